This design comes from an exercise in tuning for small area, a short achievable clock period and few clock cycles per item on the open sky130 flow, not from production work.
RTL that was checked went through simulation tests only; none was proved equivalent to the original.
Order is by start time. A run may have started before the one above it ended, and the first run may already hold edits.
Not every run is shown, and edits may drop behaviour that the tests do not exercise.
The RTL of runs 1 to 5, 11 to 16, 19 to 29, 44 to 50, 53 and 60 was laid out without a check of its function.
Power figures rest on the tool's default switching activity, not on a simulated workload.

==> flow/design.v <==
module multiplier_1(
    input clk,
    input res_n,
    input start,
    output reg done,
    input [15:0] arg1,
    input [15:0] arg2,
    output reg [31:0] product
    );
    localparam R = 8;
    localparam K = 16 / R;
    localparam CW = (K > 2) ? $clog2(K) : 1;
    reg [CW-1:0] cnt;            
    wire busy = (cnt != 0);
    wire [R-1:0] x = arg2[cnt*R +: R];
    wire [15:0] acc = busy ? product[31:16] : 16'd0;
    wire [15+R:0] t = acc + arg1 * x;
    always @(posedge clk) begin
        if (!res_n) begin
            done <= 1'b0;
            cnt <= 0;
        end else if (!done && (busy || start)) begin
            cnt <= (cnt == K-1) ? 0 : cnt + 1'b1;
            if (cnt == K-1) done <= 1'b1;
        end
        if (!done)
            product <= {t, product[15:R]};
    end
endmodule
==> flow/run.sh <==
#!/bin/bash
# synth_recipe.tcl (not shown) runs the flow's synth.tcl, then flattens the netlist and writes it again
# the make line also repeats each setting of config.mk as NAME=value (left out here)
make -C /OpenROAD-flow-scripts/flow DESIGN_CONFIG=/design/flow/config.mk WORK_HOME=/design/flow/orfs CLKGATE_MAP_FILE= SYNTH_SCRIPT=/design/flow/synth_recipe.tcl finish
==> flow/config.mk <==
export PLATFORM = sky130hd
export DESIGN_NAME = multiplier_1
export DESIGN_NICKNAME = multiplier_1
export VERILOG_FILES = /design/flow/design.v
export SDC_FILE = /design/flow/constraint.sdc
export NUM_CORES = 4
export LEC_CHECK = 0
export CAP_MARGIN = 20
export CORE_MARGIN = 2
export CORE_UTILIZATION = 40
export PLACE_DENSITY = 0.6
export SLEW_MARGIN = 20
==> flow/constraint.sdc <==
create_clock -name core_clock -period 5.0 [get_ports {clk}]
set_input_delay 1.0000 -clock core_clock [delete_from_list [all_inputs] [get_ports {clk}]]
set_output_delay 1.0000 -clock core_clock [all_outputs]
set_load 0.01 [all_outputs]
==> out/qor.yml, run 1 <==
status: "failed layout checks"
check.faults: "negative setup slack"
cts_made_buffers: 5
clk_latency_ns: 0.28
first_iter_violations: 229
io_buffers: 67
grt_max_degree: 33
num-nets-final: 944
slew_violations: 0
fin_crit_ns: 5.204
path_delay_family: "adder cells"
fin_ws_ns: -0.2037
wl_met3_um: 733
worstSetupStartpointType: "input port"
critPathKind: "input port to flip-flop"
cts_max_level: 2
synth_edf_count: 32
post-synth-top-count-cell: "inv_1"
place_inst: 902
ys_ff_latch: 34
fmax_ghz: 0.1922
cts_tree: "yes"
crit_path_max_fanout: 5
n_antenna_cell: 0
dp_slack_ns: -0.8540
crit_required_ns: 5.03
top_layer_used: "met4"
routabilityCongestion: 0.9171
ys_seq_area_frac: 0.1740
vias: 4602
end_kind: "flip-flop"
netlist_instances: 610
grt_use_total: 0.2211
min_path_type: "flip-flop to flip-flop"
synth.distinct_cells: 51
grt_setup_unrepaired: "true"
grt_pass1_wl_um: 25850
m1WireLength_um: 7328
clock-sinks: 34
period_share: 1.041
die_w_um: 123.9
root_buffer: "clkbuf_16"
rows: 43
final_cell_count_no_fill: 946
ys.flop_type: "edfxtp_1"
syn_area_per_cell_sq_um: 9.433
die-height_um: 123.9
core_area_sq_um: 13990
wl_met2_um: 7425
yosys_warnings: 1
drc: 0
worstPathCellList: "buf_6 -> mux2_4 -> and2_4 -> fa_1 -> inv_2 -> fa_1 -> inv_2 -> fa_1 -> inv_2 -> fa_1 -> inv_2 -> ha_4 -> and3_4 -> nand4_1 -> a2111o_1 -> o21ai_4 -> and4_1 -> nor4_2"
setup_violations: 10
async_reset_ff_frac: 0
grt_pass1_vias: 5011
netlist_top_cells_count: "inv_1 (144), fa_1 (100), nand2_1 (91), and2_1 (69), ha_1 (44)"
io_pins: 68
relSlewSlack: 0.7046
synth_area_sq_um: 5754
worstMarginPinSlew_ns: 0.4431
holdBufCountCts: 0
slowest_delay_ns: 0.56
cp.buffers_inverters: 5
antenna_found_initial: 0
hpwl_um: 12030
initial_utilization: 0.4114
cts_buffer_depth: 2
area_growth_pct: 40.03
drive_gt1_frac: 0.2872
totalWireLength_um: 15750
finalHoldViolCount: 0
yosysTopAreaCell: "fa_1"
critPathSlowestCell: "fa_1"
netlist.area_leader.share: 0.3479
final.setup_skew_ns: 0.004792
yosys-top-cells-area: "fa_1 (35%), edfxtp_1 (17%), ha_1 (9.6%)"
drt-pass1-iter-count: 4
viasPerCell: 4.865
postRouteAntennaNets: 0
gr-total-overflow: 0
max_cap_violations: 0
post_drt_wl_per_cell_um: 16.65
whs_ns: 0.4471
dieArea_sq_um: 15360
cp.arrival_ns: 5.23
clk_pin_slew_ns: 0.06
[path summary, 6_finish.rpt]
| kind | start | end | slack, ns | depth (start not counted) |
|---|---|---|---|---|
| max | arg2[6] | product[28] | -0.20 | 18 |
| min | product[11] | product[3] | 0.45 | 0 |
| max reg2reg | cnt | product[28] | -0.04 | 18 |
| min reg2reg | product[11] | product[3] | 0.45 | 0 |
[metrics by stage]
stage / utilization / instance area, sq um / setup TNS [ns]
after detailed placement: 0.5137 / 7186 / -10.77
final: 0.5760 / 8058 / -0.9688
after global placement: 0.5137 / 7186 / -10.15
after CTS: 0.5572 / 7795 / -0.9425
after global routing: 0.5760 / 8058 / -2.579
after floorplan: - / 5963 / -0.4690
[registers in the layout, indices dropped and copies added (netlist names)]
register  flops
done          1
product      32
cnt           1
[logic make-up (layout without fill, tap and decap cells)]
logic type                 count (synthesis)  in the layout  share of synthesized area
AOI/OAI and AO/OA                         54             54                    0.06914
xor gates and xnor gates                  14             14                    0.02131
adders and majority gates                144            144                     0.4436
buffers and inverters                    159            311                     0.1042
DFF                                       34             34                     0.1740
muxes                                     10             14                    0.01914
and+or+nand+nor                          195            195                     0.1687
[placed cells by master, fill, tap and decap left out, types with 9 or more instances in the layout]
cell type,netlist,layout
dlygate4sd2_1,0,14
a21oi_1,17,12
nor2_1,11,10
nand2_2,1,10
edfxtp_1,32,32
inv_1,144,130
buf_4,0,69
clkdlybuf4s50_1,0,36
inv_2,0,14
ha_1,44,31
mux2_4,0,9
and2_4,0,16
fa_1,100,94
ha_4,0,12
and2_1,69,53
nand2_1,91,79
buf_6,0,25
[cell type report]
| type | instances | area, sq um |
|---|---|---|
| repair buffers | 159 | 1450 |
| clock inverters | 3 | 68.82 |
| clock buffers | 5 | 125.1 |
| fillers | 1226 | 5931 |
| flip-flops and latches | 34 | 1001 |
| well taps | 180 | 225.2 |
| multi-input cells | 421 | 4647 |
| inverters | 144 | 540.5 |
[timing repair]
action,in CTS,in global routing
setup buffers,21,11
gates cloned,5,0
endpoints found under the setup margin,16,14
pin swaps,53,52
resized for setup,130,50
[routing by layer]
layer  vias up  global-route usage
li1       2182                   -
met1      2280              0.3181
met3        22             0.02793
met4         0             0.04705
met2       118              0.3602
met5         -                   0
Power of run 1 is not shown: the default activity estimate is doubtful for this run.
==> run 2, diff against run 1 <==
--- a/flow/design.v
+++ b/flow/design.v
@@ -7,7 +7,7 @@
     input [15:0] arg2,
     output reg [31:0] product
     );
-    localparam R = 8;
+    localparam R = 4;
     localparam K = 16 / R;
     localparam CW = (K > 2) ? $clog2(K) : 1;
     reg [CW-1:0] cnt;            
==> run 2 against run 1 <==
Now clean on timing, DRC and antenna. Maximum frequency is 6.4% higher. Sequential share of layout area increased by 6.8 points. Hold slack better by 0.0055 ns. Critical path depth down 2. Non-clock buffer count decreased by 28. Utilization increased by 0.48 points. Register-to-register slack better by 0.40 ns. Cell area decreased by 34%.
==> out/qor.yml, run 2 <==
clk_pin_slew_ns: 0.09
grt_setup_unrepaired: "true"
grt_pass1_wl_um: 15300
ys_ff_latch: 35
setup_violations: 0
holdBufCountCts: 0
crit_required_ns: 5.06
worstSetupEndpoint: "product[30]"
cp-startpoint: "arg2[13]"
fin_ws_ns: 0.1106
path_delay_family: "adder cells"
slew_violations: 0
synth.distinct_cells: 36
grt_max_degree: 34
drc: 0
hpwl_um: 7127
layout_common_cells: "buf_4 (64), inv_1 (60), clkdlybuf4s50_1 (55)"
critPathSlowestCell: "mux4_2"
gr-total-overflow: 0
dieArea_sq_um: 10140
final_common_cell: "buf_4"
core_area_sq_um: 9153
n_antenna_cell: 0
root_buffer: "clkbuf_8"
setup_tns_ns: 0
clk_latency_ns: 0.30
yosys_warnings: 1
cp_common_cell: "fa_1"
io_buffers: 67
grt_use_total: 0.1919
whs_ns: 0.4526
vias: 3038
postRouteAntennaNets: 0
regMostFlops: "product"
place_inst: 589
cp.arrival_ns: 4.95
area_growth_pct: 42.15
drive_gt1_frac: 0.2831
rrSetupSlack_ns: 0.36
slowest_delay_ns: 0.59
rows: 35
num-nets-final: 605
syn_area_per_cell_sq_um: 10.30
cts_max_level: 2
ys_seq_area_frac: 0.2730
clock-sinks: 35
fin_crit_ns: 4.889
worstSetupStartpointType: "input port"
period_share: 0.9779
final.setup_skew_ns: 0.01936
reg2regPathDepth: 15
reg2reg_from: "cnt[0]"
fin_area_sq_um: 5316
drt-pass1-iter-count: 4
fmax_ghz: 0.2045
cp.buffers_inverters: 4
crit_cells: 16
io_pins: 68
yosys-top-cells-area: "edfxtp_1 (26%), fa_1 (23%), ha_1 (10%)"
netlist_top_cells_count: "inv_1 (63), and2_1 (56), fa_1 (43), edfxtp_1 (32), ha_1 (30)"
worstPathCellList: "buf_6 -> mux4_2 -> and2_4 -> fa_1 -> fa_1 -> inv_1 -> fa_1 -> inv_2 -> ha_4 -> a21o_1 -> a221o_1 -> and3_4 -> buf_4 -> nor3_4 -> o21ai_2 -> xor2_1"
post-synth-top-count-cell: "inv_1"
first_iter_violations: 112
end_kind: "flip-flop"
cts_buffer_depth: 2
ys.flop_type: "edfxtp_1"
status: "no timing/DRC/antenna violations"
die-height_um: 100.7
async_reset_ff_frac: 0
dp_slack_ns: -0.7265
initial_utilization: 0.4086
synth_edf_count: 32
reg_top3: "product (32), cnt (2), done (1)"
viasPerCell: 4.989
final_cell_count_no_fill: 609
max_cap_violations: 0
dpl_cell_area_sq_um: 4987
crit_path_max_fanout: 7
routabilityCongestion: 0.8533
grt_pass1_vias: 3172
fillers: 839
cts_made_buffers: 5
antenna_found_initial: 0
finalHoldViolCount: 0
worstMarginPinSlew_ns: 0.6171
post_drt_wl_per_cell_um: 15.14
worstReg2RegEnd: "product[30]"
postLayoutCoreUtil: 0.5809
relSlewSlack: 0.5886
netlist.area_leader.share: 0.2569
die_w_um: 100.7
totalWireLength_um: 9221
synth_area_sq_um: 3740
cts_tree: "yes"
critPathKind: "input port to flip-flop"
netlist_instances: 363
largest_register_ff_count: 32
yosysTopAreaCell: "edfxtp_1"
min_path_type: "flip-flop to flip-flop"
==> run 2: cell types whose count changed after synthesis, moves of 4 or more <==
cell / previous run / this run
a21o_1: 6 / 11
and2_1: 69 / 56
mux4_2: 0 / 4
mux2_2: 8 / 0
nand2_1: 91 / 19
fa_1: 100 / 43
clkbuf_1: 12 / 6
inv_1: 144 / 63
ha_1: 44 / 30
nand2b_1: 3 / 15
==> run 2: layer usage <==
metal,global-route usage,routed length (um),part of all wire
met1,0.2661,4263,0.46
met2,0.3256,4564,0.49
met3,0.03121,304,0.033
met4,0.02634,90,0.0098
met5,0,0,0
==> run 2: cell type report <==
type                    instances  area [sq um]  share of cell area
clock buffers                   5         68.82             0.01294
flip-flops and latches         35          1022              0.1923
multi-input cells             261          2720              0.5116
well taps                     111         138.9             0.02612
clock inverters                 3         20.02            0.003766
repair buffers                131          1110              0.2088
inverters                      63         236.5             0.04448
==> run 2: logic make-up (layout without fill, tap and decap cells) <==
group,Yosys count,after routing,synth area share
AND/OR/NAND/NOR,120,120,0.1810
adder cells (fa/ha/maj),73,73,0.3305
buffers and inverters,70,202,0.07227
AO/OA/AOI/OAI,45,45,0.08164
flip-flops,35,35,0.2730
XOR/XNOR,16,16,0.03747
multiplexers,4,7,0.02409
==> run 2: what timing repair did <==
item	CTS	global route
cloned	3	0
pin swaps	36	10
resized for setup	84	12
buffers inserted	7	2
setup endpoints to repair	14	11
==> run 2: worst min path at each step <==
| stage | start | endpoint | slack (ns) | cells past startpoint |
|---|---|---|---|---|
| floorplan | product[4] | product[0] | 0.50 | 0 |
| global placement | product[13] | product[9] | 0.44 | 0 |
| detailed placement | product[9] | product[5] | 0.44 | 0 |
| CTS | product[13] | product[9] | 0.46 | 0 |
| global route | product[5] | product[1] | 0.48 | 0 |
| finish | product[13] | product[9] | 0.45 | 0 |
Power of run 2 is not shown: the default activity estimate is doubtful for this run.
==> run 3: too many edits to list; what changed since run 2 <==
flow/design.v: 29 -> 351 lines; modules unchanged: 0
  multiplier_1: edited, 29 -> 351 lines, shown in part
==> module multiplier_1, changes in run 3, first 40 of 355 lines <==
@@ -7,23 +7,345 @@
     input [15:0] arg2,
     output reg [31:0] product
     );
-    localparam R = 4;
-    localparam K = 16 / R;
-    localparam CW = (K > 2) ? $clog2(K) : 1;
-    reg [CW-1:0] cnt;            
+    reg [0:0] cnt;             
     wire busy = (cnt != 0);
-    wire [R-1:0] x = arg2[cnt*R +: R];
+    wire [7:0] x = busy ? arg2[15:8] : arg2[7:0];
     wire [15:0] acc = busy ? product[31:16] : 16'd0;
-    wire [15+R:0] t = acc + arg1 * x;
+    wire [15:0] pp0 = x[0] ? arg1 : 16'd0;
+    wire [15:0] pp1 = x[1] ? arg1 : 16'd0;
+    wire [15:0] pp2 = x[2] ? arg1 : 16'd0;
+    wire [15:0] pp3 = x[3] ? arg1 : 16'd0;
+    wire [15:0] pp4 = x[4] ? arg1 : 16'd0;
+    wire [15:0] pp5 = x[5] ? arg1 : 16'd0;
+    wire [15:0] pp6 = x[6] ? arg1 : 16'd0;
+    wire [15:0] pp7 = x[7] ? arg1 : 16'd0;
+    wire s1;
+    wire c2;
+    wire s3;
+    wire c4;
+    wire s5;
+    wire c6;
+    wire s7;
+    wire c8;
+    wire s9;
+    wire c10;
+    wire s11;
+    wire c12;
+    wire s13;
+    wire c14;
+    wire s15;
+    wire c16;
+    wire s17;
+    wire c18;
==> run 3 against run 2 <==
The layout now fails its checks (negative setup slack). Utilization is 5.4 points higher. Cell area is 51% higher. Maximum frequency is 5.1% lower. Register-to-register slack worse by 0.38 ns. First-iteration DRC count grew to 2.9 times the previous value. Die area is 38% higher. Sequential cell count is 1 lower. Non-clock buffer count is 77 higher. Global-route usage is 3.8 points higher. Area after synthesis is 40% higher. Count of clock-buffer cells in the layout stayed put. Via count is 54% higher. Critical endpoint is now product[20]. Largest cell class unchanged.
==> out/qor.yml, run 3 <==
setup_violations: 9
rrSetupSlack_ns: -0.02
synth.distinct_cells: 38
cts_max_level: 2
netlist_top_cells_count: "nand2_1 (124), fa_1 (99), inv_1 (67), and2_1 (39), edfxtp_1 (32)"
top_layer_used: "met4"
regMostFlops: "product"
clk_latency_ns: 0.29
viasPerCell: 5.140
fmax_ghz: 0.1940
crit_path_max_fanout: 5
yosys-top-cells-area: "fa_1 (38%), edfxtp_1 (18%), nand2_1 (8.9%)"
yosysTopAreaCell: "fa_1"
first_iter_violations: 327
path_delay_family: "adder cells"
fin_crit_ns: 5.154
worstReg2RegEnd: "product[20]"
post_drt_wl_per_cell_um: 17.72
worstMarginPinSlew_ns: 0.4651
min_path_type: "flip-flop to flip-flop"
wl_met2_um: 7862
critPathKind: "input port to flip-flop"
postRouteAntennaNets: 0
status: "failed layout checks"
synth_edf_count: 32
ys_ff_latch: 34
clk_pin_slew_ns: 0.06
cp.buffers_inverters: 4
cts_tree: "yes"
reg_top3: "product (32), cnt (1), done (1)"
rows: 41
async_reset_ff_frac: 0
whs_path_depth: 0
reg2reg_from: "cnt"
fin_ws_ns: -0.1544
m1WireLength_um: 6962
layout_common_cells: "buf_4 (117), nand2_1 (94), fa_1 (87)"
clock-sinks: 34
cp_common_cell: "fa_1"
core_area_sq_um: 12670
gr-usage-met3: 0.03764
yosys_warnings: 1
io_pins: 68
drt-pass1-iter-count: 5
totalWireLength_um: 16090
grt_max_degree: 33
synth_area_sq_um: 5223
largest_register_ff_count: 32
period_share: 1.031
die-height_um: 118.3
num-nets-final: 899
wl_met3_um: 976
slowest_delay_ns: 0.59
hpwl_um: 11640
min_from: "product[10]"
antenna_found_initial: 0
busiest_layer: "met2"
grt_use_met2: 0.3616
reg2regPathDepth: 17
vias: 4667
end_kind: "flip-flop"
grt_setup_unrepaired: "true"
root_buffer: "clkbuf_16"
hold_end: "product[2]"
post-synth-top-count-cell: "nand2_1"
setup_tns_ns: -0.6112
netlist_instances: 536
syn_area_per_cell_sq_um: 9.743
ys_seq_area_frac: 0.1917
die_w_um: 118.3
finalHoldViolCount: 0
netlist.area_leader.share: 0.3795
cp.arrival_ns: 5.20
holdBufCountCts: 0
crit_required_ns: 5.05
final.setup_skew_ns: 0.007265
check.faults: "negative setup slack"
routabilityCongestion: 0.9235
n_antenna_cell: 0
slew_violations: 0
worstSetupStartpointType: "input port"
area_growth_pct: 53.95
dieArea_sq_um: 13990
initial_utilization: 0.4122
cts_buffer_depth: 2
worstPathCellList: "clkdlybuf4s15_1 -> mux2_4 -> nand2_2 -> fa_1 -> fa_2 -> fa_1 -> fa_1 -> inv_2 -> ha_4 -> and3_4 -> and2_4 -> buf_4 -> a211oi_2 -> buf_4 -> nand3b_1 -> nand2_1 -> xor2_1"
ys.flop_type: "edfxtp_1"
grt_use_total: 0.2303
final_common_cell: "buf_4"
grtUsageMet1: 0.3306
drive_gt1_frac: 0.3886
critPathSlowestCell: "fa_2"
cts_made_buffers: 5
io_buffers: 67
relSlewSlack: 0.6899
grt_pass1_vias: 4864
max_cap_violations: 0
grt_pass1_wl_um: 25430
drc: 0
gr-total-overflow: 0
run 3: changes by cell type after synthesis, moves of 6 or more:
cell / before / now
nand2b_1: 15 / 1
o21ai_0: 4 / 10
fa_1: 43 / 99
buf_1: 0 / 7
mux2_2: 0 / 8
a21oi_1: 14 / 21
clkbuf_1: 6 / 13
nand2_1: 19 / 124
and2_1: 56 / 39
run 3: cell type report:
class,count,area (sq um)
Fill cell,1020,4631
Multi-Input combinational cell,419,4622
Timing Repair Buffer,208,1808
Sequential cell,34,1002
Inverter,67,251.5
Tap cell,172,215.2
Clock buffer,5,125.1
Clock inverter,3,16.27
run 3: through the flow:
stage	area (sq um)	std cells	setup slack (ns)	hold WS [ns]	utilization
after floorplan	5368	536	-0.03810	0.4990	-
after global placement	6879	851	-0.7169	0.4326	0.5429
after detailed placement	6879	851	-0.7267	0.4426	0.5429
after CTS	7651	886	-0.02222	0.4561	0.6038
after global routing	8040	908	-0.2418	0.4607	0.6345
final	8040	908	-0.1544	0.4525	0.6345
run 3: worst max-delay path by stage:
| stage | depth (start not counted) | endpoint | startpoint | slack (ns) |
|---|---|---|---|---|
| after global placement | 16 | product[30] | arg2[8] | -0.72 |
| final | 17 | product[20] | arg2[12] | -0.15 |
| after floorplan | 15 | product[30] | arg2[8] | -0.04 |
| after detailed placement | 16 | product[30] | arg2[0] | -0.73 |
| after global routing | 17 | product[20] | arg2[12] | -0.24 |
| after CTS | 15 | product[30] | arg2[12] | -0.02 |
run 3: cell families after synthesis:
| family | count (synthesis) | share of synthesized area |
|---|---|---|
| XOR/XNOR | 21 | 0.03522 |
| AND/OR/NAND/NOR | 197 | 0.1687 |
| AO/OA/AOI/OAI | 60 | 0.07331 |
| buffers and inverters | 87 | 0.06253 |
| adder cells (fa/ha/maj) | 129 | 0.4514 |
| multiplexers | 8 | 0.01725 |
| flip-flops | 34 | 0.1917 |
run 3: timing repair:
action	4_1_cts	5_1_grt
setup endpoints to repair	17	16
gates cloned	5	0
resized for setup	135	95
setup buffers	22	24
pin swaps	82	73
Power of run 3 is not shown: the default activity estimate is doubtful for this run.
==> run 4, diff against run 3 <==
==> flow/design.v (replaced) <==
module multiplier_1(
    input clk,
    input res_n,
    input start,
    output reg done,
    input [15:0] arg1,
    input [15:0] arg2,
    output reg [31:0] product
    );
    reg [1:0] cnt;             
    wire busy = (cnt != 0);
    wire [3:0] x = arg2[cnt*4 +: 4];
    wire [15:0] acc = busy ? product[31:16] : 16'd0;
    wire [15:0] pp0 = x[0] ? arg1 : 16'd0;
    wire [15:0] pp1 = x[1] ? arg1 : 16'd0;
    wire [15:0] pp2 = x[2] ? arg1 : 16'd0;
    wire [15:0] pp3 = x[3] ? arg1 : 16'd0;
    wire s1;
    wire c2;
    wire s3;
    wire c4;
    wire s5;
    wire c6;
    wire s7;
    wire c8;
    wire s9;
    wire c10;
    wire s11;
    wire c12;
    wire s13;
    wire c14;
    wire s15;
    wire c16;
    wire s17;
    wire c18;
    wire s19;
    wire c20;
    wire s21;
    wire c22;
    wire s23;
    wire c24;
    wire s25;
    wire c26;
    wire s27;
    wire c28;
    wire s29;
    wire c30;
    wire s31;
    wire c32;
    wire s33;
    wire c34;
    wire s35;
    wire c36;
    wire s37;
    wire c38;
    wire s39;
    wire c40;
    wire s41;
    wire c42;
    wire s43;
    wire c44;
    wire s45;
    wire c46;
    wire s47;
    wire c48;
    wire s49;
    wire c50;
    wire s51;
    wire c52;
    wire s53;
    wire c54;
    wire s55;
    wire c56;
    wire s57;
    wire c58;
    wire s59;
    wire c60;
    wire s61;
    wire c62;
    wire s63;
    wire c64;
    wire s65;
    wire c66;
    wire s67;
    wire c68;
    wire s69;
    wire c70;
    wire s71;
    wire c72;
    wire s73;
    wire c74;
    wire s75;
    wire c76;
    wire s77;
    wire c78;
    wire s79;
    wire c80;
    wire s81;
    wire c82;
    wire s83;
    wire c84;
    wire s85;
    wire c86;
    wire s87;
    wire c88;
    wire s89;
    wire c90;
    assign {c2, s1} = acc[3] + pp0[3];
    assign {c4, s3} = acc[4] + pp0[4] + pp1[3];
    assign {c6, s5} = acc[5] + pp0[5] + pp1[4];
    assign {c8, s7} = acc[6] + pp0[6] + pp1[5];
    assign {c10, s9} = acc[7] + pp0[7] + pp1[6];
    assign {c12, s11} = acc[8] + pp0[8] + pp1[7];
    assign {c14, s13} = acc[9] + pp0[9] + pp1[8];
    assign {c16, s15} = acc[10] + pp0[10] + pp1[9];
    assign {c18, s17} = acc[11] + pp0[11] + pp1[10];
    assign {c20, s19} = acc[12] + pp0[12] + pp1[11];
    assign {c22, s21} = acc[13] + pp0[13] + pp1[12];
    assign {c24, s23} = acc[14] + pp0[14] + pp1[13];
    assign {c26, s25} = acc[15] + pp0[15] + pp1[14];
    assign {c28, s27} = acc[2] + pp0[2];
    assign {c30, s29} = s1 + pp1[2] + pp2[1];
    assign {c32, s31} = s3 + pp2[2] + pp3[1];
    assign {c34, s33} = s5 + pp2[3] + pp3[2];
    assign {c36, s35} = s7 + pp2[4] + pp3[3];
    assign {c38, s37} = s9 + pp2[5] + pp3[4];
    assign {c40, s39} = s11 + pp2[6] + pp3[5];
    assign {c42, s41} = s13 + pp2[7] + pp3[6];
    assign {c44, s43} = s15 + pp2[8] + pp3[7];
    assign {c46, s45} = s17 + pp2[9] + pp3[8];
    assign {c48, s47} = s19 + pp2[10] + pp3[9];
    assign {c50, s49} = s21 + pp2[11] + pp3[10];
    assign {c52, s51} = s23 + pp2[12] + pp3[11];
    assign {c54, s53} = s25 + pp2[13] + pp3[12];
    assign {c56, s55} = pp1[15] + pp2[14] + pp3[13];
    assign {c58, s57} = acc[1] + pp0[1];
    assign {c60, s59} = s27 + pp1[1] + pp2[0];
    assign {c62, s61} = s29 + pp3[0] + c28;
    assign {c64, s63} = s31 + c2 + c30;
    assign {c66, s65} = s33 + c4 + c32;
    assign {c68, s67} = s35 + c6 + c34;
    assign {c70, s69} = s37 + c8 + c36;
    assign {c72, s71} = s39 + c10 + c38;
    assign {c74, s73} = s41 + c12 + c40;
    assign {c76, s75} = s43 + c14 + c42;
    assign {c78, s77} = s45 + c16 + c44;
    assign {c80, s79} = s47 + c18 + c46;
    assign {c82, s81} = s49 + c20 + c48;
    assign {c84, s83} = s51 + c22 + c50;
    assign {c86, s85} = s53 + c24 + c52;
    assign {c88, s87} = s55 + c26 + c54;
    assign {c90, s89} = pp2[15] + pp3[14] + c56;
    wire [19:0] ra = {1'b0, pp3[15], s89, s87, s85, s83, s81, s79, s77, s75, s73, s71, s69, s67, s65, s63, s61, s59, s57, acc[0]};
    wire [19:0] rb = {1'b0, c90, c88, c86, c84, c82, c80, c78, c76, c74, c72, c70, c68, c66, c64, c62, c60, c58, pp1[0], pp0[0]};
    wire [19:0] t = ra + rb;
    always @(posedge clk) begin
        if (!res_n) begin
            done <= 1'b0;
            cnt <= 0;
        end else if (!done && (busy || start)) begin
            cnt <= (cnt == 3) ? 0 : cnt + 1'b1;
            if (cnt == 3) done <= 1'b1;
        end
        if (!done)
            product <= {t, product[15:4]};
    end
endmodule
==> run 4 against run 3 <==
The run now finishes clean. Utilization is 5.2 points lower. Register-to-register slack better by 0.41 ns. Sequential cell count is 1 higher. Non-clock buffer count is 85 lower. Area after synthesis is 31% lower. First-iteration DRC count is 67% lower. Synthesized cell count is 34% lower.
==> out/qor.yml, run 4 <==
fillers: 749
final.setup_skew_ns: 0.01447
clk_latency_ns: 0.29
crit_required_ns: 5.03
whs_path_depth: 0
whs_ns: 0.4565
setup_violations: 0
root_buffer: "clkbuf_8"
initial_utilization: 0.4116
reg2reg_from: "cnt[0]"
reg2regPathDepth: 17
netlist_instances: 353
end_kind: "flip-flop"
io_buffers: 67
syn_area_per_cell_sq_um: 10.17
final_common_cell: "clkdlybuf4s50_1"
cts_made_buffers: 5
antenna_found_initial: 0
grt_setup_unrepaired: "false"
grt_max_degree: 34
hold_end: "product[2]"
yosys.area_share.simple: 0.1631
largest_register_ff_count: 32
gr-total-overflow: 0
cts_tree: "yes"
fin_ws_ns: 0.1340
crit_path_max_fanout: 6
muxShareOfSynthArea: 0.02510
ys_ff_latch: 35
viasPerCell: 5.039
die_w_um: 98.73
slowest_delay_ns: 0.58
place_inst: 570
critPathKind: "input port to flip-flop"
area_growth_pct: 41.44
num-nets-final: 576
synth_top_family_by_area: "adder cells"
worstSetupStartpointType: "input port"
grt_pass1_wl_um: 15190
worstMarginPinSlew_ns: 0.6036
postRouteAntennaNets: 0
synth_xor_xnor_area_share: 0.03904
yosys-top-cells-area: "edfxtp_1 (27%), fa_1 (24%), ha_1 (8.4%)"
fin_crit_ns: 4.866
hpwl_um: 7076
synth_fa_ha_area_frac: 0.3235
io_pins: 68
cts_buffer_depth: 2
critPathSlowestCell: "mux4_2"
drc: 0
max_cap_violations: 0
synth_area_sq_um: 3590
yosys_warnings: 1
core_area_sq_um: 8721
min_from: "product[6]"
final_cell_count_no_fill: 583
worstReg2RegEnd: "product[27]"
grt_pass1_vias: 3109
vias: 2938
netlist.area_leader.share: 0.2677
synth.distinct_cells: 36
rows: 34
finalHoldViolCount: 0
min_path_type: "flip-flop to flip-flop"
ff_latch_area_sq_um: 1021
n_antenna_cell: 0
synth_compound_area_frac: 0.09655
totalWireLength_um: 9067
setup_tns_ns: 0
multi_input_area_sq_um: 2491
drt-pass1-iter-count: 4
regMostFlops: "product"
synth_edf_count: 32
fmax_ghz: 0.2055
cp.arrival_ns: 4.90
clk_pin_slew_ns: 0.08
relSlewSlack: 0.5976
worstPathCellList: "dlygate4sd2_1 -> mux4_2 -> and2_4 -> ha_1 -> fa_1 -> fa_1 -> ha_1 -> buf_4 -> nand2_2 -> a21oi_2 -> o41a_1 -> a31oi_4 -> o31a_1 -> a31oi_1"
status: "no timing/DRC/antenna violations"
grt_use_total: 0.1963
period_share: 0.9732
drive_gt1_frac: 0.2042
layout_common_cells: "clkdlybuf4s50_1 (59), inv_1 (54), buf_4 (49)"
post_drt_wl_per_cell_um: 15.55
yosysTopAreaCell: "edfxtp_1"
reg_top3: "product (32), cnt (2), done (1)"
holdBufCountCts: 0
post-synth-top-count-cell: "inv_1"
slew_violations: 0
netlist_top_cells_count: "inv_1 (56), nand2_1 (47), fa_1 (43), edfxtp_1 (32), and2_1 (27)"
dp_slack_ns: -0.5937
first_iter_violations: 107
clock-sinks: 35
async_reset_ff_frac: 0
ys_seq_area_frac: 0.2844
cts_max_level: 2
routabilityCongestion: 0.7772
ys.flop_type: "edfxtp_1"
rrSetupSlack_ns: 0.39
dieArea_sq_um: 9748
die-height_um: 98.73
[run 4: metrics by stage]
step / util / area (sq um)
floorplan: - / 3591
global placement: 0.5468 / 4768
detailed placement: 0.5468 / 4768
CTS: 0.5818 / 5074
global route: 0.5822 / 5077
finish: 0.5822 / 5077
[run 4: cells by family (layout without fill, tap and decap cells)]
| kind of cell | Yosys count | count (layout) |
|---|---|---|
| DFF | 35 | 35 |
| adders and majority gates | 67 | 67 |
| buffers and inverters | 65 | 187 |
| and+or+nand+nor | 115 | 115 |
| AOI/OAI and AO/OA | 51 | 51 |
| muxes | 4 | 4 |
| xor gates and xnor gates | 16 | 16 |
[run 4: worst max-delay path, delay by kind of cell]
kind	cells	cell delay (ns)
fa+ha+maj	4	1.63
mux	1	0.58
simple gates	2	0.26
buf+inv	2	0.39
compound gates	5	1.03
[run 4: final cells by class]
type / instances / share of cell area
well taps: 108 / 0.02661
clock inverters: 2 / 0.002711
multi-input cells: 253 / 0.4906
clock buffers: 6 / 0.01429
inverters: 56 / 0.04140
repair buffers: 123 / 0.2233
flip-flops and latches: 35 / 0.2011
[run 4: what timing repair did]
item	CTS	global route
pin swaps	28	2
setup endpoints to repair	11	3
buffers inserted	5	0
gates resized for setup	40	1
[run 4: how the worst max path moves through the flow]
stage                        start     endpoint
after floorplan            arg2[4]  product[30]
after global placement    arg2[13]  product[31]
after detailed placement  arg2[12]  product[31]
after CTS                 arg2[12]  product[28]
after global routing      arg2[12]  product[30]
final                     arg2[12]  product[31]
[run 4: routing by layer]
metal	routed length [um]	track usage
met1	3906	0.2622
met2	4727	0.3448
met3	337	0.02270
met4	95	0.04426
met5	0	0
Power of run 4 is not shown: the default activity estimate is doubtful for this run.
--- run 5: outline of the changes from run 4 ---
flow/design.v: 167 -> 433 lines; modules unchanged: 0
  multiplier_1: edited, 167 -> 433 lines, shown in part
==> module multiplier_1, changes in run 5, first 32 of 400 lines <==
@@ -7,14 +7,23 @@
     input [15:0] arg2,
     output reg [31:0] product
     );
-    reg [1:0] cnt;             
+    reg [0:0] cnt;             
+    reg [15:0] S, C;               
+    reg ci;                        
+    reg [15:0] L;                  
     wire busy = (cnt != 0);
-    wire [3:0] x = arg2[cnt*4 +: 4];
-    wire [15:0] acc = busy ? product[31:16] : 16'd0;
+    wire [7:0] x = busy ? arg2[15:8] : arg2[7:0];
+    wire [15:0] as = busy ? S : 16'd0;
+    wire [15:0] ac = busy ? C : 16'd0;
+    wire aci = busy & ci;
     wire [15:0] pp0 = x[0] ? arg1 : 16'd0;
     wire [15:0] pp1 = x[1] ? arg1 : 16'd0;
     wire [15:0] pp2 = x[2] ? arg1 : 16'd0;
     wire [15:0] pp3 = x[3] ? arg1 : 16'd0;
+    wire [15:0] pp4 = x[4] ? arg1 : 16'd0;
+    wire [15:0] pp5 = x[5] ? arg1 : 16'd0;
+    wire [15:0] pp6 = x[6] ? arg1 : 16'd0;
+    wire [15:0] pp7 = x[7] ? arg1 : 16'd0;
     wire s1;
     wire c2;
     wire s3;
@@ -105,63 +114,320 @@
     wire c88;
     wire s89;
     wire c90;
-    assign {c2, s1} = acc[3] + pp0[3];
==> run 5 against run 4 <==
Clock skew is 0.0027 ns lower. Via count is 55% higher. First-iteration DRC count grew to 2.6 times the previous value. Wire length is 74% higher. Global-route usage is 0.12 points lower.
==> out/qor.yml, run 5 <==
worstSetupStartpointType: "input port"
cp_common_cell: "fa_1"
routabilityCongestion: 0.8648
holdBufCountCts: 0
busiest_layer: "met2"
slowest_delay_ns: 0.57
ys_ff_latch: 50
critPathSlowestCell: "fa_1"
crit_path_max_fanout: 8
worstReg2RegEnd: "L[15]"
vias: 4566
dieArea_sq_um: 17500
critPathKind: "input port to flip-flop"
drc: 0
status: "no timing/DRC/antenna violations"
gr-usage-met3: 0.04344
drt-pass1-iter-count: 4
n_antenna_cell: 0
cts_tree: "yes"
grt_max_degree: 49
grt_pass1_vias: 4911
yosysTopAreaCell: "fa_1"
end_kind: "flip-flop"
area_growth_pct: 19.17
p_leak_uw: 0.003694
totalWireLength_um: 15810
worstPathCellList: "clkdlybuf4s50_1 -> mux2_2 -> and2_1 -> fa_1 -> inv_1 -> fa_1 -> fa_1 -> fa_1 -> inv_1 -> ha_1 -> or3_1 -> o22ai_1 -> xnor2_1"
postCtsSetupRepairBufs: 0
whs_path_depth: 0
drive_gt1_frac: 0.06640
cts_max_level: 2
reg2regPathDepth: 14
netlist_top_cells_count: "inv_1 (154), fa_1 (116), and2_1 (97), nand2_1 (57), edfxtp_1 (48)"
power_density_nw_per_um2: 507.1
power.total_uw: 3979
period_share: 0.9653
io_pins: 68
cp.arrival_ns: 4.90
hold_end: "L[3]"
min_path_type: "flip-flop to flip-flop"
relSlewSlack: 0.6950
async_reset_ff_frac: 0
layout_common_cells: "inv_1 (153), fa_1 (116), and2_1 (97)"
clk_pin_slew_ns: 0.08
max_cap_violations: 0
num-nets-final: 926
netlist_instances: 648
postLayoutCoreUtil: 0.4905
initial_utilization: 0.4116
die_w_um: 132.3
setup_violations: 0
antenna_found_initial: 0
reg_top3: "L (16), S (16), C (15)"
grtUsageMet1: 0.2778
synth_edf_count: 48
yosys_warnings: 1
clk_latency_ns: 0.31
fmax_ghz: 0.2072
min_from: "L[11]"
fin_crit_ns: 4.827
grt_setup_unrepaired: "false"
grt_pass1_wl_um: 26520
cts_made_buffers: 5
first_iter_violations: 279
slew_violations: 0
grt_use_total: 0.1951
gr-total-overflow: 0
reg2reg_from: "cnt"
crit_required_ns: 5.07
grt_use_met2: 0.3044
core_area_sq_um: 16000
path_delay_family: "adder cells"
vdd_drop_max_uv: 315.5
final_common_cell: "inv_1"
post-synth-top-count-cell: "inv_1"
rrSetupSlack_ns: 0.61
io_buffers: 67
synth.distinct_cells: 46
viasPerCell: 4.786
die-height_um: 132.3
cp.buffers_inverters: 3
postRouteAntennaNets: 0
ys.flop_type: "edfxtp_1"
hpwl_um: 12980
rows: 46
ys_seq_area_frac: 0.2250
post_drt_wl_per_cell_um: 16.58
clock-sinks: 50
syn_area_per_cell_sq_um: 10.16
root_buffer: "clkbuf_16"
synth_area_sq_um: 6585
netlist.area_leader.share: 0.3527
finalHoldViolCount: 0
cts.repair.resized: 0
final.setup_skew_ns: 0.01176
worstMarginPinSlew_ns: 0.4556
yosys-top-cells-area: "fa_1 (35%), edfxtp_1 (22%), and2_1 (9.2%)"
cts_buffer_depth: 2
## run 5: area by class of cell
type	count	area, sq um
inverter	154	578.1
multi-input combinational	431	4471
clock inverter	3	28.78
tap	216	270.3
timing repair buffer	95	893.4
clock buffer	5	125.1
sequential	50	1481
fill	1519	8153
## run 5: cell families (layout without fill, tap and decap cells)
logic type               after synthesis  after routing  share of synthesized area
AND/OR/NAND/NOR                      195            195                     0.1615
buffers and inverters                167            257                    0.09614
adder cells (fa/ha/maj)              154            154                     0.4249
AO/OA/AOI/OAI                         55             55                    0.05339
flip-flops                            50             50                     0.2250
XOR/XNOR                              17             17                    0.02261
multiplexers                          10             10                    0.01653
## run 5: metrics by stage
stage,TNS (ns),setup slack (ns),area (sq um),hold slack (ns),std cells
after global placement,-0.07052,-0.07052,7674,0.4270,945
after floorplan,0,0.4137,6585,0.4990,648
after global routing,0,0.01427,7848,0.4570,954
after detailed placement,-0.2373,-0.1702,7674,0.4320,945
final,0,0.1733,7848,0.4485,954
after CTS,0,0.1734,7828,0.4509,953
## run 5: layer usage
metal	up-vias	wire length, um
met4	0	299
met2	151	7154
met3	16	1063
met5	-	0
met1	2250	7297
li1	2149	-
## run 5: worst max path at each step
stage          startpoint    end  cells past startpoint
2_1_floorplan     arg2[8]  L[15]                     14
3_3_place_gp      arg2[8]  L[15]                     13
3_5_place_dp      arg2[0]  L[15]                     13
4_1_cts           arg2[0]  L[15]                     13
5_1_grt           arg2[0]  L[15]                     13
6_report          arg2[0]  L[15]                     13
## run 5: power breakdown
part | total [uW] | switching (uW) | leakage [uW] | internal, uW
Combinational | 2740 | 1400 | 0.00309 | 1330
Clock | 365 | 174 | 0.0000759 | 191
Sequential | 874 | 109 | 0.000532 | 765
Total | 3980 | 1690 | 0.00369 | 2290
==> run 6, diff against run 5 <==
==> flow/design.v (replaced) <==
module multiplier_1(
    input clk,
    input res_n,
    input start,
    output reg done,
    input [15:0] arg1,
    input [15:0] arg2,
    output reg [31:0] product
    );
    reg [1:0] cnt;             
    reg [15:0] S, C;               
    reg ci;                        
    reg [15:0] L;                  
    wire busy = (cnt != 0);
    wire [3:0] x = arg2[cnt*4 +: 4];
    wire [15:0] as = busy ? S : 16'd0;
    wire [15:0] ac = busy ? C : 16'd0;
    wire aci = busy & ci;
    wire [15:0] pp0 = x[0] ? arg1 : 16'd0;
    wire [15:0] pp1 = x[1] ? arg1 : 16'd0;
    wire [15:0] pp2 = x[2] ? arg1 : 16'd0;
    wire [15:0] pp3 = x[3] ? arg1 : 16'd0;
    wire s1;
    wire c2;
    wire s3;
    wire c4;
    wire s5;
    wire c6;
    wire s7;
    wire c8;
    wire s9;
    wire c10;
    wire s11;
    wire c12;
    wire s13;
    wire c14;
    wire s15;
    wire c16;
    wire s17;
    wire c18;
    wire s19;
    wire c20;
    wire s21;
    wire c22;
    wire s23;
    wire c24;
    wire s25;
    wire c26;
    wire s27;
    wire c28;
    wire s29;
    wire c30;
    wire s31;
    wire c32;
    wire s33;
    wire c34;
    wire s35;
    wire c36;
    wire s37;
    wire c38;
    wire s39;
    wire c40;
    wire s41;
    wire c42;
    wire s43;
    wire c44;
    wire s45;
    wire c46;
    wire s47;
    wire c48;
    wire s49;
    wire c50;
    wire s51;
    wire c52;
    wire s53;
    wire c54;
    wire s55;
    wire c56;
    wire s57;
    wire c58;
    wire s59;
    wire c60;
    wire s61;
    wire c62;
    wire s63;
    wire c64;
    wire s65;
    wire c66;
    wire s67;
    wire c68;
    wire s69;
    wire c70;
    wire s71;
    wire c72;
    wire s73;
    wire c74;
    wire s75;
    wire c76;
    wire s77;
    wire c78;
    wire s79;
    wire c80;
    wire s81;
    wire c82;
    wire s83;
    wire c84;
    wire s85;
    wire c86;
    wire s87;
    wire c88;
    wire s89;
    wire c90;
    wire s91;
    wire c92;
    wire s93;
    wire c94;
    wire s95;
    wire c96;
    wire s97;
    wire c98;
    wire s99;
    wire c100;
    wire s101;
    wire c102;
    wire s103;
    wire c104;
    wire s105;
    wire c106;
    wire s107;
    wire c108;
    wire s109;
    wire c110;
    wire s111;
    wire c112;
    wire s113;
    wire c114;
    wire s115;
    wire c116;
    wire s117;
    wire c118;
    wire s119;
    wire c120;
    wire s121;
    wire c122;
    wire s123;
    wire c124;
    wire s125;
    wire c126;
    wire s127;
    wire c128;
    wire s129;
    wire c130;
    assign {c2, s1} = as[2] + ac[2];
    assign {c4, s3} = as[3] + ac[3] + pp0[3];
    assign {c6, s5} = pp1[2] + pp2[1];
    assign {c8, s7} = as[4] + ac[4] + pp0[4];
    assign {c10, s9} = pp1[3] + pp2[2] + pp3[1];
    assign {c12, s11} = as[5] + ac[5] + pp0[5];
    assign {c14, s13} = pp1[4] + pp2[3] + pp3[2];
    assign {c16, s15} = as[6] + ac[6] + pp0[6];
    assign {c18, s17} = pp1[5] + pp2[4] + pp3[3];
    assign {c20, s19} = as[7] + ac[7] + pp0[7];
    assign {c22, s21} = pp1[6] + pp2[5] + pp3[4];
    assign {c24, s23} = as[8] + ac[8] + pp0[8];
    assign {c26, s25} = pp1[7] + pp2[6] + pp3[5];
    assign {c28, s27} = as[9] + ac[9] + pp0[9];
    assign {c30, s29} = pp1[8] + pp2[7] + pp3[6];
    assign {c32, s31} = as[10] + ac[10] + pp0[10];
    assign {c34, s33} = pp1[9] + pp2[8] + pp3[7];
    assign {c36, s35} = as[11] + ac[11] + pp0[11];
    assign {c38, s37} = pp1[10] + pp2[9] + pp3[8];
    assign {c40, s39} = as[12] + ac[12] + pp0[12];
    assign {c42, s41} = pp1[11] + pp2[10] + pp3[9];
    assign {c44, s43} = as[13] + ac[13] + pp0[13];
    assign {c46, s45} = pp1[12] + pp2[11] + pp3[10];
    assign {c48, s47} = as[14] + ac[14] + pp0[14];
    assign {c50, s49} = pp1[13] + pp2[12] + pp3[11];
    assign {c52, s51} = as[15] + ac[15] + pp0[15];
    assign {c54, s53} = pp1[14] + pp2[13] + pp3[12];
    assign {c56, s55} = pp1[15] + pp2[14];
    assign {c58, s57} = as[0] + ac[0];
    assign {c60, s59} = as[1] + ac[1] + pp0[1];
    assign {c62, s61} = s1 + pp0[2] + pp1[1];
    assign {c64, s63} = s3 + s5 + pp3[0];
    assign {c66, s65} = s7 + s9 + c4;
    assign {c68, s67} = s11 + s13 + c8;
    assign {c70, s69} = s15 + s17 + c12;
    assign {c72, s71} = s19 + s21 + c16;
    assign {c74, s73} = s23 + s25 + c20;
    assign {c76, s75} = s27 + s29 + c24;
    assign {c78, s77} = s31 + s33 + c28;
    assign {c80, s79} = s35 + s37 + c32;
    assign {c82, s81} = s39 + s41 + c36;
    assign {c84, s83} = s43 + s45 + c40;
    assign {c86, s85} = s47 + s49 + c44;
    assign {c88, s87} = s51 + s53 + c48;
    assign {c90, s89} = s55 + pp3[13] + c52;
    assign {c92, s91} = pp2[15] + pp3[14];
    assign {c94, s93} = s57 + aci;
    assign {c96, s95} = s59 + pp1[0] + c58;
    assign {c98, s97} = s61 + pp2[0] + c60;
    assign {c100, s99} = s63 + c2 + c62;
    assign {c102, s101} = s65 + c6 + c64;
    assign {c104, s103} = s67 + c10 + c66;
    assign {c106, s105} = s69 + c14 + c68;
    assign {c108, s107} = s71 + c18 + c70;
    assign {c110, s109} = s73 + c22 + c72;
    assign {c112, s111} = s75 + c26 + c74;
    assign {c114, s113} = s77 + c30 + c76;
    assign {c116, s115} = s79 + c34 + c78;
    assign {c118, s117} = s81 + c38 + c80;
    assign {c120, s119} = s83 + c42 + c82;
    assign {c122, s121} = s85 + c46 + c84;
    assign {c124, s123} = s87 + c50 + c86;
    assign {c126, s125} = s89 + c54 + c88;
    assign {c128, s127} = s91 + c56 + c90;
    assign {c130, s129} = pp3[15] + c92;
    wire [19:0] ra = {c130, s129, s127, s125, s123, s121, s119, s117, s115, s113, s111, s109, s107, s105, s103, s101, s99, s97, s95, s93};
    wire [19:0] rb = {1'b0, c128, c126, c124, c122, c120, c118, c116, c114, c112, c110, c108, c106, c104, c102, c100, c98, c96, c94, pp0[0]};
    wire [4:0] lo = ra[3:0] + rb[3:0];
    always @(*) product = {S + C + {15'd0, ci}, L};
    always @(posedge clk) begin
        if (!res_n) begin
            done <= 1'b0;
            cnt <= 0;
        end else if (!done && (busy || start)) begin
            cnt <= (cnt == 3) ? 0 : cnt + 1'b1;
            if (cnt == 3) done <= 1'b1;
        end
        if (!done) begin
            S <= ra[19:4];
            C <= rb[19:4];
            ci <= lo[4];
            L <= {lo[3:0], L[15:4]};
        end
    end
endmodule
==> run 6 against run 5 <==
Clock power decreased by 29%. Via count decreased by 35%. Cell count decreased by 37%. Highest routed layer unchanged.
==> out/qor.yml, run 6 <==
first_iter_violations: 134
clk_pin_slew_ns: 0.11
holdBufCountCts: 0
layout_common_cells: "clkdlybuf4s50_1 (67), fa_1 (60), inv_1 (54)"
initial_utilization: 0.4100
netlist_instances: 397
fin_area_sq_um: 5376
worstSetupStartpointType: "flip-flop"
syn_area_per_cell_sq_um: 11.25
worstSetupEndpoint: "product[28]"
synth_xor_xnor_area_share: 0.02747
setup_tns_ns: 0
synth.distinct_cells: 39
cts_buffer_depth: 2
pg_seq_uw: 893
core_area_sq_um: 10890
clk_latency_ns: 0.32
yosysTopAreaCell: "edfxtp_1"
post-synth-top-count-cell: "fa_1"
min_from: "L[7]"
cts.repair.resized: 0
grt_pass1_wl_um: 15500
worstReg2RegEnd: "ci"
period_share: 0.8408
finalHoldViolCount: 0
clock-sinks: 51
reg2reg_from: "cnt[0]"
synth_area_sq_um: 4464
clockPowerShare: 0.073
reg_top3: "L (16), S (16), C (15)"
yosys-top-cells-area: "edfxtp_1 (32%), fa_1 (27%), ha_1 (7.8%)"
ys_ff_latch: 51
fin_crit_ns: 4.204
relSlewSlack: 0.4241
fillers: 998
status: "no timing/DRC/antenna violations"
netlist.area_leader.share: 0.3229
cp-startpoint: "C[0]"
slew_violations: 0
dpl_cell_area_sq_um: 5283
hpwl_um: 7460
p_leak_uw: 0.002366
yosys_warnings: 1
cts_tree: "yes"
routabilityCongestion: 0.8274
crit_required_ns: 4.00
p_int_uw: 2068
num-nets-final: 586
synth_fa_ha_area_frac: 0.3475
rrSetupSlack_ns: 1.33
ys_seq_area_frac: 0.3363
crit_path_max_fanout: 3
cp.arrival_ns: 3.20
worstMarginPinSlew_ns: 0.8629
final_common_cell: "clkdlybuf4s50_1"
viasPerCell: 4.950
cts_made_buffers: 5
vdd_drop_max_uv: 255.0
p_comb_frac: 0.676
root_buffer: "clkbuf_8"
drc: 0
yosys.area_share.simple: 0.1483
die_w_um: 109.6
power-top-group: "combinational cells"
post_drt_wl_per_cell_um: 15.07
rows: 38
cts_max_level: 2
async_reset_ff_frac: 0
synth_top_family_by_area: "adder cells"
synth_edf_count: 48
fmax_ghz: 0.2379
grt_use_total: 0.1691
pwr-share-seq: 0.251
grt_setup_unrepaired: "false"
gr-total-overflow: 0
switchingPower_uw: 1495
end_kind: "output port"
setup_violations: 0
reg2regPathDepth: 10
min_path_type: "flip-flop to flip-flop"
totalWireLength_um: 9103
io_pins: 68
muxShareOfSynthArea: 0.02018
ys.flop_type: "edfxtp_1"
pg_comb_uw: 2410
grt_max_degree: 50
max_cap_violations: 0
grt_pass1_vias: 3210
final.setup_skew_ns: 0.01427
drive_gt1_frac: 0.03879
io_buffers: 67
power_density_nw_per_um2: 662.8
swShare: 0.4196
netlist_top_cells_count: "fa_1 (60), inv_1 (55), nand2_1 (50), edfxtp_1 (48), ha_1 (28)"
dieArea_sq_um: 12020
die-height_um: 109.6
power_clock_uw: 260
drt-pass1-iter-count: 4
area_growth_pct: 20.43
synth_compound_area_frac: 0.06614
vias: 2990
critPathKind: "flip-flop to output port"
postCtsSetupRepairBufs: 0
antenna_found_initial: 0
n_antenna_cell: 0
postRouteAntennaNets: 0
## run 6: cell count changes after synthesis, moves of 5 or more
| cell | change |
|---|---|
| nand2b_1 | +5 |
| inv_1 | -99 |
| nor2_1 | +6 |
| and2_1 | -76 |
| mux2_2 | -7 |
| ha_1 | -10 |
| fa_1 | -56 |
| nor2b_1 | +14 |
| nand2_1 | -7 |
| o21ai_0 | -7 |
## run 6: worst min path at each step
stage | end | depth (start not counted)
after floorplan | L[0] | 0
after global placement | L[7] | 0
after detailed placement | L[11] | 0
after CTS | L[3] | 0
after global routing | L[11] | 0
final | L[3] | 0
## run 6: cell type report
cell class              count  area (sq um)  area share
flip-flops and latches     51          1501      0.2793
multi-input cells         282          2721      0.5062
well taps                 140         175.2     0.03258
clock buffers               5         68.82     0.01280
repair buffers             68         678.2      0.1261
inverters                  55         207.7     0.03863
clock inverters             3         23.77    0.004422
## run 6: metrics by stage
step,util,hold slack (ns),power [uW],instances,worst slack [ns]
final,0.4938,0.4549,3563,604,0.7961
after detailed placement,0.4852,0.4382,3368,596,0.5764
after floorplan,-,0.4990,2429,397,1.100
after global placement,0.4852,0.4286,3301,596,0.6633
after global routing,0.4938,0.4755,3961,604,0.6138
after CTS,0.4937,0.4572,3635,604,0.7809
## run 6: cell families after synthesis
group           Yosys count
simple gates            132
flops                    51
mux                       4
compound gates           44
xor+xnor                 14
buf+inv                  64
fa+ha+maj                88
## run 6: metal layers
metal / part of all wire / up-vias / wire length, um / track usage
met2: 0.48 / 83 / 4411 / 0.2813
met4: 0.0063 / 0 / 57 / 0.02712
met1: 0.44 / 1482 / 3969 / 0.2349
met3: 0.073 / 5 / 665 / 0.03260
met5: 0 / - / 0 / 0
li1: - / 1420 / - / -
## run 6: worst max-delay path, stage by stage (launching register included)
cell and delay (ns):
edfxtp_1 0.39, inv_1 0.11, fa_1 0.20, inv_1 0.05, fa_1 0.41, a21o_1 0.27
a221oi_2 0.36, o221ai_1 0.19, a21oi_1 0.20, xnor2_1 0.15, clkdlybuf4s50_1 0.56
Testbench counts for the RTL of run 6, summed over its fixed seeds: cycles 952, items 192.
==> run 7, diff against run 6 <==
==> flow/flow/run.sh (new file) <==
#!/bin/bash
# The standard layout, with every port buffered by a small buffer
# (sky130_fd_sc_hd__buf_2) instead of the default choice.
set -euo pipefail
bash standard.sh BUFFER_PORTS_ARGS="-buffer_cell sky130_fd_sc_hd__buf_2" > standard.log 2>&1
==> flow/standard.sh (new file) <==
#!/bin/bash
# synth_recipe.tcl (not shown) runs the flow's synth.tcl, then flattens the netlist and writes it again
# the make line also repeats each setting of config.mk as NAME=value (left out here)
make -C /OpenROAD-flow-scripts/flow DESIGN_CONFIG=/design/flow/config.mk WORK_HOME=/design/flow/orfs CLKGATE_MAP_FILE= SYNTH_SCRIPT=/design/flow/synth_recipe.tcl "${@:-finish}"
removed: flow/run.sh
==> run 7 against run 6 <==
Sequential cell count unchanged. Register-to-register slack better by 0.04 ns. Cell area down 6.3%. Power down 7.5%. First-iteration DRC count down 1.5%. Combinational power down 11%. Worst setup slack better by 0.44 ns. Clock power down 3%. Hold slack worse by 0.0074 ns. Clock skew down 0.0024 ns. Cell count down 0.17%. Die area unchanged. Critical endpoint unchanged. Largest power group unchanged.
==> out/qor.yml, run 7 <==
relSlewSlack: 0.4259
critPathKind: "flip-flop to output port"
io_pins: 68
end_kind: "output port"
grt_pass1_vias: 3123
synth_compound_area_frac: 0.06614
synth.distinct_cells: 39
synth_top_family_by_area: "adder cells"
min_from: "L[6]"
final.setup_skew_ns: 0.01189
post-synth-top-count-cell: "fa_1"
max_cap_violations: 0
rows: 38
ys_seq_area_frac: 0.3363
async_reset_ff_frac: 0
setup_violations: 0
ff_latch_area_sq_um: 1501
reg_top3: "L (16), S (16), C (15)"
initial_utilization: 0.4100
power_density_nw_per_um2: 654.0
synth_area_sq_um: 4464
cts_buffer_depth: 2
netlist.area_leader.share: 0.3229
drc: 0
hold_end: "L[2]"
period_share: 0.7525
fmax_ghz: 0.2658
viasPerCell: 4.957
yosysTopAreaCell: "edfxtp_1"
io_buffers: 67
clock-sinks: 51
worstSetupStartpointType: "flip-flop"
routabilityCongestion: 0.8182
netlist_instances: 397
clk_pin_slew_ns: 0.11
crit_required_ns: 4.00
wl_met3_um: 423
cts_max_level: 2
ys.flop_type: "edfxtp_1"
n_antenna_cell: 0
muxShareOfSynthArea: 0.02018
totalWireLength_um: 8877
area_growth_pct: 12.84
cts_made_buffers: 5
finalHoldViolCount: 0
synth_edf_count: 48
p_leak_uw: 0.002374
post_drt_wl_per_cell_um: 14.72
gr-usage-met3: 0.02490
setup_tns_ns: 0
clk_latency_ns: 0.31
final_common_cell: "buf_2"
gr-total-overflow: 0
hpwl_um: 7259
reg2regPathDepth: 12
core_area_sq_um: 10890
crit_path_max_fanout: 3
status: "no timing/DRC/antenna violations"
rrSetupSlack_ns: 1.37
fin_crit_ns: 3.762
multi_input_area_sq_um: 2724
fin_area_sq_um: 5037
yosys.area_share.simple: 0.1483
whs_path_depth: 0
grt_setup_unrepaired: "false"
holdBufCountCts: 0
grt_use_met2: 0.2743
die_w_um: 109.6
worstMarginPinSlew_ns: 0.8611
first_iter_violations: 132
antenna_found_initial: 0
vias: 2989
top_layer_used: "met4"
root_buffer: "clkbuf_8"
postCtsSetupRepairBufs: 0
drive_gt1_frac: 0.1836
yosys_warnings: 1
grtUsageMet1: 0.2195
synth_xor_xnor_area_share: 0.02747
synth_fa_ha_area_frac: 0.3475
grt_pass1_wl_um: 14810
reg2reg_from: "cnt[0]"
num-nets-final: 585
yosys-top-cells-area: "edfxtp_1 (32%), fa_1 (27%), ha_1 (7.8%)"
min_path_type: "flip-flop to flip-flop"
m1WireLength_um: 3928
die-height_um: 109.6
fillers: 1055
cp.arrival_ns: 2.76
layout_common_cells: "buf_2 (67), fa_1 (60), inv_1 (54)"
wl_met2_um: 4385
busiest_layer: "met2"
slew_violations: 0
netlist_top_cells_count: "fa_1 (60), inv_1 (55), nand2_1 (50), edfxtp_1 (48), ha_1 (28)"
worstReg2RegEnd: "ci"
drt-pass1-iter-count: 4
syn_area_per_cell_sq_um: 11.25
grt_use_total: 0.1616
ys_ff_latch: 51
cts.repair.resized: 0
postRouteAntennaNets: 0
cts_tree: "yes"
grt_max_degree: 50
dieArea_sq_um: 12020
dpl_cell_area_sq_um: 4942
vdd_drop_max_uv: 211.7
[run 7: cell counts after synthesis]
Identical to the previous run, type by type.
[run 7: cell type report]
class	instances	share of cell area
Clock inverter	3	0.004968
Timing Repair Buffer	67	0.06657
Sequential cell	51	0.2981
Clock buffer	5	0.01366
Tap cell	140	0.03477
Inverter	55	0.04123
Multi-Input combinational cell	282	0.5407
[run 7: cells by family (layout without fill, tap and decap cells)]
group	Yosys count	count (layout)
AND/OR/NAND/NOR	132	132
buffers and inverters	64	130
flip-flops	51	51
multiplexers	4	4
XOR/XNOR	14	14
AO/OA/AOI/OAI	44	44
adder cells (fa/ha/maj)	88	88
[run 7: where the power goes]
part / total (uW) / internal, uW / switching (uW)
Clock: 252 / 101 / 151
Combinational: 2150 / 936 / 1220
Sequential: 891 / 790 / 101
Total: 3290 / 1830 / 1470
[run 7: per-stage QoR]
step / setup WS, ns / hold slack, ns / total power [uW] / utilization / instances
after floorplan: 1.100 / 0.4990 / 2429 / - / 397
after global placement: 0.9728 / 0.4232 / 3040 / 0.4537 / 595
after detailed placement: 0.8867 / 0.4285 / 3104 / 0.4539 / 595
after CTS: 1.230 / 0.4532 / 3364 / 0.4625 / 603
after global routing: 1.045 / 0.4630 / 3674 / 0.4627 / 603
final: 1.238 / 0.4476 / 3295 / 0.4627 / 603
[run 7: critical path, cell delays in order, from the launching register on]
cell and delay, ns:
edfxtp_1 0.39, inv_1 0.11, fa_1 0.20, inv_1 0.05, fa_1 0.41, a21o_1 0.26
a221oi_2 0.34, o221ai_1 0.19, a21oi_1 0.20, xnor2_1 0.14, buf_2 0.15
[run 7: how the worst max path moves through the flow]
| stage | startpoint | endpoint | slack [ns] | cells past startpoint |
|---|---|---|---|---|
| after floorplan | arg2[12] | ci | 1.10 | 10 |
| after global placement | arg2[12] | L[15] | 0.97 | 11 |
| after detailed placement | arg2[12] | ci | 0.89 | 10 |
| after CTS | S[0] | product[28] | 1.23 | 10 |
| after global routing | S[0] | product[28] | 1.05 | 10 |
| final | S[0] | product[28] | 1.24 | 10 |
==> run 8, diff against run 7 <==
==> flow/flow/run.sh (replaced) <==
#!/bin/bash
# The standard layout, with every port buffered by a small buffer
# (sky130_fd_sc_hd__buf_1) instead of the default choice.
set -euo pipefail
bash standard.sh BUFFER_PORTS_ARGS="-buffer_cell sky130_fd_sc_hd__buf_1" > standard.log 2>&1
==> run 8 against run 7 <==
Cell area shrank 1.1%. Critical path type unchanged. Still clean on timing, DRC and antenna. Critical endpoint is now product[30]. Highest routed layer unchanged. Non-clock buffer count grew 1. Wire length grew 0.95%.
==> out/qor.yml, run 8 <==
critPathKind: "flip-flop to output port"
max_cap_violations: 0
routabilityCongestion: 0.8356
core_area_sq_um: 10890
finalHoldViolCount: 0
synth_edf_count: 48
first_iter_violations: 126
ys.flop_type: "edfxtp_1"
fmax_ghz: 0.2626
min_path_type: "flip-flop to flip-flop"
cts.repair.resized: 0
cts_made_buffers: 5
clk_latency_ns: 0.32
netlist_instances: 397
slew_violations: 0
fin_crit_ns: 3.809
ys_ff_latch: 51
grt_pass1_wl_um: 14980
initial_utilization: 0.4100
gr-total-overflow: 0
rows: 38
setup_violations: 0
hpwl_um: 7281
crit_required_ns: 4.00
postCtsSetupRepairBufs: 0
dieArea_sq_um: 12020
cts_buffer_depth: 2
grt_max_degree: 50
synth.distinct_cells: 39
viasPerCell: 4.987
yosysTopAreaCell: "edfxtp_1"
ys_seq_area_frac: 0.3363
clock-sinks: 51
area_growth_pct: 11.60
vias: 3012
die_w_um: 109.6
critPathSlowestCell: "a221oi_1"
yosys_warnings: 1
cp.arrival_ns: 2.81
async_reset_ff_frac: 0
drt-pass1-iter-count: 4
layout_common_cells: "buf_1 (67), fa_1 (60), inv_1 (54)"
worstSetupStartpointType: "flip-flop"
post_drt_wl_per_cell_um: 14.84
grt_use_total: 0.1637
fillers: 1026
slowest_delay_ns: 0.41
grt_pass1_vias: 3171
end_kind: "output port"
clk_pin_slew_ns: 0.11
n_antenna_cell: 0
cts_tree: "yes"
netlist.area_leader.share: 0.3229
grt_setup_unrepaired: "false"
io_pins: 68
worstMarginPinSlew_ns: 0.6244
syn_area_per_cell_sq_um: 11.25
synth_area_sq_um: 4464
setup_tns_ns: 0
postRouteAntennaNets: 0
die-height_um: 109.6
relSlewSlack: 0.5837
reg_top3: "L (16), S (16), C (15)"
crit_path_max_fanout: 3
antenna_found_initial: 0
final_common_cell: "buf_1"
totalWireLength_um: 8961
period_share: 0.7617
status: "no timing/DRC/antenna violations"
cts_max_level: 2
io_buffers: 67
drive_gt1_frac: 0.04095
holdBufCountCts: 0
netlist_top_cells_count: "fa_1 (60), inv_1 (55), nand2_1 (50), edfxtp_1 (48), ha_1 (28)"
worstPathCellList: "inv_1 -> fa_1 -> inv_1 -> fa_1 -> a21o_1 -> a221oi_1 -> o31a_1 -> o21ai_2 -> xor2_1 -> buf_1"
yosys-top-cells-area: "edfxtp_1 (32%), fa_1 (27%), ha_1 (7.8%)"
num-nets-final: 586
drc: 0
final.setup_skew_ns: 0.005750
root_buffer: "clkbuf_8"
post-synth-top-count-cell: "fa_1"
[run 8: cell counts after synthesis]
No cell type changed its count.
[run 8: routing by layer]
metal,share of wire,global-route usage
met1,0.45,0.2234
met2,0.48,0.2738
met3,0.062,0.02667
met4,0.015,0.04069
met5,0,0
[run 8: layout make-up]
type / count / area [sq um] / area share
Inverter: 55 / 206.4 / 0.04144
Timing Repair Buffer: 68 / 279.0 / 0.05600
Multi-Input combinational cell: 282 / 2724 / 0.5467
Clock inverter: 3 / 27.53 / 0.005525
Clock buffer: 5 / 68.82 / 0.01381
Tap cell: 140 / 175.2 / 0.03516
Sequential cell: 51 / 1501 / 0.3014
[run 8: worst max-delay path: cells and delay by family (launching register included)]
kind                       cells  cell delay (ns)
AOI/OAI and AO/OA              4             1.05
xor gates and xnor gates       1             0.14
buffers and inverters          3             0.33
DFF                            1             0.39
adders and majority gates      2             0.59
[run 8: path summary, 6_finish.rpt]
path	from	end	slack [ns]	cells past startpoint
max	C[0]	product[30]	1.19	10
min	L[5]	L[1]	0.46	0
min reg2reg	L[5]	L[1]	0.46	0
max reg2reg	cnt[0]	ci	1.37	9
[run 8: logic make-up after synthesis]
family	count (synthesis)	share of synthesized area
AND/OR/NAND/NOR	132	0.1483
adder cells (fa/ha/maj)	88	0.3475
buffers and inverters	64	0.05409
flip-flops	51	0.3363
AO/OA/AOI/OAI	44	0.06615
XOR/XNOR	14	0.02747
multiplexers	4	0.02018
[run 8: through the flow]
stage | hold WS [ns] | cell area [sq um] | instances | utilization | setup slack, ns
after global placement | 0.4262 | 4856 | 595 | 0.4460 | 0.9981
after floorplan | 0.4990 | 4464 | 397 | - | 1.100
final | 0.4573 | 4982 | 604 | 0.4576 | 1.191
after detailed placement | 0.4332 | 4858 | 595 | 0.4462 | 0.9115
after global routing | 0.4691 | 4982 | 604 | 0.4576 | 1.020
after CTS | 0.4596 | 4955 | 603 | 0.4551 | 1.183
Power of run 8 is not shown: the default activity estimate is doubtful for this run.
==> run 9, diff against run 8 <==
--- a/flow/config.mk
+++ b/flow/config.mk
@@ -9,4 +9,5 @@
 export CORE_MARGIN = 2
 export CORE_UTILIZATION = 40
 export PLACE_DENSITY = 0.6
+export SETUP_SLACK_MARGIN = 1.6
 export SLEW_MARGIN = 20
==> run 9 against run 8 <==
Critical path depth is the same. Synthesized cell count did not move. Wire length up 4.9%. Count of clock-buffer cells in the layout unchanged. Still clean on timing, DRC and antenna. Via count rose by 1.9%. First-iteration DRC count grew 3.2%. Cell count grew 1.3%.
==> out/qor.yml, run 9 <==
cts_made_buffers: 5
clk_latency_ns: 0.32
grt_max_degree: 50
crit_required_ns: 4.00
grt_use_total: 0.1697
cp.buffers_inverters: 3
synth_edf_count: 48
dieArea_sq_um: 12020
nonClkBufAreaFrac: 0.06513
finalHoldViolCount: 0
cts_max_level: 2
relSlewSlack: 0.4243
fin_crit_ns: 3.555
root_buffer: "clkbuf_8"
multi_input_area_sq_um: 2849
post-synth-top-count-cell: "fa_1"
seq-cell-share: 0.2908
worstPathCellList: "inv_2 -> fa_2 -> inv_2 -> fa_2 -> a21o_4 -> a221oi_4 -> o31a_1 -> o21ai_2 -> xor2_1 -> buf_2"
grt_pass1_wl_um: 15460
yosys-top-cells-area: "edfxtp_1 (32%), fa_1 (27%), ha_1 (7.8%)"
netlist_instances: 397
slew_violations: 0
ff_latch_area_sq_um: 1503
grt_setup_unrepaired: "true"
synth.distinct_cells: 39
slowest_delay_ns: 0.42
final_common_cell: "buf_1"
clock_area_frac: 0.01864
path_delay_family: "compound AO/OA/AOI/OAI gates"
antenna_found_initial: 0
clock-sinks: 51
clkbuf_count: 5
final.setup_skew_ns: 0.01240
multi_input_area_share: 0.5513
yosysTopAreaCell: "edfxtp_1"
layout_common_cells: "buf_1 (62), inv_1 (52), fa_1 (51)"
period_share: 0.7110
reg_top3: "L (16), S (16), C (15)"
max_cap_violations: 0
totalWireLength_um: 9404
cp.arrival_ns: 2.56
grt_pass1_vias: 3198
dp_slack_ns: 0.9563
status: "no timing/DRC/antenna violations"
fmax_ghz: 0.2813
n_antenna_cell: 0
die_w_um: 109.6
routabilityCongestion: 0.8481
buffers: 76
io_buffers: 67
num-nets-final: 594
worstSetupStartpointType: "flip-flop"
fin_ws_ns: 1.445
initial_utilization: 0.4100
drt-pass1-iter-count: 4
yosys_warnings: 1
ys.flop_type: "edfxtp_1"
setup_violations: 0
setup_tns_ns: 0
ys_ff_latch: 51
vias: 3068
synth_area_sq_um: 4464
io_pins: 68
holdBufCountCts: 0
min_path_type: "flip-flop to flip-flop"
drc: 0
critPathKind: "flip-flop to output port"
hpwl_um: 7319
netlist.area_leader.share: 0.3229
die-height_um: 109.6
crit_path_max_fanout: 3
rows: 38
cts_buffer_depth: 2
critPathSlowestCell: "edfxtp_1"
ys_seq_area_frac: 0.3363
core_area_sq_um: 10890
worstMarginPinSlew_ns: 0.8635
post_drt_wl_per_cell_um: 15.37
gr-total-overflow: 0
netlist_top_cells_count: "fa_1 (60), inv_1 (55), nand2_1 (50), edfxtp_1 (48), ha_1 (28)"
postRouteAntennaNets: 0
num-nonclk-inverters: 55
async_reset_ff_frac: 0
nFlopsAndLatches: 51
cts_tree: "yes"
clk_pin_slew_ns: 0.11
largestClassByArea: "multi-input combinational cells"
viasPerCell: 5.013
syn_area_per_cell_sq_um: 11.25
first_iter_violations: 130
drive_gt1_frac: 0.1271
end_kind: "output port"
multi_input_gates: 282
fillers: 1004
tapCellCount: 140
area_growth_pct: 15.75
-- run 9: cell counts after synthesis --
Identical to the previous run, type by type.
-- run 9: worst paths after layout --
kind,start,endpoint,slack [ns],cells past startpoint
setup / recovery,C[0],product[30],1.44,10
hold / removal,L[11],L[7],0.45,0
setup reg to reg,cnt[1],ci,1.74,10
hold reg to reg,L[11],L[7],0.45,0
-- run 9: through the flow --
step	util	instance area [sq um]	hold WS (ns)	instances
6_report	0.4746	5167	0.4515	612
5_1_grt	0.4746	5167	0.4687	612
4_1_cts	0.4664	5079	0.4557	608
3_5_place_dp	0.4482	4880	0.4342	596
3_3_place_gp	0.4482	4880	0.4247	596
2_1_floorplan	-	4497	0.4990	397
-- run 9: what timing repair did --
item                                    CTS  global route
gates cloned                              0             0
pin swaps                                10            14
endpoints found under the setup margin   14            19
resized for setup                        18            17
buffers inserted                          4             4
hold endpoints to repair                  0             0
-- run 9: layer usage --
metal  vias to the layer above  part of all wire  wire, um  GRT usage
li1                       1442                 -         -          -
met1                      1536              0.43      4067     0.2268
met2                        79              0.49      4589     0.2791
met3                        11             0.060       566    0.03794
met4                         0             0.019       181    0.04702
met5                         -                 0         0          0
-- run 9: logic make-up (layout without fill, tap and decap cells) --
family,after synthesis,count (layout),share of synthesized area
AO/OA/AOI/OAI,44,44,0.06615
XOR/XNOR,14,14,0.02747
adder cells (fa/ha/maj),88,88,0.3475
buffers and inverters,64,139,0.05409
flip-flops,51,51,0.3363
multiplexers,4,4,0.02018
AND/OR/NAND/NOR,132,132,0.1483
-- run 9: worst register-to-register path, cell delays in order (launching register included) --
cell,delay [ns]
dfxtp_1,0.47
inv_1,0.10
ha_2,0.27
nand2b_1,0.25
fa_1,0.51
fa_1,0.49
inv_1,0.05
fa_1,0.53
ha_4,0.21
o21ai_1,0.08
nand2b_1,0.07
Power of run 9 is not shown: the default activity estimate is doubtful for this run.
==> run 10, diff against run 9 <==
--- a/flow/config.mk
+++ b/flow/config.mk
@@ -9,5 +9,5 @@
 export CORE_MARGIN = 2
 export CORE_UTILIZATION = 40
 export PLACE_DENSITY = 0.6
-export SETUP_SLACK_MARGIN = 1.6
+export SETUP_SLACK_MARGIN = 2.2
 export SLEW_MARGIN = 20
==> run 10 against run 9 <==
Still clean on timing, DRC and antenna. Die area is the same. Sequential cell count unchanged. Register-to-register slack lost 0.16 ns. Worst setup slack worse by 0.031 ns. Cell area increased by 6.4%. Area after synthesis stayed put. Hold slack gained 0.0069 ns. Non-clock buffer count grew 8. Critical endpoint is now product[28]. Highest routed layer unchanged.
==> out/qor.yml, run 10 <==
clock-sinks: 51
synth_compound_area_frac: 0.06614
synth_top_family_by_area: "adder cells"
synth_edf_count: 48
ys_ff_latch: 51
worstMarginPinSlew_ns: 0.8717
netlist.area_leader.share: 0.3229
die-height_um: 109.6
setup_violations: 0
postRouteAntennaNets: 0
drive_gt1_frac: 0.2729
yosys-top-cells-area: "edfxtp_1 (32%), fa_1 (27%), ha_1 (7.8%)"
holdBufCountCts: 0
synth_xor_xnor_area_share: 0.02747
finalHoldViolCount: 0
n_antenna_cell: 0
gr-total-overflow: 0
setup_tns_ns: 0
area_growth_pct: 23.12
worstSetupStartpointType: "flip-flop"
reg2regPathDepth: 10
synth_area_sq_um: 4464
fin_crit_ns: 3.586
root_buffer: "clkbuf_8"
crit_required_ns: 4.00
layout_common_cells: "buf_1 (52), inv_1 (49), edfxtp_1 (48)"
drt-pass1-iter-count: 4
end_kind: "output port"
cp.buffers_inverters: 3
status: "no timing/DRC/antenna violations"
yosysTopAreaCell: "edfxtp_1"
yosys.area_share.simple: 0.1483
post_drt_wl_per_cell_um: 15.50
path_delay_family: "compound AO/OA/AOI/OAI gates"
grt_pass1_vias: 3285
die_w_um: 109.6
fin_area_sq_um: 5497
clk_latency_ns: 0.31
antenna_found_initial: 0
io_pins: 68
dieArea_sq_um: 12020
cts_made_buffers: 5
grt_max_degree: 50
reg2reg_from: "cnt[1]"
min_from: "L[4]"
hold_end: "L[0]"
netlist_instances: 397
whs_ns: 0.4584
yosys_warnings: 1
whs_path_depth: 0
crit_cells: 10
final.setup_skew_ns: 0.009778
max_cap_violations: 0
hpwl_um: 7379
netlist_top_cells_count: "fa_1 (60), inv_1 (55), nand2_1 (50), edfxtp_1 (48), ha_1 (28)"
grt_setup_unrepaired: "true"
dpl_cell_area_sq_um: 4956
synth.distinct_cells: 39
routabilityCongestion: 0.8300
post-synth-top-count-cell: "fa_1"
crit_path_max_fanout: 3
cp.arrival_ns: 2.59
rrSetupSlack_ns: 1.58
slowest_delay_ns: 0.40
place_inst: 596
grt_use_total: 0.1771
vias: 3080
cts_tree: "yes"
cts_max_level: 2
period_share: 0.7172
viasPerCell: 4.968
reg_top3: "L (16), S (16), C (15)"
final_common_cell: "buf_1"
first_iter_violations: 139
initial_utilization: 0.4100
totalWireLength_um: 9607
min_path_type: "flip-flop to flip-flop"
relSlewSlack: 0.4189
cts_buffer_depth: 2
core_area_sq_um: 10890
muxShareOfSynthArea: 0.02018
syn_area_per_cell_sq_um: 11.25
slew_violations: 0
num-nets-final: 602
critPathKind: "flip-flop to output port"
drc: 0
synth_fa_ha_area_frac: 0.3475
fmax_ghz: 0.2789
ys_seq_area_frac: 0.3363
ys.flop_type: "edfxtp_1"
rows: 38
clk_pin_slew_ns: 0.11
io_buffers: 67
critPathSlowestCell: "edfxtp_1"
worstPathCellList: "inv_2 -> fa_2 -> inv_2 -> fa_2 -> a21o_4 -> a221oi_4 -> o221ai_2 -> a21oi_2 -> xnor2_1 -> buf_2"
async_reset_ff_frac: 0
grt_pass1_wl_um: 16230
worstReg2RegEnd: "ci"
final_cell_count_no_fill: 620
[run 10: how the worst max path moves through the flow]
stage          slack (ns)      from          end
3_5_place_dp         0.92  arg2[13]           ci
2_1_floorplan        1.20  arg2[12]           ci
3_3_place_gp         1.01  arg2[13]           ci
6_report             1.41      C[0]  product[28]
4_1_cts              1.40      C[0]  product[30]
5_1_grt              1.30      C[0]  product[28]
[run 10: timing repair]
| item | CTS | global route |
|---|---|---|
| setup buffers | 13 | 2 |
| resized for setup | 71 | 12 |
| pin swaps | 43 | 20 |
| hold endpoints to repair | 0 | 0 |
| setup endpoints to repair | 48 | 48 |
| gates cloned | 1 | 0 |
[run 10: per-layer routing]
layer / share of wire / wire length, um / global-route usage / up-vias
met3: 0.044 / 421 / 0.02549 / 9
met1: 0.45 / 4327 / 0.2441 / 1552
li1: - / - / - / 1453
met2: 0.49 / 4691 / 0.2963 / 66
met5: 0 / 0 / 0 / -
met4: 0.017 / 167 / 0.04340 / 0
[run 10: area by class of cell]
class / instances / area, sq um
multi-input cells: 282 / 3060
clock buffers: 5 / 68.82
flip-flops and latches: 51 / 1503
well taps: 140 / 175.2
repair buffers: 84 / 435.4
fillers: 984 / 5391
inverters: 55 / 207.7
clock inverters: 3 / 46.29
[run 10: cell families after synthesis]
family                     Yosys count
and+or+nand+nor                    132
DFF                                 51
AOI/OAI and AO/OA                   44
muxes                                4
xor gates and xnor gates            14
buffers and inverters               64
adders and majority gates           88
[run 10: through the flow]
stage               setup slack (ns)  utilization
global placement               1.010       0.4552
detailed placement            0.9243       0.4552
finish                         1.414       0.5048
global route                   1.301       0.5048
CTS                            1.403       0.4999
floorplan                      1.201            -
[run 10: worst reg2reg max path: stages, from the launching register on]
cell and delay, ns:
dfxtp_1 0.47, inv_1 0.09, ha_1 0.36, nand2b_1 0.30, fa_1 0.51, fa_1 0.50, inv_1 0.05, fa_2 0.54
ha_4 0.20, o21ai_1 0.07, nand2b_1 0.08
Power of run 10 is not shown: the default activity estimate is doubtful for this run.
==> run 11, diff against run 10 <==
--- a/flow/design.v
+++ b/flow/design.v
@@ -8,14 +8,16 @@
     output reg [31:0] product
     );
     reg [1:0] cnt;             
+    reg busy;                      
     reg [15:0] S, C;               
-    reg ci;                        
-    reg [15:0] L;                  
-    wire busy = (cnt != 0);
-    wire [3:0] x = arg2[cnt*4 +: 4];
+    reg [3:0] LS, LC;              
+    reg [11:0] L;                  
+    reg [3:0] xr;                 
+    wire [3:0] x = busy ? xr : arg2[3:0];
+    wire [4:0] lo = LS + LC;         
     wire [15:0] as = busy ? S : 16'd0;
     wire [15:0] ac = busy ? C : 16'd0;
-    wire aci = busy & ci;
+    wire aci = busy & lo[4];
     wire [15:0] pp0 = x[0] ? arg1 : 16'd0;
     wire [15:0] pp1 = x[1] ? arg1 : 16'd0;
     wire [15:0] pp2 = x[2] ? arg1 : 16'd0;
@@ -217,21 +219,28 @@
     assign {c130, s129} = pp3[15] + c92;
     wire [19:0] ra = {c130, s129, s127, s125, s123, s121, s119, s117, s115, s113, s111, s109, s107, s105, s103, s101, s99, s97, s95, s93};
     wire [19:0] rb = {1'b0, c128, c126, c124, c122, c120, c118, c116, c114, c112, c110, c108, c106, c104, c102, c100, c98, c96, c94, pp0[0]};
-    wire [4:0] lo = ra[3:0] + rb[3:0];
-    always @(*) product = {S + C + {15'd0, ci}, L};
+    always @(*) product = {{S, LS} + {C, LC}, L};
     always @(posedge clk) begin
         if (!res_n) begin
             done <= 1'b0;
+            busy <= 1'b0;
             cnt <= 0;
         end else if (!done && (busy || start)) begin
             cnt <= (cnt == 3) ? 0 : cnt + 1'b1;
+            busy <= (cnt != 3);
             if (cnt == 3) done <= 1'b1;
         end
         if (!done) begin
             S <= ra[19:4];
             C <= rb[19:4];
-            ci <= lo[4];
-            L <= {lo[3:0], L[15:4]};
+            LS <= ra[3:0];
+            LC <= rb[3:0];
+            L <= {lo[3:0], L[11:4]};
         end
+        case (cnt)
+            0: xr <= arg2[7:4];
+            1: xr <= arg2[11:8];
+            default: xr <= arg2[15:12];
+        endcase
     end
 endmodule
--- a/flow/config.mk
+++ b/flow/config.mk
@@ -9,5 +9,5 @@
 export CORE_MARGIN = 2
 export CORE_UTILIZATION = 40
 export PLACE_DENSITY = 0.6
-export SETUP_SLACK_MARGIN = 2.2
+export SETUP_SLACK_MARGIN = 1.6
 export SLEW_MARGIN = 20
==> run 11 against run 10 <==
Critical path type unchanged. Area after synthesis rose by 5.9%. Highest routed layer unchanged. Largest cell class unchanged. Sequential share of layout area rose by 2.5 points. Critical endpoint unchanged. Still clean. Die area rose by 5.7%. Non-clock buffer count fell by 6.
==> out/qor.yml, run 11 <==
status: "no timing/DRC/antenna violations"
largest_register_ff_count: 16
syn_area_per_cell_sq_um: 11.18
cp-startpoint: "LC[0]"
yosys-top-cells-area: "edfxtp_1 (32%), fa_1 (25%), ha_1 (7.9%)"
clk_pin_slew_ns: 0.06
cts_made_buffers: 9
netlist.area_leader.share: 0.3239
grt_setup_unrepaired: "true"
totalWireLength_um: 10040
hpwl_um: 7499
core_area_sq_um: 11470
worstSetupStartpointType: "flip-flop"
critPathKind: "flip-flop to output port"
layout_common_cells: "nand2_1 (70), buf_1 (59), fa_1 (57)"
final_cell_count_no_fill: 651
slew_violations: 0
drt-pass1-iter-count: 5
multi_input_area_sq_um: 2992
reg_top3: "S (16), C (15), L (12)"
yosys_warnings: 1
finalHoldViolCount: 0
fmax_ghz: 0.2798
synth_edf_count: 51
power_density_nw_per_um2: 629.7
netlist_top_cells_count: "nand2_1 (71), fa_1 (58), edfxtp_1 (51), inv_1 (49), and2_1 (45)"
p_leak_uw: 0.002572
rows: 39
clock-sinks: 59
crit_path_max_fanout: 4
async_reset_ff_frac: 0
die_w_um: 112.7
root_buffer: "clkbuf_16"
gr-total-overflow: 0
grt_pass1_wl_um: 17150
ys.flop_type: "edfxtp_1"
drive_gt1_frac: 0.1398
die-height_um: 112.7
cp.arrival_ns: 2.57
n_antenna_cell: 0
first_iter_violations: 144
cts_buffer_depth: 2
io_pins: 68
power.total_uw: 3576
grt_pass1_vias: 3551
reg2reg_from: "busy"
synth_area_sq_um: 4728
antenna_found_initial: 0
setup_violations: 0
post_drt_wl_per_cell_um: 15.43
end_kind: "output port"
drc: 0
clk_latency_ns: 0.33
routabilityCongestion: 0.7678
place_inst: 626
cts_tree: "yes"
num-nets-final: 626
crit_required_ns: 4.00
viasPerCell: 5.028
post-synth-top-count-cell: "nand2_1"
fin_crit_ns: 3.574
area_growth_pct: 20.11
synth.distinct_cells: 40
whs_ns: 0.4449
fin_area_sq_um: 5679
rrSetupSlack_ns: 1.95
min_from: "L[8]"
initial_utilization: 0.4123
ff_latch_area_sq_um: 1693
worstMarginPinSlew_ns: 0.7297
postRouteAntennaNets: 0
netlist_instances: 423
yosysTopAreaCell: "edfxtp_1"
io_buffers: 67
vdd_drop_max_uv: 391.4
regMostFlops: "S"
fin_ws_ns: 1.426
postLayoutCoreUtil: 0.4953
final_common_cell: "nand2_1"
dpl_cell_area_sq_um: 5132
vias: 3273
holdBufCountCts: 0
dieArea_sq_um: 12710
min_path_type: "flip-flop to flip-flop"
fillers: 1018
setup_tns_ns: 0
cts_max_level: 3
final.setup_skew_ns: 0.009330
grt_use_total: 0.1704
relSlewSlack: 0.5135
period_share: 0.7148
max_cap_violations: 0
grt_max_degree: 56
dp_slack_ns: 1.325
ys_seq_area_frac: 0.3578
ys_ff_latch: 59
-- run 11: cell types whose count changed after synthesis, moves of 5 or more --
cell / delta
inv_1: -6
nand2_1: +21
dfxtp_1: +5
nand2b_1: -10
o21ai_0: +8
nor2b_1: -25
and2_1: +24
-- run 11: worst paths after layout --
kind	endpoint	cells after the start
max	product[28]	9
min	L[4]	0
max reg2reg	S[0]	7
min reg2reg	L[4]	0
-- run 11: area by class of cell --
cell class / instances / area share
timing repair buffer: 78 / 0.06125
sequential: 59 / 0.2981
inverter: 49 / 0.03239
tap: 143 / 0.03150
multi-input combinational: 306 / 0.5268
clock buffer: 9 / 0.03966
clock inverter: 7 / 0.01035
-- run 11: report_power, final --
part           internal, uW  leakage [uW]  switching (uW)
clock network           342      0.000133             244
registers               824      0.000638             132
logic                   893       0.00180            1140
total                  2060       0.00257            1520
-- run 11: cell families after synthesis --
| group | count (synthesis) | synth area share |
|---|---|---|
| DFF | 59 | 0.3578 |
| AOI/OAI and AO/OA | 57 | 0.08733 |
| and+or+nand+nor | 138 | 0.1373 |
| adders and majority gates | 88 | 0.3250 |
| muxes | 5 | 0.01164 |
| buffers and inverters | 58 | 0.04763 |
| xor gates and xnor gates | 18 | 0.03334 |
-- run 11: metal layers --
layer,share of wire,up-vias,global-route usage
met5,0,-,0
met4,0.0088,0,0.04959
met3,0.047,7,0.04285
met2,0.49,77,0.2858
met1,0.46,1628,0.2201
li1,-,1561,-
-- run 11: repair_timing --
item                                    in CTS  in global routing
gates resized for setup                     29                 11
setup buffers                                7                  2
pin swaps                                   13                  3
cloned                                       0                  0
endpoints found under the setup margin      11                 15
-- run 11: worst max-delay path, cell delays in order, from the launching register on --
cell and delay, ns:
edfxtp_1 0.42, ha_4 0.20, fa_2 0.37, a211oi_2 0.23, o21ai_2 0.12, o21ai_1 0.25
nor3_1 0.10, nor3_2 0.22, xnor2_1 0.17, buf_1 0.17
--- run 12: outline of the changes from run 11 ---
flow/design.v: 246 -> 436 lines; modules unchanged: 0
  multiplier_1: edited, 246 -> 436 lines, shown in part
==> module multiplier_1, changes in run 12, first 24 of 395 lines <==
@@ -7,21 +7,24 @@
     input [15:0] arg2,
     output reg [31:0] product
     );
-    reg [1:0] cnt;             
+    reg [0:0] cnt;             
     reg busy;                      
     reg [15:0] S, C;               
-    reg [3:0] LS, LC;              
-    reg [11:0] L;                  
-    reg [3:0] xr;                 
-    wire [3:0] x = busy ? xr : arg2[3:0];
-    wire [4:0] lo = LS + LC;         
+    reg [7:0] LS, LC;              
+    reg [7:0] L;                  
+    wire [7:0] x = busy ? arg2[15:8] : arg2[7:0];
+    wire [8:0] lo = LS + LC;         
     wire [15:0] as = busy ? S : 16'd0;
     wire [15:0] ac = busy ? C : 16'd0;
-    wire aci = busy & lo[4];
+    wire aci = busy & lo[8];
     wire [15:0] pp0 = x[0] ? arg1 : 16'd0;
     wire [15:0] pp1 = x[1] ? arg1 : 16'd0;
     wire [15:0] pp2 = x[2] ? arg1 : 16'd0;
--- a/flow/config.mk
+++ b/flow/config.mk
@@ -9,5 +9,5 @@
 export CORE_MARGIN = 2
 export CORE_UTILIZATION = 40
 export PLACE_DENSITY = 0.6
-export SETUP_SLACK_MARGIN = 1.6
+export SETUP_SLACK_MARGIN = 0.8
 export SLEW_MARGIN = 20
==> run 12 against run 11 <==
Still clean on timing, DRC and antenna. Count of clock-buffer cells in the layout is the same. Sequential power hardly changed. Hold slack better by 0.11 ns. Clock skew is 0.0020 ns lower. Wire length rose by 61%. Worst setup slack got worse by 0.50 ns. Critical path depth unchanged. Cell count grew 46%. Die area up 42%. Non-clock buffer count decreased by 5. Area after synthesis increased by 44%. Largest power group unchanged. Highest routed layer unchanged.
==> out/qor.yml, run 12 <==
synth_area_sq_um: 6813
num-nets-final: 915
grt_max_degree: 56
clock-sinks: 57
fin_ws_ns: 0.9273
power_density_nw_per_um2: 535.1
post_drt_wl_per_cell_um: 16.97
yosys_warnings: 1
worstReg2RegEnd: "LS[7]"
fin_area_sq_um: 7630
worstPathCellList: "buf_1 -> nor2b_1 -> fa_1 -> fa_1 -> inv_1 -> fa_1 -> inv_1 -> fa_1 -> fa_1"
clockPowerShare: 0.150
drive_gt1_frac: 0.04925
min_path_type: "flip-flop to flip-flop"
netlist_top_cells_count: "inv_1 (130), fa_1 (114), and2_1 (89), nand2_1 (75), edfxtp_1 (55)"
layout_common_cells: "inv_1 (129), fa_1 (114), and2_1 (89)"
cts_buffer_depth: 2
fmax_ghz: 0.2455
viasPerCell: 4.924
pg_comb_uw: 2520
power_clock_uw: 614
crit_required_ns: 5.08
worstMarginPinSlew_ns: 0.7398
slowest_delay_ns: 0.53
yosys-top-cells-area: "fa_1 (33%), edfxtp_1 (24%), and2_1 (8.2%)"
p_leak_uw: 0.003511
clk_pin_slew_ns: 0.06
whs_path_depth: 2
ys_seq_area_frac: 0.2483
cts_max_level: 3
final_cell_count_no_fill: 951
die_w_um: 134.5
slew_violations: 0
postRouteAntennaNets: 0
finalHoldViolCount: 0
core_area_sq_um: 16640
root_buffer: "clkbuf_16"
cp_common_cell: "fa_1"
crit_path_max_fanout: 8
cts_tree: "yes"
dp_slack_ns: 0.4921
rows: 47
area_growth_pct: 11.99
reg2regPathDepth: 9
async_reset_ff_frac: 0
grt_pass1_wl_um: 26550
pg_seq_uw: 954
final_common_cell: "inv_1"
whs_ns: 0.5590
p_int_uw: 2234
drc: 0
ys_ff_latch: 57
gr-total-overflow: 0
first_iter_violations: 206
vdd_drop_max_uv: 283.9
regMostFlops: "S"
cts.repair.resized: 0
postLayoutCoreUtil: 0.4585
relSlewSlack: 0.5068
synth_edf_count: 55
status: "no timing/DRC/antenna violations"
setup_violations: 0
netlist.area_leader.share: 0.3350
min_from: "done"
yosysTopAreaCell: "fa_1"
worstSetupStartpointType: "input port"
die-height_um: 134.5
setup_tns_ns: 0
grt_pass1_vias: 5223
critPathSlowestCell: "fa_1"
vias: 4683
dieArea_sq_um: 18090
clk_latency_ns: 0.34
end_kind: "flip-flop"
switchingPower_uw: 1848
netlist_instances: 660
power.total_uw: 4083
largest_register_ff_count: 16
dpl_cell_area_sq_um: 7325
totalWireLength_um: 16140
ys.flop_type: "edfxtp_1"
post-synth-top-count-cell: "inv_1"
hpwl_um: 12770
reg2reg_from: "busy"
initial_utilization: 0.4094
syn_area_per_cell_sq_um: 10.32
io_buffers: 67
grt_setup_unrepaired: "false"
drt-pass1-iter-count: 4
critPathKind: "input port to flip-flop"
synth.distinct_cells: 43
period_share: 0.8145
rrSetupSlack_ns: 0.99
path_delay_family: "adder cells"
max_cap_violations: 0
pwr-share-seq: 0.234
final.setup_skew_ns: 0.007326
reg_top3: "S (16), C (15)"
io_pins: 68
hold_end: "busy"
routabilityCongestion: 0.8582
swShare: 0.4528
p_comb_frac: 0.616
power-top-group: "combinational cells"
place_inst: 935
cp.arrival_ns: 4.15
cts_made_buffers: 9
cp.buffers_inverters: 3
antenna_found_initial: 0
n_antenna_cell: 0
fin_crit_ns: 4.073
grt_use_total: 0.1928
-- run 12: changes by cell type after synthesis, sizes merged, moves of 6 or more --
cell / previous run / this run
nand2b: 0 / 7
ha: 30 / 39
and2: 45 / 89
nor2b: 2 / 16
a21oi: 14 / 22
dfxtp: 8 / 2
inv: 49 / 130
clkbuf: 8 / 16
fa: 58 / 114
-- run 12: worst max-delay path by stage --
stage / start / end / slack, ns / depth (start not counted)
3_3_place_gp: arg2[0] / S[0] / 0.55 / 11
2_1_floorplan: arg2[0] / S[0] / 0.82 / 10
5_1_grt: busy / LS[7] / 0.84 / 9
6_report: arg1[10] / S[2] / 0.93 / 9
3_5_place_dp: arg2[0] / S[0] / 0.49 / 11
4_1_cts: arg2[0] / S[0] / 0.85 / 11
-- run 12: repair_timing --
item	CTS	global route
hold buffers	0	0
endpoints found under the setup margin	0	1
setup buffers	0	1
-- run 12: logic make-up (layout without fill, tap and decap cells) --
kind of cell,after synthesis,in the layout,synth area share
multiplexers,8,8,0.01304
buffers and inverters,147,218,0.08117
AO/OA/AOI/OAI,63,63,0.06079
XOR/XNOR,20,20,0.02571
AND/OR/NAND/NOR,212,212,0.1644
adder cells (fa/ha/maj),153,153,0.4066
flip-flops,57,57,0.2483
-- run 12: worst reg2reg max path: stages (launching register included) --
cell	delay [ns]
dfxtp_1	0.39
buf_4	0.36
mux2_2	0.55
and2_1	0.25
fa_1	0.54
inv_1	0.06
fa_1	0.52
inv_1	0.06
fa_1	0.55
fa_1	0.45
-- run 12: layer usage --
metal / global-route usage / vias to the layer above / part of all wire
met5: 0 / - / 0
met4: 0.05614 / 0 / 0.021
met3: 0.03566 / 26 / 0.032
met2: 0.3707 / 84 / 0.55
met1: 0.2160 / 2383 / 0.39
li1: - / 2190 / -
-- run 12: cell type report --
type,count,area [sq um]
Clock buffer,9,225.2
Clock inverter,6,60.06
Fill cell,1604,9012
Inverter,130,488.0
Multi-Input combinational cell,456,4581
Sequential cell,57,1692
Tap cell,220,275.3
Timing Repair Buffer,73,309.0
==> run 13: too many edits to list; what changed since run 12 <==
flow/design.v: 436 -> 261 lines; modules unchanged: 0
  multiplier_1: edited, 436 -> 261 lines, shown in part
==> module multiplier_1, changes in run 13, first 24 of 411 lines <==
@@ -7,24 +7,22 @@
     input [15:0] arg2,
     output reg [31:0] product
     );
-    reg [0:0] cnt;             
+    reg [1:0] cnt;             
     reg busy;                      
     reg [15:0] S, C;               
-    reg [7:0] LS, LC;              
-    reg [7:0] L;                  
-    wire [7:0] x = busy ? arg2[15:8] : arg2[7:0];
-    wire [8:0] lo = LS + LC;         
+    reg [3:0] LS, LC;              
+    reg [11:0] L;                  
+    wire [15:0] b = arg2;          
+    reg [3:0] xr;                 
+    wire [3:0] x = busy ? xr : b[3:0];
+    wire [4:0] lo = LS + LC;         
     wire [15:0] as = busy ? S : 16'd0;
     wire [15:0] ac = busy ? C : 16'd0;
-    wire aci = busy & lo[8];
+    wire aci = busy & lo[4];
     wire [15:0] pp0 = x[0] ? arg1 : 16'd0;
     wire [15:0] pp1 = x[1] ? arg1 : 16'd0;
--- a/flow/config.mk
+++ b/flow/config.mk
@@ -9,5 +9,5 @@
 export CORE_MARGIN = 2
 export CORE_UTILIZATION = 40
 export PLACE_DENSITY = 0.6
-export SETUP_SLACK_MARGIN = 0.8
+export SETUP_SLACK_MARGIN = 1.6
 export SLEW_MARGIN = 20
==> run 13 against run 12 <==
Synthesized cell count shrank 33%. Global-route usage shrank 1.3 points. Cell count shrank 29%. Register-to-register slack gained 0.82 ns. Utilization grew 2.5 points. Cell area shrank 24%. Maximum frequency grew 11%. Sequential cell count grew 2. Critical endpoint is now product[30]. Largest cell class unchanged.
==> out/qor.yml, run 13 <==
fillers: 1108
critPathKind: "flip-flop to output port"
grt_pass1_vias: 3633
cts_max_level: 3
power.total_uw: 3677
reg2regPathDepth: 7
worstPathCellList: "ha_2 -> fa_2 -> a21o_1 -> a31oi_4 -> nor2_1 -> o221a_2 -> or4_1 -> and3_1 -> buf_2"
grt_use_total: 0.1800
min_path_type: "flip-flop to flip-flop"
die-height_um: 113.8
area_growth_pct: 19.54
die_w_um: 113.8
layout_common_cells: "nand2_1 (73), buf_1 (58), fa_1 (57)"
drive_gt1_frac: 0.1317
setup_tns_ns: 0
n_antenna_cell: 0
clk_latency_ns: 0.34
netlist_top_cells_count: "nand2_1 (73), fa_1 (58), edfxtp_1 (51), inv_1 (49), and2_1 (42)"
m1WireLength_um: 4617
post_drt_wl_per_cell_um: 15.73
syn_area_per_cell_sq_um: 10.86
clk_pin_slew_ns: 0.06
fmax_ghz: 0.2720
fin_ws_ns: 1.324
period_share: 0.7352
top_layer_used: "met4"
viasPerCell: 5.058
relSlewSlack: 0.5268
cts_buffer_depth: 2
drc: 0
setup_violations: 0
hpwl_um: 8043
reg_top3: "S (16), C (15), L (12)"
ys_seq_area_frac: 0.3508
dp_slack_ns: 1.375
ff_latch_area_sq_um: 1692
whs_ns: 0.4494
wl_met2_um: 5106
fin_crit_ns: 3.676
drt-pass1-iter-count: 4
dieArea_sq_um: 12950
yosys_warnings: 1
power_density_nw_per_um2: 637.9
root_buffer: "clkbuf_16"
post-synth-top-count-cell: "nand2_1"
ys.flop_type: "edfxtp_1"
grt_max_degree: 56
gr-total-overflow: 0
postRouteAntennaNets: 0
vdd_drop_max_uv: 165.7
worstMarginPinSlew_ns: 0.7098
largest_register_ff_count: 16
grt_setup_unrepaired: "true"
cts_tree: "yes"
multi_input_area_sq_um: 3060
regMostFlops: "S"
io_pins: 68
critPathSlowestCell: "or4_1"
crit_path_max_fanout: 3
slowest_delay_ns: 0.38
cp.arrival_ns: 2.68
routabilityCongestion: 0.7816
totalWireLength_um: 10560
antenna_found_initial: 0
status: "no timing/DRC/antenna violations"
p_leak_uw: 0.002623
grt_pass1_wl_um: 17880
netlist_instances: 444
crit_required_ns: 4.00
first_iter_violations: 172
initial_utilization: 0.4048
async_reset_ff_frac: 0
worstSetupStartpointType: "flip-flop"
vias: 3394
io_buffers: 67
finalHoldViolCount: 0
max_cap_violations: 0
synth_edf_count: 51
final_common_cell: "nand2_1"
core_area_sq_um: 11910
netlist.area_leader.share: 0.3176
end_kind: "output port"
final.setup_skew_ns: 0.009238
cts_made_buffers: 9
wl_met3_um: 706
rows: 40
ys_ff_latch: 59
clock-sinks: 59
num-nets-final: 642
synth_area_sq_um: 4822
synth.distinct_cells: 45
fin_area_sq_um: 5764
slew_violations: 0
yosys-top-cells-area: "edfxtp_1 (32%), fa_1 (24%), ha_1 (7.8%)"
dpl_cell_area_sq_um: 5209
yosysTopAreaCell: "edfxtp_1"
whs_path_depth: 0
run 13: cell types whose count changed after synthesis, moves of 6 or more:
cell,before,now
inv_1,130,49
fa_1,114,58
and2_1,89,42
nor2b_1,16,1
ha_1,39,30
o21ai_0,14,7
dfxtp_1,2,8
run 13: final cells by class:
| cell class | instances | area share |
|---|---|---|
| Clock inverter | 7 | 0.01411 |
| Multi-Input combinational cell | 323 | 0.5309 |
| Clock buffer | 9 | 0.03907 |
| Timing Repair Buffer | 77 | 0.05861 |
| Inverter | 49 | 0.03191 |
| Sequential cell | 59 | 0.2935 |
| Tap cell | 147 | 0.03191 |
run 13: worst paths after layout:
kind	startpoint	end	slack (ns)
max reg2reg	busy	LS[3]	1.81
min reg2reg	L[4]	L[0]	0.45
max	LS[0]	product[30]	1.32
min	L[4]	L[0]	0.45
run 13: routing by layer:
metal,track usage,vias up
met2,0.2930,99
met5,0,-
met1,0.2331,1650
li1,-,1633
met4,0.04797,0
met3,0.05898,12
run 13: metrics by stage:
| step | cells | util |
|---|---|---|
| after floorplan | 444 | - |
| after global placement | 647 | 0.4373 |
| after detailed placement | 647 | 0.4373 |
| after CTS | 669 | 0.4748 |
| after global routing | 671 | 0.4839 |
| final | 671 | 0.4839 |
run 13: critical path, delay by kind of cell (launching register included):
kind            cells  cell delay (ns)
flops               1             0.37
compound gates      3             0.69
fa+ha+maj           2             0.54
simple gates        3             0.60
buf+inv             1             0.13
run 13: timing repair:
item                       CTS  global route
setup endpoints to repair   10            12
resized for setup           22            17
hold buffers                 0             0
pin swaps                   16            14
setup buffers                6             2
gates cloned                 0             0
run 13: cell families after synthesis:
| logic type | share of synthesized area |
|---|---|
| buf+inv | 0.05138 |
| simple gates | 0.1531 |
| flops | 0.3508 |
| fa+ha+maj | 0.3186 |
| mux | 0.01142 |
| compound gates | 0.08381 |
| xor+xnor | 0.03088 |
run 13: where the power goes:
part           switching (uW)  leakage [uW]  internal [uW]
clock network             247      0.000148            394
registers                 136      0.000638            823
logic                    1180       0.00184            894
==> run 14, diff against run 13 <==
--- a/flow/design.v
+++ b/flow/design.v
@@ -220,20 +220,7 @@
     assign {c130, s129} = pp3[15] + c92;
     wire [19:0] ra = {c130, s129, s127, s125, s123, s121, s119, s117, s115, s113, s111, s109, s107, s105, s103, s101, s99, s97, s95, s93};
     wire [19:0] rb = {1'b0, c128, c126, c124, c122, c120, c118, c116, c114, c112, c110, c108, c106, c104, c102, c100, c98, c96, c94, pp0[0]};
-    wire [19:0] ha = {S, LS}, hb = {C, LC};
-    wire [19:0] hp = ha ^ hb, hg0 = ha & hb;
-    wire [19:0] kg0 = hg0, kp0 = hp;
-    wire [19:0] kg1 = {kg0[19] | (kp0[19] & kg0[18]), kg0[18] | (kp0[18] & kg0[17]), kg0[17] | (kp0[17] & kg0[16]), kg0[16] | (kp0[16] & kg0[15]), kg0[15] | (kp0[15] & kg0[14]), kg0[14] | (kp0[14] & kg0[13]), kg0[13] | (kp0[13] & kg0[12]), kg0[12] | (kp0[12] & kg0[11]), kg0[11] | (kp0[11] & kg0[10]), kg0[10] | (kp0[10] & kg0[9]), kg0[9] | (kp0[9] & kg0[8]), kg0[8] | (kp0[8] & kg0[7]), kg0[7] | (kp0[7] & kg0[6]), kg0[6] | (kp0[6] & kg0[5]), kg0[5] | (kp0[5] & kg0[4]), kg0[4] | (kp0[4] & kg0[3]), kg0[3] | (kp0[3] & kg0[2]), kg0[2] | (kp0[2] & kg0[1]), kg0[1] | (kp0[1] & kg0[0]), kg0[0]};
-    wire [19:0] kp1 = {kp0[19] & kp0[18], kp0[18] & kp0[17], kp0[17] & kp0[16], kp0[16] & kp0[15], kp0[15] & kp0[14], kp0[14] & kp0[13], kp0[13] & kp0[12], kp0[12] & kp0[11], kp0[11] & kp0[10], kp0[10] & kp0[9], kp0[9] & kp0[8], kp0[8] & kp0[7], kp0[7] & kp0[6], kp0[6] & kp0[5], kp0[5] & kp0[4], kp0[4] & kp0[3], kp0[3] & kp0[2], kp0[2] & kp0[1], kp0[1] & kp0[0], kp0[0]};
-    wire [19:0] kg2 = {kg1[19] | (kp1[19] & kg1[17]), kg1[18] | (kp1[18] & kg1[16]), kg1[17] | (kp1[17] & kg1[15]), kg1[16] | (kp1[16] & kg1[14]), kg1[15] | (kp1[15] & kg1[13]), kg1[14] | (kp1[14] & kg1[12]), kg1[13] | (kp1[13] & kg1[11]), kg1[12] | (kp1[12] & kg1[10]), kg1[11] | (kp1[11] & kg1[9]), kg1[10] | (kp1[10] & kg1[8]), kg1[9] | (kp1[9] & kg1[7]), kg1[8] | (kp1[8] & kg1[6]), kg1[7] | (kp1[7] & kg1[5]), kg1[6] | (kp1[6] & kg1[4]), kg1[5] | (kp1[5] & kg1[3]), kg1[4] | (kp1[4] & kg1[2]), kg1[3] | (kp1[3] & kg1[1]), kg1[2] | (kp1[2] & kg1[0]), kg1[1], kg1[0]};
-    wire [19:0] kp2 = {kp1[19] & kp1[17], kp1[18] & kp1[16], kp1[17] & kp1[15], kp1[16] & kp1[14], kp1[15] & kp1[13], kp1[14] & kp1[12], kp1[13] & kp1[11], kp1[12] & kp1[10], kp1[11] & kp1[9], kp1[10] & kp1[8], kp1[9] & kp1[7], kp1[8] & kp1[6], kp1[7] & kp1[5], kp1[6] & kp1[4], kp1[5] & kp1[3], kp1[4] & kp1[2], kp1[3] & kp1[1], kp1[2] & kp1[0], kp1[1], kp1[0]};
-    wire [19:0] kg3 = {kg2[19] | (kp2[19] & kg2[15]), kg2[18] | (kp2[18] & kg2[14]), kg2[17] | (kp2[17] & kg2[13]), kg2[16] | (kp2[16] & kg2[12]), kg2[15] | (kp2[15] & kg2[11]), kg2[14] | (kp2[14] & kg2[10]), kg2[13] | (kp2[13] & kg2[9]), kg2[12] | (kp2[12] & kg2[8]), kg2[11] | (kp2[11] & kg2[7]), kg2[10] | (kp2[10] & kg2[6]), kg2[9] | (kp2[9] & kg2[5]), kg2[8] | (kp2[8] & kg2[4]), kg2[7] | (kp2[7] & kg2[3]), kg2[6] | (kp2[6] & kg2[2]), kg2[5] | (kp2[5] & kg2[1]), kg2[4] | (kp2[4] & kg2[0]), kg2[3], kg2[2], kg2[1], kg2[0]};
-    wire [19:0] kp3 = {kp2[19] & kp2[15], kp2[18] & kp2[14], kp2[17] & kp2[13], kp2[16] & kp2[12], kp2[15] & kp2[11], kp2[14] & kp2[10], kp2[13] & kp2[9], kp2[12] & kp2[8], kp2[11] & kp2[7], kp2[10] & kp2[6], kp2[9] & kp2[5], kp2[8] & kp2[4], kp2[7] & kp2[3], kp2[6] & kp2[2], kp2[5] & kp2[1], kp2[4] & kp2[0], kp2[3], kp2[2], kp2[1], kp2[0]};
-    wire [19:0] kg4 = {kg3[19] | (kp3[19] & kg3[11]), kg3[18] | (kp3[18] & kg3[10]), kg3[17] | (kp3[17] & kg3[9]), kg3[16] | (kp3[16] & kg3[8]), kg3[15] | (kp3[15] & kg3[7]), kg3[14] | (kp3[14] & kg3[6]), kg3[13] | (kp3[13] & kg3[5]), kg3[12] | (kp3[12] & kg3[4]), kg3[11] | (kp3[11] & kg3[3]), kg3[10] | (kp3[10] & kg3[2]), kg3[9] | (kp3[9] & kg3[1]), kg3[8] | (kp3[8] & kg3[0]), kg3[7], kg3[6], kg3[5], kg3[4], kg3[3], kg3[2], kg3[1], kg3[0]};
-    wire [19:0] kp4 = {kp3[19] & kp3[11], kp3[18] & kp3[10], kp3[17] & kp3[9], kp3[16] & kp3[8], kp3[15] & kp3[7], kp3[14] & kp3[6], kp3[13] & kp3[5], kp3[12] & kp3[4], kp3[11] & kp3[3], kp3[10] & kp3[2], kp3[9] & kp3[1], kp3[8] & kp3[0], kp3[7], kp3[6], kp3[5], kp3[4], kp3[3], kp3[2], kp3[1], kp3[0]};
-    wire [19:0] kg5 = {kg4[19] | (kp4[19] & kg4[3]), kg4[18] | (kp4[18] & kg4[2]), kg4[17] | (kp4[17] & kg4[1]), kg4[16] | (kp4[16] & kg4[0]), kg4[15], kg4[14], kg4[13], kg4[12], kg4[11], kg4[10], kg4[9], kg4[8], kg4[7], kg4[6], kg4[5], kg4[4], kg4[3], kg4[2], kg4[1], kg4[0]};
-    wire [19:0] kp5 = {kp4[19] & kp4[3], kp4[18] & kp4[2], kp4[17] & kp4[1], kp4[16] & kp4[0], kp4[15], kp4[14], kp4[13], kp4[12], kp4[11], kp4[10], kp4[9], kp4[8], kp4[7], kp4[6], kp4[5], kp4[4], kp4[3], kp4[2], kp4[1], kp4[0]};
-    wire [19:0] hi = hp ^ {kg5[18:0], 1'b0};
+    wire [19:0] hi = {S, LS} + {C, LC};
     always @(*) product = {hi[19:0], L};
     always @(posedge clk) begin
         if (!res_n) begin
--- a/flow/config.mk
+++ b/flow/config.mk
@@ -9,5 +9,5 @@
 export CORE_MARGIN = 2
 export CORE_UTILIZATION = 40
 export PLACE_DENSITY = 0.6
-export SETUP_SLACK_MARGIN = 1.6
+export SETUP_SLACK_MARGIN = 0
 export SLEW_MARGIN = 20
==> run 14 against run 13 <==
Non-clock buffer count down 8. Critical path depth unchanged. Area after synthesis down 1.9%. Hold slack got worse by 0.0038 ns. Cell area shrank 6.1%. Sequential share of layout area grew 1.9 points. Wire length fell by 6.3%. Utilization down 1.2 points. Register-to-register slack got worse by 0.08 ns. Sequential power fell by 2.9%. Count of clock-buffer cells in the layout is the same. Largest cell class unchanged.
==> out/qor.yml, run 14 <==
rows: 39
synth_edf_count: 51
relSlewSlack: 0.5082
first_iter_violations: 135
num-nets-final: 617
worstSetupStartpointType: "flip-flop"
grt_setup_unrepaired: "false"
cp.arrival_ns: 3.03
power-top-group: "combinational cells"
post_drt_wl_per_cell_um: 15.41
routabilityCongestion: 0.8068
min_path_type: "flip-flop to flip-flop"
final_cell_count_no_fill: 642
async_reset_ff_frac: 0
postRouteAntennaNets: 0
place_inst: 626
die-height_um: 112.7
reg2regPathDepth: 7
p_comb_frac: 0.541
status: "no timing/DRC/antenna violations"
swShare: 0.4293
fin_area_sq_um: 5414
grt_pass1_vias: 3444
n_antenna_cell: 0
power_clock_uw: 587
finalHoldViolCount: 0
dp_slack_ns: 1.373
clk_latency_ns: 0.34
totalWireLength_um: 9892
drc: 0
pg_comb_uw: 1790
fin_ws_ns: 0.9652
largest_register_ff_count: 16
grt_max_degree: 56
grt_pass1_wl_um: 17020
pg_seq_uw: 931
period_share: 0.8070
clockPowerShare: 0.177
layout_common_cells: "nand2_1 (71), buf_1 (67), fa_1 (58)"
regMostFlops: "S"
power.total_uw: 3306
holdBufCountCts: 0
fin_crit_ns: 4.035
die_w_um: 112.7
dpl_cell_area_sq_um: 5132
ys_ff_latch: 59
antenna_found_initial: 0
p_leak_uw: 0.002490
cts_max_level: 3
dieArea_sq_um: 12710
slew_violations: 0
critPathKind: "flip-flop to output port"
netlist.area_leader.share: 0.3239
gr-total-overflow: 0
yosysTopAreaCell: "edfxtp_1"
setup_violations: 0
reg2reg_from: "busy"
initial_utilization: 0.4123
end_kind: "output port"
cts_made_buffers: 9
grt_use_total: 0.1707
viasPerCell: 4.972
cts_tree: "yes"
postLayoutCoreUtil: 0.4721
netlist_instances: 423
io_pins: 68
ys.flop_type: "edfxtp_1"
syn_area_per_cell_sq_um: 11.18
worstMarginPinSlew_ns: 0.7377
cts.repair.resized: 0
root_buffer: "clkbuf_16"
postCtsSetupRepairBufs: 0
whs_ns: 0.4456
drive_gt1_frac: 0.06413
drt-pass1-iter-count: 4
p_int_uw: 1887
rrSetupSlack_ns: 1.73
netlist_top_cells_count: "nand2_1 (71), fa_1 (58), edfxtp_1 (51), inv_1 (49), and2_1 (45)"
clk_pin_slew_ns: 0.06
synth_area_sq_um: 4728
crit_required_ns: 4.00
crit_path_max_fanout: 4
cts_buffer_depth: 2
pwr-share-seq: 0.282
post-synth-top-count-cell: "nand2_1"
final.setup_skew_ns: 0.008041
yosys_warnings: 1
core_area_sq_um: 11470
fmax_ghz: 0.2478
yosys-top-cells-area: "edfxtp_1 (32%), fa_1 (25%), ha_1 (7.9%)"
worstSetupEndpoint: "product[28]"
cp-startpoint: "LS[0]"
area_growth_pct: 14.50
vdd_drop_max_uv: 272.5
reg_top3: "S (16), C (15), L (12)"
power_density_nw_per_um2: 610.7
vias: 3192
switchingPower_uw: 1420
synth.distinct_cells: 40
ys_seq_area_frac: 0.3578
io_buffers: 67
hpwl_um: 7660
max_cap_violations: 0
clock-sinks: 59
final_common_cell: "nand2_1"
worstReg2RegEnd: "S[0]"
setup_tns_ns: 0
run 14: cell types whose count changed in the layout (fill, tap and decap cells not counted), sizes merged, moves of 3 or more:
cell and delta:
buf -6, nand2b -3, nand3 -7, a31oi -3, and2 +3, o211ai -3
a21oi -7, o21ai +5, and3 -3
run 14: per-layer routing:
metal | global-route usage | part of all wire | up-vias
met5 | 0 | 0 | -
met4 | 0.04959 | 0.013 | 0
met3 | 0.04446 | 0.045 | 11
met2 | 0.2754 | 0.48 | 75
met1 | 0.2294 | 0.47 | 1565
li1 | - | - | 1541
run 14: cell families (layout without fill, tap and decap cells):
family,Yosys count,in the layout,synth area share
muxes,5,5,0.01164
xor gates and xnor gates,18,18,0.03334
and+or+nand+nor,138,138,0.1373
DFF,59,59,0.3578
buffers and inverters,58,134,0.04763
adders and majority gates,88,88,0.3250
AOI/OAI and AO/OA,57,57,0.08733
run 14: critical path: stages (launching register included):
cell and delay, ns:
edfxtp_1 0.37, ha_1 0.25, fa_1 0.44, a211oi_1 0.23
o21ai_0 0.24, o21ai_0 0.37, nor3_1 0.10, nor3_1 0.33
xnor2_1 0.19, buf_1 0.17
run 14: layout make-up:
cell class / instances / area, sq um
multi-input cells: 306 / 2811
flip-flops and latches: 59 / 1692
clock inverters: 7 / 56.30
well taps: 143 / 178.9
clock buffers: 9 / 225.2
fillers: 1065 / 6053
inverters: 49 / 183.9
repair buffers: 69 / 266.5
run 14: how the worst min path moves through the flow:
stage	start	endpoint	slack [ns]	cells past startpoint
final	L[4]	L[0]	0.45	0
after global routing	L[4]	L[0]	0.46	0
after CTS	L[4]	L[0]	0.45	0
after detailed placement	L[4]	L[0]	0.43	0
after global placement	L[4]	L[0]	0.43	0
after floorplan	cnt[1]	cnt[1]	0.49	2
==> run 15, diff against run 14 <==
--- a/flow/design.v
+++ b/flow/design.v
@@ -15,7 +15,8 @@
     wire [15:0] b = arg2;          
     reg [3:0] xr;                 
     wire [3:0] x = busy ? xr : b[3:0];
-    wire [4:0] lo = LS + LC;         
+    wire [19:0] hi = {S, LS} + {C, LC};
+    wire [4:0] lo = {hi[4] ^ S[0] ^ C[0], hi[3:0]};   
     wire [15:0] as = busy ? S : 16'd0;
     wire [15:0] ac = busy ? C : 16'd0;
     wire aci = busy & lo[4];
@@ -220,7 +221,6 @@
     assign {c130, s129} = pp3[15] + c92;
     wire [19:0] ra = {c130, s129, s127, s125, s123, s121, s119, s117, s115, s113, s111, s109, s107, s105, s103, s101, s99, s97, s95, s93};
     wire [19:0] rb = {1'b0, c128, c126, c124, c122, c120, c118, c116, c114, c112, c110, c108, c106, c104, c102, c100, c98, c96, c94, pp0[0]};
-    wire [19:0] hi = {S, LS} + {C, LC};
     always @(*) product = {hi[19:0], L};
     always @(posedge clk) begin
         if (!res_n) begin
--- a/flow/config.mk
+++ b/flow/config.mk
@@ -9,5 +9,5 @@
 export CORE_MARGIN = 2
 export CORE_UTILIZATION = 40
 export PLACE_DENSITY = 0.6
-export SETUP_SLACK_MARGIN = 0
+export SETUP_SLACK_MARGIN = 1.6
 export SLEW_MARGIN = 20
==> run 15 against run 14 <==
Worst setup slack gained 0.63 ns. Global-route usage is essentially flat. Maximum frequency grew 18%. Sequential power grew 2%. Register-to-register slack gained 0.16 ns. Clock skew shrank 0.0014 ns. Hold slack is essentially flat. Sequential share of layout area shrank 1.3 points. Via count grew 1.8%. First-iteration DRC count grew 64%.
==> out/qor.yml, run 15 <==
routabilityCongestion: 0.8359
drive_gt1_frac: 0.1094
setup_violations: 0
p_int_uw: 2117
p_leak_uw: 0.002548
grt_use_total: 0.1710
viasPerCell: 4.960
grt_pass1_wl_um: 16930
dp_slack_ns: 1.552
reg_top3: "S (16), C (15), L (12)"
final.setup_skew_ns: 0.006662
crit_required_ns: 4.00
postRouteAntennaNets: 0
num-nets-final: 630
pg_seq_uw: 947
netlist_top_cells_count: "nand2_1 (74), fa_1 (58), edfxtp_1 (51), inv_1 (51), and2_1 (46)"
grt_max_degree: 34
rrSetupSlack_ns: 1.89
reg2regPathDepth: 5
ys_seq_area_frac: 0.3534
whs_ns: 0.4460
clk_latency_ns: 0.33
worstSetupStartpointType: "flip-flop"
power_clock_uw: 705
synth_area_sq_um: 4787
crit_path_max_fanout: 3
power_density_nw_per_um2: 641.0
die-height_um: 113.4
netlist_instances: 433
slew_violations: 0
dpl_cell_area_sq_um: 5197
swShare: 0.4149
fin_ws_ns: 1.592
postLayoutCoreUtil: 0.4879
syn_area_per_cell_sq_um: 11.06
whs_path_depth: 0
netlist.area_leader.share: 0.3199
worstMarginPinSlew_ns: 0.5086
finalHoldViolCount: 0
relSlewSlack: 0.6604
synth_edf_count: 51
ys.flop_type: "edfxtp_1"
clockPowerShare: 0.195
io_buffers: 67
power.total_uw: 3617
yosys-top-cells-area: "edfxtp_1 (32%), fa_1 (24%), ha_1 (7.8%)"
regMostFlops: "S"
power-top-group: "combinational cells"
first_iter_violations: 221
n_antenna_cell: 0
cts_tree: "yes"
root_buffer: "clkbuf_16"
initial_utilization: 0.4139
area_growth_pct: 17.88
critPathKind: "flip-flop to output port"
rows: 39
cts_buffer_depth: 2
largest_register_ff_count: 16
pwr-share-seq: 0.262
clock-sinks: 59
fin_area_sq_um: 5643
core_area_sq_um: 11560
cts_made_buffers: 9
end_kind: "output port"
switchingPower_uw: 1501
max_cap_violations: 0
cp.arrival_ns: 2.41
io_pins: 68
die_w_um: 113.4
grt_pass1_vias: 3377
fin_crit_ns: 3.408
async_reset_ff_frac: 0
grt_setup_unrepaired: "true"
period_share: 0.6817
p_comb_frac: 0.543
dieArea_sq_um: 12860
min_path_type: "flip-flop to flip-flop"
hpwl_um: 7798
drc: 0
fmax_ghz: 0.2934
cts_max_level: 3
yosysTopAreaCell: "edfxtp_1"
layout_common_cells: "nand2_1 (74), buf_1 (61), fa_1 (57)"
vias: 3249
post_drt_wl_per_cell_um: 15.12
place_inst: 635
vdd_drop_max_uv: 231.9
post-synth-top-count-cell: "nand2_1"
antenna_found_initial: 0
pg_comb_uw: 1970
drt-pass1-iter-count: 4
yosys_warnings: 1
final_cell_count_no_fill: 655
final_common_cell: "nand2_1"
clk_pin_slew_ns: 0.05
setup_tns_ns: 0
gr-total-overflow: 0
status: "no timing/DRC/antenna violations"
totalWireLength_um: 9904
ys_ff_latch: 59
synth.distinct_cells: 43
[run 15: cell count changes after synthesis, sizes merged, moves of 2 or more]
cell    change
xor2        -2
a21oi       +7
a21o        -3
a41oi       +3
nor3        -2
xnor2       +4
nand2       +3
o21ai       -4
inv         +2
buf         +2
nand2b      +3
[run 15: logic make-up (layout without fill, tap and decap cells)]
group,after synthesis,count (layout),synth area share
AOI/OAI and AO/OA,55,55,0.08338
adders and majority gates,88,88,0.3210
buffers and inverters,61,140,0.04992
and+or+nand+nor,145,145,0.1443
muxes,5,5,0.01150
DFF,59,59,0.3534
xor gates and xnor gates,20,20,0.03659
[run 15: area by class of cell]
| class | count | area [sq um] |
|---|---|---|
| Inverter | 51 | 191.4 |
| Timing Repair Buffer | 73 | 316.6 |
| Fill cell | 1046 | 5922 |
| Clock buffer | 10 | 229.0 |
| Tap cell | 143 | 178.9 |
| Clock inverter | 6 | 103.9 |
| Multi-Input combinational cell | 313 | 2932 |
| Sequential cell | 59 | 1692 |
[run 15: path summary, 6_finish.rpt]
path                             from     endpoint
worst max-delay path            LC[0]  product[26]
worst min-delay path             L[4]         L[0]
worst max register to register   busy         S[5]
worst min register to register   L[4]         L[0]
[run 15: routing by layer]
layer  up-vias  track usage  wire (um)
li1       1570            -          -
met1      1577       0.2431       4737
met2        87       0.2567       4449
met3        15      0.03932        552
met4         0      0.06585        165
met5         -            0          0
[run 15: what timing repair did]
| action | in CTS | in global routing |
|---|---|---|
| gates resized for setup | 11 | 14 |
| hold buffers | 0 | 0 |
| endpoints found under the setup margin | 6 | 9 |
| cloned | 0 | 0 |
| setup buffers | 0 | 4 |
| pin swaps | 4 | 11 |
[run 15: worst max-delay path, stage by stage (launching register included)]
cell      delay (ns)
edfxtp_1        0.35
ha_2            0.19
inv_2           0.04
fa_2            0.35
nand2b_4        0.16
a21oi_4         0.19
o21ai_4         0.09
o31ai_4         0.32
a21boi_2        0.10
xnor2_1         0.14
buf_2           0.14
==> run 16, diff against run 15 <==
--- a/flow/design.v
+++ b/flow/design.v
@@ -15,7 +15,20 @@
     wire [15:0] b = arg2;          
     reg [3:0] xr;                 
     wire [3:0] x = busy ? xr : b[3:0];
-    wire [19:0] hi = {S, LS} + {C, LC};
+    wire [19:0] ha = {S, LS}, hb = {C, LC};
+    wire [19:0] hp = ha ^ hb, hg0 = ha & hb;
+    wire [19:0] kg0 = hg0, kp0 = hp;
+    wire [19:0] kg1 = {kg0[19] | (kp0[19] & kg0[18]), kg0[18] | (kp0[18] & kg0[17]), kg0[17] | (kp0[17] & kg0[16]), kg0[16] | (kp0[16] & kg0[15]), kg0[15] | (kp0[15] & kg0[14]), kg0[14] | (kp0[14] & kg0[13]), kg0[13] | (kp0[13] & kg0[12]), kg0[12] | (kp0[12] & kg0[11]), kg0[11] | (kp0[11] & kg0[10]), kg0[10] | (kp0[10] & kg0[9]), kg0[9] | (kp0[9] & kg0[8]), kg0[8] | (kp0[8] & kg0[7]), kg0[7] | (kp0[7] & kg0[6]), kg0[6] | (kp0[6] & kg0[5]), kg0[5] | (kp0[5] & kg0[4]), kg0[4] | (kp0[4] & kg0[3]), kg0[3] | (kp0[3] & kg0[2]), kg0[2] | (kp0[2] & kg0[1]), kg0[1] | (kp0[1] & kg0[0]), kg0[0]};
+    wire [19:0] kp1 = {kp0[19] & kp0[18], kp0[18] & kp0[17], kp0[17] & kp0[16], kp0[16] & kp0[15], kp0[15] & kp0[14], kp0[14] & kp0[13], kp0[13] & kp0[12], kp0[12] & kp0[11], kp0[11] & kp0[10], kp0[10] & kp0[9], kp0[9] & kp0[8], kp0[8] & kp0[7], kp0[7] & kp0[6], kp0[6] & kp0[5], kp0[5] & kp0[4], kp0[4] & kp0[3], kp0[3] & kp0[2], kp0[2] & kp0[1], kp0[1] & kp0[0], kp0[0]};
+    wire [19:0] kg2 = {kg1[19] | (kp1[19] & kg1[17]), kg1[18] | (kp1[18] & kg1[16]), kg1[17] | (kp1[17] & kg1[15]), kg1[16] | (kp1[16] & kg1[14]), kg1[15] | (kp1[15] & kg1[13]), kg1[14] | (kp1[14] & kg1[12]), kg1[13] | (kp1[13] & kg1[11]), kg1[12] | (kp1[12] & kg1[10]), kg1[11] | (kp1[11] & kg1[9]), kg1[10] | (kp1[10] & kg1[8]), kg1[9] | (kp1[9] & kg1[7]), kg1[8] | (kp1[8] & kg1[6]), kg1[7] | (kp1[7] & kg1[5]), kg1[6] | (kp1[6] & kg1[4]), kg1[5] | (kp1[5] & kg1[3]), kg1[4] | (kp1[4] & kg1[2]), kg1[3] | (kp1[3] & kg1[1]), kg1[2] | (kp1[2] & kg1[0]), kg1[1], kg1[0]};
+    wire [19:0] kp2 = {kp1[19] & kp1[17], kp1[18] & kp1[16], kp1[17] & kp1[15], kp1[16] & kp1[14], kp1[15] & kp1[13], kp1[14] & kp1[12], kp1[13] & kp1[11], kp1[12] & kp1[10], kp1[11] & kp1[9], kp1[10] & kp1[8], kp1[9] & kp1[7], kp1[8] & kp1[6], kp1[7] & kp1[5], kp1[6] & kp1[4], kp1[5] & kp1[3], kp1[4] & kp1[2], kp1[3] & kp1[1], kp1[2] & kp1[0], kp1[1], kp1[0]};
+    wire [19:0] kg3 = {kg2[19] | (kp2[19] & kg2[15]), kg2[18] | (kp2[18] & kg2[14]), kg2[17] | (kp2[17] & kg2[13]), kg2[16] | (kp2[16] & kg2[12]), kg2[15] | (kp2[15] & kg2[11]), kg2[14] | (kp2[14] & kg2[10]), kg2[13] | (kp2[13] & kg2[9]), kg2[12] | (kp2[12] & kg2[8]), kg2[11] | (kp2[11] & kg2[7]), kg2[10] | (kp2[10] & kg2[6]), kg2[9] | (kp2[9] & kg2[5]), kg2[8] | (kp2[8] & kg2[4]), kg2[7] | (kp2[7] & kg2[3]), kg2[6] | (kp2[6] & kg2[2]), kg2[5] | (kp2[5] & kg2[1]), kg2[4] | (kp2[4] & kg2[0]), kg2[3], kg2[2], kg2[1], kg2[0]};
+    wire [19:0] kp3 = {kp2[19] & kp2[15], kp2[18] & kp2[14], kp2[17] & kp2[13], kp2[16] & kp2[12], kp2[15] & kp2[11], kp2[14] & kp2[10], kp2[13] & kp2[9], kp2[12] & kp2[8], kp2[11] & kp2[7], kp2[10] & kp2[6], kp2[9] & kp2[5], kp2[8] & kp2[4], kp2[7] & kp2[3], kp2[6] & kp2[2], kp2[5] & kp2[1], kp2[4] & kp2[0], kp2[3], kp2[2], kp2[1], kp2[0]};
+    wire [19:0] kg4 = {kg3[19] | (kp3[19] & kg3[11]), kg3[18] | (kp3[18] & kg3[10]), kg3[17] | (kp3[17] & kg3[9]), kg3[16] | (kp3[16] & kg3[8]), kg3[15] | (kp3[15] & kg3[7]), kg3[14] | (kp3[14] & kg3[6]), kg3[13] | (kp3[13] & kg3[5]), kg3[12] | (kp3[12] & kg3[4]), kg3[11] | (kp3[11] & kg3[3]), kg3[10] | (kp3[10] & kg3[2]), kg3[9] | (kp3[9] & kg3[1]), kg3[8] | (kp3[8] & kg3[0]), kg3[7], kg3[6], kg3[5], kg3[4], kg3[3], kg3[2], kg3[1], kg3[0]};
+    wire [19:0] kp4 = {kp3[19] & kp3[11], kp3[18] & kp3[10], kp3[17] & kp3[9], kp3[16] & kp3[8], kp3[15] & kp3[7], kp3[14] & kp3[6], kp3[13] & kp3[5], kp3[12] & kp3[4], kp3[11] & kp3[3], kp3[10] & kp3[2], kp3[9] & kp3[1], kp3[8] & kp3[0], kp3[7], kp3[6], kp3[5], kp3[4], kp3[3], kp3[2], kp3[1], kp3[0]};
+    wire [19:0] kg5 = {kg4[19] | (kp4[19] & kg4[3]), kg4[18] | (kp4[18] & kg4[2]), kg4[17] | (kp4[17] & kg4[1]), kg4[16] | (kp4[16] & kg4[0]), kg4[15], kg4[14], kg4[13], kg4[12], kg4[11], kg4[10], kg4[9], kg4[8], kg4[7], kg4[6], kg4[5], kg4[4], kg4[3], kg4[2], kg4[1], kg4[0]};
+    wire [19:0] kp5 = {kp4[19] & kp4[3], kp4[18] & kp4[2], kp4[17] & kp4[1], kp4[16] & kp4[0], kp4[15], kp4[14], kp4[13], kp4[12], kp4[11], kp4[10], kp4[9], kp4[8], kp4[7], kp4[6], kp4[5], kp4[4], kp4[3], kp4[2], kp4[1], kp4[0]};
+    wire [19:0] hi = hp ^ {kg5[18:0], 1'b0};
     wire [4:0] lo = {hi[4] ^ S[0] ^ C[0], hi[3:0]};   
     wire [15:0] as = busy ? S : 16'd0;
     wire [15:0] ac = busy ? C : 16'd0;
==> run 16 against run 15 <==
Still clean on timing, DRC and antenna. Die area grew 0.66%. Sequential share of layout area shrank 1.4 points. Clock skew shrank 0.00088 ns. Cell area grew 5.0%. First-iteration DRC count shrank 13%. Cell count grew 2.7%. Area after synthesis grew 0.68%. Sequential cell count is the same. Hold slack gained 0.0035 ns. Synthesized cell count grew 0.46%. Power grew 8.8%. Non-clock buffer count grew 13. Critical endpoint is now product[30]. Largest cell class unchanged. Highest routed layer unchanged.
==> out/qor.yml, run 16 <==
status: "no timing/DRC/antenna violations"
hold_end: "L[4]"
root_buffer: "clkbuf_16"
slew_violations: 0
dieArea_sq_um: 12940
postLayoutCoreUtil: 0.4994
crit_path_max_fanout: 3
worstReg2RegEnd: "LS[3]"
min_path_type: "flip-flop to flip-flop"
io_pins: 68
fmax_ghz: 0.2813
hpwl_um: 7875
first_iter_violations: 193
min_from: "L[8]"
critPathSlowestCell: "edfxtp_1"
fin_crit_ns: 3.555
ys_ff_latch: 59
pg_seq_uw: 962
final_common_cell: "nand2_1"
cts_max_level: 3
drt-pass1-iter-count: 4
grt_use_total: 0.1742
largest_register_ff_count: 16
core_area_sq_um: 11860
final.setup_skew_ns: 0.005785
netlist.area_leader.share: 0.3178
synth.distinct_cells: 46
setup_violations: 0
netlist_instances: 435
ys_seq_area_frac: 0.3510
postCtsSetupRepairBufs: 11
die_w_um: 113.8
cts_tree: "yes"
viasPerCell: 5.055
layout_common_cells: "nand2_1 (69), fa_1 (57), buf_1 (56)"
post_drt_wl_per_cell_um: 15.62
final_cell_count_no_fill: 673
pwr-share-seq: 0.244
clk_pin_slew_ns: 0.05
post-synth-top-count-cell: "nand2_1"
vdd_drop_max_uv: 217.6
worstMarginPinSlew_ns: 0.7257
critPathKind: "flip-flop to output port"
p_comb_frac: 0.562
reg_top3: "S (16), C (15), L (12)"
reg2reg_from: "busy"
worstPathCellList: "ha_4 -> fa_2 -> a21o_1 -> a221oi_4 -> nor4_4 -> o2111a_1 -> a311oi_2 -> buf_2"
io_buffers: 67
clk_latency_ns: 0.34
num-nets-final: 644
clockPowerShare: 0.193
vias: 3402
power-top-group: "combinational cells"
crit_required_ns: 4.00
netlist_top_cells_count: "nand2_1 (69), fa_1 (58), inv_1 (56), edfxtp_1 (51), and2_1 (40)"
power_clock_uw: 760
drive_gt1_frac: 0.1464
whs_path_depth: 0
syn_area_per_cell_sq_um: 11.08
antenna_found_initial: 0
slowest_delay_ns: 0.42
yosys_warnings: 1
grt_pass1_vias: 3529
rrSetupSlack_ns: 2.05
cts.repair.resized: 29
grt_pass1_wl_um: 17420
max_cap_violations: 0
power_density_nw_per_um2: 664.6
finalHoldViolCount: 0
gr-total-overflow: 0
reg2regPathDepth: 7
switchingPower_uw: 1581
setup_tns_ns: 0
period_share: 0.7111
p_leak_uw: 0.002757
cp.arrival_ns: 2.56
holdBufCountCts: 0
ys.flop_type: "edfxtp_1"
routabilityCongestion: 0.8138
totalWireLength_um: 10510
yosys-top-cells-area: "edfxtp_1 (32%), fa_1 (24%), ha_1 (7.8%)"
clock-sinks: 59
n_antenna_cell: 0
async_reset_ff_frac: 0
synth_edf_count: 51
drc: 0
initial_utilization: 0.4063
grt_setup_unrepaired: "true"
relSlewSlack: 0.5162
rows: 40
cts_made_buffers: 9
swShare: 0.4017
postRouteAntennaNets: 0
p_int_uw: 2355
regMostFlops: "S"
end_kind: "output port"
cp-startpoint: "LC[0]"
worstSetupStartpointType: "flip-flop"
die-height_um: 113.8
synth_area_sq_um: 4820
area_growth_pct: 22.90
place_inst: 640
cts_buffer_depth: 2
yosysTopAreaCell: "edfxtp_1"
pg_comb_uw: 2210
grt_max_degree: 56
## run 16: cell count changes in the layout (fill, tap and decap cells not counted), moves of 5 or more
cell     before  now
nand2_1      74   69
a21o_1        4   13
a21oi_1      16   11
and2_1       46   40
buf_1        61   56
ha_1         25   20
ha_4          0    5
inv_1        49   55
buf_4         5   17
## run 16: logic make-up after synthesis
| family | share of synthesized area |
|---|---|
| compound gates | 0.09813 |
| simple gates | 0.1327 |
| flops | 0.3510 |
| mux | 0.01584 |
| fa+ha+maj | 0.3188 |
| xor+xnor | 0.02908 |
| buf+inv | 0.05452 |
## run 16: metrics by stage
stage / total power (uW) / hold WS (ns) / setup slack, ns / cell area (sq um)
4_1_cts: 3847 / 0.4560 / 1.457 / 5809
3_5_place_dp: 2818 / 0.4425 / 1.479 / 5218
2_1_floorplan: 2282 / 0.4905 / 1.610 / 4821
3_3_place_gp: 2768 / 0.4360 / 1.530 / 5218
6_report: 3937 / 0.4495 / 1.445 / 5923
5_1_grt: 4249 / 0.4652 / 1.306 / 5923
## run 16: how the worst max path moves through the flow
| stage | endpoint | slack (ns) |
|---|---|---|
| finish | product[30] | 1.44 |
| global route | product[30] | 1.31 |
| CTS | product[30] | 1.46 |
| detailed placement | LS[3] | 1.48 |
| global placement | LS[3] | 1.53 |
| floorplan | LS[3] | 1.61 |
## run 16: critical path, delay by kind of cell (launching register included)
kind / cells / cell delay [ns]
compound gates: 4 / 1.01
fa+ha+maj: 2 / 0.53
buf+inv: 1 / 0.17
flops: 1 / 0.42
simple gates: 1 / 0.09
## run 16: routing by layer
layer / GRT usage / vias up / wire length, um
met2: 0.2739 / 82 / 4895
met3: 0.04145 / 12 / 547
met5: 0 / - / 0
met1: 0.2386 / 1680 / 4915
met4: 0.05935 / 0 / 155
li1: - / 1628 / -
## run 16: layout make-up
type	count	area (sq um)
clock buffers	9	225.2
clock inverters	7	140.1
fillers	1095	5938
inverters	56	210.2
multi-input cells	309	3057
flip-flops and latches	59	1692
well taps	147	183.9
repair buffers	86	415.4
==> run 17, diff against run 16 <==
==> flow/design.v (replaced) <==
module multiplier_1(
    input clk,
    input res_n,
    input start,
    output reg done,
    input [15:0] arg1,
    input [15:0] arg2,
    output reg [31:0] product
    );
    reg [1:0] cnt;             
    reg [15:0] S, C;               
    reg ci;                        
    reg [15:0] L;                  
    wire busy = (cnt != 0);
    reg [3:0] xr;                 
    wire [3:0] x = busy ? xr : arg2[3:0];
    wire [15:0] as = busy ? S : 16'd0;
    wire [15:0] ac = busy ? C : 16'd0;
    wire aci = busy & ci;
    wire [15:0] pp0 = x[0] ? arg1 : 16'd0;
    wire [15:0] pp1 = x[1] ? arg1 : 16'd0;
    wire [15:0] pp2 = x[2] ? arg1 : 16'd0;
    wire [15:0] pp3 = x[3] ? arg1 : 16'd0;
    wire s1;
    wire c2;
    wire s3;
    wire c4;
    wire s5;
    wire c6;
    wire s7;
    wire c8;
    wire s9;
    wire c10;
    wire s11;
    wire c12;
    wire s13;
    wire c14;
    wire s15;
    wire c16;
    wire s17;
    wire c18;
    wire s19;
    wire c20;
    wire s21;
    wire c22;
    wire s23;
    wire c24;
    wire s25;
    wire c26;
    wire s27;
    wire c28;
    wire s29;
    wire c30;
    wire s31;
    wire c32;
    wire s33;
    wire c34;
    wire s35;
    wire c36;
    wire s37;
    wire c38;
    wire s39;
    wire c40;
    wire s41;
    wire c42;
    wire s43;
    wire c44;
    wire s45;
    wire c46;
    wire s47;
    wire c48;
    wire s49;
    wire c50;
    wire s51;
    wire c52;
    wire s53;
    wire c54;
    wire s55;
    wire c56;
    wire s57;
    wire c58;
    wire s59;
    wire c60;
    wire s61;
    wire c62;
    wire s63;
    wire c64;
    wire s65;
    wire c66;
    wire s67;
    wire c68;
    wire s69;
    wire c70;
    wire s71;
    wire c72;
    wire s73;
    wire c74;
    wire s75;
    wire c76;
    wire s77;
    wire c78;
    wire s79;
    wire c80;
    wire s81;
    wire c82;
    wire s83;
    wire c84;
    wire s85;
    wire c86;
    wire s87;
    wire c88;
    wire s89;
    wire c90;
    wire s91;
    wire c92;
    wire s93;
    wire c94;
    wire s95;
    wire c96;
    wire s97;
    wire c98;
    wire s99;
    wire c100;
    wire s101;
    wire c102;
    wire s103;
    wire c104;
    wire s105;
    wire c106;
    wire s107;
    wire c108;
    wire s109;
    wire c110;
    wire s111;
    wire c112;
    wire s113;
    wire c114;
    wire s115;
    wire c116;
    wire s117;
    wire c118;
    wire s119;
    wire c120;
    wire s121;
    wire c122;
    wire s123;
    wire c124;
    wire s125;
    wire c126;
    wire s127;
    wire c128;
    wire s129;
    wire c130;
    assign {c2, s1} = as[2] + ac[2];
    assign {c4, s3} = as[3] + ac[3] + pp0[3];
    assign {c6, s5} = pp1[2] + pp2[1];
    assign {c8, s7} = as[4] + ac[4] + pp0[4];
    assign {c10, s9} = pp1[3] + pp2[2] + pp3[1];
    assign {c12, s11} = as[5] + ac[5] + pp0[5];
    assign {c14, s13} = pp1[4] + pp2[3] + pp3[2];
    assign {c16, s15} = as[6] + ac[6] + pp0[6];
    assign {c18, s17} = pp1[5] + pp2[4] + pp3[3];
    assign {c20, s19} = as[7] + ac[7] + pp0[7];
    assign {c22, s21} = pp1[6] + pp2[5] + pp3[4];
    assign {c24, s23} = as[8] + ac[8] + pp0[8];
    assign {c26, s25} = pp1[7] + pp2[6] + pp3[5];
    assign {c28, s27} = as[9] + ac[9] + pp0[9];
    assign {c30, s29} = pp1[8] + pp2[7] + pp3[6];
    assign {c32, s31} = as[10] + ac[10] + pp0[10];
    assign {c34, s33} = pp1[9] + pp2[8] + pp3[7];
    assign {c36, s35} = as[11] + ac[11] + pp0[11];
    assign {c38, s37} = pp1[10] + pp2[9] + pp3[8];
    assign {c40, s39} = as[12] + ac[12] + pp0[12];
    assign {c42, s41} = pp1[11] + pp2[10] + pp3[9];
    assign {c44, s43} = as[13] + ac[13] + pp0[13];
    assign {c46, s45} = pp1[12] + pp2[11] + pp3[10];
    assign {c48, s47} = as[14] + ac[14] + pp0[14];
    assign {c50, s49} = pp1[13] + pp2[12] + pp3[11];
    assign {c52, s51} = as[15] + ac[15] + pp0[15];
    assign {c54, s53} = pp1[14] + pp2[13] + pp3[12];
    assign {c56, s55} = pp1[15] + pp2[14];
    assign {c58, s57} = as[0] + ac[0];
    assign {c60, s59} = as[1] + ac[1] + pp0[1];
    assign {c62, s61} = s1 + pp0[2] + pp1[1];
    assign {c64, s63} = s3 + s5 + pp3[0];
    assign {c66, s65} = s7 + s9 + c4;
    assign {c68, s67} = s11 + s13 + c8;
    assign {c70, s69} = s15 + s17 + c12;
    assign {c72, s71} = s19 + s21 + c16;
    assign {c74, s73} = s23 + s25 + c20;
    assign {c76, s75} = s27 + s29 + c24;
    assign {c78, s77} = s31 + s33 + c28;
    assign {c80, s79} = s35 + s37 + c32;
    assign {c82, s81} = s39 + s41 + c36;
    assign {c84, s83} = s43 + s45 + c40;
    assign {c86, s85} = s47 + s49 + c44;
    assign {c88, s87} = s51 + s53 + c48;
    assign {c90, s89} = s55 + pp3[13] + c52;
    assign {c92, s91} = pp2[15] + pp3[14];
    assign {c94, s93} = s57 + aci;
    assign {c96, s95} = s59 + pp1[0] + c58;
    assign {c98, s97} = s61 + pp2[0] + c60;
    assign {c100, s99} = s63 + c2 + c62;
    assign {c102, s101} = s65 + c6 + c64;
    assign {c104, s103} = s67 + c10 + c66;
    assign {c106, s105} = s69 + c14 + c68;
    assign {c108, s107} = s71 + c18 + c70;
    assign {c110, s109} = s73 + c22 + c72;
    assign {c112, s111} = s75 + c26 + c74;
    assign {c114, s113} = s77 + c30 + c76;
    assign {c116, s115} = s79 + c34 + c78;
    assign {c118, s117} = s81 + c38 + c80;
    assign {c120, s119} = s83 + c42 + c82;
    assign {c122, s121} = s85 + c46 + c84;
    assign {c124, s123} = s87 + c50 + c86;
    assign {c126, s125} = s89 + c54 + c88;
    assign {c128, s127} = s91 + c56 + c90;
    assign {c130, s129} = pp3[15] + c92;
    wire [19:0] ra = {c130, s129, s127, s125, s123, s121, s119, s117, s115, s113, s111, s109, s107, s105, s103, s101, s99, s97, s95, s93};
    wire [19:0] rb = {1'b0, c128, c126, c124, c122, c120, c118, c116, c114, c112, c110, c108, c106, c104, c102, c100, c98, c96, c94, pp0[0]};
    wire [4:0] lo = ra[3:0] + rb[3:0];
    always @(*) product = {S + C + {15'd0, ci}, L};
    always @(posedge clk) begin
        if (!res_n) begin
            done <= 1'b0;
            cnt <= 0;
        end else if (!done && (busy || start)) begin
            cnt <= (cnt == 3) ? 0 : cnt + 1'b1;
            if (cnt == 3) done <= 1'b1;
        end
        if (!done) begin
            S <= ra[19:4];
            C <= rb[19:4];
            ci <= lo[4];
            L <= {lo[3:0], L[15:4]};
            xr <= arg2[(cnt+1'b1)*4 +: 4];
        end
    end
endmodule
==> flow/flow/run.sh (replaced) <==
#!/bin/bash
# The standard layout, with every port buffered by the smallest buffer
# (sky130_fd_sc_hd__buf_1) and a leaner clock tree.
set -euo pipefail
bash standard.sh BUFFER_PORTS_ARGS="-buffer_cell sky130_fd_sc_hd__buf_1" CTS_ARGS="-sink_clustering_enable -repair_clock_nets -dont_use_dummy_load -buf_list sky130_fd_sc_hd__clkbuf_8" > standard.log 2>&1
==> run 17 against run 16 <==
Still clean on timing, DRC and antenna. Area after synthesis shrank 3.3%. Sequential share of layout area up 2.1 points. Wire length fell by 6.2%. Hold slack better by 0.015 ns. Critical path type unchanged. Critical endpoint is now product[26].
==> out/qor.yml, run 17 <==
fin_area_sq_um: 5316
n_antenna_cell: 0
netlist_top_cells_count: "nand2_1 (61), fa_1 (60), inv_1 (53), edfxtp_1 (52), ha_1 (28)"
netlist.area_leader.share: 0.3352
slowest_delay_ns: 0.43
layout_common_cells: "buf_1 (64), nand2_1 (60), fa_1 (58)"
cts_tree: "yes"
crit_path_max_fanout: 3
relSlewSlack: 0.3964
gr-usage-met3: 0.03375
io_pins: 68
finalHoldViolCount: 0
period_share: 0.6912
rows: 39
io_buffers: 67
post-synth-top-count-cell: "nand2_1"
status: "no timing/DRC/antenna violations"
critPathSlowestCell: "edfxtp_1"
ys.flop_type: "edfxtp_1"
dieArea_sq_um: 12530
setup_tns_ns: 0
final.setup_skew_ns: 0.02943
final_common_cell: "buf_1"
netlist_instances: 423
cp.buffers_inverters: 3
fin_crit_ns: 3.456
yosysTopAreaCell: "edfxtp_1"
gr-total-overflow: 0
path_delay_family: "adder cells"
crit_required_ns: 4.00
ys_ff_latch: 55
drc: 0
synth.distinct_cells: 39
whs_path_depth: 0
first_iter_violations: 171
area_growth_pct: 14.13
hpwl_um: 7680
reg2regPathDepth: 12
clock-sinks: 55
holdBufCountCts: 0
yosys-top-cells-area: "edfxtp_1 (34%), fa_1 (26%), ha_1 (7.5%)"
root_buffer: "clkbuf_8"
grt_pass1_vias: 3266
ys_seq_area_frac: 0.3481
slew_violations: 0
drt-pass1-iter-count: 4
critPathKind: "flip-flop to output port"
grtUsageMet1: 0.2354
syn_area_per_cell_sq_um: 11.01
cts_made_buffers: 5
cts_max_level: 2
postRouteAntennaNets: 0
grt_use_met2: 0.2586
synth_edf_count: 52
busiest_layer: "met2"
totalWireLength_um: 9865
worstSetupStartpointType: "flip-flop"
die_w_um: 111.9
clk_pin_slew_ns: 0.11
grt_max_degree: 54
grt_use_total: 0.1654
initial_utilization: 0.4097
grt_pass1_wl_um: 16340
worstPathCellList: "inv_2 -> fa_2 -> inv_2 -> fa_2 -> a21oi_4 -> or2_1 -> a41oi_2 -> a31oi_1 -> xnor2_1 -> buf_2"
num-nets-final: 620
crit_cells: 10
post_drt_wl_per_cell_um: 15.46
async_reset_ff_frac: 0
reg_top3: "L (16), S (16), C (15)"
cp.arrival_ns: 2.46
die-height_um: 111.9
synth_area_sq_um: 4658
dpl_cell_area_sq_um: 5055
cts_buffer_depth: 2
whs_ns: 0.4640
max_cap_violations: 0
yosys_warnings: 1
grt_setup_unrepaired: "true"
clk_latency_ns: 0.33
drive_gt1_frac: 0.09091
viasPerCell: 4.900
worstMarginPinSlew_ns: 0.9044
fmax_ghz: 0.2894
routabilityCongestion: 0.8478
core_area_sq_um: 11370
antenna_found_initial: 0
end_kind: "output port"
setup_violations: 0
postLayoutCoreUtil: 0.4676
min_path_type: "flip-flop to flip-flop"
vias: 3126
run 17: cell count changes after synthesis, sizes merged, moves of 6 or more:
cell and delta:
nand2b +11, a21o -11, nor2 +6, nor2b +26, nand2 -8, a21oi +7
and2 -19
run 17: per-layer routing:
metal  share of wire  vias to the layer above
met5               0                        -
met4           0.018                        0
met3           0.052                       12
met2            0.46                       75
met1            0.47                     1526
li1                -                     1513
run 17: what timing repair did:
| item | in CTS | in global routing |
|---|---|---|
| setup endpoints to repair | 26 | 17 |
| gates resized for setup | 20 | 10 |
| endpoints found under the hold margin | 0 | 0 |
| pin swaps | 5 | 2 |
| setup buffers | 5 | 3 |
| cloned | 1 | 0 |
run 17: area by class of cell:
cell class | instances | area [sq um]
clock buffers | 5 | 68.82
well taps | 143 | 178.9
fillers | 1082 | 6053
inverters | 53 | 200.2
flip-flops and latches | 55 | 1629
multi-input cells | 305 | 2872
repair buffers | 77 | 367.9
run 17: worst paths after layout:
| check | start | to | slack (ns) |
|---|---|---|---|
| worst min register to register | L[14] | L[10] | 0.46 |
| worst max register to register | cnt[0] | ci | 1.75 |
| worst max-delay path | C[0] | product[26] | 1.54 |
| worst min-delay path | L[14] | L[10] | 0.46 |
run 17: cells by family after synthesis:
family	after synthesis	share of synthesized area
AOI/OAI and AO/OA	42	0.05748
xor gates and xnor gates	15	0.02820
adders and majority gates	88	0.3331
buffers and inverters	63	0.05291
DFF	55	0.3481
muxes	8	0.01826
and+or+nand+nor	152	0.1620
run 17: per-stage QoR:
| step | cells | setup WS, ns |
|---|---|---|
| 2_1_floorplan | 423 | 1.479 |
| 3_3_place_gp | 624 | 1.301 |
| 3_5_place_dp | 624 | 1.252 |
| 4_1_cts | 635 | 1.563 |
| 5_1_grt | 638 | 1.453 |
| 6_report | 638 | 1.544 |
Testbench counts for the RTL of run 17, summed over its fixed seeds: cycles 952, items 192.
Power of run 17 is not shown: the default activity estimate is doubtful for this run.
==> run 18, diff against run 17 <==
==> flow/flow/run.sh (replaced) <==
#!/bin/bash
# The standard layout, with every port buffered by a small buffer
# (sky130_fd_sc_hd__buf_1) instead of the default choice.
set -euo pipefail
bash standard.sh BUFFER_PORTS_ARGS="-buffer_cell sky130_fd_sc_hd__buf_1" > standard.log 2>&1
==> run 18 against run 17 <==
Still clean on timing, DRC and antenna. Clock skew down 0.023 ns. Cell area up 0.56%. Sequential share of layout area down 0.17 points. Critical path depth stayed put. Wire length down 0.95%. Count of clock-buffer cells in the layout unchanged. Die area unchanged. Non-clock buffer count decreased by 1. First-iteration DRC count decreased by 6.4%. Via count about the same. Hold slack got worse by 0.0076 ns. Area after synthesis unchanged.
==> out/qor.yml, run 18 <==
gr-total-overflow: 0
ys.flop_type: "edfxtp_1"
die_w_um: 111.9
io_buffers: 67
ys_ff_latch: 55
postRouteAntennaNets: 0
area_growth_pct: 14.77
rrSetupSlack_ns: 1.67
cts_tree: "yes"
n_antenna_cell: 0
final_common_cell: "buf_1"
grt_pass1_wl_um: 16030
syn_area_per_cell_sq_um: 11.01
cts_buffer_depth: 2
yosys_warnings: 1
grt_setup_unrepaired: "true"
antenna_found_initial: 0
dp_slack_ns: 1.252
async_reset_ff_frac: 0
final.setup_skew_ns: 0.006243
crit_path_max_fanout: 3
whs_ns: 0.4564
num-nets-final: 619
relSlewSlack: 0.4016
totalWireLength_um: 9771
status: "no timing/DRC/antenna violations"
finalHoldViolCount: 0
clk_pin_slew_ns: 0.08
post_drt_wl_per_cell_um: 15.27
critPathKind: "flip-flop to output port"
drive_gt1_frac: 0.08652
post-synth-top-count-cell: "nand2_1"
layout_common_cells: "buf_1 (64), nand2_1 (60), fa_1 (58)"
yosys-top-cells-area: "edfxtp_1 (34%), fa_1 (26%), ha_1 (7.5%)"
holdBufCountCts: 0
slew_violations: 0
core_area_sq_um: 11370
hpwl_um: 7680
max_cap_violations: 0
fmax_ghz: 0.2922
yosysTopAreaCell: "edfxtp_1"
crit_required_ns: 4.00
fillers: 1077
grt_max_degree: 54
clk_latency_ns: 0.30
synth_edf_count: 52
worstSetupStartpointType: "flip-flop"
netlist_top_cells_count: "nand2_1 (61), fa_1 (60), inv_1 (53), edfxtp_1 (52), ha_1 (28)"
first_iter_violations: 160
cp.arrival_ns: 2.42
end_kind: "output port"
cts_max_level: 2
viasPerCell: 4.888
ff_latch_area_sq_um: 1629
routabilityCongestion: 0.8478
die-height_um: 111.9
synth_area_sq_um: 4658
dieArea_sq_um: 12530
vias: 3128
setup_tns_ns: 0
fin_ws_ns: 1.578
fin_crit_ns: 3.422
drc: 0
clock-sinks: 55
grt_use_total: 0.1621
io_pins: 68
root_buffer: "clkbuf_16"
min_path_type: "flip-flop to flip-flop"
initial_utilization: 0.4097
multi_input_area_sq_um: 2836
drt-pass1-iter-count: 4
cts_made_buffers: 5
period_share: 0.6844
ys_seq_area_frac: 0.3481
netlist.area_leader.share: 0.3352
synth.distinct_cells: 39
reg_top3: "L (16), S (16), C (15)"
grt_pass1_vias: 3226
setup_violations: 0
netlist_instances: 423
worstMarginPinSlew_ns: 0.8976
rows: 39
-- run 18: cell type report --
type	instances	area share
multi-input combinational	305	0.5305
tap	143	0.03347
sequential	55	0.3047
clock buffer	5	0.02340
timing repair buffer	76	0.06600
inverter	53	0.03744
clock inverter	3	0.004447
-- run 18: what timing repair did --
action                     CTS  global route
setup endpoints to repair   22            15
resized for setup           16            11
gates cloned                 0             1
setup buffers                5             2
pin swaps                    5             3
-- run 18: logic make-up (layout without fill, tap and decap cells) --
family | count (synthesis) | count (layout) | share of synthesized area
flops | 55 | 55 | 0.3481
xor+xnor | 15 | 15 | 0.02820
buf+inv | 63 | 137 | 0.05291
mux | 8 | 8 | 0.01826
compound gates | 42 | 42 | 0.05748
fa+ha+maj | 88 | 88 | 0.3331
simple gates | 152 | 152 | 0.1620
-- run 18: stage by stage --
stage          instances  utilization  cell area [sq um]
6_report             640       0.4702               5346
3_3_place_gp         624       0.4446               5055
5_1_grt              640       0.4702               5346
2_1_floorplan        423            -               4672
4_1_cts              637       0.4644               5280
3_5_place_dp         624       0.4446               5055
-- run 18: worst paths after layout --
| check | from | to | cells after the start |
|---|---|---|---|
| worst max-delay path | C[0] | product[26] | 10 |
| worst min-delay path | L[14] | L[10] | 0 |
| worst max register to register | cnt[1] | ci | 12 |
| worst min register to register | L[14] | L[10] | 0 |
-- run 18: worst max-delay path, stage by stage (launching register included) --
cell      delay [ns]
edfxtp_1        0.42
inv_2           0.09
fa_2            0.22
inv_2           0.04
fa_2            0.36
a21oi_4         0.15
or2_1           0.16
a41oi_2         0.16
a31oi_1         0.23
xnor2_1         0.13
buf_2           0.14
-- run 18: per-layer routing --
| metal | global-route usage | part of all wire | wire length (um) | vias up |
|---|---|---|---|---|
| met3 | 0.03647 | 0.056 | 546 | 10 |
| met5 | 0 | 0 | 0 | - |
| met1 | 0.2259 | 0.46 | 4524 | 1519 |
| met2 | 0.2570 | 0.47 | 4564 | 83 |
| li1 | - | - | - | 1516 |
| met4 | 0.04609 | 0.014 | 136 | 0 |
Power of run 18 is not shown: the default activity estimate is doubtful for this run.
==> run 19, diff against run 18 <==
--- a/flow/design.v
+++ b/flow/design.v
@@ -233,7 +233,11 @@
             C <= rb[19:4];
             ci <= lo[4];
             L <= {lo[3:0], L[15:4]};
-            xr <= arg2[(cnt+1'b1)*4 +: 4];
+            case (cnt)
+                0: xr <= arg2[7:4];
+                1: xr <= arg2[11:8];
+                default: xr <= arg2[15:12];
+            endcase
         end
     end
 endmodule
==> flow/flow/run.sh (replaced) <==
#!/bin/bash
# The standard layout, with every port buffered by the smallest buffer
# (sky130_fd_sc_hd__buf_1) and a leaner clock tree.
set -euo pipefail
bash standard.sh BUFFER_PORTS_ARGS="-buffer_cell sky130_fd_sc_hd__buf_1" CTS_ARGS="-sink_clustering_enable -repair_clock_nets -dont_use_dummy_load -buf_list sky130_fd_sc_hd__clkbuf_8" > standard.log 2>&1
==> run 19 against run 18 <==
Critical path depth unchanged. Via count fell by 3.2%. Non-clock buffer count grew 6.
==> out/qor.yml, run 19 <==
status: "no timing/DRC/antenna violations"
fillers: 1084
top_layer_used: "met4"
syn_area_per_cell_sq_um: 11.46
die-height_um: 111.2
rrSetupSlack_ns: 1.70
yosysTopAreaCell: "edfxtp_1"
clock-sinks: 55
grt_pass1_wl_um: 15790
post-synth-top-count-cell: "fa_1"
drt-pass1-iter-count: 4
async_reset_ff_frac: 0
dieArea_sq_um: 12360
synth.distinct_cells: 39
finalHoldViolCount: 0
viasPerCell: 4.859
antenna_found_initial: 0
critPathKind: "flip-flop to output port"
drc: 0
critPathSlowestCell: "edfxtp_1"
yosys_warnings: 1
min_path_type: "flip-flop to flip-flop"
initial_utilization: 0.4058
yosys.area_share.simple: 0.1457
slew_violations: 0
hpwl_um: 7524
cts_made_buffers: 5
cts_max_level: 2
worstPathCellList: "fa_2 -> inv_1 -> fa_2 -> nor2b_4 -> o21bai_4 -> a21boi_4 -> a41oi_2 -> o31ai_2 -> xor2_1 -> buf_2"
cp.buffers_inverters: 2
grt_setup_unrepaired: "true"
fmax_ghz: 0.2810
layout_common_cells: "buf_1 (59), fa_1 (58), nand2_1 (53)"
die_w_um: 111.2
netlist_instances: 401
routabilityCongestion: 0.7851
wl_met3_um: 263
netlist_top_cells_count: "fa_1 (60), inv_1 (53), nand2_1 (53), edfxtp_1 (52), ha_1 (29)"
yosys-top-cells-area: "edfxtp_1 (34%), fa_1 (26%), ha_1 (7.9%)"
ys_seq_area_frac: 0.3529
multi_input_area_sq_um: 2870
relSlewSlack: 0.3931
vias: 3027
area_growth_pct: 15.77
cp.arrival_ns: 2.56
worstMarginPinSlew_ns: 0.9103
whs_path_depth: 0
end_kind: "output port"
cp_common_cell: "fa_2"
min_from: "L[4]"
synth_area_sq_um: 4594
totalWireLength_um: 9376
reg2reg_from: "cnt[0]"
clk_latency_ns: 0.32
first_iter_violations: 118
reg_top3: "L (16), S (16), C (15)"
crit_required_ns: 4.00
rows: 39
n_antenna_cell: 0
cts_tree: "yes"
ff_latch_area_sq_um: 1623
root_buffer: "clkbuf_8"
grt_max_degree: 54
synth_top_family_by_area: "adder cells"
m1WireLength_um: 4159
io_buffers: 67
ys.flop_type: "edfxtp_1"
reg2regPathDepth: 11
max_cap_violations: 0
final.setup_skew_ns: 0.02662
clk_pin_slew_ns: 0.11
ys_ff_latch: 55
netlist.area_leader.share: 0.3399
cts_buffer_depth: 2
setup_tns_ns: 0
setup_violations: 0
worstSetupStartpointType: "flip-flop"
crit_path_max_fanout: 3
postRouteAntennaNets: 0
core_area_sq_um: 11320
synth_compound_area_frac: 0.07435
postLayoutCoreUtil: 0.4698
num-nets-final: 606
muxShareOfSynthArea: 0.01198
gr-total-overflow: 0
holdBufCountCts: 0
period_share: 0.7117
post_drt_wl_per_cell_um: 15.05
drive_gt1_frac: 0.1104
grt_pass1_vias: 3201
path_delay_family: "compound AO/OA/AOI/OAI gates"
hold_end: "L[0]"
grt_use_total: 0.1600
wl_met2_um: 4876
synth_edf_count: 52
worstReg2RegEnd: "L[15]"
final_common_cell: "buf_1"
synth_fa_ha_area_frac: 0.3404
io_pins: 68
slowest_delay_ns: 0.40
fin_crit_ns: 3.558
synth_xor_xnor_area_share: 0.02478
run 19: changes by cell type in the layout (fill, tap and decap cells not counted), moves of 6 or more:
cell	change
nand2_1	-7
o21ai_0	-8
inv_1	+6
buf_4	+7
a21oi_1	-7
nor2_1	-8
inv_2	-6
clkbuf_16	-6
a21o_1	+8
run 19: metrics by stage:
step / hold WS, ns / setup slack [ns] / std cells / instance area (sq um)
3_3_place_gp: 0.4281 / 1.215 / 604 / 5009
6_report: 0.4598 / 1.442 / 623 / 5319
3_5_place_dp: 0.4318 / 1.148 / 604 / 5009
5_1_grt: 0.4749 / 1.310 / 623 / 5319
4_1_cts: 0.4586 / 1.403 / 621 / 5258
2_1_floorplan: 0.4990 / 1.447 / 401 / 4601
run 19: per-layer routing:
metal	track usage	vias up
met1	0.2102	1513
met3	0.02078	5
li1	-	1457
met4	0.02963	0
met2	0.2866	52
met5	0	-
run 19: cells by family after synthesis:
group / count (synthesis)
AO/OA/AOI/OAI: 47
XOR/XNOR: 13
adder cells (fa/ha/maj): 89
buffers and inverters: 61
flip-flops: 55
multiplexers: 5
AND/OR/NAND/NOR: 131
run 19: cell type report:
cell class	count	area share
multi-input cells	285	0.5396
flip-flops and latches	55	0.3051
repair buffers	82	0.07104
clock buffers	5	0.01294
well taps	143	0.03364
inverters	53	0.03764
run 19: worst max path at each step:
| stage | cells past startpoint | endpoint | slack, ns | startpoint |
|---|---|---|---|---|
| 2_1_floorplan | 10 | ci | 1.45 | arg2[0] |
| 3_3_place_gp | 11 | ci | 1.21 | arg2[0] |
| 3_5_place_dp | 12 | ci | 1.15 | cnt[1] |
| 4_1_cts | 8 | product[31] | 1.40 | C[0] |
| 5_1_grt | 8 | product[31] | 1.31 | C[0] |
| 6_report | 10 | product[30] | 1.44 | ci |
run 19: repair_timing:
action	in CTS	in global routing
resized for setup	22	9
buffers inserted	12	2
endpoints found under the setup margin	39	23
pin swaps	11	6
Power of run 19 is not shown: the default activity estimate is doubtful for this run.
==> run 20, diff against run 19 <==
--- a/flow/design.v
+++ b/flow/design.v
@@ -11,7 +11,7 @@
     reg [15:0] S, C;               
     reg ci;                        
     reg [15:0] L;                  
-    wire busy = (cnt != 0);
+    reg busy;                      
     reg [3:0] xr;                 
     wire [3:0] x = busy ? xr : arg2[3:0];
     wire [15:0] as = busy ? S : 16'd0;
@@ -224,8 +224,10 @@
         if (!res_n) begin
             done <= 1'b0;
             cnt <= 0;
+            busy <= 1'b0;
         end else if (!done && (busy || start)) begin
             cnt <= (cnt == 3) ? 0 : cnt + 1'b1;
+            busy <= (cnt != 3);
             if (cnt == 3) done <= 1'b1;
         end
         if (!done) begin
==> run 20 against run 19 <==
Count of clock-buffer cells in the layout did not move. Worst setup slack lost 0.039 ns. Clock skew is 0.0078 ns lower. Critical path type unchanged.
==> out/qor.yml, run 20 <==
worstReg2RegEnd: "ci"
ys_seq_area_frac: 0.3469
finalHoldViolCount: 0
cts_max_level: 2
num-nets-final: 618
synth_area_sq_um: 4732
ff_latch_area_sq_um: 1643
max_cap_violations: 0
totalWireLength_um: 9522
ys_ff_latch: 56
min_from: "L[15]"
post_drt_wl_per_cell_um: 15.00
reg_top3: "L (16), S (16), C (15)"
p_leak_uw: 0.002404
fillers: 1074
cp.arrival_ns: 2.60
grt_use_total: 0.1535
fmax_ghz: 0.2780
netlist_top_cells_count: "fa_1 (60), nand2_1 (57), edfxtp_1 (52), inv_1 (46), and2_1 (40)"
switchingPower_uw: 1344
multi_input_area_sq_um: 2968
hold_end: "L[11]"
critPathKind: "flip-flop to output port"
drt-pass1-iter-count: 4
power.total_uw: 3036
syn_area_per_cell_sq_um: 11.24
vdd_drop_max_uv: 287.1
rows: 39
swShare: 0.4428
whs_ns: 0.4555
initial_utilization: 0.4127
dieArea_sq_um: 12720
min_path_type: "flip-flop to flip-flop"
grt_max_degree: 33
fin_crit_ns: 3.598
grt_setup_unrepaired: "true"
setup_tns_ns: 0
io_pins: 68
p_int_uw: 1692
async_reset_ff_frac: 0
crit_required_ns: 4.00
cts_made_buffers: 5
worstMarginPinSlew_ns: 0.7429
end_kind: "output port"
crit_path_max_fanout: 3
drive_gt1_frac: 0.09146
dp_slack_ns: 1.048
yosys-top-cells-area: "edfxtp_1 (33%), fa_1 (25%), ha_1 (7.7%)"
holdBufCountCts: 0
fin_area_sq_um: 5396
synth.distinct_cells: 45
power_density_nw_per_um2: 562.6
drc: 0
hpwl_um: 7666
cts_buffer_depth: 2
final.setup_skew_ns: 0.01879
die-height_um: 112.8
gr-total-overflow: 0
netlist_instances: 421
relSlewSlack: 0.5040
clock-sinks: 56
core_area_sq_um: 11470
setup_violations: 0
reg2regPathDepth: 10
ys.flop_type: "edfxtp_1"
dpl_cell_area_sq_um: 5157
worstSetupStartpointType: "flip-flop"
fin_ws_ns: 1.402
clk_pin_slew_ns: 0.11
reg2reg_from: "busy"
layout_common_cells: "buf_1 (64), fa_1 (58), nand2_1 (57)"
vias: 3189
whs_path_depth: 0
grt_pass1_wl_um: 15440
clockPowerShare: 0.076
viasPerCell: 5.022
post-synth-top-count-cell: "fa_1"
slew_violations: 0
yosys_warnings: 1
die_w_um: 112.8
p_comb_frac: 0.625
yosysTopAreaCell: "edfxtp_1"
period_share: 0.7195
root_buffer: "clkbuf_8"
postRouteAntennaNets: 0
synth_edf_count: 52
n_antenna_cell: 0
rrSetupSlack_ns: 1.81
io_buffers: 67
grt_pass1_vias: 3271
routabilityCongestion: 0.8338
antenna_found_initial: 0
first_iter_violations: 180
clk_latency_ns: 0.31
cts_tree: "yes"
status: "no timing/DRC/antenna violations"
pwr-share-seq: 0.299
final_common_cell: "buf_1"
area_growth_pct: 14.04
netlist.area_leader.share: 0.3300
## run 20: critical path, stage by stage (launching register included)
cell and delay (ns):
edfxtp_1 0.44, fa_2 0.44, inv_2 0.07, fa_2 0.21, nor2b_2 0.06, o2111ai_4 0.28, a21boi_2 0.11, or4b_1 0.47
nand3_1 0.09, buf_2 0.13
## run 20: worst max-delay path by stage
stage	from	endpoint
finish	C[0]	product[24]
global route	C[0]	product[28]
CTS	ci	product[24]
detailed placement	arg2[0]	ci
global placement	arg2[0]	ci
floorplan	arg2[0]	ci
## run 20: cell families (layout without fill, tap and decap cells)
kind of cell | after synthesis | after routing | synth area share
and+or+nand+nor | 146 | 146 | 0.1539
muxes | 7 | 7 | 0.01586
DFF | 56 | 56 | 0.3469
AOI/OAI and AO/OA | 53 | 53 | 0.08488
xor gates and xnor gates | 11 | 11 | 0.02036
buffers and inverters | 59 | 130 | 0.04759
adders and majority gates | 89 | 89 | 0.3305
## run 20: metal layers
metal  global-route usage  share of wire  wire length [um]  up-vias
met2               0.2595           0.50              4795       72
met3              0.02303          0.040               384        6
li1                     -              -                 -     1537
met4              0.04715          0.012               116        0
met1               0.2057           0.44              4225     1574
met5                    0              0                 0        -
## run 20: what timing repair did
action	in CTS	in global routing
resized for setup	10	11
buffers inserted	4	6
endpoints found under the setup margin	9	10
pin swaps	7	7
gates cloned	0	0
## run 20: power by group through the flow
stage                     Sequential (uW)  Combinational, uW  Clock [uW]
final                                 908               1900         231
after global routing                  932               2130         258
after CTS                             909               1860         239
after detailed placement              919               1790           0
after global placement                911               1750           0
after floorplan                       913               1290           0
## run 20: stage by stage
stage	utilization	std cells
after detailed placement	0.4498	620
after global routing	0.4706	635
after global placement	0.4474	619
after CTS	0.4620	629
after floorplan	-	421
final	0.4706	635
## run 20: final cells by class
cell class,count,share of cell area
Clock buffer,5,0.01275
Inverter,46,0.03200
Multi-Input combinational cell,306,0.5500
Sequential cell,56,0.3044
Tap cell,143,0.03316
Timing Repair Buffer,79,0.06770
==> run 21, diff against run 20 <==
--- a/flow/design.v
+++ b/flow/design.v
@@ -11,7 +11,7 @@
     reg [15:0] S, C;               
     reg ci;                        
     reg [15:0] L;                  
-    reg busy;                      
+    wire busy = (cnt != 0);
     reg [3:0] xr;                 
     wire [3:0] x = busy ? xr : arg2[3:0];
     wire [15:0] as = busy ? S : 16'd0;
@@ -224,10 +224,8 @@
         if (!res_n) begin
             done <= 1'b0;
             cnt <= 0;
-            busy <= 1'b0;
         end else if (!done && (busy || start)) begin
             cnt <= (cnt == 3) ? 0 : cnt + 1'b1;
-            busy <= (cnt != 3);
             if (cnt == 3) done <= 1'b1;
         end
         if (!done) begin
--- a/flow/config.mk
+++ b/flow/config.mk
@@ -9,5 +9,5 @@
 export CORE_MARGIN = 2
 export CORE_UTILIZATION = 40
 export PLACE_DENSITY = 0.6
-export SETUP_SLACK_MARGIN = 1.6
+export SETUP_SLACK_MARGIN = 2.0
 export SLEW_MARGIN = 20
==> run 21 against run 20 <==
Still clean. Sequential share of layout area fell by 2.7 points. Worst setup slack got worse by 0.055 ns. Global-route usage rose by 2.1 points. Cell area rose by 8.6%. Maximum frequency fell by 1.5%. Count of clock-buffer cells in the layout did not move. Via count rose by 0.41%. Register-to-register slack got worse by 0.11 ns. Area after synthesis fell by 2.9%. Non-clock buffer count rose by 23. Wire length rose by 8.9%. Critical path type unchanged. Largest cell class unchanged.
==> out/qor.yml, run 21 <==
grt_max_degree: 54
grt_setup_unrepaired: "true"
clk_pin_slew_ns: 0.11
cts_tree: "yes"
vias: 3202
layout_common_cells: "buf_1 (54), edfxtp_1 (52), inv_1 (42)"
worstSetupStartpointType: "flip-flop"
clk_latency_ns: 0.31
min_path_type: "flip-flop to flip-flop"
io_buffers: 67
yosys_warnings: 1
post_drt_wl_per_cell_um: 16.09
reg2regPathDepth: 13
n_antenna_cell: 0
viasPerCell: 4.972
worstPathCellList: "fa_2 -> inv_2 -> fa_2 -> nor2b_2 -> o21bai_2 -> a21boi_2 -> a221o_1 -> a21oi_2 -> xnor2_2 -> buf_2"
synth_edf_count: 52
slew_violations: 0
area_growth_pct: 27.53
end_kind: "output port"
yosys.area_share.simple: 0.1457
rrSetupSlack_ns: 1.70
num-nets-final: 627
grt_use_met2: 0.3033
yosys-top-cells-area: "edfxtp_1 (34%), fa_1 (26%), ha_1 (7.9%)"
netlist_top_cells_count: "fa_1 (60), inv_1 (53), nand2_1 (53), edfxtp_1 (52), ha_1 (29)"
status: "no timing/DRC/antenna violations"
busiest_layer: "met2"
worstReg2RegEnd: "ci"
drc: 0
reg2reg_from: "cnt[1]"
first_iter_violations: 134
crit_required_ns: 4.00
relSlewSlack: 0.3944
finalHoldViolCount: 0
final_cell_count_no_fill: 644
cp.buffers_inverters: 2
netlist_instances: 401
reg_top3: "L (16), S (16), C (15)"
cts_made_buffers: 5
worstMarginPinSlew_ns: 0.9083
ys_ff_latch: 55
cts_max_level: 2
gr-total-overflow: 0
critPathKind: "flip-flop to output port"
final.setup_skew_ns: 0.02719
synth_fa_ha_area_frac: 0.3404
fmax_ghz: 0.2738
hold_end: "L[10]"
antenna_found_initial: 0
ys_seq_area_frac: 0.3529
drt-pass1-iter-count: 4
cp.arrival_ns: 2.65
whs_path_depth: 0
core_area_sq_um: 11320
min_from: "L[14]"
fin_crit_ns: 3.653
hpwl_um: 7633
cp_common_cell: "fa_2"
holdBufCountCts: 0
clock-sinks: 55
synth_compound_area_frac: 0.07435
dieArea_sq_um: 12360
postRouteAntennaNets: 0
synth_top_family_by_area: "adder cells"
dp_slack_ns: 1.161
routabilityCongestion: 0.7832
async_reset_ff_frac: 0
die_w_um: 111.2
post-synth-top-count-cell: "fa_1"
setup_violations: 0
root_buffer: "clkbuf_8"
final_common_cell: "buf_1"
cts_buffer_depth: 2
critPathSlowestCell: "edfxtp_1"
crit_path_max_fanout: 3
fin_ws_ns: 1.347
place_inst: 604
grt_pass1_wl_um: 17060
rows: 39
grt_use_total: 0.1742
period_share: 0.7305
yosysTopAreaCell: "edfxtp_1"
die-height_um: 111.2
drive_gt1_frac: 0.3014
setup_tns_ns: 0
io_pins: 68
initial_utilization: 0.4058
synth_area_sq_um: 4594
crit_cells: 10
gr-usage-met3: 0.02078
path_delay_family: "compound AO/OA/AOI/OAI gates"
ys.flop_type: "edfxtp_1"
max_cap_violations: 0
syn_area_per_cell_sq_um: 11.46
synth_xor_xnor_area_share: 0.02478
muxShareOfSynthArea: 0.01198
slowest_delay_ns: 0.44
grtUsageMet1: 0.2297
synth.distinct_cells: 39
totalWireLength_um: 10370
netlist.area_leader.share: 0.3399
grt_pass1_vias: 3446
==> run 21: changes by cell type after synthesis, moves of 4 or more <==
cell	before	now
a21o_1	6	10
a21oi_1	14	9
and2_1	40	22
inv_1	46	53
nand2_1	57	53
nand2b_1	2	14
nor2_1	14	9
nor2b_1	19	28
nor3_1	4	0
==> run 21: per-stage QoR <==
step | hold slack [ns] | cell area (sq um) | utilization
CTS | 0.4551 | 5662 | 0.5001
finish | 0.4439 | 5859 | 0.5176
global placement | 0.4269 | 5102 | 0.4507
detailed placement | 0.4332 | 5102 | 0.4507
global route | 0.4521 | 5859 | 0.5176
floorplan | 0.4990 | 4747 | -
==> run 21: how the worst max path moves through the flow <==
stage,from,end,slack (ns)
2_1_floorplan,arg2[0],ci,1.45
3_5_place_dp,cnt[0],ci,1.16
6_report,ci,product[28],1.35
3_3_place_gp,arg2[0],ci,1.21
5_1_grt,ci,product[31],1.25
4_1_cts,C[0],product[28],1.33
==> run 21: final cells by class <==
type / instances / area, sq um
Timing Repair Buffer: 102 / 691.9
Tap cell: 143 / 178.9
Clock buffer: 5 / 68.82
Fill cell: 1035 / 5461
Sequential cell: 55 / 1624
Multi-Input combinational cell: 286 / 3093
Inverter: 53 / 202.7
==> run 21: worst register-to-register path, delay by kind of cell (launching register included) <==
| kind | cells | cell delay, ns |
|---|---|---|
| adder cells (fa/ha/maj) | 5 | 1.75 |
| multiplexers | 1 | 0.39 |
| flip-flops | 1 | 0.36 |
| buffers and inverters | 4 | 0.26 |
| AND/OR/NAND/NOR | 2 | 0.26 |
| AO/OA/AOI/OAI | 1 | 0.06 |
==> run 21: per-layer routing <==
| layer | vias to the layer above | part of all wire |
|---|---|---|
| met2 | 73 | 0.51 |
| li1 | 1508 | - |
| met4 | 0 | 0.023 |
| met3 | 18 | 0.030 |
| met5 | - | 0 |
| met1 | 1603 | 0.44 |
==> run 21: timing repair <==
action                     in CTS  in global routing
pin swaps                      49                 28
setup endpoints to repair      45                 43
cloned                          4                  0
resized for setup              73                 42
buffers inserted               24                  7
Power of run 21 is not shown: the default activity estimate is doubtful for this run.
==> run 22, diff against run 21 <==
--- a/flow/design.v
+++ b/flow/design.v
@@ -8,15 +8,18 @@
     output reg [31:0] product
     );
     reg [1:0] cnt;             
+    reg busy;                      
     reg [15:0] S, C;               
-    reg ci;                        
-    reg [15:0] L;                  
-    wire busy = (cnt != 0);
+    reg [3:0] LS, LC;              
+    reg [11:0] L;                  
+    wire [15:0] b = arg2;          
     reg [3:0] xr;                 
-    wire [3:0] x = busy ? xr : arg2[3:0];
+    wire [3:0] x = busy ? xr : b[3:0];
+    wire [19:0] hi = {S, LS} + {C, LC};
+    wire [4:0] lo = {hi[4] ^ S[0] ^ C[0], hi[3:0]};   
     wire [15:0] as = busy ? S : 16'd0;
     wire [15:0] ac = busy ? C : 16'd0;
-    wire aci = busy & ci;
+    wire aci = busy & lo[4];
     wire [15:0] pp0 = x[0] ? arg1 : 16'd0;
     wire [15:0] pp1 = x[1] ? arg1 : 16'd0;
     wire [15:0] pp2 = x[2] ? arg1 : 16'd0;
@@ -218,26 +221,28 @@
     assign {c130, s129} = pp3[15] + c92;
     wire [19:0] ra = {c130, s129, s127, s125, s123, s121, s119, s117, s115, s113, s111, s109, s107, s105, s103, s101, s99, s97, s95, s93};
     wire [19:0] rb = {1'b0, c128, c126, c124, c122, c120, c118, c116, c114, c112, c110, c108, c106, c104, c102, c100, c98, c96, c94, pp0[0]};
-    wire [4:0] lo = ra[3:0] + rb[3:0];
-    always @(*) product = {S + C + {15'd0, ci}, L};
+    always @(*) product = {hi[19:0], L};
     always @(posedge clk) begin
         if (!res_n) begin
             done <= 1'b0;
+            busy <= 1'b0;
             cnt <= 0;
         end else if (!done && (busy || start)) begin
             cnt <= (cnt == 3) ? 0 : cnt + 1'b1;
+            busy <= (cnt != 3);
             if (cnt == 3) done <= 1'b1;
         end
         if (!done) begin
             S <= ra[19:4];
             C <= rb[19:4];
-            ci <= lo[4];
-            L <= {lo[3:0], L[15:4]};
-            case (cnt)
-                0: xr <= arg2[7:4];
-                1: xr <= arg2[11:8];
-                default: xr <= arg2[15:12];
-            endcase
+            LS <= ra[3:0];
+            LC <= rb[3:0];
+            L <= {lo[3:0], L[11:4]};
         end
+        case (cnt)
+            0: xr <= b[7:4];
+            1: xr <= b[11:8];
+            default: xr <= b[15:12];
+        endcase
     end
 endmodule
==> run 22 against run 21 <==
Still clean on timing, DRC and antenna. Cell area is 0.90% lower. Hold slack worse by 0.0051 ns. Utilization shrank 1.5 points. Non-clock buffer count fell by 13. Sequential share of layout area increased by 1.4 points. Synthesized cell count grew 8.0%. Critical path type unchanged. Largest cell class unchanged.
==> out/qor.yml, run 22 <==
status: "no timing/DRC/antenna violations"
clk_pin_slew_ns: 0.08
io_buffers: 67
worstMarginPinSlew_ns: 0.7220
fillers: 1065
pwr-share-seq: 0.272
p_int_uw: 1997
crit_path_max_fanout: 2
min_path_type: "flip-flop to flip-flop"
crit_required_ns: 4.00
io_pins: 68
slowest_delay_ns: 0.34
initial_utilization: 0.4139
whs_path_depth: 0
path_delay_family: "compound AO/OA/AOI/OAI gates"
clock-sinks: 59
netlist.area_leader.share: 0.3199
drc: 0
vias: 3373
gr-total-overflow: 0
ys_ff_latch: 59
ys.flop_type: "edfxtp_1"
reg2regPathDepth: 6
vdd_drop_max_uv: 199.6
critPathSlowestCell: "edfxtp_1"
slew_violations: 0
pg_comb_uw: 2240
cts_max_level: 3
die-height_um: 113.4
period_share: 0.6788
rows: 39
grt_pass1_wl_um: 17000
post_drt_wl_per_cell_um: 15.97
cts_buffer_depth: 2
max_cap_violations: 0
postRouteAntennaNets: 0
yosys_warnings: 1
end_kind: "output port"
synth_area_sq_um: 4787
ys_seq_area_frac: 0.3534
muxShareOfSynthArea: 0.01150
cp.arrival_ns: 2.39
crit_cells: 10
swShare: 0.4348
post-synth-top-count-cell: "nand2_1"
holdBufCountCts: 0
synth_xor_xnor_area_share: 0.03659
routabilityCongestion: 0.8292
setup_tns_ns: 0
dieArea_sq_um: 12860
async_reset_ff_frac: 0
hpwl_um: 7545
final_common_cell: "nand2_1"
grt_setup_unrepaired: "true"
num-nets-final: 650
grt_use_met2: 0.2683
cts_made_buffers: 9
viasPerCell: 5.049
core_area_sq_um: 11560
netlist_instances: 433
antenna_found_initial: 0
final.setup_skew_ns: 0.02247
netlist_top_cells_count: "nand2_1 (74), fa_1 (58), edfxtp_1 (51), inv_1 (51), and2_1 (46)"
power_clock_uw: 336
pg_seq_uw: 961
reg_top3: "S (16), C (15), L (12)"
cts_tree: "yes"
postLayoutCoreUtil: 0.5021
relSlewSlack: 0.5187
die_w_um: 113.4
first_iter_violations: 239
syn_area_per_cell_sq_um: 11.06
synth_compound_area_frac: 0.08338
yosys.area_share.simple: 0.1443
drt-pass1-iter-count: 4
yosys-top-cells-area: "edfxtp_1 (32%), fa_1 (24%), ha_1 (7.8%)"
regMostFlops: "S"
area_growth_pct: 21.30
grt_pass1_vias: 3469
fin_crit_ns: 3.394
synth.distinct_cells: 43
cp.buffers_inverters: 2
n_antenna_cell: 0
clockPowerShare: 0.095
busiest_layer: "met2"
critPathKind: "flip-flop to output port"
finalHoldViolCount: 0
layout_common_cells: "nand2_1 (62), edfxtp_1 (51), inv_1 (49)"
switchingPower_uw: 1537
synth_top_family_by_area: "adder cells"
power_density_nw_per_um2: 608.5
grtUsageMet1: 0.2354
grt_use_total: 0.1701
root_buffer: "clkbuf_8"
clk_latency_ns: 0.36
synth_fa_ha_area_frac: 0.3210
power-top-group: "combinational cells"
gr-usage-met3: 0.04198
p_leak_uw: 0.002629
worstSetupStartpointType: "flip-flop"
synth_edf_count: 51
drive_gt1_frac: 0.2305
largest_register_ff_count: 16
grt_max_degree: 56
yosysTopAreaCell: "edfxtp_1"
setup_violations: 0
fmax_ghz: 0.2946
totalWireLength_um: 10670
worstPathCellList: "ha_2 -> inv_2 -> fa_2 -> nand2b_4 -> a21oi_4 -> nor2b_2 -> o31ai_4 -> a2111oi_2 -> xnor2_1 -> buf_2"
p_comb_frac: 0.633
-- run 22: cell count changes in the layout (fill, tap and decap cells not counted), moves of 7 or more --
cell | before | now
and2_1 | 14 | 41
nor2b_1 | 27 | 1
nand2_1 | 37 | 62
fa_2 | 30 | 11
fa_1 | 30 | 47
nand2b_1 | 14 | 2
buf_6 | 13 | 4
a21oi_2 | 1 | 8
buf_1 | 54 | 47
dfxtp_1 | 1 | 8
inv_1 | 42 | 49
inv_2 | 9 | 2
nand2_4 | 10 | 3
-- run 22: layout make-up --
class | instances | area (sq um) | share of cell area
Timing Repair Buffer | 89 | 456.7 | 0.07865
Inverter | 51 | 191.4 | 0.03297
Multi-Input combinational cell | 317 | 3164 | 0.5449
Tap cell | 143 | 178.9 | 0.03081
Sequential cell | 59 | 1692 | 0.2913
Clock buffer | 9 | 123.9 | 0.02133
-- run 22: repair_timing --
item                       in CTS  in global routing
pin swaps                      14                 10
resized for setup              36                 24
buffers inserted               14                  6
gates cloned                    1                  3
setup endpoints to repair      21                 29
-- run 22: final timing paths --
kind                  to  startpoint  slack [ns]
max reg2reg         S[9]        busy        2.08
max          product[30]       LS[0]        1.61
min reg2reg         L[6]       L[10]        0.44
min                 L[6]       L[10]        0.44
-- run 22: metal layers --
metal / wire length, um / up-vias
met5: 0 / -
met4: 144 / 0
met3: 580 / 13
met2: 4938 / 91
met1: 5003 / 1655
li1: - / 1614
-- run 22: per-stage QoR --
stage                     worst slack, ns  area [sq um]  total power, uW  std cells  hold WS [ns]
final                               1.606          5807             3534        668        0.4388
after global routing                1.463          5807             3833        668        0.4541
after CTS                           1.587          5652             3414        659        0.4383
after detailed placement            1.619          5281             2839        635        0.4310
after global placement              1.667          5281             2789        635        0.4248
after floorplan                     1.813          4935             2322        433        0.4905
-- run 22: kinds of logic after synthesis --
group	after synthesis
xor+xnor	20
buf+inv	61
simple gates	145
compound gates	55
mux	5
flops	59
fa+ha+maj	88
==> run 23: too many edits to list; what changed since run 22 <==
flow/design.v: 248 -> 249 lines; modules unchanged: 0
  multiplier_1: edited, 248 -> 243 lines, shown in part
  mul_fa: new, 3 lines
  mul_ha: new, 3 lines
==> module multiplier_1, changes in run 23, first 16 of 203 lines <==
@@ -8,22 +8,19 @@
     output reg [31:0] product
     );
     reg [1:0] cnt;             
-    reg busy;                      
     reg [15:0] S, C;               
-    reg [3:0] LS, LC;              
-    reg [11:0] L;                  
-    wire [15:0] b = arg2;          
+    reg ci;                        
+    reg [15:0] L;                  
+    wire busy = (cnt != 0);
     reg [3:0] xr;                 
-    wire [3:0] x = busy ? xr : b[3:0];
-    wire [19:0] hi = {S, LS} + {C, LC};
-    wire [4:0] lo = {hi[4] ^ S[0] ^ C[0], hi[3:0]};   
==> module mul_fa as of run 23 <==
module mul_fa(input a, input b, input c, output s, output co);
    assign {co, s} = a + b + c;
endmodule
==> module mul_ha as of run 23 <==
module mul_ha(input a, input b, output s, output co);
    assign {co, s} = a + b;
endmodule
--- a/flow/config.mk
+++ b/flow/config.mk
@@ -9,5 +9,6 @@
 export CORE_MARGIN = 2
 export CORE_UTILIZATION = 40
 export PLACE_DENSITY = 0.6
-export SETUP_SLACK_MARGIN = 2.0
+export SETUP_SLACK_MARGIN = 1.6
 export SLEW_MARGIN = 20
+export SYNTH_HIERARCHICAL = 1
==> run 23 against run 22 <==
Cell count is 13% lower. Count of clock-buffer cells in the layout down 4. Cell area down 13%. First-iteration DRC count fell by 54%. Sequential cell count down 4. Global-route usage down 0.53 points. Hold slack improved by 0.020 ns. Area after synthesis is 8.0% lower. Register-to-register slack got worse by 0.39 ns. Clock skew grew 0.0024 ns. Critical endpoint is now product[24]. Highest routed layer unchanged.
==> out/qor.yml, run 23 <==
status: "no timing/DRC/antenna violations"
cts_made_buffers: 5
drive_gt1_frac: 0.1810
clock-sinks: 55
layout_common_cells: "nand2_1 (80), fa_1 (66), buf_1 (61)"
root_buffer: "clkbuf_8"
io_pins: 68
rows: 38
area_growth_pct: 15.23
postCtsSetupRepairBufs: 5
drt-pass1-iter-count: 4
ys_ff_latch: 55
cts_tree: "yes"
cts_max_level: 2
cp.arrival_ns: 2.60
viasPerCell: 4.909
end_kind: "output port"
grt_pass1_vias: 3020
postRouteAntennaNets: 0
relSlewSlack: 0.4178
yosys-top-cells-area: "edfxtp_1 (33%), fa_1 (31%), nand2_1 (6.9%)"
netlist_instances: 362
clk_pin_slew_ns: 0.11
multi_input_area_sq_um: 2874
worstPathCellList: "inv_2 -> fa_2 -> inv_2 -> fa_2 -> nor2b_4 -> o2111ai_2 -> nand3_2 -> buf_4 -> a21o_2 -> a21oi_2 -> xor2_1 -> buf_2"
num-nets-final: 568
synth_edf_count: 48
fmax_ghz: 0.2776
setup_violations: 0
slew_violations: 0
synth_area_sq_um: 4404
synth.distinct_cells: 37
die-height_um: 108.9
final_common_cell: "nand2_1"
reg_top3: "L (16), S (16), C (15)"
netlist.area_leader.share: 0.3273
setup_tns_ns: 0
post-synth-top-count-cell: "nand2_1"
grt_pass1_wl_um: 14790
totalWireLength_um: 9234
die_w_um: 108.9
grt_setup_unrepaired: "true"
syn_area_per_cell_sq_um: 12.17
cts_buffer_depth: 2
finalHoldViolCount: 0
dieArea_sq_um: 11870
n_antenna_cell: 0
ys_seq_area_frac: 0.3591
async_reset_ff_frac: 0
routabilityCongestion: 0.7705
core_area_sq_um: 10790
netlist_top_cells_count: "nand2_1 (81), fa_1 (68), edfxtp_1 (48), or2_2 (31), ha_1 (21)"
clk_latency_ns: 0.32
yosys_warnings: 7
post_drt_wl_per_cell_um: 15.87
grt_use_total: 0.1648
io_buffers: 67
ys.flop_type: "edfxtp_1"
antenna_found_initial: 0
final.setup_skew_ns: 0.02492
yosysTopAreaCell: "edfxtp_1"
vias: 2857
gr-total-overflow: 0
initial_utilization: 0.4081
worstMarginPinSlew_ns: 0.8723
crit_required_ns: 4.00
drc: 0
holdBufCountCts: 0
cts.repair.resized: 11
first_iter_violations: 110
hpwl_um: 7002
critPathKind: "flip-flop to output port"
max_cap_violations: 0
fin_crit_ns: 3.603
fillers: 976
ff_latch_area_sq_um: 1583
min_path_type: "flip-flop to flip-flop"
worstSetupStartpointType: "flip-flop"
crit_path_max_fanout: 2
period_share: 0.7205
critPathSlowestCell: "edfxtp_1"
slowest_delay_ns: 0.39
cp.buffers_inverters: 4
path_delay_family: "adder cells"
grt_max_degree: 50
[run 23: cell count changes in the layout (fill, tap and decap cells not counted), moves of 12 or more]
cell | previous run | this run
fa_1 | 47 | 66
nand2_1 | 62 | 80
buf_4 | 18 | 6
and2_1 | 41 | 3
buf_1 | 47 | 61
inv_1 | 49 | 8
or2_2 | 1 | 31
[run 23: final cells by class]
type,instances,area share
flip-flops and latches,55,0.3119
well taps,140,0.03452
multi-input cells,295,0.5663
clock buffers,5,0.01356
repair buffers,76,0.06534
inverters,11,0.008383
[run 23: worst paths after layout]
check | start | depth (start not counted) | to | slack [ns]
min | L[14] | 0 | L[10] | 0.46
max reg2reg | cnt[0] | 9 | L[15] | 1.69
max | ci | 12 | product[24] | 1.40
min reg2reg | L[14] | 0 | L[10] | 0.46
[run 23: per-module statistics from Yosys (local to each module, per instance)]
module	flip-flops and latches	times used	cell area, sq um	cells
multiplier_1	55	1	3103	297
mul_fa	0	65	20.02	1
[run 23: metrics by stage]
stage          setup WS [ns]  utilization  instances  instance area (sq um)  hold WS (ns)
6_report               1.397       0.4702        582                   5075        0.4586
5_1_grt                1.265       0.4702        582                   5075        0.4734
3_5_place_dp           1.258       0.4508        568                   4866        0.4358
2_1_floorplan          1.598            -        369                   4481        0.4990
4_1_cts                1.369       0.4646        578                   5015        0.4643
3_3_place_gp           1.305       0.4508        568                   4866        0.4288
[run 23: cells by family (layout without fill, tap and decap cells)]
group           count (synthesis)  in the layout  synth area share
simple gates                  135            135            0.1455
fa+ha+maj                      89             89            0.3688
flops                          55             55            0.3591
compound gates                 44             44           0.06960
buf+inv                        19             92           0.01619
xor+xnor                       15             15           0.02983
mux                             4              4           0.01023
other cells                     1              8         0.0008515
[run 23: layer usage]
layer	GRT usage	wire, um	vias to the layer above	part of all wire
met5	0	0	-	0
met4	0.05311	133	0	0.014
met3	0.03706	436	12	0.047
met2	0.2751	4549	64	0.49
met1	0.2134	4115	1425	0.45
li1	-	-	1356	-
Power of run 23 is not shown: the default activity estimate is doubtful for this run.
==> run 24, diff against run 23 <==
==> flow/design.v (replaced) <==
module multiplier_1(
    input clk,
    input res_n,
    input start,
    output reg done,
    input [15:0] arg1,
    input [15:0] arg2,
    output reg [31:0] product
    );
    reg [1:0] cnt;             
    reg [15:0] S, C;               
    reg ci;                        
    reg [15:0] L;                  
    wire busy = (cnt != 0);
    reg [3:0] xr;                 
    wire [3:0] x = busy ? xr : arg2[3:0];
    wire [15:0] as = busy ? S : 16'd0;
    wire [15:0] ac = busy ? C : 16'd0;
    wire aci = busy & ci;
    wire [15:0] pp0 = x[0] ? arg1 : 16'd0;
    wire [15:0] pp1 = x[1] ? arg1 : 16'd0;
    wire [15:0] pp2 = x[2] ? arg1 : 16'd0;
    wire [15:0] pp3 = x[3] ? arg1 : 16'd0;
    wire s1;
    wire c2;
    wire s3;
    wire c4;
    wire s5;
    wire c6;
    wire s7;
    wire c8;
    wire s9;
    wire c10;
    wire s11;
    wire c12;
    wire s13;
    wire c14;
    wire s15;
    wire c16;
    wire s17;
    wire c18;
    wire s19;
    wire c20;
    wire s21;
    wire c22;
    wire s23;
    wire c24;
    wire s25;
    wire c26;
    wire s27;
    wire c28;
    wire s29;
    wire c30;
    wire s31;
    wire c32;
    wire s33;
    wire c34;
    wire s35;
    wire c36;
    wire s37;
    wire c38;
    wire s39;
    wire c40;
    wire s41;
    wire c42;
    wire s43;
    wire c44;
    wire s45;
    wire c46;
    wire s47;
    wire c48;
    wire s49;
    wire c50;
    wire s51;
    wire c52;
    wire s53;
    wire c54;
    wire s55;
    wire c56;
    wire s57;
    wire c58;
    wire s59;
    wire c60;
    wire s61;
    wire c62;
    wire s63;
    wire c64;
    wire s65;
    wire c66;
    wire s67;
    wire c68;
    wire s69;
    wire c70;
    wire s71;
    wire c72;
    wire s73;
    wire c74;
    wire s75;
    wire c76;
    wire s77;
    wire c78;
    wire s79;
    wire c80;
    wire s81;
    wire c82;
    wire s83;
    wire c84;
    wire s85;
    wire c86;
    wire s87;
    wire c88;
    wire s89;
    wire c90;
    wire s91;
    wire c92;
    wire s93;
    wire c94;
    wire s95;
    wire c96;
    wire s97;
    wire c98;
    wire s99;
    wire c100;
    wire s101;
    wire c102;
    wire s103;
    wire c104;
    wire s105;
    wire c106;
    wire s107;
    wire c108;
    wire s109;
    wire c110;
    wire s111;
    wire c112;
    wire s113;
    wire c114;
    wire s115;
    wire c116;
    wire s117;
    wire c118;
    wire s119;
    wire c120;
    wire s121;
    wire c122;
    wire s123;
    wire c124;
    wire s125;
    wire c126;
    wire s127;
    wire c128;
    wire s129;
    wire c130;
    assign {c2, s1} = as[2] + ac[2];
    assign {c4, s3} = as[3] + ac[3] + pp0[3];
    assign {c6, s5} = pp1[2] + pp2[1];
    assign {c8, s7} = as[4] + ac[4] + pp0[4];
    assign {c10, s9} = pp1[3] + pp2[2] + pp3[1];
    assign {c12, s11} = as[5] + ac[5] + pp0[5];
    assign {c14, s13} = pp1[4] + pp2[3] + pp3[2];
    assign {c16, s15} = as[6] + ac[6] + pp0[6];
    assign {c18, s17} = pp1[5] + pp2[4] + pp3[3];
    assign {c20, s19} = as[7] + ac[7] + pp0[7];
    assign {c22, s21} = pp1[6] + pp2[5] + pp3[4];
    assign {c24, s23} = as[8] + ac[8] + pp0[8];
    assign {c26, s25} = pp1[7] + pp2[6] + pp3[5];
    assign {c28, s27} = as[9] + ac[9] + pp0[9];
    assign {c30, s29} = pp1[8] + pp2[7] + pp3[6];
    assign {c32, s31} = as[10] + ac[10] + pp0[10];
    assign {c34, s33} = pp1[9] + pp2[8] + pp3[7];
    assign {c36, s35} = as[11] + ac[11] + pp0[11];
    assign {c38, s37} = pp1[10] + pp2[9] + pp3[8];
    assign {c40, s39} = as[12] + ac[12] + pp0[12];
    assign {c42, s41} = pp1[11] + pp2[10] + pp3[9];
    assign {c44, s43} = as[13] + ac[13] + pp0[13];
    assign {c46, s45} = pp1[12] + pp2[11] + pp3[10];
    assign {c48, s47} = as[14] + ac[14] + pp0[14];
    assign {c50, s49} = pp1[13] + pp2[12] + pp3[11];
    assign {c52, s51} = as[15] + ac[15] + pp0[15];
    assign {c54, s53} = pp1[14] + pp2[13] + pp3[12];
    assign {c56, s55} = pp1[15] + pp2[14];
    assign {c58, s57} = as[0] + ac[0];
    assign {c60, s59} = as[1] + ac[1] + pp0[1];
    assign {c62, s61} = s1 + pp0[2] + pp1[1];
    assign {c64, s63} = s3 + s5 + pp3[0];
    assign {c66, s65} = s7 + s9 + c4;
    assign {c68, s67} = s11 + s13 + c8;
    assign {c70, s69} = s15 + s17 + c12;
    assign {c72, s71} = s19 + s21 + c16;
    assign {c74, s73} = s23 + s25 + c20;
    assign {c76, s75} = s27 + s29 + c24;
    assign {c78, s77} = s31 + s33 + c28;
    assign {c80, s79} = s35 + s37 + c32;
    assign {c82, s81} = s39 + s41 + c36;
    assign {c84, s83} = s43 + s45 + c40;
    assign {c86, s85} = s47 + s49 + c44;
    assign {c88, s87} = s51 + s53 + c48;
    assign {c90, s89} = s55 + pp3[13] + c52;
    assign {c92, s91} = pp2[15] + pp3[14];
    assign {c94, s93} = s57 + aci;
    assign {c96, s95} = s59 + pp1[0] + c58;
    assign {c98, s97} = s61 + pp2[0] + c60;
    assign {c100, s99} = s63 + c2 + c62;
    assign {c102, s101} = s65 + c6 + c64;
    assign {c104, s103} = s67 + c10 + c66;
    assign {c106, s105} = s69 + c14 + c68;
    assign {c108, s107} = s71 + c18 + c70;
    assign {c110, s109} = s73 + c22 + c72;
    assign {c112, s111} = s75 + c26 + c74;
    assign {c114, s113} = s77 + c30 + c76;
    assign {c116, s115} = s79 + c34 + c78;
    assign {c118, s117} = s81 + c38 + c80;
    assign {c120, s119} = s83 + c42 + c82;
    assign {c122, s121} = s85 + c46 + c84;
    assign {c124, s123} = s87 + c50 + c86;
    assign {c126, s125} = s89 + c54 + c88;
    assign {c128, s127} = s91 + c56 + c90;
    assign {c130, s129} = pp3[15] + c92;
    wire [19:0] ra = {c130, s129, s127, s125, s123, s121, s119, s117, s115, s113, s111, s109, s107, s105, s103, s101, s99, s97, s95, s93};
    wire [19:0] rb = {1'b0, c128, c126, c124, c122, c120, c118, c116, c114, c112, c110, c108, c106, c104, c102, c100, c98, c96, c94, pp0[0]};
    wire [4:0] lo = ra[3:0] + rb[3:0];
    always @(*) product = {S + C + {15'd0, ci}, L};
    always @(posedge clk) begin
        if (!res_n) begin
            done <= 1'b0;
            cnt <= 0;
        end else if (!done && (busy || start)) begin
            cnt <= (cnt == 3) ? 0 : cnt + 1'b1;
            if (cnt == 3) done <= 1'b1;
        end
        if (!done) begin
            S <= ra[19:4];
            C <= rb[19:4];
            ci <= lo[4];
            L <= {lo[3:0], L[15:4]};
        end
        case (cnt)
            0: xr <= arg2[7:4];
            1: xr <= arg2[11:8];
            default: xr <= arg2[15:12];
        endcase
    end
endmodule
--- a/flow/config.mk
+++ b/flow/config.mk
@@ -11,4 +11,3 @@
 export PLACE_DENSITY = 0.6
 export SETUP_SLACK_MARGIN = 1.6
 export SLEW_MARGIN = 20
-export SYNTH_HIERARCHICAL = 1
==> run 24 against run 23 <==
Synthesized cell count is 11% higher. Area after synthesis up 3.4%. Non-clock buffer count up 11. Count of clock-buffer cells in the layout unchanged. Via count is 6.1% higher. Hold slack improved by 0.00080 ns. Sequential cell count unchanged. Sequential share of layout area is 1.7 points lower. Utilization grew 1.9 points. Global-route usage down 1.1 points. Worst setup slack better by 0.017 ns. Critical endpoint is now product[30].
==> out/qor.yml, run 24 <==
viasPerCell: 4.850
vias: 3031
period_share: 0.7171
post_drt_wl_per_cell_um: 14.71
first_iter_violations: 111
cts_tree: "yes"
dp_slack_ns: 1.172
yosysTopAreaCell: "edfxtp_1"
synth.distinct_cells: 39
initial_utilization: 0.4147
yosys.area_share.simple: 0.1470
yosys_warnings: 1
post-synth-top-count-cell: "fa_1"
netlist.area_leader.share: 0.3165
worstSetupStartpointType: "flip-flop"
die_w_um: 110.7
antenna_found_initial: 0
cp.arrival_ns: 2.59
postRouteAntennaNets: 0
min_path_type: "flip-flop to flip-flop"
status: "no timing/DRC/antenna violations"
rows: 38
final.setup_skew_ns: 0.03069
area_growth_pct: 18.02
muxShareOfSynthArea: 0.01209
postLayoutCoreUtil: 0.4894
whs_path_depth: 0
end_kind: "output port"
crit_required_ns: 4.00
io_buffers: 67
core_area_sq_um: 10980
ys_seq_area_frac: 0.3473
cts_max_level: 2
synth_compound_area_frac: 0.07500
totalWireLength_um: 9192
layout_common_cells: "buf_1 (59), fa_1 (58), nand2_1 (53)"
relSlewSlack: 0.3034
final_common_cell: "buf_1"
grt_pass1_vias: 3117
drive_gt1_frac: 0.1361
grt_max_degree: 50
setup_violations: 0
dieArea_sq_um: 12260
drt-pass1-iter-count: 4
synth_top_family_by_area: "adder cells"
reg2regPathDepth: 13
async_reset_ff_frac: 0
routabilityCongestion: 0.8542
fmax_ghz: 0.2789
synth_xor_xnor_area_share: 0.02500
cts_buffer_depth: 2
netlist_instances: 401
worstReg2RegEnd: "ci"
grt_setup_unrepaired: "true"
finalHoldViolCount: 0
slew_violations: 0
synth_edf_count: 48
cts_made_buffers: 5
io_pins: 68
reg_top3: "L (16), S (16), C (15)"
fillers: 1036
synth_fa_ha_area_frac: 0.3434
die-height_um: 110.7
num-nets-final: 611
synth_area_sq_um: 4554
grt_use_total: 0.1533
netlist_top_cells_count: "fa_1 (60), inv_1 (53), nand2_1 (53), edfxtp_1 (48), ha_1 (29)"
ys_ff_latch: 55
clock-sinks: 55
crit_path_max_fanout: 3
worstMarginPinSlew_ns: 1.043
hold_end: "L[0]"
hpwl_um: 7187
fin_ws_ns: 1.415
gr-total-overflow: 0
drc: 0
fin_crit_ns: 3.585
max_cap_violations: 0
grt_pass1_wl_um: 15110
n_antenna_cell: 0
clk_latency_ns: 0.31
root_buffer: "clkbuf_8"
syn_area_per_cell_sq_um: 11.36
rrSetupSlack_ns: 1.70
holdBufCountCts: 0
min_from: "L[4]"
ys.flop_type: "edfxtp_1"
reg2reg_from: "cnt[1]"
critPathKind: "flip-flop to output port"
clk_pin_slew_ns: 0.10
setup_tns_ns: 0
yosys-top-cells-area: "edfxtp_1 (32%), fa_1 (26%), ha_1 (8.0%)"
==> run 24: final cells by class <==
type                            count  area, sq um  share of cell area
Tap cell                          140        175.2             0.03259
Multi-Input combinational cell    285         2892              0.5379
Timing Repair Buffer               87        456.7             0.08496
Sequential cell                    55         1584              0.2947
Inverter                           53        198.9             0.03701
Clock buffer                        5        68.82             0.01280
==> run 24: routing by layer <==
metal / part of all wire / GRT usage / vias to the layer above
met3: 0.045 / 0.02351 / 7
li1: - / - / 1465
met2: 0.49 / 0.2589 / 62
met5: 0 / 0 / -
met4: 0.012 / 0.03500 / 0
met1: 0.45 / 0.2102 / 1497
==> run 24: cells by family after synthesis <==
family | count (synthesis)
flops | 55
mux | 5
xor+xnor | 13
compound gates | 47
simple gates | 131
fa+ha+maj | 89
buf+inv | 61
==> run 24: critical path: stages (launching register included) <==
cell and delay (ns):
edfxtp_1 0.39, fa_2 0.24, inv_2 0.05, fa_2 0.36
nor2b_4 0.15, o21bai_4 0.09, a21boi_4 0.21, a41oi_2 0.19
o31ai_2 0.29, xor2_1 0.16, buf_2 0.14
==> run 24: worst max-delay path by stage <==
stage                  from           to  slack [ns]
floorplan           arg2[0]           ci        1.45
global placement    arg2[0]           ci        1.23
detailed placement  arg2[0]           ci        1.17
CTS                      ci  product[28]        1.36
global route           C[0]  product[30]        1.26
finish                 C[0]  product[30]        1.41
==> run 24: what timing repair did <==
action                     4_1_cts  5_1_grt
resized for setup               28       13
buffers inserted                11        6
hold endpoints to repair         0        0
pin swaps                       17       13
gates cloned                     1        0
setup endpoints to repair       12       14
==> run 24: per-stage QoR <==
stage	cell area [sq um]	hold slack, ns	cells
final	5375	0.4594	625
after global routing	5375	0.4622	625
after CTS	5264	0.4588	619
after detailed placement	4972	0.4341	602
after global placement	4972	0.4277	602
after floorplan	4561	0.4990	401
Power of run 24 is not shown: the default activity estimate is doubtful for this run.
## Run 25: large edit since run 24, in outline
flow/design.v: 243 -> 251 lines; modules unchanged: 0
  multiplier_1: edited, 243 -> 248 lines, shown in part
  mul_fa: new, 3 lines
==> module multiplier_1, changes in run 25, first 21 of 203 lines <==
@@ -8,19 +8,22 @@
     output reg [31:0] product
     );
     reg [1:0] cnt;             
+    reg busy;                      
     reg [15:0] S, C;               
-    reg ci;                        
-    reg [15:0] L;                  
-    wire busy = (cnt != 0);
+    reg [3:0] LS, LC;              
+    reg [11:0] L;                  
+    wire [15:0] b = arg2;          
     reg [3:0] xr;                 
-    wire [3:0] x = busy ? xr : arg2[3:0];
-    wire [15:0] as = busy ? S : 16'd0;
-    wire [15:0] ac = busy ? C : 16'd0;
-    wire aci = busy & ci;
-    wire [15:0] pp0 = x[0] ? arg1 : 16'd0;
-    wire [15:0] pp1 = x[1] ? arg1 : 16'd0;
-    wire [15:0] pp2 = x[2] ? arg1 : 16'd0;
-    wire [15:0] pp3 = x[3] ? arg1 : 16'd0;
==> module mul_fa as of run 25 <==
module mul_fa(input a, input b, input c, output s, output co);
    assign {co, s} = a + b + c;
endmodule
--- a/flow/config.mk
+++ b/flow/config.mk
@@ -11,3 +11,4 @@
 export PLACE_DENSITY = 0.6
 export SETUP_SLACK_MARGIN = 1.6
 export SLEW_MARGIN = 20
+export SYNTH_HIERARCHICAL = 1
==> run 25 against run 24 <==
Global-route usage is 2.3 points higher. Maximum frequency is 0.72% higher. Wire length is 12% higher. Via count is 6.8% higher. Cell area is 1.2% higher. Critical path type unchanged. Critical endpoint is now product[31]. Highest routed layer unchanged.
==> out/qor.yml, run 25 <==
status: "no timing/DRC/antenna violations"
critPathKind: "flip-flop to output port"
die-height_um: 111.8
final_cell_count_no_fill: 619
rows: 39
grt_use_total: 0.1766
critPathSlowestCell: "a311o_2"
gr-usage-met3: 0.03048
cts_buffer_depth: 2
min_path_type: "flip-flop to flip-flop"
routabilityCongestion: 0.8205
root_buffer: "clkbuf_8"
io_pins: 68
synth_area_sq_um: 4646
largest_register_ff_count: 16
async_reset_ff_frac: 0
post-synth-top-count-cell: "nand2_1"
viasPerCell: 5.229
totalWireLength_um: 10330
holdBufCountCts: 0
busiest_layer: "met2"
synth_compound_area_frac: 0.08942
netlist_instances: 397
relSlewSlack: 0.6055
antenna_found_initial: 0
fin_area_sq_um: 5441
muxShareOfSynthArea: 0.01185
fin_ws_ns: 1.440
drt-pass1-iter-count: 4
yosys-top-cells-area: "edfxtp_1 (33%), fa_1 (28%), nand2_1 (6.9%)"
worstSetupStartpointType: "flip-flop"
grt_setup_unrepaired: "true"
final.setup_skew_ns: 0.01822
clock-sinks: 59
num-nets-final: 601
dieArea_sq_um: 12490
grt_max_degree: 47
fillers: 1048
path_delay_family: "compound AO/OA/AOI/OAI gates"
place_inst: 603
postRouteAntennaNets: 0
dp_slack_ns: 1.549
whs_ns: 0.4546
die_w_um: 111.8
drive_gt1_frac: 0.1176
postLayoutCoreUtil: 0.4786
netlist_top_cells_count: "nand2_1 (85), fa_1 (66), edfxtp_1 (51), nand2b_1 (34), ha_1 (22)"
period_share: 0.7119
initial_utilization: 0.4086
layout_common_cells: "nand2_1 (84), fa_1 (65), buf_1 (57)"
reg_top3: "S (16), C (15), L (12)"
grt_use_met2: 0.2695
n_antenna_cell: 0
slew_violations: 0
yosys.area_share.simple: 0.1365
finalHoldViolCount: 0
drc: 0
hold_end: "L[0]"
hpwl_um: 7874
cp.buffers_inverters: 1
core_area_sq_um: 11370
post_drt_wl_per_cell_um: 16.69
crit_path_max_fanout: 4
worstMarginPinSlew_ns: 0.5918
gr-total-overflow: 0
worstReg2RegEnd: "S[8]"
final_common_cell: "nand2_1"
ys_ff_latch: 59
setup_tns_ns: 0
synth.distinct_cells: 40
setup_violations: 0
cts_made_buffers: 9
whs_path_depth: 0
yosys_warnings: 7
slowest_delay_ns: 0.48
fin_crit_ns: 3.560
io_buffers: 67
grt_pass1_wl_um: 17240
grtUsageMet1: 0.2525
ys.flop_type: "edfxtp_1"
reg2regPathDepth: 6
cp.arrival_ns: 2.56
synth_edf_count: 51
min_from: "L[4]"
cts_max_level: 3
clk_latency_ns: 0.35
synth_fa_ha_area_frac: 0.3437
netlist.area_leader.share: 0.3297
end_kind: "output port"
reg2reg_from: "busy"
dpl_cell_area_sq_um: 5069
first_iter_violations: 234
regMostFlops: "S"
grt_pass1_vias: 3370
yosysTopAreaCell: "edfxtp_1"
worstPathCellList: "ha_1 -> nor2b_4 -> o31ai_4 -> a31oi_2 -> a311o_2 -> o22ai_2 -> xnor2_1 -> clkbuf_2"
ys_seq_area_frac: 0.3641
clk_pin_slew_ns: 0.08
area_growth_pct: 17.13
syn_area_per_cell_sq_um: 11.70
cts_tree: "yes"
synth_top_family_by_area: "adder cells"
max_cap_violations: 0
rrSetupSlack_ns: 1.85
fmax_ghz: 0.2809
vias: 3237
synth_xor_xnor_area_share: 0.03582
crit_required_ns: 4.00
[run 25: cell types whose count changed after synthesis, moves of 4 or more]
| cell | before | now |
|---|---|---|
| a31oi_1 | 1 | 8 |
| ha_1 | 29 | 22 |
| a21oi_1 | 9 | 20 |
| clkbuf_1 | 8 | 13 |
| inv_1 | 53 | 9 |
| nand2_1 | 53 | 85 |
| o21ai_0 | 3 | 9 |
| fa_1 | 60 | 66 |
| and2_1 | 22 | 1 |
| nand2b_1 | 14 | 34 |
| xor2_1 | 3 | 9 |
| a21o_1 | 10 | 5 |
| nor2b_1 | 28 | 2 |
| o211ai_1 | 1 | 5 |
[run 25: layout make-up]
cell class | instances | area (sq um) | area share
Clock buffer | 9 | 123.9 | 0.02276
Inverter | 9 | 33.78 | 0.006208
Multi-Input combinational cell | 323 | 3074 | 0.5650
Sequential cell | 59 | 1692 | 0.3109
Tap cell | 143 | 178.9 | 0.03288
Timing Repair Buffer | 76 | 339.1 | 0.06231
[run 25: repair_timing]
action | 4_1_cts | 5_1_grt
setup buffers | 3 | 4
pin swaps | 6 | 11
setup endpoints to repair | 10 | 13
gates resized for setup | 20 | 25
[run 25: layer usage]
metal,share of wire,up-vias,wire length (um)
li1,-,1507,-
met3,0.048,13,494
met1,0.46,1615,4742
met2,0.48,102,4926
met4,0.016,0,168
met5,0,-,0
[run 25: Yosys stat by module (local to each module, per instance)]
module | area, sq um | copies in the design
mul_fa | 20.02 | 65
multiplier_1 | 3344 | 1
[run 25: worst max-delay path by stage]
stage             from     endpoint  slack, ns  cells after the start
2_1_floorplan  arg2[1]        S[10]       1.69                      6
3_3_place_gp   arg2[2]        S[12]       1.59                      6
3_5_place_dp   arg2[2]        S[12]       1.55                      6
4_1_cts          LS[0]  product[28]       1.46                      9
5_1_grt          LS[1]  product[31]       1.33                      8
6_report         LC[1]  product[31]       1.44                      8
Power of run 25 is not shown: the default activity estimate is doubtful for this run.
## Run 26: large edit since run 25, in outline
flow/design.v: 251 -> 416 lines; modules unchanged: 1
  multiplier_1: edited, 248 -> 413 lines, shown in part
==> module multiplier_1, changes in run 26, first 21 of 374 lines <==
@@ -7,23 +7,28 @@
     input [15:0] arg2,
     output reg [31:0] product
     );
-    reg [1:0] cnt;             
+    reg [0:0] cnt;             
     reg busy;                      
     reg [15:0] S, C;               
-    reg [3:0] LS, LC;              
-    reg [11:0] L;                  
+    reg [7:0] LS, LC;              
+    reg [7:0] L;                  
     wire [15:0] b = arg2;          
-    reg [3:0] xr;                 
-    wire [3:0] x = busy ? xr : b[3:0];
-    wire [19:0] hi = ~({S, LS} + {C, LC} + 1'b1);    
-    wire [4:0] lo = {hi[4] ^ S[0] ^ C[0], hi[3:0]};   
+    wire [7:0] x = busy ? b[15:8] : b[7:0];
+    wire [23:0] hi = ~({S, LS} + {C, LC} + 1'b1);    
+    wire [8:0] lo = {hi[8] ^ S[0] ^ C[0], hi[7:0]};   
     wire [15:0] as = ~(busy ? ~S : 16'd0);
--- a/flow/config.mk
+++ b/flow/config.mk
@@ -9,6 +9,6 @@
 export CORE_MARGIN = 2
 export CORE_UTILIZATION = 40
 export PLACE_DENSITY = 0.6
-export SETUP_SLACK_MARGIN = 1.6
+export SETUP_SLACK_MARGIN = 1.0
 export SLEW_MARGIN = 20
 export SYNTH_HIERARCHICAL = 1
==> run 26 against run 25 <==
Still clean. Maximum frequency decreased by 12%. Via count increased by 46%. First-iteration DRC count increased by 39%. Critical path depth increased by 5.
==> out/qor.yml, run 26 <==
first_iter_violations: 325
drt-pass1-iter-count: 4
clk_pin_slew_ns: 0.07
fmax_ghz: 0.2459
crit_path_max_fanout: 3
critPathKind: "flip-flop to flip-flop"
wl_met2_um: 7704
crit_required_ns: 5.08
layout_common_cells: "nand2_1 (156), fa_1 (116), buf_1 (65)"
cts_buffer_depth: 2
reg_top3: "S (16), C (15)"
gr-usage-met3: 0.03716
drc: 0
cts_tree: "yes"
wl_met3_um: 941
top_layer_used: "met4"
largest_register_ff_count: 16
io_pins: 68
async_reset_ff_frac: 0
drive_gt1_frac: 0.07625
synth_area_sq_um: 6644
ys_ff_latch: 57
num-nets-final: 872
m1WireLength_um: 7149
io_buffers: 67
fin_crit_ns: 4.066
finalHoldViolCount: 0
final_common_cell: "nand2_1"
rrSetupSlack_ns: 0.93
period_share: 0.8132
n_antenna_cell: 0
netlist_instances: 622
cts_made_buffers: 9
netlist_top_cells_count: "nand2_1 (156), fa_1 (122), edfxtp_1 (55), ha_1 (31), inv_1 (28)"
holdBufCountCts: 0
die-height_um: 132.9
yosysTopAreaCell: "fa_1"
grt_max_degree: 56
ys_seq_area_frac: 0.2546
routabilityCongestion: 0.8800
setup_tns_ns: 0
max_cap_violations: 0
syn_area_per_cell_sq_um: 10.68
worstSetupStartpointType: "flip-flop"
grtUsageMet1: 0.2632
worstMarginPinSlew_ns: 0.7093
setup_violations: 0
initial_utilization: 0.4049
totalWireLength_um: 16020
post-synth-top-count-cell: "nand2_1"
postRouteAntennaNets: 0
area_growth_pct: 10.40
clk_latency_ns: 0.35
vias: 4724
slew_violations: 0
synth.distinct_cells: 56
yosys_warnings: 7
synth_edf_count: 55
dieArea_sq_um: 17660
cts_max_level: 3
grt_use_met2: 0.3115
end_kind: "flip-flop"
grt_pass1_wl_um: 26560
root_buffer: "clkbuf_8"
yosys-top-cells-area: "fa_1 (37%), edfxtp_1 (25%), nand2_1 (8.8%)"
regMostFlops: "S"
antenna_found_initial: 1
hpwl_um: 12530
relSlewSlack: 0.5272
cp.arrival_ns: 4.14
rows: 47
grt_pass1_vias: 5138
final.setup_skew_ns: 0.02649
ys.flop_type: "edfxtp_1"
status: "no timing/DRC/antenna violations"
busiest_layer: "met2"
die_w_um: 132.9
core_area_sq_um: 16410
clock-sinks: 57
netlist.area_leader.share: 0.3676
whs_ns: 0.5293
viasPerCell: 5.237
min_path_type: "flip-flop to flip-flop"
grt_use_total: 0.1922
post_drt_wl_per_cell_um: 17.75
gr-total-overflow: 0
grt_setup_unrepaired: "true"
-- run 26: final cells by class --
class / count / area, sq um
Clock buffer: 9 / 123.9
Fill cell: 1558 / 9072
Inverter: 28 / 105.1
Multi-Input combinational cell: 514 / 4832
Sequential cell: 57 / 1692
Tap cell: 220 / 275.3
Timing Repair Buffer: 74 / 306.5
-- run 26: path summary, 6_finish.rpt --
kind | endpoint | start | cells after the start
worst max register to register | S[8] | C[7] | 13
worst max-delay path | S[8] | C[7] | 13
worst min-delay path | busy | done | 2
worst min register to register | busy | done | 2
-- run 26: Yosys stat by module (local to each module, per instance) --
module	copies in the design	cells	cell area, sq um
multiplier_1	1	502	4242
mul_fa	120	1	20.02
-- run 26: stage by stage --
step | cell area (sq um) | util | setup slack (ns) | std cells
2_1_floorplan | 6714 | - | 1.005 | 635
6_report | 7335 | 0.4470 | 0.9339 | 902
3_3_place_gp | 7118 | 0.4338 | 0.8111 | 888
3_5_place_dp | 7118 | 0.4338 | 0.6851 | 888
5_1_grt | 7335 | 0.4470 | 0.7967 | 902
4_1_cts | 7281 | 0.4438 | 0.9694 | 900
-- run 26: what timing repair did --
action	in CTS	in global routing
pin swaps	16	7
resized for setup	5	12
buffers inserted	3	2
setup endpoints to repair	15	21
-- run 26: logic make-up (layout without fill, tap and decap cells) --
family,Yosys count,count (layout),synth area share
compound gates,85,85,0.08626
xor+xnor,23,23,0.03032
fa+ha+maj,153,153,0.4260
buf+inv,64,111,0.03634
flops,57,57,0.2546
mux,10,10,0.01676
other cells,1,14,0.0005644
simple gates,229,229,0.1492
-- run 26: worst max-delay path, cell delays in order (launching register included) --
cell,delay (ns)
edfxtp_1,0.35
inv_1,0.05
ha_2,0.19
fa_2,0.35
a21o_1,0.18
a21oi_2,0.17
o32ai_1,0.11
nor2_1,0.15
xor2_1,0.23
nand2_1,0.10
fa_1,0.40
fa_1,0.59
fa_1,0.46
fa_1,0.49
Power of run 26 is not shown: the default activity estimate is doubtful for this run.
==> run 27, diff against run 26 <==
--- a/flow/config.mk
+++ b/flow/config.mk
@@ -9,6 +9,6 @@
 export CORE_MARGIN = 2
 export CORE_UTILIZATION = 40
 export PLACE_DENSITY = 0.6
-export SETUP_SLACK_MARGIN = 1.0
+export SETUP_SLACK_MARGIN = 1.4
 export SLEW_MARGIN = 20
 export SYNTH_HIERARCHICAL = 1
==> run 27 against run 26 <==
Register-to-register slack improved by 0.11 ns. Critical endpoint is now S[7]. Die area unchanged. Wire length increased by 6.5%. Cell count is 1.9% higher. Cell area is 6.4% higher. Sequential cell count stayed put. Via count up 3.9%. First-iteration DRC count increased by 4.3%.
==> out/qor.yml, run 27 <==
post_drt_wl_per_cell_um: 18.56
root_buffer: "clkbuf_8"
post-synth-top-count-cell: "nand2_1"
initial_utilization: 0.4049
async_reset_ff_frac: 0
multi_input_area_share: 0.6595
slew_violations: 0
worstSetupStartpointType: "flip-flop"
num-nets-final: 889
drive_gt1_frac: 0.1831
first_iter_violations: 339
drt-pass1-iter-count: 6
dieArea_sq_um: 17660
worstMarginPinSlew_ns: 0.5665
fin_crit_ns: 3.957
setup_tns_ns: 0
cp.buffers_inverters: 2
grt_setup_unrepaired: "true"
clock-sinks: 57
grt_pass1_vias: 5343
largestClassByArea: "multi-input combinational cells"
grt_max_degree: 31
reg_top3: "S (16), C (15)"
relSlewSlack: 0.6183
largest_register_ff_count: 16
critPathKind: "flip-flop to flip-flop"
path_delay_family: "adder cells"
grt_pass1_wl_um: 27750
gr-total-overflow: 0
ys_ff_latch: 57
io_buffers: 67
finalHoldViolCount: 0
synth_area_sq_um: 6644
synth.distinct_cells: 56
grt_use_total: 0.1997
fillers: 1488
io_pins: 68
antenna_found_initial: 0
slowest_delay_ns: 0.55
syn_area_per_cell_sq_um: 10.68
ys.flop_type: "edfxtp_1"
clk_latency_ns: 0.35
crit_required_ns: 5.06
die-height_um: 132.9
ys_seq_area_frac: 0.2546
cts_tree: "yes"
buffers: 91
rows: 47
critPathSlowestCell: "fa_2"
period_share: 0.7914
nFlopsAndLatches: 57
cp_common_cell: "fa_2"
hpwl_um: 12910
layout_common_cells: "nand2_1 (153), fa_1 (101), buf_1 (59)"
end_kind: "flip-flop"
netlist_top_cells_count: "nand2_1 (156), fa_1 (122), edfxtp_1 (55), ha_1 (31), inv_1 (28)"
setup_violations: 0
n_antenna_cell: 0
tapCellCount: 220
multi_input_area_sq_um: 5149
final_common_cell: "nand2_1"
vias: 4908
crit_path_max_fanout: 3
routabilityCongestion: 0.8755
ff_latch_area_sq_um: 1693
yosys_warnings: 7
regMostFlops: "S"
area_growth_pct: 17.51
yosys-top-cells-area: "fa_1 (37%), edfxtp_1 (25%), nand2_1 (8.8%)"
min_path_type: "flip-flop to flip-flop"
yosysTopAreaCell: "fa_1"
fmax_ghz: 0.2527
status: "no timing/DRC/antenna violations"
worstPathCellList: "inv_1 -> ha_2 -> fa_2 -> a21o_1 -> a21oi_2 -> buf_4 -> o32ai_1 -> nor2_1 -> xor2_1 -> nand2_1 -> fa_2 -> fa_2 -> fa_1 -> fa_1"
drc: 0
totalWireLength_um: 17060
clk_pin_slew_ns: 0.06
num-nonclk-inverters: 28
netlist_instances: 622
die_w_um: 132.9
cts_max_level: 3
core_area_sq_um: 16410
nonClkBufAreaFrac: 0.05913
clkbuf_count: 9
cts_made_buffers: 9
postRouteAntennaNets: 0
netlist.area_leader.share: 0.3676
max_cap_violations: 0
final.setup_skew_ns: 0.02758
synth_edf_count: 55
multi_input_gates: 514
seq-cell-share: 0.2168
clock_area_frac: 0.01587
cp.arrival_ns: 4.02
viasPerCell: 5.341
cts_buffer_depth: 2
run 27: cell types whose count changed in the layout (fill, tap and decap cells not counted), moves of 8 or more:
cell	change
ha_1	-10
fa_1	-15
ha_4	+8
buf_4	+14
fa_2	+15
run 27: worst paths after layout:
check	startpoint	slack, ns	cells after the start	to
max	S[7]	1.04	14	S[7]
min	done	0.53	2	busy
max reg2reg	S[7]	1.04	14	S[7]
min reg2reg	done	0.53	2	busy
run 27: cell families (layout without fill, tap and decap cells):
family	count (synthesis)	in the layout	share of synthesized area
flip-flops	57	57	0.2546
adder cells (fa/ha/maj)	153	153	0.4260
XOR/XNOR	23	23	0.03032
multiplexers	10	10	0.01676
AO/OA/AOI/OAI	85	85	0.08626
other	1	14	0.0005644
AND/OR/NAND/NOR	229	229	0.1492
buffers and inverters	64	128	0.03634
run 27: metal layers:
| metal | up-vias | part of all wire | GRT usage |
|---|---|---|---|
| met3 | 27 | 0.048 | 0.02835 |
| met1 | 2515 | 0.44 | 0.2738 |
| met4 | 0 | 0.021 | 0.06093 |
| li1 | 2193 | - | - |
| met5 | - | 0 | 0 |
| met2 | 173 | 0.49 | 0.3313 |
run 27: metrics by stage:
step / worst slack (ns) / utilization / hold slack (ns) / cells / cell area [sq um]
2_1_floorplan: 1.187 / - / 0.5212 / 635 / 6862
6_report: 1.043 / 0.4759 / 0.5289 / 919 / 7807
5_1_grt: 0.8725 / 0.4759 / 0.5802 / 919 / 7807
3_3_place_gp: 1.051 / 0.4373 / 0.5002 / 887 / 7174
3_5_place_dp: 0.9708 / 0.4385 / 0.5283 / 888 / 7194
4_1_cts: 0.9945 / 0.4597 / 0.5305 / 912 / 7542
run 27: Yosys stat by module, one instance, submodules excluded:
module | area, sq um | cells | flip-flops and latches | copies in the design
multiplier_1 | 4242 | 502 | 57 | 1
mul_fa | 20.02 | 1 | 0 | 120
run 27: what timing repair did:
item                                    CTS  global route
endpoints found under the setup margin   40            40
pin swaps                                24            20
hold buffers                              0             0
buffers inserted                         15             7
resized for setup                        31            50
Power of run 27 is not shown: the default activity estimate is doubtful for this run.
## Run 28: large edit since run 27, in outline
flow/design.v: 416 -> 441 lines; modules unchanged: 1
  multiplier_1: edited, 413 -> 438 lines, shown in part
==> module multiplier_1, changes in run 28, first 9 of 39 lines <==
@@ -14,11 +14,36 @@
     reg [7:0] L;                  
     wire [15:0] b = arg2;          
     wire [7:0] x = busy ? b[15:8] : b[7:0];
-    wire [23:0] hi = ~({S, LS} + {C, LC} + 1'b1);    
+    wire [23:0] hs_a = {S, LS}, hs_b = {C, LC};
+    wire [23:0] hs_p = hs_a ^ hs_b;
+    wire [23:0] hs_g0 = {hs_a[23:1] & hs_b[23:1], hs_a[0] | hs_b[0]};
+    wire [23:0] hs_q0 = hs_p;
--- a/flow/config.mk
+++ b/flow/config.mk
@@ -9,6 +9,6 @@
 export CORE_MARGIN = 2
 export CORE_UTILIZATION = 40
 export PLACE_DENSITY = 0.6
-export SETUP_SLACK_MARGIN = 1.4
+export SETUP_SLACK_MARGIN = 1.2
 export SLEW_MARGIN = 20
 export SYNTH_HIERARCHICAL = 1
==> run 28 against run 27 <==
Still clean. Non-clock buffer count is 5 lower. Utilization down 0.83 points. Clock skew decreased by 0.0027 ns. Count of clock-buffer cells in the layout stayed put. Sequential share of layout area grew 1.2 points. Global-route usage down 1.6 points. Die area decreased by 2.6%. Wire length shrank 11%. Critical endpoint unchanged. Highest routed layer unchanged.
==> out/qor.yml, run 28 <==
power_clock_uw: 321
pg_seq_uw: 1000
slowest_delay_ns: 0.56
clock-sinks: 57
ys_seq_area_frac: 0.2617
hpwl_um: 11840
async_reset_ff_frac: 0
yosys-top-cells-area: "fa_1 (38%), edfxtp_1 (26%), nand2_1 (8.7%)"
gr-usage-met3: 0.04244
vdd_drop_max_uv: 305.6
first_iter_violations: 401
n_antenna_cell: 0
num-nets-final: 855
cp.arrival_ns: 4.17
vias: 4524
holdBufCountCts: 0
drive_gt1_frac: 0.1444
status: "no timing/DRC/antenna violations"
grt_pass1_vias: 4845
synth_area_sq_um: 6465
cts_made_buffers: 9
critPathKind: "flip-flop to flip-flop"
setup_violations: 0
p_leak_uw: 0.002615
post_drt_wl_per_cell_um: 17.32
yosys_warnings: 7
grt_pass1_wl_um: 24770
critPathSlowestCell: "fa_2"
clk_pin_slew_ns: 0.07
slew_violations: 0
netlist_instances: 591
p_int_uw: 2558
netlist.area_leader.share: 0.3778
pwr-share-seq: 0.209
clk_latency_ns: 0.34
p_comb_frac: 0.725
drt-pass1-iter-count: 4
m1WireLength_um: 6732
power-top-group: "combinational cells"
area_growth_pct: 14.48
postLayoutCoreUtil: 0.4676
cts_buffer_depth: 2
busiest_layer: "met2"
pg_comb_uw: 3480
antenna_found_initial: 0
min_path_type: "flip-flop to flip-flop"
grt_use_met2: 0.2939
synth.distinct_cells: 46
io_buffers: 67
netlist_top_cells_count: "nand2_1 (149), fa_1 (122), edfxtp_1 (55), ha_1 (31), inv_1 (28)"
routabilityCongestion: 0.8376
fin_area_sq_um: 7401
max_cap_violations: 0
wl_met2_um: 7362
gr-total-overflow: 0
viasPerCell: 5.135
initial_utilization: 0.4085
wl_met3_um: 909
power_density_nw_per_um2: 648.9
root_buffer: "clkbuf_8"
ys.flop_type: "edfxtp_1"
dpl_cell_area_sq_um: 6960
worstPathCellList: "inv_2 -> buf_4 -> fa_2 -> a21o_1 -> a21oi_2 -> o21bai_1 -> a21oi_2 -> o21ai_2 -> xnor2_1 -> nand2_1 -> fa_2 -> fa_1 -> fa_2 -> fa_1"
drc: 0
grt_setup_unrepaired: "true"
yosysTopAreaCell: "fa_1"
cp_common_cell: "fa_2"
switchingPower_uw: 2245
postRouteAntennaNets: 0
totalWireLength_um: 15260
grt_max_degree: 56
crit_required_ns: 5.06
io_pins: 68
crit_path_max_fanout: 2
layout_common_cells: "nand2_1 (146), fa_1 (102), buf_1 (65)"
final_common_cell: "nand2_1"
period_share: 0.8220
rows: 46
fmax_ghz: 0.2433
final.setup_skew_ns: 0.02492
die_w_um: 131.1
die-height_um: 131.1
synth_edf_count: 55
swShare: 0.4674
core_area_sq_um: 15830
cts_max_level: 3
cp.buffers_inverters: 2
relSlewSlack: 0.5226
setup_tns_ns: 0
reg_top3: "S (16), C (15)"
clockPowerShare: 0.067
top_layer_used: "met4"
regMostFlops: "S"
fillers: 1446
path_delay_family: "adder cells"
ys_ff_latch: 57
grtUsageMet1: 0.2494
post-synth-top-count-cell: "nand2_1"
end_kind: "flip-flop"
fin_crit_ns: 4.110
syn_area_per_cell_sq_um: 10.94
grt_use_total: 0.1840
dieArea_sq_um: 17200
whs_ns: 0.5215
worstMarginPinSlew_ns: 0.7161
cts_tree: "yes"
largest_register_ff_count: 16
worstSetupStartpointType: "flip-flop"
finalHoldViolCount: 0
run 28: cell types whose count changed after synthesis, moves of 3 or more:
| cell | change |
|---|---|
| nor2_1 | -5 |
| clkbuf_1 | -3 |
| o21bai_1 | +3 |
| o21ai_0 | -9 |
| nand2b_1 | +3 |
| nand2_1 | -7 |
| o21ai_1 | +7 |
| nor3_1 | -7 |
run 28: cell families after synthesis:
family | share of synthesized area
buffers and inverters | 0.03696
other | 0.0005801
adder cells (fa/ha/maj) | 0.4378
flip-flops | 0.2617
XOR/XNOR | 0.03658
AND/OR/NAND/NOR | 0.1357
multiplexers | 0.01568
AO/OA/AOI/OAI | 0.07509
run 28: per-stage QoR:
step,total power (uW),instances,setup WS (ns)
2_1_floorplan,3315,604,1.150
3_3_place_gp,4115,856,0.9578
3_5_place_dp,4186,856,0.9196
4_1_cts,4640,873,0.9541
5_1_grt,5277,881,0.8147
6_report,4803,881,0.8898
run 28: worst reg2reg max path, cell delays in order (launching register included):
cell and delay [ns]:
edfxtp_1 0.36, inv_2 0.06, buf_4 0.13, fa_2 0.38, a21o_1 0.18, a21oi_2 0.16
o21bai_1 0.09, a21oi_2 0.19, o21ai_2 0.08, xnor2_1 0.17, nand2_1 0.11, fa_2 0.55
fa_1 0.44, fa_2 0.56, fa_1 0.39
run 28: path summary, 6_finish.rpt:
check,from,to,slack [ns],cells after the start
max,C[8],S[7],0.89,14
min,done,busy,0.52,2
max reg2reg,C[8],S[7],0.89,14
min reg2reg,done,busy,0.52,2
run 28: cell type report:
class | instances | area (sq um) | area share
timing repair buffer | 86 | 396.6 | 0.05359
multi-input combinational | 484 | 4808 | 0.6497
inverter | 29 | 108.9 | 0.01471
sequential | 57 | 1693 | 0.2287
clock buffer | 9 | 123.9 | 0.01674
tap | 216 | 270.3 | 0.03652
run 28: timing repair:
| action | 4_1_cts | 5_1_grt |
|---|---|---|
| setup buffers | 8 | 8 |
| resized for setup | 26 | 23 |
| endpoints found under the hold margin | 0 | 0 |
| pin swaps | 23 | 24 |
| endpoints found under the setup margin | 22 | 35 |
==> run 29, diff against run 28 <==
--- a/flow/config.mk
+++ b/flow/config.mk
@@ -9,6 +9,6 @@
 export CORE_MARGIN = 2
 export CORE_UTILIZATION = 40
 export PLACE_DENSITY = 0.6
-export SETUP_SLACK_MARGIN = 1.2
+export SETUP_SLACK_MARGIN = 1.5
 export SLEW_MARGIN = 20
 export SYNTH_HIERARCHICAL = 1
==> run 29 against run 28 <==
Clock skew increased by 0.0072 ns. Maximum frequency up 1.7%. Register-to-register slack gained 0.07 ns. First-iteration DRC count is 17% lower. Global-route usage increased by 1.1 points. Critical path depth unchanged. Cell area rose by 6.3%. Hold slack got worse by 0.0076 ns. Wire length up 6.6%. Cell count increased by 1.8%. Utilization increased by 3.0 points. Critical path type unchanged.
==> out/qor.yml, run 29 <==
status: "no timing/DRC/antenna violations"
root_buffer: "clkbuf_8"
io_pins: 68
drc: 0
crit_path_max_fanout: 2
n_antenna_cell: 0
m1WireLength_um: 7063
yosys-top-cells-area: "fa_1 (38%), edfxtp_1 (26%), nand2_1 (8.7%)"
cts_tree: "yes"
rrSetupSlack_ns: 0.96
final.setup_skew_ns: 0.03212
whs_path_depth: 2
worstReg2RegEnd: "S[5]"
die-height_um: 131.1
cp_common_cell: "fa_2"
grt_pass1_vias: 5067
grt_use_met2: 0.3404
worstSetupStartpointType: "flip-flop"
num-nets-final: 871
wl_met2_um: 8288
drt-pass1-iter-count: 5
gr-usage-met3: 0.03742
reg_top3: "S (16), C (15)"
hpwl_um: 12100
wl_met3_um: 800
holdBufCountCts: 0
synth_edf_count: 55
fin_crit_ns: 4.043
grt_max_degree: 56
ys.flop_type: "edfxtp_1"
cts_buffer_depth: 2
ys_ff_latch: 57
totalWireLength_um: 16270
hold_end: "busy"
synth_area_sq_um: 6465
cts_made_buffers: 9
grt_use_total: 0.1954
crit_required_ns: 5.09
clock-sinks: 57
period_share: 0.8086
vias: 4615
core_area_sq_um: 15830
worstPathCellList: "inv_1 -> ha_4 -> fa_2 -> a21o_1 -> a21oi_2 -> o21bai_1 -> a21oi_2 -> buf_4 -> xnor2_2 -> nand2_1 -> fa_2 -> fa_2 -> fa_2 -> fa_2"
reg2regPathDepth: 14
max_cap_violations: 0
clk_latency_ns: 0.36
cp.arrival_ns: 4.13
io_buffers: 67
netlist.area_leader.share: 0.3778
initial_utilization: 0.4085
regMostFlops: "S"
gr-total-overflow: 0
clk_pin_slew_ns: 0.06
min_from: "done"
routabilityCongestion: 0.8250
slowest_delay_ns: 0.55
grt_setup_unrepaired: "true"
antenna_found_initial: 0
setup_violations: 0
die_w_um: 131.1
netlist_top_cells_count: "nand2_1 (149), fa_1 (122), edfxtp_1 (55), ha_1 (31), inv_1 (28)"
drive_gt1_frac: 0.2584
critPathSlowestCell: "fa_2"
setup_tns_ns: 0
first_iter_violations: 334
largest_register_ff_count: 16
async_reset_ff_frac: 0
layout_common_cells: "nand2_1 (138), fa_1 (93), edfxtp_1 (55)"
finalHoldViolCount: 0
viasPerCell: 5.145
synth.distinct_cells: 46
post_drt_wl_per_cell_um: 18.14
relSlewSlack: 0.4999
min_path_type: "flip-flop to flip-flop"
final_common_cell: "nand2_1"
fmax_ghz: 0.2473
dieArea_sq_um: 17200
grtUsageMet1: 0.2549
reg2reg_from: "C[7]"
cts_max_level: 3
top_layer_used: "met4"
grt_pass1_wl_um: 26190
area_growth_pct: 21.73
netlist_instances: 591
slew_violations: 0
ys_seq_area_frac: 0.2617
busiest_layer: "met2"
worstMarginPinSlew_ns: 0.7502
post-synth-top-count-cell: "nand2_1"
rows: 46
critPathKind: "flip-flop to flip-flop"
whs_ns: 0.5140
end_kind: "flip-flop"
yosysTopAreaCell: "fa_1"
syn_area_per_cell_sq_um: 10.94
yosys_warnings: 7
postRouteAntennaNets: 0
## run 29: cell counts after synthesis
Identical to the previous run, type by type.
## run 29: worst max-delay path by stage
stage / from / end / slack, ns
2_1_floorplan: C[7] / S[8] / 1.15
3_3_place_gp: C[7] / S[5] / 1.04
3_5_place_dp: C[7] / S[8] / 0.96
4_1_cts: C[7] / S[8] / 0.99
5_1_grt: S[7] / S[5] / 0.82
6_report: C[7] / S[5] / 0.96
## run 29: layout make-up
class	count	area, sq um
inverters	29	108.9
clock buffers	9	123.9
repair buffers	102	555.5
fillers	1427	7958
flip-flops and latches	57	1695
well taps	216	270.3
multi-input cells	484	5116
## run 29: kinds of logic after synthesis
kind of cell,Yosys count,synth area share
buffers and inverters,63,0.03696
xor gates and xnor gates,27,0.03658
and+or+nand+nor,206,0.1357
adders and majority gates,153,0.4378
muxes,9,0.01568
AOI/OAI and AO/OA,75,0.07509
DFF,57,0.2617
other,1,0.0005801
## run 29: through the flow
| step | setup WS [ns] | std cells | utilization | area, sq um |
|---|---|---|---|---|
| global route | 0.8186 | 897 | 0.4972 | 7870 |
| detailed placement | 0.9552 | 855 | 0.4456 | 7053 |
| CTS | 0.9897 | 880 | 0.4785 | 7574 |
| floorplan | 1.150 | 604 | - | 6736 |
| global placement | 1.042 | 855 | 0.4456 | 7053 |
| finish | 0.9571 | 897 | 0.4972 | 7870 |
## run 29: per-module statistics from Yosys (local to each module, per instance)
| module | area (sq um) | cells inside |
|---|---|---|
| mul_fa | 20.02 | 1 |
| multiplier_1 | 4063 | 471 |
## run 29: what timing repair did
item	4_1_cts	5_1_grt
buffers inserted	16	17
pin swaps	29	29
resized for setup	55	49
setup endpoints to repair	44	42
## run 29: worst max-delay path, delay by kind of cell, from the launching register on
family | cells | cell delay, ns
flops | 1 | 0.35
compound gates | 4 | 0.58
fa+ha+maj | 6 | 2.48
buf+inv | 2 | 0.21
simple gates | 1 | 0.09
xor+xnor | 1 | 0.10
Power of run 29 is not shown: the default activity estimate is doubtful for this run.
--- run 30: outline of the changes from run 29 ---
flow/design.v: 441 -> 441 lines; modules unchanged: 1
  multiplier_1: edited, 438 -> 438 lines, shown in part
==> module multiplier_1 as of run 30, first 24 of 438 lines <==
module multiplier_1(
    input clk,
    input res_n,
    input start,
    output reg done,
    input [15:0] arg1,
    input [15:0] arg2,
    output reg [31:0] product
    );
    reg [0:0] cnt;             
    reg busy;                      
    reg [15:0] S, C;               
    reg [7:0] LS, LC;              
    reg [7:0] L;                  
    wire [15:0] b = arg2;          
    wire [7:0] x = busy ? b[15:8] : b[7:0];
    wire [23:0] hi = ~({S, LS} + {C, LC} + 1'b1);    
    wire [8:0] lo = {hi[8] ^ S[0] ^ C[0], hi[7:0]};   
    wire [15:0] as = ~(busy ? ~S : 16'd0);
    wire [15:0] ac = ~(busy ? ~C : 16'd0);
    wire aci = ~(busy & lo[8]);
    wire [15:0] pp0 = ~(x[0] ? arg1 : 16'd0);
    wire [15:0] pp1 = ~(x[1] ? arg1 : 16'd0);
    wire [15:0] pp2 = ~(x[2] ? arg1 : 16'd0);
--- a/flow/config.mk
+++ b/flow/config.mk
@@ -9,6 +9,6 @@
 export CORE_MARGIN = 2
 export CORE_UTILIZATION = 40
 export PLACE_DENSITY = 0.6
-export SETUP_SLACK_MARGIN = 1.5
+export SETUP_SLACK_MARGIN = 1.0
 export SLEW_MARGIN = 20
 export SYNTH_HIERARCHICAL = 1
==> run 30 against run 29 <==
Count of clock-buffer cells in the layout is the same. Sequential share of layout area grew 2.3 points. Cell area shrank 9.9%. Global-route usage grew 1.4 points. Cell count shrank 6.1%. Wire length grew 0.87%. Non-clock buffer count shrank 27. Critical path depth shrank 5. Sequential cell count is the same. Worst setup slack gained 0.089 ns.
==> out/qor.yml, run 30 <==
status: "no timing/DRC/antenna violations"
slowest_delay_ns: 0.54
p_leak_uw: 0.002383
yosys_warnings: 7
cts_buffer_depth: 2
cp.arrival_ns: 4.06
drc: 0
n_antenna_cell: 0
holdBufCountCts: 0
post-synth-top-count-cell: "nand2_1"
area_growth_pct: 11.44
max_cap_violations: 0
regMostFlops: "S"
synth.distinct_cells: 38
grt_pass1_wl_um: 26340
power.total_uw: 4506
period_share: 0.7909
yosysTopAreaCell: "fa_1"
die_w_um: 130.2
fin_ws_ns: 1.046
slew_violations: 0
fmax_ghz: 0.2529
grt_use_total: 0.2090
grt_max_degree: 36
synth_edf_count: 55
crit_required_ns: 5.11
vias: 4438
grtUsageMet1: 0.2517
grt_setup_unrepaired: "false"
final_common_cell: "nand2_1"
io_buffers: 67
netlist_instances: 558
grt_pass1_vias: 4993
yosys-top-cells-area: "fa_1 (41%), edfxtp_1 (26%), nand2_1 (8.5%)"
post_drt_wl_per_cell_um: 19.49
rrSetupSlack_ns: 1.12
dp_slack_ns: 0.7010
wl_met2_um: 8462
syn_area_per_cell_sq_um: 11.41
postLayoutCoreUtil: 0.4515
io_pins: 68
finalHoldViolCount: 0
largest_register_ff_count: 16
first_iter_violations: 263
ys_seq_area_frac: 0.2657
gr-usage-met3: 0.04633
hpwl_um: 12490
end_kind: "flip-flop"
cts_made_buffers: 9
fillers: 1458
initial_utilization: 0.4052
netlist_top_cells_count: "nand2_1 (145), fa_1 (130), edfxtp_1 (55), nand2b_1 (36), ha_1 (23)"
worstSetupStartpointType: "input port"
routabilityCongestion: 0.8914
final.setup_skew_ns: 0.01980
wl_met3_um: 858
viasPerCell: 5.271
critPathKind: "input port to flip-flop"
totalWireLength_um: 16410
dieArea_sq_um: 16940
postRouteAntennaNets: 0
setup_violations: 0
clk_pin_slew_ns: 0.07
clock-sinks: 57
rows: 46
reg_top3: "S (16), C (15)"
cts_max_level: 3
die-height_um: 130.2
fin_area_sq_um: 7094
critPathSlowestCell: "fa_2"
core_area_sq_um: 15710
setup_tns_ns: 0
ys_ff_latch: 57
busiest_layer: "met2"
layout_common_cells: "nand2_1 (138), fa_1 (123), buf_1 (66)"
dpl_cell_area_sq_um: 6907
num-nets-final: 816
top_layer_used: "met4"
synth_area_sq_um: 6366
gr-total-overflow: 0
cts_tree: "yes"
async_reset_ff_frac: 0
drive_gt1_frac: 0.07987
worstMarginPinSlew_ns: 0.5204
antenna_found_initial: 0
cp_common_cell: "fa_1"
crit_path_max_fanout: 14
m1WireLength_um: 6623
clk_latency_ns: 0.36
worstPathCellList: "buf_1 -> mux2_4 -> buf_4 -> nand2_2 -> fa_1 -> fa_2 -> fa_1 -> fa_1 -> fa_1"
fin_crit_ns: 3.954
grt_use_met2: 0.3634
relSlewSlack: 0.6531
ys.flop_type: "edfxtp_1"
power_density_nw_per_um2: 635.1
drt-pass1-iter-count: 4
netlist.area_leader.share: 0.4088
vdd_drop_max_uv: 343.8
root_buffer: "clkbuf_8"
min_path_type: "flip-flop to flip-flop"
==> run 30: worst paths after layout <==
check,endpoint,cells after the start,start
max,S[1],9,arg2[0]
min reg2reg,busy,2,done
min,busy,2,done
max reg2reg,S[1],8,busy
==> run 30: metrics by stage <==
step	hold WS [ns]	cells
6_report	0.5582	842
5_1_grt	0.5710	842
4_1_cts	0.5485	840
3_5_place_dp	0.5402	831
3_3_place_gp	0.5204	831
2_1_floorplan	0.5212	573
==> run 30: cell type report <==
| cell class | instances | area, sq um | area share |
|---|---|---|---|
| multi-input cells | 478 | 4668 | 0.6580 |
| flip-flops and latches | 57 | 1693 | 0.2386 |
| repair buffers | 75 | 312.8 | 0.04409 |
| well taps | 216 | 270.3 | 0.03810 |
| clock buffers | 9 | 123.9 | 0.01746 |
| inverters | 7 | 26.28 | 0.003704 |
==> run 30: critical path: cells and delay by family <==
family                     cells  cell delay, ns
adders and majority gates      5            2.35
muxes                          1            0.38
buffers and inverters          2            0.25
and+or+nand+nor                1            0.06
==> run 30: where the power goes <==
part	leakage (uW)	switching [uW]	internal [uW]	total, uW
Combinational	0.00176	1860	1300	3160
Clock	0.0000647	179	160	339
Sequential	0.000553	120	886	1010
Total	0.00238	2160	2340	4510
==> run 30: cell families after synthesis <==
| group | Yosys count | synth area share |
|---|---|---|
| buffers and inverters | 38 | 0.02241 |
| AND/OR/NAND/NOR | 214 | 0.1472 |
| multiplexers | 9 | 0.01572 |
| flip-flops | 57 | 0.2657 |
| AO/OA/AOI/OAI | 62 | 0.06132 |
| adder cells (fa/ha/maj) | 153 | 0.4540 |
| other | 1 | 0.0005891 |
| XOR/XNOR | 24 | 0.03302 |
==> run 30: Yosys stat by module, one instance, submodules excluded <==
module        copies in the design  flip-flops and latches  cells  area (sq um)
mul_fa                         129                       0      1         20.02
multiplier_1                     1                      57    429          3784
==> run 30: what timing repair did <==
item | CTS | global route
buffers inserted | 0 | 2
gates cloned | 0 | 0
pin swaps | 0 | 0
endpoints found under the setup margin | 18 | 9
gates resized for setup | 5 | 10
Testbench counts for the RTL of run 30, summed over its fixed seeds: cycles 568, items 192.
--- run 31: outline of the changes from run 30 ---
flow/design.v: 441 -> 392 lines; modules unchanged: 1
  multiplier_1: edited, 438 -> 389 lines, shown in part
==> module multiplier_1, changes in run 31, first 21 of 340 lines <==
@@ -7,19 +7,17 @@
     input [15:0] arg2,
     output reg [31:0] product
     );
-    reg [0:0] cnt;             
     reg busy;                      
-    reg [15:0] S, C;               
+    reg [16:0] S, C;               
     reg [7:0] LS, LC;              
-    reg [7:0] L;                  
-    wire [15:0] b = arg2;          
-    wire [7:0] x = busy ? b[15:8] : b[7:0];
-    wire [23:0] hi = ~({S, LS} + {C, LC} + 1'b1);    
-    wire [8:0] lo = {hi[8] ^ S[0] ^ C[0], hi[7:0]};   
-    wire [15:0] as = ~(busy ? ~S : 16'd0);
-    wire [15:0] ac = ~(busy ? ~C : 16'd0);
-    wire aci = ~(busy & lo[8]);
-    wire [15:0] pp0 = ~(x[0] ? arg1 : 16'd0);
+    reg [7:0] L;                   
+    wire [24:0] hi = ~({S, LS} + {C, LC} + 1'b1);
+    wire lc = hi[8] ^ S[0] ^ C[0];    
--- a/flow/config.mk
+++ b/flow/config.mk
@@ -9,6 +9,6 @@
 export CORE_MARGIN = 2
 export CORE_UTILIZATION = 40
 export PLACE_DENSITY = 0.6
-export SETUP_SLACK_MARGIN = 1.0
+export SETUP_SLACK_MARGIN = 1.2
 export SLEW_MARGIN = 20
 export SYNTH_HIERARCHICAL = 1
==> run 31 against run 30 <==
Clock skew increased by 0.0085 ns. Sequential share of layout area grew 0.27 points. First-iteration DRC count rose by 29%. Clock power fell by 3%. Combinational power grew 3%. Area after synthesis up 1.3%. Largest cell class unchanged. Highest routed layer unchanged. Sequential power about the same. Wire length decreased by 1.1%. Utilization about the same.
==> out/qor.yml, run 31 <==
netlist_instances: 583
grt_pass1_wl_um: 25920
grt_setup_unrepaired: "false"
netlist.area_leader.share: 0.3538
critPathKind: "input port to flip-flop"
worstSetupEndpoint: "S[1]"
synth_edf_count: 56
p_leak_uw: 0.002449
grtUsageMet1: 0.2699
cts_made_buffers: 9
die-height_um: 131.0
status: "no timing/DRC/antenna violations"
post-synth-top-count-cell: "nand2_1"
whs_path_depth: 2
rrSetupSlack_ns: 1.39
pg_seq_uw: 1000
first_iter_violations: 338
crit_path_max_fanout: 8
crit_required_ns: 5.07
core_area_sq_um: 15830
grt_pass1_vias: 4887
max_cap_violations: 0
cp_common_cell: "fa_1"
final.setup_skew_ns: 0.02832
io_buffers: 67
dpl_cell_area_sq_um: 6932
swShare: 0.4749
n_antenna_cell: 0
drive_gt1_frac: 0.1076
setup_violations: 0
clockPowerShare: 0.072
postRouteAntennaNets: 0
drc: 0
drt-pass1-iter-count: 5
reg_top3: "C (16), S (16)"
critPathSlowestCell: "fa_1"
pg_comb_uw: 3250
cts_max_level: 3
die_w_um: 131.0
synth.distinct_cells: 52
power_clock_uw: 330
cts_tree: "yes"
dieArea_sq_um: 17160
cp-startpoint: "arg1[1]"
cts_buffer_depth: 2
routabilityCongestion: 0.8224
slowest_delay_ns: 0.52
reg2regPathDepth: 7
m1WireLength_um: 7188
busiest_layer: "met2"
ys_ff_latch: 58
vias: 4540
area_growth_pct: 10.67
postLayoutCoreUtil: 0.4511
grt_use_total: 0.2003
syn_area_per_cell_sq_um: 11.07
worstMarginPinSlew_ns: 0.7532
fin_area_sq_um: 7139
min_path_type: "flip-flop to flip-flop"
clk_latency_ns: 0.35
cp.arrival_ns: 3.81
initial_utilization: 0.4076
fmax_ghz: 0.2680
wl_met3_um: 680
period_share: 0.7463
power_density_nw_per_um2: 642.6
end_kind: "flip-flop"
root_buffer: "clkbuf_8"
power-top-group: "combinational cells"
worstPathCellList: "buf_1 -> buf_4 -> nor2b_1 -> a21oi_1 -> fa_1 -> fa_1 -> fa_1 -> fa_1"
whs_ns: 0.5425
holdBufCountCts: 0
synth_area_sq_um: 6451
p_comb_frac: 0.709
post_drt_wl_per_cell_um: 18.94
vdd_drop_max_uv: 331.5
ys.flop_type: "edfxtp_1"
relSlewSlack: 0.4979
grt_max_degree: 57
switchingPower_uw: 2179
yosysTopAreaCell: "fa_1"
pwr-share-seq: 0.219
ys_seq_area_frac: 0.2669
grt_use_met2: 0.3340
yosys-top-cells-area: "fa_1 (35%), edfxtp_1 (26%), nand2_1 (8.3%)"
layout_common_cells: "nand2_1 (143), fa_1 (113), buf_1 (61)"
clk_pin_slew_ns: 0.07
rows: 46
worstSetupStartpointType: "input port"
power.total_uw: 4588
worstReg2RegEnd: "S[1]"
p_int_uw: 2409
async_reset_ff_frac: 0
wl_met2_um: 8032
gr-usage-met3: 0.03094
fin_crit_ns: 3.731
num-nets-final: 815
setup_tns_ns: 0
top_layer_used: "met4"
reg2reg_from: "busy"
cp.buffers_inverters: 2
yosys_warnings: 7
netlist_top_cells_count: "nand2_1 (143), fa_1 (114), edfxtp_1 (56), a21oi_1 (30), nor2b_1 (27)"
viasPerCell: 5.298
slew_violations: 0
hpwl_um: 12580
final_common_cell: "nand2_1"
path_delay_family: "adder cells"
antenna_found_initial: 0
crit_cells: 8
io_pins: 68
gr-total-overflow: 0
clock-sinks: 58
finalHoldViolCount: 0
totalWireLength_um: 16230
run 31: cell count changes after synthesis, moves of 3 or more:
cell	previous run	this run
xor2_1	12	8
nor2b_1	3	27
mux2_2	8	16
fa_1	130	114
inv_1	7	10
o21ai_0	14	5
buf_2	0	3
o21bai_1	0	5
a21oi_1	19	30
clkbuf_1	15	22
nand2b_1	36	11
run 31: worst min-delay path by stage:
stage	slack, ns	end	from
after floorplan	0.52	busy	done
after global placement	0.51	busy	done
after detailed placement	0.54	busy	done
after CTS	0.55	busy	done
after global routing	0.60	busy	done
final	0.54	busy	done
run 31: stage by stage:
step	std cells	worst slack (ns)
2_1_floorplan	590	1.204
3_3_place_gp	846	0.7453
3_5_place_dp	846	0.6774
4_1_cts	856	1.218
5_1_grt	857	1.207
6_report	857	1.269
run 31: repair_timing:
item                       CTS  global route
hold endpoints to repair     0             0
pin swaps                    1             3
setup buffers                1             1
gates cloned                 0             0
resized for setup            8            13
setup endpoints to repair   21            28
run 31: area by class of cell:
type                       count  area (sq um)
timing repair buffer          83         382.9
sequential                    58          1723
inverter                      10         37.54
clock buffer                   9         123.9
multi-input combinational    481          4602
tap                          216         270.3
fill                        1516          8688
run 31: cell families (layout without fill, tap and decap cells):
group / Yosys count / count (layout) / synth area share
AOI/OAI and AO/OA: 84 / 84 / 0.09523
xor gates and xnor gates: 23 / 23 / 0.03336
adders and majority gates: 137 / 137 / 0.3984
buffers and inverters: 51 / 102 / 0.03258
DFF: 58 / 58 / 0.2669
muxes: 16 / 16 / 0.02793
other: 1 / 8 / 0.0005813
and+or+nand+nor: 213 / 213 / 0.1451
run 31: worst register-to-register path: stages (launching register included):
cell and delay, ns:
dfxtp_2 0.46, buf_6 0.32, nor2b_1 0.17, a21oi_1 0.35
fa_1 0.52, fa_1 0.52, fa_1 0.52, fa_1 0.49
run 31: Yosys stat by module (local to each module, per instance):
module | area [sq um] | copies in the design | cells inside
multiplier_1 | 4189 | 1 | 470
mul_fa | 20.02 | 113 | 1
Testbench counts for the RTL of run 31, summed over its fixed seeds: cycles 568, items 192.
==> run 32, diff against run 31 <==
--- a/flow/config.mk
+++ b/flow/config.mk
@@ -9,6 +9,6 @@
 export CORE_MARGIN = 2
 export CORE_UTILIZATION = 40
 export PLACE_DENSITY = 0.6
-export SETUP_SLACK_MARGIN = 1.2
+export SETUP_SLACK_MARGIN = 1.5
 export SLEW_MARGIN = 20
 export SYNTH_HIERARCHICAL = 1
==> run 32 against run 31 <==
Wire length grew 9.0%. Power grew 15%. Clock skew shrank 0.0049 ns. Critical path type is now flip-flop to output port. Die area is the same. Via count grew 4.8%. Clock power grew 2%. First-iteration DRC count grew 29%. Register-to-register slack gained 0.23 ns. Maximum frequency grew 4.7%. Worst setup slack gained 0.17 ns. Utilization grew 5.2 points.
==> out/qor.yml, run 32 <==
grt_use_met2: 0.3539
io_pins: 68
fin_crit_ns: 3.564
yosys-top-cells-area: "fa_1 (35%), edfxtp_1 (26%), nand2_1 (8.3%)"
max_cap_violations: 0
m1WireLength_um: 7341
reg2reg_from: "busy"
end_kind: "output port"
crit_path_max_fanout: 7
die-height_um: 131.0
finalHoldViolCount: 0
cp.buffers_inverters: 2
syn_area_per_cell_sq_um: 11.07
grtUsageMet1: 0.2686
postRouteAntennaNets: 0
busiest_layer: "met2"
synth_top_family_by_area: "adder cells"
clock-sinks: 58
grt_use_total: 0.2046
clockPowerShare: 0.064
holdBufCountCts: 0
critPathKind: "flip-flop to output port"
p_int_uw: 2880
ys_ff_latch: 58
io_buffers: 67
min_from: "done"
wl_met3_um: 862
final.setup_skew_ns: 0.02346
crit_required_ns: 4.00
async_reset_ff_frac: 0
slowest_delay_ns: 0.45
wl_met2_um: 9285
netlist.area_leader.share: 0.3538
grt_setup_unrepaired: "true"
cts_buffer_depth: 2
cts_max_level: 3
initial_utilization: 0.4076
drc: 0
synth_edf_count: 56
dpl_cell_area_sq_um: 7020
synth_compound_area_frac: 0.09523
p_leak_uw: 0.002824
setup_tns_ns: 0
gr-total-overflow: 0
yosys_warnings: 7
gr-usage-met3: 0.04031
final_common_cell: "nand2_1"
synth_fa_ha_area_frac: 0.3984
power_density_nw_per_um2: 660.7
antenna_found_initial: 0
worstSetupStartpointType: "flip-flop"
top_layer_used: "met4"
ys.flop_type: "edfxtp_1"
reg_top3: "C (16), S (16)"
core_area_sq_um: 15830
root_buffer: "clkbuf_8"
dieArea_sq_um: 17160
synth_area_sq_um: 6451
die_w_um: 131.0
yosys.area_share.simple: 0.1451
cp-startpoint: "S[0]"
grt_pass1_wl_um: 26230
fin_area_sq_um: 7960
status: "no timing/DRC/antenna violations"
min_path_type: "flip-flop to flip-flop"
netlist_instances: 583
layout_common_cells: "nand2_1 (129), fa_1 (98), edfxtp_1 (56)"
n_antenna_cell: 0
worstPathCellList: "ha_4 -> a21oi_2 -> o211ai_1 -> o2111ai_2 -> a31oi_2 -> buf_4 -> a221oi_2 -> xor2_1 -> buf_2"
muxShareOfSynthArea: 0.02793
slew_violations: 0
netlist_top_cells_count: "nand2_1 (143), fa_1 (114), edfxtp_1 (56), a21oi_1 (30), nor2b_1 (27)"
drive_gt1_frac: 0.2982
path_delay_family: "compound AO/OA/AOI/OAI gates"
post-synth-top-count-cell: "nand2_1"
viasPerCell: 5.284
yosysTopAreaCell: "fa_1"
clk_pin_slew_ns: 0.07
cts_tree: "yes"
hpwl_um: 12530
grt_pass1_vias: 4776
area_growth_pct: 23.39
p_comb_frac: 0.739
setup_violations: 0
relSlewSlack: 0.4846
cts_made_buffers: 9
first_iter_violations: 437
swShare: 0.4523
routabilityCongestion: 0.8294
rows: 46
clk_latency_ns: 0.35
critPathSlowestCell: "edfxtp_1"
num-nets-final: 858
totalWireLength_um: 17690
ys_seq_area_frac: 0.2669
vdd_drop_max_uv: 321.4
worstMarginPinSlew_ns: 0.7731
vias: 4756
pwr-share-seq: 0.197
fmax_ghz: 0.2806
cp.arrival_ns: 2.56
grt_max_degree: 57
period_share: 0.7128
switchingPower_uw: 2379
post_drt_wl_per_cell_um: 19.65
synth_xor_xnor_area_share: 0.03336
drt-pass1-iter-count: 5
synth.distinct_cells: 52
==> run 32: path summary, 6_finish.rpt <==
kind	end	slack [ns]	depth (start not counted)
max	product[30]	1.44	9
min	busy	0.52	2
max reg2reg	S[2]	1.62	6
min reg2reg	busy	0.52	2
==> run 32: per-module statistics from Yosys, one instance, submodules excluded <==
module        flip-flops and latches  cell area, sq um
mul_fa                             0             20.02
multiplier_1                      58              4189
==> run 32: worst register-to-register path, cell delays in order (launching register included) <==
cell and delay, ns:
dfxtp_4 0.55, buf_8 0.24, mux2_2 0.38, fa_1 0.55, fa_1 0.44, fa_1 0.51, fa_2 0.43
==> run 32: timing repair <==
item,4_1_cts,5_1_grt
endpoints found under the hold margin,0,0
gates resized for setup,56,65
endpoints found under the setup margin,44,32
pin swaps,10,21
gates cloned,0,3
setup buffers,10,33
==> run 32: final cells by class <==
class | instances | area [sq um]
Fill cell | 1392 | 7868
Multi-Input combinational cell | 484 | 5055
Sequential cell | 58 | 1725
Timing Repair Buffer | 123 | 748.2
Tap cell | 216 | 270.3
Clock buffer | 9 | 123.9
Inverter | 10 | 37.54
==> run 32: power groups by stage <==
stage	clock network [uW]	logic, uW	registers (uW)
after global placement	0	3100	1020
after global routing	362	4280	1060
after floorplan	0	2360	970
final	336	3890	1040
after CTS	338	3400	1020
after detailed placement	0	3180	1020
==> run 32: stage by stage <==
stage	power (uW)	setup WS, ns	hold slack, ns	utilization	cells
6_report	5259	1.436	0.5194	0.5029	900
5_1_grt	5698	1.290	0.5583	0.5029	900
4_1_cts	4765	1.412	0.5214	0.4692	864
3_5_place_dp	4197	0.6884	0.5139	0.4436	845
3_3_place_gp	4118	0.7335	0.4950	0.4436	845
2_1_floorplan	3334	1.318	0.5212	-	590
==> run 32: logic make-up after synthesis <==
logic type,after synthesis
mux,16
simple gates,213
other cells,1
fa+ha+maj,137
compound gates,84
buf+inv,51
xor+xnor,23
flops,58
==> run 33, diff against run 32 <==
--- a/flow/config.mk
+++ b/flow/config.mk
@@ -9,6 +9,6 @@
 export CORE_MARGIN = 2
 export CORE_UTILIZATION = 40
 export PLACE_DENSITY = 0.6
-export SETUP_SLACK_MARGIN = 1.5
+export SETUP_SLACK_MARGIN = 1.3
 export SLEW_MARGIN = 20
 export SYNTH_HIERARCHICAL = 1
==> run 33 against run 32 <==
Cell count fell by 4.9%. Global-route usage fell by 0.56 points. First-iteration DRC count fell by 18%. Synthesized cell count did not move. Register-to-register slack got worse by 0.26 ns. Count of clock-buffer cells in the layout did not move. Clock power barely moved. Cell area fell by 9.5%. Sequential cell count did not move. Power fell by 11%. Sequential share of layout area rose by 2.3 points. Critical endpoint is now S[6]. Largest cell class unchanged. Largest power group unchanged.
==> out/qor.yml, run 33 <==
first_iter_violations: 360
io_buffers: 67
dpl_cell_area_sq_um: 6903
rows: 46
fin_crit_ns: 3.653
cts_tree: "yes"
cp.arrival_ns: 3.70
worstPathCellList: "buf_1 -> mux2_2 -> nand2_1 -> fa_1 -> fa_1 -> fa_1 -> fa_1"
syn_area_per_cell_sq_um: 11.07
p_leak_uw: 0.002482
fillers: 1486
viasPerCell: 5.374
drc: 0
m1WireLength_um: 7257
grt_pass1_vias: 4843
post-synth-top-count-cell: "nand2_1"
layout_common_cells: "nand2_1 (143), fa_1 (113), buf_1 (57)"
power.total_uw: 4692
cts_buffer_depth: 2
holdBufCountCts: 0
crit_required_ns: 5.05
final.setup_skew_ns: 0.01751
wl_met3_um: 951
period_share: 0.7305
netlist_instances: 583
synth_top_family_by_area: "adder cells"
grt_pass1_wl_um: 25690
post_drt_wl_per_cell_um: 19.60
path_delay_family: "adder cells"
fin_area_sq_um: 7206
yosysTopAreaCell: "fa_1"
routabilityCongestion: 0.8568
cts_max_level: 3
ff_latch_area_sq_um: 1725
ys.flop_type: "edfxtp_1"
cp.buffers_inverters: 1
worstSetupStartpointType: "input port"
synth_xor_xnor_area_share: 0.03336
multi_input_area_sq_um: 4661
final_common_cell: "nand2_1"
synth_area_sq_um: 6451
grt_setup_unrepaired: "true"
postRouteAntennaNets: 0
clk_pin_slew_ns: 0.07
fmax_ghz: 0.2738
area_growth_pct: 11.70
setup_violations: 0
yosys_warnings: 7
synth_compound_area_frac: 0.09523
antenna_found_initial: 0
whs_ns: 0.5098
reg_top3: "C (16), S (16)"
synth.distinct_cells: 52
die_w_um: 131.0
netlist.area_leader.share: 0.3538
synth_edf_count: 56
die-height_um: 131.0
ys_seq_area_frac: 0.2669
end_kind: "flip-flop"
num-nets-final: 814
vias: 4600
synth_fa_ha_area_frac: 0.3984
grt_use_total: 0.1990
muxShareOfSynthArea: 0.02793
crit_path_max_fanout: 16
ys_ff_latch: 58
core_area_sq_um: 15830
top_layer_used: "met4"
netlist_top_cells_count: "nand2_1 (143), fa_1 (114), edfxtp_1 (56), a21oi_1 (30), nor2b_1 (27)"
gr-total-overflow: 0
dieArea_sq_um: 17160
io_pins: 68
max_cap_violations: 0
setup_tns_ns: 0
async_reset_ff_frac: 0
wl_met2_um: 8375
grt_max_degree: 57
relSlewSlack: 0.4966
power_density_nw_per_um2: 651.1
worstMarginPinSlew_ns: 0.7550
cp_common_cell: "fa_1"
slowest_delay_ns: 0.57
drive_gt1_frac: 0.1266
clk_latency_ns: 0.34
slew_violations: 0
critPathKind: "input port to flip-flop"
yosys.area_share.simple: 0.1451
min_path_type: "flip-flop to flip-flop"
n_antenna_cell: 0
yosys-top-cells-area: "fa_1 (35%), edfxtp_1 (26%), nand2_1 (8.3%)"
clock-sinks: 58
hpwl_um: 12830
critPathSlowestCell: "fa_1"
finalHoldViolCount: 0
root_buffer: "clkbuf_8"
vdd_drop_max_uv: 292.1
initial_utilization: 0.4076
drt-pass1-iter-count: 5
cts_made_buffers: 9
totalWireLength_um: 16770
status: "no timing/DRC/antenna violations"
run 33: cell types whose count changed in the layout (fill, tap and decap cells not counted), moves of 8 or more:
cell,delta
nand2_1,+14
buf_4,-37
nand2_2,-13
ha_4,-8
nor2b_1,+8
buf_1,+13
ha_1,+10
fa_1,+15
fa_2,-15
run 33: timing repair:
item	in CTS	in global routing
pin swaps	1	5
buffers inserted	1	4
gates resized for setup	16	23
setup endpoints to repair	36	35
endpoints found under the hold margin	0	0
run 33: per-stage QoR:
stage          setup slack (ns)  utilization  instances
4_1_cts                   1.247       0.4474        852
5_1_grt                   1.289       0.4553        856
2_1_floorplan             1.289            -        590
3_3_place_gp             0.7237       0.4361        842
6_report                  1.347       0.4553        856
3_5_place_dp             0.7010       0.4361        842
run 33: routing by layer:
layer	track usage	up-vias
met4	0.06383	0
met5	0	-
li1	-	2043
met2	0.3313	173
met3	0.02728	17
met1	0.2709	2367
run 33: modules after synthesis (local to each module, per instance):
module	area, sq um	copies in the design	cells inside
mul_fa	20.02	113	1
multiplier_1	4189	1	470
run 33: worst reg2reg max path, delay by kind of cell, from the launching register on:
kind / cells / cell delay, ns
AND/OR/NAND/NOR: 1 / 0.20
multiplexers: 1 / 0.56
flip-flops: 1 / 0.59
adder cells (fa/ha/maj): 4 / 2.01
run 33: path summary, 6_finish.rpt:
kind | startpoint | to | slack, ns | cells after the start
worst min-delay path | done | busy | 0.51 | 2
worst max register to register | busy | S[6] | 1.36 | 6
worst min register to register | done | busy | 0.51 | 2
worst max-delay path | arg2[15] | S[6] | 1.35 | 7
run 33: report_power, final:
part / internal [uW] / switching, uW
registers: 881 / 125
logic: 1420 / 1930
clock network: 160 / 176
total: 2460 / 2230
run 33: final cells by class:
type / instances / share of cell area
sequential: 58 / 0.2395
inverter: 10 / 0.005209
timing repair buffer: 82 / 0.05383
clock buffer: 9 / 0.01719
multi-input combinational: 481 / 0.6468
tap: 216 / 0.03751
==> run 34, diff against run 33 <==
--- a/flow/config.mk
+++ b/flow/config.mk
@@ -7,8 +7,8 @@
 export LEC_CHECK = 0
 export CAP_MARGIN = 20
 export CORE_MARGIN = 2
-export CORE_UTILIZATION = 40
-export PLACE_DENSITY = 0.6
+export CORE_UTILIZATION = 55
+export PLACE_DENSITY = 0.75
 export SETUP_SLACK_MARGIN = 1.3
 export SLEW_MARGIN = 20
 export SYNTH_HIERARCHICAL = 1
==> run 34 against run 33 <==
Highest routed layer unchanged. Sequential share of layout area rose by 0.24 points. Largest cell class unchanged. Maximum frequency rose by 0.37%. Still clean on timing, DRC and antenna. Sequential power barely moved. Area after synthesis did not move. Hold slack improved by 0.010 ns. Non-clock buffer count fell by 3. Sequential cell count did not move. Clock power fell by 3%. Combinational power barely moved. Utilization rose by 17 points.
==> out/qor.yml, run 34 <==
status: "no timing/DRC/antenna violations"
grtUsageMet1: 0.3414
p_leak_uw: 0.002453
yosys_warnings: 7
min_path_type: "flip-flop to flip-flop"
max_cap_violations: 0
final.setup_skew_ns: 0.01250
fillers: 918
ys_seq_area_frac: 0.2669
multi_input_area_sq_um: 4692
io_pins: 68
setup_tns_ns: 0
place_inst: 767
grt_pass1_wl_um: 25370
reg2regPathDepth: 7
root_buffer: "clkbuf_8"
async_reset_ff_frac: 0
power_density_nw_per_um2: 660.6
viasPerCell: 5.958
period_share: 0.7278
grt_use_met2: 0.4474
ys_ff_latch: 58
setup_violations: 0
die-height_um: 112.3
rows: 39
cts_max_level: 3
power.total_uw: 4712
postRouteAntennaNets: 0
crit_required_ns: 5.08
fmax_ghz: 0.2748
whs_ns: 0.5198
post-synth-top-count-cell: "nand2_1"
min_from: "done"
worstMarginPinSlew_ns: 0.6066
busiest_layer: "met2"
area_growth_pct: 10.57
dp_slack_ns: 0.7137
initial_utilization: 0.5650
antenna_found_initial: 0
rrSetupSlack_ns: 1.52
dieArea_sq_um: 12610
drive_gt1_frac: 0.1381
first_iter_violations: 383
fin_ws_ns: 1.361
totalWireLength_um: 15830
cp.arrival_ns: 3.72
cts_made_buffers: 9
whs_path_depth: 2
cp-startpoint: "arg2[9]"
crit_path_max_fanout: 16
layout_common_cells: "nand2_1 (143), fa_1 (113), edfxtp_1 (56)"
grt_pass1_vias: 4946
yosysTopAreaCell: "fa_1"
reg_top3: "C (16), S (16)"
worstSetupStartpointType: "input port"
netlist_top_cells_count: "nand2_1 (143), fa_1 (114), edfxtp_1 (56), a21oi_1 (30), nor2b_1 (27)"
final_cell_count_no_fill: 780
postLayoutCoreUtil: 0.6247
final_common_cell: "nand2_1"
dpl_cell_area_sq_um: 6808
worstPathCellList: "buf_1 -> mux2_2 -> nand2_1 -> fa_1 -> fa_1 -> fa_1 -> fa_1"
die_w_um: 112.3
hold_end: "busy"
cts_buffer_depth: 2
vdd_drop_max_uv: 573.5
drt-pass1-iter-count: 5
grt_use_total: 0.2604
cts_tree: "yes"
grt_setup_unrepaired: "true"
hpwl_um: 12340
synth_area_sq_um: 6451
synth_edf_count: 56
syn_area_per_cell_sq_um: 11.07
end_kind: "flip-flop"
clk_latency_ns: 0.34
gr-usage-met3: 0.04644
vias: 4647
post_drt_wl_per_cell_um: 20.29
grt_max_degree: 36
core_area_sq_um: 11420
fin_area_sq_um: 7133
clock-sinks: 58
finalHoldViolCount: 0
netlist.area_leader.share: 0.3538
routabilityCongestion: 0.8881
clk_pin_slew_ns: 0.06
reg2reg_from: "busy"
critPathKind: "input port to flip-flop"
synth.distinct_cells: 52
slowest_delay_ns: 0.64
n_antenna_cell: 0
yosys-top-cells-area: "fa_1 (35%), edfxtp_1 (26%), nand2_1 (8.3%)"
netlist_instances: 583
relSlewSlack: 0.5950
fin_crit_ns: 3.639
slew_violations: 0
ys.flop_type: "edfxtp_1"
cp_common_cell: "fa_1"
num-nets-final: 811
gr-total-overflow: 0
drc: 0
worstReg2RegEnd: "S[1]"
critPathSlowestCell: "fa_1"
ff_latch_area_sq_um: 1725
io_buffers: 67
## run 34: cell counts after synthesis
Identical to the previous run, type by type.
## run 34: cell type report
class                      instances  share of cell area
timing repair buffer              79             0.05262
multi-input combinational        481              0.6578
clock buffer                       9             0.01737
inverter                          10            0.005262
tap                              143             0.02508
sequential                        58              0.2419
## run 34: worst max path at each step
stage                  end  slack, ns
3_3_place_gp          S[5]       0.80
2_1_floorplan         S[7]       1.29
6_report              S[7]       1.36
3_5_place_dp          S[1]       0.71
4_1_cts               S[3]       1.30
5_1_grt        product[26]       1.29
## run 34: kinds of logic after synthesis
kind of cell,synth area share
compound gates,0.09523
xor+xnor,0.03336
fa+ha+maj,0.3984
buf+inv,0.03258
flops,0.2669
mux,0.02793
other cells,0.0005813
simple gates,0.1451
## run 34: critical path, delay by kind of cell
kind / cells / cell delay, ns
adders and majority gates: 4 / 2.11
muxes: 1 / 0.40
and+or+nand+nor: 1 / 0.15
buffers and inverters: 1 / 0.06
## run 34: repair_timing
action | in CTS | in global routing
pin swaps | 3 | 8
buffers inserted | 1 | 3
cloned | 0 | 0
setup endpoints to repair | 35 | 40
hold buffers | 0 | 0
gates resized for setup | 11 | 41
## run 34: metal layers
| metal | wire length, um | share of wire |
|---|---|---|
| met1 | 6275 | 0.40 |
| met2 | 8223 | 0.52 |
| met3 | 1083 | 0.068 |
| met4 | 243 | 0.015 |
| met5 | 0 | 0 |
## run 34: Yosys stat by module (local to each module, per instance)
module        cells  copies in the design  area (sq um)  flip-flops and latches
multiplier_1    470                     1          4189                      58
mul_fa            1                   113         20.02                       0
## run 34: power breakdown
| part | internal [uW] | switching, uW | total [uW] |
|---|---|---|---|
| Sequential | 882 | 134 | 1020 |
| Clock | 160 | 167 | 327 |
| Combinational | 1440 | 1930 | 3370 |
==> run 35, diff against run 34 <==
--- a/flow/config.mk
+++ b/flow/config.mk
@@ -7,8 +7,8 @@
 export LEC_CHECK = 0
 export CAP_MARGIN = 20
 export CORE_MARGIN = 2
-export CORE_UTILIZATION = 55
-export PLACE_DENSITY = 0.75
+export CORE_UTILIZATION = 70
+export PLACE_DENSITY = 0.85
 export SETUP_SLACK_MARGIN = 1.3
 export SLEW_MARGIN = 20
 export SYNTH_HIERARCHICAL = 1
==> run 35 against run 34 <==
Via count up 4.2%. First-iteration DRC count increased by 15%. Sequential cell count is the same. Cell count fell by 4.1%. Clock skew up 0.0065 ns. Largest cell class unchanged. Maximum frequency shrank 0.57%. Utilization rose by 15 points. Count of clock-buffer cells in the layout did not move.
==> out/qor.yml, run 35 <==
ys_ff_latch: 58
yosys.area_share.simple: 0.1451
crit_path_max_fanout: 8
routabilityCongestion: 0.8959
netlist_top_cells_count: "nand2_1 (143), fa_1 (114), edfxtp_1 (56), a21oi_1 (30), nor2b_1 (27)"
cp.arrival_ns: 3.72
power_clock_uw: 329
p_comb_frac: 0.716
netlist.area_leader.share: 0.3538
post-synth-top-count-cell: "nand2_1"
synth_xor_xnor_area_share: 0.03336
final.setup_skew_ns: 0.01901
fin_area_sq_um: 7052
clock-sinks: 58
clockPowerShare: 0.069
fin_crit_ns: 3.660
yosysTopAreaCell: "fa_1"
syn_area_per_cell_sq_um: 11.07
worstReg2RegEnd: "S[5]"
antenna_found_initial: 0
reg_top3: "C (16), S (16)"
die-height_um: 100
drc: 0
dieArea_sq_um: 10000
io_buffers: 67
pwr-share-seq: 0.215
yosys-top-cells-area: "fa_1 (35%), edfxtp_1 (26%), nand2_1 (8.3%)"
min_path_type: "flip-flop to flip-flop"
ys.flop_type: "edfxtp_1"
grt_pass1_vias: 4965
end_kind: "flip-flop"
crit_required_ns: 5.06
place_inst: 735
postLayoutCoreUtil: 0.7742
die_w_um: 100
initial_utilization: 0.7082
postRouteAntennaNets: 0
cts_made_buffers: 9
rrSetupSlack_ns: 1.39
finalHoldViolCount: 0
pg_comb_uw: 3390
synth_top_family_by_area: "adder cells"
final_common_cell: "nand2_1"
hpwl_um: 12190
clk_latency_ns: 0.34
min_from: "done"
whs_ns: 0.5423
reg2regPathDepth: 7
cts_max_level: 3
totalWireLength_um: 16110
worstMarginPinSlew_ns: 0.9441
post_drt_wl_per_cell_um: 21.53
power_density_nw_per_um2: 671.3
swShare: 0.4794
layout_common_cells: "nand2_1 (143), fa_1 (113), edfxtp_1 (56)"
gr-total-overflow: 0
p_leak_uw: 0.002468
critPathKind: "input port to flip-flop"
core_area_sq_um: 9109
dp_slack_ns: 0.6742
muxShareOfSynthArea: 0.02793
reg2reg_from: "busy"
vdd_drop_max_uv: 348.8
grt_max_degree: 57
clk_pin_slew_ns: 0.07
drt-pass1-iter-count: 5
whs_path_depth: 2
fin_ws_ns: 1.340
max_cap_violations: 0
p_int_uw: 2465
switchingPower_uw: 2270
power.total_uw: 4734
grt_use_total: 0.3380
async_reset_ff_frac: 0
synth_fa_ha_area_frac: 0.3984
cts_buffer_depth: 2
synth_compound_area_frac: 0.09523
first_iter_violations: 441
relSlewSlack: 0.3699
final_cell_count_no_fill: 748
setup_tns_ns: 0
n_antenna_cell: 0
root_buffer: "clkbuf_8"
ys_seq_area_frac: 0.2669
viasPerCell: 6.471
hold_end: "busy"
vias: 4840
drive_gt1_frac: 0.1177
grt_pass1_wl_um: 25350
netlist_instances: 583
slew_violations: 0
area_growth_pct: 9.309
synth_edf_count: 56
grt_setup_unrepaired: "true"
cts_tree: "yes"
rows: 35
period_share: 0.7320
worstSetupStartpointType: "input port"
yosys_warnings: 7
synth_area_sq_um: 6451
synth.distinct_cells: 52
num-nets-final: 811
fmax_ghz: 0.2732
dpl_cell_area_sq_um: 6755
status: "no timing/DRC/antenna violations"
setup_violations: 0
power-top-group: "combinational cells"
pg_seq_uw: 1020
io_pins: 68
run 35: cell counts after synthesis:
Identical to the previous run, type by type.
run 35: worst max path at each step:
stage | startpoint | end | slack [ns] | depth (start not counted)
finish | arg1[5] | S[5] | 1.34 | 7
global route | arg1[5] | S[5] | 1.25 | 7
CTS | arg2[8] | S[8] | 1.28 | 7
global placement | arg2[8] | S[8] | 0.77 | 7
detailed placement | arg2[8] | S[8] | 0.67 | 7
floorplan | arg2[14] | S[7] | 1.29 | 7
run 35: layout make-up:
cell class	count	area (sq um)
fill	592	2057
tap	111	138.9
clock buffer	9	123.9
multi-input combinational	481	4659
sequential	58	1722
timing repair buffer	79	369.1
inverter	10	38.79
run 35: logic make-up (layout without fill, tap and decap cells):
family | after synthesis | in the layout
other | 1 | 8
flip-flops | 58 | 58
adder cells (fa/ha/maj) | 137 | 137
AND/OR/NAND/NOR | 213 | 213
XOR/XNOR | 23 | 23
buffers and inverters | 51 | 98
AO/OA/AOI/OAI | 84 | 84
multiplexers | 16 | 16
run 35: layer usage:
metal / up-vias / track usage / wire, um
li1: 2036 / - / -
met1: 2355 / 0.4527 / 5746
met2: 381 / 0.5582 / 7961
met3: 68 / 0.06825 / 1723
met4: 0 / 0.1254 / 675
met5: - / 0 / 0
run 35: worst max-delay path: stages:
cell and delay [ns]:
buf_2 0.17, nor2b_1 0.17, a21oi_1 0.31, fa_1 0.51, fa_1 0.60, fa_1 0.46, fa_1 0.49
run 35: what timing repair did:
| action | 4_1_cts | 5_1_grt |
|---|---|---|
| pin swaps | 2 | 8 |
| setup buffers | 1 | 3 |
| setup endpoints to repair | 31 | 31 |
| hold buffers | 0 | 0 |
| resized for setup | 14 | 27 |
run 35: per-module statistics from Yosys, one instance, submodules excluded:
| module | area [sq um] | flip-flops and latches | copies in the design | cells |
|---|---|---|---|---|
| multiplier_1 | 4189 | 58 | 1 | 470 |
| mul_fa | 20.02 | 0 | 113 | 1 |
==> run 36, diff against run 35 <==
--- a/flow/config.mk
+++ b/flow/config.mk
@@ -7,8 +7,8 @@
 export LEC_CHECK = 0
 export CAP_MARGIN = 20
 export CORE_MARGIN = 2
-export CORE_UTILIZATION = 70
-export PLACE_DENSITY = 0.85
-export SETUP_SLACK_MARGIN = 1.3
+export CORE_UTILIZATION = 55
+export PLACE_DENSITY = 0.75
+export SETUP_SLACK_MARGIN = 1.2
 export SLEW_MARGIN = 20
 export SYNTH_HIERARCHICAL = 1
==> run 36 against run 35 <==
Cell count grew 4.4%. Utilization shrank 16 points. Clock power is essentially flat. Still clean on timing, DRC and antenna. Wire length shrank 2.8%. Critical endpoint is now S[4]. Hold slack lost 0.0053 ns.
==> out/qor.yml, run 36 <==
status: "no timing/DRC/antenna violations"
max_cap_violations: 0
period_share: 0.7407
io_pins: 68
relSlewSlack: 0.3575
n_antenna_cell: 0
postCtsSetupRepairBufs: 1
synth.distinct_cells: 52
finalHoldViolCount: 0
core_area_sq_um: 11420
num-nets-final: 812
die-height_um: 112.3
cts_max_level: 3
holdBufCountCts: 0
whs_path_depth: 2
drt-pass1-iter-count: 5
final_cell_count_no_fill: 781
setup_violations: 0
p_leak_uw: 0.002433
reg2reg_from: "busy"
vdd_drop_max_uv: 555.3
drc: 0
slowest_delay_ns: 0.52
yosysTopAreaCell: "fa_1"
yosys-top-cells-area: "fa_1 (35%), edfxtp_1 (26%), nand2_1 (8.3%)"
crit_required_ns: 5.07
grt_pass1_vias: 4950
critPathKind: "input port to flip-flop"
cts_buffer_depth: 2
clk_latency_ns: 0.34
io_buffers: 67
cp.arrival_ns: 3.77
area_growth_pct: 8.669
drive_gt1_frac: 0.09875
antenna_found_initial: 0
dieArea_sq_um: 12610
synth_area_sq_um: 6451
vias: 4623
cts_tree: "yes"
worstMarginPinSlew_ns: 0.9626
clk_pin_slew_ns: 0.06
viasPerCell: 5.919
gr-total-overflow: 0
dpl_cell_area_sq_um: 6818
power.total_uw: 4590
postRouteAntennaNets: 0
ys_ff_latch: 58
totalWireLength_um: 15660
netlist.area_leader.share: 0.3538
slew_violations: 0
crit_path_max_fanout: 9
first_iter_violations: 374
root_buffer: "clkbuf_8"
grt_pass1_wl_um: 25560
netlist_top_cells_count: "nand2_1 (143), fa_1 (114), edfxtp_1 (56), a21oi_1 (30), nor2b_1 (27)"
min_path_type: "flip-flop to flip-flop"
rows: 39
final_common_cell: "nand2_1"
layout_common_cells: "nand2_1 (143), fa_1 (113), buf_1 (62)"
hpwl_um: 11980
syn_area_per_cell_sq_um: 11.07
worstReg2RegEnd: "S[0]"
post-synth-top-count-cell: "nand2_1"
grt_use_total: 0.2614
setup_tns_ns: 0
cts.repair.resized: 3
ff_latch_area_sq_um: 1723
grt_setup_unrepaired: "true"
ys_seq_area_frac: 0.2669
async_reset_ff_frac: 0
routabilityCongestion: 0.8988
clock-sinks: 58
grt_max_degree: 57
netlist_instances: 583
hold_end: "busy"
worstSetupStartpointType: "input port"
cts_made_buffers: 9
place_inst: 770
die_w_um: 112.3
fin_crit_ns: 3.704
rrSetupSlack_ns: 1.43
multi_input_area_sq_um: 4587
fmax_ghz: 0.2700
end_kind: "flip-flop"
reg2regPathDepth: 7
critPathSlowestCell: "fa_1"
cp_common_cell: "fa_1"
min_from: "done"
reg_top3: "C (16), S (16)"
power_density_nw_per_um2: 654.8
initial_utilization: 0.5650
fin_area_sq_um: 7010
fillers: 925
synth_edf_count: 56
final.setup_skew_ns: 0.02102
yosys_warnings: 7
post_drt_wl_per_cell_um: 20.06
worstPathCellList: "buf_1 -> nand2_1 -> mux2_2 -> fa_1 -> fa_1 -> fa_1 -> fa_1"
ys.flop_type: "edfxtp_1"
run 36: worst max path at each step:
stage / startpoint / end / slack (ns) / cells after the start
global placement: arg2[8] / S[9] / 0.74 / 7
CTS: busy / S[0] / 1.20 / 7
detailed placement: arg2[0] / S[0] / 0.66 / 7
finish: arg1[12] / S[4] / 1.30 / 7
floorplan: arg2[0] / S[6] / 1.20 / 8
global route: arg1[3] / S[3] / 1.17 / 8
run 36: routing by layer:
metal | share of wire | vias to the layer above | global-route usage
met5 | 0 | - | 0
met4 | 0.016 | 0 | 0.07480
met3 | 0.062 | 24 | 0.04968
met2 | 0.51 | 190 | 0.4554
met1 | 0.41 | 2362 | 0.3373
li1 | - | 2047 | -
run 36: where the power goes:
group	switching [uW]	internal, uW	total [uW]
registers	129	882	1010
clock network	170	160	330
logic	1880	1370	3250
run 36: cells by family (layout without fill, tap and decap cells):
logic type,after synthesis,in the layout,share of synthesized area
mux,16,16,0.02793
simple gates,213,213,0.1451
compound gates,84,84,0.09523
xor+xnor,23,23,0.03336
other cells,1,8,0.0005813
flops,58,58,0.2669
buf+inv,51,99,0.03258
fa+ha+maj,137,137,0.3984
run 36: metrics by stage:
step	hold WS, ns	utilization	worst slack (ns)
global placement	0.5037	0.5971	0.7428
global route	0.5910	0.6140	1.173
finish	0.5369	0.6140	1.296
CTS	0.5437	0.6094	1.200
detailed placement	0.5352	0.5971	0.6625
floorplan	0.5212	-	1.204
run 36: per-module statistics from Yosys (local to each module, per instance):
module | times used | flip-flops and latches | cells
multiplier_1 | 1 | 58 | 470
mul_fa | 113 | 0 | 1
run 36: critical path: cells and delay by family:
| family | cells | cell delay, ns |
|---|---|---|
| muxes | 1 | 0.30 |
| and+or+nand+nor | 1 | 0.09 |
| buffers and inverters | 1 | 0.36 |
| adders and majority gates | 4 | 2.03 |
run 36: area by class of cell:
cell class                      instances  share of cell area
Multi-Input combinational cell        481              0.6543
Inverter                               10            0.005533
Tap cell                              143             0.02552
Clock buffer                            9             0.01767
Timing Repair Buffer                   80             0.05122
Sequential cell                        58              0.2458
==> run 37, diff against run 36 <==
--- a/flow/config.mk
+++ b/flow/config.mk
@@ -8,6 +8,7 @@
 export CAP_MARGIN = 20
 export CORE_MARGIN = 2
 export CORE_UTILIZATION = 55
+export GPL_TIMING_DRIVEN = 0
 export PLACE_DENSITY = 0.75
 export SETUP_SLACK_MARGIN = 1.2
 export SLEW_MARGIN = 20
==> run 37 against run 36 <==
Maximum frequency down 0.34%. Still clean. Clock power is essentially flat. Largest cell class unchanged. Highest routed layer unchanged. Power grew 2.4%.
==> out/qor.yml, run 37 <==
hold_end: "busy"
yosysTopAreaCell: "fa_1"
max_cap_violations: 0
end_kind: "flip-flop"
first_iter_violations: 364
initial_utilization: 0.5650
slew_violations: 0
cts.repair.resized: 10
yosys.area_share.simple: 0.1451
viasPerCell: 5.868
worstSetupStartpointType: "input port"
vdd_drop_max_uv: 514.1
grt_pass1_wl_um: 25810
core_area_sq_um: 11420
relSlewSlack: 0.6202
worstMarginPinSlew_ns: 0.5689
fillers: 939
synth_xor_xnor_area_share: 0.03336
dieArea_sq_um: 12610
setup_tns_ns: 0
hpwl_um: 12610
postCtsSetupRepairBufs: 2
post_drt_wl_per_cell_um: 20.10
cts_made_buffers: 9
rows: 39
final_common_cell: "nand2_1"
num-nets-final: 825
root_buffer: "clkbuf_8"
die-height_um: 112.3
final.setup_skew_ns: 0.02149
gr-total-overflow: 0
netlist_top_cells_count: "nand2_1 (143), fa_1 (114), edfxtp_1 (56), a21oi_1 (30), nor2b_1 (27)"
synth_fa_ha_area_frac: 0.3984
power_density_nw_per_um2: 657.6
postRouteAntennaNets: 0
finalHoldViolCount: 0
antenna_found_initial: 0
die_w_um: 112.3
synth.distinct_cells: 52
setup_violations: 0
grt_max_degree: 32
synth_compound_area_frac: 0.09523
synth_area_sq_um: 6451
cp.arrival_ns: 3.79
clk_latency_ns: 0.35
synth_top_family_by_area: "adder cells"
place_inst: 783
reg2regPathDepth: 8
area_growth_pct: 10.76
ys.flop_type: "edfxtp_1"
fmax_ghz: 0.2691
whs_path_depth: 2
p_leak_uw: 0.002528
drt-pass1-iter-count: 5
reg2reg_from: "busy"
totalWireLength_um: 15960
netlist.area_leader.share: 0.3538
grt_setup_unrepaired: "true"
routabilityCongestion: 0.9065
grt_use_total: 0.2666
syn_area_per_cell_sq_um: 11.07
clock-sinks: 58
drc: 0
period_share: 0.7432
yosys_warnings: 7
crit_required_ns: 5.07
cts_tree: "yes"
min_from: "done"
ys_seq_area_frac: 0.2669
status: "no timing/DRC/antenna violations"
worstReg2RegEnd: "S[5]"
dpl_cell_area_sq_um: 6887
io_pins: 68
cts_max_level: 3
cts_buffer_depth: 2
reg_top3: "C (16), S (16)"
postLayoutCoreUtil: 0.6258
async_reset_ff_frac: 0
clk_pin_slew_ns: 0.06
critPathKind: "input port to flip-flop"
grt_pass1_vias: 4943
holdBufCountCts: 0
fin_area_sq_um: 7146
min_path_type: "flip-flop to flip-flop"
io_buffers: 49
n_antenna_cell: 0
vias: 4659
yosys-top-cells-area: "fa_1 (35%), edfxtp_1 (26%), nand2_1 (8.3%)"
power.total_uw: 4699
drive_gt1_frac: 0.1214
layout_common_cells: "nand2_1 (143), fa_1 (114), edfxtp_1 (56)"
netlist_instances: 583
synth_edf_count: 56
crit_path_max_fanout: 10
post-synth-top-count-cell: "nand2_1"
rrSetupSlack_ns: 1.30
muxShareOfSynthArea: 0.02793
ys_ff_latch: 58
final_cell_count_no_fill: 794
fin_crit_ns: 3.716
## run 37: cell counts after synthesis
Identical to the previous run, type by type.
## run 37: per-layer routing
metal / vias up / global-route usage / part of all wire
met2: 218 / 0.4361 / 0.50
met4: 0 / 0.09837 / 0.020
met5: - / 0 / 0
li1: 2074 / - / -
met1: 2349 / 0.3586 / 0.41
met3: 18 / 0.05292 / 0.069
## run 37: cell type report
cell class,count,area [sq um],area share
buffer,41,244.0,0.03414
multi-input combinational,481,4619,0.6465
tap,143,178.9,0.02504
clock buffer,9,123.9,0.01734
inverter,10,37.54,0.005253
sequential,58,1722,0.2409
timing repair buffer,52,220.2,0.03082
## run 37: worst max-delay path by stage
stage	from	end	slack, ns	depth (start not counted)
2_1_floorplan	arg2[0]	S[6]	1.20	8
6_report	arg2[1]	S[5]	1.28	8
3_3_place_gp	arg2[11]	S[5]	0.72	8
3_5_place_dp	arg2[6]	S[4]	0.71	8
4_1_cts	LS[0]	product[30]	1.21	11
5_1_grt	C[0]	product[30]	1.16	10
## run 37: through the flow
| step | worst slack, ns | hold slack, ns |
|---|---|---|
| CTS | 1.207 | 0.5328 |
| detailed placement | 0.7088 | 0.5325 |
| floorplan | 1.204 | 0.5212 |
| finish | 1.284 | 0.5222 |
| global placement | 0.7189 | 0.4966 |
| global route | 1.155 | 0.5562 |
## run 37: logic make-up (layout without fill, tap and decap cells)
family	Yosys count	in the layout
buffers and inverters	51	112
AND/OR/NAND/NOR	213	213
other	1	8
multiplexers	16	16
adder cells (fa/ha/maj)	137	137
AO/OA/AOI/OAI	84	84
XOR/XNOR	23	23
flip-flops	58	58
## run 37: critical path, stage by stage
cell,delay (ns)
buf_1,0.07
mux2_4,0.34
clkbuf_4,0.22
nand2_1,0.10
fa_1,0.45
fa_1,0.53
fa_1,0.53
fa_1,0.54
## run 37: report_power, final
part / internal [uW] / leakage, uW / switching, uW
Combinational: 1420 / 0.00190 / 1940
Sequential: 881 / 0.000560 / 121
Clock: 160 / 0.0000647 / 171
Total: 2460 / 0.00253 / 2240
==> run 38: too many edits to list; what changed since run 37 <==
flow/design.v: 392 -> 392 lines; modules unchanged: 1
  multiplier_1: edited, 389 -> 389 lines, shown in part
==> module multiplier_1 as of run 38, first 23 of 389 lines <==
module multiplier_1(
    input clk,
    input res_n,
    input start,
    output reg done,
    input [15:0] arg1,
    input [15:0] arg2,
    output reg [31:0] product
    );
    reg busy;                      
    reg [16:0] S, C;               
    reg [7:0] LS, LC;              
    reg [7:0] L;                   
    wire [24:0] hi = ~({S, LS} + {C, LC} + 1'b1);
    wire lc = hi[8] ^ S[0] ^ C[0];    
    wire [7:1] x = busy ? arg2[15:9] : arg2[7:1];
    wire [16:0] i0 = busy ? S : ~{1'b0, arg2[0] ? arg1 : 16'd0};
    wire [16:0] i1 = busy ? C : ~{arg2[8] ? arg1[8:0] : 9'd0, 8'd0};
    wire [6:0] e = ~(busy ? 7'd0 : arg2[8] ? arg1[15:9] : 7'd0);
    wire aci = ~(busy & lc);
    wire [15:0] pp1 = ~(x[1] ? arg1 : 16'd0);
    wire [15:0] pp2 = ~(x[2] ? arg1 : 16'd0);
    wire [15:0] pp3 = ~(x[3] ? arg1 : 16'd0);
--- a/flow/config.mk
+++ b/flow/config.mk
@@ -8,7 +8,6 @@
 export CAP_MARGIN = 20
 export CORE_MARGIN = 2
 export CORE_UTILIZATION = 55
-export GPL_TIMING_DRIVEN = 0
 export PLACE_DENSITY = 0.75
 export SETUP_SLACK_MARGIN = 1.2
 export SLEW_MARGIN = 20
==> run 38 against run 37 <==
Non-clock buffer count fell by 20. Wire length is 1.3% lower. Sequential cell count unchanged. Still clean. Cell count shrank 2.5%.
==> out/qor.yml, run 38 <==
cts_tree: "yes"
ys.flop_type: "edfxtp_1"
die-height_um: 112.3
synth.distinct_cells: 52
die_w_um: 112.3
switchingPower_uw: 2130
postCtsSetupRepairBufs: 0
cts.repair.resized: 3
p_comb_frac: 0.702
power.total_uw: 4478
final_common_cell: "nand2_1"
fmax_ghz: 0.2693
first_iter_violations: 453
fin_crit_ns: 3.713
io_pins: 68
reg_top3: "C (16), S (16)"
layout_common_cells: "nand2_1 (143), fa_1 (114), buf_1 (66)"
cts_buffer_depth: 2
vias: 4656
worstMarginPinSlew_ns: 0.6096
post_drt_wl_per_cell_um: 20.34
postRouteAntennaNets: 0
hpwl_um: 12140
slowest_delay_ns: 0.41
swShare: 0.4757
fillers: 935
totalWireLength_um: 15740
status: "no timing/DRC/antenna violations"
path_delay_family: "compound AO/OA/AOI/OAI gates"
period_share: 0.7427
initial_utilization: 0.5650
antenna_found_initial: 0
setup_tns_ns: 0
root_buffer: "clkbuf_8"
critPathKind: "flip-flop to output port"
viasPerCell: 6.016
area_growth_pct: 8.126
cts_made_buffers: 9
netlist.area_leader.share: 0.3538
routabilityCongestion: 0.8998
synth_edf_count: 56
rows: 39
cp.buffers_inverters: 2
worstSetupStartpointType: "flip-flop"
pwr-share-seq: 0.225
clk_latency_ns: 0.35
holdBufCountCts: 0
n_antenna_cell: 0
drive_gt1_frac: 0.07765
final.setup_skew_ns: 0.01748
worstPathCellList: "inv_1 -> ha_1 -> fa_1 -> nand2b_1 -> a211oi_2 -> o2111ai_2 -> a31oi_4 -> nor3b_1 -> a211o_1 -> buf_1"
gr-total-overflow: 0
grt_pass1_vias: 4867
grt_use_total: 0.2601
drt-pass1-iter-count: 8
dieArea_sq_um: 12610
ys_ff_latch: 58
crit_required_ns: 4.00
io_buffers: 67
ys_seq_area_frac: 0.2669
min_path_type: "flip-flop to flip-flop"
slew_violations: 0
num-nets-final: 805
core_area_sq_um: 11420
vdd_drop_max_uv: 548.9
post-synth-top-count-cell: "nand2_1"
synth_area_sq_um: 6451
grt_pass1_wl_um: 25360
cp.arrival_ns: 2.71
netlist_top_cells_count: "nand2_1 (143), fa_1 (114), edfxtp_1 (56), a21oi_1 (30), nor2b_1 (27)"
relSlewSlack: 0.5930
drc: 0
syn_area_per_cell_sq_um: 11.07
setup_violations: 0
clk_pin_slew_ns: 0.06
p_leak_uw: 0.002417
p_int_uw: 2348
yosys_warnings: 7
cts_max_level: 3
max_cap_violations: 0
finalHoldViolCount: 0
yosys-top-cells-area: "fa_1 (35%), edfxtp_1 (26%), nand2_1 (8.3%)"
clock-sinks: 58
netlist_instances: 583
power_density_nw_per_um2: 641.9
async_reset_ff_frac: 0
yosysTopAreaCell: "fa_1"
critPathSlowestCell: "fa_1"
grt_max_degree: 52
end_kind: "output port"
grt_setup_unrepaired: "true"
crit_path_max_fanout: 4
clockPowerShare: 0.073
## run 38: metal layers
layer	vias to the layer above	track usage	share of wire
met5	-	0	0
met4	0	0.08374	0.019
met3	29	0.05184	0.084
met2	252	0.4301	0.50
met1	2347	0.3510	0.40
li1	2028	-	-
## run 38: final timing paths
| path | start | to | slack (ns) | cells past startpoint |
|---|---|---|---|---|
| setup / recovery | LS[0] | product[26] | 1.29 | 10 |
| hold / removal | done | busy | 0.53 | 2 |
| setup reg to reg | busy | S[8] | 1.32 | 7 |
| hold reg to reg | done | busy | 0.53 | 2 |
## run 38: through the flow
stage	util	setup WS, ns	instances	hold WS [ns]	cell area (sq um)
global placement	0.5925	0.9662	763	0.4944	6765
CTS	0.6064	1.219	773	0.5254	6924
detailed placement	0.5942	0.8345	764	0.5153	6785
finish	0.6109	1.287	774	0.5308	6975
floorplan	-	1.217	590	0.5212	6480
global route	0.6109	1.161	774	0.5563	6975
## run 38: logic make-up (layout without fill, tap and decap cells)
family | after synthesis | after routing | synth area share
adders and majority gates | 137 | 137 | 0.3984
AOI/OAI and AO/OA | 84 | 84 | 0.09523
DFF | 58 | 58 | 0.2669
xor gates and xnor gates | 23 | 23 | 0.03336
and+or+nand+nor | 213 | 213 | 0.1451
other | 1 | 8 | 0.0005813
buffers and inverters | 51 | 92 | 0.03258
muxes | 16 | 16 | 0.02793
## run 38: area by class of cell
class / instances / area [sq um] / area share
multi-input combinational: 481 / 4603 / 0.6599
sequential: 58 / 1722 / 0.2468
tap: 143 / 178.9 / 0.02565
timing repair buffer: 73 / 310.3 / 0.04448
inverter: 10 / 37.54 / 0.005381
clock buffer: 9 / 123.9 / 0.01776
## run 38: power groups by stage
stage | combinational [uW] | sequential [uW] | clock [uW]
after global routing | 3460 | 1020 | 344
after CTS | 3080 | 1000 | 330
final | 3140 | 1010 | 328
after floorplan | 2270 | 963 | 0
after global placement | 2930 | 1010 | 0
after detailed placement | 3060 | 1010 | 0
Testbench counts for the RTL of run 38, summed over its fixed seeds: cycles 568, items 192.
==> run 39, diff against run 38 <==
--- a/flow/config.mk
+++ b/flow/config.mk
@@ -9,6 +9,6 @@
 export CORE_MARGIN = 2
 export CORE_UTILIZATION = 55
 export PLACE_DENSITY = 0.75
-export SETUP_SLACK_MARGIN = 1.2
+export SETUP_SLACK_MARGIN = 1.4
 export SLEW_MARGIN = 20
 export SYNTH_HIERARCHICAL = 1
==> run 39 against run 38 <==
Global-route usage fell by 0.63 points. Combinational power rose by 8.9%. Power rose by 6.6%. Clock skew barely moved. Largest cell class unchanged. Largest power group unchanged. Highest routed layer unchanged.
==> out/qor.yml, run 39 <==
p_leak_uw: 0.002481
slowest_delay_ns: 0.39
grt_use_total: 0.2538
fmax_ghz: 0.2779
slew_violations: 0
grtUsageMet1: 0.3275
syn_area_per_cell_sq_um: 11.07
io_pins: 68
drive_gt1_frac: 0.1455
relSlewSlack: 0.5952
yosys_warnings: 7
grt_setup_unrepaired: "true"
grt_pass1_vias: 4786
ys_seq_area_frac: 0.2669
swShare: 0.4700
period_share: 0.7197
yosys-top-cells-area: "fa_1 (35%), edfxtp_1 (26%), nand2_1 (8.3%)"
grt_max_degree: 45
vdd_drop_max_uv: 776.3
io_buffers: 67
end_kind: "output port"
post-synth-top-count-cell: "nand2_1"
pwr-share-seq: 0.215
cts_made_buffers: 9
synth_top_family_by_area: "adder cells"
whs_ns: 0.5355
power_density_nw_per_um2: 662.9
initial_utilization: 0.5650
worstMarginPinSlew_ns: 0.6062
root_buffer: "clkbuf_8"
clk_latency_ns: 0.35
p_comb_frac: 0.717
vias: 4699
antenna_found_initial: 0
dieArea_sq_um: 12610
rows: 39
dpl_cell_area_sq_um: 6790
synth_compound_area_frac: 0.09523
crit_required_ns: 4.00
cp.arrival_ns: 2.60
synth_area_sq_um: 6451
cts_tree: "yes"
synth_xor_xnor_area_share: 0.03336
grt_pass1_wl_um: 24430
postRouteAntennaNets: 0
area_growth_pct: 11.60
synth_edf_count: 56
cts_buffer_depth: 2
netlist_top_cells_count: "nand2_1 (143), fa_1 (114), edfxtp_1 (56), a21oi_1 (30), nor2b_1 (27)"
worstSetupStartpointType: "flip-flop"
muxShareOfSynthArea: 0.02793
synth.distinct_cells: 52
min_path_type: "flip-flop to flip-flop"
synth_fa_ha_area_frac: 0.3984
yosys.area_share.simple: 0.1451
critPathSlowestCell: "fa_2"
viasPerCell: 6.009
routabilityCongestion: 0.8552
clk_pin_slew_ns: 0.07
netlist_instances: 583
setup_tns_ns: 0
netlist.area_leader.share: 0.3538
ys.flop_type: "edfxtp_1"
pg_seq_uw: 1020
post_drt_wl_per_cell_um: 20.40
cp.buffers_inverters: 3
setup_violations: 0
first_iter_violations: 333
final_common_cell: "nand2_1"
ys_ff_latch: 58
clock-sinks: 58
final.setup_skew_ns: 0.01752
grt_use_met2: 0.4213
pg_comb_uw: 3420
die_w_um: 112.3
fin_crit_ns: 3.599
crit_path_max_fanout: 3
cts_max_level: 3
finalHoldViolCount: 0
yosysTopAreaCell: "fa_1"
core_area_sq_um: 11420
clockPowerShare: 0.069
max_cap_violations: 0
critPathKind: "flip-flop to output port"
num-nets-final: 813
totalWireLength_um: 15960
busiest_layer: "met2"
gr-usage-met3: 0.06210
layout_common_cells: "nand2_1 (142), fa_1 (111), edfxtp_1 (56)"
p_int_uw: 2529
async_reset_ff_frac: 0
die-height_um: 112.3
status: "no timing/DRC/antenna violations"
drc: 0
worstPathCellList: "inv_2 -> ha_4 -> fa_2 -> nand2b_4 -> a211oi_4 -> o2111ai_2 -> a31oi_4 -> buf_6 -> a221oi_2 -> xor2_1 -> buf_2"
gr-total-overflow: 0
hpwl_um: 12140
power-top-group: "combinational cells"
drt-pass1-iter-count: 5
path_delay_family: "compound AO/OA/AOI/OAI gates"
power_clock_uw: 328
switchingPower_uw: 2243
fillers: 919
fin_area_sq_um: 7199
n_antenna_cell: 0
reg_top3: "C (16), S (16)"
## run 39: changes by cell type in the layout (fill, tap and decap cells not counted), moves of 4 or more
cell	previous run	this run
buf_4	5	11
a21oi_1	30	26
clkbuf_2	0	8
ha_2	2	7
ha_4	0	5
buf_1	66	55
ha_1	21	11
## run 39: worst min-delay path, cell delays in order, from the launching register on
cell and delay [ns]:
dfxtp_1 0.35, nand2_1 0.08, a21boi_0 0.07
## run 39: layer usage
| metal | vias up | routed length [um] |
|---|---|---|
| met1 | 2379 | 6262 |
| met5 | - | 0 |
| met4 | 0 | 429 |
| met3 | 39 | 1245 |
| li1 | 2046 | - |
| met2 | 235 | 8018 |
## run 39: logic make-up after synthesis
group	count (synthesis)
AO/OA/AOI/OAI	84
XOR/XNOR	23
adder cells (fa/ha/maj)	137
buffers and inverters	51
flip-flops	58
multiplexers	16
other	1
AND/OR/NAND/NOR	213
## run 39: metrics by stage
stage / instances / setup WS, ns / utilization / power, uW
after floorplan: 590 / 1.377 / - / 3238
after global placement: 763 / 0.9717 / 0.5929 / 3951
after detailed placement: 764 / 0.8883 / 0.5947 / 4075
after CTS: 775 / 1.333 / 0.6141 / 4518
after global routing: 782 / 1.281 / 0.6305 / 5143
final: 782 / 1.401 / 0.6305 / 4772
## run 39: final cells by class
type,instances,area (sq um),share of cell area
multi-input cells,481,4736,0.6578
clock buffers,9,123.9,0.01721
flip-flops and latches,58,1723,0.2393
well taps,143,178.9,0.02485
repair buffers,81,400.4,0.05561
inverters,10,37.54,0.005214
## run 39: worst paths after layout
path	startpoint	depth (start not counted)	end	slack, ns
worst max-delay path	LC[0]	11	product[30]	1.40
worst min-delay path	done	2	busy	0.54
worst max register to register	busy	7	S[8]	1.52
worst min register to register	done	2	busy	0.54
## run 39: timing repair
| action | in CTS | in global routing |
|---|---|---|
| gates cloned | 0 | 0 |
| hold buffers | 0 | 0 |
| setup buffers | 2 | 7 |
| pin swaps | 4 | 12 |
| gates resized for setup | 20 | 38 |
| setup endpoints to repair | 34 | 36 |
==> run 40, diff against run 39 <==
--- a/flow/config.mk
+++ b/flow/config.mk
@@ -9,6 +9,6 @@
 export CORE_MARGIN = 2
 export CORE_UTILIZATION = 55
 export PLACE_DENSITY = 0.75
-export SETUP_SLACK_MARGIN = 1.4
+export SETUP_SLACK_MARGIN = 1.3
 export SLEW_MARGIN = 20
 export SYNTH_HIERARCHICAL = 1
==> run 40 against run 39 <==
Still clean on timing, DRC and antenna. Sequential share of layout area rose by 0.51 points. Power fell by 4.3%. Hold slack improved by 0.0072 ns. Non-clock buffer count fell by 6. Cell area fell by 2.2%. Die area did not move. Count of clock-buffer cells in the layout did not move. Largest power group unchanged.
==> out/qor.yml, run 40 <==
critPathKind: "flip-flop to output port"
io_pins: 68
core_area_sq_um: 11420
area_growth_pct: 9.193
busiest_layer: "met2"
gr-usage-met3: 0.05940
wl_met3_um: 1168
totalWireLength_um: 15180
synth.distinct_cells: 52
gr-total-overflow: 0
finalHoldViolCount: 0
worstMarginPinSlew_ns: 0.9448
period_share: 0.7265
grt_use_total: 0.2543
fmax_ghz: 0.2753
post-synth-top-count-cell: "nand2_1"
max_cap_violations: 0
drt-pass1-iter-count: 5
die-height_um: 112.3
final.setup_skew_ns: 0.02126
cts_buffer_depth: 2
min_path_type: "flip-flop to flip-flop"
power.total_uw: 4568
crit_required_ns: 4.00
cts_max_level: 3
clk_pin_slew_ns: 0.07
crit_path_max_fanout: 4
rows: 39
die_w_um: 112.3
yosys_warnings: 7
grt_pass1_wl_um: 24920
synth_edf_count: 56
fin_crit_ns: 3.633
top_layer_used: "met4"
p_leak_uw: 0.002419
post_drt_wl_per_cell_um: 19.57
worstSetupStartpointType: "flip-flop"
layout_common_cells: "nand2_1 (143), fa_1 (113), buf_1 (64)"
grt_use_met2: 0.4108
power_density_nw_per_um2: 648.5
cts_tree: "yes"
clk_latency_ns: 0.34
drc: 0
grtUsageMet1: 0.3336
initial_utilization: 0.5650
ys_seq_area_frac: 0.2669
synth_area_sq_um: 6451
ys_ff_latch: 58
ys.flop_type: "edfxtp_1"
grt_setup_unrepaired: "true"
reg_top3: "C (16), S (16)"
netlist_instances: 583
n_antenna_cell: 0
viasPerCell: 5.920
relSlewSlack: 0.3694
root_buffer: "clkbuf_8"
final_common_cell: "nand2_1"
syn_area_per_cell_sq_um: 11.07
final_cell_count_no_fill: 776
drive_gt1_frac: 0.09795
netlist.area_leader.share: 0.3538
setup_violations: 0
yosysTopAreaCell: "fa_1"
vias: 4594
grt_max_degree: 57
routabilityCongestion: 0.9098
place_inst: 762
cts_made_buffers: 9
io_buffers: 67
hpwl_um: 11980
m1WireLength_um: 6074
status: "no timing/DRC/antenna violations"
yosys-top-cells-area: "fa_1 (35%), edfxtp_1 (26%), nand2_1 (8.3%)"
postRouteAntennaNets: 0
clock-sinks: 58
setup_tns_ns: 0
end_kind: "output port"
num-nets-final: 807
dieArea_sq_um: 12610
wl_met2_um: 7519
vdd_drop_max_uv: 690.4
antenna_found_initial: 0
cp.arrival_ns: 2.63
slew_violations: 0
first_iter_violations: 372
grt_pass1_vias: 4935
async_reset_ff_frac: 0
netlist_top_cells_count: "nand2_1 (143), fa_1 (114), edfxtp_1 (56), a21oi_1 (30), nor2b_1 (27)"
run 40: cell counts after synthesis:
Identical to the previous run, type by type.
run 40: what timing repair did:
action,4_1_cts,5_1_grt
endpoints found under the setup margin,15,28
hold buffers,0,0
pin swaps,3,7
resized for setup,10,21
setup buffers,2,3
run 40: kinds of logic (layout without fill, tap and decap cells):
group / after synthesis / count (layout) / synth area share
adders and majority gates: 137 / 137 / 0.3984
and+or+nand+nor: 213 / 213 / 0.1451
DFF: 58 / 58 / 0.2669
buffers and inverters: 51 / 94 / 0.03258
xor gates and xnor gates: 23 / 23 / 0.03336
AOI/OAI and AO/OA: 84 / 84 / 0.09523
other: 1 / 8 / 0.0005813
muxes: 16 / 16 / 0.02793
run 40: area by class of cell:
type	instances	area [sq um]
tap	143	178.9
timing repair buffer	75	326.6
fill	934	4374
clock buffer	9	123.9
multi-input combinational	481	4654
sequential	58	1722
inverter	10	38.79
run 40: worst max-delay path, stage by stage, from the launching register on:
cell	delay (ns)
edfxtp_1	0.32
inv_1	0.04
ha_2	0.19
fa_2	0.37
nand2b_4	0.17
a211oi_4	0.23
o2111ai_2	0.17
a31oi_4	0.30
nor3b_1	0.08
a211o_1	0.28
buf_1	0.13
run 40: final timing paths:
kind | from | end | depth (start not counted) | slack [ns]
setup / recovery | LS[0] | product[26] | 10 | 1.37
hold / removal | done | busy | 2 | 0.54
setup reg to reg | busy | S[8] | 7 | 1.48
hold reg to reg | done | busy | 2 | 0.54
run 40: power breakdown:
part           switching [uW]  internal (uW)
Combinational            1840           1380
Clock                     172            160
Sequential                139            873
Total                    2150           2420
run 40: metrics by stage:
stage                     area [sq um]  utilization  hold WS [ns]  worst slack (ns)
after detailed placement          6758       0.5918        0.5350            0.8806
after global routing              7044       0.6169        0.5894             1.226
after floorplan                   6492            -        0.5212             1.306
after global placement            6758       0.5918        0.4999            0.9813
after CTS                         6945       0.6083        0.5453             1.282
final                             7044       0.6169        0.5427             1.367
==> run 41, diff against run 40 <==
==> flow/flow/run.sh (replaced) <==
#!/bin/bash
# The standard layout, with every port buffered by the smallest buffer
# (sky130_fd_sc_hd__buf_1) and a leaner clock tree.
set -euo pipefail
bash standard.sh BUFFER_PORTS_ARGS="-buffer_cell sky130_fd_sc_hd__buf_1" CTS_ARGS="-sink_clustering_enable -repair_clock_nets -dont_use_dummy_load -buf_list sky130_fd_sc_hd__clkbuf_8 -sink_clustering_size 30 -sink_clustering_max_diameter 80" > standard.log 2>&1
==> run 41 against run 40 <==
Still clean. Maximum frequency is the same. Area after synthesis is the same. Sequential cell count is the same. Combinational power barely moved. Hold slack is the same. Via count unchanged. Sequential power hardly changed. First-iteration DRC count unchanged. Critical path type unchanged. Highest routed layer unchanged.
==> out/qor.yml, run 41 <==
fin_crit_ns: 3.633
drive_gt1_frac: 0.09795
final_common_cell: "nand2_1"
num-nets-final: 807
clk_latency_ns: 0.34
vias: 4594
min_path_type: "flip-flop to flip-flop"
cts_tree: "yes"
period_share: 0.7265
postCtsSetupRepairBufs: 2
ys_seq_area_frac: 0.2669
cp.arrival_ns: 2.63
status: "no timing/DRC/antenna violations"
reg2reg_from: "busy"
async_reset_ff_frac: 0
grt_setup_unrepaired: "true"
ys.flop_type: "edfxtp_1"
power_density_nw_per_um2: 648.5
critPathSlowestCell: "fa_2"
critPathKind: "flip-flop to output port"
postRouteAntennaNets: 0
nFlopsAndLatches: 58
tapCellCount: 143
grt_pass1_wl_um: 24920
gr-total-overflow: 0
yosysTopAreaCell: "fa_1"
hpwl_um: 11980
io_buffers: 67
seq-cell-share: 0.2444
max_cap_violations: 0
rows: 39
synth.distinct_cells: 52
die_w_um: 112.3
fillers: 934
ff_latch_area_sq_um: 1722
yosys-top-cells-area: "fa_1 (35%), edfxtp_1 (26%), nand2_1 (8.3%)"
grt_pass1_vias: 4935
whs_path_depth: 2
area_growth_pct: 9.193
reg_top3: "C (16), S (16)"
netlist_instances: 583
io_pins: 68
viasPerCell: 5.920
multi_input_area_share: 0.6607
buffers: 75
grt_max_degree: 57
layout_common_cells: "nand2_1 (143), fa_1 (113), buf_1 (64)"
drc: 0
num-nonclk-inverters: 10
root_buffer: "clkbuf_8"
netlist.area_leader.share: 0.3538
initial_utilization: 0.5650
post_drt_wl_per_cell_um: 19.57
n_antenna_cell: 0
cts_buffer_depth: 2
core_area_sq_um: 11420
dieArea_sq_um: 12610
slowest_delay_ns: 0.37
final.setup_skew_ns: 0.02126
min_from: "done"
synth_edf_count: 56
first_iter_violations: 372
clk_pin_slew_ns: 0.07
crit_required_ns: 4.00
syn_area_per_cell_sq_um: 11.07
clock_area_frac: 0.01758
nonClkBufAreaFrac: 0.04636
multi_input_area_sq_um: 4654
setup_violations: 0
p_leak_uw: 0.002419
grt_use_total: 0.2543
antenna_found_initial: 0
path_delay_family: "compound AO/OA/AOI/OAI gates"
vdd_drop_max_uv: 690.4
drt-pass1-iter-count: 5
crit_path_max_fanout: 4
synth_area_sq_um: 6451
cp.buffers_inverters: 2
post-synth-top-count-cell: "nand2_1"
totalWireLength_um: 15180
clock-sinks: 58
routabilityCongestion: 0.9098
hold_end: "busy"
die-height_um: 112.3
finalHoldViolCount: 0
worstMarginPinSlew_ns: 0.9448
worstPathCellList: "inv_1 -> ha_2 -> fa_2 -> nand2b_4 -> a211oi_4 -> o2111ai_2 -> a31oi_4 -> nor3b_1 -> a211o_1 -> buf_1"
largestClassByArea: "multi-input combinational cells"
yosys_warnings: 7
setup_tns_ns: 0
power.total_uw: 4568
worstReg2RegEnd: "S[8]"
end_kind: "output port"
worstSetupStartpointType: "flip-flop"
ys_ff_latch: 58
slew_violations: 0
relSlewSlack: 0.3694
reg2regPathDepth: 7
netlist_top_cells_count: "nand2_1 (143), fa_1 (114), edfxtp_1 (56), a21oi_1 (30), nor2b_1 (27)"
multi_input_gates: 481
holdBufCountCts: 0
cts_made_buffers: 9
clkbuf_count: 9
cts_max_level: 3
cts.repair.resized: 10
rrSetupSlack_ns: 1.48
fmax_ghz: 0.2753
[run 41: worst max path at each step]
stage | cells past startpoint | end | slack [ns] | from
final | 10 | product[26] | 1.37 | LS[0]
after global routing | 8 | product[26] | 1.23 | S[0]
after detailed placement | 7 | S[10] | 0.88 | arg2[8]
after floorplan | 7 | S[6] | 1.31 | arg2[12]
after CTS | 8 | product[26] | 1.28 | S[0]
after global placement | 7 | S[10] | 0.98 | arg2[8]
[run 41: power breakdown]
group | leakage [uW] | total, uW | internal (uW) | switching, uW
Combinational | 0.00179 | 3220 | 1380 | 1840
Sequential | 0.000567 | 1010 | 873 | 139
Clock | 0.0000647 | 331 | 160 | 172
[run 41: worst reg2reg max path: stages, from the launching register on]
cell and delay, ns:
dfxtp_1 0.52, buf_8 0.32, mux2_4 0.44, nand2_1 0.13, fa_1 0.46, fa_1 0.45, fa_1 0.51, fa_1 0.41
[run 41: logic make-up (layout without fill, tap and decap cells)]
group	after synthesis	count (layout)	share of synthesized area
xor+xnor	23	23	0.03336
compound gates	84	84	0.09523
other cells	1	8	0.0005813
flops	58	58	0.2669
buf+inv	51	94	0.03258
mux	16	16	0.02793
fa+ha+maj	137	137	0.3984
simple gates	213	213	0.1451
[run 41: stage by stage]
step | instance area, sq um | worst slack, ns | util | std cells | hold slack [ns]
after floorplan | 6492 | 1.306 | - | 590 | 0.5212
after detailed placement | 6758 | 0.8806 | 0.5918 | 762 | 0.5350
after global routing | 7044 | 1.226 | 0.6169 | 776 | 0.5894
after global placement | 6758 | 0.9813 | 0.5918 | 762 | 0.4999
final | 7044 | 1.367 | 0.6169 | 776 | 0.5427
after CTS | 6945 | 1.282 | 0.6083 | 773 | 0.5453
[run 41: per-layer routing]
layer  global-route usage  vias up  routed length (um)
met5                    0        -                   0
met4               0.1089        0                 421
met3              0.05940       43                1168
met2               0.4108      210                7519
met1               0.3336     2309                6074
li1                     -     2032                   -
[run 41: Yosys stat by module (local to each module, per instance)]
module        cell area (sq um)  cells
multiplier_1               4189    470
mul_fa                    20.02      1
==> run 42, diff against run 41 <==
==> flow/flow/run.sh (replaced) <==
#!/bin/bash
# The standard layout, with every port buffered by the smallest buffer
# (sky130_fd_sc_hd__buf_1) and a leaner clock tree.
set -euo pipefail
bash standard.sh BUFFER_PORTS_ARGS="-buffer_cell sky130_fd_sc_hd__buf_1" CTS_ARGS="-sink_clustering_enable -repair_clock_nets -dont_use_dummy_load -buf_list sky130_fd_sc_hd__clkbuf_8" > standard.log 2>&1
--- a/flow/config.mk
+++ b/flow/config.mk
@@ -5,10 +5,10 @@
 export SDC_FILE = /design/flow/constraint.sdc
 export NUM_CORES = 4
 export LEC_CHECK = 0
-export CAP_MARGIN = 20
+export CAP_MARGIN = 0
 export CORE_MARGIN = 2
 export CORE_UTILIZATION = 55
 export PLACE_DENSITY = 0.75
 export SETUP_SLACK_MARGIN = 1.3
-export SLEW_MARGIN = 20
+export SLEW_MARGIN = 0
 export SYNTH_HIERARCHICAL = 1
==> run 42 against run 41 <==
Still clean on timing, DRC and antenna. Cell count stayed put. Utilization barely moved. Largest cell class unchanged. Wire length hardly changed. Global-route usage unchanged. Critical endpoint unchanged. Synthesized cell count is the same. Via count is 0.17% higher.
==> out/qor.yml, run 42 <==
grt_pass1_vias: 4935
multi_input_gates: 481
vdd_drop_max_uv: 690.3
antenna_found_initial: 0
relSlewSlack: 0.2150
largestClassByArea: "multi-input combinational cells"
io_pins: 68
clock_area_frac: 0.01759
syn_area_per_cell_sq_um: 11.07
hold_end: "busy"
worstPathCellList: "inv_1 -> ha_2 -> fa_2 -> nand2b_4 -> a211oi_4 -> o2111ai_2 -> a31oi_4 -> nor3b_1 -> a211o_1 -> buf_1"
fmax_ghz: 0.2750
worstReg2RegEnd: "S[8]"
busiest_layer: "met2"
async_reset_ff_frac: 0
rows: 39
critPathSlowestCell: "fa_2"
gr-usage-met3: 0.05940
reg2regPathDepth: 7
nFlopsAndLatches: 58
grtUsageMet1: 0.3336
critPathKind: "flip-flop to output port"
whs_ns: 0.5396
fin_crit_ns: 3.636
slowest_delay_ns: 0.37
core_area_sq_um: 11420
synth.distinct_cells: 52
clkbuf_count: 9
netlist_instances: 583
setup_tns_ns: 0
ff_latch_area_sq_um: 1722
ys.flop_type: "edfxtp_1"
post_drt_wl_per_cell_um: 19.58
grt_max_degree: 57
root_buffer: "clkbuf_8"
path_delay_family: "compound AO/OA/AOI/OAI gates"
first_iter_violations: 371
p_leak_uw: 0.002419
power_density_nw_per_um2: 648.7
num-nonclk-inverters: 10
crit_path_max_fanout: 4
worstMarginPinSlew_ns: 1.176
ys_ff_latch: 58
final.setup_skew_ns: 0.02144
whs_path_depth: 2
die-height_um: 112.3
num-nets-final: 807
fillers: 935
drt-pass1-iter-count: 5
dieArea_sq_um: 12610
synth_area_sq_um: 6451
viasPerCell: 5.930
cp.arrival_ns: 2.64
wl_met3_um: 1160
routabilityCongestion: 0.9098
cp.buffers_inverters: 2
io_buffers: 67
drc: 0
netlist_top_cells_count: "nand2_1 (143), fa_1 (114), edfxtp_1 (56), a21oi_1 (30), nor2b_1 (27)"
clk_pin_slew_ns: 0.07
postRouteAntennaNets: 0
multi_input_area_sq_um: 4654
multi_input_area_share: 0.6609
grt_pass1_wl_um: 24920
die_w_um: 112.3
yosys_warnings: 7
worstSetupStartpointType: "flip-flop"
nonClkBufAreaFrac: 0.04637
min_from: "done"
dpl_cell_area_sq_um: 6758
area_growth_pct: 9.174
cts_made_buffers: 9
gr-total-overflow: 0
setup_violations: 0
cts_max_level: 3
layout_common_cells: "nand2_1 (143), fa_1 (113), buf_1 (64)"
initial_utilization: 0.5650
hpwl_um: 11980
fin_ws_ns: 1.364
dp_slack_ns: 0.8806
max_cap_violations: 0
grt_setup_unrepaired: "true"
rrSetupSlack_ns: 1.48
vias: 4602
cts_buffer_depth: 2
tapCellCount: 143
slew_violations: 0
synth_edf_count: 56
cp-startpoint: "LS[0]"
ys_seq_area_frac: 0.2669
min_path_type: "flip-flop to flip-flop"
period_share: 0.7273
reg2reg_from: "busy"
drive_gt1_frac: 0.09795
yosys-top-cells-area: "fa_1 (35%), edfxtp_1 (26%), nand2_1 (8.3%)"
fin_area_sq_um: 7043
finalHoldViolCount: 0
status: "no timing/DRC/antenna violations"
seq-cell-share: 0.2444
clock-sinks: 58
reg_top3: "C (16), S (16)"
buffers: 75
n_antenna_cell: 0
wl_met2_um: 7520
cts_tree: "yes"
clk_latency_ns: 0.34
top_layer_used: "met4"
m1WireLength_um: 6086
end_kind: "output port"
final_common_cell: "nand2_1"
totalWireLength_um: 15200
grt_use_total: 0.2543
grt_use_met2: 0.4108
yosysTopAreaCell: "fa_1"
post-synth-top-count-cell: "nand2_1"
crit_required_ns: 4.00
netlist.area_leader.share: 0.3538
==> run 42: changes by cell type in the layout (fill, tap and decap cells not counted), sizes merged <==
cell    change
clkinv      -1
inv         +1
==> run 42: Yosys stat by module (local to each module, per instance) <==
module,cell area [sq um],copies in the design,cells inside,flops+latches
multiplier_1,4189,1,470,58
mul_fa,20.02,113,1,0
==> run 42: metrics by stage <==
| step | total power (uW) | instances | util |
|---|---|---|---|
| after floorplan | 3232 | 590 | - |
| after global placement | 3942 | 762 | 0.5918 |
| after detailed placement | 4048 | 762 | 0.5918 |
| after CTS | 4459 | 773 | 0.6083 |
| after global routing | 4952 | 776 | 0.6168 |
| final | 4569 | 776 | 0.6168 |
==> run 42: timing repair <==
item | 4_1_cts | 5_1_grt
setup buffers | 2 | 3
resized for setup | 10 | 21
hold buffers | 0 | 0
setup endpoints to repair | 15 | 28
pin swaps | 3 | 7
==> run 42: power by group <==
part / switching (uW) / internal (uW) / leakage, uW
Combinational: 1840 / 1380 / 0.00179
Clock: 173 / 160 / 0.0000647
Sequential: 138 / 873 / 0.000567
Total: 2150 / 2420 / 0.00242
==> run 42: tightest hold or removal path: stages, from the launching register on <==
cell	delay, ns
dfxtp_1	0.34
nand2_1	0.07
a21boi_0	0.08
==> run 42: worst max path at each step <==
stage                        to  cells past startpoint
floorplan                  S[6]                      7
global placement          S[10]                      7
detailed placement        S[10]                      7
CTS                 product[26]                      8
global route        product[26]                      8
finish              product[26]                     10
==> run 42: cells by family (layout without fill, tap and decap cells) <==
| kind of cell | after synthesis | in the layout | synth area share |
|---|---|---|---|
| fa+ha+maj | 137 | 137 | 0.3984 |
| xor+xnor | 23 | 23 | 0.03336 |
| other cells | 1 | 8 | 0.0005813 |
| mux | 16 | 16 | 0.02793 |
| simple gates | 213 | 213 | 0.1451 |
| compound gates | 84 | 84 | 0.09523 |
| flops | 58 | 58 | 0.2669 |
| buf+inv | 51 | 94 | 0.03258 |
==> run 43, diff against run 42 <==
--- a/flow/config.mk
+++ b/flow/config.mk
@@ -5,10 +5,12 @@
 export SDC_FILE = /design/flow/constraint.sdc
 export NUM_CORES = 4
 export LEC_CHECK = 0
-export CAP_MARGIN = 0
+export CAP_MARGIN = 20
+export CELL_PAD_IN_SITES_DETAIL_PLACEMENT = 0
+export CELL_PAD_IN_SITES_GLOBAL_PLACEMENT = 0
 export CORE_MARGIN = 2
 export CORE_UTILIZATION = 55
 export PLACE_DENSITY = 0.75
 export SETUP_SLACK_MARGIN = 1.3
-export SLEW_MARGIN = 0
+export SLEW_MARGIN = 20
 export SYNTH_HIERARCHICAL = 1
==> run 43 against run 42 <==
Largest power group unchanged. Hold slack better by 0.0031 ns. Sequential share of layout area about the same. Critical path depth unchanged. Sequential cell count unchanged. Largest cell class unchanged. Non-clock buffer count unchanged. Still clean on timing, DRC and antenna. Critical endpoint unchanged.
==> out/qor.yml, run 43 <==
status: "no timing/DRC/antenna violations"
initial_utilization: 0.5650
post-synth-top-count-cell: "nand2_1"
grt_setup_unrepaired: "true"
synth_compound_area_frac: 0.09523
final_common_cell: "nand2_1"
slew_violations: 0
io_buffers: 67
cts_buffer_depth: 2
synth_xor_xnor_area_share: 0.03336
worstSetupStartpointType: "flip-flop"
synth_top_family_by_area: "adder cells"
grt_use_total: 0.2543
dieArea_sq_um: 12610
whs_path_depth: 2
fin_crit_ns: 3.633
reg_top3: "C (16), S (16)"
yosys.area_share.simple: 0.1451
drive_gt1_frac: 0.09795
cp.arrival_ns: 2.63
totalWireLength_um: 15180
layout_common_cells: "nand2_1 (143), fa_1 (113), buf_1 (64)"
finalHoldViolCount: 0
min_from: "done"
area_growth_pct: 9.193
netlist.area_leader.share: 0.3538
grt_max_degree: 57
postRouteAntennaNets: 0
grt_pass1_vias: 4935
die_w_um: 112.3
drt-pass1-iter-count: 5
gr-total-overflow: 0
synth_edf_count: 56
netlist_instances: 583
netlist_top_cells_count: "nand2_1 (143), fa_1 (114), edfxtp_1 (56), a21oi_1 (30), nor2b_1 (27)"
setup_violations: 0
clk_pin_slew_ns: 0.07
ys.flop_type: "edfxtp_1"
routabilityCongestion: 0.9098
root_buffer: "clkbuf_8"
n_antenna_cell: 0
ys_seq_area_frac: 0.2669
clock-sinks: 58
synth.distinct_cells: 52
worstPathCellList: "inv_1 -> ha_2 -> fa_2 -> nand2b_4 -> a211oi_4 -> o2111ai_2 -> a31oi_4 -> nor3b_1 -> a211o_1 -> buf_1"
cts_made_buffers: 9
period_share: 0.7265
worstReg2RegEnd: "S[8]"
antenna_found_initial: 0
final.setup_skew_ns: 0.02126
fmax_ghz: 0.2753
num-nets-final: 807
power_density_nw_per_um2: 648.5
synth_area_sq_um: 6451
yosysTopAreaCell: "fa_1"
dpl_cell_area_sq_um: 6758
min_path_type: "flip-flop to flip-flop"
synth_fa_ha_area_frac: 0.3984
worstMarginPinSlew_ns: 0.9448
async_reset_ff_frac: 0
yosys-top-cells-area: "fa_1 (35%), edfxtp_1 (26%), nand2_1 (8.3%)"
viasPerCell: 5.920
cts_max_level: 3
die-height_um: 112.3
yosys_warnings: 7
grt_pass1_wl_um: 24920
crit_required_ns: 4.00
p_leak_uw: 0.002419
drc: 0
muxShareOfSynthArea: 0.02793
ys_ff_latch: 58
post_drt_wl_per_cell_um: 19.57
critPathSlowestCell: "fa_2"
vias: 4594
clk_latency_ns: 0.34
rows: 39
relSlewSlack: 0.3694
setup_tns_ns: 0
io_pins: 68
fin_area_sq_um: 7044
end_kind: "output port"
hpwl_um: 11980
core_area_sq_um: 11420
critPathKind: "flip-flop to output port"
vdd_drop_max_uv: 690.4
syn_area_per_cell_sq_um: 11.07
max_cap_violations: 0
cp.buffers_inverters: 2
crit_path_max_fanout: 4
cts_tree: "yes"
path_delay_family: "compound AO/OA/AOI/OAI gates"
slowest_delay_ns: 0.37
reg2reg_from: "busy"
rrSetupSlack_ns: 1.48
hold_end: "busy"
first_iter_violations: 372
reg2regPathDepth: 7
[run 43: cell counts after synthesis]
Identical to the previous run, type by type.
[run 43: cell type report]
cell class	instances	area, sq um
multi-input cells	481	4654
repair buffers	75	326.6
fillers	934	4374
clock buffers	9	123.9
well taps	143	178.9
flip-flops and latches	58	1722
inverters	10	38.79
[run 43: worst max-delay path by stage]
stage | from | end | cells past startpoint
6_report | LS[0] | product[26] | 10
5_1_grt | S[0] | product[26] | 8
4_1_cts | S[0] | product[26] | 8
3_5_place_dp | arg2[8] | S[10] | 7
3_3_place_gp | arg2[8] | S[10] | 7
2_1_floorplan | arg2[12] | S[6] | 7
[run 43: worst reg2reg max path: stages, from the launching register on]
cell and delay, ns:
dfxtp_1 0.52, buf_8 0.32, mux2_4 0.44, nand2_1 0.13, fa_1 0.46, fa_1 0.45, fa_1 0.51, fa_1 0.41
[run 43: power by group]
group	internal (uW)	switching, uW	leakage, uW
clock network	160	172	0.0000647
logic	1380	1840	0.00179
registers	873	139	0.000567
[run 43: per-stage QoR]
step	worst slack [ns]	power [uW]	hold slack [ns]	utilization	cells
2_1_floorplan	1.306	3232	0.5212	-	590
3_3_place_gp	0.9813	3942	0.4999	0.5918	762
6_report	1.367	4568	0.5427	0.6169	776
3_5_place_dp	0.8806	4048	0.5350	0.5918	762
5_1_grt	1.226	4953	0.5894	0.6169	776
4_1_cts	1.282	4459	0.5453	0.6083	773
[run 43: per-module statistics from Yosys, one instance, submodules excluded]
module	copies in the design	cells	cell area, sq um
multiplier_1	1	470	4189
mul_fa	113	1	20.02
[run 43: repair_timing]
item	4_1_cts	5_1_grt
pin swaps	3	7
endpoints found under the setup margin	15	28
setup buffers	2	3
hold buffers	0	0
hold endpoints to repair	0	0
gates resized for setup	10	21
[run 43: layer usage]
layer	routed length (um)	global-route usage	vias to the layer above	part of all wire
li1	-	-	2032	-
met1	6074	0.3336	2309	0.40
met2	7519	0.4108	210	0.50
met3	1168	0.05940	43	0.077
met4	421	0.1089	0	0.028
met5	0	0	-	0
==> run 44, diff against run 43 <==
--- a/flow/design.v
+++ b/flow/design.v
@@ -251,12 +251,12 @@
     wire c224;
     wire s225;
     wire c226;
-    mul_fa us1 (.a(pp1[4]), .b(pp2[3]), .c(1'b1), .s(s1), .co(c2));
+    mul_fa us1 (.a(pp1[4]), .b(pp2[3]), .c(pp3[2]), .s(s1), .co(c2));
     mul_fa us3 (.a(pp1[5]), .b(pp2[4]), .c(pp3[3]), .s(s3), .co(c4));
-    mul_fa us5 (.a(pp4[2]), .b(pp5[1]), .c(1'b1), .s(s5), .co(c6));
+    mul_fa us5 (.a(pp4[2]), .b(pp5[1]), .c(pp6[0]), .s(s5), .co(c6));
     mul_fa us7 (.a(pp1[6]), .b(pp2[5]), .c(pp3[4]), .s(s7), .co(c8));
     mul_fa us9 (.a(pp4[3]), .b(pp5[2]), .c(pp6[1]), .s(s9), .co(c10));
-    mul_fa us11 (.a(pp7[0]), .b(i0[7]), .c(1'b1), .s(s11), .co(c12));
+    mul_fa us11 (.a(pp7[0]), .b(i0[7]), .c(i1[7]), .s(s11), .co(c12));
     mul_fa us13 (.a(pp1[7]), .b(pp2[6]), .c(pp3[5]), .s(s13), .co(c14));
     mul_fa us15 (.a(pp4[4]), .b(pp5[3]), .c(pp6[2]), .s(s15), .co(c16));
     mul_fa us17 (.a(pp7[1]), .b(i0[8]), .c(i1[8]), .s(s17), .co(c18));
@@ -287,15 +287,15 @@
     mul_fa us67 (.a(e[0]), .b(pp2[15]), .c(pp3[14]), .s(s67), .co(c68));
     mul_fa us69 (.a(pp4[13]), .b(pp5[12]), .c(pp6[11]), .s(s69), .co(c70));
     mul_fa us71 (.a(e[1]), .b(pp3[15]), .c(pp4[14]), .s(s71), .co(c72));
-    mul_fa us73 (.a(pp1[2]), .b(pp2[1]), .c(1'b1), .s(s73), .co(c74));
+    mul_fa us73 (.a(pp1[2]), .b(pp2[1]), .c(pp3[0]), .s(s73), .co(c74));
     mul_fa us75 (.a(pp1[3]), .b(pp2[2]), .c(pp3[1]), .s(s75), .co(c76));
-    mul_fa us77 (.a(pp4[0]), .b(i0[4]), .c(1'b1), .s(s77), .co(c78));
-    mul_fa us79 (.a(pp3[2]), .b(pp4[1]), .c(pp5[0]), .s(s79), .co(c80));
-    mul_fa us81 (.a(i0[5]), .b(i1[5]), .c(s1), .s(s81), .co(c82));
-    mul_fa us83 (.a(pp6[0]), .b(i0[6]), .c(i1[6]), .s(s83), .co(c84));
-    mul_fa us85 (.a(c2), .b(s5), .c(s3), .s(s85), .co(c86));
-    mul_fa us87 (.a(i1[7]), .b(c6), .c(c4), .s(s87), .co(c88));
-    mul_fa us89 (.a(s7), .b(s9), .c(s11), .s(s89), .co(c90));
+    mul_fa us77 (.a(pp4[0]), .b(i0[4]), .c(i1[4]), .s(s77), .co(c78));
+    mul_fa us79 (.a(pp4[1]), .b(pp5[0]), .c(i0[5]), .s(s79), .co(c80));
+    mul_fa us81 (.a(i1[5]), .b(s1), .c(1'b1), .s(s81), .co(c82));
+    mul_fa us83 (.a(i0[6]), .b(i1[6]), .c(c2), .s(s83), .co(c84));
+    mul_fa us85 (.a(s3), .b(s5), .c(1'b1), .s(s85), .co(c86));
+    mul_fa us87 (.a(c4), .b(c6), .c(s7), .s(s87), .co(c88));
+    mul_fa us89 (.a(s9), .b(s11), .c(1'b1), .s(s89), .co(c90));
     mul_fa us91 (.a(c8), .b(c10), .c(c12), .s(s91), .co(c92));
     mul_fa us93 (.a(s13), .b(s15), .c(s17), .s(s93), .co(c94));
     mul_fa us95 (.a(c14), .b(c16), .c(c18), .s(s95), .co(c96));
@@ -321,12 +321,12 @@
     mul_fa us135 (.a(e[2]), .b(pp4[15]), .c(pp5[14]), .s(s135), .co(c136));
     mul_fa us137 (.a(pp6[13]), .b(pp7[12]), .c(c72), .s(s137), .co(c138));
     mul_fa us139 (.a(e[3]), .b(pp5[15]), .c(pp6[14]), .s(s139), .co(c140));
-    mul_fa us141 (.a(pp1[1]), .b(pp2[0]), .c(1'b1), .s(s141), .co(c142));
-    mul_fa us143 (.a(pp3[0]), .b(i0[3]), .c(i1[3]), .s(s143), .co(c144));
-    mul_fa us145 (.a(i1[4]), .b(c74), .c(s75), .s(s145), .co(c146));
+    mul_fa us141 (.a(pp1[1]), .b(pp2[0]), .c(i0[2]), .s(s141), .co(c142));
+    mul_fa us143 (.a(i0[3]), .b(i1[3]), .c(s73), .s(s143), .co(c144));
+    mul_fa us145 (.a(c74), .b(s75), .c(s77), .s(s145), .co(c146));
     mul_fa us147 (.a(c76), .b(c78), .c(s79), .s(s147), .co(c148));
     mul_fa us149 (.a(c80), .b(s83), .c(c82), .s(s149), .co(c150));
-    mul_fa us151 (.a(c84), .b(s87), .c(c86), .s(s151), .co(c152));
+    mul_fa us151 (.a(c84), .b(c86), .c(s87), .s(s151), .co(c152));
     mul_fa us153 (.a(c88), .b(s91), .c(c90), .s(s153), .co(c154));
     mul_fa us155 (.a(c92), .b(s95), .c(c94), .s(s155), .co(c156));
     mul_fa us157 (.a(c96), .b(s99), .c(c98), .s(s157), .co(c158));
@@ -341,11 +341,11 @@
     mul_fa us175 (.a(c132), .b(s135), .c(c134), .s(s175), .co(c176));
     mul_fa us177 (.a(pp7[13]), .b(c136), .c(s139), .s(s177), .co(c178));
     mul_fa us179 (.a(e[4]), .b(pp6[15]), .c(pp7[14]), .s(s179), .co(c180));
-    mul_fa us181 (.a(i0[0]), .b(i1[0]), .c(1'b1), .s(s181), .co(c182));
+    mul_fa us181 (.a(i0[0]), .b(i1[0]), .c(aci), .s(s181), .co(c182));
     mul_fa us183 (.a(pp1[0]), .b(i0[1]), .c(i1[1]), .s(s183), .co(c184));
-    mul_fa us185 (.a(i0[2]), .b(i1[2]), .c(s141), .s(s185), .co(c186));
-    mul_fa us187 (.a(c142), .b(s73), .c(s143), .s(s187), .co(c188));
-    mul_fa us189 (.a(c144), .b(s77), .c(s145), .s(s189), .co(c190));
+    mul_fa us185 (.a(i1[2]), .b(s141), .c(1'b1), .s(s185), .co(c186));
+    mul_fa us187 (.a(c142), .b(s143), .c(1'b1), .s(s187), .co(c188));
+    mul_fa us189 (.a(c144), .b(s145), .c(1'b1), .s(s189), .co(c190));
     mul_fa us191 (.a(c146), .b(s81), .c(s147), .s(s191), .co(c192));
     mul_fa us193 (.a(c148), .b(s85), .c(s149), .s(s193), .co(c194));
     mul_fa us195 (.a(s89), .b(c150), .c(s151), .s(s195), .co(c196));
@@ -365,7 +365,7 @@
     mul_fa us223 (.a(c140), .b(s179), .c(c178), .s(s223), .co(c224));
     mul_fa us225 (.a(e[5]), .b(pp7[15]), .c(c180), .s(s225), .co(c226));
     wire [24:0] ra = {1'b1, e[6], s225, s223, s221, s219, s217, s215, s213, s211, s209, s207, s205, s203, s201, s199, s197, s195, s193, s191, s189, s187, s185, s183, s181};
-    wire [24:0] rb = {1'b1, c226, c224, c222, c220, c218, c216, c214, c212, c210, c208, c206, c204, c202, c200, c198, c196, c194, c192, c190, c188, c186, c184, c182, aci};
+    wire [24:0] rb = {1'b1, c226, c224, c222, c220, c218, c216, c214, c212, c210, c208, c206, c204, c202, c200, c198, c196, c194, c192, c190, c188, c186, c184, c182, 1'b1};
     always @(*) product = {hi[23:0], L};
     always @(posedge clk) begin
         if (!res_n) begin
--- a/flow/config.mk
+++ b/flow/config.mk
@@ -6,8 +6,6 @@
 export NUM_CORES = 4
 export LEC_CHECK = 0
 export CAP_MARGIN = 20
-export CELL_PAD_IN_SITES_DETAIL_PLACEMENT = 0
-export CELL_PAD_IN_SITES_GLOBAL_PLACEMENT = 0
 export CORE_MARGIN = 2
 export CORE_UTILIZATION = 55
 export PLACE_DENSITY = 0.75
==> run 44 against run 43 <==
Still clean. Global-route usage increased by 2.5 points. Via count decreased by 3.4%. Combinational power increased by 5%. Power increased by 3.0%. Clock power about the same. First-iteration DRC count increased by 3.8%. Die area decreased by 4.3%. Sequential cell count decreased by 1. Hold slack got worse by 0.024 ns. Maximum frequency decreased by 11%. Non-clock buffer count increased by 14. Critical path type unchanged. Largest cell class unchanged. Largest power group unchanged.
==> out/qor.yml, run 44 <==
power_clock_uw: 328
postLayoutCoreUtil: 0.6393
dieArea_sq_um: 12070
grt_max_degree: 37
die-height_um: 109.9
netlist.area_leader.share: 0.3701
layout_common_cells: "nand2_1 (138), fa_1 (113), edfxtp_1 (55)"
netlist_top_cells_count: "nand2_1 (138), fa_1 (114), edfxtp_1 (55), a21oi_1 (36), nor2b_1 (28)"
fmax_ghz: 0.2459
syn_area_per_cell_sq_um: 11.29
final_common_cell: "nand2_1"
slew_violations: 0
ys_ff_latch: 57
switchingPower_uw: 2112
p_int_uw: 2594
worstSetupStartpointType: "flip-flop"
place_inst: 728
hpwl_um: 11440
netlist_instances: 546
totalWireLength_um: 15560
multi_input_area_sq_um: 4452
drive_gt1_frac: 0.1461
cts_buffer_depth: 2
grt_use_total: 0.2792
drt-pass1-iter-count: 5
yosys_warnings: 7
min_path_type: "flip-flop to flip-flop"
reg2reg_from: "busy"
root_buffer: "clkbuf_8"
synth.distinct_cells: 41
clk_latency_ns: 0.36
area_growth_pct: 12.89
pg_comb_uw: 3380
power_density_nw_per_um2: 676.0
core_area_sq_um: 10890
async_reset_ff_frac: 0
n_antenna_cell: 0
ys.flop_type: "edfxtp_1"
pwr-share-seq: 0.212
post_drt_wl_per_cell_um: 20.58
crit_path_max_fanout: 3
final.setup_skew_ns: 0.01721
min_from: "done"
yosysTopAreaCell: "fa_1"
rrSetupSlack_ns: 1.45
grt_setup_unrepaired: "true"
routabilityCongestion: 0.9020
cp.arrival_ns: 3.07
post-synth-top-count-cell: "nand2_1"
cp.buffers_inverters: 3
first_iter_violations: 386
viasPerCell: 5.869
synth_area_sq_um: 6166
grt_pass1_vias: 4837
power-top-group: "combinational cells"
worstReg2RegEnd: "S[0]"
gr-total-overflow: 0
crit_required_ns: 4.00
final_cell_count_no_fill: 756
setup_violations: 0
io_pins: 68
rows: 38
dpl_cell_area_sq_um: 6515
postRouteAntennaNets: 0
die_w_um: 109.9
fillers: 839
status: "no timing/DRC/antenna violations"
ys_seq_area_frac: 0.2744
clockPowerShare: 0.070
period_share: 0.8133
critPathKind: "flip-flop to output port"
fin_area_sq_um: 6960
setup_tns_ns: 0
swShare: 0.4488
initial_utilization: 0.5663
grt_use_met2: 0.4759
pg_seq_uw: 999
worstMarginPinSlew_ns: 0.6380
vias: 4437
cts_max_level: 3
cts_tree: "yes"
antenna_found_initial: 0
holdBufCountCts: 0
cts_made_buffers: 9
path_delay_family: "compound AO/OA/AOI/OAI gates"
relSlewSlack: 0.5740
ff_latch_area_sq_um: 1693
reg_top3: "C (16), S (16)"
grt_pass1_wl_um: 24650
reg2regPathDepth: 7
hold_end: "busy"
slowest_delay_ns: 0.36
io_buffers: 67
critPathSlowestCell: "edfxtp_1"
clock-sinks: 57
synth_edf_count: 55
p_comb_frac: 0.718
busiest_layer: "met2"
yosys-top-cells-area: "fa_1 (37%), edfxtp_1 (27%), nand2_1 (8.4%)"
whs_path_depth: 2
fin_crit_ns: 4.066
finalHoldViolCount: 0
grtUsageMet1: 0.3607
clk_pin_slew_ns: 0.07
num-nets-final: 789
whs_ns: 0.5182
p_leak_uw: 0.002475
max_cap_violations: 0
end_kind: "output port"
drc: 0
vdd_drop_max_uv: 435.6
worstPathCellList: "inv_1 -> ha_2 -> inv_2 -> fa_2 -> a21o_2 -> a311o_1 -> a31oi_4 -> a21oi_4 -> a31o_4 -> o41ai_4 -> xor2_1 -> buf_2"
gr-usage-met3: 0.04505
run 44: cell types whose count changed after synthesis, sizes merged, moves of 4 or more:
cell / before / now
nand2: 143 / 138
nor2: 15 / 11
xnor2: 14 / 10
buf: 19 / 15
a21oi: 32 / 37
xor2: 8 / 13
run 44: worst max-delay path by stage:
stage	from	endpoint	slack [ns]	cells after the start
floorplan	arg2[12]	S[6]	1.31	7
global placement	arg2[8]	S[10]	0.94	7
detailed placement	arg2[8]	S[10]	0.80	7
CTS	LS[1]	product[29]	0.95	12
global route	LS[1]	product[23]	0.81	15
finish	LS[1]	product[29]	0.93	12
run 44: timing repair:
action                     in CTS  in global routing
resized for setup              38                 20
setup endpoints to repair      29                 18
gates cloned                    0                  0
pin swaps                      12                  9
buffers inserted               13                  6
run 44: worst register-to-register path: stages (launching register included):
cell and delay (ns):
dfxtp_2 0.57, buf_4 0.40, nor2b_1 0.14, a21oi_1 0.29, fa_1 0.50, fa_1 0.42, fa_1 0.53, fa_1 0.43
run 44: layout make-up:
class,instances,area share
clock buffers,9,0.01780
well taps,140,0.02517
repair buffers,89,0.06939
inverters,9,0.004853
flip-flops and latches,57,0.2432
multi-input cells,452,0.6396
run 44: layer usage:
metal / vias up / wire length (um) / part of all wire
met1: 2193 / 5925 / 0.38
met2: 283 / 7893 / 0.51
met3: 36 / 1368 / 0.088
met4: 0 / 367 / 0.024
li1: 1925 / - / -
met5: - / 0 / 0
run 44: kinds of logic (layout without fill, tap and decap cells):
group           after synthesis  count (layout)  synth area share
compound gates               72              72           0.07995
xor+xnor                     24              24           0.03632
fa+ha+maj                   136             136            0.4148
buf+inv                      43             107           0.02739
flops                        57              57            0.2744
mux                          15              15           0.02739
other cells                   1               7         0.0006082
simple gates                198             198            0.1392
run 44: per-stage QoR:
stage	power, uW	worst slack (ns)
6_report	4705	0.9337
5_1_grt	5090	0.8134
4_1_cts	4473	0.9539
3_5_place_dp	3765	0.7952
3_3_place_gp	3635	0.9428
2_1_floorplan	2972	1.306
==> run 45, diff against run 44 <==
--- a/flow/config.mk
+++ b/flow/config.mk
@@ -9,6 +9,6 @@
 export CORE_MARGIN = 2
 export CORE_UTILIZATION = 55
 export PLACE_DENSITY = 0.75
-export SETUP_SLACK_MARGIN = 1.3
+export SETUP_SLACK_MARGIN = 1.2
 export SLEW_MARGIN = 20
 export SYNTH_HIERARCHICAL = 1
==> run 45 against run 44 <==
Still clean. Area after synthesis stayed put. Utilization decreased by 1.1 points. Sequential power is essentially flat. Non-clock buffer count shrank 5. Largest cell class unchanged. Largest power group unchanged.
==> out/qor.yml, run 45 <==
cts_buffer_depth: 2
end_kind: "output port"
ys_seq_area_frac: 0.2744
power-top-group: "combinational cells"
cts_tree: "yes"
switchingPower_uw: 2010
pg_seq_uw: 998
final_common_cell: "nand2_1"
synth_xor_xnor_area_share: 0.03632
yosys_warnings: 7
p_comb_frac: 0.703
fillers: 866
grt_max_degree: 56
grt_use_total: 0.2619
post_drt_wl_per_cell_um: 19.57
cp_common_cell: "inv_2"
power.total_uw: 4443
max_cap_violations: 0
synth_compound_area_frac: 0.07995
period_share: 0.7957
postRouteAntennaNets: 0
dieArea_sq_um: 12070
grt_setup_unrepaired: "true"
swShare: 0.4523
relSlewSlack: 0.5239
pg_comb_uw: 3120
worstPathCellList: "inv_2 -> ha_4 -> inv_2 -> fa_2 -> a21o_2 -> a311o_1 -> a31oi_4 -> a21oi_4 -> a31o_4 -> o41ai_4 -> xor2_1 -> buf_2"
netlist_instances: 546
worstSetupStartpointType: "flip-flop"
num-nets-final: 784
vias: 4295
initial_utilization: 0.5663
ys.flop_type: "edfxtp_1"
n_antenna_cell: 0
drt-pass1-iter-count: 5
totalWireLength_um: 14700
worstMarginPinSlew_ns: 0.7141
setup_tns_ns: 0
final.setup_skew_ns: 0.01622
syn_area_per_cell_sq_um: 11.29
clockPowerShare: 0.072
viasPerCell: 5.719
finalHoldViolCount: 0
fmax_ghz: 0.2514
holdBufCountCts: 0
critPathSlowestCell: "edfxtp_1"
synth.distinct_cells: 41
drc: 0
p_int_uw: 2434
power_density_nw_per_um2: 649.9
grt_pass1_vias: 4543
core_area_sq_um: 10890
io_pins: 68
synth_edf_count: 55
yosys-top-cells-area: "fa_1 (37%), edfxtp_1 (27%), nand2_1 (8.4%)"
slew_violations: 0
min_path_type: "flip-flop to flip-flop"
drive_gt1_frac: 0.1260
power_clock_uw: 322
rows: 38
hpwl_um: 11280
reg_top3: "C (16), S (16)"
synth_top_family_by_area: "adder cells"
slowest_delay_ns: 0.40
status: "no timing/DRC/antenna violations"
routabilityCongestion: 0.9056
crit_required_ns: 4.00
crit_path_max_fanout: 3
cp.arrival_ns: 2.98
clock-sinks: 57
root_buffer: "clkbuf_8"
path_delay_family: "compound AO/OA/AOI/OAI gates"
pwr-share-seq: 0.225
cts_max_level: 3
yosys.area_share.simple: 0.1392
clk_latency_ns: 0.35
io_buffers: 67
p_leak_uw: 0.002410
ys_ff_latch: 57
async_reset_ff_frac: 0
grt_pass1_wl_um: 23140
die-height_um: 109.9
antenna_found_initial: 0
setup_violations: 0
netlist_top_cells_count: "nand2_1 (138), fa_1 (114), edfxtp_1 (55), a21oi_1 (36), nor2b_1 (28)"
fin_crit_ns: 3.978
yosysTopAreaCell: "fa_1"
post-synth-top-count-cell: "nand2_1"
first_iter_violations: 316
netlist.area_leader.share: 0.3701
vdd_drop_max_uv: 512.7
cts_made_buffers: 9
muxShareOfSynthArea: 0.02739
area_growth_pct: 10.88
synth_fa_ha_area_frac: 0.4148
synth_area_sq_um: 6166
layout_common_cells: "nand2_1 (138), fa_1 (113), edfxtp_1 (55)"
cp.buffers_inverters: 3
die_w_um: 109.9
clk_pin_slew_ns: 0.06
gr-total-overflow: 0
critPathKind: "flip-flop to output port"
## run 45: cell counts after synthesis
Identical to the previous run, type by type.
## run 45: kinds of logic after synthesis
kind of cell / Yosys count
and+or+nand+nor: 198
adders and majority gates: 136
AOI/OAI and AO/OA: 72
DFF: 57
buffers and inverters: 43
xor gates and xnor gates: 24
muxes: 15
other: 1
## run 45: modules after synthesis, one instance, submodules excluded
| module | cells | times used | flip-flops and latches | area, sq um |
|---|---|---|---|---|
| multiplier_1 | 433 | 1 | 57 | 3904 |
| mul_fa | 1 | 113 | 0 | 20.02 |
## run 45: metrics by stage
stage	cells	worst slack, ns	instance area [sq um]	utilization	hold WS [ns]
after CTS	746	1.006	6750	0.6200	0.5324
final	751	1.022	6837	0.6279	0.5289
after detailed placement	729	0.8405	6510	0.5979	0.5318
after floorplan	552	1.217	6191	-	0.5212
after global routing	751	0.9144	6837	0.6279	0.5756
after global placement	729	0.9632	6510	0.5979	0.4974
## run 45: final cells by class
cell class | instances | area (sq um) | share of cell area
Timing Repair Buffer | 84 | 402.9 | 0.05893
Tap cell | 140 | 175.2 | 0.02562
Clock buffer | 9 | 123.9 | 0.01812
Sequential cell | 57 | 1693 | 0.2476
Inverter | 9 | 33.78 | 0.004941
Multi-Input combinational cell | 452 | 4408 | 0.6448
## run 45: repair_timing
item | in CTS | in global routing
pin swaps | 15 | 4
setup endpoints to repair | 15 | 32
gates resized for setup | 23 | 18
setup buffers | 8 | 5
## run 45: per-layer routing
metal,vias up,part of all wire,global-route usage
li1,1921,-,-
met1,2163,0.40,0.3395
met2,183,0.51,0.4369
met3,28,0.072,0.05868
met4,0,0.019,0.08951
met5,-,0,0
## run 45: final timing paths
check,start,to,slack (ns),depth (start not counted)
max,LC[1],product[29],1.02,12
min,done,busy,0.53,2
max reg2reg,busy,S[3],1.44,6
min reg2reg,done,busy,0.53,2
--- run 46: outline of the changes from run 45 ---
flow/design.v: 392 -> 421 lines; modules unchanged: 1
  multiplier_1: edited, 389 -> 392 lines, not shown
  mul_pg: new, 4 lines
  mul_pfx: new, 22 lines, not shown
==> module mul_pg as of run 46 <==
module mul_pg #(parameter N = 8) (input [N-1:0] a, input [N-1:0] b, output [N-1:0] p, output [N-1:0] g);
    assign p = a ^ b;
    assign g = {a[N-1:1] & b[N-1:1], a[0] | b[0]};
endmodule
--- a/flow/config.mk
+++ b/flow/config.mk
@@ -9,6 +9,6 @@
 export CORE_MARGIN = 2
 export CORE_UTILIZATION = 55
 export PLACE_DENSITY = 0.75
-export SETUP_SLACK_MARGIN = 1.2
+export SETUP_SLACK_MARGIN = 1.3
 export SLEW_MARGIN = 20
 export SYNTH_HIERARCHICAL = 1
==> run 46 against run 45 <==
Clock power grew 4%. Hold slack worse by 0.013 ns. Global-route usage rose by 0.75 points. Maximum frequency is 5.9% higher. Sequential cell count is 1 higher. Synthesized cell count down 5.3%. Combinational power is 9.3% lower. Still clean on timing, DRC and antenna. Critical path type unchanged. Cell area shrank 1.4%. First-iteration DRC count rose by 9.5%. Sequential power hardly changed. Worst setup slack improved by 0.22 ns.
==> out/qor.yml, run 46 <==
relSlewSlack: 0.6292
p_leak_uw: 0.002379
clk_pin_slew_ns: 0.07
dieArea_sq_um: 11920
first_iter_violations: 346
grt_pass1_wl_um: 23160
power_density_nw_per_um2: 620.5
grt_use_total: 0.2694
grt_pass1_vias: 4533
routabilityCongestion: 0.9132
antenna_found_initial: 0
rows: 38
num-nets-final: 754
finalHoldViolCount: 0
viasPerCell: 5.835
cts_max_level: 3
critPathKind: "flip-flop to output port"
drc: 0
netlist_instances: 517
die_w_um: 109.2
slowest_delay_ns: 0.46
fmax_ghz: 0.2663
grt_max_degree: 43
min_path_type: "flip-flop to flip-flop"
max_cap_violations: 0
worstMarginPinSlew_ns: 0.5561
gr-total-overflow: 0
hpwl_um: 11100
cp.arrival_ns: 2.76
totalWireLength_um: 14830
grt_setup_unrepaired: "true"
vdd_drop_max_uv: 407.5
layout_common_cells: "nand2_1 (134), fa_1 (113), buf_1 (58)"
cts_tree: "yes"
status: "no timing/DRC/antenna violations"
cp.buffers_inverters: 1
worstSetupStartpointType: "flip-flop"
die-height_um: 109.2
path_delay_family: "compound AO/OA/AOI/OAI gates"
wl_met3_um: 1115
cts_buffer_depth: 2
vias: 4201
wl_met2_um: 7717
post_drt_wl_per_cell_um: 20.60
period_share: 0.7511
final.setup_skew_ns: 0.03249
root_buffer: "clkbuf_8"
drt-pass1-iter-count: 5
end_kind: "output port"
syn_area_per_cell_sq_um: 11.77
n_antenna_cell: 0
setup_tns_ns: 0
yosys_warnings: 8
clock-sinks: 58
core_area_sq_um: 10840
cts_made_buffers: 9
initial_utilization: 0.5615
crit_path_max_fanout: 4
io_pins: 68
m1WireLength_um: 5476
setup_violations: 0
reg_top3: "C (16), S (16)"
io_buffers: 67
holdBufCountCts: 0
fillers: 881
postRouteAntennaNets: 0
slew_violations: 0
worstPathCellList: "ha_4 -> and4_1 -> a221o_1 -> o21ai_4 -> o21ai_2 -> o31a_1 -> a21o_1 -> xnor2_1 -> buf_2"
critPathSlowestCell: "edfxtp_1"
area_growth_pct: 10.73
crit_required_ns: 4.00
whs_ns: 0.5160
synth_area_sq_um: 6087
top_layer_used: "met4"
drive_gt1_frac: 0.1207
clk_latency_ns: 0.34
fin_crit_ns: 3.755
final_common_cell: "nand2_1"
==> run 46: final timing paths <==
check / from / to / slack, ns / cells past startpoint
setup / recovery: S[1] / product[25] / 1.24 / 9
hold / removal: done / busy / 0.52 / 2
setup reg to reg: busy / S[0] / 1.44 / 7
hold reg to reg: done / busy / 0.52 / 2
==> run 46: routing by layer <==
layer / vias to the layer above / track usage
li1: 1809 / -
met1: 2120 / 0.3370
met2: 230 / 0.4663
met3: 42 / 0.04483
met4: 0 / 0.1121
met5: - / 0
==> run 46: final cells by class <==
cell class,instances,area (sq um),share of cell area
inverter,4,15.01,0.002228
timing repair buffer,82,382.9,0.05680
sequential,58,1722,0.2554
tap,140,175.2,0.02599
clock buffer,9,123.9,0.01838
multi-input combinational,427,4322,0.6412
==> run 46: worst reg2reg max path: cells and delay by family, from the launching register on <==
kind | cells | cell delay, ns
adder cells (fa/ha/maj) | 4 | 1.84
flip-flops | 1 | 0.59
AO/OA/AOI/OAI | 1 | 0.37
buffers and inverters | 1 | 0.35
AND/OR/NAND/NOR | 1 | 0.15
==> run 46: what timing repair did <==
item	CTS	global route
gates resized for setup	20	11
buffers inserted	9	2
pin swaps	18	4
endpoints found under the setup margin	22	19
hold endpoints to repair	0	0
==> run 46: power breakdown <==
part	internal (uW)	switching, uW
clock	160	175
sequential	878	138
combinational	1320	1510
==> run 46: stage by stage <==
step,utilization,std cells,setup slack (ns),area (sq um),total power (uW)
floorplan,-,524,1.305,6116,2763
global placement,0.5885,700,0.8882,6380,3372
detailed placement,0.5885,700,0.8434,6380,3512
CTS,0.6159,718,1.231,6676,4105
global route,0.6218,720,1.105,6740,4525
finish,0.6218,720,1.245,6740,4183
==> run 47, diff against run 46 <==
--- a/flow/design.v
+++ b/flow/design.v
@@ -254,12 +254,12 @@
     wire c224;
     wire s225;
     wire c226;
-    mul_fa us1 (.a(pp1[4]), .b(pp2[3]), .c(1'b1), .s(s1), .co(c2));
+    mul_fa us1 (.a(pp1[4]), .b(pp2[3]), .c(pp3[2]), .s(s1), .co(c2));
     mul_fa us3 (.a(pp1[5]), .b(pp2[4]), .c(pp3[3]), .s(s3), .co(c4));
-    mul_fa us5 (.a(pp4[2]), .b(pp5[1]), .c(1'b1), .s(s5), .co(c6));
+    mul_fa us5 (.a(pp4[2]), .b(pp5[1]), .c(pp6[0]), .s(s5), .co(c6));
     mul_fa us7 (.a(pp1[6]), .b(pp2[5]), .c(pp3[4]), .s(s7), .co(c8));
     mul_fa us9 (.a(pp4[3]), .b(pp5[2]), .c(pp6[1]), .s(s9), .co(c10));
-    mul_fa us11 (.a(pp7[0]), .b(i0[7]), .c(1'b1), .s(s11), .co(c12));
+    mul_fa us11 (.a(pp7[0]), .b(i0[7]), .c(i1[7]), .s(s11), .co(c12));
     mul_fa us13 (.a(pp1[7]), .b(pp2[6]), .c(pp3[5]), .s(s13), .co(c14));
     mul_fa us15 (.a(pp4[4]), .b(pp5[3]), .c(pp6[2]), .s(s15), .co(c16));
     mul_fa us17 (.a(pp7[1]), .b(i0[8]), .c(i1[8]), .s(s17), .co(c18));
@@ -290,15 +290,15 @@
     mul_fa us67 (.a(e[0]), .b(pp2[15]), .c(pp3[14]), .s(s67), .co(c68));
     mul_fa us69 (.a(pp4[13]), .b(pp5[12]), .c(pp6[11]), .s(s69), .co(c70));
     mul_fa us71 (.a(e[1]), .b(pp3[15]), .c(pp4[14]), .s(s71), .co(c72));
-    mul_fa us73 (.a(pp1[2]), .b(pp2[1]), .c(1'b1), .s(s73), .co(c74));
+    mul_fa us73 (.a(pp1[2]), .b(pp2[1]), .c(pp3[0]), .s(s73), .co(c74));
     mul_fa us75 (.a(pp1[3]), .b(pp2[2]), .c(pp3[1]), .s(s75), .co(c76));
-    mul_fa us77 (.a(pp4[0]), .b(i0[4]), .c(1'b1), .s(s77), .co(c78));
-    mul_fa us79 (.a(pp3[2]), .b(pp4[1]), .c(pp5[0]), .s(s79), .co(c80));
-    mul_fa us81 (.a(i0[5]), .b(i1[5]), .c(s1), .s(s81), .co(c82));
-    mul_fa us83 (.a(pp6[0]), .b(i0[6]), .c(i1[6]), .s(s83), .co(c84));
-    mul_fa us85 (.a(c2), .b(s5), .c(s3), .s(s85), .co(c86));
-    mul_fa us87 (.a(i1[7]), .b(c6), .c(c4), .s(s87), .co(c88));
-    mul_fa us89 (.a(s7), .b(s9), .c(s11), .s(s89), .co(c90));
+    mul_fa us77 (.a(pp4[0]), .b(i0[4]), .c(i1[4]), .s(s77), .co(c78));
+    mul_fa us79 (.a(pp4[1]), .b(pp5[0]), .c(i0[5]), .s(s79), .co(c80));
+    mul_fa us81 (.a(i1[5]), .b(s1), .c(1'b1), .s(s81), .co(c82));
+    mul_fa us83 (.a(i0[6]), .b(i1[6]), .c(c2), .s(s83), .co(c84));
+    mul_fa us85 (.a(s3), .b(s5), .c(1'b1), .s(s85), .co(c86));
+    mul_fa us87 (.a(c4), .b(c6), .c(s7), .s(s87), .co(c88));
+    mul_fa us89 (.a(s9), .b(s11), .c(1'b1), .s(s89), .co(c90));
     mul_fa us91 (.a(c8), .b(c10), .c(c12), .s(s91), .co(c92));
     mul_fa us93 (.a(s13), .b(s15), .c(s17), .s(s93), .co(c94));
     mul_fa us95 (.a(c14), .b(c16), .c(c18), .s(s95), .co(c96));
@@ -324,12 +324,12 @@
     mul_fa us135 (.a(e[2]), .b(pp4[15]), .c(pp5[14]), .s(s135), .co(c136));
     mul_fa us137 (.a(pp6[13]), .b(pp7[12]), .c(c72), .s(s137), .co(c138));
     mul_fa us139 (.a(e[3]), .b(pp5[15]), .c(pp6[14]), .s(s139), .co(c140));
-    mul_fa us141 (.a(pp1[1]), .b(pp2[0]), .c(1'b1), .s(s141), .co(c142));
-    mul_fa us143 (.a(pp3[0]), .b(i0[3]), .c(i1[3]), .s(s143), .co(c144));
-    mul_fa us145 (.a(i1[4]), .b(c74), .c(s75), .s(s145), .co(c146));
+    mul_fa us141 (.a(pp1[1]), .b(pp2[0]), .c(i0[2]), .s(s141), .co(c142));
+    mul_fa us143 (.a(i0[3]), .b(i1[3]), .c(s73), .s(s143), .co(c144));
+    mul_fa us145 (.a(c74), .b(s75), .c(s77), .s(s145), .co(c146));
     mul_fa us147 (.a(c76), .b(c78), .c(s79), .s(s147), .co(c148));
     mul_fa us149 (.a(c80), .b(s83), .c(c82), .s(s149), .co(c150));
-    mul_fa us151 (.a(c84), .b(s87), .c(c86), .s(s151), .co(c152));
+    mul_fa us151 (.a(c84), .b(c86), .c(s87), .s(s151), .co(c152));
     mul_fa us153 (.a(c88), .b(s91), .c(c90), .s(s153), .co(c154));
     mul_fa us155 (.a(c92), .b(s95), .c(c94), .s(s155), .co(c156));
     mul_fa us157 (.a(c96), .b(s99), .c(c98), .s(s157), .co(c158));
@@ -344,11 +344,11 @@
     mul_fa us175 (.a(c132), .b(s135), .c(c134), .s(s175), .co(c176));
     mul_fa us177 (.a(pp7[13]), .b(c136), .c(s139), .s(s177), .co(c178));
     mul_fa us179 (.a(e[4]), .b(pp6[15]), .c(pp7[14]), .s(s179), .co(c180));
-    mul_fa us181 (.a(i0[0]), .b(i1[0]), .c(1'b1), .s(s181), .co(c182));
+    mul_fa us181 (.a(i0[0]), .b(i1[0]), .c(aci), .s(s181), .co(c182));
     mul_fa us183 (.a(pp1[0]), .b(i0[1]), .c(i1[1]), .s(s183), .co(c184));
-    mul_fa us185 (.a(i0[2]), .b(i1[2]), .c(s141), .s(s185), .co(c186));
-    mul_fa us187 (.a(c142), .b(s73), .c(s143), .s(s187), .co(c188));
-    mul_fa us189 (.a(c144), .b(s77), .c(s145), .s(s189), .co(c190));
+    mul_fa us185 (.a(i1[2]), .b(s141), .c(1'b1), .s(s185), .co(c186));
+    mul_fa us187 (.a(c142), .b(s143), .c(1'b1), .s(s187), .co(c188));
+    mul_fa us189 (.a(c144), .b(s145), .c(1'b1), .s(s189), .co(c190));
     mul_fa us191 (.a(c146), .b(s81), .c(s147), .s(s191), .co(c192));
     mul_fa us193 (.a(c148), .b(s85), .c(s149), .s(s193), .co(c194));
     mul_fa us195 (.a(s89), .b(c150), .c(s151), .s(s195), .co(c196));
@@ -368,7 +368,7 @@
     mul_fa us223 (.a(c140), .b(s179), .c(c178), .s(s223), .co(c224));
     mul_fa us225 (.a(e[5]), .b(pp7[15]), .c(c180), .s(s225), .co(c226));
     wire [24:0] ra = {1'b1, e[6], s225, s223, s221, s219, s217, s215, s213, s211, s209, s207, s205, s203, s201, s199, s197, s195, s193, s191, s189, s187, s185, s183, s181};
-    wire [24:0] rb = {1'b1, c226, c224, c222, c220, c218, c216, c214, c212, c210, c208, c206, c204, c202, c200, c198, c196, c194, c192, c190, c188, c186, c184, c182, aci};
+    wire [24:0] rb = {1'b1, c226, c224, c222, c220, c218, c216, c214, c212, c210, c208, c206, c204, c202, c200, c198, c196, c194, c192, c190, c188, c186, c184, c182, 1'b1};
     always @(*) product = {hi[23:0], L};
     always @(posedge clk) begin
         if (!res_n) begin
==> run 47 against run 46 <==
Worst setup slack worse by 0.040 ns. Non-clock buffer count is 1 higher. Still clean. Sequential share of layout area is 0.39 points lower. Power is 0.84% lower. Wire length is 4.5% lower. Maximum frequency is 1.1% lower.
==> out/qor.yml, run 47 <==
status: "no timing/DRC/antenna violations"
worstReg2RegEnd: "S[2]"
wl_met3_um: 998
cts_tree: "yes"
postRouteAntennaNets: 0
final.setup_skew_ns: 0.01977
routabilityCongestion: 0.8801
swShare: 0.4357
drc: 0
layout_common_cells: "nand2_1 (133), fa_1 (113), buf_1 (57)"
relSlewSlack: 0.4991
finalHoldViolCount: 0
num-nets-final: 754
vias: 4113
cts_made_buffers: 9
crit_required_ns: 4.00
clock-sinks: 57
netlist_instances: 516
worstMarginPinSlew_ns: 0.7513
crit_path_max_fanout: 5
fin_crit_ns: 3.796
fillers: 825
cts_buffer_depth: 2
p_comb_frac: 0.676
power_density_nw_per_um2: 616.7
io_buffers: 67
reg2reg_from: "busy"
pwr-share-seq: 0.244
grt_setup_unrepaired: "true"
hpwl_um: 10720
antenna_found_initial: 0
grt_max_degree: 56
worstSetupStartpointType: "flip-flop"
drt-pass1-iter-count: 4
post_drt_wl_per_cell_um: 19.67
core_area_sq_um: 10790
clockPowerShare: 0.080
root_buffer: "clkbuf_8"
drive_gt1_frac: 0.1259
grt_pass1_vias: 4441
period_share: 0.7591
area_growth_pct: 11.03
end_kind: "output port"
yosys_warnings: 8
grt_pass1_wl_um: 21950
die_w_um: 108.9
vdd_drop_max_uv: 515.6
postCtsSetupRepairBufs: 6
viasPerCell: 5.713
initial_utilization: 0.5612
final_common_cell: "nand2_1"
fmax_ghz: 0.2635
p_int_uw: 2341
grt_use_total: 0.2512
totalWireLength_um: 14160
whs_ns: 0.5405
holdBufCountCts: 0
rrSetupSlack_ns: 1.47
reg_top3: "C (16), S (16)"
cp.arrival_ns: 2.80
hold_end: "busy"
switchingPower_uw: 1807
slew_violations: 0
clk_pin_slew_ns: 0.06
n_antenna_cell: 0
top_layer_used: "met4"
setup_violations: 0
min_from: "done"
max_cap_violations: 0
m1WireLength_um: 5429
clk_latency_ns: 0.36
min_path_type: "flip-flop to flip-flop"
gr-total-overflow: 0
wl_met2_um: 7489
synth_area_sq_um: 6057
critPathKind: "flip-flop to output port"
reg2regPathDepth: 7
cts_max_level: 3
syn_area_per_cell_sq_um: 11.74
setup_tns_ns: 0
die-height_um: 108.9
cts.repair.resized: 17
whs_path_depth: 2
first_iter_violations: 352
p_leak_uw: 0.002368
io_pins: 68
rows: 38
dieArea_sq_um: 11870
run 47: per-layer routing:
metal	vias up	global-route usage
li1	1805	-
met4	0	0.08791
met3	18	0.03825
met2	166	0.4401
met1	2124	0.3183
met5	-	0
run 47: how the worst max path moves through the flow:
stage | start | slack, ns | to | depth (start not counted)
after floorplan | arg2[0] | 1.31 | S[7] | 8
after global placement | arg2[0] | 0.95 | S[6] | 7
after detailed placement | arg2[8] | 0.82 | S[10] | 7
after CTS | C[0] | 1.24 | product[26] | 9
after global routing | C[0] | 1.08 | product[26] | 10
final | C[0] | 1.20 | product[26] | 10
run 47: area by class of cell:
class / count / area, sq um / area share
Multi-Input combinational cell: 427 / 4329 / 0.6437
Tap cell: 140 / 175.2 / 0.02605
Inverter: 4 / 17.52 / 0.002605
Timing Repair Buffer: 83 / 387.9 / 0.05767
Sequential cell: 57 / 1692 / 0.2515
Clock buffer: 9 / 123.9 / 0.01842
run 47: critical path, cell delays in order (launching register included):
cell and delay [ns]:
edfxtp_1 0.45, ha_4 0.29, a21oi_2 0.13, nand2_1 0.08
a221o_1 0.38, o21ai_4 0.27, o21ai_2 0.10, o31a_1 0.28
a31o_1 0.19, xnor2_1 0.13, buf_2 0.15
run 47: power by group through the flow:
| stage | Clock (uW) | Combinational [uW] | Sequential (uW) |
|---|---|---|---|
| floorplan | 0 | 1810 | 960 |
| global placement | 0 | 2410 | 999 |
| detailed placement | 0 | 2500 | 1000 |
| CTS | 334 | 2670 | 1000 |
| global route | 351 | 3110 | 1030 |
| finish | 333 | 2800 | 1010 |
run 47: through the flow:
step	area, sq um	power (uW)	std cells	setup WS (ns)	util
floorplan	6086	2771	523	1.305	-
global route	6725	4494	720	1.076	0.6231
finish	6725	4148	720	1.204	0.6231
detailed placement	6352	3502	699	0.8192	0.5886
CTS	6619	4008	714	1.237	0.6133
global placement	6350	3407	699	0.9481	0.5883
==> run 48, diff against run 47 <==
==> flow/design.v: back to that of run 46 <==
--- a/flow/config.mk
+++ b/flow/config.mk
@@ -9,6 +9,6 @@
 export CORE_MARGIN = 2
 export CORE_UTILIZATION = 55
 export PLACE_DENSITY = 0.75
-export SETUP_SLACK_MARGIN = 1.3
+export SETUP_SLACK_MARGIN = 1.4
 export SLEW_MARGIN = 20
 export SYNTH_HIERARCHICAL = 1
==> run 48 against run 47 <==
Cell area up 1.4%. Sequential cell count is 1 higher. Register-to-register slack improved by 0.17 ns. Via count increased by 2.1%. Global-route usage is 1.6 points higher. Synthesized cell count is 0.19% higher. Non-clock buffer count is 4 higher. Sequential power is essentially flat. Die area rose by 0.48%. Power rose by 3.2%. Combinational power grew 5%. Cell count rose by 0.69%. Critical path type unchanged. Critical endpoint unchanged. Highest routed layer unchanged.
==> out/qor.yml, run 48 <==
setup_violations: 0
slowest_delay_ns: 0.46
grt_pass1_wl_um: 22990
die_w_um: 109.2
num-nets-final: 759
postLayoutCoreUtil: 0.6288
cts_made_buffers: 9
max_cap_violations: 0
grt_setup_unrepaired: "true"
cts_buffer_depth: 2
relSlewSlack: 0.4939
clock-sinks: 58
synth_area_sq_um: 6087
post_drt_wl_per_cell_um: 20.22
path_delay_family: "compound AO/OA/AOI/OAI gates"
routabilityCongestion: 0.9075
slew_violations: 0
area_growth_pct: 11.98
min_from: "done"
power_density_nw_per_um2: 628.0
cp.buffers_inverters: 1
crit_path_max_fanout: 4
final_common_cell: "nand2_1"
final_cell_count_no_fill: 725
finalHoldViolCount: 0
die-height_um: 109.2
io_buffers: 67
dieArea_sq_um: 11920
grt_pass1_vias: 4559
clk_pin_slew_ns: 0.06
worstMarginPinSlew_ns: 0.7591
drive_gt1_frac: 0.1487
cts_tree: "yes"
critPathKind: "flip-flop to output port"
core_area_sq_um: 10840
clk_latency_ns: 0.35
reg2reg_from: "busy"
min_path_type: "flip-flop to flip-flop"
crit_required_ns: 4.00
layout_common_cells: "nand2_1 (134), fa_1 (113), edfxtp_1 (56)"
grt_use_total: 0.2671
rows: 38
drt-pass1-iter-count: 5
fin_ws_ns: 1.248
fin_crit_ns: 3.752
root_buffer: "clkbuf_8"
grt_max_degree: 57
status: "no timing/DRC/antenna violations"
setup_tns_ns: 0
yosys_warnings: 8
vias: 4199
worstPathCellList: "ha_4 -> and4_1 -> a221o_1 -> o21ai_4 -> o21ai_2 -> o31a_1 -> a31o_1 -> xnor2_1 -> buf_2"
viasPerCell: 5.792
postRouteAntennaNets: 0
fmax_ghz: 0.2665
final.setup_skew_ns: 0.01877
reg_top3: "C (16), S (16)"
drc: 0
critPathSlowestCell: "edfxtp_1"
dp_slack_ns: 1.035
cts_max_level: 3
initial_utilization: 0.5615
period_share: 0.7505
worstSetupStartpointType: "flip-flop"
place_inst: 701
hpwl_um: 10840
netlist_instances: 517
p_leak_uw: 0.002437
antenna_found_initial: 0
vdd_drop_max_uv: 490.3
totalWireLength_um: 14660
first_iter_violations: 375
syn_area_per_cell_sq_um: 11.77
cp-startpoint: "C[1]"
end_kind: "output port"
io_pins: 68
cp.arrival_ns: 2.75
n_antenna_cell: 0
gr-total-overflow: 0
==> run 48: final cells by class <==
type,instances,area [sq um]
Inverter,4,15.01
Multi-Input combinational cell,427,4349
Fill cell,851,4024
Tap cell,140,175.2
Timing Repair Buffer,87,430.4
Sequential cell,58,1723
Clock buffer,9,123.9
==> run 48: layer usage <==
layer  vias up  GRT usage  routed length, um
met3        39    0.05619                863
met2       192     0.4663               7604
met1      2153     0.3167               5550
met5         -          0                  0
li1       1815          -                  -
met4         0     0.1239                642
==> run 48: final timing paths <==
check,end,slack (ns),depth (start not counted)
max,product[26],1.25,9
min,busy,0.52,2
max reg2reg,S[0],1.64,7
min reg2reg,busy,0.52,2
==> run 48: report_power, final <==
part           internal (uW)  leakage, uW  total, uW  switching (uW)
logic                   1390      0.00180       2930            1540
registers                878     0.000567       1020             138
clock network            160    0.0000647        340             180
total                   2420      0.00244       4280            1860
==> run 48: tightest hold or removal path, delay by kind of cell, from the launching register on <==
kind | cells | cell delay (ns)
AO/OA/AOI/OAI | 1 | 0.07
flip-flops | 1 | 0.34
AND/OR/NAND/NOR | 1 | 0.07
==> run 48: repair_timing <==
item                                    CTS  global route
pin swaps                                22             4
gates resized for setup                  25            18
setup buffers                            13             2
hold buffers                              0             0
endpoints found under the setup margin   17            19
==> run 48: through the flow <==
step / instance area (sq um) / hold WS, ns / power, uW
after global routing: 6817 / 0.5741 / 4632
after global placement: 6387 / 0.5181 / 3384
after detailed placement: 6387 / 0.5123 / 3495
final: 6817 / 0.5222 / 4281
after CTS: 6733 / 0.5314 / 4118
after floorplan: 6143 / 0.5212 / 2766
==> run 49, diff against run 48 <==
--- a/flow/config.mk
+++ b/flow/config.mk
@@ -9,6 +9,6 @@
 export CORE_MARGIN = 2
 export CORE_UTILIZATION = 55
 export PLACE_DENSITY = 0.75
-export SETUP_SLACK_MARGIN = 1.4
+export SETUP_SLACK_MARGIN = 1.6
 export SLEW_MARGIN = 20
 export SYNTH_HIERARCHICAL = 1
==> run 49 against run 48 <==
Clock skew decreased by 0.0063 ns. Hold slack worse by 0.019 ns. Area after synthesis unchanged. Clock power about the same. Critical path type unchanged. Critical endpoint is now product[25].
==> out/qor.yml, run 49 <==
end_kind: "output port"
io_pins: 68
yosys_warnings: 8
postLayoutCoreUtil: 0.6771
multi_input_area_sq_um: 4557
initial_utilization: 0.5615
root_buffer: "clkbuf_8"
antenna_found_initial: 0
core_area_sq_um: 10840
die_w_um: 109.2
ff_latch_area_sq_um: 1725
routabilityCongestion: 0.8871
totalWireLength_um: 15450
grt_max_degree: 57
cts_tree: "yes"
layout_common_cells: "nand2_1 (129), fa_1 (76), edfxtp_1 (56)"
switchingPower_uw: 1865
cts_buffer_depth: 2
relSlewSlack: 0.5039
final_cell_count_no_fill: 757
grt_pass1_wl_um: 22870
worstSetupStartpointType: "flip-flop"
clockPowerShare: 0.076
clock-sinks: 58
crit_required_ns: 4.00
cp.arrival_ns: 2.77
io_buffers: 67
area_growth_pct: 20.58
netlist_instances: 517
period_share: 0.7530
drt-pass1-iter-count: 5
drive_gt1_frac: 0.3096
finalHoldViolCount: 0
status: "no timing/DRC/antenna violations"
grt_use_total: 0.2644
swShare: 0.4186
fmax_ghz: 0.2656
final.setup_skew_ns: 0.01245
die-height_um: 109.2
path_delay_family: "compound AO/OA/AOI/OAI gates"
cts_max_level: 3
gr-total-overflow: 0
grt_setup_unrepaired: "true"
drc: 0
hpwl_um: 10880
power_density_nw_per_um2: 607.1
cp.buffers_inverters: 1
worstPathCellList: "ha_4 -> a21oi_2 -> nand2_1 -> a221o_1 -> o21ai_4 -> o21ai_2 -> o31a_1 -> a21o_1 -> xnor2_2 -> buf_2"
first_iter_violations: 421
pwr-share-seq: 0.228
critPathKind: "flip-flop to output port"
worstReg2RegEnd: "S[8]"
reg2reg_from: "busy"
clk_latency_ns: 0.35
cts_made_buffers: 9
max_cap_violations: 0
hold_end: "busy"
p_leak_uw: 0.002699
p_comb_frac: 0.697
setup_violations: 0
synth_area_sq_um: 6087
num-nets-final: 791
rrSetupSlack_ns: 1.77
postRouteAntennaNets: 0
post_drt_wl_per_cell_um: 20.41
grt_pass1_vias: 4581
whs_path_depth: 2
min_path_type: "flip-flop to flip-flop"
p_int_uw: 2591
n_antenna_cell: 0
fin_crit_ns: 3.765
reg_top3: "C (16), S (16)"
crit_path_max_fanout: 4
fillers: 810
syn_area_per_cell_sq_um: 11.77
worstMarginPinSlew_ns: 0.7441
final_common_cell: "nand2_1"
slowest_delay_ns: 0.43
dieArea_sq_um: 11920
slew_violations: 0
reg2regPathDepth: 7
vias: 4398
viasPerCell: 5.810
rows: 38
setup_tns_ns: 0
vdd_drop_max_uv: 480.1
place_inst: 703
critPathSlowestCell: "edfxtp_1"
holdBufCountCts: 0
min_from: "done"
clk_pin_slew_ns: 0.06
-- run 49: power groups by stage --
stage,Clock (uW),Combinational [uW],Sequential [uW]
4_1_cts,342,2830,1020
6_report,337,3100,1010
5_1_grt,360,3420,1030
2_1_floorplan,0,1850,969
3_3_place_gp,0,2410,1010
3_5_place_dp,0,2510,1010
-- run 49: worst max-delay path by stage --
stage	start	to	slack [ns]	depth (start not counted)
after detailed placement	arg2[8]	S[9]	0.79	7
after global routing	LS[1]	product[31]	1.11	12
final	C[0]	product[25]	1.23	10
after CTS	C[0]	product[26]	1.26	10
after floorplan	arg2[0]	S[7]	1.43	8
after global placement	arg2[8]	S[9]	0.88	7
-- run 49: timing repair --
action                                  in CTS  in global routing
gates cloned                                 0                  3
pin swaps                                   26                 22
resized for setup                           52                 34
buffers inserted                            19                 23
endpoints found under the setup margin      47                 27
-- run 49: worst register-to-register path, cell delays in order, from the launching register on --
cell     delay [ns]
dfxtp_4        0.42
buf_12         0.14
mux2_4         0.41
nand2_1        0.13
fa_1           0.44
fa_2           0.41
fa_1           0.59
fa_2           0.44
-- run 49: layer usage --
layer	wire length, um	up-vias	track usage
li1	-	1885	-
met1	5768	2212	0.3125
met2	7920	239	0.4530
met3	999	62	0.04244
met4	762	0	0.1618
met5	0	-	0
-- run 49: metrics by stage --
step | total power, uW | worst slack (ns) | cell area [sq um] | hold slack [ns]
global placement | 3419 | 0.8798 | 6524 | 0.4930
floorplan | 2815 | 1.427 | 6319 | 0.5212
global route | 4814 | 1.112 | 7340 | 0.5596
finish | 4456 | 1.235 | 7340 | 0.5028
detailed placement | 3521 | 0.7863 | 6524 | 0.5020
CTS | 4185 | 1.264 | 7003 | 0.5072
-- run 49: layout make-up --
class	instances	area share
Tap cell	140	0.02387
Multi-Input combinational cell	429	0.6209
Clock buffer	9	0.01688
Inverter	4	0.002046
Timing Repair Buffer	117	0.1013
Sequential cell	58	0.2351
==> run 50, diff against run 49 <==
--- a/flow/design.v
+++ b/flow/design.v
@@ -11,10 +11,10 @@
     reg [16:0] S, C;               
     reg [7:0] LS, LC;              
     reg [7:0] L;                   
-    wire [24:0] hp, hg, hc;
-    mul_pg #(25) upg (.a({S, LS}), .b({C, LC}), .p(hp), .g(hg));
-    mul_pfx #(25) upfx (.p(hp), .g(hg), .c(hc));
-    wire [24:0] hi = ~(hp ^ hc);
+    wire [23:0] hp, hg, hc;
+    mul_pg #(24) upg (.a({S[15:0], LS}), .b({C[15:0], LC}), .p(hp), .g(hg));
+    mul_pfx #(24) upfx (.p(hp), .g(hg), .c(hc));
+    wire [23:0] hi = ~(hp ^ hc);
     wire lc = hi[8] ^ S[0] ^ C[0];    
     wire [7:1] x = busy ? arg2[15:9] : arg2[7:1];
     wire [16:0] i0 = busy ? S : ~{1'b0, arg2[0] ? arg1 : 16'd0};
--- a/flow/config.mk
+++ b/flow/config.mk
@@ -9,6 +9,6 @@
 export CORE_MARGIN = 2
 export CORE_UTILIZATION = 55
 export PLACE_DENSITY = 0.75
-export SETUP_SLACK_MARGIN = 1.6
+export SETUP_SLACK_MARGIN = 1.3
 export SLEW_MARGIN = 20
 export SYNTH_HIERARCHICAL = 1
==> run 50 against run 49 <==
Hold slack gained 0.021 ns. Cell area down 7.3%. Largest power group unchanged. Worst setup slack gained 0.14 ns. Highest routed layer unchanged. Die area increased by 3.0%. Combinational power decreased by 4%. Via count shrank 0.64%. Largest cell class unchanged.
==> out/qor.yml, run 50 <==
yosys.area_share.simple: 0.1355
period_share: 0.7260
status: "no timing/DRC/antenna violations"
n_antenna_cell: 0
yosys-top-cells-area: "fa_1 (36%), edfxtp_1 (27%), nand2_1 (8.6%)"
fin_crit_ns: 3.630
swShare: 0.4612
netlist.area_leader.share: 0.3604
pg_seq_uw: 1010
finalHoldViolCount: 0
power_clock_uw: 332
slew_violations: 0
root_buffer: "clkbuf_8"
die_w_um: 110.8
drive_gt1_frac: 0.09524
power.total_uw: 4316
relSlewSlack: 0.3689
ys.flop_type: "edfxtp_1"
m1WireLength_um: 5967
cts_made_buffers: 9
synth_area_sq_um: 6277
pwr-share-seq: 0.235
clk_pin_slew_ns: 0.07
drc: 0
reg2regPathDepth: 7
post_drt_wl_per_cell_um: 19.43
initial_utilization: 0.5569
fillers: 887
die-height_um: 110.8
async_reset_ff_frac: 0
synth_fa_ha_area_frac: 0.4082
power-top-group: "combinational cells"
min_path_type: "flip-flop to flip-flop"
core_area_sq_um: 11270
worstSetupEndpoint: "product[31]"
synth_top_family_by_area: "adder cells"
dp_slack_ns: 0.8204
cp.buffers_inverters: 1
pg_comb_uw: 2970
antenna_found_initial: 0
hpwl_um: 11260
critPathKind: "flip-flop to output port"
layout_common_cells: "nand2_1 (143), fa_1 (113), buf_1 (61)"
grt_max_degree: 57
netlist_top_cells_count: "nand2_1 (143), fa_1 (113), edfxtp_1 (56), a21oi_1 (30), xnor2_1 (26)"
wl_met3_um: 1027
area_growth_pct: 8.371
final_common_cell: "nand2_1"
worstPathCellList: "ha_4 -> a21o_1 -> a31o_4 -> o22a_4 -> a21o_4 -> o221ai_4 -> o221ai_2 -> xnor2_1 -> buf_2"
rows: 39
clock-sinks: 58
grt_pass1_vias: 4795
yosysTopAreaCell: "fa_1"
routabilityCongestion: 0.8941
cts_buffer_depth: 2
synth_compound_area_frac: 0.07654
final.setup_skew_ns: 0.01502
wl_met2_um: 7242
reg_top3: "C (16), S (16)"
worstMarginPinSlew_ns: 0.9466
ys_seq_area_frac: 0.2743
worstSetupStartpointType: "flip-flop"
switchingPower_uw: 1991
max_cap_violations: 0
cts_max_level: 3
muxShareOfSynthArea: 0.02810
totalWireLength_um: 14610
synth_xor_xnor_area_share: 0.03628
vdd_drop_max_uv: 536.4
crit_path_max_fanout: 6
critPathSlowestCell: "edfxtp_1"
viasPerCell: 5.811
worstReg2RegEnd: "S[2]"
first_iter_violations: 289
netlist_instances: 554
postRouteAntennaNets: 0
grt_use_total: 0.2486
end_kind: "output port"
rrSetupSlack_ns: 1.43
clockPowerShare: 0.077
grt_pass1_wl_um: 23920
io_buffers: 67
setup_violations: 0
multi_input_area_sq_um: 4404
io_pins: 68
reg2reg_from: "busy"
syn_area_per_cell_sq_um: 11.33
cp-startpoint: "LS[1]"
top_layer_used: "met4"
fin_ws_ns: 1.370
slowest_delay_ns: 0.42
synth.distinct_cells: 48
ys_ff_latch: 58
synth_edf_count: 56
cp.arrival_ns: 2.63
p_comb_frac: 0.688
gr-total-overflow: 0
drt-pass1-iter-count: 5
dieArea_sq_um: 12280
post-synth-top-count-cell: "nand2_1"
power_density_nw_per_um2: 634.4
p_int_uw: 2325
grt_setup_unrepaired: "true"
yosys_warnings: 8
setup_tns_ns: 0
num-nets-final: 783
crit_required_ns: 4.00
p_leak_uw: 0.002336
ff_latch_area_sq_um: 1723
clk_latency_ns: 0.35
path_delay_family: "compound AO/OA/AOI/OAI gates"
crit_cells: 9
cts_tree: "yes"
fmax_ghz: 0.2755
vias: 4370
## run 50: cell count changes in the layout (fill, tap and decap cells not counted), moves of 6 or more
cell / delta
a21oi_1: +15
buf_2: -21
a21o_1: -16
buf_1: +28
xnor2_1: +6
nand2_1: +14
inv_1: +13
fa_1: +37
fa_2: -37
buf_4: -35
xnor2_2: -6
a21oi_2: -6
mux2_4: -6
nor2_1: +6
## run 50: worst min path at each step
stage           end  startpoint  slack [ns]  cells past startpoint
4_1_cts        busy        done        0.52                      2
6_report       busy        done        0.52                      2
3_3_place_gp   busy        done        0.50                      2
5_1_grt        busy        done        0.55                      2
3_5_place_dp   busy        done        0.52                      2
2_1_floorplan  busy        done        0.52                      2
## run 50: kinds of logic (layout without fill, tap and decap cells)
logic type | after synthesis | in the layout
AO/OA/AOI/OAI | 69 | 69
XOR/XNOR | 26 | 26
adder cells (fa/ha/maj) | 137 | 137
buffers and inverters | 51 | 99
flip-flops | 58 | 58
multiplexers | 15 | 15
other | 2 | 9
AND/OR/NAND/NOR | 196 | 196
## run 50: per-stage QoR
stage               utilization  cells  instance area (sq um)  hold WS, ns
finish                   0.6035    752                   6803       0.5242
detailed placement       0.5825    739                   6566       0.5171
floorplan                     -    561                   6306       0.5212
CTS                      0.5964    749                   6723       0.5226
global route             0.6035    752                   6803       0.5510
global placement         0.5825    739                   6566       0.4978
## run 50: repair_timing
item	CTS	global route
setup endpoints to repair	30	9
setup buffers	1	3
resized for setup	11	10
pin swaps	4	6
hold buffers	0	0
## run 50: area by class of cell
| cell class | instances | share of cell area |
|---|---|---|
| Multi-Input combinational cell | 452 | 0.6474 |
| Tap cell | 143 | 0.02630 |
| Sequential cell | 58 | 0.2533 |
| Inverter | 16 | 0.009012 |
| Clock buffer | 9 | 0.01821 |
| Timing Repair Buffer | 74 | 0.04580 |
## run 50: layer usage
metal  track usage  up-vias
met3       0.05194       34
met1        0.3263     2188
met4       0.08500        0
met5             0        -
li1              -     1918
met2        0.4155      230
==> run 51, diff against run 50 <==
--- a/flow/design.v
+++ b/flow/design.v
@@ -11,10 +11,10 @@
     reg [16:0] S, C;               
     reg [7:0] LS, LC;              
     reg [7:0] L;                   
-    wire [23:0] hp, hg, hc;
-    mul_pg #(24) upg (.a({S[15:0], LS}), .b({C[15:0], LC}), .p(hp), .g(hg));
-    mul_pfx #(24) upfx (.p(hp), .g(hg), .c(hc));
-    wire [23:0] hi = ~(hp ^ hc);
+    wire [24:0] hp, hg, hc;
+    mul_pg #(25) upg (.a({S, LS}), .b({C, LC}), .p(hp), .g(hg));
+    mul_pfx #(25, 5) upfx (.p(hp), .g(hg), .c(hc));
+    wire [24:0] hi = ~(hp ^ hc);
     wire lc = hi[8] ^ S[0] ^ C[0];    
     wire [7:1] x = busy ? arg2[15:9] : arg2[7:1];
     wire [16:0] i0 = busy ? S : ~{1'b0, arg2[0] ? arg1 : 16'd0};
@@ -394,8 +394,7 @@
     assign p = a ^ b;
     assign g = {a[N-1:1] & b[N-1:1], a[0] | b[0]};
 endmodule
-module mul_pfx #(parameter N = 8) (input [N-1:0] p, input [N-1:0] g, output [N-1:0] c);
-    localparam L = $clog2(N);
+module mul_pfx #(parameter N = 8, parameter L = 3) (input [N-1:0] p, input [N-1:0] g, output [N-1:0] c);
     wire [N-1:0] gg [0:L];
     wire [N-1:0] pp [0:L];
     assign gg[0] = g;
==> run 51 against run 50 <==
Register-to-register slack about the same. Worst setup slack worse by 0.13 ns. Hold slack worse by 0.0082 ns. Synthesized cell count down 6.7%. Largest cell class unchanged. Largest power group unchanged.
==> out/qor.yml, run 51 <==
initial_utilization: 0.5615
place_inst: 700
dieArea_sq_um: 11920
end_kind: "output port"
critPathKind: "flip-flop to output port"
reg2reg_from: "busy"
slew_violations: 0
cts_max_level: 3
fmax_ghz: 0.2663
worstSetupStartpointType: "flip-flop"
relSlewSlack: 0.6292
reg_top3: "C (16), S (16)"
final_cell_count_no_fill: 720
setup_violations: 0
whs_path_depth: 2
root_buffer: "clkbuf_8"
p_comb_frac: 0.677
power_density_nw_per_um2: 620.5
postRouteAntennaNets: 0
swShare: 0.4359
area_growth_pct: 10.73
holdBufCountCts: 0
postLayoutCoreUtil: 0.6218
grt_pass1_vias: 4533
grt_max_degree: 43
reg2regPathDepth: 7
clk_latency_ns: 0.34
cts_buffer_depth: 2
max_cap_violations: 0
dpl_cell_area_sq_um: 6380
num-nets-final: 754
post_drt_wl_per_cell_um: 20.60
layout_common_cells: "nand2_1 (134), fa_1 (113), buf_1 (58)"
grt_pass1_wl_um: 23160
antenna_found_initial: 0
totalWireLength_um: 14830
grt_use_total: 0.2694
yosys_warnings: 8
io_pins: 68
syn_area_per_cell_sq_um: 11.77
finalHoldViolCount: 0
routabilityCongestion: 0.9132
first_iter_violations: 346
cp.arrival_ns: 2.76
period_share: 0.7511
worstReg2RegEnd: "S[0]"
pwr-share-seq: 0.243
hold_end: "busy"
min_path_type: "flip-flop to flip-flop"
vias: 4201
final.setup_skew_ns: 0.03249
die-height_um: 109.2
vdd_drop_max_uv: 407.5
final_common_cell: "nand2_1"
clock-sinks: 58
p_leak_uw: 0.002379
p_int_uw: 2359
clk_pin_slew_ns: 0.07
drive_gt1_frac: 0.1207
core_area_sq_um: 10840
setup_tns_ns: 0
crit_path_max_fanout: 4
netlist_instances: 517
grt_setup_unrepaired: "true"
die_w_um: 109.2
io_buffers: 67
cts_tree: "yes"
crit_required_ns: 4.00
rrSetupSlack_ns: 1.44
cp-startpoint: "S[1]"
drc: 0
n_antenna_cell: 0
viasPerCell: 5.835
cts_made_buffers: 9
clockPowerShare: 0.080
fin_area_sq_um: 6740
worstMarginPinSlew_ns: 0.5561
drt-pass1-iter-count: 5
fillers: 881
gr-total-overflow: 0
switchingPower_uw: 1823
status: "no timing/DRC/antenna violations"
min_from: "done"
hpwl_um: 11100
fin_crit_ns: 3.755
power.total_uw: 4183
synth_area_sq_um: 6087
rows: 38
-- run 51: area by class of cell --
type                            instances  area, sq um  area share
Tap cell                              140        175.2     0.02599
Multi-Input combinational cell        427         4322      0.6412
Inverter                                4        15.01    0.002228
Timing Repair Buffer                   82        382.9     0.05680
Sequential cell                        58         1722      0.2554
Clock buffer                            9        123.9     0.01838
-- run 51: worst max-delay path by stage --
| stage | end |
|---|---|
| 6_report | product[25] |
| 3_5_place_dp | S[10] |
| 3_3_place_gp | S[10] |
| 2_1_floorplan | S[7] |
| 5_1_grt | product[25] |
| 4_1_cts | product[29] |
-- run 51: metal layers --
metal	vias to the layer above	global-route usage	wire length, um
li1	1809	-	-
met1	2120	0.3370	5476
met2	230	0.4663	7717
met3	42	0.04483	1115
met4	0	0.1121	524
met5	-	0	0
-- run 51: critical path, cell delays in order, from the launching register on --
cell      delay, ns
edfxtp_1       0.46
ha_4           0.26
and4_1         0.22
a221o_1        0.34
o21ai_4        0.27
o21ai_2        0.09
o31a_1         0.31
a21o_1         0.17
xnor2_1        0.13
buf_2          0.15
-- run 51: what timing repair did --
action | CTS | global route
pin swaps | 18 | 4
gates resized for setup | 20 | 11
setup endpoints to repair | 22 | 19
buffers inserted | 9 | 2
-- run 51: stage by stage --
stage / hold slack (ns) / worst slack, ns
finish: 0.5160 / 1.245
global route: 0.5714 / 1.105
CTS: 0.5226 / 1.231
detailed placement: 0.5031 / 0.8434
global placement: 0.5036 / 0.8882
floorplan: 0.5212 / 1.305
-- run 51: power by group through the flow --
| stage | sequential, uW | clock [uW] | combinational [uW] |
|---|---|---|---|
| floorplan | 969 | 0 | 1790 |
| global placement | 1010 | 0 | 2370 |
| detailed placement | 1010 | 0 | 2500 |
| CTS | 1010 | 339 | 2750 |
| global route | 1040 | 361 | 3130 |
| finish | 1020 | 335 | 2830 |
Testbench counts for the RTL of run 51, summed over its fixed seeds: cycles 568, items 192.
==> run 52, diff against run 51 <==
--- a/flow/design.v
+++ b/flow/design.v
@@ -11,10 +11,10 @@
     reg [16:0] S, C;               
     reg [7:0] LS, LC;              
     reg [7:0] L;                   
-    wire [24:0] hp, hg, hc;
-    mul_pg #(25) upg (.a({S, LS}), .b({C, LC}), .p(hp), .g(hg));
-    mul_pfx #(25, 5) upfx (.p(hp), .g(hg), .c(hc));
-    wire [24:0] hi = ~(hp ^ hc);
+    wire [23:0] hp, hg, hc;
+    mul_pg #(24) upg (.a({S[15:0], LS}), .b({C[15:0], LC}), .p(hp), .g(hg));
+    mul_pfx #(24, 5) upfx (.p(hp), .g(hg), .c(hc));
+    wire [23:0] hi = ~(hp ^ hc);
     wire lc = hi[8] ^ S[0] ^ C[0];    
     wire [7:1] x = busy ? arg2[15:9] : arg2[7:1];
     wire [16:0] i0 = busy ? S : ~{1'b0, arg2[0] ? arg1 : 16'd0};
==> run 52 against run 51 <==
Worst setup slack better by 0.13 ns. Largest cell class unchanged. Highest routed layer unchanged. Register-to-register slack hardly changed. Area after synthesis is 3.1% higher. Hold slack better by 0.0082 ns. Die area is 3.0% higher. Sequential share of layout area is 0.22 points lower. Global-route usage is 2.1 points lower. Clock skew is 0.017 ns lower. Count of clock-buffer cells in the layout stayed put. Critical path type unchanged. Sequential power hardly changed. Wire length is 1.5% lower. Sequential cell count stayed put.
==> out/qor.yml, run 52 <==
gr-usage-met3: 0.05194
netlist_instances: 554
rows: 39
worstMarginPinSlew_ns: 0.9466
netlist_top_cells_count: "nand2_1 (143), fa_1 (113), edfxtp_1 (56), a21oi_1 (30), xnor2_1 (26)"
n_antenna_cell: 0
crit_required_ns: 4.00
grtUsageMet1: 0.3263
slowest_delay_ns: 0.42
io_buffers: 67
ys.flop_type: "edfxtp_1"
reg_top3: "C (16), S (16)"
fin_crit_ns: 3.630
synth.distinct_cells: 48
post_drt_wl_per_cell_um: 19.43
synth_xor_xnor_area_share: 0.03628
setup_violations: 0
holdBufCountCts: 0
gr-total-overflow: 0
top_layer_used: "met4"
cts_tree: "yes"
totalWireLength_um: 14610
die_w_um: 110.8
critPathKind: "flip-flop to output port"
async_reset_ff_frac: 0
crit_path_max_fanout: 6
grt_max_degree: 57
drive_gt1_frac: 0.09524
power_density_nw_per_um2: 634.4
wl_met3_um: 1027
syn_area_per_cell_sq_um: 11.33
relSlewSlack: 0.3689
fmax_ghz: 0.2755
worstSetupStartpointType: "flip-flop"
netlist.area_leader.share: 0.3604
area_growth_pct: 8.371
setup_tns_ns: 0
root_buffer: "clkbuf_8"
yosys.area_share.simple: 0.1355
grt_use_total: 0.2486
slew_violations: 0
clk_latency_ns: 0.35
dieArea_sq_um: 12280
finalHoldViolCount: 0
drc: 0
p_leak_uw: 0.002336
drt-pass1-iter-count: 5
period_share: 0.7260
grt_pass1_wl_um: 23920
hpwl_um: 11260
final.setup_skew_ns: 0.01502
post-synth-top-count-cell: "nand2_1"
multi_input_area_sq_um: 4404
cts_buffer_depth: 2
ff_latch_area_sq_um: 1723
busiest_layer: "met2"
synth_fa_ha_area_frac: 0.4082
fillers: 887
final_cell_count_no_fill: 752
m1WireLength_um: 5967
routabilityCongestion: 0.8941
synth_top_family_by_area: "adder cells"
synth_area_sq_um: 6277
antenna_found_initial: 0
synth_edf_count: 56
layout_common_cells: "nand2_1 (143), fa_1 (113), buf_1 (61)"
cp.arrival_ns: 2.63
rrSetupSlack_ns: 1.43
core_area_sq_um: 11270
clk_pin_slew_ns: 0.07
min_path_type: "flip-flop to flip-flop"
critPathSlowestCell: "edfxtp_1"
synth_compound_area_frac: 0.07654
end_kind: "output port"
ys_ff_latch: 58
vias: 4370
status: "no timing/DRC/antenna violations"
wl_met2_um: 7242
max_cap_violations: 0
grt_use_met2: 0.4155
final_common_cell: "nand2_1"
muxShareOfSynthArea: 0.02810
yosys-top-cells-area: "fa_1 (36%), edfxtp_1 (27%), nand2_1 (8.6%)"
grt_setup_unrepaired: "true"
num-nets-final: 783
die-height_um: 110.8
cts_made_buffers: 9
yosysTopAreaCell: "fa_1"
grt_pass1_vias: 4795
first_iter_violations: 289
postRouteAntennaNets: 0
place_inst: 739
cts_max_level: 3
clock-sinks: 58
worstPathCellList: "ha_4 -> a21o_1 -> a31o_4 -> o22a_4 -> a21o_4 -> o221ai_4 -> o221ai_2 -> xnor2_1 -> buf_2"
vdd_drop_max_uv: 536.4
viasPerCell: 5.811
ys_seq_area_frac: 0.2743
io_pins: 68
initial_utilization: 0.5569
yosys_warnings: 8
[run 52: repair_timing]
item / in CTS / in global routing
resized for setup: 11 / 10
setup buffers: 1 / 3
endpoints found under the setup margin: 30 / 9
hold endpoints to repair: 0 / 0
pin swaps: 4 / 6
[run 52: per-stage QoR]
stage	cell area (sq um)	setup slack, ns	hold slack [ns]	power (uW)	utilization
5_1_grt	6803	1.238	0.5510	4669	0.6035
6_report	6803	1.370	0.5242	4316	0.6035
4_1_cts	6723	1.286	0.5226	4207	0.5964
2_1_floorplan	6306	1.305	0.5212	3014	-
3_5_place_dp	6566	0.8204	0.5171	3836	0.5825
3_3_place_gp	6566	0.9234	0.4978	3698	0.5825
[run 52: area by class of cell]
cell class | instances | share of cell area
Timing Repair Buffer | 74 | 0.04580
Tap cell | 143 | 0.02630
Clock buffer | 9 | 0.01821
Sequential cell | 58 | 0.2533
Inverter | 16 | 0.009012
Multi-Input combinational cell | 452 | 0.6474
[run 52: path summary, 6_finish.rpt]
kind	start	to	cells after the start
worst min-delay path	done	busy	2
worst max register to register	busy	S[2]	7
worst max-delay path	LS[1]	product[31]	9
worst min register to register	done	busy	2
[run 52: power by group]
part	leakage (uW)	internal, uW	switching [uW]
clock network	0.0000647	160	172
logic	0.00170	1290	1680
registers	0.000567	879	135
[run 52: per-module statistics from Yosys, one instance, submodules excluded, excerpt]
module,copies in the design,flip-flops and latches,area [sq um]
multiplier_1,1,58,3114
mul_fa,113,0,20.02
[run 52: cell families (layout without fill, tap and decap cells)]
kind of cell	Yosys count	after routing
flops	58	58
xor+xnor	26	26
fa+ha+maj	137	137
mux	15	15
buf+inv	51	99
simple gates	196	196
other cells	2	9
compound gates	69	69
[run 52: critical path: cells and delay by family (launching register included)]
| family | cells | cell delay, ns |
|---|---|---|
| buf+inv | 1 | 0.16 |
| fa+ha+maj | 1 | 0.26 |
| xor+xnor | 1 | 0.17 |
| flops | 1 | 0.42 |
| compound gates | 6 | 1.26 |
Testbench counts for the RTL of run 52, summed over its fixed seeds: cycles 568, items 192.
==> run 53, diff against run 52 <==
--- a/flow/design.v
+++ b/flow/design.v
@@ -254,12 +254,12 @@
     wire c224;
     wire s225;
     wire c226;
-    mul_fa us1 (.a(pp1[4]), .b(pp2[3]), .c(1'b1), .s(s1), .co(c2));
+    mul_fa us1 (.a(pp1[4]), .b(pp2[3]), .c(pp3[2]), .s(s1), .co(c2));
     mul_fa us3 (.a(pp1[5]), .b(pp2[4]), .c(pp3[3]), .s(s3), .co(c4));
-    mul_fa us5 (.a(pp4[2]), .b(pp5[1]), .c(1'b1), .s(s5), .co(c6));
+    mul_fa us5 (.a(pp4[2]), .b(pp5[1]), .c(pp6[0]), .s(s5), .co(c6));
     mul_fa us7 (.a(pp1[6]), .b(pp2[5]), .c(pp3[4]), .s(s7), .co(c8));
     mul_fa us9 (.a(pp4[3]), .b(pp5[2]), .c(pp6[1]), .s(s9), .co(c10));
-    mul_fa us11 (.a(pp7[0]), .b(i0[7]), .c(1'b1), .s(s11), .co(c12));
+    mul_fa us11 (.a(pp7[0]), .b(i0[7]), .c(i1[7]), .s(s11), .co(c12));
     mul_fa us13 (.a(pp1[7]), .b(pp2[6]), .c(pp3[5]), .s(s13), .co(c14));
     mul_fa us15 (.a(pp4[4]), .b(pp5[3]), .c(pp6[2]), .s(s15), .co(c16));
     mul_fa us17 (.a(pp7[1]), .b(i0[8]), .c(i1[8]), .s(s17), .co(c18));
@@ -290,15 +290,15 @@
     mul_fa us67 (.a(e[0]), .b(pp2[15]), .c(pp3[14]), .s(s67), .co(c68));
     mul_fa us69 (.a(pp4[13]), .b(pp5[12]), .c(pp6[11]), .s(s69), .co(c70));
     mul_fa us71 (.a(e[1]), .b(pp3[15]), .c(pp4[14]), .s(s71), .co(c72));
-    mul_fa us73 (.a(pp1[2]), .b(pp2[1]), .c(1'b1), .s(s73), .co(c74));
+    mul_fa us73 (.a(pp1[2]), .b(pp2[1]), .c(pp3[0]), .s(s73), .co(c74));
     mul_fa us75 (.a(pp1[3]), .b(pp2[2]), .c(pp3[1]), .s(s75), .co(c76));
-    mul_fa us77 (.a(pp4[0]), .b(i0[4]), .c(1'b1), .s(s77), .co(c78));
-    mul_fa us79 (.a(pp3[2]), .b(pp4[1]), .c(pp5[0]), .s(s79), .co(c80));
-    mul_fa us81 (.a(i0[5]), .b(i1[5]), .c(s1), .s(s81), .co(c82));
-    mul_fa us83 (.a(pp6[0]), .b(i0[6]), .c(i1[6]), .s(s83), .co(c84));
-    mul_fa us85 (.a(c2), .b(s5), .c(s3), .s(s85), .co(c86));
-    mul_fa us87 (.a(i1[7]), .b(c6), .c(c4), .s(s87), .co(c88));
-    mul_fa us89 (.a(s7), .b(s9), .c(s11), .s(s89), .co(c90));
+    mul_fa us77 (.a(pp4[0]), .b(i0[4]), .c(i1[4]), .s(s77), .co(c78));
+    mul_fa us79 (.a(pp4[1]), .b(pp5[0]), .c(i0[5]), .s(s79), .co(c80));
+    mul_fa us81 (.a(i1[5]), .b(s1), .c(1'b1), .s(s81), .co(c82));
+    mul_fa us83 (.a(i0[6]), .b(i1[6]), .c(c2), .s(s83), .co(c84));
+    mul_fa us85 (.a(s3), .b(s5), .c(1'b1), .s(s85), .co(c86));
+    mul_fa us87 (.a(c4), .b(c6), .c(s7), .s(s87), .co(c88));
+    mul_fa us89 (.a(s9), .b(s11), .c(1'b1), .s(s89), .co(c90));
     mul_fa us91 (.a(c8), .b(c10), .c(c12), .s(s91), .co(c92));
     mul_fa us93 (.a(s13), .b(s15), .c(s17), .s(s93), .co(c94));
     mul_fa us95 (.a(c14), .b(c16), .c(c18), .s(s95), .co(c96));
@@ -324,12 +324,12 @@
     mul_fa us135 (.a(e[2]), .b(pp4[15]), .c(pp5[14]), .s(s135), .co(c136));
     mul_fa us137 (.a(pp6[13]), .b(pp7[12]), .c(c72), .s(s137), .co(c138));
     mul_fa us139 (.a(e[3]), .b(pp5[15]), .c(pp6[14]), .s(s139), .co(c140));
-    mul_fa us141 (.a(pp1[1]), .b(pp2[0]), .c(1'b1), .s(s141), .co(c142));
-    mul_fa us143 (.a(pp3[0]), .b(i0[3]), .c(i1[3]), .s(s143), .co(c144));
-    mul_fa us145 (.a(i1[4]), .b(c74), .c(s75), .s(s145), .co(c146));
+    mul_fa us141 (.a(pp1[1]), .b(pp2[0]), .c(i0[2]), .s(s141), .co(c142));
+    mul_fa us143 (.a(i0[3]), .b(i1[3]), .c(s73), .s(s143), .co(c144));
+    mul_fa us145 (.a(c74), .b(s75), .c(s77), .s(s145), .co(c146));
     mul_fa us147 (.a(c76), .b(c78), .c(s79), .s(s147), .co(c148));
     mul_fa us149 (.a(c80), .b(s83), .c(c82), .s(s149), .co(c150));
-    mul_fa us151 (.a(c84), .b(s87), .c(c86), .s(s151), .co(c152));
+    mul_fa us151 (.a(c84), .b(c86), .c(s87), .s(s151), .co(c152));
     mul_fa us153 (.a(c88), .b(s91), .c(c90), .s(s153), .co(c154));
     mul_fa us155 (.a(c92), .b(s95), .c(c94), .s(s155), .co(c156));
     mul_fa us157 (.a(c96), .b(s99), .c(c98), .s(s157), .co(c158));
@@ -344,11 +344,11 @@
     mul_fa us175 (.a(c132), .b(s135), .c(c134), .s(s175), .co(c176));
     mul_fa us177 (.a(pp7[13]), .b(c136), .c(s139), .s(s177), .co(c178));
     mul_fa us179 (.a(e[4]), .b(pp6[15]), .c(pp7[14]), .s(s179), .co(c180));
-    mul_fa us181 (.a(i0[0]), .b(i1[0]), .c(1'b1), .s(s181), .co(c182));
+    mul_fa us181 (.a(i0[0]), .b(i1[0]), .c(aci), .s(s181), .co(c182));
     mul_fa us183 (.a(pp1[0]), .b(i0[1]), .c(i1[1]), .s(s183), .co(c184));
-    mul_fa us185 (.a(i0[2]), .b(i1[2]), .c(s141), .s(s185), .co(c186));
-    mul_fa us187 (.a(c142), .b(s73), .c(s143), .s(s187), .co(c188));
-    mul_fa us189 (.a(c144), .b(s77), .c(s145), .s(s189), .co(c190));
+    mul_fa us185 (.a(i1[2]), .b(s141), .c(1'b1), .s(s185), .co(c186));
+    mul_fa us187 (.a(c142), .b(s143), .c(1'b1), .s(s187), .co(c188));
+    mul_fa us189 (.a(c144), .b(s145), .c(1'b1), .s(s189), .co(c190));
     mul_fa us191 (.a(c146), .b(s81), .c(s147), .s(s191), .co(c192));
     mul_fa us193 (.a(c148), .b(s85), .c(s149), .s(s193), .co(c194));
     mul_fa us195 (.a(s89), .b(c150), .c(s151), .s(s195), .co(c196));
@@ -368,7 +368,7 @@
     mul_fa us223 (.a(c140), .b(s179), .c(c178), .s(s223), .co(c224));
     mul_fa us225 (.a(e[5]), .b(pp7[15]), .c(c180), .s(s225), .co(c226));
     wire [24:0] ra = {1'b1, e[6], s225, s223, s221, s219, s217, s215, s213, s211, s209, s207, s205, s203, s201, s199, s197, s195, s193, s191, s189, s187, s185, s183, s181};
-    wire [24:0] rb = {1'b1, c226, c224, c222, c220, c218, c216, c214, c212, c210, c208, c206, c204, c202, c200, c198, c196, c194, c192, c190, c188, c186, c184, c182, aci};
+    wire [24:0] rb = {1'b1, c226, c224, c222, c220, c218, c216, c214, c212, c210, c208, c206, c204, c202, c200, c198, c196, c194, c192, c190, c188, c186, c184, c182, 1'b1};
     always @(*) product = {hi[23:0], L};
     always @(posedge clk) begin
         if (!res_n) begin
==> run 53 against run 52 <==
Still clean. Register-to-register slack better by 0.02 ns. Maximum frequency is 0.98% lower. Non-clock buffer count is 1 higher. Clock power is 1% lower. Wire length is 1.2% higher. First-iteration DRC count is 19% higher. Sequential power hardly changed. Cell area hardly changed. Critical path depth stayed put.
==> out/qor.yml, run 53 <==
grt_use_total: 0.2510
num-nets-final: 783
cp.arrival_ns: 2.67
setup_tns_ns: 0
io_buffers: 67
post_drt_wl_per_cell_um: 19.75
grt_max_degree: 56
io_pins: 68
die-height_um: 110.6
synth_area_sq_um: 6247
switchingPower_uw: 2001
pwr-share-seq: 0.231
cts_buffer_depth: 2
whs_path_depth: 2
antenna_found_initial: 0
core_area_sq_um: 10980
min_path_type: "flip-flop to flip-flop"
layout_common_cells: "nand2_1 (143), fa_1 (113), buf_1 (58)"
netlist.area_leader.share: 0.3621
power_density_nw_per_um2: 641.4
grt_pass1_wl_um: 23970
dp_slack_ns: 0.8190
pg_comb_uw: 3030
power-top-group: "combinational cells"
totalWireLength_um: 14790
status: "no timing/DRC/antenna violations"
drive_gt1_frac: 0.1100
hpwl_um: 11330
ys_seq_area_frac: 0.2708
viasPerCell: 5.883
syn_area_per_cell_sq_um: 11.30
synth.distinct_cells: 48
clockPowerShare: 0.075
min_from: "done"
finalHoldViolCount: 0
wl_met2_um: 7337
grt_pass1_vias: 4637
reg_top3: "C (16), S (16)"
n_antenna_cell: 0
ys_ff_latch: 57
vdd_drop_max_uv: 458.2
worstReg2RegEnd: "S[2]"
setup_violations: 0
wl_met3_um: 1333
synth_edf_count: 55
period_share: 0.7332
vias: 4406
worstMarginPinSlew_ns: 0.7272
max_cap_violations: 0
dieArea_sq_um: 12230
p_int_uw: 2360
die_w_um: 110.6
worstSetupEndpoint: "product[28]"
fin_ws_ns: 1.334
cts_made_buffers: 9
yosys_warnings: 8
ys.flop_type: "edfxtp_1"
slew_violations: 0
end_kind: "output port"
rrSetupSlack_ns: 1.45
root_buffer: "clkbuf_8"
yosys-top-cells-area: "fa_1 (36%), edfxtp_1 (26%), nand2_1 (8.6%)"
relSlewSlack: 0.5152
reg2reg_from: "busy"
final.setup_skew_ns: 0.01179
m1WireLength_um: 5733
final_common_cell: "nand2_1"
drt-pass1-iter-count: 5
power.total_uw: 4361
area_growth_pct: 8.832
first_iter_violations: 344
drc: 0
post-synth-top-count-cell: "nand2_1"
postRouteAntennaNets: 0
initial_utilization: 0.5688
hold_end: "busy"
fmax_ghz: 0.2728
crit_path_max_fanout: 6
p_leak_uw: 0.002345
crit_required_ns: 4.00
holdBufCountCts: 0
rows: 38
routabilityCongestion: 0.8630
netlist_instances: 553
grt_setup_unrepaired: "true"
worstSetupStartpointType: "flip-flop"
clk_pin_slew_ns: 0.06
pg_seq_uw: 1010
top_layer_used: "met4"
swShare: 0.4589
postLayoutCoreUtil: 0.6190
p_comb_frac: 0.694
yosysTopAreaCell: "fa_1"
critPathKind: "flip-flop to output port"
power_clock_uw: 328
netlist_top_cells_count: "nand2_1 (143), fa_1 (113), edfxtp_1 (55), a21oi_1 (30), xnor2_1 (26)"
cts_max_level: 3
gr-total-overflow: 0
clock-sinks: 57
fillers: 873
cp-startpoint: "LC[1]"
async_reset_ff_frac: 0
clk_latency_ns: 0.34
cts_tree: "yes"
fin_crit_ns: 3.666
reg2regPathDepth: 7
[run 53: kinds of logic after synthesis]
logic type,count (synthesis),synth area share
flops,57,0.2708
xor+xnor,26,0.03645
fa+ha+maj,137,0.4102
buf+inv,51,0.04005
mux,15,0.02824
other cells,2,0.001202
compound gates,69,0.07691
simple gates,196,0.1362
[run 53: routing by layer]
metal,up-vias,track usage
li1,1914,-
met1,2191,0.3270
met2,265,0.4221
met3,36,0.05434
met4,0,0.08250
met5,-,0
[run 53: what timing repair did]
action	CTS	global route
setup endpoints to repair	29	13
cloned	0	0
pin swaps	3	17
resized for setup	6	26
hold endpoints to repair	0	0
buffers inserted	1	4
[run 53: critical path, cell delays in order, from the launching register on]
cell	delay [ns]
edfxtp_1	0.42
ha_4	0.27
a21o_1	0.21
a31o_4	0.26
o22a_4	0.20
a21o_4	0.24
o221ai_4	0.29
o31ai_4	0.11
xnor2_1	0.19
buf_2	0.16
[run 53: final cells by class]
type | instances | area, sq um | share of cell area
Sequential cell | 57 | 1693 | 0.2490
Timing Repair Buffer | 75 | 322.8 | 0.04748
Tap cell | 140 | 175.2 | 0.02576
Clock buffer | 9 | 123.9 | 0.01822
Multi-Input combinational cell | 452 | 4424 | 0.6507
Inverter | 16 | 60.06 | 0.008833
[run 53: per-module statistics from Yosys, one instance, submodules excluded, excerpt]
| module | cell area [sq um] | flip-flops and latches | times used | cells inside |
|---|---|---|---|---|
| mul_fa | 20.02 | 0 | 113 | 1 |
| multiplier_1 | 3084 | 57 | 1 | 316 |
[run 53: per-stage QoR]
step           std cells  cell area [sq um]  hold slack (ns)
3_3_place_gp         735               6533           0.4980
6_report             749               6799           0.5295
5_1_grt              749               6799           0.5728
4_1_cts              745               6676           0.5285
3_5_place_dp         735               6533           0.5177
2_1_floorplan        560               6276           0.5212
==> run 54, diff against run 53 <==
==> flow/design.v: back to that of run 52 <==
--- a/flow/config.mk
+++ b/flow/config.mk
@@ -9,6 +9,6 @@
 export CORE_MARGIN = 2
 export CORE_UTILIZATION = 55
 export PLACE_DENSITY = 0.75
-export SETUP_SLACK_MARGIN = 1.3
+export SETUP_SLACK_MARGIN = 1.2
 export SLEW_MARGIN = 20
 export SYNTH_HIERARCHICAL = 1
==> run 54 against run 53 <==
Sequential share of layout area rose by 0.49 points. Synthesized cell count rose by 0.18%. Via count rose by 1.3%. Power fell by 1.9%. Cell area fell by 0.18%.
==> out/qor.yml, run 54 <==
cts_buffer_depth: 2
power_density_nw_per_um2: 630.2
end_kind: "output port"
grt_setup_unrepaired: "true"
period_share: 0.7439
max_cap_violations: 0
fin_area_sq_um: 6787
vdd_drop_max_uv: 463.7
holdBufCountCts: 0
hpwl_um: 11710
worstPathCellList: "ha_4 -> a21o_1 -> a31o_4 -> o22a_4 -> a21o_4 -> o221ai_4 -> o21ai_2 -> xnor2_1 -> buf_2"
area_growth_pct: 8.112
gr-total-overflow: 0
num-nets-final: 784
power.total_uw: 4277
dp_slack_ns: 0.7642
post_drt_wl_per_cell_um: 20.11
clock-sinks: 58
die-height_um: 110.8
setup_tns_ns: 0
die_w_um: 110.8
slowest_delay_ns: 0.44
layout_common_cells: "nand2_1 (143), fa_1 (113), buf_1 (61)"
critPathSlowestCell: "edfxtp_1"
syn_area_per_cell_sq_um: 11.33
final_cell_count_no_fill: 753
first_iter_violations: 273
crit_required_ns: 4.00
ys_ff_latch: 58
final.setup_skew_ns: 0.01480
yosysTopAreaCell: "fa_1"
grt_pass1_wl_um: 24010
postRouteAntennaNets: 0
antenna_found_initial: 0
path_delay_family: "compound AO/OA/AOI/OAI gates"
io_pins: 68
p_leak_uw: 0.002343
crit_path_max_fanout: 6
vias: 4463
post-synth-top-count-cell: "nand2_1"
rows: 39
io_buffers: 67
drive_gt1_frac: 0.09344
yosys_warnings: 8
ys.flop_type: "edfxtp_1"
fmax_ghz: 0.2689
ys_seq_area_frac: 0.2743
grt_pass1_vias: 4768
cp.arrival_ns: 2.72
postLayoutCoreUtil: 0.6021
clk_latency_ns: 0.36
worstMarginPinSlew_ns: 0.9120
relSlewSlack: 0.3913
drc: 0
cts_tree: "yes"
dpl_cell_area_sq_um: 6566
clk_pin_slew_ns: 0.06
reg_top3: "C (16), S (16)"
netlist_top_cells_count: "nand2_1 (143), fa_1 (113), edfxtp_1 (56), a21oi_1 (30), xnor2_1 (26)"
yosys-top-cells-area: "fa_1 (36%), edfxtp_1 (27%), nand2_1 (8.6%)"
dieArea_sq_um: 12280
status: "no timing/DRC/antenna violations"
root_buffer: "clkbuf_8"
routabilityCongestion: 0.8682
viasPerCell: 5.927
core_area_sq_um: 11270
final_common_cell: "nand2_1"
grt_use_total: 0.2541
drt-pass1-iter-count: 5
netlist.area_leader.share: 0.3604
fin_crit_ns: 3.719
synth_edf_count: 56
netlist_instances: 554
critPathKind: "flip-flop to output port"
synth.distinct_cells: 48
min_path_type: "flip-flop to flip-flop"
cts_max_level: 3
fin_ws_ns: 1.281
async_reset_ff_frac: 0
slew_violations: 0
worstSetupStartpointType: "flip-flop"
synth_area_sq_um: 6277
whs_ns: 0.5125
cp.buffers_inverters: 1
initial_utilization: 0.5569
place_inst: 739
grt_max_degree: 57
n_antenna_cell: 0
setup_violations: 0
cts_made_buffers: 9
finalHoldViolCount: 0
totalWireLength_um: 15140
-- run 54: cell families (layout without fill, tap and decap cells) --
kind of cell,after synthesis,count (layout),share of synthesized area
AND/OR/NAND/NOR,196,196,0.1355
multiplexers,15,15,0.02810
other,2,9,0.001196
flip-flops,58,58,0.2743
XOR/XNOR,26,26,0.03628
adder cells (fa/ha/maj),137,137,0.4082
AO/OA/AOI/OAI,69,69,0.07654
buffers and inverters,51,100,0.03986
-- run 54: where the power goes --
group          internal (uW)  switching, uW  total, uW
sequential               879            135       1010
combinational           1260           1670       2930
clock                    160            173        333
total                   2290           1980       4280
-- run 54: what timing repair did --
item | in CTS | in global routing
buffers inserted | 0 | 5
hold endpoints to repair | 0 | 0
resized for setup | 6 | 11
pin swaps | 3 | 9
setup endpoints to repair | 13 | 14
-- run 54: Yosys stat by module (local to each module, per instance), excerpt --
module,copies in the design,cells,flip-flops and latches
mul_fa,113,1,0
multiplier_1,1,317,58
-- run 54: layout make-up --
| cell class | count | area, sq um |
|---|---|---|
| Inverter | 16 | 61.31 |
| Multi-Input combinational cell | 452 | 4374 |
| Sequential cell | 58 | 1723 |
| Clock buffer | 9 | 123.9 |
| Fill cell | 893 | 4486 |
| Tap cell | 143 | 178.9 |
| Timing Repair Buffer | 75 | 325.3 |
-- run 54: routing by layer --
layer / global-route usage / vias to the layer above / part of all wire
met5: 0 / - / 0
met4: 0.1317 / 0 / 0.044
met3: 0.06069 / 59 / 0.079
met2: 0.4131 / 236 / 0.48
met1: 0.3188 / 2251 / 0.39
li1: - / 1917 / -
-- run 54: worst paths after layout --
path	startpoint	end	slack, ns	cells past startpoint
worst max-delay path	LC[1]	product[25]	1.28	9
worst min register to register	done	busy	0.51	2
worst max register to register	busy	S[8]	1.41	6
worst min-delay path	done	busy	0.51	2
Testbench counts for the RTL of run 54, summed over its fixed seeds: cycles 568, items 192.
==> run 55, diff against run 54 <==
--- a/flow/config.mk
+++ b/flow/config.mk
@@ -9,6 +9,6 @@
 export CORE_MARGIN = 2
 export CORE_UTILIZATION = 55
 export PLACE_DENSITY = 0.75
-export SETUP_SLACK_MARGIN = 1.2
+export SETUP_SLACK_MARGIN = 1.5
 export SLEW_MARGIN = 20
 export SYNTH_HIERARCHICAL = 1
==> run 55 against run 54 <==
Still clean on timing, DRC and antenna. Combinational power is 9.9% higher. Via count is 2.2% lower. Area after synthesis stayed put. Maximum frequency is 1.6% higher. Worst setup slack better by 0.059 ns. Sequential power hardly changed. Critical endpoint is now product[31]. Largest power group unchanged.
==> out/qor.yml, run 55 <==
clk_pin_slew_ns: 0.06
die-height_um: 110.8
ys.flop_type: "edfxtp_1"
multi_input_area_sq_um: 4564
crit_path_max_fanout: 5
worstMarginPinSlew_ns: 0.6066
io_buffers: 67
layout_common_cells: "nand2_1 (140), fa_1 (92), edfxtp_1 (56)"
finalHoldViolCount: 0
rows: 39
netlist_instances: 554
netlist_top_cells_count: "nand2_1 (143), fa_1 (113), edfxtp_1 (56), a21oi_1 (30), xnor2_1 (26)"
yosys-top-cells-area: "fa_1 (36%), edfxtp_1 (27%), nand2_1 (8.6%)"
grt_max_degree: 43
totalWireLength_um: 15060
worstPathCellList: "ha_4 -> a21o_1 -> a31o_4 -> o22a_4 -> a21o_4 -> o221ai_4 -> o221ai_2 -> xnor2_1 -> buf_2"
power_clock_uw: 330
synth.distinct_cells: 48
num-nets-final: 788
cts_tree: "yes"
path_delay_family: "compound AO/OA/AOI/OAI gates"
p_int_uw: 2493
critPathKind: "flip-flop to output port"
cts_buffer_depth: 2
p_leak_uw: 0.002468
hold_end: "busy"
grt_pass1_vias: 4725
n_antenna_cell: 0
io_pins: 68
drive_gt1_frac: 0.1889
cts_made_buffers: 9
final_common_cell: "nand2_1"
rrSetupSlack_ns: 1.59
postRouteAntennaNets: 0
vias: 4364
grt_use_total: 0.2556
fmax_ghz: 0.2732
reg2regPathDepth: 6
clock-sinks: 58
die_w_um: 110.8
period_share: 0.7322
pwr-share-seq: 0.224
drt-pass1-iter-count: 5
synth_edf_count: 56
yosysTopAreaCell: "fa_1"
grt_pass1_wl_um: 24360
gr-total-overflow: 0
holdBufCountCts: 0
vdd_drop_max_uv: 492.1
dpl_cell_area_sq_um: 6648
crit_required_ns: 4.00
slew_violations: 0
area_growth_pct: 12.26
min_path_type: "flip-flop to flip-flop"
reg2reg_from: "busy"
ys_seq_area_frac: 0.2743
worstSetupStartpointType: "flip-flop"
fin_crit_ns: 3.661
synth_area_sq_um: 6277
pg_comb_uw: 3220
min_from: "done"
hpwl_um: 11420
clockPowerShare: 0.072
swShare: 0.4543
root_buffer: "clkbuf_8"
drc: 0
cp.buffers_inverters: 1
critPathSlowestCell: "edfxtp_1"
ff_latch_area_sq_um: 1723
reg_top3: "C (16), S (16)"
status: "no timing/DRC/antenna violations"
power_density_nw_per_um2: 648.3
async_reset_ff_frac: 0
slowest_delay_ns: 0.41
netlist.area_leader.share: 0.3604
end_kind: "output port"
cts_max_level: 3
relSlewSlack: 0.5950
first_iter_violations: 346
p_comb_frac: 0.704
fillers: 890
worstReg2RegEnd: "S[1]"
grt_setup_unrepaired: "true"
cp.arrival_ns: 2.66
setup_violations: 0
post-synth-top-count-cell: "nand2_1"
syn_area_per_cell_sq_um: 11.33
whs_path_depth: 2
ys_ff_latch: 58
core_area_sq_um: 11270
setup_tns_ns: 0
antenna_found_initial: 0
clk_latency_ns: 0.35
post_drt_wl_per_cell_um: 19.89
yosys_warnings: 8
pg_seq_uw: 1020
routabilityCongestion: 0.8556
switchingPower_uw: 2075
initial_utilization: 0.5569
power-top-group: "combinational cells"
dieArea_sq_um: 12280
viasPerCell: 5.765
final.setup_skew_ns: 0.02223
fin_area_sq_um: 7047
max_cap_violations: 0
==> run 55: modules after synthesis (local to each module, per instance), a selection <==
module	area [sq um]	cells inside	times used
multiplier_1	3114	317	1
mul_fa	20.02	1	113
==> run 55: worst max-delay path by stage <==
stage	start	end	slack, ns	cells after the start
detailed placement	arg2[8]	S[9]	0.77	7
global route	S[8]	product[31]	1.24	9
CTS	LC[1]	product[31]	1.33	9
global placement	arg2[8]	S[9]	0.92	7
finish	LS[3]	product[31]	1.34	9
floorplan	arg2[0]	S[7]	1.42	8
==> run 55: cell type report <==
cell class | count | share of cell area
clock buffer | 9 | 0.01758
timing repair buffer | 79 | 0.05629
sequential | 58 | 0.2445
multi-input combinational | 452 | 0.6477
inverter | 16 | 0.008523
tap | 143 | 0.02539
==> run 55: cell families (layout without fill, tap and decap cells) <==
logic type / Yosys count / count (layout) / synth area share
AOI/OAI and AO/OA: 69 / 69 / 0.07654
DFF: 58 / 58 / 0.2743
xor gates and xnor gates: 26 / 26 / 0.03628
buffers and inverters: 51 / 104 / 0.03986
other: 2 / 9 / 0.001196
muxes: 15 / 15 / 0.02810
and+or+nand+nor: 196 / 196 / 0.1355
adders and majority gates: 137 / 137 / 0.4082
==> run 55: repair_timing <==
action                                  CTS  global route
pin swaps                                16             7
endpoints found under the hold margin     0             0
resized for setup                        26            31
buffers inserted                          8             2
endpoints found under the setup margin   37            31
==> run 55: metrics by stage <==
step	std cells	util	hold slack (ns)	total power (uW)	setup slack [ns]
6_report	757	0.6252	0.5295	4568	1.339
4_1_cts	755	0.6137	0.5352	4395	1.335
3_3_place_gp	737	0.5880	0.5029	3738	0.9157
5_1_grt	757	0.6252	0.5637	4946	1.237
2_1_floorplan	561	-	0.5212	3048	1.425
3_5_place_dp	738	0.5897	0.5165	3857	0.7743
==> run 55: layer usage <==
metal  GRT usage  share of wire  up-vias
met5           0              0        -
met4     0.07917          0.021        0
met3     0.05030          0.067       29
met2      0.4258           0.50      210
met1      0.3431           0.41     2204
li1            -              -     1921
==> run 56, diff against run 55 <==
--- a/flow/design.v
+++ b/flow/design.v
@@ -403,9 +403,9 @@
     generate
         for (k = 0; k < L; k = k + 1) begin : lvl
             for (i = 0; i < N; i = i + 1) begin : bt
-                if (i >= (1 << k)) begin : op
-                    assign gg[k+1][i] = gg[k][i] | (pp[k][i] & gg[k][i - (1 << k)]);
-                    assign pp[k+1][i] = pp[k][i] & pp[k][i - (1 << k)];
+                if ((i >> k) & 1) begin : op
+                    assign gg[k+1][i] = gg[k][i] | (pp[k][i] & gg[k][((i >> k) << k) - 1]);
+                    assign pp[k+1][i] = pp[k][i] & pp[k][((i >> k) << k) - 1];
                 end else begin : thru
                     assign gg[k+1][i] = gg[k][i];
                     assign pp[k+1][i] = pp[k][i];
--- a/flow/config.mk
+++ b/flow/config.mk
@@ -9,6 +9,6 @@
 export CORE_MARGIN = 2
 export CORE_UTILIZATION = 55
 export PLACE_DENSITY = 0.75
-export SETUP_SLACK_MARGIN = 1.5
+export SETUP_SLACK_MARGIN = 1.3
 export SLEW_MARGIN = 20
 export SYNTH_HIERARCHICAL = 1
==> run 56 against run 55 <==
Cell count decreased by 5.5%. Die area decreased by 2.7%. Utilization decreased by 2.0 points. Register-to-register slack got worse by 0.14 ns. Clock skew about the same. Synthesized cell count decreased by 5.4%. Largest cell class unchanged. Power decreased by 16%.
==> out/qor.yml, run 56 <==
max_cap_violations: 0
yosys_warnings: 8
fin_crit_ns: 3.621
synth.distinct_cells: 41
fillers: 904
core_area_sq_um: 10840
synth_area_sq_um: 6102
yosysTopAreaCell: "fa_1"
worstSetupEndpoint: "S[2]"
grt_use_total: 0.2585
drc: 0
final_cell_count_no_fill: 715
clk_pin_slew_ns: 0.07
finalHoldViolCount: 0
rrSetupSlack_ns: 1.45
grt_setup_unrepaired: "false"
dpl_cell_area_sq_um: 6387
reg_top3: "C (16), S (16)"
worstReg2RegEnd: "S[2]"
post-synth-top-count-cell: "nand2_1"
ys_seq_area_frac: 0.2821
vias: 4166
period_share: 0.7241
fin_area_sq_um: 6564
fin_ws_ns: 1.379
totalWireLength_um: 14260
reg2regPathDepth: 7
viasPerCell: 5.827
status: "no timing/DRC/antenna violations"
dp_slack_ns: 0.7886
async_reset_ff_frac: 0
cts_max_level: 3
cts_made_buffers: 9
yosys.area_share.simple: 0.1386
relSlewSlack: 0.4973
postRouteAntennaNets: 0
synth_xor_xnor_area_share: 0.03732
end_kind: "flip-flop"
area_growth_pct: 7.566
vdd_drop_max_uv: 373.1
routabilityCongestion: 0.8601
grt_pass1_vias: 4635
netlist.area_leader.share: 0.3707
power_density_nw_per_um2: 585.9
root_buffer: "clkbuf_8"
ys_ff_latch: 58
io_buffers: 67
worstMarginPinSlew_ns: 0.7541
critPathKind: "input port to flip-flop"
cp-startpoint: "arg1[8]"
cp.arrival_ns: 3.70
fmax_ghz: 0.2762
min_path_type: "flip-flop to flip-flop"
syn_area_per_cell_sq_um: 11.65
p_leak_uw: 0.002265
cts_buffer_depth: 2
grt_max_degree: 57
cts_tree: "yes"
final.setup_skew_ns: 0.02181
first_iter_violations: 295
yosys-top-cells-area: "fa_1 (37%), edfxtp_1 (28%), nand2_1 (8.4%)"
netlist_instances: 524
netlist_top_cells_count: "nand2_1 (136), fa_1 (113), edfxtp_1 (56), a21oi_1 (26), xnor2_1 (26)"
power.total_uw: 3846
initial_utilization: 0.5629
ys.flop_type: "edfxtp_1"
post_drt_wl_per_cell_um: 19.95
final_common_cell: "nand2_1"
reg2reg_from: "busy"
rows: 38
antenna_found_initial: 0
synth_edf_count: 56
die_w_um: 109.3
muxShareOfSynthArea: 0.02891
grt_pass1_wl_um: 22650
clk_latency_ns: 0.34
clock-sinks: 58
drt-pass1-iter-count: 5
synth_compound_area_frac: 0.05762
die-height_um: 109.3
crit_path_max_fanout: 9
gr-total-overflow: 0
setup_tns_ns: 0
hpwl_um: 11010
postCtsSetupRepairBufs: 0
slew_violations: 0
synth_fa_ha_area_frac: 0.4199
synth_top_family_by_area: "adder cells"
dieArea_sq_um: 11950
crit_required_ns: 5.08
num-nets-final: 749
io_pins: 68
worstSetupStartpointType: "input port"
setup_violations: 0
place_inst: 706
layout_common_cells: "nand2_1 (136), fa_1 (113), buf_1 (64)"
drive_gt1_frac: 0.07652
n_antenna_cell: 0
-- run 56: per-module statistics from Yosys (local to each module, per instance), a selection --
module | times used | cells inside
mul_fa | 113 | 1
multiplier_1 | 1 | 317
-- run 56: critical path, cell delays in order --
cell,delay (ns)
buf_1,0.43
nand2_1,0.11
mux2_2,0.30
fa_1,0.41
fa_1,0.43
fa_1,0.58
fa_1,0.42
-- run 56: worst min path at each step --
stage	to	slack, ns	from	cells after the start
final	busy	0.55	done	2
after global routing	busy	0.60	done	2
after CTS	busy	0.54	done	2
after detailed placement	busy	0.53	done	2
after global placement	busy	0.51	done	2
after floorplan	busy	0.52	done	2
-- run 56: per-stage QoR --
step / hold WS (ns) / utilization
after global placement: 0.5076 / 0.5892
after global routing: 0.5990 / 0.6055
after floorplan: 0.5212 / -
final: 0.5488 / 0.6055
after detailed placement: 0.5332 / 0.5892
after CTS: 0.5433 / 0.6015
-- run 56: repair_timing --
| action | CTS | global route |
|---|---|---|
| hold buffers | 0 | 0 |
| resized for setup | 2 | 10 |
| pin swaps | 0 | 5 |
| setup endpoints to repair | 11 | 13 |
-- run 56: routing by layer --
metal	vias to the layer above	part of all wire	track usage
li1	1799	-	-
met2	208	0.53	0.4705
met4	0	0.039	0.1248
met1	2110	0.37	0.3008
met3	49	0.068	0.03379
met5	-	0	0
-- run 56: cell families after synthesis --
| family | count (synthesis) |
|---|---|
| and+or+nand+nor | 190 |
| adders and majority gates | 137 |
| DFF | 58 |
| AOI/OAI and AO/OA | 56 |
| buffers and inverters | 40 |
| xor gates and xnor gates | 26 |
| muxes | 15 |
| other | 2 |
-- run 56: layout make-up --
cell class,count,area [sq um],area share
multi-input cells,433,4243,0.6464
flip-flops and latches,58,1722,0.2623
repair buffers,70,281.5,0.04289
well taps,140,175.2,0.02669
clock buffers,9,123.9,0.01887
inverters,5,18.77,0.002859
-- run 56: power by group --
part	internal [uW]	total [uW]	switching, uW
logic	1100	2510	1410
registers	873	1000	127
clock network	160	332	172
total	2130	3850	1710
Testbench counts for the RTL of run 56, summed over its fixed seeds: cycles 568, items 192.
==> run 57, diff against run 56 <==
--- a/flow/config.mk
+++ b/flow/config.mk
@@ -9,6 +9,6 @@
 export CORE_MARGIN = 2
 export CORE_UTILIZATION = 55
 export PLACE_DENSITY = 0.75
-export SETUP_SLACK_MARGIN = 1.3
+export SETUP_SLACK_MARGIN = 1.4
 export SLEW_MARGIN = 20
 export SYNTH_HIERARCHICAL = 1
==> run 57 against run 56 <==
Sequential share of layout area decreased by 0.40 points. Count of clock-buffer cells in the layout did not move. Sequential power about the same. Still clean on timing, DRC and antenna. Largest power group unchanged. Clock power hardly changed. Power rose by 3.6%. Wire length grew 1.3%. Critical path depth is 1 higher. Cell area rose by 1.6%.
==> out/qor.yml, run 57 <==
grt_setup_unrepaired: "false"
clk_pin_slew_ns: 0.07
fmax_ghz: 0.2810
cp.arrival_ns: 2.56
cts_buffer_depth: 2
min_path_type: "flip-flop to flip-flop"
holdBufCountCts: 0
status: "no timing/DRC/antenna violations"
setup_tns_ns: 0
dp_slack_ns: 0.7669
first_iter_violations: 334
p_int_uw: 2222
synth.distinct_cells: 41
synth_area_sq_um: 6102
slew_violations: 0
root_buffer: "clkbuf_8"
grt_max_degree: 57
synth_xor_xnor_area_share: 0.03732
netlist_instances: 524
synth_fa_ha_area_frac: 0.4199
slowest_delay_ns: 0.45
whs_path_depth: 2
worstSetupStartpointType: "flip-flop"
power_density_nw_per_um2: 597.1
ys_ff_latch: 58
min_from: "done"
io_pins: 68
syn_area_per_cell_sq_um: 11.65
synth_edf_count: 56
whs_ns: 0.5402
fin_ws_ns: 1.441
reg2reg_from: "busy"
dieArea_sq_um: 11950
dpl_cell_area_sq_um: 6380
core_area_sq_um: 10840
netlist.area_leader.share: 0.3707
io_buffers: 67
hpwl_um: 10930
layout_common_cells: "nand2_1 (136), fa_1 (113), buf_1 (57)"
grt_pass1_vias: 4541
num-nets-final: 750
final_common_cell: "nand2_1"
postCtsSetupRepairBufs: 1
relSlewSlack: 0.5127
fin_crit_ns: 3.559
vdd_drop_max_uv: 353.1
gr-total-overflow: 0
ys.flop_type: "edfxtp_1"
clk_latency_ns: 0.34
pwr-share-seq: 0.257
drt-pass1-iter-count: 5
worstPathCellList: "ha_4 -> a21o_1 -> and3_1 -> a211o_1 -> o21ai_2 -> o21ai_0 -> xnor2_1 -> clkbuf_2"
totalWireLength_um: 14450
cts_tree: "yes"
drive_gt1_frac: 0.1007
cts_made_buffers: 9
worstMarginPinSlew_ns: 0.7310
switchingPower_uw: 1762
muxShareOfSynthArea: 0.02891
antenna_found_initial: 0
netlist_top_cells_count: "nand2_1 (136), fa_1 (113), edfxtp_1 (56), a21oi_1 (26), xnor2_1 (26)"
place_inst: 705
yosysTopAreaCell: "fa_1"
cts.repair.resized: 10
finalHoldViolCount: 0
yosys.area_share.simple: 0.1386
synth_top_family_by_area: "adder cells"
max_cap_violations: 0
path_delay_family: "compound AO/OA/AOI/OAI gates"
critPathSlowestCell: "edfxtp_1"
n_antenna_cell: 0
crit_path_max_fanout: 5
reg2regPathDepth: 7
rows: 38
fillers: 866
p_leak_uw: 0.002312
drc: 0
vias: 4216
ys_seq_area_frac: 0.2821
swShare: 0.4423
yosys-top-cells-area: "fa_1 (37%), edfxtp_1 (28%), nand2_1 (8.4%)"
grt_use_total: 0.2569
area_growth_pct: 9.330
async_reset_ff_frac: 0
period_share: 0.7118
die_w_um: 109.3
clockPowerShare: 0.083
post-synth-top-count-cell: "nand2_1"
end_kind: "output port"
final.setup_skew_ns: 0.01983
rrSetupSlack_ns: 1.57
crit_required_ns: 4.00
clock-sinks: 58
yosys_warnings: 8
reg_top3: "C (16), S (16)"
synth_compound_area_frac: 0.05762
post_drt_wl_per_cell_um: 20.18
hold_end: "busy"
viasPerCell: 5.888
die-height_um: 109.3
initial_utilization: 0.5629
routabilityCongestion: 0.8862
fin_area_sq_um: 6671
cp.buffers_inverters: 1
worstReg2RegEnd: "S[2]"
critPathKind: "flip-flop to output port"
grt_pass1_wl_um: 22650
p_comb_frac: 0.660
postRouteAntennaNets: 0
cts_max_level: 3
final_cell_count_no_fill: 716
setup_violations: 0
-- run 57: cell count changes in the layout (fill, tap and decap cells not counted), sizes merged --
cell / delta
clkbuf: +6
buf: -5
-- run 57: worst reg2reg max path: stages (launching register included) --
cell and delay [ns]:
dfxtp_2 0.50, buf_6 0.34, and2b_1 0.26, a21oi_1 0.23, fa_1 0.48, fa_1 0.40
fa_1 0.52, fa_1 0.42
-- run 57: cells by family after synthesis --
logic type	after synthesis
flops	58
other cells	2
mux	15
xor+xnor	26
simple gates	190
compound gates	56
buf+inv	40
fa+ha+maj	137
-- run 57: worst max-delay path by stage --
stage	to	startpoint	depth (start not counted)
2_1_floorplan	S[0]	arg2[10]	7
3_3_place_gp	S[11]	arg2[8]	7
3_5_place_dp	S[10]	arg2[8]	7
4_1_cts	S[10]	arg2[8]	7
5_1_grt	product[30]	S[5]	8
6_report	product[27]	S[5]	8
-- run 57: final cells by class --
class                   instances  area [sq um]  area share
well taps                     140         175.2     0.02626
repair buffers                 71         297.8     0.04464
multi-input cells             433          4333      0.6495
inverters                       5         18.77    0.002813
clock buffers                   9         123.9     0.01857
flip-flops and latches         58          1723      0.2583
-- run 57: routing by layer --
layer / up-vias / track usage / routed length (um)
li1: 1803 / - / -
met1: 2153 / 0.3246 / 5526
met2: 216 / 0.4466 / 7287
met3: 44 / 0.02964 / 1061
met4: 0 / 0.1148 / 573
met5: - / 0 / 0
-- run 57: power groups by stage --
stage	clock, uW	sequential (uW)	combinational [uW]
after floorplan	0	964	1810
after global placement	0	1010	2390
after detailed placement	0	1010	2500
after CTS	333	1010	2550
after global routing	352	1050	2930
final	330	1030	2630
-- run 57: through the flow --
stage	utilization	total power, uW
finish	0.6154	3984
floorplan	-	2773
detailed placement	0.5885	3511
CTS	0.6055	3893
global placement	0.5885	3394
global route	0.6154	4332
-- run 57: Yosys stat by module (local to each module, per instance), a selection --
module	flops+latches	area (sq um)	cells inside	times used
mul_fa	0	20.02	1	113
multiplier_1	58	3114	317	1
==> run 58, diff against run 57 <==
==> flow/flow/run.sh (replaced) <==
#!/bin/bash
# The standard layout, with every port buffered by the smallest buffer
# (sky130_fd_sc_hd__buf_1) and a leaner clock tree.
set -euo pipefail
bash standard.sh BUFFER_PORTS_ARGS="-buffer_cell sky130_fd_sc_hd__buf_1" CTS_ARGS="-sink_clustering_enable -repair_clock_nets -dont_use_dummy_load -buf_list sky130_fd_sc_hd__clkbuf_4 -sink_clustering_size 10" > standard.log 2>&1
==> run 58 against run 57 <==
Sequential share of layout area down 0.14 points. First-iteration DRC count up 20%. Count of clock-buffer cells in the layout unchanged. Utilization up 0.33 points. Cell count up 1.3%. Power up 1.5%. Combinational power up 5%. Sequential cell count unchanged. Clock skew up 0.0080 ns. Sequential power about the same. Critical path type unchanged. Critical endpoint unchanged. Largest power group unchanged. Highest routed layer unchanged.
==> out/qor.yml, run 58 <==
power_density_nw_per_um2: 602.7
post-synth-top-count-cell: "nand2_1"
fmax_ghz: 0.2771
gr-total-overflow: 0
fillers: 878
die-height_um: 109.3
synth_edf_count: 56
seq-cell-share: 0.2569
root_buffer: "clkbuf_4"
cts_tree: "yes"
num-nonclk-inverters: 5
crit_path_max_fanout: 5
nonClkBufAreaFrac: 0.05391
grt_pass1_wl_um: 22650
clkbuf_count: 9
drt-pass1-iter-count: 5
reg_top3: "C (16), S (16)"
setup_violations: 0
cp.arrival_ns: 2.61
layout_common_cells: "nand2_1 (136), fa_1 (113), buf_1 (57)"
nFlopsAndLatches: 58
die_w_um: 109.3
first_iter_violations: 402
hpwl_um: 10930
synth.distinct_cells: 41
p_leak_uw: 0.002314
status: "no timing/DRC/antenna violations"
vdd_drop_max_uv: 358.1
multi_input_gates: 433
largestClassByArea: "multi-input combinational cells"
slew_violations: 0
drc: 0
syn_area_per_cell_sq_um: 11.65
buffers: 79
grt_use_total: 0.2581
setup_tns_ns: 0
grt_setup_unrepaired: "true"
final.setup_skew_ns: 0.02778
fin_area_sq_um: 6708
core_area_sq_um: 10840
ff_latch_area_sq_um: 1723
multi_input_area_sq_um: 4359
worstMarginPinSlew_ns: 0.7300
vias: 4219
ys_ff_latch: 58
initial_utilization: 0.5629
max_cap_violations: 0
tapCellCount: 140
finalHoldViolCount: 0
drive_gt1_frac: 0.1216
dpl_cell_area_sq_um: 6380
ys_seq_area_frac: 0.2821
netlist_top_cells_count: "nand2_1 (136), fa_1 (113), edfxtp_1 (56), a21oi_1 (26), xnor2_1 (26)"
totalWireLength_um: 14530
netlist_instances: 524
relSlewSlack: 0.5133
async_reset_ff_frac: 0
dieArea_sq_um: 11950
yosysTopAreaCell: "fa_1"
crit_required_ns: 4.00
final_common_cell: "nand2_1"
cts_made_buffers: 9
holdBufCountCts: 0
num-nets-final: 758
postRouteAntennaNets: 0
clock-sinks: 58
yosys_warnings: 8
ys.flop_type: "edfxtp_1"
yosys-top-cells-area: "fa_1 (37%), edfxtp_1 (28%), nand2_1 (8.4%)"
rows: 38
io_pins: 68
multi_input_area_share: 0.6499
grt_max_degree: 57
min_path_type: "flip-flop to flip-flop"
worstSetupStartpointType: "flip-flop"
synth_area_sq_um: 6102
viasPerCell: 5.819
grt_pass1_vias: 4549
clock_area_frac: 0.01007
cts_max_level: 3
period_share: 0.7217
clk_pin_slew_ns: 0.11
io_buffers: 67
end_kind: "output port"
netlist.area_leader.share: 0.3707
routabilityCongestion: 0.8862
n_antenna_cell: 1
cts_buffer_depth: 2
antenna_found_initial: 1
post_drt_wl_per_cell_um: 20.05
clk_latency_ns: 0.41
fin_crit_ns: 3.608
area_growth_pct: 9.924
critPathKind: "flip-flop to output port"
-- run 58: cell counts after synthesis --
Identical to the previous run, type by type.
-- run 58: per-stage QoR --
step | util | setup slack, ns | cells | power (uW) | hold slack, ns
after global routing | 0.6188 | 1.330 | 725 | 4387 | 0.5706
after detailed placement | 0.5885 | 0.7669 | 705 | 3511 | 0.5301
after floorplan | - | 1.401 | 531 | 2773 | 0.5212
after CTS | 0.6039 | 1.391 | 717 | 3848 | 0.5472
after global placement | 0.5885 | 0.8956 | 705 | 3394 | 0.5067
final | 0.6188 | 1.392 | 725 | 4043 | 0.5385
-- run 58: path summary, 6_finish.rpt --
path         start          end  slack (ns)  cells after the start
max           S[1]  product[27]        1.39                      8
min           done         busy        0.54                      2
max reg2reg   busy         S[2]        1.60                      7
min reg2reg   done         busy        0.54                      2
-- run 58: critical path, cell delays in order (launching register included) --
cell and delay [ns]:
edfxtp_1 0.49, ha_4 0.30, a21oi_1 0.16, o21ai_1 0.12, a211o_4 0.40, o21ai_2 0.23
o21ai_0 0.14, xnor2_1 0.19, clkbuf_2 0.16
-- run 58: kinds of logic after synthesis --
group,share of synthesized area
buffers and inverters,0.03424
other,0.001231
and+or+nand+nor,0.1386
muxes,0.02891
DFF,0.2821
xor gates and xnor gates,0.03732
adders and majority gates,0.4199
AOI/OAI and AO/OA,0.05762
-- run 58: layer usage --
metal / part of all wire / vias to the layer above / track usage
li1: - / 1821 / -
met1: 0.39 / 2134 / 0.3263
met2: 0.51 / 222 / 0.4444
met3: 0.065 / 42 / 0.02964
met4: 0.035 / 0 / 0.1239
met5: 0 / - / 0
-- run 58: what timing repair did --
action                                  CTS  global route
gates resized for setup                  13            25
endpoints found under the setup margin   35            23
setup buffers                             3             7
pin swaps                                 8            12
-- run 58: power by group --
group / leakage, uW / total (uW) / switching [uW] / internal (uW)
combinational: 0.00170 / 2770 / 1490 / 1290
clock: 0.0000414 / 245 / 161 / 83.5
sequential: 0.000567 / 1030 / 153 / 873
==> run 59, diff against run 58 <==
--- a/flow/config.mk
+++ b/flow/config.mk
@@ -9,6 +9,6 @@
 export CORE_MARGIN = 2
 export CORE_UTILIZATION = 55
 export PLACE_DENSITY = 0.75
-export SETUP_SLACK_MARGIN = 1.4
+export SETUP_SLACK_MARGIN = 1.3
 export SLEW_MARGIN = 20
 export SYNTH_HIERARCHICAL = 1
==> run 59 against run 58 <==
Largest cell class unchanged. Critical path depth shrank 1. Global-route usage shrank 0.12 points. Critical path type is now flip-flop to flip-flop. Largest power group unchanged. Register-to-register slack lost 0.21 ns.
==> out/qor.yml, run 59 <==
clk_latency_ns: 0.41
worstMarginPinSlew_ns: 0.7455
die-height_um: 109.3
postCtsSetupRepairBufs: 0
synth_edf_count: 56
final.setup_skew_ns: 0.03460
status: "no timing/DRC/antenna violations"
grt_setup_unrepaired: "true"
grt_pass1_wl_um: 22490
root_buffer: "clkbuf_4"
netlist_top_cells_count: "nand2_1 (136), fa_1 (113), edfxtp_1 (56), a21oi_1 (26), xnor2_1 (26)"
finalHoldViolCount: 0
io_buffers: 67
end_kind: "flip-flop"
cts.repair.resized: 3
num-nets-final: 751
post_drt_wl_per_cell_um: 19.89
area_growth_pct: 7.525
synth_area_sq_um: 6102
power_density_nw_per_um2: 582.5
yosysTopAreaCell: "fa_1"
whs_ns: 0.5531
path_delay_family: "adder cells"
cp_common_cell: "fa_1"
cp.arrival_ns: 3.76
setup_tns_ns: 0
async_reset_ff_frac: 0
first_iter_violations: 253
ys.flop_type: "edfxtp_1"
rows: 38
cts_max_level: 3
netlist_instances: 524
holdBufCountCts: 0
fin_crit_ns: 3.612
die_w_um: 109.3
crit_path_max_fanout: 42
vdd_drop_max_uv: 368.3
totalWireLength_um: 14260
worstSetupStartpointType: "flip-flop"
gr-total-overflow: 0
relSlewSlack: 0.5030
worstPathCellList: "buf_6 -> and2b_1 -> a21oi_1 -> fa_1 -> fa_1 -> fa_1 -> fa_1"
hpwl_um: 11010
clock-sinks: 58
ys_seq_area_frac: 0.2821
max_cap_violations: 0
ys_ff_latch: 58
place_inst: 706
dieArea_sq_um: 11950
drt-pass1-iter-count: 5
worstReg2RegEnd: "S[2]"
crit_required_ns: 5.15
synth.distinct_cells: 41
initial_utilization: 0.5629
vias: 4164
layout_common_cells: "nand2_1 (136), fa_1 (113), buf_1 (66)"
reg2regPathDepth: 7
postRouteAntennaNets: 0
clk_pin_slew_ns: 0.10
slowest_delay_ns: 0.60
min_path_type: "flip-flop to flip-flop"
setup_violations: 0
whs_path_depth: 2
min_from: "done"
yosys_warnings: 8
core_area_sq_um: 10840
critPathKind: "flip-flop to flip-flop"
drc: 0
yosys-top-cells-area: "fa_1 (37%), edfxtp_1 (28%), nand2_1 (8.4%)"
slew_violations: 0
grt_max_degree: 57
cp.buffers_inverters: 1
period_share: 0.7223
viasPerCell: 5.808
cts_buffer_depth: 2
netlist.area_leader.share: 0.3707
reg_top3: "C (16), S (16)"
rrSetupSlack_ns: 1.39
fmax_ghz: 0.2769
postLayoutCoreUtil: 0.6053
final_cell_count_no_fill: 717
grt_pass1_vias: 4628
cts_made_buffers: 9
antenna_found_initial: 0
final_common_cell: "nand2_1"
critPathSlowestCell: "dfxtp_1"
reg2reg_from: "busy"
drive_gt1_frac: 0.08492
n_antenna_cell: 0
routabilityCongestion: 0.8601
hold_end: "busy"
grt_use_total: 0.2569
cts_tree: "yes"
post-synth-top-count-cell: "nand2_1"
syn_area_per_cell_sq_um: 11.65
io_pins: 68
p_leak_uw: 0.002245
## run 59: logic make-up (layout without fill, tap and decap cells)
kind of cell / Yosys count / in the layout / synth area share
AOI/OAI and AO/OA: 56 / 56 / 0.05762
xor gates and xnor gates: 26 / 26 / 0.03732
adders and majority gates: 137 / 137 / 0.4199
buffers and inverters: 40 / 86 / 0.03424
DFF: 58 / 58 / 0.2821
muxes: 15 / 15 / 0.02891
other: 2 / 9 / 0.001231
and+or+nand+nor: 190 / 190 / 0.1386
## run 59: worst max path at each step
stage	to	depth (start not counted)	start	slack, ns
2_1_floorplan	S[7]	8	arg2[0]	1.31
3_3_place_gp	S[10]	7	arg2[8]	0.88
3_5_place_dp	S[10]	7	arg2[8]	0.79
4_1_cts	product[23]	8	LC[2]	1.29
5_1_grt	product[28]	8	S[0]	1.25
6_report	S[2]	7	busy	1.39
## run 59: metrics by stage
step	setup slack (ns)	power (uW)	instance area, sq um
after global placement	0.8849	3394	6387
after floorplan	1.305	2770	6131
after CTS	1.287	3760	6467
final	1.388	3822	6561
after detailed placement	0.7886	3510	6387
after global routing	1.246	4175	6561
## run 59: area by class of cell
class | count | area, sq um
sequential | 58 | 1722
tap | 140 | 175.2
fill | 908 | 4279
clock buffer | 9 | 67.56
timing repair buffer | 72 | 297.8
multi-input combinational | 433 | 4280
inverter | 5 | 18.77
## run 59: power by group
part,switching [uW],internal (uW),total (uW),leakage [uW]
combinational,1440,1140,2580,0.00164
sequential,129,872,1000,0.000567
clock,159,83.5,243,0.0000414
## run 59: worst min-delay path: stages (launching register included)
cell	delay, ns
dfxtp_1	0.36
nand2_1	0.07
a21boi_0	0.08
## run 59: per-layer routing
metal  part of all wire  vias to the layer above  GRT usage
met1               0.37                     2121     0.2964
met3              0.058                       36    0.03557
met2               0.53                      202     0.4696
met4              0.035                        0     0.1221
li1                   -                     1805          -
met5                  0                        -          0
## run 59: per-module statistics from Yosys (local to each module, per instance), excerpt
module	area, sq um	flops+latches	times used
mul_fa	20.02	0	113
multiplier_1	3114	58	1
==> run 60, diff against run 59 <==
--- a/flow/design.v
+++ b/flow/design.v
@@ -254,12 +254,12 @@
     wire c224;
     wire s225;
     wire c226;
-    mul_fa us1 (.a(pp1[4]), .b(pp2[3]), .c(1'b1), .s(s1), .co(c2));
+    mul_hai us1 (.a(pp1[4]), .b(pp2[3]), .s(s1), .co(c2));
     mul_fa us3 (.a(pp1[5]), .b(pp2[4]), .c(pp3[3]), .s(s3), .co(c4));
-    mul_fa us5 (.a(pp4[2]), .b(pp5[1]), .c(1'b1), .s(s5), .co(c6));
+    mul_hai us5 (.a(pp4[2]), .b(pp5[1]), .s(s5), .co(c6));
     mul_fa us7 (.a(pp1[6]), .b(pp2[5]), .c(pp3[4]), .s(s7), .co(c8));
     mul_fa us9 (.a(pp4[3]), .b(pp5[2]), .c(pp6[1]), .s(s9), .co(c10));
-    mul_fa us11 (.a(pp7[0]), .b(i0[7]), .c(1'b1), .s(s11), .co(c12));
+    mul_hai us11 (.a(pp7[0]), .b(i0[7]), .s(s11), .co(c12));
     mul_fa us13 (.a(pp1[7]), .b(pp2[6]), .c(pp3[5]), .s(s13), .co(c14));
     mul_fa us15 (.a(pp4[4]), .b(pp5[3]), .c(pp6[2]), .s(s15), .co(c16));
     mul_fa us17 (.a(pp7[1]), .b(i0[8]), .c(i1[8]), .s(s17), .co(c18));
@@ -290,9 +290,9 @@
     mul_fa us67 (.a(e[0]), .b(pp2[15]), .c(pp3[14]), .s(s67), .co(c68));
     mul_fa us69 (.a(pp4[13]), .b(pp5[12]), .c(pp6[11]), .s(s69), .co(c70));
     mul_fa us71 (.a(e[1]), .b(pp3[15]), .c(pp4[14]), .s(s71), .co(c72));
-    mul_fa us73 (.a(pp1[2]), .b(pp2[1]), .c(1'b1), .s(s73), .co(c74));
+    mul_hai us73 (.a(pp1[2]), .b(pp2[1]), .s(s73), .co(c74));
     mul_fa us75 (.a(pp1[3]), .b(pp2[2]), .c(pp3[1]), .s(s75), .co(c76));
-    mul_fa us77 (.a(pp4[0]), .b(i0[4]), .c(1'b1), .s(s77), .co(c78));
+    mul_hai us77 (.a(pp4[0]), .b(i0[4]), .s(s77), .co(c78));
     mul_fa us79 (.a(pp3[2]), .b(pp4[1]), .c(pp5[0]), .s(s79), .co(c80));
     mul_fa us81 (.a(i0[5]), .b(i1[5]), .c(s1), .s(s81), .co(c82));
     mul_fa us83 (.a(pp6[0]), .b(i0[6]), .c(i1[6]), .s(s83), .co(c84));
@@ -324,7 +324,7 @@
     mul_fa us135 (.a(e[2]), .b(pp4[15]), .c(pp5[14]), .s(s135), .co(c136));
     mul_fa us137 (.a(pp6[13]), .b(pp7[12]), .c(c72), .s(s137), .co(c138));
     mul_fa us139 (.a(e[3]), .b(pp5[15]), .c(pp6[14]), .s(s139), .co(c140));
-    mul_fa us141 (.a(pp1[1]), .b(pp2[0]), .c(1'b1), .s(s141), .co(c142));
+    mul_hai us141 (.a(pp1[1]), .b(pp2[0]), .s(s141), .co(c142));
     mul_fa us143 (.a(pp3[0]), .b(i0[3]), .c(i1[3]), .s(s143), .co(c144));
     mul_fa us145 (.a(i1[4]), .b(c74), .c(s75), .s(s145), .co(c146));
     mul_fa us147 (.a(c76), .b(c78), .c(s79), .s(s147), .co(c148));
@@ -344,7 +344,7 @@
     mul_fa us175 (.a(c132), .b(s135), .c(c134), .s(s175), .co(c176));
     mul_fa us177 (.a(pp7[13]), .b(c136), .c(s139), .s(s177), .co(c178));
     mul_fa us179 (.a(e[4]), .b(pp6[15]), .c(pp7[14]), .s(s179), .co(c180));
-    mul_fa us181 (.a(i0[0]), .b(i1[0]), .c(1'b1), .s(s181), .co(c182));
+    mul_hai us181 (.a(i0[0]), .b(i1[0]), .s(s181), .co(c182));
     mul_fa us183 (.a(pp1[0]), .b(i0[1]), .c(i1[1]), .s(s183), .co(c184));
     mul_fa us185 (.a(i0[2]), .b(i1[2]), .c(s141), .s(s185), .co(c186));
     mul_fa us187 (.a(c142), .b(s73), .c(s143), .s(s187), .co(c188));
@@ -415,6 +415,16 @@
     endgenerate
     assign c = {gg[L][N-2:0], 1'b1};
 endmodule
+module mul_hai(input a, input b, output s, output co);
+    mul_xnor ux (.a(a), .b(b), .y(s));
+    mul_or uo (.a(a), .b(b), .y(co));
+endmodule
+module mul_xnor(input a, input b, output y);
+    assign y = ~(a ^ b);
+endmodule
+module mul_or(input a, input b, output y);
+    assign y = a | b;
+endmodule
 module mul_fa(input a, input b, input c, output s, output co);
     assign {co, s} = a + b + c;
 endmodule
==> run 60 against run 59 <==
Still clean. Area after synthesis shrank 0.57%. Synthesized cell count grew 1.3%. Power shrank 1.7%. Clock skew grew 0.0042 ns. Cell area shrank 0.72%. Largest cell class unchanged. Highest routed layer unchanged.
==> out/qor.yml, run 60 <==
post-synth-top-count-cell: "nand2_1"
relSlewSlack: 0.6422
io_buffers: 67
yosys.area_share.simple: 0.1466
reg_top3: "C (16), S (16)"
cts_buffer_depth: 2
power_density_nw_per_um2: 576.8
setup_violations: 0
post_drt_wl_per_cell_um: 20.24
crit_path_max_fanout: 3
die_w_um: 109.0
drive_gt1_frac: 0.08478
dp_slack_ns: 0.7530
clk_pin_slew_ns: 0.11
p_int_uw: 2061
viasPerCell: 5.889
ff_latch_area_sq_um: 1723
critPathKind: "flip-flop to output port"
fin_crit_ns: 3.634
dieArea_sq_um: 11890
ys_seq_area_frac: 0.2838
antenna_found_initial: 0
period_share: 0.7267
whs_path_depth: 2
slew_violations: 0
totalWireLength_um: 14560
switchingPower_uw: 1697
root_buffer: "clkbuf_4"
multi_input_area_sq_um: 4220
async_reset_ff_frac: 0
io_pins: 68
end_kind: "output port"
yosys_warnings: 8
yosys-top-cells-area: "fa_1 (35%), edfxtp_1 (28%), nand2_1 (8.4%)"
slowest_delay_ns: 0.50
cts_made_buffers: 9
grt_max_degree: 43
die-height_um: 109.0
final.setup_skew_ns: 0.03878
grt_pass1_wl_um: 22900
pwr-share-seq: 0.262
fin_ws_ns: 1.366
grt_use_total: 0.2628
netlist.area_leader.share: 0.3498
synth_fa_ha_area_frac: 0.3993
vias: 4234
rrSetupSlack_ns: 1.57
drc: 0
final_common_cell: "nand2_1"
busiest_layer: "met2"
swShare: 0.4515
num-nets-final: 745
fmax_ghz: 0.2752
grt_pass1_vias: 4661
path_delay_family: "compound AO/OA/AOI/OAI gates"
muxShareOfSynthArea: 0.02908
initial_utilization: 0.5621
gr-total-overflow: 0
rows: 38
holdBufCountCts: 0
vdd_drop_max_uv: 336.4
synth_top_family_by_area: "adder cells"
p_leak_uw: 0.002212
syn_area_per_cell_sq_um: 11.43
power.total_uw: 3757
cp.buffers_inverters: 1
hpwl_um: 11070
synth_xor_xnor_area_share: 0.04764
synth_area_sq_um: 6067
reg2regPathDepth: 6
min_path_type: "flip-flop to flip-flop"
max_cap_violations: 0
worstMarginPinSlew_ns: 0.5367
cts_tree: "yes"
synth_edf_count: 56
fillers: 863
p_comb_frac: 0.675
yosysTopAreaCell: "fa_1"
finalHoldViolCount: 0
postRouteAntennaNets: 0
netlist_top_cells_count: "nand2_1 (136), fa_1 (106), edfxtp_1 (56), xnor2_1 (33), a21oi_1 (26)"
setup_tns_ns: 0
status: "no timing/DRC/antenna violations"
synth.distinct_cells: 42
critPathSlowestCell: "edfxtp_1"
grt_use_met2: 0.4734
grtUsageMet1: 0.3050
cp.arrival_ns: 2.63
routabilityCongestion: 0.8536
hold_end: "busy"
synth_compound_area_frac: 0.05795
ys.flop_type: "edfxtp_1"
cts_max_level: 3
netlist_instances: 531
layout_common_cells: "nand2_1 (136), fa_1 (106), buf_1 (65)"
worstReg2RegEnd: "S[1]"
grt_setup_unrepaired: "true"
first_iter_violations: 268
min_from: "done"
ys_ff_latch: 58
crit_required_ns: 4.00
core_area_sq_um: 10790
drt-pass1-iter-count: 5
clockPowerShare: 0.063
clk_latency_ns: 0.42
reg2reg_from: "busy"
worstSetupStartpointType: "flip-flop"
area_growth_pct: 7.362
worstPathCellList: "ha_1 -> and4_1 -> nand3b_1 -> o22ai_4 -> o21ai_2 -> a21boi_0 -> xnor2_1 -> buf_1"
gr-usage-met3: 0.04005
clock-sinks: 58
## run 60: kinds of logic after synthesis
logic type               Yosys count
adder cells (fa/ha/maj)          130
AO/OA/AOI/OAI                     56
other                              2
flip-flops                        58
AND/OR/NAND/NOR                  197
multiplexers                      15
buffers and inverters             40
XOR/XNOR                          33
## run 60: power by group through the flow
stage	clock network, uW	registers [uW]	logic, uW
after floorplan	0	951	1750
after global placement	0	984	2330
after detailed placement	0	986	2450
after CTS	239	976	2460
after global routing	257	1000	2810
final	237	985	2540
## run 60: layer usage
layer,up-vias,wire (um)
li1,1824,-
met1,2161,5353
met4,0,622
met5,-,0
met2,197,7748
met3,52,832
## run 60: repair_timing
item,CTS,global route
cloned,0,0
setup endpoints to repair,10,24
pin swaps,0,5
resized for setup,2,19
hold endpoints to repair,0,0
buffers inserted,0,3
## run 60: how the worst max path moves through the flow
stage	slack (ns)	cells past startpoint	from	end
5_1_grt	1.27	8	S[0]	product[30]
2_1_floorplan	1.31	8	arg2[0]	S[7]
6_report	1.37	8	S[0]	product[30]
3_5_place_dp	0.75	7	arg2[8]	S[10]
3_3_place_gp	0.94	7	arg2[8]	S[10]
4_1_cts	1.25	8	C[1]	product[30]
## run 60: cell type report
class                   count  share of cell area
diodes                      1           0.0003842
clock buffers               9             0.01037
inverters                   5            0.002881
flip-flops and latches     58              0.2645
multi-input cells         433              0.6479
well taps                 140             0.02689
repair buffers             73             0.04706
## run 60: modules after synthesis (local to each module, per instance), a selection
module / copies in the design / cells / area [sq um] / flops+latches
multiplier_1: 1 / 317 / 3114 / 58
mul_or: 7 / 1 / 6.256 / 0
mul_fa: 106 / 1 / 20.02 / 0
mul_xnor: 7 / 1 / 8.758 / 0
## run 60: metrics by stage
step	area [sq um]	hold slack (ns)	instances	utilization
final	6514	0.5249	719	0.6035
after global routing	6511	0.5584	718	0.6033
after CTS	6402	0.5302	715	0.5932
after detailed placement	6326	0.5126	706	0.5861
after global placement	6326	0.5090	706	0.5861
after floorplan	6070	0.5212	531	-
==> run 61, diff against run 60 <==
==> flow/design.v: back to that of run 56 <==
--- a/flow/config.mk
+++ b/flow/config.mk
@@ -7,8 +7,8 @@
 export LEC_CHECK = 0
 export CAP_MARGIN = 20
 export CORE_MARGIN = 2
-export CORE_UTILIZATION = 55
-export PLACE_DENSITY = 0.75
+export CORE_UTILIZATION = 45
+export PLACE_DENSITY = 0.65
 export SETUP_SLACK_MARGIN = 1.3
 export SLEW_MARGIN = 20
 export SYNTH_HIERARCHICAL = 1
==> run 61 against run 60 <==
First-iteration DRC count shrank 32%. Combinational power up about 10%. Sequential cell count unchanged. Cell area is 3.3% higher. Non-clock buffer count up 6. Clock skew is 0.011 ns lower. Worst setup slack worse by 0.031 ns. Area after synthesis increased by 0.58%. Maximum frequency down 0.85%. Count of clock-buffer cells in the layout stayed put. Hold slack improved by 0.015 ns. Global-route usage decreased by 4.6 points.
==> out/qor.yml, run 61 <==
status: "no timing/DRC/antenna violations"
ys_ff_latch: 58
dpl_cell_area_sq_um: 6440
clock-sinks: 58
max_cap_violations: 0
yosysTopAreaCell: "fa_1"
antenna_found_initial: 1
synth_xor_xnor_area_share: 0.03732
synth_edf_count: 56
cts_made_buffers: 9
slowest_delay_ns: 0.56
layout_common_cells: "nand2_1 (136), fa_1 (113), buf_1 (57)"
netlist_instances: 524
postRouteAntennaNets: 0
worstPathCellList: "buf_1 -> nor2b_2 -> nand2_1 -> fa_1 -> fa_1 -> fa_1 -> fa_1"
vias: 4018
netlist.area_leader.share: 0.3707
reg_top3: "C (16), S (16)"
finalHoldViolCount: 0
first_iter_violations: 182
yosys.area_share.simple: 0.1386
min_path_type: "flip-flop to flip-flop"
muxShareOfSynthArea: 0.02891
fmax_ghz: 0.2729
grt_max_degree: 43
post-synth-top-count-cell: "nand2_1"
setup_violations: 0
synth_area_sq_um: 6102
period_share: 0.7330
reg2reg_from: "busy"
slew_violations: 0
final_cell_count_no_fill: 761
cts_max_level: 3
ys.flop_type: "edfxtp_1"
die-height_um: 120.5
num-nets-final: 758
cp.arrival_ns: 3.81
grt_setup_unrepaired: "true"
worstMarginPinSlew_ns: 0.6019
drive_gt1_frac: 0.1199
synth_fa_ha_area_frac: 0.4199
p_leak_uw: 0.002333
clk_pin_slew_ns: 0.10
whs_path_depth: 2
syn_area_per_cell_sq_um: 11.65
grt_pass1_vias: 4526
cts_tree: "yes"
fillers: 1193
path_delay_family: "adder cells"
end_kind: "flip-flop"
cts.repair.resized: 11
io_pins: 68
dieArea_sq_um: 14510
synth_top_family_by_area: "adder cells"
ys_seq_area_frac: 0.2821
initial_utilization: 0.4608
critPathSlowestCell: "fa_1"
cts_buffer_depth: 2
yosys_warnings: 8
netlist_top_cells_count: "nand2_1 (136), fa_1 (113), edfxtp_1 (56), a21oi_1 (26), xnor2_1 (26)"
final_common_cell: "nand2_1"
fin_crit_ns: 3.665
grt_pass1_wl_um: 23470
die_w_um: 120.5
cp.buffers_inverters: 1
synth_compound_area_frac: 0.05762
core_area_sq_um: 13240
async_reset_ff_frac: 0
crit_path_max_fanout: 9
hpwl_um: 11360
vdd_drop_max_uv: 220.3
power_density_nw_per_um2: 601.8
rrSetupSlack_ns: 1.43
setup_tns_ns: 0
final.setup_skew_ns: 0.02777
totalWireLength_um: 14710
reg2regPathDepth: 6
post_drt_wl_per_cell_um: 19.33
grt_use_total: 0.2168
min_from: "done"
io_buffers: 67
crit_required_ns: 5.15
worstReg2RegEnd: "LS[7]"
cp_common_cell: "fa_1"
postLayoutCoreUtil: 0.5081
postCtsSetupRepairBufs: 2
yosys-top-cells-area: "fa_1 (37%), edfxtp_1 (28%), nand2_1 (8.4%)"
clk_latency_ns: 0.41
synth.distinct_cells: 41
critPathKind: "input port to flip-flop"
drc: 0
viasPerCell: 5.280
dp_slack_ns: 0.8111
fin_ws_ns: 1.335
holdBufCountCts: 0
rows: 42
area_growth_pct: 10.27
place_inst: 743
hold_end: "busy"
gr-total-overflow: 0
routabilityCongestion: 0.8576
worstSetupStartpointType: "input port"
relSlewSlack: 0.5987
drt-pass1-iter-count: 4
fin_area_sq_um: 6729
root_buffer: "clkbuf_4"
[run 61: cell types whose count changed after synthesis]
cell / previous run / this run
or2_1: 7 / 0
fa_1: 106 / 113
xnor2_1: 33 / 26
[run 61: metal layers]
layer  track usage  vias up  wire [um]
li1              -     1818          -
met4       0.07558        0        259
met5             0        -          0
met1        0.2776     2061       6023
met3       0.04198       13        734
met2        0.3694      126       7692
[run 61: power by group]
part	internal, uW	switching [uW]
Sequential	872	132
Clock	83.4	157
Combinational	1290	1510
[run 61: worst max path at each step]
stage | slack (ns) | from | to | depth (start not counted)
2_1_floorplan | 1.31 | arg2[0] | S[7] | 8
3_3_place_gp | 0.94 | arg2[8] | S[10] | 7
3_5_place_dp | 0.81 | arg2[8] | S[10] | 7
4_1_cts | 1.26 | LS[1] | product[23] | 8
5_1_grt | 1.24 | LS[1] | product[23] | 8
6_report | 1.34 | arg2[8] | S[10] | 7
[run 61: final cells by class]
cell class	instances	area (sq um)	share of cell area
Inverter	5	18.77	0.002789
Sequential cell	58	1722	0.2559
Clock buffer	9	67.56	0.01004
Antenna cell	1	2.502	0.0003719
Tap cell	176	220.2	0.03273
Multi-Input combinational cell	433	4340	0.6450
Timing Repair Buffer	79	357.8	0.05318
[run 61: through the flow]
step | hold WS (ns) | power [uW]
4_1_cts | 0.5388 | 3885
3_3_place_gp | 0.5096 | 3467
6_report | 0.5404 | 4049
5_1_grt | 0.5581 | 4422
3_5_place_dp | 0.5153 | 3553
2_1_floorplan | 0.5212 | 2770
[run 61: per-module statistics from Yosys, one instance, submodules excluded, excerpt]
| module | flip-flops and latches | cell area (sq um) | copies in the design | cells |
|---|---|---|---|---|
| mul_fa | 0 | 20.02 | 113 | 1 |
| multiplier_1 | 58 | 3114 | 1 | 317 |
[run 61: logic make-up (layout without fill, tap and decap cells)]
kind of cell	Yosys count	after routing
AOI/OAI and AO/OA	56	56
DFF	58	58
adders and majority gates	137	137
xor gates and xnor gates	26	26
other	2	10
and+or+nand+nor	190	190
muxes	15	15
buffers and inverters	40	93
Testbench counts for the RTL of run 61, summed over its fixed seeds: cycles 568, items 192.
==> run 62, diff against run 61 <==
--- a/flow/config.mk
+++ b/flow/config.mk
@@ -7,8 +7,8 @@
 export LEC_CHECK = 0
 export CAP_MARGIN = 20
 export CORE_MARGIN = 2
-export CORE_UTILIZATION = 45
-export PLACE_DENSITY = 0.65
+export CORE_UTILIZATION = 65
+export PLACE_DENSITY = 0.8
 export SETUP_SLACK_MARGIN = 1.3
 export SLEW_MARGIN = 20
 export SYNTH_HIERARCHICAL = 1
==> run 62 against run 61 <==
Synthesized cell count is the same. Sequential share of layout area is 0.94 points higher. Sequential power about the same. Sequential cell count is the same. Register-to-register slack is essentially flat. Clock power is essentially flat. Wire length decreased by 3.2%. Non-clock buffer count fell by 8. Via count is 4.6% higher. Die area down 30%. Maximum frequency is 1.2% higher. Largest cell class unchanged.
==> out/qor.yml, run 62 <==
ys.flop_type: "edfxtp_1"
final_cell_count_no_fill: 687
slew_violations: 0
reg_top3: "C (16), S (16)"
fin_ws_ns: 1.380
num-nets-final: 750
io_pins: 68
grt_pass1_wl_um: 22870
async_reset_ff_frac: 0
power.total_uw: 3826
grt_setup_unrepaired: "true"
io_buffers: 67
n_antenna_cell: 0
dieArea_sq_um: 10180
status: "no timing/DRC/antenna violations"
ys_ff_latch: 58
rows: 35
setup_violations: 0
cts_made_buffers: 9
netlist.area_leader.share: 0.3707
area_growth_pct: 6.459
period_share: 0.7240
antenna_found_initial: 0
min_path_type: "flip-flop to flip-flop"
drive_gt1_frac: 0.08160
place_inst: 676
clk_latency_ns: 0.42
layout_common_cells: "nand2_1 (136), fa_1 (113), buf_1 (65)"
netlist_top_cells_count: "nand2_1 (136), fa_1 (113), edfxtp_1 (56), a21oi_1 (26), xnor2_1 (26)"
netlist_instances: 524
vias: 4203
drt-pass1-iter-count: 5
viasPerCell: 6.118
core_area_sq_um: 9153
vdd_drop_max_uv: 264.6
cts_tree: "yes"
synth_edf_count: 56
synth_area_sq_um: 6102
p_leak_uw: 0.002251
totalWireLength_um: 14230
root_buffer: "clkbuf_4"
dp_slack_ns: 0.8178
routabilityCongestion: 0.9143
crit_required_ns: 4.00
cts_buffer_depth: 2
yosysTopAreaCell: "fa_1"
cp.arrival_ns: 2.62
final_common_cell: "nand2_1"
postRouteAntennaNets: 0
post-synth-top-count-cell: "nand2_1"
cts_max_level: 3
postLayoutCoreUtil: 0.7098
end_kind: "output port"
worstSetupStartpointType: "flip-flop"
clock-sinks: 58
worstMarginPinSlew_ns: 0.5739
initial_utilization: 0.6667
whs_ns: 0.5367
grt_use_total: 0.3052
ys_seq_area_frac: 0.2821
grt_pass1_vias: 4451
syn_area_per_cell_sq_um: 11.65
holdBufCountCts: 0
gr-total-overflow: 0
fmax_ghz: 0.2762
relSlewSlack: 0.6174
synth.distinct_cells: 41
dpl_cell_area_sq_um: 6344
fin_area_sq_um: 6496
die-height_um: 100.9
crit_path_max_fanout: 4
yosys_warnings: 8
die_w_um: 100.9
hpwl_um: 11010
fillers: 655
drc: 0
max_cap_violations: 0
yosys-top-cells-area: "fa_1 (37%), edfxtp_1 (28%), nand2_1 (8.4%)"
clk_pin_slew_ns: 0.12
first_iter_violations: 333
final.setup_skew_ns: 0.04095
power_density_nw_per_um2: 589.0
post_drt_wl_per_cell_um: 20.72
setup_tns_ns: 0
grt_max_degree: 39
critPathKind: "flip-flop to output port"
finalHoldViolCount: 0
fin_crit_ns: 3.620
## run 62: modules after synthesis (local to each module, per instance), excerpt
module | copies in the design | cell area, sq um | flip-flops and latches
multiplier_1 | 1 | 3114 | 58
mul_fa | 113 | 20.02 | 0
## run 62: path summary, 6_finish.rpt
path	startpoint	endpoint	slack, ns	cells after the start
max	LS[1]	product[23]	1.38	8
min	done	busy	0.54	2
max reg2reg	busy	S[6]	1.43	6
min reg2reg	done	busy	0.54	2
## run 62: worst max-delay path, stage by stage, from the launching register on
cell and delay [ns]:
edfxtp_1 0.44, ha_4 0.27, a21o_1 0.20, a22oi_2 0.31, o21ai_2 0.11, a21o_1 0.24
a221o_1 0.32, xnor2_1 0.16, clkbuf_2 0.15
## run 62: cells by family (layout without fill, tap and decap cells)
logic type | after synthesis | count (layout) | synth area share
xor+xnor | 26 | 26 | 0.03732
flops | 58 | 58 | 0.2821
buf+inv | 40 | 85 | 0.03424
fa+ha+maj | 137 | 137 | 0.4199
compound gates | 56 | 56 | 0.05762
simple gates | 190 | 190 | 0.1386
other cells | 2 | 9 | 0.001231
mux | 15 | 15 | 0.02891
## run 62: final cells by class
class                   count  area (sq um)  area share
clock buffers               9         67.56     0.01040
inverters                   5         18.77    0.002889
multi-input cells         433          4264      0.6564
flip-flops and latches     58          1723      0.2652
well taps                 111         138.9     0.02138
repair buffers             71         284.0     0.04372
## run 62: what timing repair did
action | in CTS | in global routing
endpoints found under the setup margin | 11 | 15
gates resized for setup | 6 | 6
pin swaps | 0 | 5
setup buffers | 0 | 2
## run 62: per-layer routing
metal	share of wire	global-route usage	vias up	wire, um
li1	-	-	1809	-
met3	0.069	0.05062	43	977
met1	0.36	0.3769	2120	5097
met5	0	0	-	0
met2	0.53	0.5313	231	7583
met4	0.040	0.1362	0	572
## run 62: power breakdown
part           leakage (uW)  internal [uW]  switching [uW]
registers          0.000567            872             141
logic               0.00164           1140            1430
clock network     0.0000414           83.5             156
total               0.00225           2100            1730

## separate check: timing with driven ports
Ports are ideal in the flow. The routed layouts listed here were re-timed in OpenROAD.
Step 1 sets driving cells, clkbuf_16 on the clock port and buf_2 on the other inputs (assumed; they add their load-dependent delay and slew).
Step 2, shift: input delay + t, output delay - t, t = (earliest + latest rising clock arrival at the registers) / 2. This alone moves slack from input paths to output paths.
Slacks: ideal / step 1 / step 2; pairs: ideal / step 1.
| run | t (ns) | slack for setup (ns) | worst setup path at the end | clock arrival spread, ns | worst slew at a driven data input, ns |
|---|---|---|---|---|---|
| run 1 | 0.311 | -0.204 / -0.206 / -0.518 | input to register | 0.005 / 0.005 | 0.05 |
| run 2 | 0.318 | 0.111 / 0.104 / -0.214 | input to register | 0.020 / 0.020 | 0.05 |
| run 3 | 0.321 | -0.154 / -0.138 / -0.459 | input to register | 0.008 / 0.008 | 0.04 |
| run 4 | 0.314 | 0.134 / 0.142 / -0.171 | input to register | 0.015 / 0.015 | 0.04 |
| run 5 | 0.343 | 0.173 / 0.180 / -0.163 | input to register | 0.013 / 0.012 | 0.04 |
| run 6 | 0.343 | 0.796 / 0.764 / 0.600 | input to register | 0.016 / 0.016 | 0.04 |
| run 7 | 0.337 | 1.238 / 1.205 / 0.921 | input to register | 0.012 / 0.012 | 0.03 |
| run 8 | 0.347 | 1.191 / 1.158 / 0.916 | input to register | 0.006 / 0.005 | 0.04 |
| run 9 | 0.347 | 1.445 / 1.409 / 1.168 | input to register | 0.013 / 0.012 | 0.04 |
| run 10 | 0.343 | 1.414 / 1.379 / 1.118 | input to register | 0.011 / 0.010 | 0.04 |
| run 11 | 0.361 | 1.426 / 1.392 / 1.488 | input to register | 0.009 / 0.009 | 0.04 |
| run 12 | 0.375 | 0.927 / 0.939 / 0.564 | input to register | 0.008 / 0.008 | 0.04 |
| run 13 | 0.373 | 1.324 / 1.287 / 1.496 | input to register | 0.009 / 0.009 | 0.04 |
| run 14 | 0.369 | 0.965 / 0.928 / 1.297 | register to output | 0.008 / 0.008 | 0.04 |
| run 15 | 0.370 | 1.592 / 1.552 / 1.572 | input to register | 0.006 / 0.007 | 0.04 |
| run 16 | 0.375 | 1.445 / 1.407 / 1.492 | input to register | 0.006 / 0.006 | 0.04 |
| run 17 | 0.342 | 1.544 / 1.514 / 1.500 | input to register | 0.030 / 0.030 | 0.04 |
| run 18 | 0.335 | 1.578 / 1.544 / 1.416 | input to register | 0.006 / 0.006 | 0.04 |
| run 19 | 0.336 | 1.442 / 1.407 / 1.320 | input to register | 0.028 / 0.028 | 0.06 |
| run 20 | 0.333 | 1.402 / 1.372 / 1.388 | input to register | 0.021 / 0.020 | 0.05 |
| run 21 | 0.330 | 1.347 / 1.317 / 1.248 | input to register | 0.029 / 0.028 | 0.06 |
| run 22 | 0.388 | 1.606 / 1.571 / 1.617 | input to register | 0.023 / 0.023 | 0.04 |
| run 23 | 0.339 | 1.397 / 1.363 / 1.355 | input to register | 0.026 / 0.026 | 0.03 |
| run 24 | 0.325 | 1.415 / 1.382 / 1.357 | input to register | 0.032 / 0.032 | 0.06 |
| run 25 | 0.367 | 1.440 / 1.409 / 1.579 | input to register | 0.032 / 0.032 | 0.06 |
| run 26 | 0.370 | 0.934 / 0.934 / 0.934 | register to register | 0.028 / 0.028 | 0.03 |
| run 27 | 0.363 | 1.043 / 1.043 / 1.043 | register to register | 0.039 / 0.039 | 0.06 |
| run 28 | 0.364 | 0.890 / 0.890 / 0.890 | register to register | 0.028 / 0.028 | 0.04 |
| run 29 | 0.377 | 0.957 / 0.957 / 0.957 | register to register | 0.032 / 0.032 | 0.06 |
| run 30 | 0.389 | 1.046 / 1.051 / 0.663 | input to register | 0.019 / 0.020 | 0.04 |
| run 31 | 0.375 | 1.269 / 1.280 / 0.905 | input to register | 0.032 / 0.032 | 0.03 |
| run 32 | 0.379 | 1.436 / 1.396 / 1.145 | input to register | 0.023 / 0.023 | 0.03 |
| run 33 | 0.360 | 1.347 / 1.351 / 0.990 | input to register | 0.017 / 0.017 | 0.04 |
| run 34 | 0.369 | 1.361 / 1.370 / 1.001 | input to register | 0.012 / 0.013 | 0.04 |
| run 35 | 0.366 | 1.340 / 1.353 / 0.987 | input to register | 0.019 / 0.019 | 0.04 |
| run 36 | 0.358 | 1.296 / 1.305 / 0.946 | input to register | 0.021 / 0.021 | 0.06 |
| run 37 | 0.373 | 1.284 / 1.283 / 0.919 | input to register | 0.022 / 0.021 | 0.06 |
| run 38 | 0.370 | 1.287 / 1.255 / 0.975 | input to register | 0.017 / 0.018 | 0.03 |
| run 39 | 0.374 | 1.401 / 1.369 / 1.114 | input to register | 0.018 / 0.018 | 0.03 |
| run 40 | 0.361 | 1.367 / 1.336 / 1.026 | input to register | 0.022 / 0.021 | 0.04 |
| run 41 | 0.361 | 1.367 / 1.336 / 1.026 | input to register | 0.022 / 0.021 | 0.04 |
| run 42 | 0.365 | 1.364 / 1.332 / 1.030 | input to register | 0.021 / 0.022 | 0.04 |
| run 43 | 0.361 | 1.367 / 1.336 / 1.026 | input to register | 0.022 / 0.021 | 0.04 |
| run 44 | 0.382 | 0.934 / 0.900 / 1.054 | input to register | 0.020 / 0.020 | 0.03 |
| run 45 | 0.379 | 1.022 / 0.990 / 0.927 | input to register | 0.024 / 0.024 | 0.03 |
| run 46 | 0.360 | 1.245 / 1.209 / 1.003 | input to register | 0.032 / 0.032 | 0.03 |
| run 47 | 0.380 | 1.204 / 1.175 / 1.028 | input to register | 0.019 / 0.019 | 0.03 |
| run 48 | 0.380 | 1.248 / 1.214 / 1.108 | input to register | 0.019 / 0.019 | 0.04 |
| run 49 | 0.374 | 1.235 / 1.204 / 1.199 | input to register | 0.013 / 0.013 | 0.05 |
| run 50 | 0.374 | 1.370 / 1.338 / 1.066 | input to register | 0.016 / 0.015 | 0.03 |
| run 51 | 0.360 | 1.245 / 1.209 / 1.003 | input to register | 0.032 / 0.032 | 0.03 |
| run 52 | 0.374 | 1.370 / 1.338 / 1.066 | input to register | 0.016 / 0.015 | 0.03 |
| run 53 | 0.372 | 1.334 / 1.301 / 1.059 | input to register | 0.014 / 0.014 | 0.04 |
| run 54 | 0.390 | 1.281 / 1.247 / 0.950 | input to register | 0.015 / 0.015 | 0.03 |
| run 55 | 0.374 | 1.339 / 1.306 / 1.199 | input to register | 0.022 / 0.022 | 0.05 |
| run 56 | 0.362 | 1.379 / 1.385 / 1.023 | input to register | 0.021 / 0.022 | 0.04 |
| run 57 | 0.362 | 1.441 / 1.411 / 1.100 | input to register | 0.020 / 0.020 | 0.04 |
| run 58 | 0.430 | 1.392 / 1.360 / 1.034 | input to register | 0.028 / 0.028 | 0.04 |
| run 59 | 0.420 | 1.388 / 1.360 / 1.001 | input to register | 0.035 / 0.035 | 0.04 |
| run 60 | 0.432 | 1.366 / 1.334 / 0.949 | input to register | 0.039 / 0.039 | 0.04 |
| run 61 | 0.429 | 1.335 / 1.317 / 0.887 | input to register | 0.028 / 0.029 | 0.05 |
| run 62 | 0.428 | 1.380 / 1.350 / 1.007 | input to register | 0.041 / 0.042 | 0.04 |
With both steps, setup timing fails in run 2, run 4 and run 5, where it was met with ideal ports. The setup slack of run 61, which loses most, moves by -0.018 ns with the drivers and by -0.448 ns with both steps.
